This is an optimization exercise on Yosys and OpenROAD, whose aim is small area and a short achievable clock period, not a production implementation.
At most, simulation tests tie the RTL to the original design; equivalence was not proved.
Runs are listed by start time; runs that overlapped did not see each other's results, and the first one shown may already differ from the original design.
Not every run is shown, and edits may drop behaviour that the tests do not exercise.
The RTL of runs 1 to 5, 8 to 10, 18, 19 and 22 was laid out without a check of its function.
No activity file was given, so power comes from the tool's default toggle rates.

**config.mk**
```make
export PLATFORM = sky130hd
export DESIGN_NAME = Compressor
export DESIGN_NICKNAME = Compressor
export VERILOG_FILES = /design/flow/design.v
export SDC_FILE = /design/flow/constraint.sdc
export NUM_CORES = 4
export LEC_CHECK = 0
export CAP_MARGIN = 20
export CORE_MARGIN = 2
export CORE_UTILIZATION = 40
export SLEW_MARGIN = 20
```
**constraint.sdc**
```tcl
create_clock -name core_clock -period 16.0 [get_ports {CLK_8}]
set_input_delay 3.2000 -clock core_clock [delete_from_list [all_inputs] [get_ports {CLK_8}]]
set_output_delay 3.2000 -clock core_clock [all_outputs]
set_load 0.01 [all_outputs]
```
**design.v**
```verilog
`timescale 1ns / 1ps
module Control_Unit(CE,CLK_8,Reset,Clipped,Row,Column,YUV_turn,Valid_Sub_Sampler,Alternate,Active_1,Valid_1,Active_2,Valid_2,First_Pixel,Third_Pixel,New_Frame);
input wire CLK_8,Reset,Clipped;
output wire CE;
output reg [7:0] Row,Column;
output reg [1:0] YUV_turn;
output wire Valid_Sub_Sampler,Active_1,Valid_1,Active_2,Valid_2,First_Pixel,Third_Pixel,New_Frame;
output reg Alternate;
wire First_Row;
assign First_Row=(Row==8'd0)?1'b1:1'b0;
assign New_Frame=(First_Row & Column==8'd0)?1'b1:1'b0;
assign First_Pixel=(First_Row & Column==8'd75)?1'b1:1'b0;
assign Third_Pixel=(First_Row & Column==8'd77)?1'b1:1'b0;
reg [3:0] Counter;
reg [2:0] CLK_Divider;
assign CE=(CLK_Divider==3'b011)?1'b1:1'b0;
wire c0,c1,c2,c3,c6,c7,c8,c9;
assign c0=(Counter==4'd0)?1'b1:1'b0;
assign c1=(Counter==4'd1)?1'b1:1'b0;
assign c2=(Counter==4'd2)?1'b1:1'b0;
assign c3=(Counter==4'd3)?1'b1:1'b0;
assign c6=(Counter==4'd6)?1'b1:1'b0;
assign c7=(Counter==4'd7)?1'b1:1'b0;
assign c8=(Counter==4'd8)?1'b1:1'b0;
assign c9=(Counter==4'd9)?1'b1:1'b0;
always @(posedge CLK_8)
begin
	if(Reset)
	begin
		CLK_Divider<=3'b0;
	end
	else
	begin
		CLK_Divider<=CLK_Divider+1'b1;
	end
end
always @(posedge CLK_8)
begin
    if(Reset)
    begin
        Row<=8'b11111111;
        Column<=8'b11111110;
        Alternate<=1'b0;
    end
    else if(CE)
    begin
        if(YUV_turn==2'b10)
        begin
            Alternate<=~Alternate;
            Column<=Column+1'b1;
            if(Column==8'b11111111)
            begin
                Row<=Row+1'b1;
            end
        end
    end
end
always @(posedge CLK_8)
begin
    if(Reset)
    begin
        YUV_turn<=2'b10;
    end
    else if(CE)
    begin
        if(YUV_turn==2'b10)
        begin
            YUV_turn<=2'b00;
        end
        else
        begin
            YUV_turn<=YUV_turn+1'b1;
        end
    end
end
always @(posedge CLK_8)
begin
    if(Reset)
    begin
        Counter<=4'b0000;
    end
    else if(CE)
    begin
        if(~Clipped)
        begin
                if(Counter==4'b1011)
                begin
                    Counter<=4'b0000;
                end
                else
                begin
                    Counter<=Counter+1'b1;
                end
        end
    end
end
assign Valid_Sub_Sampler=((~Third_Pixel | c6) & (c0 | c7 | c8 | c3 | c6 | c9))?1'b1:1'b0;
assign Active_1=1'b1;
assign Valid_1=(c1 | c2 | c7 | c8)?1'b1:1'b0;
assign Active_2=Valid_1;
assign Valid_2=(c7 | c8)?1'b1:1'b0; 
endmodule
`timescale 1ns / 1ps
module corner_clipper(row_number,col_number,clipped);
parameter bits = 8;
input [(bits-1):0] row_number;
input [(bits-1):0] col_number;
output clipped;
wire [bits:0] addition;
wire signed [bits:0] subtraction;
wire comp1,comp2,comp3,comp4,comp5,comp6;
assign addition = {1'b0,row_number} + {1'b0,col_number};
assign subtraction = {1'b0,col_number} - {1'b0,row_number};
assign comp1 = (addition < 75) ? 1'b1:1'b0;
assign comp2 = (addition > 435) ? 1'b1:1'b0;
assign comp3 = (subtraction > 180) ? 1'b1:1'b0;
assign comp4 = (subtraction < -180) ? 1'b1:1'b0;
assign clipped = comp1 | comp2 | comp3 | comp4;
endmodule
`timescale 1ns / 1ps
module RGB(CLK,CE,Reset,Pixel,RGB_turn,Alternate,R,G,B);
input wire CLK,CE,Reset,Alternate;
input wire [1:0] RGB_turn;
input wire [7:0] Pixel;
output wire [7:0] R,G,B;
reg [7:0] R_1,G_1,B_1,R_2,G_2,B_2;
assign R=(Alternate)?R_1:R_2;
assign G=(Alternate)?G_1:G_2;
assign B=(Alternate)?B_1:B_2;
always @(posedge CLK)
begin
    if(Reset)
    begin
        R_1<=8'b00000000;
        G_1<=8'b00000000;
        B_1<=8'b00000000;
        R_2<=8'b00000000;
        G_2<=8'b00000000;
        B_2<=8'b00000000;
    end
    else if(CE)
    begin
        if(Alternate)
        begin
            if(RGB_turn==2'b00)
            begin
                R_2<=Pixel;
            end
            else if(RGB_turn==2'b01)
            begin
                G_2<=Pixel;
            end
            else
            begin
                B_2<=Pixel;
            end
        end
        else
        begin
            if(RGB_turn==2'b00)
            begin
                R_1<=Pixel;
            end
            else if(RGB_turn==2'b01)
            begin
                G_1<=Pixel;
            end
            else
            begin
                B_1<=Pixel;
            end
        end
    end
end
endmodule
`timescale 1ns / 1ps
module Forward_RCT(YUV_turn,R,G,B,YUV);
input wire[1:0] YUV_turn;
input wire[7:0] R;
input wire[7:0] G;
input wire[7:0] B;
output wire[8:0] YUV;
wire [9:0] R_10,G_10,B_10,G2_10;
assign R_10={2'b00,R[7:0]};
assign G_10={2'b00,G[7:0]};
assign G2_10={1'b0,G[7:0],1'b0};
assign B_10={2'b00,B[7:0]};
reg [9:0] answer;
assign YUV=(YUV_turn==2'b00)?{1'b0,answer[9:2]}:answer[8:0];
always @(*)
begin
    if(YUV_turn==2'b00)
    begin
        answer=R_10+G2_10+B_10;
    end
    else if(YUV_turn==2'b01)
    begin
        answer=R_10-G_10;
    end
    else
    begin
        answer=G_10-B_10;
    end
end
endmodule
`timescale 1ns / 1ps
module Quantizer(YUV,YUV_Quantized);
input wire [8:0] YUV;
output wire [5:0] YUV_Quantized;
wire [6:0] YUV_Round;
assign YUV_Round = YUV[8:2]+1'b1;
assign YUV_Quantized=(YUV_Round==7'b1000000)?6'b011111:YUV_Round[6:1];
endmodule
`timescale 1ns / 1ps
module DWT(Input_CLK,CE,Reset,Clipped,First_Pixel,Active,Valid,YUV_turn,X_n,S_n);
parameter SIZE=6;
input wire Input_CLK,CE,Reset,Clipped,Active,Valid,First_Pixel;
input wire [1:0] YUV_turn;
input wire [SIZE-1:0] X_n;
output wire [SIZE:0] S_n;
wire [SIZE:0] D_n;
reg [SIZE-1:0] U_X_n_1,U_X_n_2,V_X_n_1,V_X_n_2;
reg [SIZE:0] U_D_n_1,V_D_n_1;
wire [SIZE-1:0] X_n_1,X_n_2;
wire [SIZE:0] D_n_1;
wire temp=~Clipped & Active;
assign X_n_1=(YUV_turn==2'b01)?U_X_n_1:V_X_n_1;
assign X_n_2=(YUV_turn==2'b01)?U_X_n_2:V_X_n_2;
assign D_n_1=(YUV_turn==2'b01)?U_D_n_1:V_D_n_1;
always @(posedge Input_CLK)
begin
    if(Reset)
    begin
        U_X_n_1<=0;
        U_X_n_2<=0;
        U_D_n_1<=0;
        V_X_n_1<=0;
        V_X_n_2<=0;
        V_D_n_1<=0;
    end
    else if(CE)
    begin
        if(temp & YUV_turn==2'b01)
        begin
            U_X_n_2<=U_X_n_1;
            U_X_n_1<=X_n;
            if(Valid & ~First_Pixel)
            begin
                U_D_n_1<=D_n;
            end
        end
        if(temp & YUV_turn==2'b10)
        begin
            V_X_n_2<=V_X_n_1;
            V_X_n_1<=X_n;
            if(Valid & ~First_Pixel)
            begin
                V_D_n_1<=D_n;
            end
        end
    end
end
wire [SIZE:0] D_temp;
wire [SIZE-1:0] D_temp_2;
wire [SIZE+1:0] S_temp;
wire [SIZE-1:0] S_temp_4;
assign D_temp={X_n[SIZE-1],X_n}+{X_n_2[SIZE-1],X_n_2};
assign D_temp_2=D_temp[SIZE:1];
assign D_n={X_n_1[SIZE-1],X_n_1}-{D_temp_2[SIZE-1],D_temp_2};
assign S_temp={D_n[SIZE],D_n}+{D_n_1[SIZE],D_n_1}+2'b10;
assign S_temp_4=S_temp[SIZE+1:2];
assign S_n={X_n_2[SIZE-1],X_n_2}+{S_temp_4[SIZE-1],S_temp_4};
endmodule
`timescale 1ns / 1ps
module dpcm(clk,ce,reset,x_in,yuvselector,valid,x_out);
parameter input_bits = 8;
input [(input_bits-1):0] x_in;
input [1:0] yuvselector;
input valid;
input reset;
input clk;
input ce;
output [input_bits:0] x_out;
reg [(input_bits-1):0] y_prev,u_prev,v_prev;
reg [(input_bits-1):0] selected;
assign x_out = {x_in[input_bits-1],x_in} - {selected[input_bits-1],selected};
always @(*)
begin
	case(yuvselector)
		2'b00 : selected = y_prev;
		2'b01 : selected = u_prev;
		2'b10 : selected = v_prev;
	default : selected = v_prev;
	endcase
end
always @(posedge clk)
begin
	if(reset)
	begin
		y_prev <=0;
		u_prev <=0;
		v_prev <=0;
	end
	else
	begin
		if(valid & ce)
		begin
			case(yuvselector)
			2'b00 : y_prev <= x_in;
			2'b01 : u_prev <= x_in;
			2'b10 : v_prev <= x_in;
			endcase
		end
	end
end
endmodule
`timescale 1ns / 100ps
module mapper(x_in,mapped_x_in);
input [8:0] x_in;
output [8:0] mapped_x_in;
reg [8:0] outp;
wire [8:0] not_x;
assign not_x = ~x_in;
assign mapped_x_in = outp;
always @(*)
begin
	if(x_in[8] == 1'b1)
	begin
		outp = {not_x[7:0],1'b0} + 1'b1;
	end
	else
	begin
		outp = {x_in[7:0],1'b0};
	end
end
endmodule
`timescale 1ns / 100ps
module determine_k(A,N2,k);
input [11:0] A;
input [2:0] N2;
output [1:0] k;
reg [1:0] outp;
wire [11:0] temp;
wire [3:0] lead1A;
wire [2:0] lead1N;
reg [3:0] leadA;
reg [2:0] leadN;
wire [3:0] difference;
wire [11:0] shifted_N;
wire [3:0] N;
assign N={N2,1'b0};
assign lead1A = leadA;
assign lead1N = leadN;
assign difference = lead1A-{1'b0,lead1N};
assign shifted_N = N << difference[1:0];
assign temp = A - shifted_N;
assign k = outp;
always @(*)
begin
case (1'b1)
A[11] : leadA = 11;
A[10] :  leadA = 10;
A[9] :  leadA = 9;
A[8] :  leadA = 8;
A[7] :  leadA = 7;
A[6] :	leadA = 6;
A[5] :	leadA = 5;
A[4] :	leadA = 4;
A[3] :	leadA = 3;
A[2] :	leadA = 2;
A[1] :	leadA = 1;
A[0] :	leadA = 0;
default : leadA = 0;
endcase
end
always @(*)
begin
case (1'b1)
N[3] : leadN = 3'd3;
N[2] : leadN = 3'd2;
N[1] : leadN = 3'd1;
N[0] : leadN = 3'd0;
default : leadN = 0;
endcase
end
always @ (*)
begin
	if(difference[3] == 1'b1)
	begin
		outp = 2'b00;
	end
	else if (difference >= 4'b0011)
	begin
		outp = 2'b11;
	end
	else
	begin
		if(temp[11] ==  1'b0 && temp != 12'b000000000000)
			outp = difference[1:0] +1;
		else
			outp = difference[1:0];
	end
end
endmodule
`timescale 1ns / 100ps
module golomb_encoder(k,x_in,CWL,CW);
parameter input_bits = 9;
parameter glimit = 16;
parameter code_word_length = 4;
input [(input_bits-1):0] x_in;
input [1:0] k;
output [(glimit-1):0] CW;
output [(code_word_length):0] CWL;
wire [(input_bits-1):0] quotient;
wire [(input_bits-1):0] for_remainder;
wire [2:0] remainder;
reg [(code_word_length):0] CWL1;
reg [(glimit-1):0] CW1;
wire [(glimit-1):0] CW2;
assign quotient = x_in >> k;
assign for_remainder = quotient << k;
assign remainder = for_remainder[2:0] ^ x_in[2:0];
assign CW2 = (remainder<<(quotient[2:0]+1'b1)) | CW1;
assign CW = (quotient > 9'b000000110) ? CW1:CW2; 
assign CWL = (quotient > 9'b000000110) ? 5'b10000:(k+1'b1+ quotient[3:0]);
always @(*)
	begin
	case (quotient[8:0])
		9'b000000000 : CW1 = 16'b0000000000000000;
		9'b000000001 : CW1 = 16'b0000000000000001;
		9'b000000010 : CW1 = 16'b0000000000000011;
		9'b000000011 : CW1 = 16'b0000000000000111;
		9'b000000100 : CW1 = 16'b0000000000001111;
		9'b000000101 : CW1 = 16'b0000000000011111;
		9'b000000110 : CW1 = 16'b0000000000111111;
		default : CW1 = {x_in,7'b1111111}; 
	endcase
	end
endmodule
`timescale 1ns / 100ps
module adaptive_golomb(clk,ce,reset,x_in,yuvselector,valid,CWL,CW);
input [8:0] x_in;
input [1:0] yuvselector;
input valid;
input reset;
input clk;
input ce;
output [15:0] CW;
output [4:0] CWL;
reg [11:0] ACY;
reg [11:0] ACU;
reg [11:0] ACV;
reg [2:0] NY;
reg [2:0] NU;
wire [8:0] mapped_x_in;
wire [1:0] k;
reg [11:0] A_in;
reg [2:0] N_in; 
mapper mapper1(x_in,mapped_x_in);
determine_k kfinder(A_in,N_in,k);
golomb_encoder golomb_comb(k,mapped_x_in,CWL,CW);
always @(*)
begin
	case(yuvselector)
	2'b00 : 
	begin
		A_in = ACY;
		N_in = NY;
	end
	2'b01 :
	begin
		A_in = ACU;
		N_in = NU;
	end
	2'b10 :
	begin
		A_in = ACV;
		N_in = NU;
	end
	2'b11 :
	begin
		A_in = ACY;
		N_in = NY;
	end
	endcase
end
always @(posedge clk)
begin
	if(reset)
		begin
			ACY <= 0;
			ACU <= 0;
			ACV <= 0;
			NY <=0;
			NU <=0;
		end
	else
		begin
			if(valid & ce)
			begin
				case (yuvselector)
				2'b00 : 
				begin	
					if (NY == 3'b111)
					begin
						NY <= 3'b011;
						ACY <= {1'b0,ACY[11:1]};
					end
					else
					begin
						ACY <= ACY + mapped_x_in;
						NY <= NY + 1'b1;
					end	
				end
				2'b01 : 
				begin
					if (NU == 3'b111)
					begin
						ACU <= {1'b0,ACU[11:1]};	
					end
					else
					begin
						ACU <= ACU + mapped_x_in;
					end
				end
				2'b10 :
				begin
					if (NU == 3'b111)
					begin
						NU <= 3'b011;
						ACV <= {1'b0,ACV[11:1]};	
					end
					else
					begin
						ACV <= ACV + mapped_x_in;
						NU <= NU + 1'b1;
					end	
				end
				endcase
			end
		end
end
endmodule
`timescale 1ns / 1ps
module Serializer(CLK_8,Reset,CW,CWL,VC,OB,SCLK);
input wire CLK_8,Reset,VC;
input wire[15:0] CW;
input wire[4:0] CWL;
output wire SCLK;
output wire OB;
reg[5:0] Buffer_Occupancy;
reg[39:0] FIFO;
reg[2:0] Clock_Matcher;
wire [39:0] Barrel_Output;
wire[5:0] Shift;
wire[5:0] S;
wire[5:0] Push_Index;
wire Empty_Buffer,Input_Time,Valid_Input_Time;
assign Input_Time=(Clock_Matcher==3'b000)?(1'b1):(1'b0);
assign Empty_Buffer=(Buffer_Occupancy==6'b000000)?(1'b1):(1'b0);
assign Push_Index=Buffer_Occupancy-6'b000001;
assign S=(Empty_Buffer)?(Buffer_Occupancy):(Push_Index);
assign Shift=(Input_Time)?(S):(6'b000000);
assign Barrel_Output=CW<<<Shift;
assign Valid_Input_Time=VC & Input_Time;
assign OB=FIFO[0];
assign SCLK = ~Empty_Buffer;
always @(posedge CLK_8)
begin
    if(Reset) begin
        Clock_Matcher<=3'b000;
    end else begin
        Clock_Matcher<=Clock_Matcher+1;
    end
end
genvar i;
generate
    for(i=0;i<40;i=i+1) begin : shift
        if(i<39) begin
            always @(posedge CLK_8) begin
                if(Reset) begin
                    FIFO[i]<=1'b0;
                end else begin
                    FIFO[i]<=(FIFO[i+1] | (Valid_Input_Time & Barrel_Output[i]));
                end
            end
        end else begin
            always @(posedge CLK_8) begin
                if(Reset) begin
                    FIFO[i]<=1'b0;
                end else begin
                    FIFO[i]<=(Valid_Input_Time & Barrel_Output[i]);
                end    
            end
        end
    end
endgenerate
always @(posedge CLK_8)
begin  
    if(Reset) begin
        Buffer_Occupancy<=6'b000000;
    end else if(Input_Time) begin
        if(VC) begin
            if(Empty_Buffer) begin
                Buffer_Occupancy<={1'b0,CWL};
            end else begin
                Buffer_Occupancy<=Push_Index+CWL;
            end
        end else begin
            if(Empty_Buffer) begin
               Buffer_Occupancy <= Buffer_Occupancy;
            end else begin
                Buffer_Occupancy<=Push_Index;
            end
        end
     end else begin
        if(Empty_Buffer) begin
            Buffer_Occupancy <= Buffer_Occupancy;
        end else begin
            Buffer_Occupancy<=Push_Index;
        end
     end
 end
endmodule
`timescale 1ns / 1ps
module Compressor(CLK_8,RESET,Pixel,OB,SCLK);
input wire RESET,CLK_8;
input wire [7:0] Pixel;
output wire OB,SCLK;
wire [15:0] CW;
wire [4:0] CWL;
wire VC;
wire Valid_Sub_Sampler;
wire Clipped,New_Frame;
assign VC=Valid_Sub_Sampler & ~Clipped;
wire CE;
wire [7:0] Row_Number,Column_Number;
wire [1:0] YUV_Turn;
wire Alternate,Active_1,Valid_1,Active_2,Valid_2,First_Pixel,Third_Pixel;
Control_Unit CU(CE,CLK_8,RESET,Clipped,Row_Number,Column_Number,YUV_Turn,Valid_Sub_Sampler,Alternate,Active_1,Valid_1,Active_2,Valid_2,First_Pixel,Third_Pixel,New_Frame);
wire RESET2;
assign RESET2=RESET | (CE & New_Frame);
corner_clipper Clipper(Row_Number,Column_Number,Clipped);
wire [7:0] R,G,B;
RGB RGB_Pixel_Storage(CLK_8,CE,RESET2,Pixel,YUV_Turn,Alternate,R,G,B);
wire [8:0] YUV;
Forward_RCT RGB_TO_YUV(YUV_Turn,R,G,B,YUV);
wire [5:0] YUV_Quantized;
Quantizer Qua(YUV,YUV_Quantized);
wire yo;
assign yo = 1'b1;
wire [6:0] S_n_1;
DWT DWT_Level_1(CLK_8,CE,RESET2,Clipped,First_Pixel,yo,Valid_1,YUV_Turn,YUV_Quantized,S_n_1);
wire [7:0] S_n_2;
DWT #(7) DWT_Level_2(CLK_8,CE,RESET2,Clipped,Third_Pixel,Active_2,Valid_2,YUV_Turn,S_n_1,S_n_2);
wire [7:0] DPCM_In;
wire [8:0] DPCM_Out;
assign DPCM_In=(YUV_Turn==2'b00)?{YUV_Quantized[5],YUV_Quantized[5],YUV_Quantized}:S_n_2;
dpcm DPCM_calculate(CLK_8,CE,RESET2,DPCM_In,YUV_Turn,VC,DPCM_Out);
adaptive_golomb Encoder(CLK_8,CE,RESET2,DPCM_Out,YUV_Turn,VC,CWL,CW);
Serializer Ser(CLK_8,RESET,CW,CWL,VC,OB,SCLK);
endmodule
```
**run.sh**
```bash
#!/bin/bash
# synth_recipe.tcl (not shown) runs the flow's synth.tcl, then flattens the netlist and writes it again
# the make line also repeats each setting of config.mk as NAME=value (left out here)
make -C /OpenROAD-flow-scripts/flow DESIGN_CONFIG=/design/flow/config.mk WORK_HOME=/design/flow/orfs CLKGATE_MAP_FILE= SYNTH_SCRIPT=/design/flow/synth_recipe.tcl finish
```
==> load_flow_metrics.sql, run 1 <==
INSERT INTO impl_metrics (metric_group, metric, value, unit) VALUES
('status', 'status', 'finished clean', ''),
('setup_path', 'timing_worst_setup_path_type', 'register to register', ''),
('logic_synthesis', 'synth.yosys.seq_area_share', '27.30', '%'),
('logic_synthesis', 'postSynth.topFlopCell', 'sky130_fd_sc_hd__dfxtp_1', ''),
('sta', 'tightest_slew', '1111', 'ps'),
('detailed_routing', 'detailedRoute.firstPassIterationCount', '7', ''),
('pwr', 'power_density', '220.4', 'nW/um^2'),
('sta', 'holdWs', '412.5', 'ps'),
('sta', 'fmax', '65.35', 'MHz'),
('cts', 'insertion_delay', '550', 'ps'),
('logic_synthesis', 'post_synthesis_area_per_instance', '8.130', 'sq um'),
('setup_path', 'cpMostUsedCell', 'sky130_fd_sc_hd__fa_1', ''),
('logic_synthesis', 'synthesis_stage_register_bit_count', '271', ''),
('logic_synthesis', 'gate_count_of_the_mapped_netlist', '2444', ''),
('pwr', 'finalPower', '0.005000', 'W'),
('global_routing', 'grt_max_degree', '80', ''),
('cts', 'clock_tree.htree_level_count', '2', ''),
('sta', 'fin_tns_setup', '0', 'ps'),
('sta', 'period_share', '95.65', '%'),
('setup_path', 'crit_required', '16410', 'ps'),
('cts', 'cts.path.max_buffers', '3', ''),
('min_path', 'whs_endpoint', 'Ser.FIFO[10]', ''),
('sta', 'setup_violations', '0', ''),
('sta', 'layout_min_cycle_time', '15300', 'ps'),
('place', 'place_area', '20680', 'sq um'),
('pwr', 'leakagePower', '9.682', 'nW'),
('global_routing', 'grt_antenna_before_repair', '0', ''),
('logic_synthesis', 'synth_compound_area_share', '21.03', '%'),
('setup_path', 'worstSetupEndpointType', 'register', ''),
('setup_path', 'critical-path-slowest-cell', 'sky130_fd_sc_hd__fa_1', ''),
('min_path', 'hp-start', 'Ser.FIFO[11]', ''),
('die', 'starting_density', '40.59', '%'),
('logic_synthesis', 'netlist_area', '19870', 'sq um'),
('logic_synthesis', 'synth-async-reset-ratio', '0', '%'),
('sta', 'slew-limit-headroom', '25.82', '%'),
('die', 'core', '48950', 'sq um'),
('setup_path', 'reg2reg_launch_point', 'CU.Alternate', ''),
('final_layout', 'sequential_cell_area', '5429', 'sq um'),
('logic_synthesis', 'yosys.area_share.simple', '17.32', '%'),
('global_routing', 'globalRouteOverflowTotal', '0', ''),
('setup_path', 'critical_path.max_stage_delay', '590', 'ps'),
('logic_synthesis', 'multiplexer_share_of_the_synthesized_area', '10.98', '%'),
('place', 'numPortBuffers', '11', ''),
('die', 'die_h', '226.9', 'um'),
('final_layout', 'layout.nets', '2635', ''),
('detailed_routing', 'routed_wirelength', '52.12', 'mm'),
('job', 'maxCapViolations', '0', ''),
('detailed_routing', 'drcViolationCount', '0', ''),
('sta', 'timing.final.hold_violations', '0', ''),
('setup_path', 'rr_endpoint', 'Ser.FIFO[35]', ''),
('pwr', 'worst_vdd_rail_ir_drop', '0.2169', 'mV'),
('logic_synthesis', 'synthDistinctLibCells', '98', ''),
('min_path', 'hold_path.class', 'register to register', ''),
('die', 'num_rows', '81', ''),
('final_layout', 'layout.core_utilization', '46.35', '%'),
('die', 'die_area', '51470', 'sq um'),
('final_layout', 'post-route-cell-area', '22690', 'sq um'),
('die', 'num_io_pins', '12', ''),
('cts', 'hold_bufs_at_cts', '0', ''),
('final_layout', 'multi_input_comb_area', '14190', 'sq um'),
('detailed_routing', 'total_vias_in_the_final_route', '17330', ''),
('global_routing', 'grt_pass1_wl', '85.08', 'mm'),
('detailed_routing', 'wl_per_cell', '16.70', 'um'),
('cts', 'worst_setup_hold_path_clk_slew', '60', 'ps'),
('die', 'die_x', '226.9', 'um'),
('logic_synthesis', 'yosysWarnings', '11', ''),
('cts', 'cts_tree', 'done', ''),
('final_layout', 'flow.area_growth_from_synthesis', '14.18', '%'),
('detailed_routing', 'postRouteAntennaNets', '0', ''),
('logic_synthesis', 'synth_xor_xnor_area_share', '4.981', '%'),
('cts', 'cts_sinks', '271', '');
cells in the mapped netlist (6+ instances only):
cell type / n / area [sq um]
sky130_fd_sc_hd__buf_2: 6 / 30.03
sky130_fd_sc_hd__and2_1: 10 / 62.56
sky130_fd_sc_hd__o21bai_1: 31 / 232.7
sky130_fd_sc_hd__buf_1: 12 / 45.04
sky130_fd_sc_hd__ha_1: 169 / 2115
sky130_fd_sc_hd__nor2_1: 321 / 1205
sky130_fd_sc_hd__nor3_1: 39 / 195.2
sky130_fd_sc_hd__o211ai_1: 16 / 120.1
sky130_fd_sc_hd__o21ai_1: 13 / 65.06
sky130_fd_sc_hd__nand3b_1: 9 / 67.56
sky130_fd_sc_hd__nor4_1: 16 / 100.1
sky130_fd_sc_hd__mux2i_1: 157 / 1572
sky130_fd_sc_hd__maj3_1: 8 / 80.08
sky130_fd_sc_hd__xor2_1: 30 / 262.8
sky130_fd_sc_hd__mux2_2: 49 / 551.8
sky130_fd_sc_hd__inv_1: 129 / 484.2
sky130_fd_sc_hd__a311oi_1: 7 / 61.31
sky130_fd_sc_hd__nand2_1: 212 / 795.8
sky130_fd_sc_hd__a22o_1: 13 / 113.9
sky130_fd_sc_hd__a21oi_1: 199 / 996.0
sky130_fd_sc_hd__fa_1: 24 / 480.5
sky130_fd_sc_hd__o21a_1: 20 / 150.1
sky130_fd_sc_hd__a22oi_1: 21 / 157.7
sky130_fd_sc_hd__o21ai_0: 85 / 425.4
sky130_fd_sc_hd__o31a_1: 6 / 52.55
sky130_fd_sc_hd__o22ai_1: 6 / 37.54
sky130_fd_sc_hd__o31ai_1: 10 / 75.07
sky130_fd_sc_hd__a2bb2oi_1: 7 / 61.31
sky130_fd_sc_hd__a31oi_1: 23 / 143.9
sky130_fd_sc_hd__a221oi_1: 9 / 78.83
sky130_fd_sc_hd__nand2b_1: 22 / 137.6
sky130_fd_sc_hd__or3_1: 9 / 56.30
sky130_fd_sc_hd__a211oi_1: 57 / 427.9
sky130_fd_sc_hd__dfxtp_1: 271 / 5425
sky130_fd_sc_hd__a31o_2: 7 / 61.31
sky130_fd_sc_hd__xnor2_1: 83 / 727.0
sky130_fd_sc_hd__clkinv_1: 6 / 22.52
sky130_fd_sc_hd__clkbuf_1: 93 / 349.1
sky130_fd_sc_hd__and3_1: 16 / 100.1
sky130_fd_sc_hd__o2bb2ai_1: 6 / 52.55
sky130_fd_sc_hd__a21o_1: 41 / 307.8
sky130_fd_sc_hd__nor2b_1: 36 / 225.2
sky130_fd_sc_hd__nand3_1: 36 / 180.2
stage by stage:
| stage | setup WS [ps] | std cells |
|---|---|---|
| 3_3_place_gp | 218.4 | 3041 |
| 4_1_cts | 2.437 | 3102 |
| 5_1_grt | -295.0 | 3121 |
| 2_1_floorplan | 42.83 | 2444 |
| 6_report | 696.6 | 3121 |
| 3_5_place_dp | -228.5 | 3041 |
sequential cells by signal, indices dropped and copies added (netlist names), 8 cells and up:
| signal | cells |
|---|---|
| RGB_Pixel_Storage.G_2 | 8 |
| DPCM_calculate.u_prev | 8 |
| DWT_Level_2.V_D_n_1 | 8 |
| RGB_Pixel_Storage.R_1 | 8 |
| DPCM_calculate.y_prev | 8 |
| Encoder.ACU | 12 |
| Ser.FIFO | 40 |
| Encoder.ACV | 12 |
| CU.Column | 8 |
| RGB_Pixel_Storage.G_1 | 8 |
| CU.Row | 8 |
| RGB_Pixel_Storage.B_1 | 8 |
| Encoder.ACY | 12 |
| DPCM_calculate.v_prev | 8 |
| DWT_Level_2.U_D_n_1 | 8 |
| RGB_Pixel_Storage.R_2 | 8 |
| RGB_Pixel_Storage.B_2 | 8 |
cell type report:
type | count | share of cell area [%]
Timing Repair Buffer | 67 | 2.482
Multi-Input combinational cell | 1921 | 62.57
Sequential cell | 271 | 23.93
Tap cell | 664 | 3.662
Clock buffer | 48 | 4.384
Inverter | 137 | 2.294
Clock inverter | 13 | 0.6838
worst max path at each step:
stage,start,endpoint,slack (ps),cells after the start
2_1_floorplan,CU.Alternate,Encoder.ACY[9],40,70
3_3_place_gp,CU.Alternate,Ser.FIFO[28],220,66
3_5_place_dp,CU.Alternate,Ser.FIFO[26],-230,67
4_1_cts,CU.Alternate,Encoder.ACY[9],2,65
5_1_grt,CU.Alternate,Ser.FIFO[14],-290,73
6_report,CU.Alternate,Ser.FIFO[35],700,63
placed cells by master (no fill, tap or decap), types with 24 or more instances in the layout:
cell                          n
sky130_fd_sc_hd__a21oi_1    184
sky130_fd_sc_hd__o21ai_0     77
sky130_fd_sc_hd__ha_1       163
sky130_fd_sc_hd__a21o_1      41
sky130_fd_sc_hd__nand3_1     35
sky130_fd_sc_hd__nor2_1     315
sky130_fd_sc_hd__xor2_1      24
sky130_fd_sc_hd__nor2b_1     36
sky130_fd_sc_hd__o21bai_1    30
sky130_fd_sc_hd__dfxtp_1    270
sky130_fd_sc_hd__clkbuf_16   36
sky130_fd_sc_hd__mux2i_1    146
sky130_fd_sc_hd__fa_1        24
sky130_fd_sc_hd__buf_4       52
sky130_fd_sc_hd__mux2_2      48
sky130_fd_sc_hd__xnor2_1     68
sky130_fd_sc_hd__nand2_1    210
sky130_fd_sc_hd__inv_1      128
sky130_fd_sc_hd__a211oi_1    52
sky130_fd_sc_hd__nor3_1      34
report_power, final:
part	leakage [nW]	total (W)	switching, W	internal [W]
clock network	0.560	0.000798	0.000315	0.000483
logic	6.94	0.00351	0.00214	0.00136
registers	2.19	0.000695	0.00000917	0.000686
total	9.68	0.00500	0.00247	0.00253
timing repair:
action / in CTS / in global routing
setup endpoints to repair: 40 / 63
endpoints found under the hold margin: 0 / 0
pin swaps: 0 / 22
buffers inserted: 0 / 17
resized for setup: 12 / 121
gates cloned: 0 / 2
layer usage:
layer,up-vias,GRT usage (%),part of all wire (%)
li1,8632,-,-
met1,8264,26.69,46
met2,359,34.11,47
met3,73,2.799,4.4
met4,0,4.945,1.7
met5,-,0,0
logic make-up (layout without fill, tap and decap cells):
group | count (synthesis) | in the layout
DFF | 271 | 271
buffers and inverters | 253 | 265
AOI/OAI and AO/OA | 631 | 632
adders and majority gates | 201 | 201
and+or+nand+nor | 765 | 765
xor gates and xnor gates | 113 | 113
muxes | 210 | 210
worst max-delay path, delay by kind of cell (launching register included):
kind | cells | cell delay [ps]
fa+ha+maj | 16 | 6190
compound gates | 22 | 4090
xor+xnor | 6 | 1440
simple gates | 7 | 1180
buf+inv | 9 | 1030
mux | 3 | 800
flops | 1 | 380
==> inputs of run 2 (changes only) <==
==> design.v (replaced) <==
`timescale 1ns / 1ps
module Compressor(CLK_8,RESET,Pixel,OB,SCLK);
input wire RESET,CLK_8;
input wire [7:0] Pixel;
output wire OB,SCLK;
reg [2:0] ph;
always @(posedge CLK_8)
    if (RESET) ph <= 3'd0;
    else       ph <= ph + 3'd1;
wire E0 = (ph == 3'd0);
wire E7 = (ph == 3'd7);
reg [7:0] Row, Col;
reg [1:0] turn;
reg [3:0] Cnt;
wire [8:0] rc_add = {1'b0,Row} + {1'b0,Col};
wire signed [8:0] rc_sub = {1'b0,Col} - {1'b0,Row};
wire clip_c = (rc_add < 75) | (rc_add > 435) | (rc_sub > 180) | (rc_sub < -180);
wire first_row = (Row == 8'd0);
wire nf_c = first_row & (Col == 8'd0);
wire fp_c = first_row & (Col == 8'd75);
wire tp_c = first_row & (Col == 8'd77);
wire c0 = (Cnt == 4'd0), c1 = (Cnt == 4'd1), c2 = (Cnt == 4'd2), c3 = (Cnt == 4'd3);
wire c6 = (Cnt == 4'd6), c7 = (Cnt == 4'd7), c8 = (Cnt == 4'd8), c9 = (Cnt == 4'd9);
wire vss_c = (~tp_c | c6) & (c0 | c3 | c6 | c7 | c8 | c9);
wire v1_c = c1 | c2 | c7 | c8;
wire v2_c = c7 | c8;
wire uv_c = ~clip_c & (turn != 2'b00);
reg f_clip, f_vc, f_nf, f_x1, f_d1, f_x2, f_d2;
always @(posedge CLK_8)
    if (RESET) begin
        f_clip <= 1'b1; f_vc <= 1'b0; f_nf <= 1'b0;
        f_x1 <= 1'b0; f_d1 <= 1'b0; f_x2 <= 1'b0; f_d2 <= 1'b0;
    end else begin
        f_clip <= clip_c;
        f_vc   <= vss_c & ~clip_c;
        f_nf   <= nf_c;
        f_x1   <= uv_c;
        f_d1   <= uv_c & v1_c & ~fp_c;
        f_x2   <= uv_c & v1_c;
        f_d2   <= uv_c & v2_c & ~tp_c;
    end
always @(posedge CLK_8)
    if (RESET) begin
        Row <= 8'd255; Col <= 8'd254; turn <= 2'b10; Cnt <= 4'd0;
    end else if (E0) begin
        if (turn == 2'b10) begin
            turn <= 2'b00;
            Col <= Col + 8'd1;
            if (Col == 8'd255) Row <= Row + 8'd1;
        end else
            turn <= turn + 2'b01;
        if (~f_clip) Cnt <= (Cnt == 4'd11) ? 4'd0 : Cnt + 4'd1;
    end
reg [7:0] rR, rG, rB;
always @(posedge CLK_8) begin
    if (E0 && turn == 2'b10) rB <= Pixel;
    if (E7 && turn == 2'b01) rR <= Pixel;
    if (E7 && turn == 2'b10) rG <= Pixel;
end
reg [5:0] u1x1, u1x2, v1x1, v1x2;
reg [6:0] u1d, v1d;
reg [6:0] u2x1, u2x2, v2x1, v2x2;
reg [7:0] u2d, v2d;
reg [4:0] y_prev;
reg [7:0] u_prev, v_prev;
reg [11:0] ACY, ACU, ACV;
reg [2:0] NY, NU;
wire isU = (turn == 2'b01);
wire [10:0] ysum = {3'b0,rR} + {2'b0,rG,1'b0} + {3'b0,rB} + 11'd16;
wire [4:0]  yq = ysum[10] ? 5'd31 : ysum[9:5];
wire [9:0]  usum = {2'b0,rR} - {2'b0,rG} + 10'd4;
wire [9:0]  vsum = {2'b0,rG} - {2'b0,rB} + 10'd4;
wire [6:0]  uv7 = isU ? usum[9:3] : vsum[9:3];
wire [5:0]  uvq = (uv7 == 7'd32) ? 6'd31 : uv7[5:0];
reg  [5:0]  P1;
always @(posedge CLK_8) P1 <= (turn == 2'b00) ? {1'b0,yq} : uvq;
wire [5:0] l1x1 = isU ? u1x1 : v1x1;
wire [5:0] l1x2 = isU ? u1x2 : v1x2;
wire [6:0] l1dp = isU ? u1d  : v1d;
wire [6:0] l1dt = {P1[5],P1} + {l1x2[5],l1x2};
wire [5:0] l1dt2 = l1dt[6:1];
reg  [6:0] P2;
always @(posedge CLK_8) P2 <= {l1x1[5],l1x1} - {l1dt2[5],l1dt2};
wire [7:0] l1st = {P2[6],P2} + {l1dp[6],l1dp} + 8'd2;
wire [5:0] l1st4 = l1st[7:2];
reg  [6:0] P3;
always @(posedge CLK_8) P3 <= {l1x2[5],l1x2} + {l1st4[5],l1st4};
wire [6:0] l2x1 = isU ? u2x1 : v2x1;
wire [6:0] l2x2 = isU ? u2x2 : v2x2;
wire [7:0] l2dp = isU ? u2d  : v2d;
wire [7:0] l2dt = {P3[6],P3} + {l2x2[6],l2x2};
wire [6:0] l2dt2 = l2dt[7:1];
reg  [7:0] P4;
always @(posedge CLK_8) P4 <= {l2x1[6],l2x1} - {l2dt2[6],l2dt2};
wire [8:0] l2st = {P4[7],P4} + {l2dp[7],l2dp} + 9'd2;
wire [6:0] l2st4 = l2st[8:2];
reg  [7:0] P5;
always @(posedge CLK_8) P5 <= {l2x2[6],l2x2} + {l2st4[6],l2st4};
wire [7:0] dpcm_in = (turn == 2'b00) ? {3'b000,P1[4:0]} : P5;
reg  [7:0] prev;
always @(*)
    case (turn)
        2'b00:   prev = {3'b000,y_prev};
        2'b01:   prev = u_prev;
        default: prev = v_prev;
    endcase
wire [8:0] diff = {dpcm_in[7],dpcm_in} - {prev[7],prev};
reg  [8:0] P6;
always @(posedge CLK_8) P6 <= diff[8] ? {~diff[7:0],1'b1} : {diff[7:0],1'b0};
reg [11:0] A_in;
reg [2:0]  N_in;
always @(*)
    case (turn)
        2'b00:   begin A_in = ACY; N_in = NY; end
        2'b01:   begin A_in = ACU; N_in = NU; end
        2'b10:   begin A_in = ACV; N_in = NU; end
        default: begin A_in = ACY; N_in = NY; end
    endcase
reg [3:0] leadA;
always @(*)
    casez (A_in)
        12'b1???????????: leadA = 4'd11;
        12'b01??????????: leadA = 4'd10;
        12'b001?????????: leadA = 4'd9;
        12'b0001????????: leadA = 4'd8;
        12'b00001???????: leadA = 4'd7;
        12'b000001??????: leadA = 4'd6;
        12'b0000001?????: leadA = 4'd5;
        12'b00000001????: leadA = 4'd4;
        12'b000000001???: leadA = 4'd3;
        12'b0000000001??: leadA = 4'd2;
        12'b00000000001?: leadA = 4'd1;
        default:          leadA = 4'd0;
    endcase
wire [2:0] leadN = N_in[2] ? 3'd3 : N_in[1] ? 3'd2 : N_in[0] ? 3'd1 : 3'd0;
reg [3:0] Ka;
always @(posedge CLK_8) Ka <= leadA - {1'b0,leadN};
wire [3:0]  Nfull = {N_in,1'b0};
wire [11:0] shN = {8'b0,Nfull} << Ka[1:0];
wire [11:0] ktmp = A_in - shN;
reg [1:0] Kb;
always @(posedge CLK_8)
    if (Ka[3])              Kb <= 2'b00;
    else if (Ka >= 4'd3)    Kb <= 2'b11;
    else if (~ktmp[11] && ktmp != 12'd0) Kb <= Ka[1:0] + 2'b01;
    else                    Kb <= Ka[1:0];
wire [8:0]  quo = P6 >> Kb;
wire [8:0]  forrem = quo << Kb;
wire [2:0]  rem = forrem[2:0] ^ P6[2:0];
wire        esc = (quo > 9'd6);
reg  [15:0] ones;
always @(*)
    case (quo[2:0])
        3'd0: ones = 16'h0000;
        3'd1: ones = 16'h0001;
        3'd2: ones = 16'h0003;
        3'd3: ones = 16'h0007;
        3'd4: ones = 16'h000f;
        3'd5: ones = 16'h001f;
        default: ones = 16'h003f;
    endcase
wire [2:0]  qp1 = quo[2:0] + 3'd1;
wire [15:0] cw2 = ({13'b0,rem} << qp1) | ones;
reg  [15:0] P7cw;
reg  [3:0]  P7lm1;
always @(posedge CLK_8) begin
    P7cw  <= esc ? {P6,7'b1111111} : cw2;
    P7lm1 <= esc ? 4'd15 : ({2'b00,Kb} + quo[3:0]);
end
wire clr = RESET | (E0 & f_nf);
always @(posedge CLK_8)
    if (clr) begin
        u1x1 <= 0; u1x2 <= 0; v1x1 <= 0; v1x2 <= 0; u1d <= 0; v1d <= 0;
        u2x1 <= 0; u2x2 <= 0; v2x1 <= 0; v2x2 <= 0; u2d <= 0; v2d <= 0;
        y_prev <= 0; u_prev <= 0; v_prev <= 0;
        ACY <= 0; ACU <= 0; ACV <= 0; NY <= 0; NU <= 0;
    end else if (E0) begin
        if (f_x1) begin
            if (isU) begin u1x2 <= u1x1; u1x1 <= P1; end
            else     begin v1x2 <= v1x1; v1x1 <= P1; end
        end
        if (f_d1) begin
            if (isU) u1d <= P2; else v1d <= P2;
        end
        if (f_x2) begin
            if (isU) begin u2x2 <= u2x1; u2x1 <= P3; end
            else     begin v2x2 <= v2x1; v2x1 <= P3; end
        end
        if (f_d2) begin
            if (isU) u2d <= P4; else v2d <= P4;
        end
        if (f_vc) begin
            case (turn)
                2'b00: begin
                    y_prev <= P1[4:0];
                    if (NY == 3'b111) begin NY <= 3'b011; ACY <= {1'b0,ACY[11:1]}; end
                    else begin ACY <= ACY + {3'b0,P6}; NY <= NY + 3'd1; end
                end
                2'b01: begin
                    u_prev <= P5;
                    if (NU == 3'b111) ACU <= {1'b0,ACU[11:1]};
                    else ACU <= ACU + {3'b0,P6};
                end
                2'b10: begin
                    v_prev <= P5;
                    if (NU == 3'b111) begin NU <= 3'b011; ACV <= {1'b0,ACV[11:1]}; end
                    else begin ACV <= ACV + {3'b0,P6}; NU <= NU + 3'd1; end
                end
                default: ;
            endcase
        end
    end
reg [39:0] fifo;
reg [5:0]  sreg;    
reg        nz;      
wire push = E0 & f_vc;
wire [39:0] shifted = {24'b0,P7cw} << sreg;
always @(posedge CLK_8)
    if (RESET) begin
        fifo <= 40'b0; sreg <= 6'd0; nz <= 1'b0;
    end else begin
        fifo <= {1'b0,fifo[39:1]} | (push ? shifted : 40'b0);
        if (push) begin
            sreg <= sreg + {2'b00,P7lm1};
            nz   <= 1'b1;
        end else begin
            sreg <= (sreg == 6'd0) ? 6'd0 : sreg - 6'd1;
            nz   <= (sreg != 6'd0);
        end
    end
assign OB = fifo[0];
assign SCLK = nz;
endmodule
==> run 2 against run 1 <==
  * Still clean on timing, DRC and antenna
  * Clock power rose by 5.0%
  * Global-route usage fell by 1.3 points
  * Die area fell by 0.69%
  * Count of clock-buffer cells in the layout rose by 1
  * Wire length fell by 9.3%
  * Core utilization fell by 2.4 points
  * Highest routed layer unchanged
==> load_flow_metrics.sql, run 2 <==
INSERT INTO impl_metrics (metric_group, metric, value, unit) VALUES
('status', 'status', 'finished clean', ''),
('sta', 'rsz0062_at_grt', 'no', ''),
('cts', 'clock_tree.htree_level_count', '2', ''),
('cts', 'cts_tree', 'done', ''),
('die', 'core', '48850', 'sq um'),
('final_layout', 'top_register', 'fifo', ''),
('final_layout', 'highest_count_cells_in_the_layout_ignoring_fill_and_taps', '330 x sky130_fd_sc_hd__nand2_1, 295 x sky130_fd_sc_hd__dfxtp_1, 243 x sky130_fd_sc_hd__a21oi_1', ''),
('global_routing', 'grt_max_degree', '101', ''),
('logic_synthesis', 'synth-async-reset-ratio', '0', '%'),
('logic_synthesis', 'synth_most_common_cell', 'sky130_fd_sc_hd__nand2_1', ''),
('detailed_routing', 'wl_per_cell', '15.90', 'um'),
('logic_synthesis', 'yosysWarnings', '1', ''),
('sta', 'holdWs', '421.8', 'ps'),
('final_layout', 'biggestRegsByFlops', 'fifo x40, P7cw x16', ''),
('final_layout', 'largest_register_ff_count', '40', ''),
('logic_synthesis', 'post_synthesis_area_per_instance', '8.446', 'sq um'),
('cts', 'numCtsBuffers', '37', ''),
('sta', 'worst_slack', '10270', 'ps'),
('sta', 'setup_violations', '0', ''),
('die', 'die_x', '226.1', 'um'),
('sta', 'layout_min_cycle_time', '5731', 'ps'),
('logic_synthesis', 'yosys.area.top_type', 'sky130_fd_sc_hd__dfxtp_1', ''),
('setup_path', 'critical-path-slowest-cell', 'sky130_fd_sc_hd__buf_4', ''),
('final_layout', 'antennaDiodeCount', '0', ''),
('detailed_routing', 'post_drt_via_cell_ratio', '5.390', ''),
('global_routing', 'grt_pass1_wl', '78.62', 'mm'),
('detailed_routing', 'postRouteAntennaNets', '0', ''),
('logic_synthesis', 'postSynth.topFlopCell', 'sky130_fd_sc_hd__dfxtp_1', ''),
('final_layout', 'final_layout_size_suffix_gt1_share', '6.753', '%'),
('setup_path', 'timing_worst_setup_path_type', 'input port to register', ''),
('sta', 'period_share', '35.82', '%'),
('setup_path', 'critical_path.max_stage_delay', '890', 'ps'),
('sta', 'timing.final.hold_violations', '0', ''),
('detailed_routing', 'detailroute.wirelength.met3', '2.112', 'mm'),
('sta', 'fin_tns_setup', '0', 'ps'),
('setup_path', 'crit_required', '16380', 'ps'),
('global_routing', 'globalRouteOverflowTotal', '0', ''),
('die', 'die_h', '226.1', 'um'),
('logic_synthesis', 'synthDistinctLibCells', '83', ''),
('global_routing', 'track_usage', '18.80', '%'),
('detailed_routing', 'drcViolationCount', '0', ''),
('min_path', 'hold_path.class', 'register to register', ''),
('setup_path', 'path_cells', 'buf_2 > buf_4 > clkinv_1 > nand2_4 > buf_4 > a21oi_1', ''),
('cts', 'insertion_delay', '560', 'ps'),
('pwr', 'worst_vdd_rail_ir_drop', '0.1152', 'mV'),
('logic_synthesis', 'netlist_area', '19730', 'sq um'),
('cts', 'clock-root-buffer', 'sky130_fd_sc_hd__clkbuf_16', ''),
('place', 'numPlacedInstances', '2907', ''),
('final_layout', 'layout.nets', '2501', ''),
('logic_synthesis', 'synthDominantCellAreaShare', '29.93', '%'),
('pwr', 'power_density', '152.5', 'nW/um^2'),
('setup_path', 'cp_top_family', 'buffers and inverters', ''),
('detailed_routing', 'total_vias_in_the_final_route', '16030', ''),
('cts', 'post_cts.resized_instances', '0', ''),
('sta', 'slew-limit-headroom', '28.38', '%'),
('setup_path', 'crit_buf_inv', '4', ''),
('detailed_routing', 'routed_wirelength', '47.27', 'mm'),
('setup_path', 'reg2reg_setup_slack', '11550', 'ps'),
('final_layout', 'flow.area_growth_from_synthesis', '8.916', '%'),
('cts', 'hold_bufs_at_cts', '0', ''),
('detailed_routing', 'dr_wl_met2', '22.13', 'mm'),
('logic_synthesis', 'syn-num-nets', '2555', ''),
('setup_path', 'timing.critical_path.fanout_max', '100', ''),
('place', 'post-place-ws', '9704', 'ps'),
('final_layout', 'finalNonFillerCells', '2974', ''),
('logic_synthesis', 'gate_count_of_the_mapped_netlist', '2336', ''),
('setup_path', 'cpMostUsedCell', 'sky130_fd_sc_hd__buf_4', ''),
('cts', 'postCtsSetupRepairBufs', '0', ''),
('cts', 'worst_setup_hold_path_clk_slew', '60', 'ps'),
('sta', 'timing.final.max_slew_violations', '0', ''),
('setup_path', 'critPathArrivalTime', '6110', 'ps'),
('global_routing', 'grt_antenna_before_repair', '0', ''),
('pwr', 'leakagePower', '8.758', 'nW'),
('detailed_routing', 'detailedRoute.firstPassIterationCount', '6', ''),
('detailed_routing', 'wirelength_met1', '22.02', 'mm'),
('logic_synthesis', 'synthesis_stage_register_bit_count', '319', ''),
('die', 'num_rows', '81', ''),
('cts', 'cts.path.max_buffers', '3', ''),
('cts', 'cts_sinks', '319', ''),
('die', 'starting_density', '40.39', '%'),
('global_routing', 'via_count_of_the_first_global_routing_pass', '15790', ''),
('place', 'numPortBuffers', '11', ''),
('final_layout', 'final_common_cell', 'sky130_fd_sc_hd__nand2_1', ''),
('detailed_routing', 'dr.first_iter.drc_count', '918', ''),
('logic_synthesis', 'synthTopCellsByArea', 'sky130_fd_sc_hd__dfxtp_1 30%, sky130_fd_sc_hd__ha_1 12%, sky130_fd_sc_hd__nand2_1 6.3%', ''),
('setup_path', 'timing.critical_path.from_type', 'input port', ''),
('place', 'place_congestion', '0.8519', ''),
('logic_synthesis', 'netlist_top_cells_count', '331 x sky130_fd_sc_hd__nand2_1, 295 x sky130_fd_sc_hd__dfxtp_1, 243 x sky130_fd_sc_hd__a21oi_1, 186 x sky130_fd_sc_hd__ha_1, 166 x sky130_fd_sc_hd__nor2_1', ''),
('place', 'post-dp-hpwl', '33.46', 'mm'),
('sta', 'fmax', '174.5', 'MHz'),
('setup_path', 'worstSetupEndpointType', 'register', ''),
('logic_synthesis', 'edff_count_synth', '24', ''),
('sta', 'tightest_slew', '1074', 'ps'),
('die', 'die_area', '51120', 'sq um'),
('logic_synthesis', 'synth.yosys.seq_area_share', '33.58', '%'),
('detailed_routing', 'topRoutingLayerUsed', 'met4', ''),
('die', 'num_io_pins', '12', ''),
('sta', 'clock-skew-final', '18.33', 'ps'),
('job', 'maxCapViolations', '0', '');
## run 2: stage by stage
stage	total power, W	utilization (%)	cell area, sq um
after global routing	0.003515	43.99	21490
after floorplan	0.002120	-	19730
final	0.003276	43.99	21490
after detailed placement	0.002439	41.54	20290
after CTS	0.003293	43.99	21490
after global placement	0.002411	41.54	20290
## run 2: worst register-to-register path, stage by stage (launching register included)
cell and delay (ps):
sky130_fd_sc_hd__dfxtp_1 400, sky130_fd_sc_hd__inv_1 120, sky130_fd_sc_hd__ha_1 290, sky130_fd_sc_hd__buf_4 360, sky130_fd_sc_hd__mux4_2 590, sky130_fd_sc_hd__a22oi_1 210
sky130_fd_sc_hd__ha_1 360, sky130_fd_sc_hd__or3b_2 190, sky130_fd_sc_hd__o2111ai_1 100, sky130_fd_sc_hd__a311o_1 330, sky130_fd_sc_hd__or4_1 490, sky130_fd_sc_hd__a211oi_1 340
sky130_fd_sc_hd__a41oi_2 210, sky130_fd_sc_hd__mux2i_1 160, sky130_fd_sc_hd__a21oi_1 220
## run 2: area by class of cell
type                       instances  area, sq um
inverter                         133        499.2
clock inverter                    18        166.4
sequential                       319         6626
multi-input combinational       1768        12140
clock buffer                      49         1031
fill                            4818        27360
tap                              664        830.8
timing repair buffer              23        195.2
## run 2: where the power goes
part,internal (W),total (W),switching (W)
clock network,0.000490,0.000838,0.000349
registers,0.000931,0.00110,0.000172
logic,0.000571,0.00133,0.000764
total,0.00199,0.00328,0.00128
## run 2: metal layers
| metal | track usage, % | vias to the layer above |
|---|---|---|
| li1 | - | 8088 |
| met1 | 24.65 | 7556 |
| met2 | 31.91 | 313 |
| met3 | 2.862 | 74 |
| met4 | 5.560 | 0 |
| met5 | 0 | - |
## run 2: cells by family (layout without fill, tap and decap cells)
group | count (synthesis) | after routing | synth area share [%]
mux | 115 | 115 | 6.538
xor+xnor | 97 | 97 | 4.306
flops | 319 | 319 | 33.58
fa+ha+maj | 211 | 211 | 14.24
buf+inv | 249 | 223 | 4.984
compound gates | 583 | 583 | 18.69
simple gates | 762 | 762 | 17.65
## run 2: path summary, 6_finish.rpt
kind / start / to / cells past startpoint
max reg2reg: turn[0] / Kb[1] / 14
max: RESET / u1d[2] / 6
min reg2reg: Ka[3] / Kb[0] / 1
min: Ka[3] / Kb[0] / 1
==> inputs of run 3 (changes only) <==
==> design.v (replaced) <==
`timescale 1ns / 1ps
module rca #(parameter W = 8) (input [W-1:0] a, input [W-1:0] b, input ci, output [W-1:0] s);
    wire [W:0] c;
    assign c[0] = ci;
    genvar i;
    generate for (i = 0; i < W; i = i + 1) begin : bit_
        assign s[i] = a[i] ^ b[i] ^ c[i];
        assign c[i+1] = (a[i] & b[i]) | (c[i] & (a[i] ^ b[i]));
    end endgenerate
endmodule
module rinc #(parameter W = 8) (input [W-1:0] a, input ci, output [W-1:0] s);
    wire [W:0] c;
    assign c[0] = ci;
    genvar i;
    generate for (i = 0; i < W; i = i + 1) begin : bit_
        assign s[i] = a[i] ^ c[i];
        assign c[i+1] = a[i] & c[i];
    end endgenerate
endmodule
module Compressor(CLK_8,RESET,Pixel,OB,SCLK);
input wire RESET,CLK_8;
input wire [7:0] Pixel;
output wire OB,SCLK;
reg [2:0] ph;
reg e0, e7;
wire [2:0] ph_inc;
rinc #(3) i_ph (ph, 1'b1, ph_inc);
always @(posedge CLK_8)
    if (RESET) begin ph <= 3'd0; e0 <= 1'b1; e7 <= 1'b0; end
    else begin ph <= ph_inc; e0 <= (ph == 3'd7); e7 <= (ph == 3'd6); end
reg [7:0] Row, Col;
reg [1:0] turn;
reg [3:0] Cnt;
wire [8:0] rc_add, rc_sub;
rca #(9) i_rca (.a({1'b0,Row}), .b({1'b0,Col}), .ci(1'b0), .s(rc_add));
rca #(9) i_rcs (.a({1'b0,Col}), .b({1'b1,~Row}), .ci(1'b1), .s(rc_sub));
wire clip_c = (rc_add < 9'd75) | (rc_add > 9'd435)
            | (~rc_sub[8] & (rc_sub[7:0] > 8'd180))
            | ( rc_sub[8] & (rc_sub[7:0] < 8'd76));
wire first_row = (Row == 8'd0);
wire nf_c = first_row & (Col == 8'd0);
wire fp_c = first_row & (Col == 8'd75);
wire tp_c = first_row & (Col == 8'd77);
wire c0 = (Cnt == 4'd0), c1 = (Cnt == 4'd1), c2 = (Cnt == 4'd2), c3 = (Cnt == 4'd3);
wire c6 = (Cnt == 4'd6), c7 = (Cnt == 4'd7), c8 = (Cnt == 4'd8), c9 = (Cnt == 4'd9);
wire vss_c = (~tp_c | c6) & (c0 | c3 | c6 | c7 | c8 | c9);
wire v1_c = c1 | c2 | c7 | c8;
wire v2_c = c7 | c8;
wire uv_c = ~clip_c & (turn != 2'b00);
reg f_clip, f_vc, f_nf, f_x1, f_d1, f_x2, f_d2;
always @(posedge CLK_8) begin
    if (RESET) begin f_clip <= 1'b1; f_vc <= 1'b0; end
    else begin f_clip <= clip_c; f_vc <= vss_c & ~clip_c; end
    f_nf <= nf_c;
    f_x1 <= uv_c;
    f_d1 <= uv_c & v1_c & ~fp_c;
    f_x2 <= uv_c & v1_c;
    f_d2 <= uv_c & v2_c & ~tp_c;
end
wire [7:0] col_inc, row_inc;
wire [3:0] cnt_inc;
rinc #(8) i_ci (Col, 1'b1, col_inc);
rinc #(8) i_ri (Row, 1'b1, row_inc);
rinc #(4) i_ni (Cnt, 1'b1, cnt_inc);
always @(posedge CLK_8)
    if (RESET) begin
        Row <= 8'd255; Col <= 8'd254; turn <= 2'b10; Cnt <= 4'd0;
    end else if (e0) begin
        if (turn == 2'b10) begin
            turn <= 2'b00;
            Col <= col_inc;
            if (Col == 8'd255) Row <= row_inc;
        end else
            turn <= {turn[0], ~turn[0]};
        if (~f_clip) Cnt <= (Cnt == 4'd11) ? 4'd0 : cnt_inc;
    end
reg [7:0] rR, rG, rB;
always @(posedge CLK_8) begin
    if (e0 && turn == 2'b10) rB <= Pixel;
    if (e7 && turn == 2'b01) rR <= Pixel;
    if (e7 && turn == 2'b10) rG <= Pixel;
end
reg [5:0] u1x1, u1x2, v1x1, v1x2;
reg [6:0] u1d, v1d;
reg [6:0] u2x1, u2x2, v2x1, v2x2;
reg [7:0] u2d, v2d;
reg [4:0] y_prev;
reg [7:0] u_prev, v_prev;
reg [11:0] ACY, ACU, ACV;
reg [2:0] NY, NU;
wire isU = (turn == 2'b01);
wire [7:0] dx = (turn == 2'b00) ? rR : rG;
wire [7:0] dy = (turn == 2'b00) ? rG : rB;
wire [9:0] dd;
rca #(10) i_dd (.a({2'b00,dx}), .b({2'b11,~dy}), .ci(1'b1), .s(dd));
reg  [6:0] Da;                          
always @(posedge CLK_8) Da <= dd[8:2];
wire [6:0] uvr;                         
rinc #(7) i_uvr ({Da[6],Da[6:1]}, Da[0], uvr);
wire [5:0] uvq = (uvr == 7'd32) ? 6'd31 : uvr[5:0];
reg  [5:0] P1;                          
always @(posedge CLK_8) if (e0) P1 <= uvq;
wire [8:0] yt;
rca #(9) i_yt (.a({1'b0,rR}), .b({1'b0,rB}), .ci(1'b0), .s(yt));
reg  [8:0] Ya;
always @(posedge CLK_8) Ya <= yt;
wire [8:0] yu;
rca #(9) i_yu (.a({1'b0,rG}), .b({1'b0,Ya[8:1]}), .ci(1'b0), .s(yu));
reg  [5:0] Yb;                          
always @(posedge CLK_8) Yb <= yu[8:3];
wire [5:0] yr;
rinc #(6) i_yr ({1'b0,Yb[5:1]}, Yb[0], yr);
reg  [4:0] P1y;
always @(posedge CLK_8) P1y <= yr[5] ? 5'd31 : yr[4:0];
wire [5:0] l1x1 = isU ? u1x1 : v1x1;
wire [5:0] l1x2 = isU ? u1x2 : v1x2;
wire [6:0] l1dp = isU ? u1d  : v1d;
wire [6:0] l1dt;
rca #(7) i_l1dt (.a({P1[5],P1}), .b({l1x2[5],l1x2}), .ci(1'b0), .s(l1dt));
wire [6:0] l1d;
rca #(7) i_l1d (.a({l1x1[5],l1x1}), .b(~{l1dt[6],l1dt[6:1]}), .ci(1'b1), .s(l1d));
reg  [6:0] P2;
always @(posedge CLK_8) P2 <= l1d;
wire [7:0] l1dp2;                       
rinc #(7) i_l1dp2 ({l1dp[6],l1dp[6:1]}, 1'b1, l1dp2[7:1]);
assign l1dp2[0] = l1dp[0];
wire [7:0] l1st;
rca #(8) i_l1st (.a({P2[6],P2}), .b(l1dp2), .ci(1'b0), .s(l1st));
wire [6:0] l1s;
rca #(7) i_l1s (.a({l1x2[5],l1x2}), .b({l1st[7],l1st[7:2]}), .ci(1'b0), .s(l1s));
reg  [6:0] P3;
always @(posedge CLK_8) P3 <= l1s;
wire [6:0] l2x1 = isU ? u2x1 : v2x1;
wire [6:0] l2x2 = isU ? u2x2 : v2x2;
wire [7:0] l2dp = isU ? u2d  : v2d;
wire [7:0] l2dt;
rca #(8) i_l2dt (.a({P3[6],P3}), .b({l2x2[6],l2x2}), .ci(1'b0), .s(l2dt));
wire [7:0] l2d;
rca #(8) i_l2d (.a({l2x1[6],l2x1}), .b(~{l2dt[7],l2dt[7:1]}), .ci(1'b1), .s(l2d));
reg  [7:0] P4;
always @(posedge CLK_8) P4 <= l2d;
wire [8:0] l2dp2;
rinc #(8) i_l2dp2 ({l2dp[7],l2dp[7:1]}, 1'b1, l2dp2[8:1]);
assign l2dp2[0] = l2dp[0];
wire [8:0] l2st;
rca #(9) i_l2st (.a({P4[7],P4}), .b(l2dp2), .ci(1'b0), .s(l2st));
wire [7:0] l2s;
rca #(8) i_l2s (.a({l2x2[6],l2x2}), .b({l2st[8],l2st[8:2]}), .ci(1'b0), .s(l2s));
reg  [7:0] P5;
always @(posedge CLK_8) P5 <= l2s;
wire [7:0] dpcm_in = (turn == 2'b00) ? {3'b000,P1y} : P5;
reg  [7:0] prev;
always @(*)
    case (turn)
        2'b00:   prev = {3'b000,y_prev};
        2'b01:   prev = u_prev;
        default: prev = v_prev;
    endcase
wire [8:0] diff;
rca #(9) i_diff (.a({dpcm_in[7],dpcm_in}), .b(~{prev[7],prev}), .ci(1'b1), .s(diff));
reg  [8:0] P6;
always @(posedge CLK_8) P6 <= diff[8] ? {~diff[7:0],1'b1} : {diff[7:0],1'b0};
reg [11:0] A_in;
reg [2:0]  N_in;
always @(*)
    case (turn)
        2'b01:   begin A_in = ACU; N_in = NU; end
        2'b10:   begin A_in = ACV; N_in = NU; end
        default: begin A_in = ACY; N_in = NY; end
    endcase
reg [3:0] leadA;
always @(*)
    casez (A_in)
        12'b1???????????: leadA = 4'd11;
        12'b01??????????: leadA = 4'd10;
        12'b001?????????: leadA = 4'd9;
        12'b0001????????: leadA = 4'd8;
        12'b00001???????: leadA = 4'd7;
        12'b000001??????: leadA = 4'd6;
        12'b0000001?????: leadA = 4'd5;
        12'b00000001????: leadA = 4'd4;
        12'b000000001???: leadA = 4'd3;
        12'b0000000001??: leadA = 4'd2;
        12'b00000000001?: leadA = 4'd1;
        default:          leadA = 4'd0;
    endcase
wire [1:0] leadN = N_in[2] ? 2'd3 : N_in[1] ? 2'd2 : N_in[0] ? 2'd1 : 2'd0;
wire [3:0] kdiff;
rca #(4) i_kd (.a(leadA), .b({2'b11,~leadN}), .ci(1'b1), .s(kdiff));
reg [3:0] Ka;
always @(posedge CLK_8) Ka <= kdiff;
wire [5:0] shN = {2'b00,N_in,1'b0} << Ka[1:0];
reg [1:0] Kb;
always @(posedge CLK_8)
    if (Ka[3])                   Kb <= 2'b00;
    else if (Ka[2] | (Ka[1:0] == 2'b11)) Kb <= 2'b11;
    else if (A_in[5:0] > shN)    Kb <= Ka[1:0] + 2'b01;
    else                         Kb <= Ka[1:0];
wire [8:0]  quo = P6 >> Kb;
reg  [2:0]  rem;
always @(*)
    case (Kb)
        2'd0: rem = 3'b000;
        2'd1: rem = {2'b00,P6[0]};
        2'd2: rem = {1'b0,P6[1:0]};
        default: rem = P6[2:0];
    endcase
wire        esc = (quo[8:3] != 6'd0) | (quo[2:0] == 3'd7);
reg  [15:0] ones;
always @(*)
    case (quo[2:0])
        3'd0: ones = 16'h0000;
        3'd1: ones = 16'h0001;
        3'd2: ones = 16'h0003;
        3'd3: ones = 16'h0007;
        3'd4: ones = 16'h000f;
        3'd5: ones = 16'h001f;
        default: ones = 16'h003f;
    endcase
wire [15:0] cw2 = ({13'b0,rem} << (quo[2:0] + 3'd1)) | ones;
reg  [15:0] P7cw;
reg  [3:0]  P7lm1;
always @(posedge CLK_8) begin
    P7cw  <= esc ? {P6,7'b1111111} : cw2;
    P7lm1 <= esc ? 4'd15 : ({2'b00,Kb} + {1'b0,quo[2:0]});
end
wire [6:0] aclo;
rca #(7) i_aclo (.a({1'b0,A_in[5:0]}), .b({1'b0,P6[5:0]}), .ci(1'b0), .s(aclo));
reg  [6:0] Alo;
always @(posedge CLK_8) Alo <= aclo;
wire [5:0] achi;
rca #(6) i_achi (.a(A_in[11:6]), .b({3'b000,P6[8:6]}), .ci(Alo[6]), .s(achi));
wire [11:0] acsum = {achi, Alo[5:0]};
wire [2:0] ny_inc, nu_inc;
rinc #(3) i_nyi (NY, 1'b1, ny_inc);
rinc #(3) i_nui (NU, 1'b1, nu_inc);
always @(posedge CLK_8)
    if (e0 & f_nf) begin
        u1x1 <= 0; u1x2 <= 0; v1x1 <= 0; v1x2 <= 0; u1d <= 0; v1d <= 0;
        u2x1 <= 0; u2x2 <= 0; v2x1 <= 0; v2x2 <= 0; u2d <= 0; v2d <= 0;
        y_prev <= 0; u_prev <= 0; v_prev <= 0;
        ACY <= 0; ACU <= 0; ACV <= 0; NY <= 0; NU <= 0;
    end else if (e0) begin
        if (f_x1) begin
            if (isU) begin u1x2 <= u1x1; u1x1 <= P1; end
            else     begin v1x2 <= v1x1; v1x1 <= P1; end
        end
        if (f_d1) begin
            if (isU) u1d <= P2; else v1d <= P2;
        end
        if (f_x2) begin
            if (isU) begin u2x2 <= u2x1; u2x1 <= P3; end
            else     begin v2x2 <= v2x1; v2x1 <= P3; end
        end
        if (f_d2) begin
            if (isU) u2d <= P4; else v2d <= P4;
        end
        if (f_vc) begin
            case (turn)
                2'b00: begin
                    y_prev <= P1y;
                    if (NY == 3'b111) begin NY <= 3'b011; ACY <= {1'b0,ACY[11:1]}; end
                    else begin ACY <= acsum; NY <= ny_inc; end
                end
                2'b01: begin
                    u_prev <= P5;
                    if (NU == 3'b111) ACU <= {1'b0,ACU[11:1]};
                    else ACU <= acsum;
                end
                2'b10: begin
                    v_prev <= P5;
                    if (NU == 3'b111) begin NU <= 3'b011; ACV <= {1'b0,ACV[11:1]}; end
                    else begin ACV <= acsum; NU <= nu_inc; end
                end
                default: ;
            endcase
        end
    end
reg [39:0] fifo;
reg [5:0]  sreg;    
reg        nz;      
wire push = e0 & f_vc;
wire [39:0] shifted = {24'b0,P7cw} << sreg;
wire [5:0] s_add, s_dec;
rca #(6) i_sadd (.a(sreg), .b({2'b00,P7lm1}), .ci(1'b0), .s(s_add));
rca #(6) i_sdec (.a(sreg), .b(6'b111111), .ci(1'b0), .s(s_dec));
always @(posedge CLK_8) begin
    fifo <= {1'b0,fifo[39:1]} | (push ? shifted : 40'b0);
    if (RESET) begin
        sreg <= 6'd0; nz <= 1'b0;
    end else if (push) begin
        sreg <= s_add;
        nz   <= 1'b1;
    end else begin
        sreg <= (sreg == 6'd0) ? 6'd0 : s_dec;
        nz   <= (sreg != 6'd0);
    end
end
assign OB = fifo[0];
assign SCLK = nz;
endmodule
==> run 3 against run 2 <==
  * Sequential power up 22%
  * Die area down 9.9%
  * Clock skew up 5.2 ps
  * Synthesized cell count down 22%
  * Global-route usage down 2.1 points
  * Via count down 23%
  * Still clean on timing, DRC and antenna
  * Clock power up 15%
  * First-iteration DRC count down 32%
  * Synthesized area down 10%
  * Core utilization up 0.86 points
==> load_flow_metrics.sql, run 3 <==
INSERT INTO impl_metrics (metric_group, metric, value, unit) VALUES
('global_routing', 'grt_antenna_before_repair', '0', ''),
('setup_path', 'reg2reg_launch_point', 'turn[1]', ''),
('sta', 'fin_tns_setup', '0', 'ps'),
('min_path', 'hp-start', 'fifo[13]', ''),
('sta', 'slew-limit-headroom', '26.77', '%'),
('die', 'die_area', '46040', 'sq um'),
('place', 'post-place-ws', '10040', 'ps'),
('sta', 'tightest_slew', '1095', 'ps'),
('cts', 'clock-root-buffer', 'sky130_fd_sc_hd__clkbuf_16', ''),
('sta', 'layout_min_cycle_time', '5918', 'ps'),
('cts', 'insertion_delay', '550', 'ps'),
('final_layout', 'biggestRegsByFlops', 'fifo x40, P7cw x16', ''),
('logic_synthesis', 'synthDistinctLibCells', '63', ''),
('global_routing', 'use_met2', '28.34', '%'),
('final_layout', 'layout.nets', '1989', ''),
('sta', 'fmax', '169.0', 'MHz'),
('setup_path', 'rr_endpoint', 'P5[6]', ''),
('die', 'core', '44030', 'sq um'),
('setup_path', 'timing.critical_path.from_type', 'register', ''),
('die', 'num_rows', '77', ''),
('min_path', 'hold_path.class', 'register to register', ''),
('die', 'die_x', '214.6', 'um'),
('logic_synthesis', 'gate_count_of_the_mapped_netlist', '1820', ''),
('die', 'num_io_pins', '12', ''),
('setup_path', 'timing.critical_path.fanout_max', '46', ''),
('cts', 'cts.path.max_buffers', '3', ''),
('global_routing', 'grtUsageMet1', '21.52', '%'),
('setup_path', 'critical-path-slowest-cell', 'sky130_fd_sc_hd__buf_4', ''),
('place', 'numPortBuffers', '11', ''),
('logic_synthesis', 'synthTopCellsByArea', 'sky130_fd_sc_hd__dfxtp_1 37%, sky130_fd_sc_hd__fa_1 11%, sky130_fd_sc_hd__ha_1 6.3%', ''),
('cts', 'worst_setup_hold_path_clk_slew', '60', 'ps'),
('pwr', 'finalPower', '0.003537', 'W'),
('global_routing', 'grt_max_degree', '112', ''),
('job', 'maxCapViolations', '0', ''),
('pwr', 'power_density', '179.1', 'nW/um^2'),
('detailed_routing', 'postRouteAntennaNets', '0', ''),
('global_routing', 'track_usage', '16.72', '%'),
('setup_path', 'crit_buf_inv', '4', ''),
('logic_synthesis', 'edff_count_synth', '30', ''),
('global_routing', 'globalRouteOverflowTotal', '0', ''),
('die', 'die_h', '214.6', 'um'),
('final_layout', 'final_layout_size_suffix_gt1_share', '8.951', '%'),
('logic_synthesis', 'yosysWarnings', '1', ''),
('logic_synthesis', 'netlist_area', '17730', 'sq um'),
('setup_path', 'cp_top_family', 'adder cells', ''),
('setup_path', 'crit_required', '16450', 'ps'),
('detailed_routing', 'dr.first_iter.drc_count', '620', ''),
('final_layout', 'antennaDiodeCount', '0', ''),
('cts', 'cts_sinks', '354', ''),
('logic_synthesis', 'synthDominantCellAreaShare', '36.57', '%'),
('min_path', 'timing.hold.worst_path_depth', '1', ''),
('cts', 'hold_bufs_at_cts', '0', ''),
('pwr', 'leakagePower', '8.354', 'nW'),
('cts', 'cts_tree', 'done', ''),
('detailed_routing', 'drcViolationCount', '0', ''),
('sta', 'timing.final.max_slew_violations', '0', ''),
('logic_synthesis', 'netlist_top_cells_count', '324 x sky130_fd_sc_hd__dfxtp_1, 263 x sky130_fd_sc_hd__nand2_1, 151 x sky130_fd_sc_hd__inv_1, 129 x sky130_fd_sc_hd__a21oi_1, 105 x sky130_fd_sc_hd__nor2_1', ''),
('place', 'post-dp-hpwl', '26.94', 'mm'),
('setup_path', 'timing_worst_setup_path_type', 'register to register', ''),
('logic_synthesis', 'synthesis_stage_register_bit_count', '354', ''),
('place', 'place_congestion', '0.8468', ''),
('cts', 'clock_tree.htree_level_count', '2', ''),
('min_path', 'whs_endpoint', 'fifo[12]', ''),
('global_routing', 'grt_most_used_layer', 'met2', ''),
('pwr', 'worst_vdd_rail_ir_drop', '0.09783', 'mV'),
('logic_synthesis', 'yosys.area.top_type', 'sky130_fd_sc_hd__dfxtp_1', ''),
('global_routing', 'grt_pass1_wl', '63.59', 'mm'),
('detailed_routing', 'total_vias_in_the_final_route', '12380', ''),
('cts', 'post_cts.resized_instances', '0', ''),
('final_layout', 'multi_input_comb_area', '9417', 'sq um'),
('detailed_routing', 'post_drt_via_cell_ratio', '5.128', ''),
('die', 'starting_density', '40.28', '%'),
('logic_synthesis', 'synth-async-reset-ratio', '0', '%'),
('detailed_routing', 'wl_per_cell', '15.79', 'um'),
('sta', 'clock-skew-final', '23.51', 'ps'),
('logic_synthesis', 'post_synthesis_area_per_instance', '9.744', 'sq um'),
('setup_path', 'path_cells', 'inv_1 > ha_4 > buf_4 > mux2i_1 > ha_1 > a31o_2 > fa_1 > fa_1 > fa_1 > fa_1 > inv_1 > fa_1 > fa_1 > fa_1 > fa_1 > inv_1', ''),
('final_layout', 'highest_count_cells_in_the_layout_ignoring_fill_and_taps', '324 x sky130_fd_sc_hd__dfxtp_1, 263 x sky130_fd_sc_hd__nand2_1, 151 x sky130_fd_sc_hd__inv_1', ''),
('final_layout', 'sequential_cell_area', '7387', 'sq um'),
('cts', 'numCtsBuffers', '41', ''),
('sta', 'timing.final.hold_violations', '0', ''),
('final_layout', 'top_register', 'fifo', ''),
('logic_synthesis', 'synth.yosys.seq_area_share', '41.65', '%'),
('setup_path', 'worst_r2r_path_depth', '16', ''),
('setup_path', 'cpMostUsedCell', 'sky130_fd_sc_hd__fa_1', ''),
('logic_synthesis', 'synth_most_common_cell', 'sky130_fd_sc_hd__dfxtp_1', ''),
('detailed_routing', 'routed_wirelength', '38.10', 'mm'),
('setup_path', 'critPathArrivalTime', '6370', 'ps'),
('sta', 'rsz0062_at_grt', 'no', ''),
('final_layout', 'flow.area_growth_from_synthesis', '11.34', '%'),
('detailed_routing', 'detailedRoute.firstPassIterationCount', '5', ''),
('logic_synthesis', 'postSynth.topFlopCell', 'sky130_fd_sc_hd__dfxtp_1', ''),
('setup_path', 'critical_path.max_stage_delay', '650', 'ps'),
('final_layout', 'layout.core_utilization', '44.85', '%'),
('setup_path', 'reg2reg_setup_slack', '10080', 'ps'),
('global_routing', 'grtUsageMet3', '2.652', '%'),
('cts', 'postCtsSetupRepairBufs', '0', ''),
('sta', 'worst_slack', '10080', 'ps'),
('sta', 'setup_violations', '0', ''),
('sta', 'period_share', '36.99', '%'),
('final_layout', 'final_common_cell', 'sky130_fd_sc_hd__dfxtp_1', ''),
('place', 'place_area', '18330', 'sq um'),
('final_layout', 'largest_register_ff_count', '40', ''),
('logic_synthesis', 'syn-num-nets', '2019', ''),
('global_routing', 'via_count_of_the_first_global_routing_pass', '12610', ''),
('final_layout', 'post-route-cell-area', '19750', 'sq um'),
('final_layout', 'filler_cell_count', '4211', ''),
('setup_path', 'worstSetupEndpointType', 'register', ''),
('status', 'status', 'finished clean', '');
[run 3: cell families (layout without fill, tap and decap cells)]
kind of cell | count (synthesis) | after routing | synth area share (%)
simple gates | 544 | 544 | 13.65
flops | 354 | 354 | 41.65
compound gates | 312 | 312 | 11.41
buf+inv | 251 | 252 | 5.390
fa+ha+maj | 189 | 189 | 17.53
mux | 150 | 150 | 9.383
xor+xnor | 20 | 20 | 0.9877
[run 3: worst max path at each step]
stage	from	endpoint	slack, ps	depth (start not counted)
2_1_floorplan	turn[1]	P5[6]	10180	19
3_3_place_gp	turn[1]	P5[6]	10190	16
3_5_place_dp	turn[1]	P5[6]	10040	16
4_1_cts	turn[1]	P5[6]	10030	16
5_1_grt	turn[1]	P5[6]	9870	16
6_report	turn[1]	P5[6]	10080	16
[run 3: layout make-up]
| cell class | count | area share, % |
|---|---|---|
| inverters | 155 | 2.946 |
| flip-flops and latches | 354 | 37.41 |
| clock buffers | 53 | 6.045 |
| multi-input cells | 1215 | 47.69 |
| repair buffers | 23 | 1.033 |
| well taps | 592 | 3.751 |
| clock inverters | 21 | 1.128 |
[run 3: layer usage]
| metal | vias to the layer above | wire, um |
|---|---|---|
| met5 | - | 0 |
| li1 | 6101 | - |
| met2 | 220 | 18230 |
| met4 | 0 | 1097 |
| met1 | 5981 | 17390 |
| met3 | 73 | 1386 |
[run 3: metrics by stage]
| step | std cells | hold WS [ps] |
|---|---|---|
| floorplan | 1820 | 381.9 |
| global placement | 2339 | 387.5 |
| detailed placement | 2339 | 391.2 |
| CTS | 2413 | 405.7 |
| global route | 2413 | 425.8 |
| finish | 2413 | 401.5 |
[run 3: power by group]
part           switching [W]  total (W)  leakage, nW  internal (W)
clock               0.000374   0.000965        0.712      0.000591
combinational       0.000686    0.00123         4.69      0.000547
sequential          0.000205    0.00134         2.95       0.00113
==> inputs of run 4 (changes only) <==
==> design.v (replaced) <==
`timescale 1ns / 1ps
module rca #(parameter W = 8) (input [W-1:0] a, input [W-1:0] b, input ci, output [W-1:0] s);
    wire [W:0] c;
    assign c[0] = ci;
    genvar i;
    generate for (i = 0; i < W; i = i + 1) begin : bit_
        assign s[i] = a[i] ^ b[i] ^ c[i];
        assign c[i+1] = (a[i] & b[i]) | (c[i] & (a[i] ^ b[i]));
    end endgenerate
endmodule
module rinc #(parameter W = 8) (input [W-1:0] a, input ci, output [W-1:0] s);
    wire [W:0] c;
    assign c[0] = ci;
    genvar i;
    generate for (i = 0; i < W; i = i + 1) begin : bit_
        assign s[i] = a[i] ^ c[i];
        assign c[i+1] = a[i] & c[i];
    end endgenerate
endmodule
module Compressor(CLK_8,RESET,Pixel,OB,SCLK);
input wire RESET,CLK_8;
input wire [7:0] Pixel;
output wire OB,SCLK;
reg [2:0] ph;
reg e0, e7;
wire [2:0] ph_inc;
rinc #(3) i_ph (ph, 1'b1, ph_inc);
always @(posedge CLK_8)
    if (RESET) begin ph <= 3'd0; e0 <= 1'b1; e7 <= 1'b0; end
    else begin ph <= ph_inc; e0 <= (ph == 3'd7); e7 <= (ph == 3'd6); end
reg [7:0] Col;
reg [8:0] rsum, rdif;
reg [1:0] turn;
reg [3:0] Cnt;
wire clip_c = (rsum < 9'd75) | (rsum > 9'd435)
            | (~rdif[8] & (rdif[7:0] > 8'd180))
            | ( rdif[8] & (rdif[7:0] < 8'd76));
wire nf_c = (rsum == 9'd0);
wire fp_c = (rsum == 9'd75) & (rdif == 9'd75);
wire tp_c = (rsum == 9'd77) & (rdif == 9'd77);
wire c0 = (Cnt == 4'd0), c1 = (Cnt == 4'd1), c2 = (Cnt == 4'd2), c3 = (Cnt == 4'd3);
wire c6 = (Cnt == 4'd6), c7 = (Cnt == 4'd7), c8 = (Cnt == 4'd8), c9 = (Cnt == 4'd9);
wire vss_c = (~tp_c | c6) & (c0 | c3 | c6 | c7 | c8 | c9);
wire v1_c = c1 | c2 | c7 | c8;
wire v2_c = c7 | c8;
wire uv_c = ~clip_c & (turn != 2'b00);
reg f_clip, f_vc, f_nf, f_x1, f_d1, f_x2, f_d2;
always @(posedge CLK_8) begin
    if (RESET) begin f_clip <= 1'b1; f_vc <= 1'b0; end
    else begin f_clip <= clip_c; f_vc <= vss_c & ~clip_c; end
    f_nf <= nf_c;
    f_x1 <= uv_c;
    f_d1 <= uv_c & v1_c & ~fp_c;
    f_x2 <= uv_c & v1_c;
    f_d2 <= uv_c & v2_c & ~tp_c;
end
wire [7:0] col_inc, rs_inc2;
wire [8:0] rs_inc, rd_inc;
wire [3:0] cnt_inc;
rinc #(8) i_ci (Col, 1'b1, col_inc);
rinc #(9) i_rsi (rsum, 1'b1, rs_inc);
rinc #(8) i_rs2 (rsum[8:1], 1'b1, rs_inc2);      
rinc #(9) i_rdi (rdif, 1'b1, rd_inc);
rinc #(4) i_ni (Cnt, 1'b1, cnt_inc);
always @(posedge CLK_8)
    if (RESET) begin
        Col <= 8'd254; rsum <= 9'd509; rdif <= 9'h1ff; turn <= 2'b10; Cnt <= 4'd0;
    end else if (e0) begin
        if (turn == 2'b10) begin
            turn <= 2'b00;
            Col <= col_inc;
            if (Col == 8'd255) begin
                if (rsum == 9'd510) begin           
                    rsum <= 9'd0; rdif <= 9'd0;
                end else begin                      
                    rsum <= {~rs_inc2[7], rs_inc2[6:0], rsum[0]};    
                    rdif <= {~rdif[8], rdif[7:0]};                    
                end
            end else begin
                rsum <= rs_inc; rdif <= rd_inc;
            end
        end else
            turn <= {turn[0], ~turn[0]};
        if (~f_clip) Cnt <= (Cnt == 4'd11) ? 4'd0 : cnt_inc;
    end
reg [7:0] rR, rG, rB;
always @(posedge CLK_8) begin
    if (e0 && turn == 2'b10) rB <= Pixel;
    if (e7 && turn == 2'b01) rR <= Pixel;
    if (e7 && turn == 2'b10) rG <= Pixel;
end
wire clr = e0 & f_nf;               
wire [7:0] dx = (turn == 2'b00) ? rR : rG;
wire [7:0] dy = (turn == 2'b00) ? rG : rB;
wire [5:0] ddlo;
rca #(6) i_ddlo (.a({1'b0,dx[4:0]}), .b({1'b0,~dy[4:0]}), .ci(1'b1), .s(ddlo));
reg  [3:0] Dlo;                         
always @(posedge CLK_8) Dlo <= {ddlo[5], ddlo[4:2]};
wire [4:0] ddhi;
rca #(5) i_ddhi (.a({2'b00,dx[7:5]}), .b({2'b11,~dy[7:5]}), .ci(Dlo[3]), .s(ddhi));
reg  [3:0] Dhi;                         
always @(posedge CLK_8) Dhi <= ddhi[3:0];
wire [6:0] Q = {Dhi, Dlo[2:0]};         
wire [6:0] uvr;                         
rinc #(7) i_uvr ({Q[6],Q[6:1]}, Q[0], uvr);
wire [5:0] uvq = (uvr == 7'd32) ? 6'd31 : uvr[5:0];
reg  [5:0] P1;                          
always @(posedge CLK_8) if (e0) P1 <= uvq;
wire [8:0] yt;
rca #(9) i_yt (.a({1'b0,rR}), .b({1'b0,rB}), .ci(1'b0), .s(yt));
reg  [8:0] Ya;
always @(posedge CLK_8) Ya <= yt;
wire [8:0] yu;
rca #(9) i_yu (.a({1'b0,rG}), .b({1'b0,Ya[8:1]}), .ci(1'b0), .s(yu));
reg  [5:0] Yb;                          
always @(posedge CLK_8) Yb <= yu[8:3];
wire [5:0] yr;
rinc #(6) i_yr ({1'b0,Yb[5:1]}, Yb[0], yr);
reg  [4:0] P1y;
always @(posedge CLK_8) P1y <= yr[5] ? 5'd31 : yr[4:0];
reg [5:0] cX1, cX2, oX1, oX2;
reg [7:0] cDp, oDp;
reg [6:0] cY1, cY2, oY1, oY2;
reg [8:0] cEp, oEp;
wire swap = e0 & (turn != 2'b00);
wire [6:0] l1dt;
rca #(7) i_l1dt (.a({P1[5],P1}), .b({cX2[5],cX2}), .ci(1'b0), .s(l1dt));
wire [6:0] l1d;
rca #(7) i_l1d (.a({cX1[5],cX1}), .b(~{l1dt[6],l1dt[6:1]}), .ci(1'b1), .s(l1d));
reg  [6:0] P2;
always @(posedge CLK_8) P2 <= l1d;
wire [7:0] l1st;
rca #(8) i_l1st (.a({P2[6],P2}), .b(cDp), .ci(1'b0), .s(l1st));
wire [6:0] l1s;
rca #(7) i_l1s (.a({cX2[5],cX2}), .b({l1st[7],l1st[7:2]}), .ci(1'b0), .s(l1s));
reg  [6:0] P3;
always @(posedge CLK_8) P3 <= l1s;
wire [7:0] l2dt;
rca #(8) i_l2dt (.a({P3[6],P3}), .b({cY2[6],cY2}), .ci(1'b0), .s(l2dt));
wire [7:0] l2d;
rca #(8) i_l2d (.a({cY1[6],cY1}), .b(~{l2dt[7],l2dt[7:1]}), .ci(1'b1), .s(l2d));
reg  [7:0] P4;
always @(posedge CLK_8) P4 <= l2d;
wire [8:0] l2st;
rca #(9) i_l2st (.a({P4[7],P4}), .b(cEp), .ci(1'b0), .s(l2st));
wire [7:0] l2s;
rca #(8) i_l2s (.a({cY2[6],cY2}), .b({l2st[8],l2st[8:2]}), .ci(1'b0), .s(l2s));
reg  [7:0] P5;
always @(posedge CLK_8) P5 <= l2s;
wire [7:0] P2p2;
rinc #(7) i_p2p2 ({P2[6],P2[6:1]}, 1'b1, P2p2[7:1]);
assign P2p2[0] = P2[0];
wire [8:0] P4p2;
rinc #(8) i_p4p2 ({P4[7],P4[7:1]}, 1'b1, P4p2[8:1]);
assign P4p2[0] = P4[0];
always @(posedge CLK_8)
    if (clr) begin
        cX1 <= 0; cX2 <= 0; oX1 <= 0; oX2 <= 0; cDp <= 8'd2; oDp <= 8'd2;
        cY1 <= 0; cY2 <= 0; oY1 <= 0; oY2 <= 0; cEp <= 9'd2; oEp <= 9'd2;
    end else if (swap) begin
        cX1 <= oX1; cX2 <= oX2; cDp <= oDp;
        cY1 <= oY1; cY2 <= oY2; cEp <= oEp;
        oX1 <= f_x1 ? P1  : cX1;
        oX2 <= f_x1 ? cX1 : cX2;
        oDp <= f_d1 ? P2p2 : cDp;
        oY1 <= f_x2 ? P3  : cY1;
        oY2 <= f_x2 ? cY1 : cY2;
        oEp <= f_d2 ? P4p2 : cEp;
    end
reg [7:0] pv0, pv1, pv2;
wire [7:0] dpcm_in = (turn == 2'b00) ? {3'b000,P1y} : P5;
wire [5:0] dflo;
rca #(6) i_dflo (.a({1'b0,dpcm_in[4:0]}), .b({1'b0,~pv0[4:0]}), .ci(1'b1), .s(dflo));
reg  [5:0] P6a;                         
always @(posedge CLK_8) P6a <= dflo;
wire [3:0] dfhi;
rca #(4) i_dfhi (.a({dpcm_in[7],dpcm_in[7:5]}), .b(~{pv0[7],pv0[7:5]}), .ci(P6a[5]), .s(dfhi));
wire [8:0] diff = {dfhi, P6a[4:0]};
reg  [8:0] P6;
always @(posedge CLK_8) P6 <= diff[8] ? {~diff[7:0],1'b1} : {diff[7:0],1'b0};
always @(posedge CLK_8)
    if (clr) begin
        pv0 <= 8'd0; pv1 <= 8'd0; pv2 <= 8'd0;
    end else if (e0) begin
        pv0 <= pv1; pv1 <= pv2;
        pv2 <= f_vc ? dpcm_in : pv0;
    end
reg [11:0] ac0, ac1, ac2;
reg [2:0]  NY, NU;
wire [2:0] N_in = (turn == 2'b00) ? NY : NU;
reg [3:0] leadA;
always @(*)
    casez (ac0)
        12'b1???????????: leadA = 4'd11;
        12'b01??????????: leadA = 4'd10;
        12'b001?????????: leadA = 4'd9;
        12'b0001????????: leadA = 4'd8;
        12'b00001???????: leadA = 4'd7;
        12'b000001??????: leadA = 4'd6;
        12'b0000001?????: leadA = 4'd5;
        12'b00000001????: leadA = 4'd4;
        12'b000000001???: leadA = 4'd3;
        12'b0000000001??: leadA = 4'd2;
        12'b00000000001?: leadA = 4'd1;
        default:          leadA = 4'd0;
    endcase
wire [1:0] leadN = N_in[2] ? 2'd3 : N_in[1] ? 2'd2 : N_in[0] ? 2'd1 : 2'd0;
wire [3:0] kdiff;
rca #(4) i_kd (.a(leadA), .b({2'b11,~leadN}), .ci(1'b1), .s(kdiff));
reg [3:0] Ka;
always @(posedge CLK_8) Ka <= kdiff;
wire [5:0] shN = {2'b00,N_in,1'b0} << Ka[1:0];
reg [1:0] Kb;
always @(posedge CLK_8)
    if (Ka[3])                           Kb <= 2'b00;
    else if (Ka[2] | (Ka[1:0] == 2'b11)) Kb <= 2'b11;
    else if (ac0[5:0] > shN)             Kb <= Ka[1:0] + 2'b01;
    else                                 Kb <= Ka[1:0];
wire [8:0]  quo = P6 >> Kb;
reg  [2:0]  rem;
always @(*)
    case (Kb)
        2'd0: rem = 3'b000;
        2'd1: rem = {2'b00,P6[0]};
        2'd2: rem = {1'b0,P6[1:0]};
        default: rem = P6[2:0];
    endcase
wire        esc = (quo[8:3] != 6'd0) | (quo[2:0] == 3'd7);
reg  [15:0] ones;
always @(*)
    case (quo[2:0])
        3'd0: ones = 16'h0000;
        3'd1: ones = 16'h0001;
        3'd2: ones = 16'h0003;
        3'd3: ones = 16'h0007;
        3'd4: ones = 16'h000f;
        3'd5: ones = 16'h001f;
        default: ones = 16'h003f;
    endcase
wire [15:0] cw2 = ({13'b0,rem} << (quo[2:0] + 3'd1)) | ones;
reg  [15:0] P7cw;
reg  [3:0]  P7lm1;
always @(posedge CLK_8) begin
    P7cw  <= esc ? {P6,7'b1111111} : cw2;
    P7lm1 <= esc ? 4'd15 : ({2'b00,Kb} + {1'b0,quo[2:0]});
end
wire [6:0] aclo;
rca #(7) i_aclo (.a({1'b0,ac0[5:0]}), .b({1'b0,P6[5:0]}), .ci(1'b0), .s(aclo));
reg  [6:0] Alo;
always @(posedge CLK_8) Alo <= aclo;
wire [5:0] achi;
rca #(6) i_achi (.a(ac0[11:6]), .b({3'b000,P6[8:6]}), .ci(Alo[6]), .s(achi));
wire [11:0] acsum = {achi, Alo[5:0]};
wire [2:0] ny_inc, nu_inc;
rinc #(3) i_nyi (NY, 1'b1, ny_inc);
rinc #(3) i_nui (NU, 1'b1, nu_inc);
wire n7 = (N_in == 3'b111);
always @(posedge CLK_8)
    if (clr) begin
        ac0 <= 0; ac1 <= 0; ac2 <= 0; NY <= 0; NU <= 0;
    end else if (e0) begin
        ac0 <= ac1; ac1 <= ac2;
        ac2 <= ~f_vc ? ac0 : n7 ? {1'b0,ac0[11:1]} : acsum;
        if (f_vc & (turn == 2'b00)) NY <= n7 ? 3'b011 : ny_inc;
        if (f_vc & (turn == 2'b10)) NU <= n7 ? 3'b011 : nu_inc;
    end
reg [39:0] fifo;
reg [5:0]  sreg;    
reg        nz;      
wire push = e0 & f_vc;
wire [39:0] shifted = {24'b0,P7cw} << sreg;
wire [5:0] s_add, s_dec;
rca #(6) i_sadd (.a(sreg), .b({2'b00,P7lm1}), .ci(1'b0), .s(s_add));
rca #(6) i_sdec (.a(sreg), .b(6'b111111), .ci(1'b0), .s(s_dec));
always @(posedge CLK_8) begin
    fifo <= {1'b0,fifo[39:1]} | (push ? shifted : 40'b0);
    if (RESET) begin
        sreg <= 6'd0; nz <= 1'b0;
    end else if (push) begin
        sreg <= s_add;
        nz   <= 1'b1;
    end else begin
        sreg <= (sreg == 6'd0) ? 6'd0 : s_dec;
        nz   <= (sreg != 6'd0);
    end
end
assign OB = fifo[0];
assign SCLK = nz;
endmodule
==> run 4 against run 3 <==
  * Synthesized area increased by 2.5%
  * Cell count is 1.8% higher
  * Clock skew increased by 11 ps
  * Non-clock buffer count rose by 3
  * Maximum frequency up 27%
  * Count of clock-buffer cells in the layout grew 7
  * Largest cell class unchanged
  * Wire length shrank 3.5%
  * Core utilization fell by 0.45 points
  * Critical path type is now register to output port
  * Critical path depth is 15 lower
  * First-iteration DRC count rose by 26%
==> load_flow_metrics.sql, run 4 <==
INSERT INTO impl_metrics (metric_group, metric, value, unit) VALUES
('die', 'num_io_pins', '12', ''),
('logic_synthesis', 'post_synthesis_area_per_instance', '9.741', 'sq um'),
('setup_path', 'timing.critical_path.from_type', 'register', ''),
('final_layout', 'antennaDiodeCount', '0', ''),
('final_layout', 'filler_cell_count', '4336', ''),
('sta', 'slew-limit-headroom', '32.93', '%'),
('cts', 'clock_tree.htree_level_count', '2', ''),
('setup_path', 'timing.critical_path.from', 'nz', ''),
('detailed_routing', 'detailedRoute.firstPassIterationCount', '5', ''),
('logic_synthesis', 'synth-async-reset-ratio', '0', '%'),
('setup_path', 'timing.critical_path.fanout_max', '1', ''),
('die', 'num_rows', '78', ''),
('detailed_routing', 'dr.first_iter.drc_count', '779', ''),
('cts', 'cts_sinks', '378', ''),
('place', 'post-place-ws', '10990', 'ps'),
('logic_synthesis', 'syn-num-nets', '2060', ''),
('logic_synthesis', 'synthTopCellsByArea', 'sky130_fd_sc_hd__dfxtp_1 38%, sky130_fd_sc_hd__fa_1 9.4%, sky130_fd_sc_hd__ha_1 6.8%', ''),
('global_routing', 'track_usage', '15.90', '%'),
('sta', 'layout_min_cycle_time', '4677', 'ps'),
('setup_path', 'crit_buf_inv', '1', ''),
('die', 'die_area', '47160', 'sq um'),
('cts', 'insertion_delay', '570', 'ps'),
('setup_path', 'critical_path.max_stage_delay', '560', 'ps'),
('final_layout', 'highest_count_cells_in_the_layout_ignoring_fill_and_taps', '347 x sky130_fd_sc_hd__dfxtp_1, 242 x sky130_fd_sc_hd__nand2_1, 204 x sky130_fd_sc_hd__inv_1', ''),
('setup_path', 'critical-path-slowest-cell', 'sky130_fd_sc_hd__clkdlybuf4s50_1', ''),
('sta', 'fin_tns_setup', '0', 'ps'),
('pwr', 'worst_vdd_rail_ir_drop', '0.08600', 'mV'),
('cts', 'postCtsSetupRepairBufs', '0', ''),
('logic_synthesis', 'synth_most_common_cell', 'sky130_fd_sc_hd__dfxtp_1', ''),
('detailed_routing', 'total_vias_in_the_final_route', '12510', ''),
('setup_path', 'worstSetupEndpointType', 'output port', ''),
('logic_synthesis', 'synthDistinctLibCells', '81', ''),
('pwr', 'leakagePower', '8.259', 'nW'),
('global_routing', 'grt_antenna_before_repair', '0', ''),
('detailed_routing', 'dr_wl_met2', '17.09', 'mm'),
('place', 'place_congestion', '0.8095', ''),
('sta', 'worst_slack', '11320', 'ps'),
('detailed_routing', 'routed_wirelength', '36.77', 'mm'),
('final_layout', 'top_register', 'fifo', ''),
('cts', 'cts.path.max_buffers', '3', ''),
('die', 'die_x', '217.2', 'um'),
('logic_synthesis', 'edff_count_synth', '30', ''),
('cts', 'worst_setup_hold_path_clk_slew', '60', 'ps'),
('logic_synthesis', 'synthDominantCellAreaShare', '38.33', '%'),
('final_layout', 'layout.nets', '2023', ''),
('sta', 'clock-skew-final', '34.89', 'ps'),
('global_routing', 'grt_max_degree', '126', ''),
('final_layout', 'final_common_cell', 'sky130_fd_sc_hd__dfxtp_1', ''),
('sta', 'rsz0062_at_grt', 'no', ''),
('sta', 'setup_violations', '0', ''),
('logic_synthesis', 'yosys.area.top_type', 'sky130_fd_sc_hd__dfxtp_1', ''),
('setup_path', 'path_cells', 'clkdlybuf4s50_1', ''),
('final_layout', 'multi_input_comb_area', '9066', 'sq um'),
('final_layout', 'final_layout_size_suffix_gt1_share', '6.893', '%'),
('setup_path', 'rr_endpoint', 'P5[6]', ''),
('final_layout', 'biggestRegsByFlops', 'fifo x40, P7cw x16', ''),
('place', 'post-dp-hpwl', '25.38', 'mm'),
('global_routing', 'grt_pass1_wl', '61.65', 'mm'),
('cts', 'post_cts.resized_instances', '0', ''),
('detailed_routing', 'wl_per_cell', '14.96', 'um'),
('job', 'maxCapViolations', '0', ''),
('cts', 'clock-root-buffer', 'sky130_fd_sc_hd__clkbuf_16', ''),
('cts', 'cts_tree', 'done', ''),
('detailed_routing', 'post_drt_via_cell_ratio', '5.090', ''),
('setup_path', 'critPathArrivalTime', '1480', 'ps'),
('pwr', 'power_density', '185.1', 'nW/um^2'),
('die', 'core', '45090', 'sq um'),
('detailed_routing', 'drcViolationCount', '0', ''),
('logic_synthesis', 'netlist_top_cells_count', '348 x sky130_fd_sc_hd__dfxtp_1, 242 x sky130_fd_sc_hd__nand2_1, 205 x sky130_fd_sc_hd__inv_1, 108 x sky130_fd_sc_hd__mux2i_1, 99 x sky130_fd_sc_hd__ha_1', ''),
('sta', 'period_share', '29.23', '%'),
('detailed_routing', 'wirelength_met1', '17.28', 'mm'),
('place', 'numPortBuffers', '11', ''),
('final_layout', 'sequential_cell_area', '7871', 'sq um'),
('global_routing', 'globalRouteOverflowTotal', '0', ''),
('cts', 'numCtsBuffers', '41', ''),
('setup_path', 'crit_required', '12800', 'ps'),
('logic_synthesis', 'yosysWarnings', '1', ''),
('sta', 'timing.final.max_slew_violations', '0', ''),
('final_layout', 'largest_register_ff_count', '40', ''),
('logic_synthesis', 'synth.yosys.seq_area_share', '43.28', '%'),
('pwr', 'finalPower', '0.003705', 'W'),
('sta', 'fmax', '213.8', 'MHz'),
('min_path', 'hold_path.class', 'register to register', ''),
('die', 'die_h', '217.2', 'um'),
('logic_synthesis', 'postSynth.topFlopCell', 'sky130_fd_sc_hd__dfxtp_1', ''),
('setup_path', 'worst_r2r_path_depth', '11', ''),
('setup_path', 'cp_top_family', 'buffers and inverters', ''),
('setup_path', 'timing_worst_setup_path_type', 'register to output port', ''),
('setup_path', 'worstSetupPathDepth', '1', ''),
('final_layout', 'flow.area_growth_from_synthesis', '10.15', '%'),
('detailed_routing', 'detailroute.wirelength.met3', '1.417', 'mm'),
('logic_synthesis', 'synthesis_stage_register_bit_count', '378', ''),
('detailed_routing', 'postRouteAntennaNets', '0', ''),
('sta', 'timing.final.hold_violations', '0', ''),
('setup_path', 'reg2reg_setup_slack', '11760', 'ps'),
('sta', 'tightest_slew', '999.9', 'ps'),
('die', 'starting_density', '40.31', '%'),
('global_routing', 'via_count_of_the_first_global_routing_pass', '12290', ''),
('setup_path', 'reg2reg_launch_point', 'P4[1]', ''),
('setup_path', 'cp-endpoint', 'SCLK', ''),
('status', 'status', 'finished clean', ''),
('logic_synthesis', 'netlist_area', '18180', 'sq um'),
('cts', 'hold_bufs_at_cts', '0', ''),
('logic_synthesis', 'gate_count_of_the_mapped_netlist', '1866', ''),
('detailed_routing', 'topRoutingLayerUsed', 'met4', '');
==> run 4: changes by cell type in the layout (fill, tap and decap cells not counted), sizes merged, moves of 20 or more <==
cell | before | now
o22ai | 1 | 53
inv | 155 | 204
a21oi | 130 | 97
dfxtp | 324 | 348
mux2 | 40 | 17
o21ai | 28 | 51
nand2 | 263 | 243
==> run 4: worst min-delay path by stage <==
| stage | from | to | slack, ps | cells after the start |
|---|---|---|---|---|
| 2_1_floorplan | fifo[1] | fifo[0] | 380 | 1 |
| 3_3_place_gp | fifo[6] | fifo[5] | 390 | 1 |
| 3_5_place_dp | fifo[4] | fifo[3] | 390 | 1 |
| 4_1_cts | P6[6] | P7cw[13] | 390 | 0 |
| 5_1_grt | P6[6] | P7cw[13] | 400 | 0 |
| 6_report | P6[6] | P7cw[13] | 380 | 0 |
==> run 4: per-layer routing <==
| metal | up-vias | GRT usage, % |
|---|---|---|
| met3 | 65 | 2.530 |
| li1 | 6248 | - |
| met4 | 0 | 5.890 |
| met1 | 5989 | 20.83 |
| met5 | - | 0 |
| met2 | 203 | 26.46 |
==> run 4: final cells by class <==
class,count,share of cell area [%]
timing repair buffer,26,1.131
inverter,207,3.881
sequential,378,39.32
clock inverter,11,0.4937
clock buffer,60,6.143
multi-input combinational,1175,45.28
tap,600,3.750
==> run 4: metrics by stage <==
step | cells | utilization (%) | hold slack, ps | area, sq um
after CTS | 2457 | 44.39 | 388.2 | 20020
after global routing | 2457 | 44.40 | 401.8 | 20020
after detailed placement | 2386 | 41.45 | 390.8 | 18690
final | 2457 | 44.40 | 376.4 | 20020
after floorplan | 1866 | - | 381.9 | 18180
after global placement | 2386 | 41.43 | 390.0 | 18680
==> run 4: power breakdown <==
part | internal [W] | switching [W] | total (W)
clock network | 0.000548 | 0.000385 | 0.000933
logic | 0.000588 | 0.000769 | 0.00136
registers | 0.00122 | 0.000196 | 0.00142
total | 0.00235 | 0.00135 | 0.00370
==> run 4: cells by family after synthesis <==
logic type,synth area share [%]
simple gates,11.86
flops,43.28
compound gates,13.35
buf+inv,6.904
fa+ha+maj,16.18
mux,7.558
xor+xnor,0.8674
==> inputs of run 5 (changes only) <==
==> flow/run.sh (new file) <==
#!/bin/bash
export BUFFER_PORTS_ARGS="-buffer_cell sky130_fd_sc_hd__buf_2"
bash standard.sh > standard.log 2>&1
==> standard.sh (new file) <==
#!/bin/bash
# synth_recipe.tcl (not shown) runs the flow's synth.tcl, then flattens the netlist and writes it again
# the make line also repeats each setting of config.mk as NAME=value (left out here)
make -C /OpenROAD-flow-scripts/flow DESIGN_CONFIG=/design/flow/config.mk WORK_HOME=/design/flow/orfs CLKGATE_MAP_FILE= SYNTH_SCRIPT=/design/flow/synth_recipe.tcl "${@:-finish}"
removed: run.sh
==> run 5 against run 4 <==
  * Still clean
  * Wire length is essentially flat
  * Sequential cell count unchanged
  * Synthesized area unchanged
  * Global-route usage up 0.13 points
  * Non-clock buffer count is 1 higher
  * Clock power rose by 4.7%
  * Final area increased by 0.20%
  * Largest cell class unchanged
  * Largest power group unchanged
  * Highest routed layer unchanged
==> load_flow_metrics.sql, run 5 <==
INSERT INTO impl_metrics (metric_group, metric, value, unit) VALUES
('status', 'status', 'finished clean', ''),
('setup_path', 'crit_buf_inv', '1', ''),
('pwr', 'combinationalPowerShare', '36.1', '%'),
('detailed_routing', 'dr.first_iter.drc_count', '649', ''),
('die', 'starting_density', '40.31', '%'),
('final_layout', 'layout.nets', '2026', ''),
('cts', 'post_cts.resized_instances', '0', ''),
('logic_synthesis', 'synth-async-reset-ratio', '0', '%'),
('place', 'post-dp-hpwl', '25.55', 'mm'),
('cts', 'clock-root-buffer', 'sky130_fd_sc_hd__clkbuf_16', ''),
('global_routing', 'grtUsageMet3', '2.977', '%'),
('sta', 'period_share', '26.85', '%'),
('global_routing', 'grt_antenna_before_repair', '0', ''),
('pwr', 'net-switching-power', '0.001360', 'W'),
('sta', 'fin_tns_setup', '0', 'ps'),
('logic_synthesis', 'synthesis_stage_register_bit_count', '378', ''),
('final_layout', 'biggestRegsByFlops', 'fifo x40, P7cw x16', ''),
('sta', 'clock-skew-final', '34.30', 'ps'),
('detailed_routing', 'routed_wirelength', '36.73', 'mm'),
('pwr', 'share_clk_of_total_power', '26.1', '%'),
('final_layout', 'final_common_cell', 'sky130_fd_sc_hd__dfxtp_1', ''),
('global_routing', 'grt_pass1_wl', '62.27', 'mm'),
('global_routing', 'grt_max_degree', '126', ''),
('detailed_routing', 'wl_per_cell', '14.92', 'um'),
('detailed_routing', 'total_vias_in_the_final_route', '12550', ''),
('die', 'num_io_pins', '12', ''),
('global_routing', 'track_usage', '16.03', '%'),
('min_path', 'hp-start', 'fifo[3]', ''),
('setup_path', 'timing.critical_path.from_type', 'register', ''),
('setup_path', 'critPathArrivalTime', '1100', 'ps'),
('pwr', 'power_switching_share', '36.31', '%'),
('logic_synthesis', 'netlist_area', '18180', 'sq um'),
('logic_synthesis', 'synthDistinctLibCells', '81', ''),
('setup_path', 'reg2reg_launch_point', 'cEp[1]', ''),
('sta', 'layout_min_cycle_time', '4296', 'ps'),
('final_layout', 'final_layout_size_suffix_gt1_share', '7.519', '%'),
('place', 'numPortBuffers', '11', ''),
('final_layout', 'antennaDiodeCount', '0', ''),
('min_path', 'whs_endpoint', 'fifo[2]', ''),
('sta', 'timing.final.hold_violations', '0', ''),
('pwr', 'leakagePower', '8.311', 'nW'),
('final_layout', 'largest_register_ff_count', '40', ''),
('setup_path', 'path_cells', 'buf_2', ''),
('logic_synthesis', 'gate_count_of_the_mapped_netlist', '1866', ''),
('logic_synthesis', 'yosysWarnings', '1', ''),
('die', 'die_h', '217.2', 'um'),
('sta', 'fmax', '232.8', 'MHz'),
('die', 'core', '45090', 'sq um'),
('setup_path', 'critical_path.max_stage_delay', '370', 'ps'),
('job', 'maxCapViolations', '0', ''),
('cts', 'cts_sinks', '378', ''),
('die', 'die_x', '217.2', 'um'),
('setup_path', 'timing.critical_path.fanout_max', '1', ''),
('logic_synthesis', 'netlist_top_cells_count', '348 x sky130_fd_sc_hd__dfxtp_1, 242 x sky130_fd_sc_hd__nand2_1, 205 x sky130_fd_sc_hd__inv_1, 108 x sky130_fd_sc_hd__mux2i_1, 99 x sky130_fd_sc_hd__ha_1', ''),
('logic_synthesis', 'syn-num-nets', '2060', ''),
('global_routing', 'use_met2', '26.67', '%'),
('setup_path', 'crit_required', '12800', 'ps'),
('global_routing', 'grtUsageMet1', '21.13', '%'),
('global_routing', 'grt_most_used_layer', 'met2', ''),
('place', 'place_congestion', '0.8341', ''),
('global_routing', 'via_count_of_the_first_global_routing_pass', '12660', ''),
('die', 'num_rows', '78', ''),
('final_layout', 'finalNonFillerCells', '2462', ''),
('setup_path', 'cp_top_family', 'flip-flops', ''),
('logic_synthesis', 'synth.yosys.seq_area_share', '43.28', '%'),
('detailed_routing', 'drcViolationCount', '0', ''),
('sta', 'setup_violations', '0', ''),
('logic_synthesis', 'synthTopCellsByArea', 'sky130_fd_sc_hd__dfxtp_1 38%, sky130_fd_sc_hd__fa_1 9.4%, sky130_fd_sc_hd__ha_1 6.8%', ''),
('global_routing', 'globalRouteOverflowTotal', '0', ''),
('sta', 'rsz0062_at_grt', 'no', ''),
('final_layout', 'top_register', 'fifo', ''),
('cts', 'cts.path.max_buffers', '3', ''),
('logic_synthesis', 'synthDominantCellAreaShare', '38.33', '%'),
('logic_synthesis', 'edff_count_synth', '30', ''),
('pwr', 'worst_vdd_rail_ir_drop', '0.09090', 'mV'),
('die', 'die_area', '47160', 'sq um'),
('cts', 'insertion_delay', '580', 'ps'),
('setup_path', 'timing_worst_setup_path_type', 'register to output port', ''),
('setup_path', 'reg2reg_setup_slack', '11810', 'ps'),
('final_layout', 'flow.area_growth_from_synthesis', '10.37', '%'),
('min_path', 'timing.hold.worst_path_depth', '1', ''),
('detailed_routing', 'detailedRoute.firstPassIterationCount', '5', ''),
('cts', 'numCtsBuffers', '43', ''),
('cts', 'hold_bufs_at_cts', '0', ''),
('detailed_routing', 'post_drt_via_cell_ratio', '5.097', ''),
('logic_synthesis', 'postSynth.topFlopCell', 'sky130_fd_sc_hd__dfxtp_1', ''),
('cts', 'clock_tree.htree_level_count', '2', ''),
('sta', 'slew-limit-headroom', '30.67', '%'),
('logic_synthesis', 'synth_most_common_cell', 'sky130_fd_sc_hd__dfxtp_1', ''),
('cts', 'cts_tree', 'done', ''),
('setup_path', 'worstSetupEndpointType', 'output port', ''),
('setup_path', 'worst_r2r_path_depth', '11', ''),
('detailed_routing', 'postRouteAntennaNets', '0', ''),
('logic_synthesis', 'post_synthesis_area_per_instance', '9.741', 'sq um'),
('setup_path', 'rr_endpoint', 'P5[6]', ''),
('sta', 'timing.final.max_slew_violations', '0', ''),
('min_path', 'hold_path.class', 'register to register', ''),
('pwr', 'seq_power_share', '37.8', '%'),
('final_layout', 'highest_count_cells_in_the_layout_ignoring_fill_and_taps', '347 x sky130_fd_sc_hd__dfxtp_1, 242 x sky130_fd_sc_hd__nand2_1, 205 x sky130_fd_sc_hd__inv_1', ''),
('pwr', 'power_density', '186.8', 'nW/um^2'),
('final_layout', 'filler_cell_count', '4304', ''),
('setup_path', 'critical-path-slowest-cell', 'sky130_fd_sc_hd__dfxtp_1', ''),
('cts', 'worst_setup_hold_path_clk_slew', '60', 'ps'),
('place', 'numPlacedInstances', '2386', ''),
('logic_synthesis', 'yosys.area.top_type', 'sky130_fd_sc_hd__dfxtp_1', ''),
('sta', 'tightest_slew', '1038', 'ps'),
('cts', 'postCtsSetupRepairBufs', '0', ''),
('pwr', 'internal_power', '0.002386', 'W');
run 5: cell counts after synthesis:
Identical to the previous run, type by type.
run 5: layout make-up:
class / count / area [sq um] / share of cell area [%]
inverters: 207 / 777.0 / 3.873
well taps: 600 / 750.7 / 3.742
clock buffers: 61 / 1224 / 6.100
clock inverters: 14 / 190.2 / 0.9480
flip-flops and latches: 378 / 7871 / 39.24
multi-input cells: 1175 / 9060 / 45.16
repair buffers: 27 / 187.7 / 0.9356
run 5: power by group through the flow:
stage | clock network, W | registers [W] | logic, W
2_1_floorplan | 0 | 0.00135 | 0.00106
3_3_place_gp | 0 | 0.00143 | 0.00132
3_5_place_dp | 0 | 0.00144 | 0.00137
4_1_cts | 0.00100 | 0.00142 | 0.00138
5_1_grt | 0.00104 | 0.00145 | 0.00157
6_report | 0.000977 | 0.00142 | 0.00135
run 5: through the flow:
step	setup WS, ps	area, sq um	hold WS (ps)	util, %	power, W
final	11700	20060	401.5	44.49	0.003747
after global routing	11510	20060	413.2	44.49	0.004064
after CTS	11660	20040	404.5	44.45	0.003801
after detailed placement	11230	18630	390.2	41.31	0.002804
after global placement	11290	18630	386.6	41.31	0.002751
after floorplan	11920	18180	381.9	-	0.002420
run 5: worst register-to-register path: cells and delay by family (launching register included):
family | cells | cell delay [ps]
DFF | 1 | 320
buffers and inverters | 1 | 40
AOI/OAI and AO/OA | 1 | 100
adders and majority gates | 9 | 3620
run 5: worst max path at each step:
stage	startpoint	endpoint	slack, ps	depth (start not counted)
2_1_floorplan	cEp[1]	P5[6]	11920	11
3_3_place_gp	RESET	e7	11290	3
3_5_place_dp	RESET	e7	11230	3
4_1_cts	nz	SCLK	11660	1
5_1_grt	cEp[1]	P5[6]	11510	13
6_report	nz	SCLK	11700	1
run 5: logic make-up after synthesis:
logic type / synth area share (%)
AOI/OAI and AO/OA: 13.35
xor gates and xnor gates: 0.8674
adders and majority gates: 16.18
buffers and inverters: 6.904
DFF: 43.28
muxes: 7.558
and+or+nand+nor: 11.86
run 5: routing by layer:
metal / routed length, um / part of all wire, % / up-vias
li1: - / - / 6267
met1: 17110 / 47 / 5988
met2: 17230 / 47 / 227
met3: 1493 / 4.1 / 67
met4: 901 / 2.5 / 0
met5: 0 / 0 / -
==> inputs of run 6 (changes only) <==
--- a/design.v
+++ b/design.v
@@ -18,2 +18,6 @@
     end endgenerate
+endmodule
+module csa #(parameter W = 8) (input [W-1:0] a, input [W-1:0] b, input [W-1:0] c, output [W-1:0] s, output [W-1:0] cy);
+    assign s  = a ^ b ^ c;
+    assign cy = (a & b) | (c & (a ^ b));
 endmodule
@@ -46,12 +50,9 @@
 wire uv_c = ~clip_c & (turn != 2'b00);
-reg f_clip, f_vc, f_nf, f_x1, f_d1, f_x2, f_d2;
-always @(posedge CLK_8) begin
-    if (RESET) begin f_clip <= 1'b1; f_vc <= 1'b0; end
-    else begin f_clip <= clip_c; f_vc <= vss_c & ~clip_c; end
-    f_nf <= nf_c;
-    f_x1 <= uv_c;
-    f_d1 <= uv_c & v1_c & ~fp_c;
-    f_x2 <= uv_c & v1_c;
-    f_d2 <= uv_c & v2_c & ~tp_c;
-end
+wire f_clip = clip_c;
+wire f_vc   = vss_c & ~clip_c;
+wire f_nf   = nf_c;
+wire f_x1   = uv_c;
+wire f_d1   = uv_c & v1_c & ~fp_c;
+wire f_x2   = uv_c & v1_c;
+wire f_d2   = uv_c & v2_c & ~tp_c;
 wire [7:0] col_inc, rs_inc2;
@@ -64,5 +65,11 @@
 rinc #(4) i_ni (Cnt, 1'b1, cnt_inc);
-always @(posedge CLK_8)
-    if (RESET) begin
-        Col <= 8'd254; rsum <= 9'd509; rdif <= 9'h1ff; turn <= 2'b10; Cnt <= 4'd0;
+reg rst_q;
+always @(posedge CLK_8) rst_q <= RESET;
+always @(posedge CLK_8)
+    if (rst_q) begin
+        if (RESET) begin
+            Col <= 8'd254; rsum <= 9'd509; rdif <= 9'h1ff; turn <= 2'b10; Cnt <= 4'd0;
+        end else begin
+            Col <= 8'd255; rsum <= 9'd510; rdif <= 9'h000; turn <= 2'b00; Cnt <= 4'd0;
+        end
     end else if (e0) begin
@@ -125,24 +132,23 @@
 wire swap = e0 & (turn != 2'b00);
-wire [6:0] l1dt;
-rca #(7) i_l1dt (.a({P1[5],P1}), .b({cX2[5],cX2}), .ci(1'b0), .s(l1dt));
-wire [6:0] l1d;
-rca #(7) i_l1d (.a({cX1[5],cX1}), .b(~{l1dt[6],l1dt[6:1]}), .ci(1'b1), .s(l1d));
+wire [6:0] l1a_s, l1a_c, l1d;
+csa #(7) i_l1a (.a({cX1[5],cX1}), .b(~{P1[5],P1[5],P1[5:1]}), .c(~{cX2[5],cX2[5],cX2[5:1]}), .s(l1a_s), .cy(l1a_c));
+rca #(7) i_l1d (.a(l1a_s), .b({l1a_c[5:0], ~(P1[0] & cX2[0])}), .ci(1'b1), .s(l1d));
 reg  [6:0] P2;
 always @(posedge CLK_8) P2 <= l1d;
-wire [7:0] l1st;
-rca #(8) i_l1st (.a({P2[6],P2}), .b(cDp), .ci(1'b0), .s(l1st));
-wire [6:0] l1s;
-rca #(7) i_l1s (.a({cX2[5],cX2}), .b({l1st[7],l1st[7:2]}), .ci(1'b0), .s(l1s));
+wire l1cl = (P2[1] & cDp[1]) | ((P2[1] ^ cDp[1]) & P2[0] & cDp[0]);
+wire l1ov = (P2 == 7'd63) & (cDp == 8'd65);
+wire [6:0] l1b_s, l1b_c, l1s;
+csa #(7) i_l1b (.a({cX2[5],cX2}), .b({P2[6],P2[6],P2[6:2]}), .c({cDp[7],cDp[7:2]}), .s(l1b_s), .cy(l1b_c));
+rca #(7) i_l1s (.a(l1b_s), .b({l1b_c[5:0], 1'b0}), .ci(l1cl), .s(l1s));
 reg  [6:0] P3;
-always @(posedge CLK_8) P3 <= l1s;
-wire [7:0] l2dt;
-rca #(8) i_l2dt (.a({P3[6],P3}), .b({cY2[6],cY2}), .ci(1'b0), .s(l2dt));
-wire [7:0] l2d;
-rca #(8) i_l2d (.a({cY1[6],cY1}), .b(~{l2dt[7],l2dt[7:1]}), .ci(1'b1), .s(l2d));
+always @(posedge CLK_8) P3 <= {l1s[6] ^ l1ov, l1s[5:0]};
+wire [7:0] l2a_s, l2a_c, l2d;
+csa #(8) i_l2a (.a({cY1[6],cY1}), .b(~{P3[6],P3[6],P3[6:1]}), .c(~{cY2[6],cY2[6],cY2[6:1]}), .s(l2a_s), .cy(l2a_c));
+rca #(8) i_l2d (.a(l2a_s), .b({l2a_c[6:0], ~(P3[0] & cY2[0])}), .ci(1'b1), .s(l2d));
 reg  [7:0] P4;
 always @(posedge CLK_8) P4 <= l2d;
-wire [8:0] l2st;
-rca #(9) i_l2st (.a({P4[7],P4}), .b(cEp), .ci(1'b0), .s(l2st));
-wire [7:0] l2s;
-rca #(8) i_l2s (.a({cY2[6],cY2}), .b({l2st[8],l2st[8:2]}), .ci(1'b0), .s(l2s));
+wire l2cl = (P4[1] & cEp[1]) | ((P4[1] ^ cEp[1]) & P4[0] & cEp[0]);
+wire [7:0] l2b_s, l2b_c, l2s;
+csa #(8) i_l2b (.a({cY2[6],cY2}), .b({P4[7],P4[7],P4[7:2]}), .c({cEp[8],cEp[8:2]}), .s(l2b_s), .cy(l2b_c));
+rca #(8) i_l2s (.a(l2b_s), .b({l2b_c[6:0], 1'b0}), .ci(l2cl), .s(l2s));
 reg  [7:0] P5;
@@ -243,3 +249,3 @@
 always @(posedge CLK_8) begin
-    P7cw  <= esc ? {P6,7'b1111111} : cw2;
+    P7cw  <= ~(e7 & f_vc) ? 16'b0 : esc ? {P6,7'b1111111} : cw2;
     P7lm1 <= esc ? 4'd15 : ({2'b00,Kb} + {1'b0,quo[2:0]});
@@ -269,3 +275,3 @@
 reg        nz;      
-wire push = e0 & f_vc;
+wire push = e0 & f_vc & ~rst_q;
 wire [39:0] shifted = {24'b0,P7cw} << sreg;
@@ -275,12 +281,8 @@
 always @(posedge CLK_8) begin
-    fifo <= {1'b0,fifo[39:1]} | (push ? shifted : 40'b0);
-    if (RESET) begin
-        sreg <= 6'd0; nz <= 1'b0;
-    end else if (push) begin
-        sreg <= s_add;
-        nz   <= 1'b1;
-    end else begin
-        sreg <= (sreg == 6'd0) ? 6'd0 : s_dec;
-        nz   <= (sreg != 6'd0);
-    end
+    fifo <= {1'b0,fifo[39:1]} | shifted;
+    if (RESET | rst_q) nz <= 1'b0;
+    else               nz <= push | (sreg != 6'd0);
+    if (rst_q)         sreg <= 6'd0;
+    else if (push)     sreg <= s_add;
+    else               sreg <= (sreg == 6'd0) ? 6'd0 : s_dec;
 end
--- a/config.mk
+++ b/config.mk
@@ -9,3 +9,6 @@
 export CORE_MARGIN = 2
-export CORE_UTILIZATION = 40
+export CORE_UTILIZATION = 60
+export CTS_BUF_LIST = sky130_fd_sc_hd__clkbuf_8
+export CTS_CLUSTER_DIAMETER = 80
+export CTS_CLUSTER_SIZE = 18
 export SLEW_MARGIN = 20
==> run 6 against run 5 <==
  * Global-route usage increased by 6.5 points
  * Sequential power increased by 8%
  * Synthesized area decreased by 1.4%
  * Final area decreased by 7.5%
  * Sequential cell count decreased by 6
  * Synthesized cell count decreased by 6.6%
  * Setup slack got worse by 29 ps
  * First-iteration DRC count decreased by 1.2%
  * Worst hold slack improved by 9.9 ps
  * Still clean on timing, DRC and antenna
==> load_flow_metrics.sql, run 6 <==
INSERT INTO impl_metrics (metric_group, metric, value, unit) VALUES
('status', 'status', 'finished clean', ''),
('logic_synthesis', 'yosys.area.top_type', 'sky130_fd_sc_hd__dfxtp_1', ''),
('setup_path', 'path_cells', 'buf_2', ''),
('final_layout', 'final_common_cell', 'sky130_fd_sc_hd__dfxtp_1', ''),
('logic_synthesis', 'synthTopCellsByArea', 'sky130_fd_sc_hd__dfxtp_1 35%, sky130_fd_sc_hd__edfxtp_1 9.7%, sky130_fd_sc_hd__fa_1 9.5%', ''),
('logic_synthesis', 'postSynth.topFlopCell', 'sky130_fd_sc_hd__dfxtp_1', ''),
('logic_synthesis', 'syn-num-nets', '1937', ''),
('detailed_routing', 'detailedRoute.firstPassIterationCount', '7', ''),
('logic_synthesis', 'synth-async-reset-ratio', '0', '%'),
('final_layout', 'layout.core_utilization', '62.96', '%'),
('logic_synthesis', 'edff_count_synth', '58', ''),
('sta', 'slew-limit-headroom', '28.82', '%'),
('global_routing', 'track_usage', '22.53', '%'),
('final_layout', 'final_layout_size_suffix_gt1_share', '7.130', '%'),
('setup_path', 'worst_r2r_path_depth', '12', ''),
('min_path', 'hold_path.class', 'register to register', ''),
('setup_path', 'rr_endpoint', 'P4[7]', ''),
('die', 'die_area', '31260', 'sq um'),
('setup_path', 'critPathArrivalTime', '1120', 'ps'),
('detailed_routing', 'dr.first_iter.drc_count', '641', ''),
('logic_synthesis', 'yosysWarnings', '1', ''),
('setup_path', 'critical_path.max_stage_delay', '390', 'ps'),
('die', 'core', '29480', 'sq um'),
('setup_path', 'timing.critical_path.fanout_max', '1', ''),
('detailed_routing', 'wl_per_cell', '16.49', 'um'),
('global_routing', 'globalRouteOverflowTotal', '0', ''),
('die', 'die_x', '176.8', 'um'),
('die', 'num_rows', '63', ''),
('die', 'starting_density', '60.77', '%'),
('logic_synthesis', 'synth.yosys.seq_area_share', '44.81', '%'),
('min_path', 'hp-start', 'fifo[11]', ''),
('setup_path', 'cp_top_family', 'flip-flops', ''),
('place', 'post-dp-hpwl', '23.94', 'mm'),
('global_routing', 'grt_pass1_wl', '57.45', 'mm'),
('pwr', 'worst_vdd_rail_ir_drop', '0.1459', 'mV'),
('logic_synthesis', 'synthDistinctLibCells', '75', ''),
('place', 'numPortBuffers', '11', ''),
('final_layout', 'largest_register_ff_count', '40', ''),
('job', 'maxCapViolations', '0', ''),
('pwr', 'finalPower', '0.003237', 'W'),
('final_layout', 'biggestRegsByFlops', 'fifo x40, P7cw x16', ''),
('setup_path', 'timing.critical_path.from_type', 'register', ''),
('cts', 'clock-root-buffer', 'sky130_fd_sc_hd__clkbuf_8', ''),
('logic_synthesis', 'synthesis_stage_register_bit_count', '372', ''),
('final_layout', 'antennaDiodeCount', '0', ''),
('sta', 'rsz0062_at_grt', 'no', ''),
('setup_path', 'crit_buf_inv', '1', ''),
('final_layout', 'highest_count_cells_in_the_layout_ignoring_fill_and_taps', '313 x sky130_fd_sc_hd__dfxtp_1, 182 x sky130_fd_sc_hd__nand2_1, 155 x sky130_fd_sc_hd__a21oi_1', ''),
('logic_synthesis', 'netlist_top_cells_count', '314 x sky130_fd_sc_hd__dfxtp_1, 182 x sky130_fd_sc_hd__nand2_1, 155 x sky130_fd_sc_hd__a21oi_1, 139 x sky130_fd_sc_hd__inv_1, 119 x sky130_fd_sc_hd__mux2i_1', ''),
('logic_synthesis', 'synth_most_common_cell', 'sky130_fd_sc_hd__dfxtp_1', ''),
('sta', 'fin_tns_setup', '0', 'ps'),
('detailed_routing', 'post_drt_via_cell_ratio', '5.604', ''),
('sta', 'clock-skew-final', '38.52', 'ps'),
('cts', 'worst_setup_hold_path_clk_slew', '120', 'ps'),
('global_routing', 'grt_max_degree', '89', ''),
('pwr', 'leakagePower', '8.168', 'nW'),
('sta', 'timing.final.max_slew_violations', '0', ''),
('min_path', 'timing.hold.worst_path_depth', '1', ''),
('sta', 'period_share', '27.03', '%'),
('sta', 'fmax', '231.3', 'MHz'),
('cts', 'post_cts.resized_instances', '0', ''),
('global_routing', 'grt_antenna_before_repair', '0', ''),
('final_layout', 'layout.nets', '1898', ''),
('logic_synthesis', 'netlist_area', '17910', 'sq um'),
('sta', 'layout_min_cycle_time', '4324', 'ps'),
('die', 'num_io_pins', '12', ''),
('sta', 'setup_violations', '0', ''),
('sta', 'tightest_slew', '1068', 'ps'),
('detailed_routing', 'drcViolationCount', '0', ''),
('setup_path', 'worstSetupEndpointType', 'output port', ''),
('detailed_routing', 'postRouteAntennaNets', '0', ''),
('global_routing', 'via_count_of_the_first_global_routing_pass', '11440', ''),
('cts', 'insertion_delay', '600', 'ps'),
('cts', 'cts_tree', 'done', ''),
('die', 'die_h', '176.8', 'um'),
('setup_path', 'reg2reg_launch_point', 'cY1[0]', ''),
('sta', 'timing.final.hold_violations', '0', ''),
('setup_path', 'timing_worst_setup_path_type', 'register to output port', ''),
('place', 'place_congestion', '0.8368', ''),
('setup_path', 'crit_required', '12800', 'ps'),
('cts', 'cts_sinks', '372', ''),
('cts', 'postCtsSetupRepairBufs', '0', ''),
('detailed_routing', 'routed_wirelength', '34.65', 'mm'),
('cts', 'numCtsBuffers', '24', ''),
('setup_path', 'critical-path-slowest-cell', 'sky130_fd_sc_hd__dfxtp_1', ''),
('min_path', 'whs_endpoint', 'fifo[10]', ''),
('logic_synthesis', 'gate_count_of_the_mapped_netlist', '1743', ''),
('logic_synthesis', 'synthDominantCellAreaShare', '35.09', '%'),
('logic_synthesis', 'post_synthesis_area_per_instance', '10.28', 'sq um'),
('pwr', 'power_density', '174.4', 'nW/um^2'),
('cts', 'cts.path.max_buffers', '3', ''),
('cts', 'hold_bufs_at_cts', '0', ''),
('final_layout', 'flow.area_growth_from_synthesis', '3.604', '%'),
('final_layout', 'top_register', 'fifo', ''),
('cts', 'clock_tree.htree_level_count', '1', ''),
('detailed_routing', 'total_vias_in_the_final_route', '11770', ''),
('setup_path', 'reg2reg_setup_slack', '12060', 'ps');
[run 6: cell count changes after synthesis, sizes merged, moves of 13 or more]
cell / change
inv: -64
nand2: -61
a21oi: +58
a211oi: -48
o22ai: -37
o21ai: +35
dfxtp: -34
edfxtp: +28
buf: -22
nor2: +13
[run 6: area by class of cell]
type	instances	area, sq um
Sequential cell	372	8031
Tap cell	390	488.0
Clock buffer	25	344.1
Fill cell	2487	10920
Timing Repair Buffer	20	122.6
Multi-Input combinational cell	1145	9010
Clock inverter	8	35.03
Inverter	141	529.3
[run 6: through the flow]
step           area, sq um  std cells  hold slack [ps]  worst slack (ps)
2_1_floorplan        17910       1743            381.9             12070
3_3_place_gp         18170       2068            384.7             11920
3_5_place_dp         18170       2068            388.0             11870
4_1_cts              18550       2101            414.2             11640
5_1_grt              18560       2101            427.4             11630
6_report             18560       2101            411.5             11680
[run 6: metal layers]
layer  vias to the layer above  routed length [um]  global-route usage [%]
met1                      5718               16260                   29.99
li1                       5885                   -                       -
met4                         0                 705                   4.718
met2                       132               16940                   40.10
met3                        38                 743                   2.083
met5                         -                   0                       0
[run 6: worst max-delay path by stage]
stage / from / endpoint / slack [ps] / cells past startpoint
after CTS: nz / SCLK / 11640 / 1
after global placement: RESET / rsum[0] / 11920 / 3
after global routing: nz / SCLK / 11630 / 1
after floorplan: RESET / rdif[0] / 12070 / 3
after detailed placement: RESET / rsum[0] / 11870 / 3
final: nz / SCLK / 11680 / 1
[run 6: logic make-up after synthesis]
group           Yosys count  share of synthesized area, %
mux                     151                         9.310
xor+xnor                 21                         1.027
compound gates          348                         11.67
fa+ha+maj               184                         16.41
flops                   372                         44.81
simple gates            441                         11.81
buf+inv                 226                         4.959
[run 6: where the power goes]
group / internal (W) / leakage [nW] / switching [W] / total [W]
clock: 0.000144 / 0.221 / 0.000286 / 0.000429
combinational: 0.000604 / 4.79 / 0.000660 / 0.00126
sequential: 0.00129 / 3.15 / 0.000258 / 0.00154
==> inputs of run 7 (changes only) <==
--- a/config.mk
+++ b/config.mk
@@ -10,5 +10,5 @@
 export CORE_UTILIZATION = 60
-export CTS_BUF_LIST = sky130_fd_sc_hd__clkbuf_8
-export CTS_CLUSTER_DIAMETER = 80
-export CTS_CLUSTER_SIZE = 18
+export CTS_BUF_LIST = sky130_fd_sc_hd__clkbuf_16
+export CTS_CLUSTER_DIAMETER = 100
+export CTS_CLUSTER_SIZE = 30
 export SLEW_MARGIN = 20
==> run 7 against run 6 <==
  * Die area unchanged
  * Final area up 0.45%
  * Still clean
  * Global-route usage down 0.073 points
  * Critical path type unchanged
  * Count of clock-buffer cells in the layout down 8
  * Cell count down 0.48%
==> load_flow_metrics.sql, run 7 <==
INSERT INTO impl_metrics (metric_group, metric, value, unit) VALUES
('place', 'numPortBuffers', '11', ''),
('final_layout', 'layout.nets', '1890', ''),
('setup_path', 'critical_path.max_stage_delay', '400', 'ps'),
('cts', 'cts_tree', 'done', ''),
('cts', 'post_cts.resized_instances', '0', ''),
('cts', 'clock-root-buffer', 'sky130_fd_sc_hd__clkbuf_16', ''),
('detailed_routing', 'detailedRoute.firstPassIterationCount', '6', ''),
('logic_synthesis', 'synth.yosys.seq_area_share', '44.81', '%'),
('place', 'post-dp-hpwl', '23.94', 'mm'),
('cts', 'cts.path.max_buffers', '3', ''),
('pwr', 'share_clk_of_total_power', '14.7', '%'),
('global_routing', 'grt_max_degree', '89', ''),
('detailed_routing', 'drcViolationCount', '0', ''),
('die', 'core', '29480', 'sq um'),
('setup_path', 'worstSetupEndpointType', 'output port', ''),
('final_layout', 'filler_cell_count', '2454', ''),
('final_layout', 'top_register', 'fifo', ''),
('setup_path', 'path_cells', 'buf_2', ''),
('status', 'status', 'finished clean', ''),
('logic_synthesis', 'post_synthesis_area_per_instance', '10.28', 'sq um'),
('sta', 'fin_tns_setup', '0', 'ps'),
('pwr', 'net-switching-power', '0.001203', 'W'),
('logic_synthesis', 'synthDistinctLibCells', '75', ''),
('sta', 'tightest_slew', '1085', 'ps'),
('final_layout', 'flow.area_growth_from_synthesis', '4.072', '%'),
('logic_synthesis', 'yosysWarnings', '1', ''),
('die', 'num_io_pins', '12', ''),
('detailed_routing', 'post_drt_via_cell_ratio', '5.613', ''),
('cts', 'insertion_delay', '530', 'ps'),
('final_layout', 'antennaDiodeCount', '0', ''),
('final_layout', 'final_layout_size_suffix_gt1_share', '6.820', '%'),
('sta', 'slew-limit-headroom', '27.65', '%'),
('die', 'num_rows', '63', ''),
('global_routing', 'grt_antenna_before_repair', '0', ''),
('cts', 'worst_setup_hold_path_clk_slew', '120', 'ps'),
('setup_path', 'critical-path-slowest-cell', 'sky130_fd_sc_hd__dfxtp_1', ''),
('logic_synthesis', 'synth-async-reset-ratio', '0', '%'),
('logic_synthesis', 'netlist_area', '17910', 'sq um'),
('final_layout', 'post-route-cell-area', '18640', 'sq um'),
('die', 'starting_density', '60.77', '%'),
('detailed_routing', 'routed_wirelength', '34.44', 'mm'),
('sta', 'layout_min_cycle_time', '4278', 'ps'),
('pwr', 'internal_power', '0.002086', 'W'),
('die', 'die_area', '31260', 'sq um'),
('logic_synthesis', 'yosys.area.top_type', 'sky130_fd_sc_hd__dfxtp_1', ''),
('sta', 'timing.final.max_slew_violations', '0', ''),
('place', 'place_area', '18170', 'sq um'),
('logic_synthesis', 'synthDominantCellAreaShare', '35.09', '%'),
('sta', 'period_share', '26.74', '%'),
('detailed_routing', 'total_vias_in_the_final_route', '11740', ''),
('pwr', 'power_density', '176.4', 'nW/um^2'),
('logic_synthesis', 'netlist_top_cells_count', '314 x sky130_fd_sc_hd__dfxtp_1, 182 x sky130_fd_sc_hd__nand2_1, 155 x sky130_fd_sc_hd__a21oi_1, 139 x sky130_fd_sc_hd__inv_1, 119 x sky130_fd_sc_hd__mux2i_1', ''),
('final_layout', 'largest_register_ff_count', '40', ''),
('logic_synthesis', 'syn-num-nets', '1937', ''),
('logic_synthesis', 'postSynth.topFlopCell', 'sky130_fd_sc_hd__dfxtp_1', ''),
('setup_path', 'cp_top_family', 'flip-flops', ''),
('sta', 'clock-skew-final', '28.89', 'ps'),
('logic_synthesis', 'synthTopCellsByArea', 'sky130_fd_sc_hd__dfxtp_1 35%, sky130_fd_sc_hd__edfxtp_1 9.7%, sky130_fd_sc_hd__fa_1 9.5%', ''),
('final_layout', 'biggestRegsByFlops', 'fifo x40, P7cw x16', ''),
('setup_path', 'crit_buf_inv', '1', ''),
('sta', 'setup_violations', '0', ''),
('sta', 'fmax', '233.8', 'MHz'),
('setup_path', 'crit_required', '12800', 'ps'),
('cts', 'cts_sinks', '372', ''),
('final_layout', 'final_common_cell', 'sky130_fd_sc_hd__dfxtp_1', ''),
('die', 'die_h', '176.8', 'um'),
('logic_synthesis', 'edff_count_synth', '58', ''),
('cts', 'clock_tree.htree_level_count', '1', ''),
('global_routing', 'globalRouteOverflowTotal', '0', ''),
('final_layout', 'highest_count_cells_in_the_layout_ignoring_fill_and_taps', '313 x sky130_fd_sc_hd__dfxtp_1, 182 x sky130_fd_sc_hd__nand2_1, 155 x sky130_fd_sc_hd__a21oi_1', ''),
('logic_synthesis', 'synth_most_common_cell', 'sky130_fd_sc_hd__dfxtp_1', ''),
('global_routing', 'grt_pass1_wl', '57.28', 'mm'),
('setup_path', 'timing.critical_path.from_type', 'register', ''),
('job', 'maxCapViolations', '0', ''),
('pwr', 'worst_vdd_rail_ir_drop', '0.1457', 'mV'),
('place', 'place_congestion', '0.8368', ''),
('pwr', 'leakagePower', '8.187', 'nW'),
('detailed_routing', 'wl_per_cell', '16.47', 'um'),
('setup_path', 'critPathArrivalTime', '1080', 'ps'),
('pwr', 'seq_power_share', '46.9', '%'),
('global_routing', 'track_usage', '22.46', '%'),
('min_path', 'hold_path.class', 'register to register', ''),
('die', 'die_x', '176.8', 'um'),
('logic_synthesis', 'gate_count_of_the_mapped_netlist', '1743', ''),
('detailed_routing', 'postRouteAntennaNets', '0', ''),
('setup_path', 'timing_worst_setup_path_type', 'register to output port', ''),
('cts', 'hold_bufs_at_cts', '0', ''),
('sta', 'rsz0062_at_grt', 'no', ''),
('cts', 'numCtsBuffers', '16', ''),
('cts', 'postCtsSetupRepairBufs', '0', ''),
('pwr', 'combinationalPowerShare', '38.4', '%'),
('pwr', 'power_switching_share', '36.58', '%'),
('global_routing', 'via_count_of_the_first_global_routing_pass', '11410', ''),
('logic_synthesis', 'synthesis_stage_register_bit_count', '372', ''),
('detailed_routing', 'dr.first_iter.drc_count', '726', ''),
('setup_path', 'timing.critical_path.fanout_max', '1', ''),
('sta', 'timing.final.hold_violations', '0', '');
## run 7: power by group through the flow
stage               Sequential (W)  Clock [W]  Combinational (W)
detailed placement         0.00157          0            0.00128
global placement           0.00156          0            0.00124
finish                     0.00154   0.000482            0.00126
floorplan                  0.00147          0            0.00102
global route               0.00159   0.000529            0.00147
CTS                        0.00155   0.000499            0.00128
## run 7: layer usage
layer	vias up	GRT usage (%)	share of wire [%]	wire, um
li1	5875	-	-	-
met1	5698	29.88	47	16040
met5	-	0	0	0
met2	128	40.15	49	17040
met4	0	4.270	1.5	533
met3	36	2.126	2.4	823
## run 7: worst paths after layout
| kind | startpoint | endpoint | slack, ps | cells past startpoint |
|---|---|---|---|---|
| setup / recovery | nz | SCLK | 11720 | 1 |
| hold reg to reg | fifo[11] | fifo[10] | 410 | 1 |
| setup reg to reg | cY1[0] | P4[7] | 12080 | 12 |
| hold / removal | fifo[11] | fifo[10] | 410 | 1 |
## run 7: cell type report
cell class	instances	area, sq um	area share (%)
clock inverters	6	37.54	0.2013
well taps	390	488.0	2.617
repair buffers	20	122.6	0.6577
inverters	141	529.3	2.839
flip-flops and latches	372	8031	43.08
clock buffers	17	425.4	2.282
multi-input cells	1145	9010	48.33
## run 7: cells by family (layout without fill, tap and decap cells)
family / Yosys count / after routing / share of synthesized area (%)
adders and majority gates: 184 / 184 / 16.41
muxes: 151 / 151 / 9.310
xor gates and xnor gates: 21 / 21 / 1.027
AOI/OAI and AO/OA: 348 / 348 / 11.67
buffers and inverters: 226 / 184 / 4.959
and+or+nand+nor: 441 / 441 / 11.81
DFF: 372 / 372 / 44.81
## run 7: worst register-to-register path, delay by kind of cell, from the launching register on
family | cells | cell delay (ps)
xor gates and xnor gates | 2 | 320
adders and majority gates | 8 | 3030
buffers and inverters | 2 | 130
DFF | 1 | 380
## run 7: stage by stage
stage	total power [W]	hold slack, ps	util (%)	setup WS, ps	instances
after detailed placement	0.002850	388.0	61.65	11870	2068
after CTS	0.003332	414.2	63.22	11730	2091
after floorplan	0.002486	381.9	-	12070	1743
after global placement	0.002799	384.7	61.65	11920	2068
final	0.003289	412.1	63.24	11720	2091
after global routing	0.003593	428.3	63.24	11700	2091
==> inputs of run 8 (changes only) <==
--- a/design.v
+++ b/design.v
@@ -1,24 +1,2 @@
 `timescale 1ns / 1ps
-module rca #(parameter W = 8) (input [W-1:0] a, input [W-1:0] b, input ci, output [W-1:0] s);
-    wire [W:0] c;
-    assign c[0] = ci;
-    genvar i;
-    generate for (i = 0; i < W; i = i + 1) begin : bit_
-        assign s[i] = a[i] ^ b[i] ^ c[i];
-        assign c[i+1] = (a[i] & b[i]) | (c[i] & (a[i] ^ b[i]));
-    end endgenerate
-endmodule
-module rinc #(parameter W = 8) (input [W-1:0] a, input ci, output [W-1:0] s);
-    wire [W:0] c;
-    assign c[0] = ci;
-    genvar i;
-    generate for (i = 0; i < W; i = i + 1) begin : bit_
-        assign s[i] = a[i] ^ c[i];
-        assign c[i+1] = a[i] & c[i];
-    end endgenerate
-endmodule
-module csa #(parameter W = 8) (input [W-1:0] a, input [W-1:0] b, input [W-1:0] c, output [W-1:0] s, output [W-1:0] cy);
-    assign s  = a ^ b ^ c;
-    assign cy = (a & b) | (c & (a ^ b));
-endmodule
 module Compressor(CLK_8,RESET,Pixel,OB,SCLK);
@@ -27,2 +5,24 @@
 output wire OB,SCLK;
+function [15:0] f_add(input [15:0] a, input [15:0] b, input ci);
+    integer i;
+    reg c;
+    begin
+        c = ci;
+        for (i = 0; i < 16; i = i + 1) begin
+            f_add[i] = a[i] ^ b[i] ^ c;
+            c = (a[i] & b[i]) | (c & (a[i] ^ b[i]));
+        end
+    end
+endfunction
+function [15:0] f_inc(input [15:0] a, input ci);
+    integer i;
+    reg c;
+    begin
+        c = ci;
+        for (i = 0; i < 16; i = i + 1) begin
+            f_inc[i] = a[i] ^ c;
+            c = a[i] & c;
+        end
+    end
+endfunction
 reg [2:0] ph;
@@ -30,3 +30,3 @@
 wire [2:0] ph_inc;
-rinc #(3) i_ph (ph, 1'b1, ph_inc);
+assign ph_inc = f_inc(ph, 1'b1);
 always @(posedge CLK_8)
@@ -34,3 +34,2 @@
     else begin ph <= ph_inc; e0 <= (ph == 3'd7); e7 <= (ph == 3'd6); end
-reg [7:0] Col;
 reg [8:0] rsum, rdif;
@@ -57,10 +56,9 @@
 wire f_d2   = uv_c & v2_c & ~tp_c;
-wire [7:0] col_inc, rs_inc2;
+wire [7:0] rs_inc2;
 wire [8:0] rs_inc, rd_inc;
 wire [3:0] cnt_inc;
-rinc #(8) i_ci (Col, 1'b1, col_inc);
-rinc #(9) i_rsi (rsum, 1'b1, rs_inc);
-rinc #(8) i_rs2 (rsum[8:1], 1'b1, rs_inc2);      
-rinc #(9) i_rdi (rdif, 1'b1, rd_inc);
-rinc #(4) i_ni (Cnt, 1'b1, cnt_inc);
+assign rs_inc = f_inc(rsum, 1'b1);
+assign rs_inc2 = f_inc(rsum[8:1], 1'b1);      
+assign rd_inc = f_inc(rdif, 1'b1);
+assign cnt_inc = f_inc(Cnt, 1'b1);
 reg rst_q;
@@ -70,5 +68,5 @@
         if (RESET) begin
-            Col <= 8'd254; rsum <= 9'd509; rdif <= 9'h1ff; turn <= 2'b10; Cnt <= 4'd0;
+            rsum <= 9'd509; rdif <= 9'h1ff; turn <= 2'b10; Cnt <= 4'd0;
         end else begin
-            Col <= 8'd255; rsum <= 9'd510; rdif <= 9'h000; turn <= 2'b00; Cnt <= 4'd0;
+            rsum <= 9'd510; rdif <= 9'h000; turn <= 2'b00; Cnt <= 4'd0;
         end
@@ -77,4 +75,3 @@
             turn <= 2'b00;
-            Col <= col_inc;
-            if (Col == 8'd255) begin
+            if (rdif == ~rs_inc) begin
                 if (rsum == 9'd510) begin           
@@ -102,3 +99,3 @@
 wire [5:0] ddlo;
-rca #(6) i_ddlo (.a({1'b0,dx[4:0]}), .b({1'b0,~dy[4:0]}), .ci(1'b1), .s(ddlo));
+assign ddlo = f_add({1'b0,dx[4:0]}, {1'b0,~dy[4:0]}, 1'b1);
 reg  [3:0] Dlo;                         
@@ -106,3 +103,3 @@
 wire [4:0] ddhi;
-rca #(5) i_ddhi (.a({2'b00,dx[7:5]}), .b({2'b11,~dy[7:5]}), .ci(Dlo[3]), .s(ddhi));
+assign ddhi = f_add({2'b00,dx[7:5]}, {2'b11,~dy[7:5]}, Dlo[3]);
 reg  [3:0] Dhi;                         
@@ -111,3 +108,3 @@
 wire [6:0] uvr;                         
-rinc #(7) i_uvr ({Q[6],Q[6:1]}, Q[0], uvr);
+assign uvr = f_inc({Q[6],Q[6:1]}, Q[0]);
 wire [5:0] uvq = (uvr == 7'd32) ? 6'd31 : uvr[5:0];
@@ -116,3 +113,3 @@
 wire [8:0] yt;
-rca #(9) i_yt (.a({1'b0,rR}), .b({1'b0,rB}), .ci(1'b0), .s(yt));
+assign yt = f_add({1'b0,rR}, {1'b0,rB}, 1'b0);
 reg  [8:0] Ya;
@@ -120,3 +117,3 @@
 wire [8:0] yu;
-rca #(9) i_yu (.a({1'b0,rG}), .b({1'b0,Ya[8:1]}), .ci(1'b0), .s(yu));
+assign yu = f_add({1'b0,rG}, {1'b0,Ya[8:1]}, 1'b0);
 reg  [5:0] Yb;                          
@@ -124,3 +121,3 @@
 wire [5:0] yr;
-rinc #(6) i_yr ({1'b0,Yb[5:1]}, Yb[0], yr);
+assign yr = f_inc({1'b0,Yb[5:1]}, Yb[0]);
 reg  [4:0] P1y;
@@ -128,16 +125,18 @@
 reg [5:0] cX1, cX2, oX1, oX2;
-reg [7:0] cDp, oDp;
+reg [6:0] cDp, oDp;
 reg [6:0] cY1, cY2, oY1, oY2;
-reg [8:0] cEp, oEp;
+reg [7:0] cEp, oEp;
 wire swap = e0 & (turn != 2'b00);
 wire [6:0] l1a_s, l1a_c, l1d;
-csa #(7) i_l1a (.a({cX1[5],cX1}), .b(~{P1[5],P1[5],P1[5:1]}), .c(~{cX2[5],cX2[5],cX2[5:1]}), .s(l1a_s), .cy(l1a_c));
-rca #(7) i_l1d (.a(l1a_s), .b({l1a_c[5:0], ~(P1[0] & cX2[0])}), .ci(1'b1), .s(l1d));
+assign l1a_s = ({cX1[5],cX1}) ^ (~{P1[5],P1[5],P1[5:1]}) ^ (~{cX2[5],cX2[5],cX2[5:1]});
+assign l1a_c = (({cX1[5],cX1}) & (~{P1[5],P1[5],P1[5:1]})) | ((~{cX2[5],cX2[5],cX2[5:1]}) & (({cX1[5],cX1}) ^ (~{P1[5],P1[5],P1[5:1]})));
+assign l1d = f_add(l1a_s, {l1a_c[5:0], ~(P1[0] & cX2[0])}, 1'b1);
 reg  [6:0] P2;
 always @(posedge CLK_8) P2 <= l1d;
-wire l1cl = (P2[1] & cDp[1]) | ((P2[1] ^ cDp[1]) & P2[0] & cDp[0]);
-wire l1ov = (P2 == 7'd63) & (cDp == 8'd65);
+wire [2:0] l1lo = {1'b0,P2[1:0]} + {1'b0,cDp[1:0]};
+wire l1ov = (P2 == 7'd63) & (cDp == 7'd63);
 wire [6:0] l1b_s, l1b_c, l1s;
-csa #(7) i_l1b (.a({cX2[5],cX2}), .b({P2[6],P2[6],P2[6:2]}), .c({cDp[7],cDp[7:2]}), .s(l1b_s), .cy(l1b_c));
-rca #(7) i_l1s (.a(l1b_s), .b({l1b_c[5:0], 1'b0}), .ci(l1cl), .s(l1s));
+assign l1b_s = ({cX2[5],cX2}) ^ ({P2[6],P2[6],P2[6:2]}) ^ ({cDp[6],cDp[6],cDp[6:2]});
+assign l1b_c = (({cX2[5],cX2}) & ({P2[6],P2[6],P2[6:2]})) | (({cDp[6],cDp[6],cDp[6:2]}) & (({cX2[5],cX2}) ^ ({P2[6],P2[6],P2[6:2]})));
+assign l1s = f_add(l1b_s, {l1b_c[5:0], l1lo == 3'd6}, l1lo >= 3'd2);
 reg  [6:0] P3;
@@ -145,22 +144,18 @@
 wire [7:0] l2a_s, l2a_c, l2d;
-csa #(8) i_l2a (.a({cY1[6],cY1}), .b(~{P3[6],P3[6],P3[6:1]}), .c(~{cY2[6],cY2[6],cY2[6:1]}), .s(l2a_s), .cy(l2a_c));
-rca #(8) i_l2d (.a(l2a_s), .b({l2a_c[6:0], ~(P3[0] & cY2[0])}), .ci(1'b1), .s(l2d));
+assign l2a_s = ({cY1[6],cY1}) ^ (~{P3[6],P3[6],P3[6:1]}) ^ (~{cY2[6],cY2[6],cY2[6:1]});
+assign l2a_c = (({cY1[6],cY1}) & (~{P3[6],P3[6],P3[6:1]})) | ((~{cY2[6],cY2[6],cY2[6:1]}) & (({cY1[6],cY1}) ^ (~{P3[6],P3[6],P3[6:1]})));
+assign l2d = f_add(l2a_s, {l2a_c[6:0], ~(P3[0] & cY2[0])}, 1'b1);
 reg  [7:0] P4;
 always @(posedge CLK_8) P4 <= l2d;
-wire l2cl = (P4[1] & cEp[1]) | ((P4[1] ^ cEp[1]) & P4[0] & cEp[0]);
+wire [2:0] l2lo = {1'b0,P4[1:0]} + {1'b0,cEp[1:0]};
 wire [7:0] l2b_s, l2b_c, l2s;
-csa #(8) i_l2b (.a({cY2[6],cY2}), .b({P4[7],P4[7],P4[7:2]}), .c({cEp[8],cEp[8:2]}), .s(l2b_s), .cy(l2b_c));
-rca #(8) i_l2s (.a(l2b_s), .b({l2b_c[6:0], 1'b0}), .ci(l2cl), .s(l2s));
+assign l2b_s = ({cY2[6],cY2}) ^ ({P4[7],P4[7],P4[7:2]}) ^ ({cEp[7],cEp[7],cEp[7:2]});
+assign l2b_c = (({cY2[6],cY2}) & ({P4[7],P4[7],P4[7:2]})) | (({cEp[7],cEp[7],cEp[7:2]}) & (({cY2[6],cY2}) ^ ({P4[7],P4[7],P4[7:2]})));
+assign l2s = f_add(l2b_s, {l2b_c[6:0], l2lo == 3'd6}, l2lo >= 3'd2);
 reg  [7:0] P5;
 always @(posedge CLK_8) P5 <= l2s;
-wire [7:0] P2p2;
-rinc #(7) i_p2p2 ({P2[6],P2[6:1]}, 1'b1, P2p2[7:1]);
-assign P2p2[0] = P2[0];
-wire [8:0] P4p2;
-rinc #(8) i_p4p2 ({P4[7],P4[7:1]}, 1'b1, P4p2[8:1]);
-assign P4p2[0] = P4[0];
 always @(posedge CLK_8)
     if (clr) begin
-        cX1 <= 0; cX2 <= 0; oX1 <= 0; oX2 <= 0; cDp <= 8'd2; oDp <= 8'd2;
-        cY1 <= 0; cY2 <= 0; oY1 <= 0; oY2 <= 0; cEp <= 9'd2; oEp <= 9'd2;
+        cX1 <= 0; cX2 <= 0; oX1 <= 0; oX2 <= 0; cDp <= 0; oDp <= 0;
+        cY1 <= 0; cY2 <= 0; oY1 <= 0; oY2 <= 0; cEp <= 0; oEp <= 0;
     end else if (swap) begin
@@ -170,6 +165,6 @@
         oX2 <= f_x1 ? cX1 : cX2;
-        oDp <= f_d1 ? P2p2 : cDp;
+        oDp <= f_d1 ? P2 : cDp;
         oY1 <= f_x2 ? P3  : cY1;
         oY2 <= f_x2 ? cY1 : cY2;
-        oEp <= f_d2 ? P4p2 : cEp;
+        oEp <= f_d2 ? P4 : cEp;
     end
@@ -178,3 +173,3 @@
 wire [5:0] dflo;
-rca #(6) i_dflo (.a({1'b0,dpcm_in[4:0]}), .b({1'b0,~pv0[4:0]}), .ci(1'b1), .s(dflo));
+assign dflo = f_add({1'b0,dpcm_in[4:0]}, {1'b0,~pv0[4:0]}, 1'b1);
 reg  [5:0] P6a;                         
@@ -182,3 +177,3 @@
 wire [3:0] dfhi;
-rca #(4) i_dfhi (.a({dpcm_in[7],dpcm_in[7:5]}), .b(~{pv0[7],pv0[7:5]}), .ci(P6a[5]), .s(dfhi));
+assign dfhi = f_add({dpcm_in[7],dpcm_in[7:5]}, ~{pv0[7],pv0[7:5]}, P6a[5]);
 wire [8:0] diff = {dfhi, P6a[4:0]};
@@ -214,3 +209,3 @@
 wire [3:0] kdiff;
-rca #(4) i_kd (.a(leadA), .b({2'b11,~leadN}), .ci(1'b1), .s(kdiff));
+assign kdiff = f_add(leadA, {2'b11,~leadN}, 1'b1);
 reg [3:0] Ka;
@@ -253,3 +248,3 @@
 wire [6:0] aclo;
-rca #(7) i_aclo (.a({1'b0,ac0[5:0]}), .b({1'b0,P6[5:0]}), .ci(1'b0), .s(aclo));
+assign aclo = f_add({1'b0,ac0[5:0]}, {1'b0,P6[5:0]}, 1'b0);
 reg  [6:0] Alo;
@@ -257,7 +252,7 @@
 wire [5:0] achi;
-rca #(6) i_achi (.a(ac0[11:6]), .b({3'b000,P6[8:6]}), .ci(Alo[6]), .s(achi));
+assign achi = f_add(ac0[11:6], {3'b000,P6[8:6]}, Alo[6]);
 wire [11:0] acsum = {achi, Alo[5:0]};
 wire [2:0] ny_inc, nu_inc;
-rinc #(3) i_nyi (NY, 1'b1, ny_inc);
-rinc #(3) i_nui (NU, 1'b1, nu_inc);
+assign ny_inc = f_inc(NY, 1'b1);
+assign nu_inc = f_inc(NU, 1'b1);
 wire n7 = (N_in == 3'b111);
@@ -278,4 +273,4 @@
 wire [5:0] s_add, s_dec;
-rca #(6) i_sadd (.a(sreg), .b({2'b00,P7lm1}), .ci(1'b0), .s(s_add));
-rca #(6) i_sdec (.a(sreg), .b(6'b111111), .ci(1'b0), .s(s_dec));
+assign s_add = f_add(sreg, {2'b00,P7lm1}, 1'b0);
+assign s_dec = f_add(sreg, 6'b111111, 1'b0);
 always @(posedge CLK_8) begin
==> run 8 against run 7 <==
  * Clock skew down 8.7 ps
  * Via count down 3.0%
  * Count of clock-buffer cells in the layout up 1
  * Register-to-register slack worse by 320 ps
  * Non-clock buffer count up 1
  * Total power up 1.8%
  * Global-route usage down 0.26 points
  * Combinational power up 5%
  * Wire length down 3.4%
  * Synthesized cell count down 3.2%
  * Sequential share of layout area down 0.86 points
  * Clock power up 5.0%
  * Highest routed layer unchanged
==> load_flow_metrics.sql, run 8 <==
INSERT INTO impl_metrics (metric_group, metric, value, unit) VALUES
('status', 'status', 'finished clean', ''),
('cts', 'postCtsSetupRepairBufs', '0', ''),
('detailed_routing', 'routed_wirelength', '33.29', 'mm'),
('logic_synthesis', 'synthTopCellsByArea', 'sky130_fd_sc_hd__dfxtp_1 36%, sky130_fd_sc_hd__fa_1 10%, sky130_fd_sc_hd__edfxtp_1 8.6%', ''),
('sta', 'fmax', '235.7', 'MHz'),
('cts', 'insertion_delay', '520', 'ps'),
('job', 'maxCapViolations', '0', ''),
('setup_path', 'cpMostUsedCell', 'sky130_fd_sc_hd__fa_1', ''),
('setup_path', 'worstSetupPathDepth', '13', ''),
('global_routing', 'grt_max_degree', '124', ''),
('setup_path', 'critPathArrivalTime', '4690', 'ps'),
('logic_synthesis', 'yosys.area.top_type', 'sky130_fd_sc_hd__dfxtp_1', ''),
('setup_path', 'cp_top_family', 'adder cells', ''),
('logic_synthesis', 'yosysWarnings', '1', ''),
('sta', 'layout_min_cycle_time', '4242', 'ps'),
('die', 'die_h', '174.7', 'um'),
('setup_path', 'reg2reg_launch_point', 'cEp[0]', ''),
('final_layout', 'highest_count_cells_in_the_layout_ignoring_fill_and_taps', '308 x sky130_fd_sc_hd__dfxtp_1, 168 x sky130_fd_sc_hd__nand2_1, 142 x sky130_fd_sc_hd__mux2i_1', ''),
('setup_path', 'reg2reg_setup_slack', '11760', 'ps'),
('final_layout', 'final_layout_size_suffix_gt1_share', '6.679', '%'),
('final_layout', 'top_register', 'fifo', ''),
('die', 'num_rows', '62', ''),
('setup_path', 'timing.critical_path.fanout_max', '3', ''),
('cts', 'post_cts.resized_instances', '0', ''),
('logic_synthesis', 'post_synthesis_area_per_instance', '10.36', 'sq um'),
('detailed_routing', 'detailedRoute.firstPassIterationCount', '5', ''),
('detailed_routing', 'total_vias_in_the_final_route', '11390', ''),
('setup_path', 'timing.critical_path.from', 'cEp[0]', ''),
('logic_synthesis', 'syn-num-nets', '1866', ''),
('detailed_routing', 'dr.first_iter.drc_count', '656', ''),
('min_path', 'hold_path.class', 'register to register', ''),
('die', 'starting_density', '60.90', '%'),
('sta', 'timing.final.max_slew_violations', '0', ''),
('detailed_routing', 'wl_per_cell', '16.39', 'um'),
('setup_path', 'critical-path-slowest-cell', 'sky130_fd_sc_hd__fa_1', ''),
('cts', 'cts.path.max_buffers', '3', ''),
('die', 'die_x', '174.7', 'um'),
('final_layout', 'antennaDiodeCount', '0', ''),
('pwr', 'power_density', '183.3', 'nW/um^2'),
('sta', 'tightest_slew', '1041', 'ps'),
('global_routing', 'via_count_of_the_first_global_routing_pass', '11110', ''),
('setup_path', 'worstSetupEndpointType', 'register', ''),
('setup_path', 'timing_worst_setup_path_type', 'register to register', ''),
('place', 'numPortBuffers', '11', ''),
('logic_synthesis', 'netlist_top_cells_count', '310 x sky130_fd_sc_hd__dfxtp_1, 168 x sky130_fd_sc_hd__nand2_1, 142 x sky130_fd_sc_hd__mux2i_1, 135 x sky130_fd_sc_hd__inv_1, 130 x sky130_fd_sc_hd__a21oi_1', ''),
('die', 'die_area', '30510', 'sq um'),
('setup_path', 'path_cells', 'ha_1 > inv_1 > fa_1 > nor3_1 > fa_1 > fa_1 > fa_1 > fa_1 > fa_1 > fa_1 > fa_1 > xnor2_1 > xnor2_1', ''),
('logic_synthesis', 'synth.yosys.seq_area_share', '44.09', '%'),
('sta', 'timing.final.hold_violations', '0', ''),
('logic_synthesis', 'synth-async-reset-ratio', '0', '%'),
('final_layout', 'filler_cell_count', '2353', ''),
('sta', 'slew-limit-headroom', '30.59', '%'),
('die', 'num_io_pins', '12', ''),
('final_layout', 'sequential_cell_area', '7712', 'sq um'),
('final_layout', 'layout.nets', '1819', ''),
('final_layout', 'flow.area_growth_from_synthesis', '4.516', '%'),
('logic_synthesis', 'yosys.area_share.simple', '11.09', '%'),
('cts', 'clock_tree.htree_level_count', '1', ''),
('logic_synthesis', 'multiplexer_share_of_the_synthesized_area', '10.77', '%'),
('place', 'place_congestion', '0.8197', ''),
('min_path', 'hp-start', 'fifo[2]', ''),
('global_routing', 'track_usage', '22.20', '%'),
('logic_synthesis', 'netlist_area', '17480', 'sq um'),
('global_routing', 'grt_pass1_wl', '56.23', 'mm'),
('cts', 'cts_tree', 'done', ''),
('sta', 'period_share', '26.51', '%'),
('final_layout', 'biggestRegsByFlops', 'fifo x40, P7cw x16', ''),
('setup_path', 'critical_path.max_stage_delay', '500', 'ps'),
('sta', 'setup_violations', '0', ''),
('place', 'post-place-ws', '11740', 'ps'),
('cts', 'numCtsBuffers', '16', ''),
('detailed_routing', 'post_drt_via_cell_ratio', '5.607', ''),
('logic_synthesis', 'synthDominantCellAreaShare', '35.50', '%'),
('min_path', 'timing.hold.worst_path_depth', '1', ''),
('logic_synthesis', 'synth-adder-area-share', '15.92', '%'),
('cts', 'cts_sinks', '360', ''),
('die', 'core', '28700', 'sq um'),
('final_layout', 'multi_input_comb_area', '8901', 'sq um'),
('logic_synthesis', 'synth_xor_xnor_area_share', '1.503', '%'),
('cts', 'clock-root-buffer', 'sky130_fd_sc_hd__clkbuf_16', ''),
('detailed_routing', 'drcViolationCount', '0', ''),
('logic_synthesis', 'postSynth.topFlopCell', 'sky130_fd_sc_hd__dfxtp_1', ''),
('global_routing', 'grt_antenna_before_repair', '0', ''),
('setup_path', 'crit_required', '16450', 'ps'),
('final_layout', 'final_common_cell', 'sky130_fd_sc_hd__dfxtp_1', ''),
('logic_synthesis', 'synth_compound_area_share', '11.57', '%'),
('setup_path', 'worst_r2r_path_depth', '13', ''),
('logic_synthesis', 'synth_most_common_cell', 'sky130_fd_sc_hd__dfxtp_1', ''),
('pwr', 'leakagePower', '7.751', 'nW'),
('sta', 'fin_tns_setup', '0', 'ps'),
('logic_synthesis', 'synthDistinctLibCells', '72', ''),
('setup_path', 'timing.critical_path.from_type', 'register', ''),
('logic_synthesis', 'combinational_family_with_the_most_area_after_synthesis', 'adder cells', ''),
('cts', 'hold_bufs_at_cts', '0', ''),
('cts', 'worst_setup_hold_path_clk_slew', '110', 'ps'),
('global_routing', 'globalRouteOverflowTotal', '0', ''),
('final_layout', 'largest_register_ff_count', '40', ''),
('logic_synthesis', 'synthesis_stage_register_bit_count', '360', ''),
('sta', 'clock-skew-final', '20.14', 'ps'),
('setup_path', 'crit_buf_inv', '1', ''),
('logic_synthesis', 'gate_count_of_the_mapped_netlist', '1687', ''),
('logic_synthesis', 'edff_count_synth', '50', ''),
('sta', 'rsz0062_at_grt', 'no', ''),
('detailed_routing', 'postRouteAntennaNets', '0', ''),
('pwr', 'worst_vdd_rail_ir_drop', '0.1339', 'mV'),
('sta', 'worst_slack', '11760', 'ps'),
('place', 'post-dp-hpwl', '22.97', 'mm');
==> run 8: changes by cell type after synthesis, sizes merged, moves of 13 or more <==
cell   before  now
ha         99   80
a21oi     155  130
mux2i     119  142
nand2     182  169
==> run 8: logic make-up (layout without fill, tap and decap cells) <==
family | Yosys count | after routing
simple gates | 405 | 405
flops | 360 | 360
compound gates | 326 | 326
buf+inv | 223 | 183
mux | 174 | 174
fa+ha+maj | 169 | 169
xor+xnor | 30 | 30
==> run 8: path summary, 6_finish.rpt <==
| path | endpoint |
|---|---|
| setup / recovery | P5[7] |
| hold / removal | fifo[1] |
| hold reg to reg | fifo[1] |
| setup reg to reg | P5[7] |
==> run 8: routing by layer <==
layer | GRT usage (%) | wire length, um | vias to the layer above
li1 | - | - | 5664
met1 | 30.82 | 15850 | 5533
met2 | 38.01 | 16080 | 158
met3 | 2.328 | 901 | 33
met4 | 4.410 | 456 | 0
met5 | 0 | 0 | -
==> run 8: layout make-up <==
type / instances / share of cell area, %
sequential: 360 / 42.21
clock inverter: 7 / 0.3904
clock buffer: 18 / 2.465
tap: 384 / 2.630
timing repair buffer: 21 / 0.7670
inverter: 137 / 2.815
multi-input combinational: 1104 / 48.72
==> run 8: per-stage QoR <==
step / cells / power [W] / hold WS (ps) / area (sq um) / utilization, %
3_5_place_dp: 2005 / 0.002881 / 388.2 / 17730 / 61.76
3_3_place_gp: 2004 / 0.002825 / 383.3 / 17720 / 61.74
2_1_floorplan: 1687 / 0.002499 / 381.9 / 17480 / -
4_1_cts: 2030 / 0.003400 / 413.8 / 18250 / 63.58
5_1_grt: 2031 / 0.003660 / 431.3 / 18270 / 63.65
6_report: 2031 / 0.003349 / 412.9 / 18270 / 63.65
==> run 8: worst reg2reg max path: cells and delay by family (launching register included) <==
family	cells	cell delay (ps)
buffers and inverters	1	40
and+or+nand+nor	1	70
DFF	1	370
adders and majority gates	9	3370
xor gates and xnor gates	2	320
==> run 8: power breakdown <==
group | total [W] | internal [W] | switching, W
Sequential | 0.00152 | 0.00125 | 0.000268
Combinational | 0.00132 | 0.000633 | 0.000691
Clock | 0.000506 | 0.000224 | 0.000282
Total | 0.00335 | 0.00211 | 0.00124
==> inputs of run 9 (changes only) <==
--- a/config.mk
+++ b/config.mk
@@ -9,3 +9,3 @@
 export CORE_MARGIN = 2
-export CORE_UTILIZATION = 60
+export CORE_UTILIZATION = 70
 export CTS_BUF_LIST = sky130_fd_sc_hd__clkbuf_16
@@ -13,2 +13,3 @@
 export CTS_CLUSTER_SIZE = 30
+export PLACE_DENSITY = 0.75
 export SLEW_MARGIN = 20
==> run 9 against run 8 <==
  * Setup slack got worse by 30 ps
  * Still clean
  * Final area fell by 0.58%
  * Sequential cell count did not move
  * Synthesized cell count did not move
==> load_flow_metrics.sql, run 9 <==
INSERT INTO impl_metrics (metric_group, metric, value, unit) VALUES
('cts', 'cts_tree', 'done', ''),
('sta', 'timing.final.hold_violations', '0', ''),
('final_layout', 'post-route-cell-area', '18160', 'sq um'),
('logic_synthesis', 'synthDistinctLibCells', '72', ''),
('sta', 'rsz0062_at_grt', 'no', ''),
('global_routing', 'grt_pass1_wl', '55.48', 'mm'),
('detailed_routing', 'dr.first_iter.drc_count', '833', ''),
('detailed_routing', 'postRouteAntennaNets', '0', ''),
('global_routing', 'via_count_of_the_first_global_routing_pass', '11420', ''),
('setup_path', 'critical-path-slowest-cell', 'sky130_fd_sc_hd__fa_1', ''),
('detailed_routing', 'detailroute.wirelength.met3', '1.276', 'mm'),
('cts', 'clock-root-buffer', 'sky130_fd_sc_hd__clkbuf_16', ''),
('place', 'post-place-ws', '11740', 'ps'),
('cts', 'numCtsBuffers', '16', ''),
('final_layout', 'largest_register_ff_count', '40', ''),
('logic_synthesis', 'synthesis_stage_register_bit_count', '360', ''),
('sta', 'timing.final.max_slew_violations', '0', ''),
('detailed_routing', 'wl_per_cell', '16.60', 'um'),
('global_routing', 'track_usage', '25.58', '%'),
('die', 'die_x', '162.0', 'um'),
('setup_path', 'critical_path.max_stage_delay', '500', 'ps'),
('final_layout', 'antennaDiodeCount', '0', ''),
('cts', 'cts.path.max_buffers', '3', ''),
('die', 'core', '24390', 'sq um'),
('setup_path', 'timing_worst_setup_path_type', 'register to register', ''),
('cts', 'insertion_delay', '520', 'ps'),
('place', 'post-dp-hpwl', '22.70', 'mm'),
('global_routing', 'globalRouteOverflowTotal', '0', ''),
('sta', 'layout_min_cycle_time', '4272', 'ps'),
('die', 'num_rows', '57', ''),
('cts', 'post_cts.resized_instances', '0', ''),
('detailed_routing', 'wirelength_met1', '14.71', 'mm'),
('logic_synthesis', 'synth-async-reset-ratio', '0', '%'),
('setup_path', 'timing.critical_path.fanout_max', '3', ''),
('final_layout', 'filler_cell_count', '1729', ''),
('logic_synthesis', 'yosys.area_share.simple', '11.09', '%'),
('logic_synthesis', 'syn-num-nets', '1866', ''),
('final_layout', 'multi_input_comb_area', '8900', 'sq um'),
('pwr', 'power_density', '183.2', 'nW/um^2'),
('setup_path', 'crit_buf_inv', '1', ''),
('die', 'die_area', '26250', 'sq um'),
('status', 'status', 'finished clean', ''),
('sta', 'period_share', '26.70', '%'),
('detailed_routing', 'post_drt_via_cell_ratio', '5.849', ''),
('cts', 'postCtsSetupRepairBufs', '0', ''),
('pwr', 'worst_vdd_rail_ir_drop', '0.1479', 'mV'),
('final_layout', 'final_common_cell', 'sky130_fd_sc_hd__dfxtp_1', ''),
('logic_synthesis', 'yosys.area.top_type', 'sky130_fd_sc_hd__dfxtp_1', ''),
('setup_path', 'path_cells', 'ha_1 > inv_1 > fa_1 > nor3_1 > fa_1 > fa_1 > fa_1 > fa_1 > fa_1 > fa_1 > fa_1 > xnor2_1 > xnor2_1', ''),
('logic_synthesis', 'synth-adder-area-share', '15.92', '%'),
('logic_synthesis', 'gate_count_of_the_mapped_netlist', '1687', ''),
('sta', 'setup_violations', '0', ''),
('cts', 'worst_setup_hold_path_clk_slew', '110', 'ps'),
('pwr', 'leakagePower', '7.740', 'nW'),
('cts', 'cts_sinks', '360', ''),
('place', 'place_area', '17660', 'sq um'),
('die', 'starting_density', '71.67', '%'),
('cts', 'clock_tree.htree_level_count', '1', ''),
('logic_synthesis', 'multiplexer_share_of_the_synthesized_area', '10.77', '%'),
('logic_synthesis', 'synthTopCellsByArea', 'sky130_fd_sc_hd__dfxtp_1 36%, sky130_fd_sc_hd__fa_1 10%, sky130_fd_sc_hd__edfxtp_1 8.6%', ''),
('place', 'numPortBuffers', '11', ''),
('setup_path', 'timing.critical_path.from_type', 'register', ''),
('detailed_routing', 'routed_wirelength', '32.72', 'mm'),
('final_layout', 'finalNonFillerCells', '1971', ''),
('detailed_routing', 'topRoutingLayerUsed', 'met4', ''),
('sta', 'fin_tns_setup', '0', 'ps'),
('global_routing', 'grt_max_degree', '124', ''),
('logic_synthesis', 'synthDominantCellAreaShare', '35.50', '%'),
('final_layout', 'final_layout_size_suffix_gt1_share', '6.679', '%'),
('setup_path', 'critPathArrivalTime', '4730', 'ps'),
('sta', 'tightest_slew', '992.8', 'ps'),
('logic_synthesis', 'synth_most_common_cell', 'sky130_fd_sc_hd__dfxtp_1', ''),
('setup_path', 'cpMostUsedCell', 'sky130_fd_sc_hd__fa_1', ''),
('logic_synthesis', 'netlist_top_cells_count', '310 x sky130_fd_sc_hd__dfxtp_1, 168 x sky130_fd_sc_hd__nand2_1, 142 x sky130_fd_sc_hd__mux2i_1, 135 x sky130_fd_sc_hd__inv_1, 130 x sky130_fd_sc_hd__a21oi_1', ''),
('logic_synthesis', 'synth.yosys.seq_area_share', '44.09', '%'),
('detailed_routing', 'detailedRoute.firstPassIterationCount', '6', ''),
('final_layout', 'biggestRegsByFlops', 'fifo x40, P7cw x16', ''),
('final_layout', 'highest_count_cells_in_the_layout_ignoring_fill_and_taps', '308 x sky130_fd_sc_hd__dfxtp_1, 168 x sky130_fd_sc_hd__nand2_1, 142 x sky130_fd_sc_hd__mux2i_1', ''),
('final_layout', 'sequential_cell_area', '7712', 'sq um'),
('setup_path', 'worstSetupEndpointType', 'register', ''),
('final_layout', 'flow.area_growth_from_synthesis', '3.915', '%'),
('place', 'place_congestion', '0.8531', ''),
('logic_synthesis', 'synth_xor_xnor_area_share', '1.503', '%'),
('detailed_routing', 'total_vias_in_the_final_route', '11530', ''),
('sta', 'clock-skew-final', '9.902', 'ps'),
('detailed_routing', 'drcViolationCount', '0', ''),
('min_path', 'hold_path.class', 'register to register', ''),
('final_layout', 'top_register', 'fifo', ''),
('sta', 'worst_slack', '11730', 'ps'),
('global_routing', 'grt_antenna_before_repair', '0', ''),
('logic_synthesis', 'edff_count_synth', '50', ''),
('cts', 'hold_bufs_at_cts', '0', ''),
('setup_path', 'cp_top_family', 'adder cells', ''),
('sta', 'slew-limit-headroom', '33.81', '%'),
('job', 'maxCapViolations', '0', ''),
('final_layout', 'layout.nets', '1820', ''),
('sta', 'fmax', '234.1', 'MHz'),
('logic_synthesis', 'synth_compound_area_share', '11.57', '%'),
('logic_synthesis', 'combinational_family_with_the_most_area_after_synthesis', 'adder cells', ''),
('detailed_routing', 'dr_wl_met2', '16.20', 'mm'),
('logic_synthesis', 'post_synthesis_area_per_instance', '10.36', 'sq um'),
('logic_synthesis', 'yosysWarnings', '1', ''),
('logic_synthesis', 'postSynth.topFlopCell', 'sky130_fd_sc_hd__dfxtp_1', ''),
('place', 'numPlacedInstances', '1946', ''),
('setup_path', 'crit_required', '16460', 'ps'),
('logic_synthesis', 'netlist_area', '17480', 'sq um'),
('die', 'die_h', '162.0', 'um'),
('die', 'num_io_pins', '12', '');
==> run 9: cell counts after synthesis <==
No cell type changed its count.
==> run 9: final timing paths <==
kind | depth (start not counted) | startpoint | slack [ps] | endpoint
max | 13 | cEp[0] | 11730 | P5[7]
min | 1 | fifo[6] | 410 | fifo[5]
max reg2reg | 13 | cEp[0] | 11730 | P5[7]
min reg2reg | 1 | fifo[6] | 410 | fifo[5]
==> run 9: stage by stage <==
step	power [W]	utilization (%)	hold slack, ps
final	0.003327	74.47	411.3
after global routing	0.003620	74.47	426.0
after CTS	0.003363	74.36	415.6
after detailed placement	0.002879	72.41	389.3
after global placement	0.002803	72.41	383.5
after floorplan	0.002499	-	381.9
==> run 9: cell families after synthesis <==
logic type	Yosys count
compound gates	326
xor+xnor	30
fa+ha+maj	169
buf+inv	223
flops	360
mux	174
simple gates	405
==> run 9: power breakdown <==
part           internal [W]  leakage [nW]  switching [W]  total [W]
registers           0.00125          3.05       0.000267    0.00152
logic              0.000633          4.44       0.000695    0.00133
clock network      0.000199         0.242       0.000283   0.000482
==> run 9: cell type report <==
| cell class | count | share of cell area, % |
|---|---|---|
| Tap cell | 324 | 2.232 |
| Clock buffer | 17 | 2.342 |
| Timing Repair Buffer | 22 | 0.8679 |
| Clock inverter | 7 | 0.2755 |
| Sequential cell | 360 | 42.46 |
| Multi-Input combinational cell | 1104 | 48.99 |
| Inverter | 137 | 2.831 |
==> run 9: routing by layer <==
metal | global-route usage [%] | up-vias
li1 | - | 5664
met1 | 34.85 | 5619
met2 | 44.66 | 200
met3 | 2.962 | 45
met4 | 5.109 | 0
met5 | 0 | -
==> inputs of run 10 (changes only) <==
==> flow/run.sh (replaced) <==
#!/bin/bash
export BUFFER_PORTS_ARGS="-buffer_cell sky130_fd_sc_hd__buf_2"
export SETUP_SLACK_MARGIN=11.9
bash standard.sh > standard.log 2>&1
--- a/config.mk
+++ b/config.mk
@@ -9,3 +9,3 @@
 export CORE_MARGIN = 2
-export CORE_UTILIZATION = 70
+export CORE_UTILIZATION = 60
 export CTS_BUF_LIST = sky130_fd_sc_hd__clkbuf_16
@@ -13,3 +13,2 @@
 export CTS_CLUSTER_SIZE = 30
-export PLACE_DENSITY = 0.75
 export SLEW_MARGIN = 20
==> run 10 against run 9 <==
  * Setup slack better by 110 ps
  * Via count down 1.6%
  * Worst hold slack better by 5.5 ps
  * Largest cell class unchanged
  * Critical path depth down 12
  * Sequential power about the same
==> load_flow_metrics.sql, run 10 <==
INSERT INTO impl_metrics (metric_group, metric, value, unit) VALUES
('status', 'status', 'finished clean', ''),
('pwr', 'power_density', '181.8', 'nW/um^2'),
('setup_path', 'cp_top_family', 'flip-flops', ''),
('min_path', 'hold_path.class', 'register to register', ''),
('setup_path', 'critPathArrivalTime', '970', 'ps'),
('detailed_routing', 'post_drt_via_cell_ratio', '5.600', ''),
('cts', 'insertion_delay', '520', 'ps'),
('final_layout', 'layout.nets', '1818', ''),
('sta', 'setup_violations', '0', ''),
('logic_synthesis', 'gate_count_of_the_mapped_netlist', '1687', ''),
('setup_path', 'timing.critical_path.fanout_max', '1', ''),
('sta', 'layout_min_cycle_time', '4166', 'ps'),
('logic_synthesis', 'yosys.area.top_type', 'sky130_fd_sc_hd__dfxtp_1', ''),
('cts', 'worst_setup_hold_path_clk_slew', '120', 'ps'),
('final_layout', 'highest_count_cells_in_the_layout_ignoring_fill_and_taps', '306 x sky130_fd_sc_hd__dfxtp_1, 168 x sky130_fd_sc_hd__nand2_1, 142 x sky130_fd_sc_hd__mux2i_1', ''),
('detailed_routing', 'routed_wirelength', '33.28', 'mm'),
('cts', 'cts_sinks', '360', ''),
('place', 'numPlacedInstances', '2005', ''),
('place', 'post-dp-hpwl', '23.00', 'mm'),
('logic_synthesis', 'synth-async-reset-ratio', '0', '%'),
('pwr', 'leakagePower', '7.712', 'nW'),
('setup_path', 'crit_required', '12800', 'ps'),
('global_routing', 'grt_pass1_wl', '56.45', 'mm'),
('final_layout', 'finalNonFillerCells', '2026', ''),
('final_layout', 'biggestRegsByFlops', 'fifo x40, P7cw x16', ''),
('detailed_routing', 'postRouteAntennaNets', '0', ''),
('die', 'die_h', '174.7', 'um'),
('sta', 'rsz0062_at_grt', 'yes', ''),
('logic_synthesis', 'syn-num-nets', '1866', ''),
('logic_synthesis', 'synthDominantCellAreaShare', '35.50', '%'),
('sta', 'timing.final.max_slew_violations', '0', ''),
('detailed_routing', 'drcViolationCount', '0', ''),
('setup_path', 'reg2reg_launch_point', 'cEp[0]', ''),
('global_routing', 'via_count_of_the_first_global_routing_pass', '11170', ''),
('die', 'num_io_pins', '12', ''),
('global_routing', 'grt_antenna_before_repair', '0', ''),
('setup_path', 'worstSetupPathDepth', '1', ''),
('final_layout', 'multi_input_comb_area', '8931', 'sq um'),
('sta', 'fin_tns_setup', '0', 'ps'),
('sta', 'timing.final.hold_violations', '0', ''),
('setup_path', 'timing_worst_setup_path_type', 'register to output port', ''),
('detailed_routing', 'wl_per_cell', '16.43', 'um'),
('global_routing', 'grtUsageMet1', '30.83', '%'),
('detailed_routing', 'detailedRoute.firstPassIterationCount', '5', ''),
('setup_path', 'timing.critical_path.from_type', 'register', ''),
('sta', 'tightest_slew', '1049', 'ps'),
('place', 'place_congestion', '0.8224', ''),
('die', 'num_rows', '62', ''),
('cts', 'cts_tree', 'done', ''),
('logic_synthesis', 'post_synthesis_area_per_instance', '10.36', 'sq um'),
('setup_path', 'worstSetupEndpointType', 'output port', ''),
('die', 'starting_density', '60.90', '%'),
('sta', 'slew-limit-headroom', '30.07', '%'),
('setup_path', 'reg2reg_setup_slack', '11900', 'ps'),
('logic_synthesis', 'synthesis_stage_register_bit_count', '360', ''),
('global_routing', 'grt_max_degree', '124', ''),
('final_layout', 'flow.area_growth_from_synthesis', '4.051', '%'),
('die', 'core', '28700', 'sq um'),
('global_routing', 'track_usage', '22.40', '%'),
('logic_synthesis', 'netlist_top_cells_count', '310 x sky130_fd_sc_hd__dfxtp_1, 168 x sky130_fd_sc_hd__nand2_1, 142 x sky130_fd_sc_hd__mux2i_1, 135 x sky130_fd_sc_hd__inv_1, 130 x sky130_fd_sc_hd__a21oi_1', ''),
('global_routing', 'grt_most_used_layer', 'met2', ''),
('sta', 'fmax', '240.1', 'MHz'),
('final_layout', 'antennaDiodeCount', '0', ''),
('setup_path', 'timing.critical_path.from', 'nz', ''),
('job', 'maxCapViolations', '0', ''),
('cts', 'numCtsBuffers', '15', ''),
('die', 'die_area', '30510', 'sq um'),
('final_layout', 'largest_register_ff_count', '40', ''),
('logic_synthesis', 'postSynth.topFlopCell', 'sky130_fd_sc_hd__dfxtp_1', ''),
('detailed_routing', 'total_vias_in_the_final_route', '11350', ''),
('logic_synthesis', 'edff_count_synth', '50', ''),
('sta', 'period_share', '26.03', '%'),
('setup_path', 'path_cells', 'buf_6', ''),
('final_layout', 'filler_cell_count', '2384', ''),
('logic_synthesis', 'synthTopCellsByArea', 'sky130_fd_sc_hd__dfxtp_1 36%, sky130_fd_sc_hd__fa_1 10%, sky130_fd_sc_hd__edfxtp_1 8.6%', ''),
('pwr', 'worst_vdd_rail_ir_drop', '0.1273', 'mV'),
('cts', 'clock-root-buffer', 'sky130_fd_sc_hd__clkbuf_16', ''),
('setup_path', 'critical_path.max_stage_delay', '330', 'ps'),
('setup_path', 'critical-path-slowest-cell', 'sky130_fd_sc_hd__dfxtp_2', ''),
('logic_synthesis', 'netlist_area', '17480', 'sq um'),
('detailed_routing', 'dr.first_iter.drc_count', '641', ''),
('setup_path', 'worst_r2r_path_depth', '13', ''),
('final_layout', 'final_layout_size_suffix_gt1_share', '6.821', '%'),
('final_layout', 'top_register', 'fifo', ''),
('setup_path', 'cp-endpoint', 'SCLK', ''),
('global_routing', 'grtUsageMet3', '2.067', '%'),
('logic_synthesis', 'synth_most_common_cell', 'sky130_fd_sc_hd__dfxtp_1', ''),
('sta', 'clock-skew-final', '23.67', 'ps'),
('global_routing', 'use_met2', '39.10', '%'),
('global_routing', 'globalRouteOverflowTotal', '0', ''),
('setup_path', 'rr_endpoint', 'P5[7]', ''),
('setup_path', 'crit_buf_inv', '1', ''),
('cts', 'cts.path.max_buffers', '3', ''),
('logic_synthesis', 'synthDistinctLibCells', '72', ''),
('logic_synthesis', 'yosysWarnings', '1', ''),
('final_layout', 'final_common_cell', 'sky130_fd_sc_hd__dfxtp_1', ''),
('cts', 'clock_tree.htree_level_count', '1', ''),
('cts', 'hold_bufs_at_cts', '0', ''),
('final_layout', 'sequential_cell_area', '7715', 'sq um'),
('logic_synthesis', 'synth.yosys.seq_area_share', '44.09', '%'),
('die', 'die_x', '174.7', 'um'),
('place', 'numPortBuffers', '11', '');
-- run 10: cell counts after synthesis --
No cell type changed its count.
-- run 10: cells by family (layout without fill, tap and decap cells) --
family / Yosys count / count (layout) / share of synthesized area [%]
mux: 174 / 174 / 10.77
buf+inv: 223 / 178 / 5.060
compound gates: 326 / 326 / 11.57
fa+ha+maj: 169 / 169 / 15.92
xor+xnor: 30 / 30 / 1.503
flops: 360 / 360 / 44.09
simple gates: 405 / 405 / 11.09
-- run 10: how the worst min path moves through the flow --
stage | end | depth (start not counted) | startpoint | slack (ps)
after floorplan | fifo[0] | 1 | fifo[1] | 380
after global placement | fifo[11] | 1 | fifo[12] | 380
after global routing | fifo[9] | 1 | fifo[10] | 430
after CTS | fifo[13] | 1 | fifo[14] | 420
final | fifo[13] | 1 | fifo[14] | 420
after detailed placement | fifo[9] | 1 | fifo[10] | 390
-- run 10: layer usage --
metal / vias to the layer above / routed length (um)
met2: 127 / 16180
met1: 5516 / 15810
met5: - / 0
met3: 33 / 741
li1: 5669 / -
met4: 0 / 550
-- run 10: final cells by class --
| type | instances | area share [%] |
|---|---|---|
| Clock inverter | 5 | 0.1307 |
| Multi-Input combinational cell | 1104 | 49.10 |
| Inverter | 137 | 2.827 |
| Clock buffer | 15 | 2.064 |
| Sequential cell | 360 | 42.42 |
| Timing Repair Buffer | 21 | 0.8186 |
| Tap cell | 384 | 2.642 |
-- run 10: timing repair --
item                                    4_1_cts  5_1_grt
resized for setup                             5        5
setup buffers                                 0        0
endpoints found under the setup margin        3        5
-- run 10: where the power goes --
part / internal (W) / switching, W
combinational: 0.000644 / 0.000701
clock: 0.000173 / 0.000269
sequential: 0.00125 / 0.000267
-- run 10: metrics by stage --
step	setup slack [ps]	total power, W	hold WS, ps	instance area [sq um]	util, %
2_1_floorplan	11900	0.002499	381.9	17480	-
3_3_place_gp	11800	0.002828	383.7	17730	61.77
5_1_grt	11790	0.003619	433.9	18190	63.37
3_5_place_dp	11660	0.002891	388.6	17740	61.79
4_1_cts	11810	0.003352	419.3	18150	63.24
6_report	11830	0.003306	416.8	18190	63.37
==> inputs of run 11 (changes only) <==
--- a/design.v
+++ b/design.v
@@ -157,14 +157,11 @@
 always @(posedge CLK_8)
-    if (clr) begin
-        cX1 <= 0; cX2 <= 0; oX1 <= 0; oX2 <= 0; cDp <= 0; oDp <= 0;
-        cY1 <= 0; cY2 <= 0; oY1 <= 0; oY2 <= 0; cEp <= 0; oEp <= 0;
-    end else if (swap) begin
+    if (swap) begin
         cX1 <= oX1; cX2 <= oX2; cDp <= oDp;
         cY1 <= oY1; cY2 <= oY2; cEp <= oEp;
-        oX1 <= f_x1 ? P1  : cX1;
-        oX2 <= f_x1 ? cX1 : cX2;
-        oDp <= f_d1 ? P2 : cDp;
-        oY1 <= f_x2 ? P3  : cY1;
-        oY2 <= f_x2 ? cY1 : cY2;
-        oEp <= f_d2 ? P4 : cEp;
+        oX1 <= clr ? 6'd0 : f_x1 ? P1  : cX1;
+        oX2 <= clr ? 6'd0 : f_x1 ? cX1 : cX2;
+        oDp <= clr ? 7'd0 : f_d1 ? P2 : cDp;
+        oY1 <= clr ? 7'd0 : f_x2 ? P3  : cY1;
+        oY2 <= clr ? 7'd0 : f_x2 ? cY1 : cY2;
+        oEp <= clr ? 8'd0 : f_d2 ? P4 : cEp;
     end
@@ -182,7 +179,5 @@
 always @(posedge CLK_8)
-    if (clr) begin
-        pv0 <= 8'd0; pv1 <= 8'd0; pv2 <= 8'd0;
-    end else if (e0) begin
+    if (e0) begin
         pv0 <= pv1; pv1 <= pv2;
-        pv2 <= f_vc ? dpcm_in : pv0;
+        pv2 <= clr ? 8'd0 : f_vc ? dpcm_in : pv0;
     end
@@ -248,3 +243,4 @@
 wire [6:0] aclo;
-assign aclo = f_add({1'b0,ac0[5:0]}, {1'b0,P6[5:0]}, 1'b0);
+wire [8:0] P6v = f_vc ? P6 : 9'd0;
+assign aclo = f_add({1'b0,ac0[5:0]}, {1'b0,P6v[5:0]}, 1'b0);
 reg  [6:0] Alo;
@@ -252,3 +248,3 @@
 wire [5:0] achi;
-assign achi = f_add(ac0[11:6], {3'b000,P6[8:6]}, Alo[6]);
+assign achi = f_add(ac0[11:6], {3'b000,P6v[8:6]}, Alo[6]);
 wire [11:0] acsum = {achi, Alo[5:0]};
@@ -260,6 +256,6 @@
     if (clr) begin
-        ac0 <= 0; ac1 <= 0; ac2 <= 0; NY <= 0; NU <= 0;
+        ac0 <= ac1; ac1 <= ac2; ac2 <= 12'd0; NY <= 3'd0; NU <= 3'd0;
     end else if (e0) begin
         ac0 <= ac1; ac1 <= ac2;
-        ac2 <= ~f_vc ? ac0 : n7 ? {1'b0,ac0[11:1]} : acsum;
+        ac2 <= (f_vc & n7) ? {1'b0,ac0[11:1]} : acsum;
         if (f_vc & (turn == 2'b00)) NY <= n7 ? 3'b011 : ny_inc;
@@ -272,5 +268,4 @@
 wire [39:0] shifted = {24'b0,P7cw} << sreg;
-wire [5:0] s_add, s_dec;
-assign s_add = f_add(sreg, {2'b00,P7lm1}, 1'b0);
-assign s_dec = f_add(sreg, 6'b111111, 1'b0);
+wire [5:0] s_add;
+assign s_add = f_add(sreg, push ? {2'b00,P7lm1} : {6{sreg != 6'd0}}, 1'b0);
 always @(posedge CLK_8) begin
@@ -280,4 +275,3 @@
     if (rst_q)         sreg <= 6'd0;
-    else if (push)     sreg <= s_add;
-    else               sreg <= (sreg == 6'd0) ? 6'd0 : s_dec;
+    else               sreg <= s_add;
 end
--- a/config.mk
+++ b/config.mk
@@ -11,4 +11,4 @@
 export CTS_BUF_LIST = sky130_fd_sc_hd__clkbuf_16
-export CTS_CLUSTER_DIAMETER = 100
-export CTS_CLUSTER_SIZE = 30
+export CTS_CLUSTER_DIAMETER = 80
+export CTS_CLUSTER_SIZE = 20
 export SLEW_MARGIN = 20
==> run 11 against run 10 <==
  * Highest routed layer unchanged
  * Count of clock-buffer cells in the layout grew 8
  * Sequential share of layout area is 6.8 points higher
  * Wire length is 6.3% lower
  * Sequential power fell by 11%
  * Synthesized cell count shrank 15%
  * Final area grew 0.59%
  * Via count shrank 12%
==> load_flow_metrics.sql, run 11 <==
INSERT INTO impl_metrics (metric_group, metric, value, unit) VALUES
('cts', 'insertion_delay', '540', 'ps'),
('logic_synthesis', 'synth-async-reset-ratio', '0', '%'),
('detailed_routing', 'routed_wirelength', '31.17', 'mm'),
('final_layout', 'layout.nets', '1610', ''),
('die', 'starting_density', '61.13', '%'),
('logic_synthesis', 'netlist_top_cells_count', '180 x sky130_fd_sc_hd__dfxtp_1, 180 x sky130_fd_sc_hd__edfxtp_1, 140 x sky130_fd_sc_hd__nand2_1, 129 x sky130_fd_sc_hd__inv_1, 109 x sky130_fd_sc_hd__nor2_1', ''),
('final_layout', 'largest_register_ff_count', '40', ''),
('sta', 'layout_min_cycle_time', '4188', 'ps'),
('die', 'die_x', '172.7', 'um'),
('die', 'num_io_pins', '12', ''),
('final_layout', 'antennaDiodeCount', '0', ''),
('setup_path', 'timing.critical_path.from_type', 'register', ''),
('setup_path', 'reg2reg_setup_slack', '11830', 'ps'),
('detailed_routing', 'wl_per_cell', '17.04', 'um'),
('setup_path', 'worstSetupEndpointType', 'output port', ''),
('min_path', 'whs_endpoint', 'fifo[11]', ''),
('logic_synthesis', 'synthDominantCellAreaShare', '31.65', '%'),
('die', 'die_area', '29830', 'sq um'),
('setup_path', 'worst_r2r_path_depth', '18', ''),
('cts', 'cts_tree', 'done', ''),
('sta', 'tightest_slew', '1051', 'ps'),
('sta', 'worst_slack', '11810', 'ps'),
('sta', 'fin_tns_setup', '0', 'ps'),
('sta', 'setup_violations', '0', ''),
('global_routing', 'grtUsageMet3', '2.748', '%'),
('setup_path', 'critPathArrivalTime', '990', 'ps'),
('sta', 'period_share', '26.18', '%'),
('place', 'numPortBuffers', '11', ''),
('logic_synthesis', 'netlist_area', '17080', 'sq um'),
('min_path', 'timing.hold.worst_path_depth', '1', ''),
('global_routing', 'use_met2', '35.53', '%'),
('setup_path', 'reg2reg_launch_point', 'rsum[2]', ''),
('final_layout', 'layout.core_utilization', '65.50', '%'),
('setup_path', 'critical-path-slowest-cell', 'sky130_fd_sc_hd__dfxtp_2', ''),
('logic_synthesis', 'yosysWarnings', '1', ''),
('die', 'die_h', '172.7', 'um'),
('cts', 'worst_setup_hold_path_clk_slew', '80', 'ps'),
('logic_synthesis', 'post_synthesis_area_per_instance', '11.92', 'sq um'),
('sta', 'timing.final.hold_violations', '0', ''),
('detailed_routing', 'dr.first_iter.drc_count', '604', ''),
('cts', 'hold_bufs_at_cts', '0', ''),
('die', 'core', '27930', 'sq um'),
('logic_synthesis', 'yosys.area.top_type', 'sky130_fd_sc_hd__edfxtp_1', ''),
('setup_path', 'timing_worst_setup_path_type', 'register to output port', ''),
('logic_synthesis', 'synthesis_stage_register_bit_count', '360', ''),
('sta', 'timing.final.max_slew_violations', '0', ''),
('setup_path', 'path_cells', 'buf_6', ''),
('detailed_routing', 'total_vias_in_the_final_route', '10030', ''),
('detailed_routing', 'postRouteAntennaNets', '0', ''),
('cts', 'clock-root-buffer', 'sky130_fd_sc_hd__clkbuf_16', ''),
('detailed_routing', 'post_drt_via_cell_ratio', '5.483', ''),
('sta', 'slew-limit-headroom', '29.92', '%'),
('logic_synthesis', 'syn-num-nets', '1606', ''),
('final_layout', 'biggestRegsByFlops', 'fifo x40, P7cw x16', ''),
('logic_synthesis', 'postSynth.topFlopCell', 'sky130_fd_sc_hd__edfxtp_1', ''),
('min_path', 'hp-start', 'fifo[12]', ''),
('global_routing', 'grt_antenna_before_repair', '0', ''),
('place', 'post-place-ws', '11270', 'ps'),
('die', 'num_rows', '61', ''),
('cts', 'numCtsBuffers', '22', ''),
('final_layout', 'final_layout_size_suffix_gt1_share', '9.924', '%'),
('setup_path', 'critical_path.max_stage_delay', '350', 'ps'),
('cts', 'clock_tree.htree_level_count', '1', ''),
('final_layout', 'final_common_cell', 'sky130_fd_sc_hd__edfxtp_1', ''),
('final_layout', 'top_register', 'fifo', ''),
('cts', 'cts.path.max_buffers', '3', ''),
('place', 'place_congestion', '0.8578', ''),
('global_routing', 'globalRouteOverflowTotal', '0', ''),
('logic_synthesis', 'gate_count_of_the_mapped_netlist', '1432', ''),
('pwr', 'power_density', '155.3', 'nW/um^2'),
('setup_path', 'crit_required', '12800', 'ps'),
('logic_synthesis', 'synthTopCellsByArea', 'sky130_fd_sc_hd__edfxtp_1 32%, sky130_fd_sc_hd__dfxtp_1 21%, sky130_fd_sc_hd__fa_1 11%', ''),
('logic_synthesis', 'edff_count_synth', '180', ''),
('min_path', 'hold_path.class', 'register to register', ''),
('logic_synthesis', 'synth.yosys.seq_area_share', '52.75', '%'),
('detailed_routing', 'drcViolationCount', '0', ''),
('sta', 'rsz0062_at_grt', 'yes', ''),
('setup_path', 'cp_top_family', 'flip-flops', ''),
('sta', 'clock-skew-final', '13.39', 'ps'),
('global_routing', 'grtUsageMet1', '30.47', '%'),
('global_routing', 'track_usage', '21.46', '%'),
('setup_path', 'crit_buf_inv', '1', ''),
('place', 'post-dp-hpwl', '22.02', 'mm'),
('cts', 'cts_sinks', '360', ''),
('global_routing', 'grt_pass1_wl', '52.07', 'mm'),
('final_layout', 'highest_count_cells_in_the_layout_ignoring_fill_and_taps', '180 x sky130_fd_sc_hd__edfxtp_1, 178 x sky130_fd_sc_hd__dfxtp_1, 140 x sky130_fd_sc_hd__nand2_1', ''),
('setup_path', 'timing.critical_path.fanout_max', '1', ''),
('global_routing', 'grt_most_used_layer', 'met2', ''),
('detailed_routing', 'detailedRoute.firstPassIterationCount', '5', ''),
('setup_path', 'rr_endpoint', 'sreg[5]', ''),
('global_routing', 'via_count_of_the_first_global_routing_pass', '10100', ''),
('job', 'maxCapViolations', '0', ''),
('sta', 'fmax', '238.7', 'MHz'),
('pwr', 'leakagePower', '7.398', 'nW'),
('pwr', 'finalPower', '0.002841', 'W'),
('final_layout', 'flow.area_growth_from_synthesis', '7.144', '%'),
('status', 'status', 'finished clean', ''),
('global_routing', 'grt_max_degree', '83', ''),
('pwr', 'worst_vdd_rail_ir_drop', '0.1096', 'mV'),
('logic_synthesis', 'synthDistinctLibCells', '73', '');
-- run 11: how the worst max path moves through the flow --
stage | startpoint | to | slack [ps] | cells after the start
6_report | nz | SCLK | 11810 | 1
5_1_grt | rsum[2] | sreg[5] | 11650 | 18
4_1_cts | nz | SCLK | 11800 | 1
3_5_place_dp | rsum[2] | Alo[5] | 11270 | 17
3_3_place_gp | rsum[2] | Alo[5] | 11400 | 17
2_1_floorplan | rsum[2] | sreg[5] | 11680 | 20
-- run 11: cell families (layout without fill, tap and decap cells) --
kind of cell | count (synthesis) | after routing | share of synthesized area [%]
and+or+nand+nor | 380 | 381 | 10.59
DFF | 360 | 360 | 52.75
adders and majority gates | 164 | 164 | 15.97
AOI/OAI and AO/OA | 209 | 209 | 7.972
buffers and inverters | 187 | 205 | 4.418
muxes | 98 | 98 | 6.550
xor gates and xnor gates | 34 | 34 | 1.744
-- run 11: metal layers --
layer	vias to the layer above	wire, um
met5	-	0
met4	0	724
met3	44	1087
met2	148	14710
met1	4900	14640
li1	4937	-
-- run 11: final cells by class --
cell class | count | area (sq um)
Inverter | 130 | 491.7
Timing Repair Buffer | 36 | 252.7
Fill cell | 2180 | 9638
Clock inverter | 16 | 71.32
Tap cell | 378 | 473.0
Clock buffer | 23 | 575.6
Sequential cell | 360 | 9011
Multi-Input combinational cell | 886 | 7421
-- run 11: repair_timing --
action | in CTS | in global routing
resized for setup | 10 | 14
setup buffers | 13 | 5
cloned | 1 | 0
pin swaps | 8 | 5
endpoints found under the setup margin | 22 | 7
-- run 11: stage by stage --
stage | instance area (sq um) | cells | hold WS (ps)
after detailed placement | 17420 | 1771 | 390.0
after floorplan | 17100 | 1432 | 381.9
after global placement | 17420 | 1771 | 386.2
after CTS | 18210 | 1824 | 409.5
final | 18300 | 1829 | 404.4
after global routing | 18300 | 1829 | 416.3
-- run 11: where the power goes --
group | internal, W | switching, W | total [W] | leakage (nW)
clock | 0.000262 | 0.000297 | 0.000559 | 0.365
combinational | 0.000422 | 0.000509 | 0.000931 | 3.82
sequential | 0.00120 | 0.000146 | 0.00135 | 3.21
==> inputs of run 12 (changes only) <==
--- a/config.mk
+++ b/config.mk
@@ -11,4 +11,4 @@
 export CTS_BUF_LIST = sky130_fd_sc_hd__clkbuf_16
-export CTS_CLUSTER_DIAMETER = 80
-export CTS_CLUSTER_SIZE = 20
+export CTS_CLUSTER_DIAMETER = 100
+export CTS_CLUSTER_SIZE = 30
 export SLEW_MARGIN = 20
==> run 12 against run 11 <==
  * Core utilization down 0.58 points
  * Setup slack better by 1.5 ps
  * Maximum frequency about the same
  * Critical path depth unchanged
  * Die area unchanged
  * Clock power down 13%
  * Sequential share of layout area up 0.44 points
  * Worst hold slack better by 9.8 ps
  * Sequential power about the same
  * Synthesized cell count unchanged
  * Cell count down 0.66%
  * Critical path type unchanged
  * Critical endpoint unchanged
  * Largest cell class unchanged
  * Largest power group unchanged
==> load_flow_metrics.sql, run 12 <==
INSERT INTO impl_metrics (metric_group, metric, value, unit) VALUES
('pwr', 'power_switching_share', '34.14', '%'),
('setup_path', 'critical-path-slowest-cell', 'sky130_fd_sc_hd__dfxtp_2', ''),
('final_layout', 'flow.area_growth_from_synthesis', '6.191', '%'),
('logic_synthesis', 'netlist_area', '17080', 'sq um'),
('pwr', 'net-switching-power', '0.0009457', 'W'),
('setup_path', 'worstSetupEndpointType', 'output port', ''),
('place', 'post-dp-hpwl', '22.02', 'mm'),
('detailed_routing', 'wl_per_cell', '17.19', 'um'),
('global_routing', 'via_count_of_the_first_global_routing_pass', '10050', ''),
('final_layout', 'antennaDiodeCount', '0', ''),
('cts', 'cts.path.max_buffers', '3', ''),
('die', 'die_h', '172.7', 'um'),
('final_layout', 'final_layout_size_suffix_gt1_share', '8.895', '%'),
('detailed_routing', 'routed_wirelength', '31.24', 'mm'),
('logic_synthesis', 'netlist_top_cells_count', '180 x sky130_fd_sc_hd__dfxtp_1, 180 x sky130_fd_sc_hd__edfxtp_1, 140 x sky130_fd_sc_hd__nand2_1, 129 x sky130_fd_sc_hd__inv_1, 109 x sky130_fd_sc_hd__nor2_1', ''),
('sta', 'rsz0062_at_grt', 'yes', ''),
('place', 'numPortBuffers', '11', ''),
('sta', 'timing.final.max_slew_violations', '0', ''),
('pwr', 'seq_power_share', '48.7', '%'),
('pwr', 'leakagePower', '7.311', 'nW'),
('die', 'num_io_pins', '12', ''),
('setup_path', 'crit_required', '12800', 'ps'),
('die', 'die_area', '29830', 'sq um'),
('final_layout', 'highest_count_cells_in_the_layout_ignoring_fill_and_taps', '180 x sky130_fd_sc_hd__edfxtp_1, 178 x sky130_fd_sc_hd__dfxtp_1, 140 x sky130_fd_sc_hd__nand2_1', ''),
('cts', 'clock_tree.htree_level_count', '1', ''),
('logic_synthesis', 'syn-num-nets', '1606', ''),
('min_path', 'hold_path.class', 'register to register', ''),
('place', 'place_congestion', '0.8578', ''),
('setup_path', 'crit_buf_inv', '1', ''),
('setup_path', 'reg2reg_setup_slack', '11930', 'ps'),
('cts', 'worst_setup_hold_path_clk_slew', '110', 'ps'),
('sta', 'holdWs', '414.1', 'ps'),
('logic_synthesis', 'postSynth.topFlopCell', 'sky130_fd_sc_hd__edfxtp_1', ''),
('sta', 'slew-limit-headroom', '29.94', '%'),
('logic_synthesis', 'synthesis_stage_register_bit_count', '360', ''),
('setup_path', 'timing.critical_path.fanout_max', '1', ''),
('sta', 'fmax', '238.8', 'MHz'),
('setup_path', 'critPathArrivalTime', '990', 'ps'),
('logic_synthesis', 'post_synthesis_area_per_instance', '11.92', 'sq um'),
('setup_path', 'critical_path.max_stage_delay', '360', 'ps'),
('pwr', 'worst_vdd_rail_ir_drop', '0.1237', 'mV'),
('global_routing', 'grt_antenna_before_repair', '0', ''),
('logic_synthesis', 'yosys.area.top_type', 'sky130_fd_sc_hd__edfxtp_1', ''),
('final_layout', 'layout.core_utilization', '64.92', '%'),
('final_layout', 'final_common_cell', 'sky130_fd_sc_hd__edfxtp_1', ''),
('cts', 'cts_tree', 'done', ''),
('final_layout', 'layout.nets', '1604', ''),
('final_layout', 'biggestRegsByFlops', 'fifo x40, P7cw x16', ''),
('pwr', 'combinationalPowerShare', '33.8', '%'),
('logic_synthesis', 'gate_count_of_the_mapped_netlist', '1432', ''),
('sta', 'timing.final.hold_violations', '0', ''),
('cts', 'hold_bufs_at_cts', '0', ''),
('cts', 'insertion_delay', '530', 'ps'),
('global_routing', 'grt_max_degree', '83', ''),
('sta', 'tightest_slew', '1048', 'ps'),
('global_routing', 'grt_pass1_wl', '52.03', 'mm'),
('status', 'status', 'finished clean', ''),
('pwr', 'share_clk_of_total_power', '17.5', '%'),
('logic_synthesis', 'yosysWarnings', '1', ''),
('setup_path', 'timing_worst_setup_path_type', 'register to output port', ''),
('final_layout', 'top_register', 'fifo', ''),
('detailed_routing', 'total_vias_in_the_final_route', '10050', ''),
('cts', 'cts_sinks', '360', ''),
('pwr', 'internal_power', '0.001825', 'W'),
('detailed_routing', 'detailedRoute.firstPassIterationCount', '5', ''),
('logic_synthesis', 'edff_count_synth', '180', ''),
('die', 'num_rows', '61', ''),
('setup_path', 'path_cells', 'buf_6', ''),
('detailed_routing', 'drcViolationCount', '0', ''),
('detailed_routing', 'postRouteAntennaNets', '0', ''),
('logic_synthesis', 'synthTopCellsByArea', 'sky130_fd_sc_hd__edfxtp_1 32%, sky130_fd_sc_hd__dfxtp_1 21%, sky130_fd_sc_hd__fa_1 11%', ''),
('setup_path', 'timing.critical_path.from_type', 'register', ''),
('die', 'die_x', '172.7', 'um'),
('die', 'core', '27930', 'sq um'),
('detailed_routing', 'post_drt_via_cell_ratio', '5.529', ''),
('logic_synthesis', 'synth-async-reset-ratio', '0', '%'),
('die', 'starting_density', '61.13', '%'),
('logic_synthesis', 'synthDistinctLibCells', '73', ''),
('global_routing', 'track_usage', '21.44', '%'),
('cts', 'numCtsBuffers', '16', ''),
('job', 'maxCapViolations', '0', ''),
('logic_synthesis', 'synthDominantCellAreaShare', '31.65', '%'),
('sta', 'period_share', '26.17', '%'),
('global_routing', 'globalRouteOverflowTotal', '0', ''),
('sta', 'setup_violations', '0', ''),
('logic_synthesis', 'synth.yosys.seq_area_share', '52.75', '%'),
('pwr', 'power_density', '152.8', 'nW/um^2'),
('detailed_routing', 'dr.first_iter.drc_count', '640', ''),
('sta', 'layout_min_cycle_time', '4187', 'ps'),
('final_layout', 'largest_register_ff_count', '40', ''),
('setup_path', 'cp_top_family', 'flip-flops', ''),
('sta', 'clock-skew-final', '15.97', 'ps'),
('sta', 'fin_tns_setup', '0', 'ps'),
('cts', 'clock-root-buffer', 'sky130_fd_sc_hd__clkbuf_16', '');
-- run 12: power groups by stage --
| stage | Sequential [W] | Clock (W) | Combinational, W |
|---|---|---|---|
| after detailed placement | 0.00137 | 0 | 0.000912 |
| after global routing | 0.00138 | 0.000528 | 0.00108 |
| final | 0.00135 | 0.000484 | 0.000936 |
| after CTS | 0.00135 | 0.000502 | 0.000935 |
| after floorplan | 0.00132 | 0 | 0.000708 |
| after global placement | 0.00137 | 0 | 0.000881 |
-- run 12: cell type report --
type / count / area [sq um]
well taps: 378 / 473.0
flip-flops and latches: 360 / 9011
fillers: 2206 / 9801
repair buffers: 36 / 252.7
inverters: 130 / 491.7
clock inverters: 10 / 62.56
clock buffers: 17 / 425.4
multi-input cells: 886 / 7417
-- run 12: cells by family (layout without fill, tap and decap cells) --
kind of cell,Yosys count,after routing,synth area share (%)
xor gates and xnor gates,34,34,1.744
DFF,360,360,52.75
and+or+nand+nor,380,381,10.59
adders and majority gates,164,164,15.97
AOI/OAI and AO/OA,209,209,7.972
muxes,98,98,6.550
buffers and inverters,187,193,4.418
-- run 12: worst paths after layout --
| kind | depth (start not counted) | endpoint | from |
|---|---|---|---|
| max | 1 | SCLK | nz |
| min | 1 | fifo[5] | fifo[6] |
| max reg2reg | 18 | sreg[5] | rsum[2] |
| min reg2reg | 1 | fifo[5] | fifo[6] |
-- run 12: what timing repair did --
action	in CTS	in global routing
gates cloned	1	0
pin swaps	8	4
endpoints found under the setup margin	22	6
setup buffers	16	2
resized for setup	10	8
endpoints found under the hold margin	0	0
-- run 12: stage by stage --
stage	setup slack [ps]	total power (W)	instances	cell area, sq um
floorplan	11680	0.002024	1432	17100
global placement	11400	0.002250	1771	17420
detailed placement	11270	0.002286	1771	17420
CTS	11810	0.002790	1815	18070
global route	11730	0.002984	1817	18130
finish	11810	0.002770	1817	18130
-- run 12: per-layer routing --
| metal | up-vias | share of wire [%] | GRT usage [%] |
|---|---|---|---|
| met1 | 4928 | 47 | 30.27 |
| li1 | 4924 | - | - |
| met5 | - | 0 | 0 |
| met2 | 154 | 48 | 35.89 |
| met4 | 0 | 2.1 | 5.332 |
| met3 | 41 | 3.1 | 2.485 |
==> inputs of run 13 (changes only) <==
--- a/flow/run.sh
+++ b/flow/run.sh
@@ -3,2 +3,3 @@
 export SETUP_SLACK_MARGIN=11.9
+export CTS_ARGS="-sink_clustering_enable -repair_clock_nets -sink_clustering_size 30 -sink_clustering_max_diameter 100 -buf_list sky130_fd_sc_hd__clkbuf_16 -distance_between_buffers 400 -branching_point_buffers_distance 400"
 bash standard.sh > standard.log 2>&1
==> run 13 against run 12 <==
  * First-iteration DRC count did not move
  * Worst hold slack unchanged
  * Clock power hardly changed
  * Final area unchanged
  * Still clean
  * Wire length stayed put
  * Setup slack is the same
  * Synthesized cell count did not move
==> load_flow_metrics.sql, run 13 <==
INSERT INTO impl_metrics (metric_group, metric, value, unit) VALUES
('status', 'status', 'finished clean', ''),
('logic_synthesis', 'yosys.area.top_type', 'sky130_fd_sc_hd__edfxtp_1', ''),
('setup_path', 'cp_top_family', 'flip-flops', ''),
('sta', 'fin_tns_setup', '0', 'ps'),
('pwr', 'leakagePower', '7.311', 'nW'),
('global_routing', 'grt_antenna_before_repair', '0', ''),
('cts', 'insertion_delay', '530', 'ps'),
('place', 'numPlacedInstances', '1771', ''),
('setup_path', 'path_cells', 'buf_6', ''),
('place', 'numPortBuffers', '11', ''),
('setup_path', 'crit_buf_inv', '1', ''),
('sta', 'slew-limit-headroom', '29.94', '%'),
('cts', 'numCtsBuffers', '16', ''),
('place', 'post-place-ws', '11270', 'ps'),
('detailed_routing', 'dr.first_iter.drc_count', '640', ''),
('min_path', 'hold_path.class', 'register to register', ''),
('setup_path', 'cp-endpoint', 'SCLK', ''),
('place', 'post-dp-hpwl', '22.02', 'mm'),
('logic_synthesis', 'synthDominantCellAreaShare', '31.65', '%'),
('pwr', 'worst_vdd_rail_ir_drop', '0.1237', 'mV'),
('sta', 'worst_slack', '11810', 'ps'),
('place', 'place_congestion', '0.8578', ''),
('final_layout', 'top_register', 'fifo', ''),
('setup_path', 'timing.critical_path.fanout_max', '1', ''),
('setup_path', 'worst_r2r_path_depth', '18', ''),
('sta', 'clock-skew-final', '15.97', 'ps'),
('cts', 'clock_tree.htree_level_count', '1', ''),
('global_routing', 'grt_pass1_wl', '52.03', 'mm'),
('setup_path', 'worstSetupPathDepth', '1', ''),
('final_layout', 'final_layout_size_suffix_gt1_share', '8.895', '%'),
('final_layout', 'antennaDiodeCount', '0', ''),
('logic_synthesis', 'post_synthesis_area_per_instance', '11.92', 'sq um'),
('sta', 'period_share', '26.17', '%'),
('logic_synthesis', 'netlist_area', '17080', 'sq um'),
('cts', 'cts.path.max_buffers', '3', ''),
('global_routing', 'grt_max_degree', '83', ''),
('final_layout', 'final_common_cell', 'sky130_fd_sc_hd__edfxtp_1', ''),
('detailed_routing', 'routed_wirelength', '31.24', 'mm'),
('detailed_routing', 'post_drt_via_cell_ratio', '5.529', ''),
('die', 'starting_density', '61.13', '%'),
('logic_synthesis', 'synthesis_stage_register_bit_count', '360', ''),
('die', 'core', '27930', 'sq um'),
('logic_synthesis', 'gate_count_of_the_mapped_netlist', '1432', ''),
('sta', 'fmax', '238.8', 'MHz'),
('final_layout', 'largest_register_ff_count', '40', ''),
('logic_synthesis', 'synth-async-reset-ratio', '0', '%'),
('final_layout', 'filler_cell_count', '2206', ''),
('setup_path', 'timing.critical_path.from', 'nz', ''),
('setup_path', 'crit_required', '12800', 'ps'),
('global_routing', 'via_count_of_the_first_global_routing_pass', '10050', ''),
('detailed_routing', 'total_vias_in_the_final_route', '10050', ''),
('final_layout', 'biggestRegsByFlops', 'fifo x40, P7cw x16', ''),
('die', 'num_rows', '61', ''),
('setup_path', 'critical-path-slowest-cell', 'sky130_fd_sc_hd__dfxtp_2', ''),
('die', 'die_x', '172.7', 'um'),
('die', 'die_h', '172.7', 'um'),
('logic_synthesis', 'netlist_top_cells_count', '180 x sky130_fd_sc_hd__dfxtp_1, 180 x sky130_fd_sc_hd__edfxtp_1, 140 x sky130_fd_sc_hd__nand2_1, 129 x sky130_fd_sc_hd__inv_1, 109 x sky130_fd_sc_hd__nor2_1', ''),
('detailed_routing', 'drcViolationCount', '0', ''),
('setup_path', 'critPathArrivalTime', '990', 'ps'),
('setup_path', 'critical_path.max_stage_delay', '360', 'ps'),
('logic_synthesis', 'edff_count_synth', '180', ''),
('setup_path', 'reg2reg_setup_slack', '11930', 'ps'),
('logic_synthesis', 'syn-num-nets', '1606', ''),
('detailed_routing', 'detailedRoute.firstPassIterationCount', '5', ''),
('setup_path', 'worstSetupEndpointType', 'output port', ''),
('sta', 'timing.final.max_slew_violations', '0', ''),
('global_routing', 'globalRouteOverflowTotal', '0', ''),
('pwr', 'finalPower', '0.002770', 'W'),
('logic_synthesis', 'synthDistinctLibCells', '73', ''),
('job', 'maxCapViolations', '0', ''),
('detailed_routing', 'wl_per_cell', '17.19', 'um'),
('logic_synthesis', 'postSynth.topFlopCell', 'sky130_fd_sc_hd__edfxtp_1', ''),
('logic_synthesis', 'synth.yosys.seq_area_share', '52.75', '%'),
('die', 'num_io_pins', '12', ''),
('final_layout', 'finalNonFillerCells', '1817', ''),
('sta', 'rsz0062_at_grt', 'yes', ''),
('die', 'die_area', '29830', 'sq um'),
('sta', 'timing.final.hold_violations', '0', ''),
('cts', 'worst_setup_hold_path_clk_slew', '110', 'ps'),
('cts', 'clock-root-buffer', 'sky130_fd_sc_hd__clkbuf_16', ''),
('final_layout', 'flow.area_growth_from_synthesis', '6.191', '%'),
('global_routing', 'track_usage', '21.44', '%'),
('cts', 'cts_tree', 'done', ''),
('pwr', 'power_density', '152.8', 'nW/um^2'),
('final_layout', 'highest_count_cells_in_the_layout_ignoring_fill_and_taps', '180 x sky130_fd_sc_hd__edfxtp_1, 178 x sky130_fd_sc_hd__dfxtp_1, 140 x sky130_fd_sc_hd__nand2_1', ''),
('cts', 'hold_bufs_at_cts', '0', ''),
('cts', 'cts_sinks', '360', ''),
('final_layout', 'layout.core_utilization', '64.92', '%'),
('setup_path', 'timing_worst_setup_path_type', 'register to output port', ''),
('detailed_routing', 'postRouteAntennaNets', '0', ''),
('logic_synthesis', 'yosysWarnings', '1', ''),
('min_path', 'timing.hold.worst_path_depth', '1', ''),
('sta', 'setup_violations', '0', ''),
('logic_synthesis', 'synthTopCellsByArea', 'sky130_fd_sc_hd__edfxtp_1 32%, sky130_fd_sc_hd__dfxtp_1 21%, sky130_fd_sc_hd__fa_1 11%', ''),
('setup_path', 'timing.critical_path.from_type', 'register', ''),
('final_layout', 'layout.nets', '1604', ''),
('setup_path', 'rr_endpoint', 'sreg[5]', ''),
('setup_path', 'reg2reg_launch_point', 'rsum[2]', ''),
('sta', 'tightest_slew', '1048', 'ps'),
('sta', 'layout_min_cycle_time', '4187', 'ps');
-- run 13: cell counts in the layout (fill, tap and decap cells not counted) --
Identical to the previous run, type by type.
-- run 13: report_power, final --
part	switching, W	total (W)	internal [W]
Clock	0.000284	0.000484	0.000200
Combinational	0.000515	0.000936	0.000421
Sequential	0.000146	0.00135	0.00120
Total	0.000946	0.00277	0.00182
-- run 13: area by class of cell --
| class | instances | area [sq um] | share of cell area [%] |
|---|---|---|---|
| sequential | 360 | 9011 | 49.69 |
| multi-input combinational | 886 | 7417 | 40.90 |
| inverter | 130 | 491.7 | 2.712 |
| tap | 378 | 473.0 | 2.608 |
| clock buffer | 17 | 425.4 | 2.346 |
| timing repair buffer | 36 | 252.7 | 1.394 |
| clock inverter | 10 | 62.56 | 0.3450 |
-- run 13: metal layers --
metal / part of all wire [%] / routed length (um) / global-route usage (%)
met1: 47 / 14640 / 30.27
met5: 0 / 0 / 0
met4: 2.1 / 645 / 5.332
met3: 3.1 / 972 / 2.485
met2: 48 / 14980 / 35.89
-- run 13: repair_timing --
action / 4_1_cts / 5_1_grt
resized for setup: 10 / 8
pin swaps: 8 / 4
buffers inserted: 16 / 2
setup endpoints to repair: 22 / 6
cloned: 1 / 0
-- run 13: worst min-delay path by stage --
| stage | from | end |
|---|---|---|
| floorplan | fifo[11] | fifo[10] |
| global placement | fifo[6] | fifo[5] |
| detailed placement | fifo[12] | fifo[11] |
| CTS | pv1[1] | pv0[1] |
| global route | fifo[12] | fifo[11] |
| finish | fifo[6] | fifo[5] |
-- run 13: cell families after synthesis --
group,count (synthesis),share of synthesized area (%)
buf+inv,187,4.418
mux,98,6.550
flops,360,52.75
simple gates,380,10.59
compound gates,209,7.972
xor+xnor,34,1.744
fa+ha+maj,164,15.97
-- run 13: metrics by stage --
stage               hold slack (ps)  area (sq um)
detailed placement            390.0         17420
global placement              386.2         17420
global route                  422.5         18130
floorplan                     381.9         17100
finish                        414.1         18130
CTS                           414.0         18070
==> inputs of run 14 (changes only) <==
==> flow/run.sh (replaced) <==
#!/bin/bash
export BUFFER_PORTS_ARGS="-buffer_cell sky130_fd_sc_hd__buf_2"
export SETUP_SLACK_MARGIN=11.9
export CTS_ARGS="-sink_clustering_enable -repair_clock_nets -sink_clustering_size 30 -sink_clustering_max_diameter 100 -buf_list sky130_fd_sc_hd__clkbuf_16 -dont_use_dummy_load"
bash standard.sh > standard.log 2>&1
==> run 14 against run 13 <==
  * Global-route usage fell by 0.064 points
  * Count of clock-buffer cells in the layout down 1
  * Critical endpoint unchanged
  * Still clean
  * Sequential share of layout area grew 0.15 points
  * Worst hold slack worse by 3.2 ps
  * Maximum frequency grew 0.38%
==> load_flow_metrics.sql, run 14 <==
INSERT INTO impl_metrics (metric_group, metric, value, unit) VALUES
('logic_synthesis', 'netlist_area', '17080', 'sq um'),
('setup_path', 'crit_buf_inv', '1', ''),
('setup_path', 'critical-path-slowest-cell', 'sky130_fd_sc_hd__dfxtp_2', ''),
('detailed_routing', 'post_drt_via_cell_ratio', '5.518', ''),
('global_routing', 'grt_max_degree', '83', ''),
('final_layout', 'final_common_cell', 'sky130_fd_sc_hd__edfxtp_1', ''),
('die', 'die_x', '172.7', 'um'),
('setup_path', 'worstSetupEndpointType', 'output port', ''),
('setup_path', 'crit_required', '12800', 'ps'),
('logic_synthesis', 'syn-num-nets', '1606', ''),
('die', 'die_h', '172.7', 'um'),
('final_layout', 'highest_count_cells_in_the_layout_ignoring_fill_and_taps', '180 x sky130_fd_sc_hd__edfxtp_1, 178 x sky130_fd_sc_hd__dfxtp_1, 140 x sky130_fd_sc_hd__nand2_1', ''),
('final_layout', 'filler_cell_count', '2215', ''),
('place', 'place_area', '17420', 'sq um'),
('die', 'die_area', '29830', 'sq um'),
('place', 'post-dp-hpwl', '22.02', 'mm'),
('die', 'core', '27930', 'sq um'),
('logic_synthesis', 'synthDominantCellAreaShare', '31.65', '%'),
('sta', 'setup_violations', '0', ''),
('sta', 'period_share', '26.07', '%'),
('sta', 'slew-limit-headroom', '30.63', '%'),
('logic_synthesis', 'edff_count_synth', '180', ''),
('setup_path', 'timing.critical_path.from', 'nz', ''),
('cts', 'cts.path.max_buffers', '3', ''),
('job', 'maxCapViolations', '0', ''),
('detailed_routing', 'dr.first_iter.drc_count', '670', ''),
('die', 'num_rows', '61', ''),
('final_layout', 'final_layout_size_suffix_gt1_share', '9.664', '%'),
('cts', 'cts_tree', 'done', ''),
('setup_path', 'timing.critical_path.fanout_max', '1', ''),
('setup_path', 'rr_endpoint', 'sreg[5]', ''),
('logic_synthesis', 'postSynth.topFlopCell', 'sky130_fd_sc_hd__edfxtp_1', ''),
('die', 'starting_density', '61.13', '%'),
('setup_path', 'timing.critical_path.from_type', 'register', ''),
('final_layout', 'top_register', 'fifo', ''),
('global_routing', 'via_count_of_the_first_global_routing_pass', '10030', ''),
('cts', 'clock-root-buffer', 'sky130_fd_sc_hd__clkbuf_16', ''),
('cts', 'insertion_delay', '520', 'ps'),
('setup_path', 'worst_r2r_path_depth', '18', ''),
('setup_path', 'timing_worst_setup_path_type', 'register to output port', ''),
('final_layout', 'largest_register_ff_count', '40', ''),
('pwr', 'power_density', '151.3', 'nW/um^2'),
('setup_path', 'cp-endpoint', 'SCLK', ''),
('logic_synthesis', 'netlist_top_cells_count', '180 x sky130_fd_sc_hd__dfxtp_1, 180 x sky130_fd_sc_hd__edfxtp_1, 140 x sky130_fd_sc_hd__nand2_1, 129 x sky130_fd_sc_hd__inv_1, 109 x sky130_fd_sc_hd__nor2_1', ''),
('place', 'place_congestion', '0.8578', ''),
('setup_path', 'cp_top_family', 'flip-flops', ''),
('detailed_routing', 'detailedRoute.firstPassIterationCount', '5', ''),
('logic_synthesis', 'post_synthesis_area_per_instance', '11.92', 'sq um'),
('logic_synthesis', 'yosys.area.top_type', 'sky130_fd_sc_hd__edfxtp_1', ''),
('cts', 'hold_bufs_at_cts', '0', ''),
('global_routing', 'grt_pass1_wl', '51.92', 'mm'),
('setup_path', 'worstSetupPathDepth', '1', ''),
('global_routing', 'globalRouteOverflowTotal', '0', ''),
('logic_synthesis', 'yosysWarnings', '1', ''),
('sta', 'timing.final.hold_violations', '0', ''),
('setup_path', 'reg2reg_setup_slack', '11850', 'ps'),
('detailed_routing', 'wl_per_cell', '17.23', 'um'),
('final_layout', 'post-route-cell-area', '18080', 'sq um'),
('final_layout', 'layout.nets', '1604', ''),
('cts', 'clock_tree.htree_level_count', '1', ''),
('sta', 'fmax', '239.8', 'MHz'),
('sta', 'timing.final.max_slew_violations', '0', ''),
('logic_synthesis', 'synthDistinctLibCells', '73', ''),
('sta', 'holdWs', '410.9', 'ps'),
('sta', 'clock-skew-final', '42.08', 'ps'),
('place', 'post-place-ws', '11270', 'ps'),
('sta', 'tightest_slew', '1038', 'ps'),
('sta', 'rsz0062_at_grt', 'yes', ''),
('logic_synthesis', 'synth-async-reset-ratio', '0', '%'),
('cts', 'worst_setup_hold_path_clk_slew', '110', 'ps'),
('cts', 'cts_sinks', '360', ''),
('pwr', 'worst_vdd_rail_ir_drop', '0.1229', 'mV'),
('min_path', 'hold_path.class', 'register to register', ''),
('final_layout', 'antennaDiodeCount', '0', ''),
('sta', 'layout_min_cycle_time', '4171', 'ps'),
('die', 'num_io_pins', '12', ''),
('status', 'status', 'finished clean', ''),
('pwr', 'leakagePower', '7.230', 'nW'),
('logic_synthesis', 'synthTopCellsByArea', 'sky130_fd_sc_hd__edfxtp_1 32%, sky130_fd_sc_hd__dfxtp_1 21%, sky130_fd_sc_hd__fa_1 11%', ''),
('final_layout', 'flow.area_growth_from_synthesis', '5.876', '%'),
('place', 'numPortBuffers', '11', ''),
('global_routing', 'grt_antenna_before_repair', '0', ''),
('logic_synthesis', 'gate_count_of_the_mapped_netlist', '1432', ''),
('final_layout', 'biggestRegsByFlops', 'fifo x40, P7cw x16', ''),
('global_routing', 'track_usage', '21.38', '%'),
('sta', 'fin_tns_setup', '0', 'ps'),
('sta', 'worst_slack', '11830', 'ps'),
('logic_synthesis', 'synthesis_stage_register_bit_count', '360', ''),
('detailed_routing', 'postRouteAntennaNets', '0', ''),
('min_path', 'hp-start', 'fifo[12]', ''),
('cts', 'numCtsBuffers', '16', ''),
('detailed_routing', 'routed_wirelength', '31.11', 'mm'),
('logic_synthesis', 'synth.yosys.seq_area_share', '52.75', '%'),
('setup_path', 'reg2reg_launch_point', 'rsum[2]', ''),
('detailed_routing', 'drcViolationCount', '0', ''),
('pwr', 'finalPower', '0.002736', 'W'),
('setup_path', 'path_cells', 'buf_6', ''),
('detailed_routing', 'total_vias_in_the_final_route', '9965', ''),
('setup_path', 'critical_path.max_stage_delay', '360', 'ps'),
('setup_path', 'critPathArrivalTime', '970', 'ps');
-- run 14: cell counts after synthesis --
Identical to the previous run, type by type.
-- run 14: stage by stage --
stage	utilization (%)	cells
4_1_cts	64.30	1801
6_report	64.72	1806
3_3_place_gp	62.35	1771
3_5_place_dp	62.35	1771
5_1_grt	64.72	1806
2_1_floorplan	-	1432
-- run 14: cell families after synthesis --
group | count (synthesis) | synth area share (%)
AND/OR/NAND/NOR | 380 | 10.59
flip-flops | 360 | 52.75
AO/OA/AOI/OAI | 209 | 7.972
buffers and inverters | 187 | 4.418
adder cells (fa/ha/maj) | 164 | 15.97
multiplexers | 98 | 6.550
XOR/XNOR | 34 | 1.744
-- run 14: area by class of cell --
type	count	area (sq um)	share of cell area [%]
sequential	360	9011	49.84
multi-input combinational	886	7443	41.17
inverter	130	491.7	2.720
tap	378	473.0	2.616
clock buffer	16	400.4	2.215
timing repair buffer	36	260.3	1.439
-- run 14: how the worst min path moves through the flow --
| stage | endpoint | slack (ps) | cells past startpoint |
|---|---|---|---|
| after floorplan | fifo[10] | 380 | 1 |
| after global placement | fifo[5] | 390 | 1 |
| after detailed placement | fifo[11] | 390 | 1 |
| after CTS | pv0[1] | 410 | 0 |
| after global routing | fifo[11] | 420 | 1 |
| final | fifo[11] | 410 | 1 |
-- run 14: what timing repair did --
item                                    4_1_cts  5_1_grt
setup buffers                                13        5
pin swaps                                     8       10
gates cloned                                  1        0
gates resized for setup                      10       22
endpoints found under the setup margin       22        8
-- run 14: per-layer routing --
layer	up-vias	global-route usage, %	share of wire, %
li1	4911	-	-
met3	34	2.353	3.4
met4	0	5.120	2.1
met5	-	0	0
met2	146	35.51	48
met1	4874	30.60	47
-- run 14: where the power goes --
group          switching [W]  internal, W  total [W]
clock network       0.000267     0.000181   0.000449
registers           0.000146      0.00120    0.00135
logic               0.000513     0.000424   0.000938
==> inputs of run 15 (changes only) <==
--- a/design.v
+++ b/design.v
@@ -28,3 +28,2 @@
 reg [2:0] ph;
-reg e0, e7;
 wire [2:0] ph_inc;
@@ -32,4 +31,6 @@
 always @(posedge CLK_8)
-    if (RESET) begin ph <= 3'd0; e0 <= 1'b1; e7 <= 1'b0; end
-    else begin ph <= ph_inc; e0 <= (ph == 3'd7); e7 <= (ph == 3'd6); end
+    if (RESET) ph <= 3'd0;
+    else       ph <= ph_inc;
+wire e0 = (ph == 3'd0);
+wire e7 = (ph == 3'd7);
 reg [8:0] rsum, rdif;
@@ -63,11 +64,5 @@
 assign cnt_inc = f_inc(Cnt, 1'b1);
-reg rst_q;
-always @(posedge CLK_8) rst_q <= RESET;
-always @(posedge CLK_8)
-    if (rst_q) begin
-        if (RESET) begin
-            rsum <= 9'd509; rdif <= 9'h1ff; turn <= 2'b10; Cnt <= 4'd0;
-        end else begin
-            rsum <= 9'd510; rdif <= 9'h000; turn <= 2'b00; Cnt <= 4'd0;
-        end
+always @(posedge CLK_8)
+    if (RESET) begin
+        rsum <= 9'd509; rdif <= 9'h1ff; turn <= 2'b10; Cnt <= 4'd0;
     end else if (e0) begin
@@ -266,3 +261,3 @@
 reg        nz;      
-wire push = e0 & f_vc & ~rst_q;
+wire push = e0 & f_vc;
 wire [39:0] shifted = {24'b0,P7cw} << sreg;
@@ -272,5 +267,5 @@
     fifo <= {1'b0,fifo[39:1]} | shifted;
-    if (RESET | rst_q) nz <= 1'b0;
+    if (RESET)         nz <= 1'b0;
     else               nz <= push | (sreg != 6'd0);
-    if (rst_q)         sreg <= 6'd0;
+    if (RESET)         sreg <= 6'd0;
     else               sreg <= s_add;
==> flow/run.sh (replaced) <==
#!/bin/bash
export BUFFER_PORTS_ARGS="-buffer_cell sky130_fd_sc_hd__buf_2"
export SETUP_SLACK_MARGIN=11.9
bash standard.sh > standard.log 2>&1
==> run 15 against run 14 <==
  * Setup slack got worse by 38 ps
  * Largest power group unchanged
  * Global-route usage increased by 1.2 points
  * Synthesized area decreased by 1.6%
  * Still clean
  * Clock power increased by 7.6%
  * Wire length increased by 3.7%
  * Count of clock-buffer cells in the layout increased by 1
  * Critical endpoint unchanged
  * Register-to-register slack improved by 80 ps
==> load_flow_metrics.sql, run 15 <==
INSERT INTO impl_metrics (metric_group, metric, value, unit) VALUES
('sta', 'setup_violations', '0', ''),
('sta', 'holdWs', '413.6', 'ps'),
('detailed_routing', 'drcViolationCount', '0', ''),
('cts', 'clock_tree.htree_level_count', '1', ''),
('sta', 'rsz0062_at_grt', 'yes', ''),
('logic_synthesis', 'syn-num-nets', '1620', ''),
('setup_path', 'timing_worst_setup_path_type', 'register to output port', ''),
('final_layout', 'largest_register_ff_count', '40', ''),
('logic_synthesis', 'synth.yosys.seq_area_share', '52.08', '%'),
('die', 'die_h', '171.3', 'um'),
('logic_synthesis', 'edff_count_synth', '160', ''),
('sta', 'fin_tns_setup', '0', 'ps'),
('setup_path', 'critPathArrivalTime', '1010', 'ps'),
('job', 'maxCapViolations', '0', ''),
('place', 'post-dp-hpwl', '22.75', 'mm'),
('logic_synthesis', 'netlist_top_cells_count', '197 x sky130_fd_sc_hd__dfxtp_1, 160 x sky130_fd_sc_hd__edfxtp_1, 125 x sky130_fd_sc_hd__inv_1, 109 x sky130_fd_sc_hd__a21oi_1, 108 x sky130_fd_sc_hd__nand2_1', ''),
('cts', 'hold_bufs_at_cts', '0', ''),
('cts', 'cts.path.max_buffers', '3', ''),
('setup_path', 'critical-path-slowest-cell', 'sky130_fd_sc_hd__dfxtp_4', ''),
('logic_synthesis', 'synthDistinctLibCells', '70', ''),
('setup_path', 'worstSetupEndpointType', 'output port', ''),
('setup_path', 'timing.critical_path.fanout_max', '1', ''),
('die', 'starting_density', '60.63', '%'),
('detailed_routing', 'routed_wirelength', '32.26', 'mm'),
('global_routing', 'via_count_of_the_first_global_routing_pass', '9901', ''),
('pwr', 'power_density', '172.2', 'nW/um^2'),
('setup_path', 'cp_top_family', 'flip-flops', ''),
('final_layout', 'highest_count_cells_in_the_layout_ignoring_fill_and_taps', '193 x sky130_fd_sc_hd__dfxtp_1, 160 x sky130_fd_sc_hd__edfxtp_1, 131 x sky130_fd_sc_hd__inv_1', ''),
('sta', 'layout_min_cycle_time', '4209', 'ps'),
('final_layout', 'final_layout_size_suffix_gt1_share', '7.783', '%'),
('logic_synthesis', 'netlist_area', '16800', 'sq um'),
('logic_synthesis', 'yosys.area.top_type', 'sky130_fd_sc_hd__edfxtp_1', ''),
('cts', 'cts_sinks', '357', ''),
('cts', 'clock-root-buffer', 'sky130_fd_sc_hd__clkbuf_16', ''),
('sta', 'timing.final.max_slew_violations', '0', ''),
('detailed_routing', 'dr.first_iter.drc_count', '739', ''),
('setup_path', 'timing.critical_path.from_type', 'register', ''),
('final_layout', 'filler_cell_count', '2191', ''),
('pwr', 'worst_vdd_rail_ir_drop', '0.1488', 'mV'),
('die', 'num_rows', '61', ''),
('detailed_routing', 'postRouteAntennaNets', '0', ''),
('die', 'core', '27710', 'sq um'),
('detailed_routing', 'wl_per_cell', '17.75', 'um'),
('logic_synthesis', 'synth_most_common_cell', 'sky130_fd_sc_hd__dfxtp_1', ''),
('min_path', 'hold_path.class', 'register to register', ''),
('logic_synthesis', 'post_synthesis_area_per_instance', '11.62', 'sq um'),
('global_routing', 'grt_max_degree', '83', ''),
('logic_synthesis', 'gate_count_of_the_mapped_netlist', '1446', ''),
('detailed_routing', 'total_vias_in_the_final_route', '10120', ''),
('final_layout', 'top_register', 'fifo', ''),
('logic_synthesis', 'postSynth.topFlopCell', 'sky130_fd_sc_hd__dfxtp_1', ''),
('place', 'place_congestion', '0.8628', ''),
('cts', 'worst_setup_hold_path_clk_slew', '110', 'ps'),
('logic_synthesis', 'yosysWarnings', '1', ''),
('logic_synthesis', 'synthesis_stage_register_bit_count', '357', ''),
('detailed_routing', 'post_drt_via_cell_ratio', '5.569', ''),
('sta', 'period_share', '26.31', '%'),
('place', 'numPortBuffers', '11', ''),
('detailed_routing', 'detailedRoute.firstPassIterationCount', '5', ''),
('die', 'die_x', '171.3', 'um'),
('sta', 'slew-limit-headroom', '28.45', '%'),
('final_layout', 'flow.area_growth_from_synthesis', '6.048', '%'),
('cts', 'cts_tree', 'done', ''),
('setup_path', 'crit_buf_inv', '1', ''),
('status', 'status', 'finished clean', ''),
('final_layout', 'biggestRegsByFlops', 'fifo x40, P7cw x16', ''),
('sta', 'clock-skew-final', '36.09', 'ps'),
('sta', 'fmax', '237.6', 'MHz'),
('setup_path', 'reg2reg_setup_slack', '11930', 'ps'),
('global_routing', 'grt_antenna_before_repair', '0', ''),
('final_layout', 'antennaDiodeCount', '0', ''),
('global_routing', 'track_usage', '22.57', '%'),
('final_layout', 'final_common_cell', 'sky130_fd_sc_hd__dfxtp_1', ''),
('pwr', 'leakagePower', '7.166', 'nW'),
('global_routing', 'grt_pass1_wl', '52.22', 'mm'),
('die', 'num_io_pins', '12', ''),
('setup_path', 'critical_path.max_stage_delay', '380', 'ps'),
('final_layout', 'layout.nets', '1603', ''),
('setup_path', 'path_cells', 'buf_6', ''),
('setup_path', 'crit_required', '12800', 'ps'),
('logic_synthesis', 'synth-async-reset-ratio', '0', '%'),
('sta', 'timing.final.hold_violations', '0', ''),
('global_routing', 'globalRouteOverflowTotal', '0', ''),
('cts', 'insertion_delay', '530', 'ps'),
('logic_synthesis', 'synthDominantCellAreaShare', '28.60', '%'),
('sta', 'tightest_slew', '1067', 'ps'),
('logic_synthesis', 'synthTopCellsByArea', 'sky130_fd_sc_hd__edfxtp_1 29%, sky130_fd_sc_hd__dfxtp_1 23%, sky130_fd_sc_hd__fa_1 11%', ''),
('die', 'die_area', '29350', 'sq um'),
('cts', 'numCtsBuffers', '16', '');
[run 15: changes by cell type in the layout (fill, tap and decap cells not counted), moves of 15 or more]
cell | before | now
sky130_fd_sc_hd__a21oi_1 | 51 | 109
sky130_fd_sc_hd__nand2_1 | 140 | 108
sky130_fd_sc_hd__nor2_1 | 105 | 74
sky130_fd_sc_hd__edfxtp_1 | 180 | 160
sky130_fd_sc_hd__nor3_1 | 17 | 33
sky130_fd_sc_hd__dfxtp_1 | 178 | 193
[run 15: timing repair]
| action | in CTS | in global routing |
|---|---|---|
| endpoints found under the setup margin | 13 | 16 |
| setup buffers | 1 | 6 |
| cloned | 0 | 1 |
| resized for setup | 13 | 15 |
| pin swaps | 2 | 8 |
[run 15: layout make-up]
class / instances / area (sq um) / area share [%]
Sequential cell: 357 / 8758 / 49.17
Clock inverter: 11 / 73.82 / 0.4144
Clock buffer: 17 / 425.4 / 2.388
Tap cell: 378 / 473.0 / 2.655
Timing Repair Buffer: 29 / 224.0 / 1.257
Inverter: 128 / 484.2 / 2.718
Multi-Input combinational cell: 897 / 7375 / 41.40
[run 15: path summary, 6_finish.rpt]
| check | from | end | cells past startpoint |
|---|---|---|---|
| worst max-delay path | nz | SCLK | 1 |
| worst min-delay path | fifo[7] | fifo[6] | 1 |
| worst max register to register | rsum[1] | Alo[5] | 15 |
| worst min register to register | fifo[7] | fifo[6] | 1 |
[run 15: where the power goes]
| part | switching (W) | internal (W) | total, W |
|---|---|---|---|
| registers | 0.000203 | 0.00126 | 0.00146 |
| logic | 0.000617 | 0.000508 | 0.00112 |
| clock network | 0.000283 | 0.000200 | 0.000483 |
| total | 0.00110 | 0.00197 | 0.00307 |
[run 15: cell families after synthesis]
group	synth area share, %
mux	5.661
compound gates	9.967
flops	52.08
xor+xnor	1.721
buf+inv	4.477
simple gates	9.855
fa+ha+maj	16.24
[run 15: stage by stage]
stage	instance area (sq um)	setup slack (ps)	std cells	power, W	utilization [%]
after global placement	17140	11640	1780	0.002540	61.86
after CTS	17720	11770	1810	0.003076	63.95
final	17810	11790	1817	0.003068	64.30
after detailed placement	17170	11540	1781	0.002573	61.96
after floorplan	16800	11910	1446	0.002254	-
after global routing	17810	11740	1817	0.003307	64.30
[run 15: per-layer routing]
| layer | wire, um | vias up | GRT usage [%] |
|---|---|---|---|
| li1 | - | 4989 | - |
| met1 | 16050 | 4943 | 34.24 |
| met2 | 14710 | 159 | 36.06 |
| met3 | 993 | 28 | 2.071 |
| met4 | 503 | 0 | 4.090 |
| met5 | 0 | - | 0 |
==> inputs of run 16 (changes only) <==
--- a/flow/run.sh
+++ b/flow/run.sh
@@ -3,2 +3,3 @@
 export SETUP_SLACK_MARGIN=11.9
+export CTS_ARGS="-sink_clustering_enable -repair_clock_nets -sink_clustering_size 30 -sink_clustering_max_diameter 100 -buf_list sky130_fd_sc_hd__clkbuf_16 -dont_use_dummy_load"
 bash standard.sh > standard.log 2>&1
==> run 16 against run 15 <==
  * Register-to-register slack hardly changed
  * Wire length is 0.57% higher
  * Core utilization is 0.099 points lower
  * Count of clock-buffer cells in the layout is 1 lower
  * Still clean on timing, DRC and antenna
  * Setup slack better by 6.1 ps
  * Largest cell class unchanged
  * Sequential cell count stayed put
  * Synthesized area stayed put
  * Via count is 0.42% higher
  * First-iteration DRC count is 3.0% higher
  * Critical path depth stayed put
  * Sequential share of layout area is 0.097 points higher
  * Largest power group unchanged
==> load_flow_metrics.sql, run 16 <==
INSERT INTO impl_metrics (metric_group, metric, value, unit) VALUES
('sta', 'timing.final.hold_violations', '0', ''),
('detailed_routing', 'routed_wirelength', '32.45', 'mm'),
('cts', 'numCtsBuffers', '16', ''),
('setup_path', 'critical-path-slowest-cell', 'sky130_fd_sc_hd__dfxtp_4', ''),
('die', 'core', '27710', 'sq um'),
('cts', 'cts.path.max_buffers', '3', ''),
('logic_synthesis', 'synth.yosys.seq_area_share', '52.08', '%'),
('setup_path', 'rr_endpoint', 'Alo[5]', ''),
('pwr', 'worst_vdd_rail_ir_drop', '0.1001', 'mV'),
('min_path', 'hold_path.class', 'register to register', ''),
('sta', 'fin_tns_setup', '0', 'ps'),
('sta', 'worst_slack', '11800', 'ps'),
('die', 'die_h', '171.3', 'um'),
('logic_synthesis', 'yosys.area.top_type', 'sky130_fd_sc_hd__edfxtp_1', ''),
('detailed_routing', 'post_drt_via_cell_ratio', '5.620', ''),
('cts', 'cts_sinks', '357', ''),
('setup_path', 'reg2reg_launch_point', 'rsum[2]', ''),
('sta', 'timing.final.max_slew_violations', '0', ''),
('final_layout', 'filler_cell_count', '2187', ''),
('cts', 'insertion_delay', '520', 'ps'),
('final_layout', 'multi_input_comb_area', '7422', 'sq um'),
('sta', 'fmax', '237.9', 'MHz'),
('setup_path', 'reg2reg_setup_slack', '11920', 'ps'),
('logic_synthesis', 'post_synthesis_area_per_instance', '11.62', 'sq um'),
('logic_synthesis', 'synth_xor_xnor_area_share', '1.721', '%'),
('cts', 'clock-root-buffer', 'sky130_fd_sc_hd__clkbuf_16', ''),
('cts', 'cts_tree', 'done', ''),
('detailed_routing', 'detailedRoute.firstPassIterationCount', '5', ''),
('global_routing', 'globalRouteOverflowTotal', '0', ''),
('global_routing', 'track_usage', '22.54', '%'),
('die', 'starting_density', '60.63', '%'),
('logic_synthesis', 'synthDistinctLibCells', '70', ''),
('logic_synthesis', 'edff_count_synth', '160', ''),
('setup_path', 'cp_top_family', 'flip-flops', ''),
('sta', 'rsz0062_at_grt', 'yes', ''),
('die', 'num_io_pins', '12', ''),
('final_layout', 'top_register', 'fifo', ''),
('final_layout', 'sequential_cell_area', '8762', 'sq um'),
('logic_synthesis', 'netlist_top_cells_count', '197 x sky130_fd_sc_hd__dfxtp_1, 160 x sky130_fd_sc_hd__edfxtp_1, 125 x sky130_fd_sc_hd__inv_1, 109 x sky130_fd_sc_hd__a21oi_1, 108 x sky130_fd_sc_hd__nand2_1', ''),
('status', 'status', 'finished clean', ''),
('setup_path', 'timing.critical_path.from_type', 'register', ''),
('cts', 'worst_setup_hold_path_clk_slew', '110', 'ps'),
('final_layout', 'highest_count_cells_in_the_layout_ignoring_fill_and_taps', '192 x sky130_fd_sc_hd__dfxtp_1, 160 x sky130_fd_sc_hd__edfxtp_1, 123 x sky130_fd_sc_hd__inv_1', ''),
('die', 'die_x', '171.3', 'um'),
('final_layout', 'final_common_cell', 'sky130_fd_sc_hd__dfxtp_1', ''),
('logic_synthesis', 'syn-num-nets', '1620', ''),
('final_layout', 'antennaDiodeCount', '0', ''),
('setup_path', 'path_cells', 'buf_6', ''),
('global_routing', 'grt_antenna_before_repair', '0', ''),
('sta', 'setup_violations', '0', ''),
('final_layout', 'largest_register_ff_count', '40', ''),
('sta', 'slew-limit-headroom', '28.98', '%'),
('detailed_routing', 'total_vias_in_the_final_route', '10160', ''),
('setup_path', 'worstSetupPathDepth', '1', ''),
('setup_path', 'worstSetupEndpointType', 'output port', ''),
('sta', 'period_share', '26.27', '%'),
('setup_path', 'cp-endpoint', 'SCLK', ''),
('sta', 'clock-skew-final', '73.27', 'ps'),
('detailed_routing', 'dr.first_iter.drc_count', '761', ''),
('cts', 'clock_tree.htree_level_count', '1', ''),
('die', 'num_rows', '61', ''),
('logic_synthesis', 'gate_count_of_the_mapped_netlist', '1446', ''),
('setup_path', 'critPathArrivalTime', '1000', 'ps'),
('final_layout', 'layout.core_utilization', '64.20', '%'),
('logic_synthesis', 'synth_compound_area_share', '9.966', '%'),
('pwr', 'power_density', '170.6', 'nW/um^2'),
('cts', 'hold_bufs_at_cts', '0', ''),
('logic_synthesis', 'synthDominantCellAreaShare', '28.60', '%'),
('job', 'maxCapViolations', '0', ''),
('global_routing', 'grt_pass1_wl', '52.07', 'mm'),
('logic_synthesis', 'yosys.area_share.simple', '9.855', '%'),
('place', 'place_congestion', '0.8628', ''),
('final_layout', 'flow.area_growth_from_synthesis', '5.884', '%'),
('setup_path', 'crit_buf_inv', '1', ''),
('detailed_routing', 'drcViolationCount', '0', ''),
('logic_synthesis', 'netlist_area', '16800', 'sq um'),
('final_layout', 'biggestRegsByFlops', 'fifo x40, P7cw x16', ''),
('place', 'post-place-ws', '11540', 'ps'),
('logic_synthesis', 'synthTopCellsByArea', 'sky130_fd_sc_hd__edfxtp_1 29%, sky130_fd_sc_hd__dfxtp_1 23%, sky130_fd_sc_hd__fa_1 11%', ''),
('sta', 'holdWs', '412.2', 'ps'),
('place', 'numPortBuffers', '11', ''),
('logic_synthesis', 'synthesis_stage_register_bit_count', '357', ''),
('global_routing', 'via_count_of_the_first_global_routing_pass', '9887', ''),
('logic_synthesis', 'yosysWarnings', '1', ''),
('pwr', 'leakagePower', '7.125', 'nW'),
('setup_path', 'timing.critical_path.from', 'nz', ''),
('logic_synthesis', 'synth-async-reset-ratio', '0', '%'),
('setup_path', 'critical_path.max_stage_delay', '370', 'ps'),
('setup_path', 'timing.critical_path.fanout_max', '1', ''),
('logic_synthesis', 'synth-adder-area-share', '16.24', '%'),
('setup_path', 'worst_r2r_path_depth', '16', ''),
('die', 'die_area', '29350', 'sq um'),
('global_routing', 'grt_max_degree', '83', ''),
('setup_path', 'timing_worst_setup_path_type', 'register to output port', ''),
('place', 'post-dp-hpwl', '22.75', 'mm'),
('sta', 'tightest_slew', '1059', 'ps'),
('sta', 'layout_min_cycle_time', '4203', 'ps'),
('logic_synthesis', 'synth_most_common_cell', 'sky130_fd_sc_hd__dfxtp_1', ''),
('final_layout', 'layout.nets', '1606', ''),
('detailed_routing', 'wl_per_cell', '17.95', 'um'),
('logic_synthesis', 'multiplexer_share_of_the_synthesized_area', '5.661', '%'),
('logic_synthesis', 'postSynth.topFlopCell', 'sky130_fd_sc_hd__dfxtp_1', ''),
('setup_path', 'crit_required', '12800', 'ps'),
('logic_synthesis', 'combinational_family_with_the_most_area_after_synthesis', 'adder cells', ''),
('detailed_routing', 'postRouteAntennaNets', '0', ''),
('final_layout', 'final_layout_size_suffix_gt1_share', '8.252', '%');
## run 16: cell counts after synthesis
Identical to the previous run, type by type.
## run 16: area by class of cell
cell class,instances,area share (%)
Clock buffer,16,2.251
Inverter,128,2.722
Tap cell,378,2.659
Timing Repair Buffer,32,1.372
Sequential cell,357,49.26
Multi-Input combinational cell,897,41.73
## run 16: cells by family (layout without fill, tap and decap cells)
group | after synthesis | in the layout
flip-flops | 357 | 357
AND/OR/NAND/NOR | 337 | 337
AO/OA/AOI/OAI | 276 | 276
buffers and inverters | 192 | 176
adder cells (fa/ha/maj) | 164 | 164
multiplexers | 87 | 87
XOR/XNOR | 33 | 33
## run 16: power breakdown
group | internal [W] | switching [W] | leakage [nW]
Clock | 0.000181 | 0.000263 | 0.197
Sequential | 0.00126 | 0.000204 | 3.17
Combinational | 0.000510 | 0.000619 | 3.76
Total | 0.00195 | 0.00109 | 7.13
## run 16: stage by stage
step	instances	instance area, sq um	power [W]
floorplan	1446	16800	0.002254
global placement	1780	17140	0.002540
detailed placement	1781	17170	0.002573
CTS	1798	17620	0.003038
global route	1808	17790	0.003271
finish	1808	17790	0.003035
## run 16: metal layers
layer | vias to the layer above | global-route usage [%] | share of wire [%]
li1 | 4981 | - | -
met2 | 164 | 36.12 | 46
met5 | - | 0 | 0
met1 | 4988 | 34.06 | 50
met3 | 28 | 2.094 | 3.2
met4 | 0 | 4.127 | 1.5
## run 16: worst min path at each step
stage | endpoint | cells past startpoint | slack (ps) | from
after floorplan | fifo[10] | 1 | 380 | fifo[11]
after detailed placement | fifo[6] | 1 | 390 | fifo[7]
after global placement | fifo[4] | 1 | 390 | fifo[5]
after CTS | ac0[3] | 0 | 410 | ac1[3]
after global routing | fifo[6] | 1 | 420 | fifo[7]
final | fifo[6] | 1 | 410 | fifo[7]
## run 16: what timing repair did
| item | in CTS | in global routing |
|---|---|---|
| setup endpoints to repair | 13 | 14 |
| buffers inserted | 1 | 8 |
| cloned | 0 | 2 |
| gates resized for setup | 14 | 25 |
| pin swaps | 2 | 10 |
==> inputs of run 17 (changes only) <==
--- a/design.v
+++ b/design.v
@@ -111,10 +111,8 @@
 always @(posedge CLK_8) Ya <= yt;
-wire [8:0] yu;
-assign yu = f_add({1'b0,rG}, {1'b0,Ya[8:1]}, 1'b0);
+wire [8:0] g8 = {f_inc({3'b000,rG[7:3]}, 1'b1), rG[2:0]};
+wire [9:0] yu;
+assign yu = f_add({1'b0,g8}, {2'b0,Ya[8:1]}, 1'b0);
 reg  [5:0] Yb;                          
-always @(posedge CLK_8) Yb <= yu[8:3];
-wire [5:0] yr;
-assign yr = f_inc({1'b0,Yb[5:1]}, Yb[0]);
-reg  [4:0] P1y;
-always @(posedge CLK_8) P1y <= yr[5] ? 5'd31 : yr[4:0];
+always @(posedge CLK_8) Yb <= yu[9:4];
+wire [4:0] P1y = Yb[5] ? 5'd31 : Yb[4:0];
 reg [5:0] cX1, cX2, oX1, oX2;
@@ -200,11 +198,12 @@
 assign kdiff = f_add(leadA, {2'b11,~leadN}, 1'b1);
-reg [3:0] Ka;
-always @(posedge CLK_8) Ka <= kdiff;
-wire [5:0] shN = {2'b00,N_in,1'b0} << Ka[1:0];
+wire gt0 = ac0[5:0] > {2'b00,N_in,1'b0};
+wire gt1 = ac0[5:0] > {1'b0,N_in,2'b00};
+wire gt2 = ac0[5:0] > {N_in,3'b000};
+wire gtk = (kdiff[1:0] == 2'd0) ? gt0 : (kdiff[1:0] == 2'd1) ? gt1 : gt2;
 reg [1:0] Kb;
 always @(posedge CLK_8)
-    if (Ka[3])                           Kb <= 2'b00;
-    else if (Ka[2] | (Ka[1:0] == 2'b11)) Kb <= 2'b11;
-    else if (ac0[5:0] > shN)             Kb <= Ka[1:0] + 2'b01;
-    else                                 Kb <= Ka[1:0];
+    if (kdiff[3])                              Kb <= 2'b00;
+    else if (kdiff[2] | (kdiff[1:0] == 2'b11)) Kb <= 2'b11;
+    else if (gtk)                              Kb <= kdiff[1:0] + 2'b01;
+    else                                       Kb <= kdiff[1:0];
 wire [8:0]  quo = P6 >> Kb;
==> run 17 against run 16 <==
  * Global-route usage fell by 1.1 points
  * First-iteration DRC count fell by 8.3%
  * Combinational power fell by 9.7%
  * Clock power fell by 4.7%
  * Cell count fell by 0.61%
  * Core utilization fell by 0.54 points
  * Largest power group unchanged
==> load_flow_metrics.sql, run 17 <==
INSERT INTO impl_metrics (metric_group, metric, value, unit) VALUES
('min_path', 'hold_path.class', 'register to register', ''),
('setup_path', 'worstSetupEndpointType', 'output port', ''),
('place', 'post-place-ws', '11660', 'ps'),
('cts', 'cts_tree', 'done', ''),
('die', 'die_h', '171.4', 'um'),
('logic_synthesis', 'synth-async-reset-ratio', '0', '%'),
('detailed_routing', 'routed_wirelength', '30.34', 'mm'),
('cts', 'clock-root-buffer', 'sky130_fd_sc_hd__clkbuf_16', ''),
('sta', 'fmax', '241.4', 'MHz'),
('detailed_routing', 'postRouteAntennaNets', '0', ''),
('final_layout', 'top_register', 'fifo', ''),
('die', 'num_io_pins', '12', ''),
('logic_synthesis', 'netlist_area', '16810', 'sq um'),
('min_path', 'hp-start', 'fifo[15]', ''),
('final_layout', 'post-route-cell-area', '17640', 'sq um'),
('final_layout', 'final_layout_size_suffix_gt1_share', '7.400', '%'),
('final_layout', 'highest_count_cells_in_the_layout_ignoring_fill_and_taps', '181 x sky130_fd_sc_hd__dfxtp_1, 160 x sky130_fd_sc_hd__edfxtp_1, 134 x sky130_fd_sc_hd__inv_1', ''),
('pwr', 'power_density', '161.7', 'nW/um^2'),
('place', 'post-dp-hpwl', '21.78', 'mm'),
('detailed_routing', 'wl_per_cell', '16.89', 'um'),
('logic_synthesis', 'edff_count_synth', '160', ''),
('pwr', 'leakagePower', '7.140', 'nW'),
('sta', 'fin_tns_setup', '0', 'ps'),
('final_layout', 'layout.nets', '1601', ''),
('global_routing', 'track_usage', '21.48', '%'),
('detailed_routing', 'post_drt_via_cell_ratio', '5.581', ''),
('logic_synthesis', 'synth_most_common_cell', 'sky130_fd_sc_hd__dfxtp_1', ''),
('setup_path', 'timing.critical_path.from_type', 'register', ''),
('cts', 'worst_setup_hold_path_clk_slew', '110', 'ps'),
('sta', 'worst_slack', '11860', 'ps'),
('final_layout', 'final_common_cell', 'sky130_fd_sc_hd__dfxtp_1', ''),
('setup_path', 'timing.critical_path.fanout_max', '1', ''),
('sta', 'timing.final.max_slew_violations', '0', ''),
('setup_path', 'critical-path-slowest-cell', 'sky130_fd_sc_hd__dfxtp_2', ''),
('setup_path', 'cp_top_family', 'flip-flops', ''),
('sta', 'clock-skew-final', '20.30', 'ps'),
('logic_synthesis', 'yosys.area.top_type', 'sky130_fd_sc_hd__edfxtp_1', ''),
('setup_path', 'timing.critical_path.from', 'nz', ''),
('final_layout', 'antennaDiodeCount', '0', ''),
('sta', 'timing.final.hold_violations', '0', ''),
('place', 'numPortBuffers', '11', ''),
('logic_synthesis', 'synthTopCellsByArea', 'sky130_fd_sc_hd__edfxtp_1 29%, sky130_fd_sc_hd__dfxtp_1 22%, sky130_fd_sc_hd__fa_1 11%', ''),
('sta', 'setup_violations', '0', ''),
('cts', 'numCtsBuffers', '15', ''),
('sta', 'layout_min_cycle_time', '4143', 'ps'),
('setup_path', 'crit_buf_inv', '1', ''),
('sta', 'period_share', '25.89', '%'),
('sta', 'rsz0062_at_grt', 'yes', ''),
('setup_path', 'timing_worst_setup_path_type', 'register to output port', ''),
('logic_synthesis', 'yosysWarnings', '1', ''),
('place', 'place_congestion', '0.8362', ''),
('die', 'num_rows', '61', ''),
('logic_synthesis', 'netlist_top_cells_count', '188 x sky130_fd_sc_hd__dfxtp_1, 160 x sky130_fd_sc_hd__edfxtp_1, 135 x sky130_fd_sc_hd__inv_1, 96 x sky130_fd_sc_hd__nor2_1, 94 x sky130_fd_sc_hd__nand2_1', ''),
('logic_synthesis', 'synthesis_stage_register_bit_count', '348', ''),
('detailed_routing', 'total_vias_in_the_final_route', '10030', ''),
('logic_synthesis', 'syn-num-nets', '1612', ''),
('final_layout', 'largest_register_ff_count', '40', ''),
('job', 'maxCapViolations', '0', ''),
('cts', 'cts_sinks', '348', ''),
('logic_synthesis', 'post_synthesis_area_per_instance', '11.74', 'sq um'),
('setup_path', 'crit_required', '12800', 'ps'),
('cts', 'clock_tree.htree_level_count', '1', ''),
('cts', 'insertion_delay', '500', 'ps'),
('final_layout', 'biggestRegsByFlops', 'fifo x40, P7cw x16', ''),
('logic_synthesis', 'synthDistinctLibCells', '74', ''),
('cts', 'cts.path.max_buffers', '3', ''),
('logic_synthesis', 'synthDominantCellAreaShare', '28.58', '%'),
('status', 'status', 'finished clean', ''),
('logic_synthesis', 'postSynth.topFlopCell', 'sky130_fd_sc_hd__dfxtp_1', ''),
('detailed_routing', 'dr.first_iter.drc_count', '698', ''),
('final_layout', 'flow.area_growth_from_synthesis', '4.921', '%'),
('cts', 'hold_bufs_at_cts', '0', ''),
('die', 'core', '27710', 'sq um'),
('logic_synthesis', 'gate_count_of_the_mapped_netlist', '1432', ''),
('detailed_routing', 'drcViolationCount', '0', ''),
('die', 'starting_density', '60.67', '%'),
('sta', 'slew-limit-headroom', '28.75', '%'),
('detailed_routing', 'detailedRoute.firstPassIterationCount', '6', ''),
('global_routing', 'via_count_of_the_first_global_routing_pass', '9984', ''),
('global_routing', 'globalRouteOverflowTotal', '0', ''),
('pwr', 'worst_vdd_rail_ir_drop', '0.1199', 'mV'),
('setup_path', 'reg2reg_launch_point', 'cEp[0]', ''),
('logic_synthesis', 'synth.yosys.seq_area_share', '50.98', '%'),
('global_routing', 'grt_max_degree', '83', ''),
('global_routing', 'grt_pass1_wl', '50.33', 'mm'),
('sta', 'holdWs', '415.6', 'ps'),
('die', 'die_area', '29370', 'sq um'),
('sta', 'tightest_slew', '1069', 'ps'),
('place', 'place_area', '17150', 'sq um'),
('setup_path', 'critPathArrivalTime', '940', 'ps'),
('setup_path', 'path_cells', 'buf_6', ''),
('setup_path', 'critical_path.max_stage_delay', '340', 'ps'),
('global_routing', 'grt_antenna_before_repair', '0', ''),
('die', 'die_x', '171.4', 'um');
-- run 17: cell count changes after synthesis, sizes merged, moves of 6 or more --
cell    before  now
a211oi      11    2
a21oi      109   81
ha          74   81
xor2         9   15
mux2i       68   76
nand2      109   95
o21ai       67   74
buf         26   20
clkbuf      38   32
nor2        78   97
xnor2       24   17
nand4        7   13
dfxtp      197  188
inv        127  136
-- run 17: report_power, final --
part / internal (W) / switching [W]
clock: 0.000170 / 0.000253
combinational: 0.000460 / 0.000561
sequential: 0.00122 / 0.000188
-- run 17: worst paths after layout --
| path | cells past startpoint | endpoint | slack, ps |
|---|---|---|---|
| max | 1 | SCLK | 11860 |
| min | 1 | fifo[14] | 420 |
| max reg2reg | 12 | P5[7] | 12050 |
| min reg2reg | 1 | fifo[14] | 420 |
-- run 17: routing by layer --
metal | part of all wire, % | wire length (um) | vias up | track usage, %
met3 | 3.0 | 903 | 26 | 2.232
met4 | 1.4 | 411 | 0 | 3.500
met2 | 49 | 14990 | 153 | 37.68
li1 | - | - | 4944 | -
met1 | 46 | 14030 | 4906 | 29.60
met5 | 0 | 0 | - | 0
-- run 17: stage by stage --
stage,utilization [%],cells,total power (W)
3_3_place_gp,61.88,1776,0.002408
2_1_floorplan,-,1432,0.002172
4_1_cts,63.38,1794,0.002884
5_1_grt,63.65,1797,0.003099
6_report,63.65,1797,0.002851
3_5_place_dp,61.88,1776,0.002453
-- run 17: what timing repair did --
action / 4_1_cts / 5_1_grt
pin swaps: 1 / 3
endpoints found under the setup margin: 6 / 9
setup buffers: 3 / 2
gates resized for setup: 4 / 18
-- run 17: logic make-up (layout without fill, tap and decap cells) --
| kind of cell | count (synthesis) | after routing | share of synthesized area (%) |
|---|---|---|---|
| xor gates and xnor gates | 32 | 32 | 1.667 |
| AOI/OAI and AO/OA | 252 | 252 | 9.260 |
| DFF | 348 | 348 | 50.98 |
| and+or+nand+nor | 342 | 342 | 10.29 |
| buffers and inverters | 193 | 180 | 4.697 |
| muxes | 95 | 95 | 6.476 |
| adders and majority gates | 170 | 170 | 16.63 |
-- run 17: layout make-up --
class	instances	area [sq um]
Clock buffer	15	375.4
Fill cell	2228	10070
Inverter	141	529.3
Multi-Input combinational cell	891	7515
Sequential cell	348	8577
Tap cell	378	473.0
Timing Repair Buffer	24	166.4
==> inputs of run 18 (changes only) <==
--- a/design.v
+++ b/design.v
@@ -99,4 +99,3 @@
 assign ddhi = f_add({2'b00,dx[7:5]}, {2'b11,~dy[7:5]}, Dlo[3]);
-reg  [3:0] Dhi;                         
-always @(posedge CLK_8) Dhi <= ddhi[3:0];
+wire [3:0] Dhi = ddhi[3:0];             
 wire [6:0] Q = {Dhi, Dlo[2:0]};         
==> run 18 against run 17 <==
  * Maximum frequency down 0.19%
  * Synthesized area decreased by 0.41%
  * Core utilization grew 0.34 points
  * Still clean
  * Largest cell class unchanged
  * Die area decreased by 0.40%
  * Final area is 0.26% higher
  * Synthesized cell count shrank 0.77%
  * Worst hold slack got worse by 4.2 ps
  * Highest routed layer unchanged
  * Total power increased by 0.55%
  * Combinational power increased by 4%
  * Clock skew grew 2.3 ps
==> load_flow_metrics.sql, run 18 <==
INSERT INTO impl_metrics (metric_group, metric, value, unit) VALUES
('detailed_routing', 'postRouteAntennaNets', '0', ''),
('final_layout', 'final_layout_size_suffix_gt1_share', '8.150', '%'),
('cts', 'hold_bufs_at_cts', '0', ''),
('die', 'die_x', '171.0', 'um'),
('setup_path', 'timing.critical_path.from_type', 'register', ''),
('final_layout', 'layout.core_utilization', '63.99', '%'),
('final_layout', 'filler_cell_count', '2219', ''),
('setup_path', 'timing_worst_setup_path_type', 'register to output port', ''),
('logic_synthesis', 'synth_most_common_cell', 'sky130_fd_sc_hd__dfxtp_1', ''),
('logic_synthesis', 'netlist_area', '16740', 'sq um'),
('logic_synthesis', 'synthDistinctLibCells', '78', ''),
('global_routing', 'track_usage', '21.79', '%'),
('die', 'starting_density', '60.59', '%'),
('place', 'place_area', '17100', 'sq um'),
('die', 'core', '27630', 'sq um'),
('detailed_routing', 'dr_wl_met2', '14.89', 'mm'),
('logic_synthesis', 'post_synthesis_area_per_instance', '11.78', 'sq um'),
('setup_path', 'reg2reg_setup_slack', '12000', 'ps'),
('pwr', 'power_density', '162.2', 'nW/um^2'),
('detailed_routing', 'drcViolationCount', '0', ''),
('setup_path', 'timing.critical_path.from', 'nz', ''),
('cts', 'worst_setup_hold_path_clk_slew', '110', 'ps'),
('final_layout', 'antennaDiodeCount', '0', ''),
('detailed_routing', 'detailedRoute.firstPassIterationCount', '5', ''),
('global_routing', 'grt_antenna_before_repair', '0', ''),
('setup_path', 'cp_top_family', 'flip-flops', ''),
('place', 'numPortBuffers', '11', ''),
('place', 'post-dp-hpwl', '21.68', 'mm'),
('setup_path', 'crit_required', '12800', 'ps'),
('logic_synthesis', 'synthDominantCellAreaShare', '28.70', '%'),
('setup_path', 'worst_r2r_path_depth', '13', ''),
('final_layout', 'highest_count_cells_in_the_layout_ignoring_fill_and_taps', '177 x sky130_fd_sc_hd__dfxtp_1, 160 x sky130_fd_sc_hd__edfxtp_1, 133 x sky130_fd_sc_hd__inv_1', ''),
('final_layout', 'post-route-cell-area', '17680', 'sq um'),
('logic_synthesis', 'yosysWarnings', '1', ''),
('job', 'maxCapViolations', '0', ''),
('sta', 'rsz0062_at_grt', 'yes', ''),
('logic_synthesis', 'yosys.area.top_type', 'sky130_fd_sc_hd__edfxtp_1', ''),
('setup_path', 'rr_endpoint', 'P5[7]', ''),
('global_routing', 'globalRouteOverflowTotal', '0', ''),
('setup_path', 'worstSetupPathDepth', '1', ''),
('detailed_routing', 'total_vias_in_the_final_route', '10020', ''),
('die', 'num_io_pins', '12', ''),
('setup_path', 'critical_path.max_stage_delay', '340', 'ps'),
('sta', 'fmax', '240.9', 'MHz'),
('pwr', 'net-switching-power', '0.001009', 'W'),
('final_layout', 'sequential_cell_area', '8499', 'sq um'),
('setup_path', 'cp-endpoint', 'SCLK', ''),
('logic_synthesis', 'synth_xor_xnor_area_share', '1.622', '%'),
('sta', 'slew-limit-headroom', '30.31', '%'),
('min_path', 'hold_path.class', 'register to register', ''),
('final_layout', 'top_register', 'fifo', ''),
('sta', 'timing.final.max_slew_violations', '0', ''),
('die', 'num_rows', '61', ''),
('setup_path', 'path_cells', 'buf_6', ''),
('sta', 'timing.final.hold_violations', '0', ''),
('setup_path', 'critical-path-slowest-cell', 'sky130_fd_sc_hd__dfxtp_2', ''),
('final_layout', 'layout.nets', '1593', ''),
('final_layout', 'largest_register_ff_count', '40', ''),
('logic_synthesis', 'synth.yosys.seq_area_share', '50.71', '%'),
('cts', 'insertion_delay', '500', 'ps'),
('sta', 'period_share', '25.94', '%'),
('logic_synthesis', 'synthesis_stage_register_bit_count', '344', ''),
('sta', 'fin_tns_setup', '0', 'ps'),
('die', 'die_h', '171.0', 'um'),
('cts', 'cts_tree', 'done', ''),
('cts', 'clock_tree.htree_level_count', '1', ''),
('setup_path', 'timing.critical_path.fanout_max', '1', ''),
('detailed_routing', 'topRoutingLayerUsed', 'met4', ''),
('die', 'die_area', '29250', 'sq um'),
('detailed_routing', 'dr.first_iter.drc_count', '754', ''),
('setup_path', 'reg2reg_launch_point', 'cEp[0]', ''),
('logic_synthesis', 'edff_count_synth', '160', ''),
('detailed_routing', 'post_drt_via_cell_ratio', '5.600', ''),
('pwr', 'leakagePower', '7.219', 'nW'),
('sta', 'setup_violations', '0', ''),
('setup_path', 'critPathArrivalTime', '950', 'ps'),
('logic_synthesis', 'synth-async-reset-ratio', '0', '%'),
('detailed_routing', 'detailroute.wirelength.met3', '946', 'um'),
('cts', 'cts.path.max_buffers', '3', ''),
('final_layout', 'final_common_cell', 'sky130_fd_sc_hd__dfxtp_1', ''),
('logic_synthesis', 'synthTopCellsByArea', 'sky130_fd_sc_hd__edfxtp_1 29%, sky130_fd_sc_hd__dfxtp_1 22%, sky130_fd_sc_hd__fa_1 11%', ''),
('logic_synthesis', 'multiplexer_share_of_the_synthesized_area', '6.660', '%'),
('final_layout', 'multi_input_comb_area', '7528', 'sq um'),
('logic_synthesis', 'yosys.area_share.simple', '10.04', '%'),
('detailed_routing', 'wl_per_cell', '17.19', 'um'),
('sta', 'layout_min_cycle_time', '4151', 'ps'),
('cts', 'cts_sinks', '344', ''),
('global_routing', 'grt_max_degree', '83', ''),
('logic_synthesis', 'combinational_family_with_the_most_area_after_synthesis', 'adder cells', ''),
('sta', 'tightest_slew', '1038', 'ps'),
('pwr', 'worst_vdd_rail_ir_drop', '0.07928', 'mV'),
('cts', 'clock-root-buffer', 'sky130_fd_sc_hd__clkbuf_16', ''),
('pwr', 'internal_power', '0.001858', 'W'),
('status', 'status', 'finished clean', ''),
('global_routing', 'via_count_of_the_first_global_routing_pass', '10170', ''),
('pwr', 'power_switching_share', '35.19', '%'),
('logic_synthesis', 'synth_compound_area_share', '9.537', '%'),
('place', 'place_congestion', '0.8461', ''),
('detailed_routing', 'routed_wirelength', '30.75', 'mm'),
('final_layout', 'flow.area_growth_from_synthesis', '5.621', '%'),
('detailed_routing', 'wirelength_met1', '14.45', 'mm'),
('logic_synthesis', 'synth-adder-area-share', '16.70', '%'),
('logic_synthesis', 'gate_count_of_the_mapped_netlist', '1421', ''),
('global_routing', 'grt_pass1_wl', '51.18', 'mm'),
('logic_synthesis', 'syn-num-nets', '1601', ''),
('cts', 'numCtsBuffers', '15', ''),
('pwr', 'share_clk_of_total_power', '14.8', '%'),
('final_layout', 'biggestRegsByFlops', 'fifo x40, P7cw x16', ''),
('logic_synthesis', 'postSynth.topFlopCell', 'sky130_fd_sc_hd__dfxtp_1', ''),
('logic_synthesis', 'netlist_top_cells_count', '184 x sky130_fd_sc_hd__dfxtp_1, 160 x sky130_fd_sc_hd__edfxtp_1, 133 x sky130_fd_sc_hd__inv_1, 97 x sky130_fd_sc_hd__nor2_1, 89 x sky130_fd_sc_hd__fa_1', ''),
('setup_path', 'worstSetupEndpointType', 'output port', ''),
('setup_path', 'crit_buf_inv', '1', ''),
('pwr', 'seq_power_share', '48.3', '%'),
('pwr', 'combinationalPowerShare', '36.9', '%'),
('sta', 'clock-skew-final', '22.56', 'ps');
run 18: stage by stage:
step | power [W] | hold slack [ps] | instances | setup WS (ps)
floorplan | 0.002159 | 381.9 | 1421 | 11930
global placement | 0.002407 | 386.1 | 1762 | 11670
detailed placement | 0.002447 | 388.8 | 1763 | 11610
CTS | 0.002883 | 413.7 | 1781 | 11830
global route | 0.003111 | 418.9 | 1789 | 11810
finish | 0.002867 | 411.4 | 1789 | 11850
run 18: worst min path at each step:
stage,from,end,cells past startpoint
CTS,fifo[10],fifo[9],1
global route,pv2[1],pv1[1],0
floorplan,fifo[11],fifo[10],1
detailed placement,fifo[10],fifo[9],1
global placement,fifo[11],fifo[10],1
finish,fifo[6],fifo[5],1
run 18: logic make-up (layout without fill, tap and decap cells):
kind of cell    count (synthesis)  after routing
buf+inv                       195            185
mux                            96             96
flops                         344            344
compound gates                256            256
xor+xnor                       31             31
fa+ha+maj                     170            170
simple gates                  329            329
run 18: layout make-up:
type / count / share of cell area [%]
clock buffers: 15 / 2.123
inverters: 137 / 2.908
multi-input cells: 882 / 42.58
flip-flops and latches: 344 / 48.07
well taps: 378 / 2.675
repair buffers: 33 / 1.642
run 18: power by group through the flow:
stage	clock (W)	sequential (W)	combinational, W
2_1_floorplan	0	0.00132	0.000836
5_1_grt	0.000468	0.00142	0.00123
3_3_place_gp	0	0.00140	0.00101
4_1_cts	0.000437	0.00139	0.00106
6_report	0.000425	0.00138	0.00106
3_5_place_dp	0	0.00140	0.00104
run 18: repair_timing:
action / CTS / global route
resized for setup: 8 / 19
endpoints found under the setup margin: 8 / 8
gates cloned: 0 / 1
setup buffers: 3 / 6
pin swaps: 1 / 4
run 18: routing by layer:
layer / GRT usage, % / up-vias
met2: 37.55 / 142
li1: - / 4917
met4: 3.906 / 0
met1: 30.37 / 4928
met3: 2.359 / 31
met5: 0 / -
==> inputs of run 19 (changes only) <==
--- a/design.v
+++ b/design.v
@@ -229,8 +229,11 @@
 wire [15:0] cw2 = ({13'b0,rem} << (quo[2:0] + 3'd1)) | ones;
-reg  [15:0] P7cw;
+reg  [9:0]  P7cw2;
+reg         P7esc;
 reg  [3:0]  P7lm1;
 always @(posedge CLK_8) begin
-    P7cw  <= ~(e7 & f_vc) ? 16'b0 : esc ? {P6,7'b1111111} : cw2;
+    P7cw2 <= (e7 & f_vc & ~esc) ? cw2[9:0] : 10'b0;
+    P7esc <= e7 & f_vc & esc;
     P7lm1 <= esc ? 4'd15 : ({2'b00,Kb} + {1'b0,quo[2:0]});
 end
+wire [15:0] P7cw = P7esc ? {P6,7'b1111111} : {6'b0,P7cw2};
 wire [6:0] aclo;
==> run 19 against run 18 <==
  * Total power is 2.9% higher
  * Combinational power is 9% higher
  * Clock skew increased by 8.0 ps
  * Sequential share of layout area decreased by 0.66 points
  * Synthesized area grew 0.86%
  * Via count rose by 6.4%
  * Count of clock-buffer cells in the layout unchanged
  * Clock power about the same
  * Critical path type unchanged
==> load_flow_metrics.sql, run 19 <==
INSERT INTO impl_metrics (metric_group, metric, value, unit) VALUES
('setup_path', 'critical-path-slowest-cell', 'sky130_fd_sc_hd__dfxtp_2', ''),
('detailed_routing', 'detailedRoute.firstPassIterationCount', '5', ''),
('cts', 'cts.path.max_buffers', '3', ''),
('setup_path', 'rr_endpoint', 'P5[7]', ''),
('sta', 'fmax', '238.7', 'MHz'),
('final_layout', 'antennaDiodeCount', '0', ''),
('cts', 'clock_tree.htree_level_count', '1', ''),
('final_layout', 'highest_count_cells_in_the_layout_ignoring_fill_and_taps', '172 x sky130_fd_sc_hd__dfxtp_1, 160 x sky130_fd_sc_hd__edfxtp_1, 143 x sky130_fd_sc_hd__nand2_1', ''),
('logic_synthesis', 'synth_most_common_cell', 'sky130_fd_sc_hd__dfxtp_1', ''),
('logic_synthesis', 'combinational_family_with_the_most_area_after_synthesis', 'adder cells', ''),
('sta', 'tightest_slew', '1115', 'ps'),
('die', 'num_io_pins', '12', ''),
('final_layout', 'final_layout_size_suffix_gt1_share', '6.577', '%'),
('pwr', 'worst_vdd_rail_ir_drop', '0.1111', 'mV'),
('cts', 'numCtsBuffers', '15', ''),
('final_layout', 'largest_register_ff_count', '40', ''),
('detailed_routing', 'routed_wirelength', '33.29', 'mm'),
('logic_synthesis', 'synthTopCellsByArea', 'sky130_fd_sc_hd__edfxtp_1 28%, sky130_fd_sc_hd__dfxtp_1 21%, sky130_fd_sc_hd__fa_1 11%', ''),
('place', 'numPlacedInstances', '1851', ''),
('logic_synthesis', 'yosysWarnings', '1', ''),
('die', 'die_area', '29500', 'sq um'),
('setup_path', 'worstSetupEndpointType', 'output port', ''),
('status', 'status', 'finished clean', ''),
('setup_path', 'path_cells', 'buf_6', ''),
('setup_path', 'critPathArrivalTime', '990', 'ps'),
('final_layout', 'filler_cell_count', '2278', ''),
('logic_synthesis', 'postSynth.topFlopCell', 'sky130_fd_sc_hd__dfxtp_1', ''),
('setup_path', 'timing_worst_setup_path_type', 'register to output port', ''),
('sta', 'clock-skew-final', '30.51', 'ps'),
('sta', 'timing.final.max_slew_violations', '0', ''),
('sta', 'rsz0062_at_grt', 'yes', ''),
('sta', 'fin_tns_setup', '0', 'ps'),
('sta', 'layout_min_cycle_time', '4189', 'ps'),
('logic_synthesis', 'yosys.area_share.simple', '11.58', '%'),
('cts', 'cts_sinks', '339', ''),
('logic_synthesis', 'synth-async-reset-ratio', '0', '%'),
('detailed_routing', 'post_drt_via_cell_ratio', '5.708', ''),
('setup_path', 'crit_required', '12800', 'ps'),
('logic_synthesis', 'edff_count_synth', '160', ''),
('setup_path', 'cp_top_family', 'flip-flops', ''),
('global_routing', 'grt_pass1_wl', '54.77', 'mm'),
('cts', 'cts_tree', 'done', ''),
('logic_synthesis', 'synth_xor_xnor_area_share', '1.660', '%'),
('die', 'core', '27780', 'sq um'),
('logic_synthesis', 'synthesis_stage_register_bit_count', '339', ''),
('place', 'post-dp-hpwl', '23.21', 'mm'),
('cts', 'insertion_delay', '510', 'ps'),
('job', 'maxCapViolations', '0', ''),
('sta', 'worst_slack', '11810', 'ps'),
('logic_synthesis', 'netlist_area', '16880', 'sq um'),
('pwr', 'leakagePower', '6.952', 'nW'),
('detailed_routing', 'drcViolationCount', '0', ''),
('logic_synthesis', 'synth-adder-area-share', '16.56', '%'),
('logic_synthesis', 'gate_count_of_the_mapped_netlist', '1520', ''),
('logic_synthesis', 'syn-num-nets', '1700', ''),
('logic_synthesis', 'netlist_top_cells_count', '179 x sky130_fd_sc_hd__dfxtp_1, 160 x sky130_fd_sc_hd__edfxtp_1, 144 x sky130_fd_sc_hd__nand2_1, 137 x sky130_fd_sc_hd__inv_1, 116 x sky130_fd_sc_hd__a21oi_1', ''),
('place', 'place_area', '17230', 'sq um'),
('logic_synthesis', 'synthDominantCellAreaShare', '28.46', '%'),
('final_layout', 'top_register', 'fifo', ''),
('final_layout', 'post-route-cell-area', '17710', 'sq um'),
('sta', 'setup_violations', '0', ''),
('final_layout', 'final_common_cell', 'sky130_fd_sc_hd__dfxtp_1', ''),
('sta', 'slew-limit-headroom', '25.67', '%'),
('place', 'post-place-ws', '11720', 'ps'),
('min_path', 'hp-start', 'P6a[3]', ''),
('die', 'num_rows', '61', ''),
('place', 'numPortBuffers', '11', ''),
('logic_synthesis', 'yosys.area.top_type', 'sky130_fd_sc_hd__edfxtp_1', ''),
('global_routing', 'via_count_of_the_first_global_routing_pass', '10530', ''),
('final_layout', 'flow.area_growth_from_synthesis', '4.921', '%'),
('logic_synthesis', 'post_synthesis_area_per_instance', '11.11', 'sq um'),
('global_routing', 'track_usage', '23.46', '%'),
('sta', 'period_share', '26.18', '%'),
('final_layout', 'layout.nets', '1672', ''),
('logic_synthesis', 'multiplexer_share_of_the_synthesized_area', '3.861', '%'),
('logic_synthesis', 'synth_compound_area_share', '11.78', '%'),
('detailed_routing', 'postRouteAntennaNets', '0', ''),
('min_path', 'hold_path.class', 'register to register', ''),
('setup_path', 'reg2reg_setup_slack', '12030', 'ps'),
('setup_path', 'critical_path.max_stage_delay', '380', 'ps'),
('min_path', 'timing.hold.worst_path_depth', '1', ''),
('die', 'die_h', '171.8', 'um'),
('detailed_routing', 'dr.first_iter.drc_count', '825', ''),
('setup_path', 'worstSetupPathDepth', '1', ''),
('global_routing', 'grt_antenna_before_repair', '0', ''),
('setup_path', 'timing.critical_path.from_type', 'register', ''),
('setup_path', 'worst_r2r_path_depth', '12', ''),
('place', 'place_congestion', '0.8675', ''),
('pwr', 'power_density', '166.6', 'nW/um^2'),
('cts', 'clock-root-buffer', 'sky130_fd_sc_hd__clkbuf_16', ''),
('detailed_routing', 'wl_per_cell', '17.82', 'um'),
('cts', 'hold_bufs_at_cts', '0', ''),
('setup_path', 'reg2reg_launch_point', 'cEp[0]', ''),
('cts', 'worst_setup_hold_path_clk_slew', '110', 'ps'),
('logic_synthesis', 'synth.yosys.seq_area_share', '49.68', '%'),
('logic_synthesis', 'synthDistinctLibCells', '81', ''),
('setup_path', 'timing.critical_path.fanout_max', '1', ''),
('sta', 'timing.final.hold_violations', '0', ''),
('global_routing', 'globalRouteOverflowTotal', '0', ''),
('final_layout', 'finalNonFillerCells', '1868', ''),
('die', 'starting_density', '60.77', '%'),
('setup_path', 'crit_buf_inv', '1', ''),
('detailed_routing', 'total_vias_in_the_final_route', '10660', ''),
('die', 'die_x', '171.8', 'um'),
('global_routing', 'grt_max_degree', '83', ''),
('min_path', 'whs_endpoint', 'P6[4]', '');
[run 19: changes by cell type after synthesis, moves of 9 or more]
cell / previous run / this run
sky130_fd_sc_hd__a21oi_1: 84 / 116
sky130_fd_sc_hd__and3_1: 11 / 2
sky130_fd_sc_hd__clkbuf_1: 36 / 49
sky130_fd_sc_hd__mux2i_1: 74 / 40
sky130_fd_sc_hd__nand2_1: 87 / 144
sky130_fd_sc_hd__nand3_1: 14 / 45
sky130_fd_sc_hd__nor2_1: 97 / 56
sky130_fd_sc_hd__nor2b_1: 13 / 26
sky130_fd_sc_hd__o21ai_1: 7 / 18
[run 19: layer usage]
layer	track usage [%]	routed length, um	up-vias
li1	-	-	5223
met1	33.62	15540	5205
met2	39.50	16140	202
met3	2.094	1072	32
met4	4.640	540	0
met5	0	0	-
[run 19: worst max-delay path by stage]
| stage | start | to | slack, ps |
|---|---|---|---|
| 2_1_floorplan | ph[0] | sreg[5] | 11980 |
| 5_1_grt | nz | SCLK | 11780 |
| 3_3_place_gp | RESET | rsum[7] | 11770 |
| 4_1_cts | nz | SCLK | 11790 |
| 6_report | nz | SCLK | 11810 |
| 3_5_place_dp | RESET | rsum[4] | 11720 |
[run 19: per-stage QoR]
stage	hold slack [ps]	power, W	util [%]
2_1_floorplan	381.9	0.002210	-
3_3_place_gp	388.7	0.002504	62.03
3_5_place_dp	389.0	0.002542	62.03
4_1_cts	407.3	0.002971	63.46
5_1_grt	420.8	0.003193	63.76
6_report	409.3	0.002951	63.76
[run 19: report_power, final]
| part | internal [W] | switching, W |
|---|---|---|
| registers | 0.00120 | 0.000170 |
| logic | 0.000498 | 0.000663 |
| clock network | 0.000170 | 0.000252 |
[run 19: cell families after synthesis]
kind of cell / after synthesis
AO/OA/AOI/OAI: 318
XOR/XNOR: 32
adder cells (fa/ha/maj): 170
buffers and inverters: 209
flip-flops: 339
multiplexers: 59
AND/OR/NAND/NOR: 393
[run 19: final cells by class]
class / instances / area, sq um / share of cell area, %
sequential: 339 / 8399 / 47.41
clock buffer: 15 / 375.4 / 2.119
inverter: 137 / 514.2 / 2.903
timing repair buffer: 27 / 207.7 / 1.172
tap: 378 / 473.0 / 2.670
multi-input combinational: 972 / 7745 / 43.72
[run 19: what timing repair did]
action,CTS,global route
buffers inserted,1,1
resized for setup,3,22
pin swaps,1,6
setup endpoints to repair,5,15
endpoints found under the hold margin,0,0
==> inputs of run 20 (changes only) <==
--- a/design.v
+++ b/design.v
@@ -99,3 +99,4 @@
 assign ddhi = f_add({2'b00,dx[7:5]}, {2'b11,~dy[7:5]}, Dlo[3]);
-wire [3:0] Dhi = ddhi[3:0];             
+reg  [3:0] Dhi;                         
+always @(posedge CLK_8) Dhi <= ddhi[3:0];
 wire [6:0] Q = {Dhi, Dlo[2:0]};         
@@ -229,11 +230,8 @@
 wire [15:0] cw2 = ({13'b0,rem} << (quo[2:0] + 3'd1)) | ones;
-reg  [9:0]  P7cw2;
-reg         P7esc;
+reg  [15:0] P7cw;
 reg  [3:0]  P7lm1;
 always @(posedge CLK_8) begin
-    P7cw2 <= (e7 & f_vc & ~esc) ? cw2[9:0] : 10'b0;
-    P7esc <= e7 & f_vc & esc;
+    P7cw  <= ~(e7 & f_vc) ? 16'b0 : esc ? {P6,7'b1111111} : cw2;
     P7lm1 <= esc ? 4'd15 : ({2'b00,Kb} + {1'b0,quo[2:0]});
 end
-wire [15:0] P7cw = P7esc ? {P6,7'b1111111} : {6'b0,P7cw2};
 wire [6:0] aclo;
==> flow/run.sh (replaced) <==
#!/bin/bash
export BUFFER_PORTS_ARGS="-buffer_cell sky130_fd_sc_hd__buf_2"
export SETUP_SLACK_MARGIN=11.7
export CTS_ARGS="-sink_clustering_enable -repair_clock_nets -sink_clustering_size 30 -sink_clustering_max_diameter 100 -buf_list sky130_fd_sc_hd__clkbuf_16 -dont_use_dummy_load"
bash standard.sh > standard.log 2>&1
==> run 20 against run 19 <==
  * Final area decreased by 0.64%
  * Critical path depth did not move
  * Still clean
  * Setup slack improved by 31 ps
  * Maximum frequency is 0.74% higher
  * Synthesized cell count shrank 5.8%
  * Clock power about the same
  * Sequential power up 3%
==> load_flow_metrics.sql, run 20 <==
INSERT INTO impl_metrics (metric_group, metric, value, unit) VALUES
('global_routing', 'via_count_of_the_first_global_routing_pass', '9982', ''),
('global_routing', 'grt_pass1_wl', '50.31', 'mm'),
('logic_synthesis', 'netlist_area', '16810', 'sq um'),
('final_layout', 'final_common_cell', 'sky130_fd_sc_hd__dfxtp_1', ''),
('detailed_routing', 'dr.first_iter.drc_count', '685', ''),
('detailed_routing', 'total_vias_in_the_final_route', '10000', ''),
('sta', 'clock-skew-final', '17.37', 'ps'),
('setup_path', 'critical-path-slowest-cell', 'sky130_fd_sc_hd__dfxtp_1', ''),
('place', 'post-dp-hpwl', '21.78', 'mm'),
('setup_path', 'cp_top_family', 'flip-flops', ''),
('logic_synthesis', 'syn-num-nets', '1612', ''),
('logic_synthesis', 'synthesis_stage_register_bit_count', '348', ''),
('place', 'place_area', '17150', 'sq um'),
('global_routing', 'track_usage', '21.48', '%'),
('die', 'num_rows', '61', ''),
('pwr', 'net-switching-power', '0.0009975', 'W'),
('die', 'die_area', '29370', 'sq um'),
('setup_path', 'timing.critical_path.from_type', 'register', ''),
('final_layout', 'antennaDiodeCount', '0', ''),
('pwr', 'worst_vdd_rail_ir_drop', '0.1206', 'mV'),
('final_layout', 'final_layout_size_suffix_gt1_share', '6.408', '%'),
('setup_path', 'crit_required', '12800', 'ps'),
('logic_synthesis', 'synthDistinctLibCells', '74', ''),
('sta', 'timing.final.hold_violations', '0', ''),
('sta', 'fin_tns_setup', '0', 'ps'),
('pwr', 'combinationalPowerShare', '35.6', '%'),
('logic_synthesis', 'synth-async-reset-ratio', '0', '%'),
('global_routing', 'grt_max_degree', '83', ''),
('logic_synthesis', 'edff_count_synth', '160', ''),
('die', 'starting_density', '60.67', '%'),
('setup_path', 'path_cells', 'buf_2', ''),
('logic_synthesis', 'synth_most_common_cell', 'sky130_fd_sc_hd__dfxtp_1', ''),
('pwr', 'leakagePower', '7.147', 'nW'),
('cts', 'worst_setup_hold_path_clk_slew', '110', 'ps'),
('setup_path', 'worstSetupEndpointType', 'output port', ''),
('die', 'die_h', '171.4', 'um'),
('sta', 'fmax', '240.5', 'MHz'),
('final_layout', 'highest_count_cells_in_the_layout_ignoring_fill_and_taps', '186 x sky130_fd_sc_hd__dfxtp_1, 160 x sky130_fd_sc_hd__edfxtp_1, 134 x sky130_fd_sc_hd__inv_1', ''),
('final_layout', 'largest_register_ff_count', '40', ''),
('logic_synthesis', 'synthDominantCellAreaShare', '28.58', '%'),
('cts', 'clock_tree.htree_level_count', '1', ''),
('logic_synthesis', 'synthTopCellsByArea', 'sky130_fd_sc_hd__edfxtp_1 29%, sky130_fd_sc_hd__dfxtp_1 22%, sky130_fd_sc_hd__fa_1 11%', ''),
('cts', 'insertion_delay', '500', 'ps'),
('sta', 'layout_min_cycle_time', '4158', 'ps'),
('sta', 'tightest_slew', '1068', 'ps'),
('logic_synthesis', 'netlist_top_cells_count', '188 x sky130_fd_sc_hd__dfxtp_1, 160 x sky130_fd_sc_hd__edfxtp_1, 135 x sky130_fd_sc_hd__inv_1, 96 x sky130_fd_sc_hd__nor2_1, 94 x sky130_fd_sc_hd__nand2_1', ''),
('setup_path', 'critical_path.max_stage_delay', '340', 'ps'),
('pwr', 'share_clk_of_total_power', '14.9', '%'),
('place', 'place_congestion', '0.8362', ''),
('job', 'maxCapViolations', '0', ''),
('sta', 'setup_violations', '0', ''),
('cts', 'cts_tree', 'done', ''),
('sta', 'timing.final.max_slew_violations', '0', ''),
('pwr', 'power_switching_share', '35.13', '%'),
('final_layout', 'flow.area_growth_from_synthesis', '4.712', '%'),
('place', 'numPortBuffers', '11', ''),
('setup_path', 'critPathArrivalTime', '960', 'ps'),
('logic_synthesis', 'synth.yosys.seq_area_share', '50.98', '%'),
('detailed_routing', 'routed_wirelength', '30.35', 'mm'),
('setup_path', 'crit_buf_inv', '1', ''),
('detailed_routing', 'detailedRoute.firstPassIterationCount', '5', ''),
('detailed_routing', 'postRouteAntennaNets', '0', ''),
('sta', 'slew-limit-headroom', '28.82', '%'),
('cts', 'cts_sinks', '348', ''),
('die', 'die_x', '171.4', 'um'),
('global_routing', 'globalRouteOverflowTotal', '0', ''),
('final_layout', 'post-route-cell-area', '17600', 'sq um'),
('detailed_routing', 'wl_per_cell', '16.88', 'um'),
('final_layout', 'layout.nets', '1602', ''),
('global_routing', 'grt_antenna_before_repair', '0', ''),
('setup_path', 'timing_worst_setup_path_type', 'register to output port', ''),
('status', 'status', 'finished clean', ''),
('die', 'core', '27710', 'sq um'),
('final_layout', 'filler_cell_count', '2241', ''),
('detailed_routing', 'post_drt_via_cell_ratio', '5.563', ''),
('cts', 'clock-root-buffer', 'sky130_fd_sc_hd__clkbuf_16', ''),
('detailed_routing', 'drcViolationCount', '0', ''),
('sta', 'period_share', '25.99', '%'),
('logic_synthesis', 'post_synthesis_area_per_instance', '11.74', 'sq um'),
('sta', 'rsz0062_at_grt', 'yes', ''),
('final_layout', 'biggestRegsByFlops', 'fifo x40, P7cw x16', ''),
('logic_synthesis', 'postSynth.topFlopCell', 'sky130_fd_sc_hd__dfxtp_1', ''),
('cts', 'numCtsBuffers', '15', ''),
('final_layout', 'sequential_cell_area', '8571', 'sq um'),
('cts', 'cts.path.max_buffers', '3', ''),
('pwr', 'internal_power', '0.001842', 'W'),
('logic_synthesis', 'yosys.area.top_type', 'sky130_fd_sc_hd__edfxtp_1', ''),
('min_path', 'hold_path.class', 'register to register', ''),
('final_layout', 'top_register', 'fifo', ''),
('pwr', 'seq_power_share', '49.5', '%'),
('setup_path', 'timing.critical_path.fanout_max', '1', ''),
('pwr', 'power_density', '161.3', 'nW/um^2'),
('logic_synthesis', 'gate_count_of_the_mapped_netlist', '1432', ''),
('final_layout', 'multi_input_comb_area', '7485', 'sq um'),
('die', 'num_io_pins', '12', ''),
('logic_synthesis', 'yosysWarnings', '1', '');
run 20: cell count changes after synthesis, sizes merged, moves of 17 or more:
cell	before	now
nand2	144	95
nor2	56	97
mux2i	40	76
a21oi	116	81
nand3	45	17
clkbuf	49	32
run 20: metal layers:
metal / global-route usage, % / vias to the layer above / routed length, um
met5: 0 / - / 0
met4: 3.500 / 0 / 416
met3: 2.232 / 26 / 768
met2: 37.75 / 136 / 14940
met1: 29.52 / 4899 / 14230
li1: - / 4941 / -
run 20: cell families (layout without fill, tap and decap cells):
| family | count (synthesis) | count (layout) | share of synthesized area (%) |
|---|---|---|---|
| xor+xnor | 32 | 32 | 1.667 |
| fa+ha+maj | 170 | 170 | 16.63 |
| compound gates | 252 | 252 | 9.260 |
| buf+inv | 193 | 181 | 4.697 |
| simple gates | 342 | 342 | 10.29 |
| mux | 95 | 95 | 6.476 |
| flops | 348 | 348 | 50.98 |
run 20: worst paths after layout:
| path | depth (start not counted) | endpoint | slack [ps] | start |
|---|---|---|---|---|
| worst max-delay path | 1 | SCLK | 11840 | nz |
| worst min-delay path | 1 | fifo[14] | 420 | fifo[15] |
| worst max register to register | 12 | P5[7] | 11930 | cEp[0] |
| worst min register to register | 1 | fifo[14] | 420 | fifo[15] |
run 20: through the flow:
| stage | cells | hold slack (ps) | worst slack [ps] | utilization (%) | total power [W] |
|---|---|---|---|---|---|
| 2_1_floorplan | 1432 | 381.9 | 12000 | - | 0.002172 |
| 3_3_place_gp | 1776 | 383.1 | 11710 | 61.88 | 0.002408 |
| 3_5_place_dp | 1776 | 392.8 | 11660 | 61.88 | 0.002453 |
| 4_1_cts | 1792 | 420.0 | 11760 | 63.27 | 0.002879 |
| 5_1_grt | 1798 | 432.9 | 11720 | 63.53 | 0.003089 |
| 6_report | 1798 | 415.5 | 11840 | 63.53 | 0.002840 |
run 20: area by class of cell:
type,instances,area share [%]
Clock buffer,15,2.133
Inverter,141,3.007
Tap cell,378,2.687
Sequential cell,348,48.70
Timing Repair Buffer,25,0.9526
Multi-Input combinational cell,891,42.53
run 20: power by group through the flow:
stage | clock, W | sequential (W) | combinational (W)
after floorplan | 0 | 0.00134 | 0.000830
after global placement | 0 | 0.00143 | 0.000982
after detailed placement | 0 | 0.00143 | 0.00102
after CTS | 0.000439 | 0.00141 | 0.00103
after global routing | 0.000465 | 0.00144 | 0.00118
final | 0.000423 | 0.00141 | 0.00101
run 20: timing repair:
item / CTS / global route
setup buffers: 1 / 5
resized for setup: 0 / 6
setup endpoints to repair: 1 / 4
pin swaps: 1 / 0
hold buffers: 0 / 0
==> inputs of run 21 (changes only) <==
==> flow/run.sh (replaced) <==
#!/bin/bash
export BUFFER_PORTS_ARGS="-buffer_cell sky130_fd_sc_hd__buf_2"
export SETUP_SLACK_MARGIN=12.1
export CTS_ARGS="-sink_clustering_enable -repair_clock_nets -sink_clustering_size 30 -sink_clustering_max_diameter 100 -buf_list sky130_fd_sc_hd__clkbuf_16 -dont_use_dummy_load"
bash standard.sh > standard.log 2>&1
==> run 21 against run 20 <==
  * Synthesized area stayed put
  * Critical path depth did not move
  * Total power up 0.78%
  * Non-clock buffer count rose by 4
  * Worst hold slack worse by 14 ps
  * Via count increased by 1.3%
  * Combinational power barely moved
  * Die area unchanged
  * First-iteration DRC count grew 21%
  * Synthesized cell count stayed put
  * Sequential share of layout area decreased by 0.34 points
  * Global-route usage about the same
  * Largest power group unchanged
  * Critical endpoint unchanged
  * Largest cell class unchanged
==> load_flow_metrics.sql, run 21 <==
INSERT INTO impl_metrics (metric_group, metric, value, unit) VALUES
('cts', 'insertion_delay', '520', 'ps'),
('global_routing', 'grt_antenna_before_repair', '0', ''),
('setup_path', 'critical_path.max_stage_delay', '350', 'ps'),
('global_routing', 'via_count_of_the_first_global_routing_pass', '10160', ''),
('logic_synthesis', 'synthDominantCellAreaShare', '28.58', '%'),
('setup_path', 'timing.critical_path.from_type', 'register', ''),
('logic_synthesis', 'post_synthesis_area_per_instance', '11.74', 'sq um'),
('final_layout', 'biggestRegsByFlops', 'fifo x40, P7cw x16', ''),
('cts', 'cts_tree', 'done', ''),
('final_layout', 'highest_count_cells_in_the_layout_ignoring_fill_and_taps', '181 x sky130_fd_sc_hd__dfxtp_1, 160 x sky130_fd_sc_hd__edfxtp_1, 132 x sky130_fd_sc_hd__inv_1', ''),
('cts', 'clock_tree.htree_level_count', '1', ''),
('pwr', 'worst_vdd_rail_ir_drop', '0.09699', 'mV'),
('cts', 'numCtsBuffers', '15', ''),
('global_routing', 'track_usage', '21.48', '%'),
('sta', 'clock-skew-final', '57.49', 'ps'),
('detailed_routing', 'drcViolationCount', '0', ''),
('die', 'num_io_pins', '12', ''),
('detailed_routing', 'dr.first_iter.drc_count', '830', ''),
('cts', 'hold_bufs_at_cts', '0', ''),
('logic_synthesis', 'synth-async-reset-ratio', '0', '%'),
('detailed_routing', 'routed_wirelength', '30.55', 'mm'),
('setup_path', 'cp_top_family', 'flip-flops', ''),
('final_layout', 'top_register', 'fifo', ''),
('detailed_routing', 'total_vias_in_the_final_route', '10130', ''),
('detailed_routing', 'postRouteAntennaNets', '0', ''),
('sta', 'holdWs', '401.2', 'ps'),
('logic_synthesis', 'synth_compound_area_share', '9.260', '%'),
('die', 'die_x', '171.4', 'um'),
('setup_path', 'crit_required', '12800', 'ps'),
('logic_synthesis', 'synth-adder-area-share', '16.63', '%'),
('logic_synthesis', 'yosys.area.top_type', 'sky130_fd_sc_hd__edfxtp_1', ''),
('final_layout', 'layout.nets', '1606', ''),
('logic_synthesis', 'synthesis_stage_register_bit_count', '348', ''),
('sta', 'timing.final.hold_violations', '0', ''),
('sta', 'setup_violations', '0', ''),
('detailed_routing', 'wl_per_cell', '16.96', 'um'),
('logic_synthesis', 'synthTopCellsByArea', 'sky130_fd_sc_hd__edfxtp_1 29%, sky130_fd_sc_hd__dfxtp_1 22%, sky130_fd_sc_hd__fa_1 11%', ''),
('logic_synthesis', 'multiplexer_share_of_the_synthesized_area', '6.476', '%'),
('cts', 'worst_setup_hold_path_clk_slew', '110', 'ps'),
('logic_synthesis', 'combinational_family_with_the_most_area_after_synthesis', 'adder cells', ''),
('sta', 'slew-limit-headroom', '28.91', '%'),
('setup_path', 'crit_buf_inv', '1', ''),
('place', 'post-place-ws', '11660', 'ps'),
('cts', 'cts.path.max_buffers', '3', ''),
('logic_synthesis', 'gate_count_of_the_mapped_netlist', '1432', ''),
('logic_synthesis', 'synth.yosys.seq_area_share', '50.98', '%'),
('logic_synthesis', 'netlist_area', '16810', 'sq um'),
('setup_path', 'worstSetupEndpointType', 'output port', ''),
('final_layout', 'post-route-cell-area', '17750', 'sq um'),
('place', 'place_area', '17150', 'sq um'),
('status', 'status', 'finished clean', ''),
('place', 'numPortBuffers', '11', ''),
('sta', 'fin_tns_setup', '0', 'ps'),
('sta', 'timing.final.max_slew_violations', '0', ''),
('sta', 'worst_slack', '11820', 'ps'),
('min_path', 'hold_path.class', 'register to register', ''),
('logic_synthesis', 'synthDistinctLibCells', '74', ''),
('logic_synthesis', 'synth_most_common_cell', 'sky130_fd_sc_hd__dfxtp_1', ''),
('logic_synthesis', 'netlist_top_cells_count', '188 x sky130_fd_sc_hd__dfxtp_1, 160 x sky130_fd_sc_hd__edfxtp_1, 135 x sky130_fd_sc_hd__inv_1, 96 x sky130_fd_sc_hd__nor2_1, 94 x sky130_fd_sc_hd__nand2_1', ''),
('cts', 'clock-root-buffer', 'sky130_fd_sc_hd__clkbuf_16', ''),
('setup_path', 'critPathArrivalTime', '980', 'ps'),
('detailed_routing', 'post_drt_via_cell_ratio', '5.624', ''),
('sta', 'period_share', '26.09', '%'),
('logic_synthesis', 'yosysWarnings', '1', ''),
('detailed_routing', 'detailedRoute.firstPassIterationCount', '5', ''),
('logic_synthesis', 'yosys.area_share.simple', '10.29', '%'),
('setup_path', 'path_cells', 'buf_6', ''),
('sta', 'fmax', '239.5', 'MHz'),
('sta', 'rsz0062_at_grt', 'yes', ''),
('final_layout', 'flow.area_growth_from_synthesis', '5.583', '%'),
('final_layout', 'largest_register_ff_count', '40', ''),
('logic_synthesis', 'postSynth.topFlopCell', 'sky130_fd_sc_hd__dfxtp_1', ''),
('die', 'starting_density', '60.67', '%'),
('die', 'die_h', '171.4', 'um'),
('pwr', 'finalPower', '0.002862', 'W'),
('place', 'post-dp-hpwl', '21.59', 'mm'),
('logic_synthesis', 'synth_xor_xnor_area_share', '1.667', '%'),
('final_layout', 'antennaDiodeCount', '0', ''),
('global_routing', 'grt_max_degree', '83', ''),
('die', 'die_area', '29370', 'sq um'),
('sta', 'layout_min_cycle_time', '4175', 'ps'),
('final_layout', 'final_layout_size_suffix_gt1_share', '8.708', '%'),
('global_routing', 'globalRouteOverflowTotal', '0', ''),
('final_layout', 'final_common_cell', 'sky130_fd_sc_hd__dfxtp_1', ''),
('place', 'place_congestion', '0.8592', ''),
('die', 'core', '27710', 'sq um'),
('global_routing', 'grt_pass1_wl', '50.40', 'mm'),
('sta', 'tightest_slew', '1066', 'ps'),
('pwr', 'leakagePower', '7.167', 'nW'),
('setup_path', 'timing.critical_path.fanout_max', '1', ''),
('die', 'num_rows', '61', ''),
('cts', 'cts_sinks', '348', ''),
('job', 'maxCapViolations', '0', ''),
('setup_path', 'critical-path-slowest-cell', 'sky130_fd_sc_hd__dfxtp_2', ''),
('logic_synthesis', 'edff_count_synth', '160', ''),
('setup_path', 'timing_worst_setup_path_type', 'register to output port', ''),
('logic_synthesis', 'syn-num-nets', '1612', ''),
('pwr', 'power_density', '161.3', 'nW/um^2');
## run 21: routing by layer
layer / GRT usage (%) / wire length [um] / share of wire, %
met4: 3.979 / 347 / 1.1
met2: 37.68 / 14900 / 49
met3: 2.347 / 969 / 3.2
met5: 0 / 0 / 0
met1: 29.33 / 14340 / 47
## run 21: metrics by stage
step / instances / utilization [%]
global placement: 1776 / 61.90
detailed placement: 1776 / 61.90
global route: 1802 / 64.06
CTS: 1795 / 63.51
floorplan: 1432 / -
finish: 1802 / 64.06
## run 21: what timing repair did
action | CTS | global route
gates cloned | 0 | 1
endpoints found under the hold margin | 0 | 0
resized for setup | 14 | 27
buffers inserted | 4 | 5
endpoints found under the setup margin | 10 | 15
pin swaps | 2 | 10
## run 21: final cells by class
cell class                 count  area, sq um
fill                        2210         9958
sequential                   348         8582
multi-input combinational    891         7555
inverter                     141        529.3
tap                          378        473.0
clock buffer                  15        375.4
timing repair buffer          29        232.7
## run 21: where the power goes
part           internal (W)  switching (W)
logic              0.000469       0.000562
clock network      0.000170       0.000252
registers           0.00122       0.000190
total               0.00186        0.00100
## run 21: cell families (layout without fill, tap and decap cells)
family | Yosys count | after routing
flip-flops | 348 | 348
adder cells (fa/ha/maj) | 170 | 170
multiplexers | 95 | 95
AO/OA/AOI/OAI | 252 | 252
XOR/XNOR | 32 | 32
buffers and inverters | 193 | 185
AND/OR/NAND/NOR | 342 | 342
## run 21: worst paths after layout
kind,start,endpoint,slack [ps],cells past startpoint
min,oX1[0],cX1[0],400,0
min reg2reg,oX1[0],cX1[0],400,0
max reg2reg,cEp[0],P5[6],12180,11
max,nz,SCLK,11820,1
==> inputs of run 22 (changes only) <==
--- a/design.v
+++ b/design.v
@@ -179,21 +179,11 @@
 wire [2:0] N_in = (turn == 2'b00) ? NY : NU;
-reg [3:0] leadA;
+wire [1:0] L = N_in[2] ? 2'd3 : N_in[1] ? 2'd2 : N_in[0] ? 2'd1 : 2'd0;
+reg kneg, kbig, kge3, kb2, kb1;
 always @(*)
-    casez (ac0)
-        12'b1???????????: leadA = 4'd11;
-        12'b01??????????: leadA = 4'd10;
-        12'b001?????????: leadA = 4'd9;
-        12'b0001????????: leadA = 4'd8;
-        12'b00001???????: leadA = 4'd7;
-        12'b000001??????: leadA = 4'd6;
-        12'b0000001?????: leadA = 4'd5;
-        12'b00000001????: leadA = 4'd4;
-        12'b000000001???: leadA = 4'd3;
-        12'b0000000001??: leadA = 4'd2;
-        12'b00000000001?: leadA = 4'd1;
-        default:          leadA = 4'd0;
+    case (L)
+        2'd0: begin kneg = 1'b0;          kbig = |ac0[11:8];  kge3 = |ac0[11:3]; kb2 = ac0[2]; kb1 = ac0[1]; end
+        2'd1: begin kneg = ~|ac0[11:1];   kbig = |ac0[11:9];  kge3 = |ac0[11:4]; kb2 = ac0[3]; kb1 = ac0[2]; end
+        2'd2: begin kneg = ~|ac0[11:2];   kbig = |ac0[11:10]; kge3 = |ac0[11:5]; kb2 = ac0[4]; kb1 = ac0[3]; end
+        default: begin kneg = ~|ac0[11:3]; kbig = ac0[11];    kge3 = |ac0[11:6]; kb2 = ac0[5]; kb1 = ac0[4]; end
     endcase
-wire [1:0] leadN = N_in[2] ? 2'd3 : N_in[1] ? 2'd2 : N_in[0] ? 2'd1 : 2'd0;
-wire [3:0] kdiff;
-assign kdiff = f_add(leadA, {2'b11,~leadN}, 1'b1);
 wire gt0 = ac0[5:0] > {2'b00,N_in,1'b0};
@@ -201,9 +191,9 @@
 wire gt2 = ac0[5:0] > {N_in,3'b000};
-wire gtk = (kdiff[1:0] == 2'd0) ? gt0 : (kdiff[1:0] == 2'd1) ? gt1 : gt2;
 reg [1:0] Kb;
 always @(posedge CLK_8)
-    if (kdiff[3])                              Kb <= 2'b00;
-    else if (kdiff[2] | (kdiff[1:0] == 2'b11)) Kb <= 2'b11;
-    else if (gtk)                              Kb <= kdiff[1:0] + 2'b01;
-    else                                       Kb <= kdiff[1:0];
+    if (kneg | kbig)   Kb <= 2'b00;
+    else if (kge3)     Kb <= 2'b11;
+    else if (kb2)      Kb <= gt2 ? 2'd3 : 2'd2;
+    else if (kb1)      Kb <= gt1 ? 2'd2 : 2'd1;
+    else               Kb <= gt0 ? 2'd1 : 2'd0;
 wire [8:0]  quo = P6 >> Kb;
==> flow/run.sh (replaced) <==
#!/bin/bash
export BUFFER_PORTS_ARGS="-buffer_cell sky130_fd_sc_hd__buf_2"
export SETUP_SLACK_MARGIN=11.9
export CTS_ARGS="-sink_clustering_enable -repair_clock_nets -sink_clustering_size 30 -sink_clustering_max_diameter 100 -buf_list sky130_fd_sc_hd__clkbuf_16 -dont_use_dummy_load"
bash standard.sh > standard.log 2>&1
==> run 22 against run 21 <==
  * Combinational power about the same
  * Sequential cell count unchanged
  * Still clean on timing, DRC and antenna
  * Largest power group unchanged
  * Critical path type unchanged
  * Register-to-register slack got worse by 190 ps
==> load_flow_metrics.sql, run 22 <==
INSERT INTO impl_metrics (metric_group, metric, value, unit) VALUES
('final_layout', 'antennaDiodeCount', '0', ''),
('detailed_routing', 'wl_per_cell', '17.59', 'um'),
('logic_synthesis', 'synthDominantCellAreaShare', '28.74', '%'),
('status', 'status', 'finished clean', ''),
('logic_synthesis', 'postSynth.topFlopCell', 'sky130_fd_sc_hd__dfxtp_1', ''),
('detailed_routing', 'routed_wirelength', '32.10', 'mm'),
('place', 'place_congestion', '0.8645', ''),
('detailed_routing', 'detailedRoute.firstPassIterationCount', '5', ''),
('place', 'place_area', '17070', 'sq um'),
('final_layout', 'final_common_cell', 'sky130_fd_sc_hd__dfxtp_1', ''),
('final_layout', 'layout.nets', '1623', ''),
('setup_path', 'critical_path.max_stage_delay', '340', 'ps'),
('logic_synthesis', 'yosysWarnings', '1', ''),
('setup_path', 'timing.critical_path.fanout_max', '1', ''),
('final_layout', 'largest_register_ff_count', '40', ''),
('logic_synthesis', 'synthDistinctLibCells', '70', ''),
('cts', 'cts_sinks', '348', ''),
('job', 'maxCapViolations', '0', ''),
('global_routing', 'grt_pass1_wl', '52.48', 'mm'),
('setup_path', 'crit_buf_inv', '1', ''),
('cts', 'cts.path.max_buffers', '3', ''),
('global_routing', 'grt_antenna_before_repair', '0', ''),
('sta', 'timing.final.max_slew_violations', '0', ''),
('global_routing', 'via_count_of_the_first_global_routing_pass', '10120', ''),
('logic_synthesis', 'synthTopCellsByArea', 'sky130_fd_sc_hd__edfxtp_1 29%, sky130_fd_sc_hd__dfxtp_1 23%, sky130_fd_sc_hd__fa_1 11%', ''),
('final_layout', 'biggestRegsByFlops', 'fifo x40, P7cw x16', ''),
('final_layout', 'final_layout_size_suffix_gt1_share', '7.326', '%'),
('setup_path', 'critPathArrivalTime', '960', 'ps'),
('final_layout', 'highest_count_cells_in_the_layout_ignoring_fill_and_taps', '185 x sky130_fd_sc_hd__dfxtp_1, 160 x sky130_fd_sc_hd__edfxtp_1, 137 x sky130_fd_sc_hd__nand2_1', ''),
('die', 'die_x', '170.9', 'um'),
('sta', 'setup_violations', '0', ''),
('logic_synthesis', 'synth-async-reset-ratio', '0', '%'),
('sta', 'fin_tns_setup', '0', 'ps'),
('logic_synthesis', 'edff_count_synth', '160', ''),
('sta', 'rsz0062_at_grt', 'yes', ''),
('final_layout', 'flow.area_growth_from_synthesis', '5.299', '%'),
('global_routing', 'grt_max_degree', '83', ''),
('logic_synthesis', 'netlist_top_cells_count', '188 x sky130_fd_sc_hd__dfxtp_1, 160 x sky130_fd_sc_hd__edfxtp_1, 137 x sky130_fd_sc_hd__nand2_1, 130 x sky130_fd_sc_hd__inv_1, 112 x sky130_fd_sc_hd__a21oi_1', ''),
('die', 'num_rows', '61', ''),
('cts', 'clock_tree.htree_level_count', '1', ''),
('detailed_routing', 'post_drt_via_cell_ratio', '5.682', ''),
('detailed_routing', 'dr.first_iter.drc_count', '852', ''),
('die', 'starting_density', '60.51', '%'),
('detailed_routing', 'postRouteAntennaNets', '0', ''),
('sta', 'tightest_slew', '1052', 'ps'),
('logic_synthesis', 'post_synthesis_area_per_instance', '11.38', 'sq um'),
('setup_path', 'cp_top_family', 'flip-flops', ''),
('logic_synthesis', 'synth.yosys.seq_area_share', '51.25', '%'),
('logic_synthesis', 'syn-num-nets', '1643', ''),
('sta', 'layout_min_cycle_time', '4161', 'ps'),
('die', 'die_h', '170.9', 'um'),
('logic_synthesis', 'netlist_area', '16720', 'sq um'),
('logic_synthesis', 'synth_most_common_cell', 'sky130_fd_sc_hd__dfxtp_1', ''),
('pwr', 'leakagePower', '7.039', 'nW'),
('setup_path', 'reg2reg_setup_slack', '11990', 'ps'),
('setup_path', 'critical-path-slowest-cell', 'sky130_fd_sc_hd__dfxtp_2', ''),
('logic_synthesis', 'yosys.area.top_type', 'sky130_fd_sc_hd__edfxtp_1', ''),
('setup_path', 'path_cells', 'buf_6', ''),
('final_layout', 'top_register', 'fifo', ''),
('place', 'post-dp-hpwl', '22.18', 'mm'),
('global_routing', 'globalRouteOverflowTotal', '0', ''),
('sta', 'slew-limit-headroom', '29.86', '%'),
('final_layout', 'post-route-cell-area', '17600', 'sq um'),
('pwr', 'power_density', '164.4', 'nW/um^2'),
('cts', 'cts_tree', 'done', ''),
('cts', 'hold_bufs_at_cts', '0', ''),
('cts', 'clock-root-buffer', 'sky130_fd_sc_hd__clkbuf_16', ''),
('die', 'die_area', '29220', 'sq um'),
('die', 'num_io_pins', '12', ''),
('sta', 'fmax', '240.3', 'MHz'),
('sta', 'timing.final.hold_violations', '0', ''),
('die', 'core', '27630', 'sq um'),
('cts', 'worst_setup_hold_path_clk_slew', '110', 'ps'),
('pwr', 'worst_vdd_rail_ir_drop', '0.09280', 'mV'),
('setup_path', 'crit_required', '12800', 'ps'),
('sta', 'clock-skew-final', '40.60', 'ps'),
('place', 'numPortBuffers', '11', ''),
('cts', 'numCtsBuffers', '16', ''),
('setup_path', 'timing_worst_setup_path_type', 'register to output port', ''),
('logic_synthesis', 'gate_count_of_the_mapped_netlist', '1469', ''),
('cts', 'insertion_delay', '520', 'ps'),
('setup_path', 'timing.critical_path.from_type', 'register', ''),
('global_routing', 'track_usage', '22.55', '%'),
('min_path', 'hold_path.class', 'register to register', ''),
('sta', 'period_share', '26.01', '%'),
('detailed_routing', 'total_vias_in_the_final_route', '10370', ''),
('logic_synthesis', 'synthesis_stage_register_bit_count', '348', ''),
('detailed_routing', 'drcViolationCount', '0', ''),
('setup_path', 'worstSetupEndpointType', 'output port', '');
run 22: cell type report:
type / instances / area (sq um)
flip-flops and latches: 348 / 8572
fillers: 2224 / 10020
inverters: 133 / 503.0
well taps: 378 / 473.0
clock buffers: 16 / 400.4
multi-input cells: 924 / 7478
repair buffers: 26 / 177.7
run 22: power breakdown:
part	switching [W]	internal [W]
registers	0.000189	0.00122
logic	0.000577	0.000468
clock network	0.000260	0.000181
run 22: worst paths after layout:
check | from | to | depth (start not counted)
worst max-delay path | nz | SCLK | 1
worst min register to register | P6a[4] | P6[5] | 1
worst max register to register | cEp[0] | P5[7] | 13
worst min-delay path | P6a[4] | P6[5] | 1
run 22: layer usage:
metal  vias to the layer above  part of all wire [%]  GRT usage, %
met3                        31                   3.6         2.151
met4                         0                   1.6         4.679
li1                       5064                     -             -
met5                         -                     0             0
met2                       195                    48         37.79
met1                      5080                    47         32.35
run 22: stage by stage:
| step | util (%) | setup slack (ps) | total power (W) | hold slack, ps | instances |
|---|---|---|---|---|---|
| after CTS | 63.41 | 11810 | 0.002905 | 405.7 | 1823 |
| after detailed placement | 61.77 | 11560 | 0.002447 | 388.6 | 1804 |
| after global placement | 61.77 | 11650 | 0.002419 | 385.0 | 1804 |
| final | 63.72 | 11840 | 0.002894 | 405.3 | 1825 |
| after global routing | 63.72 | 11770 | 0.003132 | 434.2 | 1825 |
| after floorplan | - | 11900 | 0.002164 | 381.9 | 1469 |
run 22: cells by family after synthesis:
kind of cell,after synthesis,share of synthesized area [%]
buffers and inverters,197,4.588
AND/OR/NAND/NOR,370,10.67
flip-flops,348,51.25
adder cells (fa/ha/maj),164,16.23
XOR/XNOR,30,1.572
multiplexers,72,5.171
AO/OA/AOI/OAI,288,10.52
run 22: repair_timing:
action / CTS / global route
setup buffers: 3 / 2
cloned: 0 / 0
pin swaps: 2 / 8
setup endpoints to repair: 9 / 19
gates resized for setup: 10 / 19
==> inputs of run 23 (changes only) <==
--- a/design.v
+++ b/design.v
@@ -179,11 +179,21 @@
 wire [2:0] N_in = (turn == 2'b00) ? NY : NU;
-wire [1:0] L = N_in[2] ? 2'd3 : N_in[1] ? 2'd2 : N_in[0] ? 2'd1 : 2'd0;
-reg kneg, kbig, kge3, kb2, kb1;
+reg [3:0] leadA;
 always @(*)
-    case (L)
-        2'd0: begin kneg = 1'b0;          kbig = |ac0[11:8];  kge3 = |ac0[11:3]; kb2 = ac0[2]; kb1 = ac0[1]; end
-        2'd1: begin kneg = ~|ac0[11:1];   kbig = |ac0[11:9];  kge3 = |ac0[11:4]; kb2 = ac0[3]; kb1 = ac0[2]; end
-        2'd2: begin kneg = ~|ac0[11:2];   kbig = |ac0[11:10]; kge3 = |ac0[11:5]; kb2 = ac0[4]; kb1 = ac0[3]; end
-        default: begin kneg = ~|ac0[11:3]; kbig = ac0[11];    kge3 = |ac0[11:6]; kb2 = ac0[5]; kb1 = ac0[4]; end
+    casez (ac0)
+        12'b1???????????: leadA = 4'd11;
+        12'b01??????????: leadA = 4'd10;
+        12'b001?????????: leadA = 4'd9;
+        12'b0001????????: leadA = 4'd8;
+        12'b00001???????: leadA = 4'd7;
+        12'b000001??????: leadA = 4'd6;
+        12'b0000001?????: leadA = 4'd5;
+        12'b00000001????: leadA = 4'd4;
+        12'b000000001???: leadA = 4'd3;
+        12'b0000000001??: leadA = 4'd2;
+        12'b00000000001?: leadA = 4'd1;
+        default:          leadA = 4'd0;
     endcase
+wire [1:0] leadN = N_in[2] ? 2'd3 : N_in[1] ? 2'd2 : N_in[0] ? 2'd1 : 2'd0;
+wire [3:0] kdiff;
+assign kdiff = f_add(leadA, {2'b11,~leadN}, 1'b1);
 wire gt0 = ac0[5:0] > {2'b00,N_in,1'b0};
@@ -191,9 +201,9 @@
 wire gt2 = ac0[5:0] > {N_in,3'b000};
+wire gtk = (kdiff[1:0] == 2'd0) ? gt0 : (kdiff[1:0] == 2'd1) ? gt1 : gt2;
 reg [1:0] Kb;
 always @(posedge CLK_8)
-    if (kneg | kbig)   Kb <= 2'b00;
-    else if (kge3)     Kb <= 2'b11;
-    else if (kb2)      Kb <= gt2 ? 2'd3 : 2'd2;
-    else if (kb1)      Kb <= gt1 ? 2'd2 : 2'd1;
-    else               Kb <= gt0 ? 2'd1 : 2'd0;
+    if (kdiff[3])                              Kb <= 2'b00;
+    else if (kdiff[2] | (kdiff[1:0] == 2'b11)) Kb <= 2'b11;
+    else if (gtk)                              Kb <= kdiff[1:0] + 2'b01;
+    else                                       Kb <= kdiff[1:0];
 wire [8:0]  quo = P6 >> Kb;
--- a/config.mk
+++ b/config.mk
@@ -9,3 +9,3 @@
 export CORE_MARGIN = 2
-export CORE_UTILIZATION = 60
+export CORE_UTILIZATION = 66
 export CTS_BUF_LIST = sky130_fd_sc_hd__clkbuf_16
==> run 23 against run 22 <==
  * First-iteration DRC count up 2.3%
  * Count of clock-buffer cells in the layout down 1
  * Synthesized cell count down 2.5%
  * Clock skew up 4.3 ps
==> load_flow_metrics.sql, run 23 <==
INSERT INTO impl_metrics (metric_group, metric, value, unit) VALUES
('pwr', 'finalPower', '0.002877', 'W'),
('die', 'num_io_pins', '12', ''),
('sta', 'slew-limit-headroom', '28.59', '%'),
('detailed_routing', 'routed_wirelength', '30.81', 'mm'),
('setup_path', 'timing_worst_setup_path_type', 'register to output port', ''),
('global_routing', 'grt_pass1_wl', '51.38', 'mm'),
('logic_synthesis', 'synth-async-reset-ratio', '0', '%'),
('global_routing', 'grt_antenna_before_repair', '0', ''),
('final_layout', 'final_common_cell', 'sky130_fd_sc_hd__dfxtp_1', ''),
('final_layout', 'biggestRegsByFlops', 'fifo x40, P7cw x16', ''),
('detailed_routing', 'postRouteAntennaNets', '0', ''),
('logic_synthesis', 'synthesis_stage_register_bit_count', '348', ''),
('setup_path', 'crit_buf_inv', '1', ''),
('logic_synthesis', 'post_synthesis_area_per_instance', '11.74', 'sq um'),
('logic_synthesis', 'netlist_area', '16810', 'sq um'),
('sta', 'timing.final.max_slew_violations', '0', ''),
('cts', 'clock-root-buffer', 'sky130_fd_sc_hd__clkbuf_16', ''),
('min_path', 'hold_path.class', 'register to register', ''),
('logic_synthesis', 'postSynth.topFlopCell', 'sky130_fd_sc_hd__dfxtp_1', ''),
('final_layout', 'flow.area_growth_from_synthesis', '4.741', '%'),
('sta', 'rsz0062_at_grt', 'yes', ''),
('setup_path', 'path_cells', 'buf_6', ''),
('die', 'starting_density', '66.94', '%'),
('sta', 'fmax', '239.3', 'MHz'),
('pwr', 'power_density', '163.4', 'nW/um^2'),
('detailed_routing', 'wl_per_cell', '17.60', 'um'),
('setup_path', 'critical_path.max_stage_delay', '350', 'ps'),
('detailed_routing', 'total_vias_in_the_final_route', '10130', ''),
('setup_path', 'timing.critical_path.fanout_max', '1', ''),
('detailed_routing', 'detailedRoute.firstPassIterationCount', '5', ''),
('global_routing', 'globalRouteOverflowTotal', '0', ''),
('global_routing', 'track_usage', '24.10', '%'),
('setup_path', 'critPathArrivalTime', '980', 'ps'),
('global_routing', 'grt_max_degree', '83', ''),
('detailed_routing', 'dr.first_iter.drc_count', '872', ''),
('place', 'numPortBuffers', '11', ''),
('cts', 'worst_setup_hold_path_clk_slew', '110', 'ps'),
('logic_synthesis', 'synth_most_common_cell', 'sky130_fd_sc_hd__dfxtp_1', ''),
('die', 'die_area', '26760', 'sq um'),
('cts', 'cts_tree', 'done', ''),
('pwr', 'worst_vdd_rail_ir_drop', '0.1147', 'mV'),
('sta', 'timing.final.hold_violations', '0', ''),
('logic_synthesis', 'synthDominantCellAreaShare', '28.58', '%'),
('final_layout', 'layout.nets', '1602', ''),
('final_layout', 'largest_register_ff_count', '40', ''),
('cts', 'cts.path.max_buffers', '3', ''),
('cts', 'insertion_delay', '520', 'ps'),
('setup_path', 'crit_required', '12800', 'ps'),
('global_routing', 'via_count_of_the_first_global_routing_pass', '10160', ''),
('logic_synthesis', 'edff_count_synth', '160', ''),
('logic_synthesis', 'synth.yosys.seq_area_share', '50.98', '%'),
('logic_synthesis', 'synthDistinctLibCells', '74', ''),
('cts', 'numCtsBuffers', '15', ''),
('die', 'num_rows', '58', ''),
('sta', 'period_share', '26.12', '%'),
('place', 'post-dp-hpwl', '21.86', 'mm'),
('final_layout', 'finalNonFillerCells', '1750', ''),
('logic_synthesis', 'netlist_top_cells_count', '188 x sky130_fd_sc_hd__dfxtp_1, 160 x sky130_fd_sc_hd__edfxtp_1, 135 x sky130_fd_sc_hd__inv_1, 96 x sky130_fd_sc_hd__nor2_1, 94 x sky130_fd_sc_hd__nand2_1', ''),
('logic_synthesis', 'yosys.area.top_type', 'sky130_fd_sc_hd__edfxtp_1', ''),
('logic_synthesis', 'gate_count_of_the_mapped_netlist', '1432', ''),
('detailed_routing', 'post_drt_via_cell_ratio', '5.787', ''),
('sta', 'clock-skew-final', '44.89', 'ps'),
('logic_synthesis', 'syn-num-nets', '1612', ''),
('logic_synthesis', 'synthTopCellsByArea', 'sky130_fd_sc_hd__edfxtp_1 29%, sky130_fd_sc_hd__dfxtp_1 22%, sky130_fd_sc_hd__fa_1 11%', ''),
('final_layout', 'top_register', 'fifo', ''),
('detailed_routing', 'drcViolationCount', '0', ''),
('cts', 'clock_tree.htree_level_count', '1', ''),
('logic_synthesis', 'yosysWarnings', '1', ''),
('sta', 'setup_violations', '0', ''),
('final_layout', 'antennaDiodeCount', '0', ''),
('place', 'place_congestion', '0.8486', ''),
('final_layout', 'final_layout_size_suffix_gt1_share', '7.324', '%'),
('sta', 'tightest_slew', '1063', 'ps'),
('setup_path', 'critical-path-slowest-cell', 'sky130_fd_sc_hd__dfxtp_2', ''),
('sta', 'layout_min_cycle_time', '4180', 'ps'),
('setup_path', 'worstSetupEndpointType', 'output port', ''),
('pwr', 'leakagePower', '7.150', 'nW'),
('final_layout', 'highest_count_cells_in_the_layout_ignoring_fill_and_taps', '181 x sky130_fd_sc_hd__dfxtp_1, 160 x sky130_fd_sc_hd__edfxtp_1, 134 x sky130_fd_sc_hd__inv_1', ''),
('job', 'maxCapViolations', '0', ''),
('cts', 'cts_sinks', '348', ''),
('die', 'die_h', '163.6', 'um'),
('setup_path', 'timing.critical_path.from_type', 'register', ''),
('cts', 'hold_bufs_at_cts', '0', ''),
('place', 'numPlacedInstances', '1729', ''),
('status', 'status', 'finished clean', ''),
('die', 'core', '25110', 'sq um'),
('sta', 'fin_tns_setup', '0', 'ps'),
('setup_path', 'cp_top_family', 'flip-flops', ''),
('die', 'die_x', '163.6', 'um');
[run 23: changes by cell type in the layout (fill, tap and decap cells not counted), moves of 7 or more]
cell and change:
sky130_fd_sc_hd__o21ai_0 +13, sky130_fd_sc_hd__nor3_1 -11, sky130_fd_sc_hd__nand2_1 -44, sky130_fd_sc_hd__o21ai_1 -8
sky130_fd_sc_hd__nor2_1 +20, sky130_fd_sc_hd__inv_1 +7, sky130_fd_sc_hd__a21oi_1 -31, sky130_fd_sc_hd__mux2i_1 +19
[run 23: cells by family after synthesis]
group                    after synthesis  synth area share [%]
AND/OR/NAND/NOR                      342                 10.29
adder cells (fa/ha/maj)              170                 16.63
buffers and inverters                193                 4.697
multiplexers                          95                 6.476
XOR/XNOR                              32                 1.667
flip-flops                           348                 50.98
AO/OA/AOI/OAI                        252                 9.260
[run 23: metal layers]
layer / track usage, % / up-vias / wire length [um]
met1: 33.76 / 4982 / 13890
met5: 0 / - / 0
met2: 41.39 / 181 / 15330
met4: 5.144 / 0 / 502
met3: 2.285 / 37 / 1085
li1: - / 4928 / -
[run 23: what timing repair did]
action | CTS | global route
gates resized for setup | 5 | 16
buffers inserted | 2 | 3
endpoints found under the setup margin | 7 | 8
endpoints found under the hold margin | 0 | 0
pin swaps | 1 | 4
[run 23: final cells by class]
type	count	area [sq um]
clock buffer	15	375.4
tap	330	412.9
inverter	141	529.3
timing repair buffer	25	198.9
fill	1900	7503
multi-input combinational	891	7512
sequential	348	8577
[run 23: path summary, 6_finish.rpt]
path	slack (ps)	cells after the start	to	start
worst min-delay path	400	0	cX1[0]	oX1[0]
worst max register to register	12010	19	sreg[5]	Cnt[0]
worst min register to register	400	0	cX1[0]	oX1[0]
worst max-delay path	11820	1	SCLK	nz
[run 23: stage by stage]
stage	instance area, sq um	hold WS, ps	utilization [%]	setup slack (ps)
6_report	17610	404.8	70.12	11820
5_1_grt	17610	421.3	70.12	11780
4_1_cts	17500	406.4	69.70	11800
3_5_place_dp	17090	390.0	68.07	11560
3_3_place_gp	17090	387.6	68.07	11700
2_1_floorplan	16810	381.9	-	12000
[run 23: report_power, final]
group	switching (W)	total, W	internal (W)
Combinational	0.000574	0.00104	0.000470
Sequential	0.000191	0.00141	0.00122
Clock	0.000253	0.000423	0.000170
Total	0.00102	0.00288	0.00186
==> inputs of run 24 (changes only) <==
--- a/config.mk
+++ b/config.mk
@@ -9,3 +9,3 @@
 export CORE_MARGIN = 2
-export CORE_UTILIZATION = 66
+export CORE_UTILIZATION = 55
 export CTS_BUF_LIST = sky130_fd_sc_hd__clkbuf_16
==> run 24 against run 23 <==
  * Still clean
  * Clock skew shrank 4.0 ps
  * Sequential cell count unchanged
  * Setup slack improved by 24 ps
  * First-iteration DRC count down 5.3%
  * Largest cell class unchanged
  * Largest power group unchanged
==> load_flow_metrics.sql, run 24 <==
INSERT INTO impl_metrics (metric_group, metric, value, unit) VALUES
('sta', 'clock-skew-final', '40.85', 'ps'),
('place', 'numPortBuffers', '11', ''),
('sta', 'layout_min_cycle_time', '4156', 'ps'),
('status', 'status', 'finished clean', ''),
('cts', 'insertion_delay', '520', 'ps'),
('global_routing', 'use_met2', '35.08', '%'),
('logic_synthesis', 'synthTopCellsByArea', 'sky130_fd_sc_hd__edfxtp_1 29%, sky130_fd_sc_hd__dfxtp_1 22%, sky130_fd_sc_hd__fa_1 11%', ''),
('setup_path', 'reg2reg_launch_point', 'cEp[0]', ''),
('detailed_routing', 'routed_wirelength', '31.17', 'mm'),
('logic_synthesis', 'synthDistinctLibCells', '74', ''),
('job', 'maxCapViolations', '0', ''),
('die', 'die_area', '31970', 'sq um'),
('setup_path', 'critical_path.max_stage_delay', '350', 'ps'),
('setup_path', 'reg2reg_setup_slack', '12040', 'ps'),
('logic_synthesis', 'netlist_top_cells_count', '188 x sky130_fd_sc_hd__dfxtp_1, 160 x sky130_fd_sc_hd__edfxtp_1, 135 x sky130_fd_sc_hd__inv_1, 96 x sky130_fd_sc_hd__nor2_1, 94 x sky130_fd_sc_hd__nand2_1', ''),
('logic_synthesis', 'synthesis_stage_register_bit_count', '348', ''),
('final_layout', 'largest_register_ff_count', '40', ''),
('cts', 'clock-root-buffer', 'sky130_fd_sc_hd__clkbuf_16', ''),
('setup_path', 'crit_buf_inv', '1', ''),
('place', 'place_congestion', '0.8584', ''),
('final_layout', 'final_layout_size_suffix_gt1_share', '7.665', '%'),
('cts', 'cts_sinks', '348', ''),
('logic_synthesis', 'synth_most_common_cell', 'sky130_fd_sc_hd__dfxtp_1', ''),
('sta', 'timing.final.hold_violations', '0', ''),
('die', 'starting_density', '55.38', '%'),
('setup_path', 'critical-path-slowest-cell', 'sky130_fd_sc_hd__dfxtp_2', ''),
('cts', 'cts.path.max_buffers', '3', ''),
('cts', 'numCtsBuffers', '16', ''),
('setup_path', 'worstSetupEndpointType', 'output port', ''),
('final_layout', 'finalNonFillerCells', '1818', ''),
('setup_path', 'critPathArrivalTime', '960', 'ps'),
('setup_path', 'rr_endpoint', 'P5[6]', ''),
('logic_synthesis', 'postSynth.topFlopCell', 'sky130_fd_sc_hd__dfxtp_1', ''),
('setup_path', 'timing.critical_path.fanout_max', '1', ''),
('final_layout', 'layout.nets', '1604', ''),
('global_routing', 'grt_most_used_layer', 'met2', ''),
('global_routing', 'grt_max_degree', '83', ''),
('final_layout', 'filler_cell_count', '2573', ''),
('detailed_routing', 'postRouteAntennaNets', '0', ''),
('sta', 'fmax', '240.6', 'MHz'),
('final_layout', 'biggestRegsByFlops', 'fifo x40, P7cw x16', ''),
('logic_synthesis', 'post_synthesis_area_per_instance', '11.74', 'sq um'),
('logic_synthesis', 'gate_count_of_the_mapped_netlist', '1432', ''),
('sta', 'tightest_slew', '1056', 'ps'),
('detailed_routing', 'total_vias_in_the_final_route', '10040', ''),
('logic_synthesis', 'synthDominantCellAreaShare', '28.58', '%'),
('setup_path', 'worstSetupPathDepth', '1', ''),
('setup_path', 'cp-endpoint', 'SCLK', ''),
('global_routing', 'globalRouteOverflowTotal', '0', ''),
('die', 'core', '30350', 'sq um'),
('final_layout', 'flow.area_growth_from_synthesis', '5.382', '%'),
('global_routing', 'via_count_of_the_first_global_routing_pass', '10010', ''),
('sta', 'rsz0062_at_grt', 'yes', ''),
('setup_path', 'crit_required', '12800', 'ps'),
('logic_synthesis', 'netlist_area', '16810', 'sq um'),
('sta', 'fin_tns_setup', '0', 'ps'),
('detailed_routing', 'post_drt_via_cell_ratio', '5.521', ''),
('global_routing', 'grt_pass1_wl', '51.26', 'mm'),
('min_path', 'hold_path.class', 'register to register', ''),
('logic_synthesis', 'yosysWarnings', '1', ''),
('logic_synthesis', 'syn-num-nets', '1612', ''),
('place', 'post-dp-hpwl', '21.97', 'mm'),
('setup_path', 'worst_r2r_path_depth', '11', ''),
('place', 'numPlacedInstances', '1795', ''),
('cts', 'clock_tree.htree_level_count', '1', ''),
('global_routing', 'grtUsageMet1', '27.86', '%'),
('logic_synthesis', 'edff_count_synth', '160', ''),
('detailed_routing', 'wl_per_cell', '17.14', 'um'),
('sta', 'period_share', '25.98', '%'),
('logic_synthesis', 'synth.yosys.seq_area_share', '50.98', '%'),
('detailed_routing', 'detailedRoute.firstPassIterationCount', '6', ''),
('sta', 'timing.final.max_slew_violations', '0', ''),
('final_layout', 'top_register', 'fifo', ''),
('pwr', 'power_density', '162.3', 'nW/um^2'),
('setup_path', 'timing.critical_path.from_type', 'register', ''),
('logic_synthesis', 'synth-async-reset-ratio', '0', '%'),
('die', 'die_x', '178.8', 'um'),
('detailed_routing', 'dr.first_iter.drc_count', '826', ''),
('final_layout', 'highest_count_cells_in_the_layout_ignoring_fill_and_taps', '181 x sky130_fd_sc_hd__dfxtp_1, 160 x sky130_fd_sc_hd__edfxtp_1, 134 x sky130_fd_sc_hd__inv_1', ''),
('pwr', 'worst_vdd_rail_ir_drop', '0.1231', 'mV'),
('global_routing', 'grtUsageMet3', '1.845', '%'),
('setup_path', 'timing.critical_path.from', 'nz', ''),
('logic_synthesis', 'yosys.area.top_type', 'sky130_fd_sc_hd__edfxtp_1', ''),
('detailed_routing', 'drcViolationCount', '0', ''),
('sta', 'slew-limit-headroom', '29.58', '%'),
('die', 'die_h', '178.8', 'um'),
('setup_path', 'timing_worst_setup_path_type', 'register to output port', ''),
('global_routing', 'track_usage', '20.13', '%'),
('die', 'num_rows', '64', ''),
('cts', 'worst_setup_hold_path_clk_slew', '110', 'ps'),
('sta', 'setup_violations', '0', ''),
('final_layout', 'final_common_cell', 'sky130_fd_sc_hd__dfxtp_1', ''),
('cts', 'cts_tree', 'done', ''),
('global_routing', 'grt_antenna_before_repair', '0', ''),
('setup_path', 'path_cells', 'buf_6', ''),
('setup_path', 'cp_top_family', 'flip-flops', ''),
('pwr', 'leakagePower', '7.164', 'nW'),
('final_layout', 'antennaDiodeCount', '0', ''),
('cts', 'hold_bufs_at_cts', '0', ''),
('die', 'num_io_pins', '12', '');
-- run 24: layout make-up --
class	count	area, sq um	share of cell area [%]
Tap cell	396	495.5	2.797
Multi-Input combinational cell	891	7527	42.49
Timing Repair Buffer	26	183.9	1.038
Clock buffer	16	400.4	2.260
Sequential cell	348	8577	48.42
Inverter	141	529.3	2.988
-- run 24: how the worst min path moves through the flow --
stage | slack, ps | from | end | cells past startpoint
CTS | 410 | fifo[38] | fifo[37] | 2
detailed placement | 390 | fifo[11] | fifo[10] | 1
floorplan | 380 | fifo[11] | fifo[10] | 1
finish | 410 | fifo[38] | fifo[37] | 2
global route | 430 | fifo[10] | fifo[9] | 1
global placement | 380 | fifo[11] | fifo[10] | 1
-- run 24: timing repair --
action,CTS,global route
gates resized for setup,6,18
setup endpoints to repair,6,7
pin swaps,1,7
setup buffers,2,4
-- run 24: per-layer routing --
layer / wire [um] / part of all wire [%] / vias to the layer above
li1: - / - / 4945
met5: 0 / 0 / -
met1: 14550 / 47 / 4944
met4: 437 / 1.4 / 0
met2: 15260 / 49 / 129
met3: 915 / 2.9 / 19
-- run 24: where the power goes --
part / leakage [nW] / total, W / switching (W) / internal, W
sequential: 3.09 / 0.00141 / 0.000191 / 0.00122
combinational: 3.87 / 0.00102 / 0.000562 / 0.000461
clock: 0.197 / 0.000441 / 0.000260 / 0.000181
-- run 24: kinds of logic after synthesis --
family / after synthesis / share of synthesized area (%)
DFF: 348 / 50.98
muxes: 95 / 6.476
buffers and inverters: 193 / 4.697
xor gates and xnor gates: 32 / 1.667
AOI/OAI and AO/OA: 252 / 9.260
adders and majority gates: 170 / 16.63
and+or+nand+nor: 342 / 10.29
-- run 24: through the flow --
step / hold WS, ps / setup WS [ps] / power (W) / cell area, sq um / utilization [%]
after global placement: 382.5 / 11700 / 0.002413 / 17180 / 56.59
after detailed placement: 390.5 / 11600 / 0.002447 / 17180 / 56.59
after global routing: 426.6 / 11810 / 0.003130 / 17710 / 58.36
final: 410.8 / 11840 / 0.002874 / 17710 / 58.36
after CTS: 414.5 / 11810 / 0.002902 / 17610 / 58.04
after floorplan: 381.9 / 12000 / 0.002172 / 16810 / -

-- static timing again, ports no longer ideal --
The results above use ideal ports. As a check the final layouts listed here were re-extracted and re-timed, cells and wires unchanged. Step 1 (the two cells are an assumption about what drives the block):
set clk [get_ports {CLK_8}]
set_driving_cell -lib_cell sky130_fd_sc_hd__clkbuf_16 $clk
set_driving_cell -lib_cell sky130_fd_sc_hd__buf_2 [delete_from_list [all_inputs] $clk]
Step 2 adds t to the input delays and takes it off the output delays; t is the mean of the earliest and latest rising clock arrival at the registers after step 1. Input paths then give back, and output paths get back, about the clock's delay inside the block. Three values: ideal ports, drivers, drivers and shift; two values: the first two.
run | t, ns | setup slack, ns | worst register clock-pin slew, ns | worst data-port slew with drivers (ns)
run 1 | 0.593 | 0.697 / 0.697 / 0.697 | 0.06 / 0.06 | 0.06
run 2 | 0.603 | 10.269 / 10.299 / 9.696 | 0.06 / 0.06 | 0.03
run 3 | 0.592 | 10.082 / 10.082 / 10.082 | 0.06 / 0.06 | 0.06
run 4 | 0.603 | 11.323 / 11.272 / 11.039 | 0.06 / 0.06 | 0.03
run 5 | 0.621 | 11.705 / 11.650 / 11.241 | 0.06 / 0.06 | 0.04
run 6 | 0.629 | 11.676 / 11.629 / 11.920 | 0.12 / 0.12 | 0.03
run 7 | 0.569 | 11.722 / 11.670 / 11.905 | 0.12 / 0.12 | 0.03
run 8 | 0.562 | 11.758 / 11.758 / 11.758 | 0.11 / 0.11 | 0.03
run 9 | 0.563 | 11.728 / 11.728 / 11.728 | 0.11 / 0.11 | 0.03
run 10 | 0.562 | 11.834 / 11.783 / 11.904 | 0.12 / 0.12 | 0.03
run 11 | 0.580 | 11.811 / 11.760 / 11.810 | 0.09 / 0.09 | 0.03
run 12 | 0.571 | 11.813 / 11.761 / 11.823 | 0.11 / 0.11 | 0.03
run 13 | 0.571 | 11.813 / 11.761 / 11.823 | 0.11 / 0.11 | 0.03
run 14 | 0.552 | 11.829 / 11.778 / 11.810 | 0.12 / 0.12 | 0.03
run 15 | 0.564 | 11.791 / 11.739 / 11.629 | 0.12 / 0.12 | 0.03
run 16 | 0.536 | 11.797 / 11.745 / 11.613 | 0.12 / 0.12 | 0.03
run 17 | 0.544 | 11.857 / 11.808 / 11.700 | 0.11 / 0.11 | 0.03
run 18 | 0.540 | 11.849 / 11.801 / 11.679 | 0.12 / 0.12 | 0.03
run 19 | 0.542 | 11.811 / 11.759 / 11.698 | 0.12 / 0.12 | 0.03
run 20 | 0.542 | 11.842 / 11.793 / 11.687 | 0.11 / 0.11 | 0.03
run 21 | 0.542 | 11.825 / 11.774 / 11.776 | 0.11 / 0.11 | 0.03
run 22 | 0.547 | 11.839 / 11.793 / 11.636 | 0.11 / 0.11 | 0.03
run 23 | 0.548 | 11.820 / 11.771 / 11.680 | 0.11 / 0.11 | 0.03
run 24 | 0.551 | 11.844 / 11.792 / 11.635 | 0.11 / 0.11 | 0.03
After both steps every run listed still meets setup and hold. For run 2, which loses most, drivers alone change the setup slack by +0.030 ns; drivers and shift together by -0.573 ns.
